What follows belongs to an exercise in optimizing a design on an open flow for small area and a short achievable clock period; a production flow would make more cautious choices. RTL that was checked went through simulation tests only; none was proved equivalent to the original. Order is by start time. A run may have started before the one above it ended, and the first run may already hold edits. The series may have gaps, and a smaller design here may also do less where the tests do not look. No functional check of the RTL was part of runs 2 to 4, 11, 12, 14, 16, 19, 23, 24, 26, 27, 29 to 31, 44 to 46, 50 to 54, 61, 63, 65, 75 to 77, 81 to 84 and 90 to 92. The flow treats the clock pin as an ideal source, which a real chip does not have. Power figures rest on the tool's default switching activity, not on a simulated workload.

==> flow/design.v <==
`timescale 1ns / 1ps
module gelu_lut_module (
    input                       clk,
    input                       rst_n,
    input                       in_valid,     
    input      signed [15:0]    in_data,      
    output reg                  out_valid, 
    output reg signed [10:0]    out_data    
);
    logic signed [10:0] gelu_rom [0:2047];
    initial begin
        $readmemh("gelu_rom.hex", gelu_rom);
    end
    logic [10:0] address_n, address;
    logic [15:0] out_data_n,out_valid_n;
    logic get_address, get_address_n;
    assign address_n = $unsigned(in_data) + 640;
    always_ff @(posedge clk,negedge rst_n) begin
        if(!rst_n)begin
            out_data<=0;
            out_valid<=0;
            address<=0;
            get_address<=0;
        end else begin
            out_data<=out_data_n;
            out_valid<=out_valid_n;
            address<=address_n;
            get_address<=get_address_n;
        end
    end
    always_comb begin 
        out_data_n = gelu_rom[address];
        get_address_n = 0;
        out_valid_n = 0;
        if(in_valid)begin
            get_address_n = 1;
        end
        if (get_address) begin
            out_valid_n = 1;
        end 
    end
endmodule
==> flow/gelu_rom.hex <==
7FC
7FC
7FC
7FC
7FC
7FC
7FC
7FC
7FC
7FC
7FC
7FC
7FC
7FC
7FB
7FB
7FB
7FB
7FB
7FB
7FB
7FB
7FB
7FB
7FB
7FB
7FB
7FB
7FB
7FB
7FB
7FB
7FB
7FB
7FB
7FB
7FA
7FA
7FA
7FA
7FA
7FA
7FA
7FA
7FA
7FA
7FA
7FA
7FA
7FA
7FA
7FA
7FA
7FA
7FA
7F9
7F9
7F9
7F9
7F9
7F9
7F9
7F9
7F9
7F9
7F9
7F9
7F9
7F9
7F9
7F9
7F9
7F8
7F8
7F8
7F8
7F8
7F8
7F8
7F8
7F8
7F8
7F8
7F8
7F8
7F8
7F8
7F7
7F7
7F7
7F7
7F7
7F7
7F7
7F7
7F7
7F7
7F7
7F7
7F7
7F7
7F7
7F6
7F6
7F6
7F6
7F6
7F6
7F6
7F6
7F6
7F6
7F6
7F6
7F6
7F5
7F5
7F5
7F5
7F5
7F5
7F5
7F5
7F5
7F5
7F5
7F5
7F4
7F4
7F4
7F4
7F4
7F4
7F4
7F4
7F4
7F4
7F4
7F3
7F3
7F3
7F3
7F3
7F3
7F3
7F3
7F3
7F3
7F3
7F2
7F2
7F2
7F2
7F2
7F2
7F2
7F2
7F2
7F2
7F2
7F1
7F1
7F1
7F1
7F1
7F1
7F1
7F1
7F1
7F1
7F0
7F0
7F0
7F0
7F0
7F0
7F0
7F0
7F0
7EF
7EF
7EF
7EF
7EF
7EF
7EF
7EF
7EF
7EE
7EE
7EE
7EE
7EE
7EE
7EE
7EE
7EE
7ED
7ED
7ED
7ED
7ED
7ED
7ED
7ED
7ED
7EC
7EC
7EC
7EC
7EC
7EC
7EC
7EC
7EC
7EB
7EB
7EB
7EB
7EB
7EB
7EB
7EB
7EA
7EA
7EA
7EA
7EA
7EA
7EA
7EA
7E9
7E9
7E9
7E9
7E9
7E9
7E9
7E9
7E8
7E8
7E8
7E8
7E8
7E8
7E8
7E8
7E7
7E7
7E7
7E7
7E7
7E7
7E7
7E7
7E6
7E6
7E6
7E6
7E6
7E6
7E6
7E6
7E5
7E5
7E5
7E5
7E5
7E5
7E5
7E5
7E4
7E4
7E4
7E4
7E4
7E4
7E4
7E4
7E3
7E3
7E3
7E3
7E3
7E3
7E3
7E2
7E2
7E2
7E2
7E2
7E2
7E2
7E2
7E1
7E1
7E1
7E1
7E1
7E1
7E1
7E1
7E0
7E0
7E0
7E0
7E0
7E0
7E0
7E0
7DF
7DF
7DF
7DF
7DF
7DF
7DF
7DF
7DE
7DE
7DE
7DE
7DE
7DE
7DE
7DE
7DD
7DD
7DD
7DD
7DD
7DD
7DD
7DD
7DD
7DC
7DC
7DC
7DC
7DC
7DC
7DC
7DC
7DB
7DB
7DB
7DB
7DB
7DB
7DB
7DB
7DB
7DA
7DA
7DA
7DA
7DA
7DA
7DA
7DA
7DA
7DA
7D9
7D9
7D9
7D9
7D9
7D9
7D9
7D9
7D9
7D9
7D8
7D8
7D8
7D8
7D8
7D8
7D8
7D8
7D8
7D8
7D8
7D7
7D7
7D7
7D7
7D7
7D7
7D7
7D7
7D7
7D7
7D7
7D7
7D7
7D6
7D6
7D6
7D6
7D6
7D6
7D6
7D6
7D6
7D6
7D6
7D6
7D6
7D6
7D6
7D6
7D5
7D5
7D5
7D5
7D5
7D5
7D5
7D5
7D5
7D5
7D5
7D5
7D5
7D5
7D5
7D5
7D5
7D5
7D5
7D5
7D5
7D5
7D5
7D5
7D5
7D5
7D5
7D5
7D5
7D5
7D5
7D5
7D4
7D4
7D4
7D4
7D4
7D4
7D4
7D4
7D5
7D5
7D5
7D5
7D5
7D5
7D5
7D5
7D5
7D5
7D5
7D5
7D5
7D5
7D5
7D5
7D5
7D5
7D5
7D5
7D5
7D5
7D5
7D5
7D5
7D5
7D5
7D5
7D5
7D6
7D6
7D6
7D6
7D6
7D6
7D6
7D6
7D6
7D6
7D6
7D6
7D6
7D7
7D7
7D7
7D7
7D7
7D7
7D7
7D7
7D7
7D7
7D8
7D8
7D8
7D8
7D8
7D8
7D8
7D8
7D9
7D9
7D9
7D9
7D9
7D9
7D9
7D9
7DA
7DA
7DA
7DA
7DA
7DA
7DB
7DB
7DB
7DB
7DB
7DB
7DC
7DC
7DC
7DC
7DC
7DD
7DD
7DD
7DD
7DD
7DE
7DE
7DE
7DE
7DE
7DF
7DF
7DF
7DF
7E0
7E0
7E0
7E0
7E1
7E1
7E1
7E1
7E2
7E2
7E2
7E2
7E3
7E3
7E3
7E3
7E4
7E4
7E4
7E5
7E5
7E5
7E5
7E6
7E6
7E6
7E7
7E7
7E7
7E8
7E8
7E8
7E9
7E9
7E9
7EA
7EA
7EA
7EB
7EB
7EB
7EC
7EC
7EC
7ED
7ED
7ED
7EE
7EE
7EE
7EF
7EF
7F0
7F0
7F0
7F1
7F1
7F2
7F2
7F2
7F3
7F3
7F4
7F4
7F4
7F5
7F5
7F6
7F6
7F7
7F7
7F8
7F8
7F8
7F9
7F9
7FA
7FA
7FB
7FB
7FC
7FC
7FD
7FD
7FE
7FE
7FF
7FF
000
000
001
001
002
002
003
003
004
004
005
005
006
006
007
007
008
008
009
00A
00A
00B
00B
00C
00C
00D
00D
00E
00F
00F
010
010
011
012
012
013
013
014
015
015
016
016
017
018
018
019
01A
01A
01B
01C
01C
01D
01E
01E
01F
020
020
021
022
022
023
024
024
025
026
026
027
028
028
029
02A
02B
02B
02C
02D
02D
02E
02F
030
030
031
032
033
033
034
035
036
036
037
038
039
039
03A
03B
03C
03C
03D
03E
03F
040
040
041
042
043
044
044
045
046
047
048
048
049
04A
04B
04C
04D
04D
04E
04F
050
051
052
052
053
054
055
056
057
058
059
059
05A
05B
05C
05D
05E
05F
060
060
061
062
063
064
065
066
067
068
069
069
06A
06B
06C
06D
06E
06F
070
071
072
073
074
075
075
076
077
078
079
07A
07B
07C
07D
07E
07F
080
081
082
083
084
085
086
087
088
089
08A
08B
08C
08D
08E
08F
090
091
091
092
093
094
095
096
097
098
09A
09B
09C
09D
09E
09F
0A0
0A1
0A2
0A3
0A4
0A5
0A6
0A7
0A8
0A9
0AA
0AB
0AC
0AD
0AE
0AF
0B0
0B1
0B2
0B3
0B4
0B5
0B6
0B7
0B8
0B9
0BB
0BC
0BD
0BE
0BF
0C0
0C1
0C2
0C3
0C4
0C5
0C6
0C7
0C8
0C9
0CA
0CC
0CD
0CE
0CF
0D0
0D1
0D2
0D3
0D4
0D5
0D6
0D7
0D8
0DA
0DB
0DC
0DD
0DE
0DF
0E0
0E1
0E2
0E3
0E4
0E6
0E7
0E8
0E9
0EA
0EB
0EC
0ED
0EE
0EF
0F1
0F2
0F3
0F4
0F5
0F6
0F7
0F8
0F9
0FA
0FC
0FD
0FE
0FF
100
101
102
103
104
106
107
108
109
10A
10B
10C
10D
10F
110
111
112
113
114
115
116
117
119
11A
11B
11C
11D
11E
11F
120
122
123
124
125
126
127
128
129
12B
12C
12D
12E
12F
130
131
132
134
135
136
137
138
139
13A
13B
13D
13E
13F
140
141
142
143
144
146
147
148
149
14A
14B
14C
14E
14F
150
151
152
153
154
155
157
158
159
15A
15B
15C
15D
15E
160
161
162
163
164
165
166
167
169
16A
16B
16C
16D
16E
16F
170
172
173
174
175
176
177
178
179
17B
17C
17D
17E
17F
180
181
182
184
185
186
187
188
189
18A
18B
18D
18E
18F
190
191
192
193
194
196
197
198
199
19A
19B
19C
19D
19E
1A0
1A1
1A2
1A3
1A4
1A5
1A6
1A7
1A8
1AA
1AB
1AC
1AD
1AE
1AF
1B0
1B1
1B2
1B4
1B5
1B6
1B7
1B8
1B9
1BA
1BB
1BC
1BE
1BF
1C0
1C1
1C2
1C3
1C4
1C5
1C6
1C8
1C9
1CA
1CB
1CC
1CD
1CE
1CF
1D0
1D1
1D3
1D4
1D5
1D6
1D7
1D8
1D9
1DA
1DB
1DC
1DD
1DF
1E0
1E1
1E2
1E3
1E4
1E5
1E6
1E7
1E8
1E9
1EB
1EC
1ED
1EE
1EF
1F0
1F1
1F2
1F3
1F4
1F5
1F7
1F8
1F9
1FA
1FB
1FC
1FD
1FE
1FF
200
201
202
204
205
206
207
208
209
20A
20B
20C
20D
20E
20F
210
212
213
214
215
216
217
218
219
21A
21B
21C
21D
21E
21F
220
222
223
224
225
226
227
228
229
22A
22B
22C
22D
22E
22F
230
232
233
234
235
236
237
238
239
23A
23B
23C
23D
23E
23F
240
241
242
244
245
246
247
248
249
24A
24B
24C
24D
24E
24F
250
251
252
253
254
255
256
258
259
25A
25B
25C
25D
25E
25F
260
261
262
263
264
265
266
267
268
269
26A
26B
26C
26D
26F
270
271
272
273
274
275
276
277
278
279
27A
27B
000
000
000
000
000
000
000
000
000
000
000
000
000
000
000
000
000
000
000
000
000
000
000
000
000
000
000
000
000
000
000
000
000
000
000
000
000
000
000
000
000
000
000
000
000
000
000
000
000
000
000
000
000
000
000
000
000
000
000
000
000
000
000
000
000
000
000
000
000
000
000
000
000
000
000
000
000
000
000
000
000
000
000
000
000
000
000
000
000
000
000
000
000
000
000
000
000
000
000
000
000
000
000
000
000
000
000
000
000
000
000
000
000
000
000
000
000
000
000
000
000
000
000
000
000
000
000
000
000
000
000
000
000
000
000
000
000
000
000
000
000
000
000
000
000
000
000
000
000
000
000
000
000
000
000
000
000
000
000
000
000
000
000
000
000
000
000
000
000
000
000
000
000
000
000
000
000
000
000
000
000
000
000
000
000
000
000
000
000
000
000
000
000
000
000
000
000
000
000
000
000
000
000
000
000
000
000
000
000
000
000
000
000
000
000
000
000
000
000
000
000
000
000
000
000
000
000
000
000
000
000
000
000
000
000
000
000
000
000
000
000
000
000
000
000
000
000
000
000
000
000
000
000
000
000
000
000
000
000
000
000
000
000
000
000
000
000
000
000
000
000
000
000
000
000
000
000
000
000
000
000
000
000
000
000
000
000
000
000
000
000
000
000
000
000
000
000
000
000
000
000
000
000
000
000
000
000
000
000
000
000
000
000
000
000
000
000
000
000
000
000
000
000
000
000
000
000
000
000
000
000
000
000
000
000
000
000
000
000
000
000
000
000
000
000
000
000
000
000
000
000
000
000
000
000
000
000
000
000
000
000
000
000
000
000
000
000
000
000
000
000
000
000
000
000
000
000
000
000
000
000
000
000
000
000
000
000
000
000
000
000
000
000
000
000
000
000
000
000
000
000
000
000
000
000
000
000
000
000
000
000
000
000
000
000
000
000
000
000
000
000
000
000
000
000
000
000
000
000
000
000
000
000
000
000
000
000
000
000
000
000
000
000
000
000
000
000
000
000
000
000
000
000
000
000
000
000
000
000
000
000
000
000
000
000
000
000
000
000
000
000
000
000
000
000
000
000
000
000
000
000
000
000
000
000
000
000
000
000
000
000
000
000
000
000
000
000
000
000
000
000
000
000
000
000
000
000
000
000
000
000
000
000
000
000
000
000
000
000
000
000
000
000
000
000
000
000
000
000
000
000
000
000
000
000
000
000
000
000
000
000
000
000
000
000
000
000
000
000
000
000
000
000
000
000
000
000
000
000
000
000
000
000
000
000
000
000
000
000
000
000
000
000
000
000
000
000
000
000
000
000
000
000
000
000
000
000
000
000
000
000
000
000
000
000
000
000
000
000
000
000
000
000
000
000
000
000
000
000
000
000
000
000
000
000
000
000
000
000
000
000
000
000
000
000
000
000
000
000
000
000
000
000
000
000
000
000
000
000
000
000
000
000
000
000
000
000
000
000
000
000
000
000
000
000
000
000
000
000
000
000
000
000
000
000
000
000
000
000
000
000
000
000
000
000
000
000
000
000
000
000
000
000
000
000
000
000
000
000
000
000
000
000
000
000
000
000
000
000
000
000
000
000
000
000
000
000
000
000
000
000
000
000
000
000
000
000
000
000
000
000
000
000
000
000
000
000
000
000
000
000
000
000
000
000
000
000
000
000
000
000
000
000
000
000
000
000
000
000
000
000
000
000
000
000
000
000
000
000
000
000
000
000
000
000
000
000
000
==> flow/run.sh <==
#!/bin/bash
# synth_recipe.tcl (not shown) runs the flow's synth.tcl, then flattens the netlist and writes it again
# the make line also repeats each setting of config.mk as NAME=value (left out here)
make -C /OpenROAD-flow-scripts/flow DESIGN_CONFIG=/design/flow/config.mk WORK_HOME=/design/flow/orfs CLKGATE_MAP_FILE= SYNTH_SCRIPT=/design/flow/synth_recipe.tcl finish
==> flow/config.mk <==
export PLATFORM = sky130hd
export DESIGN_NAME = gelu_lut_module
export DESIGN_NICKNAME = gelu_lut_module
export VERILOG_FILES = /design/flow/design.v
export SDC_FILE = /design/flow/constraint.sdc
export NUM_CORES = 4
export LEC_CHECK = 0
export CAP_MARGIN = 20
export CORE_MARGIN = 2
export CORE_UTILIZATION = 40
export SLEW_MARGIN = 20
export SYNTH_MEMORY_MAX_BITS = 32768
==> flow/constraint.sdc <==
create_clock -name core_clock -period 5.0 [get_ports {clk}]
set_input_delay 1.0000 -clock core_clock [delete_from_list [all_inputs] [get_ports {clk}]]
set_output_delay 1.0000 -clock core_clock [all_outputs]
set_load 0.01 [all_outputs]
==> results of run 1 <==
[layer usage]
layer	share of wire [%]	vias up	track usage, %
li1	-	3106	-
met1	40	3266	45.1
met2	41	583	48.2
met3	12	142	6.20
met4	6.6	0	19.3
met5	0	-	0
[synthesized netlist by cell type, types with 9 or more instances]
cell,count,area (um2)
a311oi_1,10,87.6
dfrtp_1,24,601
nor3_1,18,90.1
a21oi_1,93,465
nand4_1,9,56.3
a211oi_1,32,240
nand3_1,29,145
ha_1,18,225
clkbuf_1,37,139
nand2_1,95,357
nand2b_1,31,194
a31oi_1,18,113
buf_2,42,210
o22ai_1,11,68.8
a2111oi_0,10,87.6
mux2i_1,9,90.1
nor2_1,67,251
o21ai_0,71,355
nor2b_1,15,93.8
o211ai_1,24,180
buf_4,9,67.6
[layout make-up]
class / count / area [um2]
inverter: 11 / 41.3
tap: 176 / 220
clock buffer: 3 / 75.1
multi-input combinational: 710 / 4380
timing repair buffer: 50 / 450
antenna: 1 / 2.50
clock inverter: 1 / 30.0
sequential: 24 / 612
fill: 1471 / 7540
[flip-flops by register name (all words and copies together), names as in the netlist]
| signal | count |
|---|---|
| out_valid | 1 |
| address | 11 |
| get_address | 1 |
| out_data | 11 |
[power by group through the flow]
| stage | sequential [W] | combinational, W | clock, W |
|---|---|---|---|
| after floorplan | 0.000241 | 0.000386 | 0 |
| after global placement | 0.000262 | 0.000548 | 0 |
| after detailed placement | 0.000263 | 0.000546 | 0 |
| after CTS | 0.000258 | 0.000548 | 0.000248 |
| after global routing | 0.000263 | 0.000607 | 0.000257 |
| final | 0.000260 | 0.000569 | 0.000245 |
[critical path: stages, from the launching register on]
cell       delay (ns)
dfrtp_1          0.36
buf_4            0.22
inv_1            0.35
ha_1             0.55
and2b_1          0.37
a2111oi_4        0.31
or2_2            0.20
a21oi_2          0.08
a221oi_2         0.29
nand4_1          0.18
a221o_1          0.44
[stage by stage]
| step | instance area [um2] | std cells | power, W | setup WS, ns |
|---|---|---|---|---|
| after floorplan | 5520 | 846 | 0.000626 | 2.08 |
| after global placement | 5700 | 971 | 0.000810 | 1.60 |
| after detailed placement | 5700 | 971 | 0.000809 | 1.61 |
| after CTS | 5810 | 975 | 0.00105 | 1.58 |
| after global routing | 5810 | 975 | 0.00113 | 1.22 |
| final | 5810 | 976 | 0.00107 | 1.50 |
[path summary, 6_finish.rpt]
path / endpoint / cells past startpoint / slack [ns]
min in group asynchronous: address[0] / 2 / 1.08
setup reg to reg: out_data[2] / 10 / 1.50
hold reg to reg: out_valid / 0 / 0.35
max in group asynchronous: address[6] / 2 / 3.63
setup / recovery: out_data[2] / 10 / 1.50
hold / removal: out_valid / 0 / 0.35
[logic make-up (layout without fill, tap and decap cells)]
logic type	count (synthesis)	in the layout
muxes	12	12
and+or+nand+nor	304	304
xor gates and xnor gates	9	9
adders and majority gates	20	20
AOI/OAI and AO/OA	365	365
buffers and inverters	112	65
other	0	1
DFF	24	24
==> impl_metrics.yaml, run 1 <==
power:
  leakagePower_nw: 2.05
  p_sw_w: 0.000488
  p_clk_share_pct: 22.8
  p_per_area_nw_per_um2: 185
  vdd_ir_drop_max_mv: 0.0945
  swShare_pct: 45.4
  sequentialPowerShare_pct: 24.2
  power_frac_comb_pct: 53.0
  p_int_w: 0.000586
timing:
  rsz0062_at_grt: "no"
  finalCritPeriodShare_pct: 70.0
  hold_viol: 0
  slew-limit-headroom_pct: 31.4
  whs_ns: 0.353
  clock_skew_ns: 0.0111
  fin_tns_setup_ns: 0
  fmax_mhz: 286
  period_minus_slack_ns: 3.50
  setup_viol: 0
  drv_slew: 0
  max_slew.worst_pin.slew_ns: 1.03
critical_path:
  critPathCaptureType: "flop"
  path_max_fanout: 18
  cp_data_required_time_ns: 5.14
  critPathLaunchType: "flop"
  critPathKind: "reg2reg"
  crit_start: "address[1]"
  reg2reg_from: "address[1]"
  cp.arrival_ns: 3.64
detailed_routing:
  wirelength_um: 24500
  routedWlPerCell_um: 25.1
  vias: 7097
  viasPerCell: 7.27
  drtIter0Drc: 1331
  drt_drc_violations_left: 0
  ant_nets: 0
  drt_pre_antenna_iters: 7
global_routing:
  antenna_found_initial: 0
  grt_remaining_overflow: 0
  grt_usage_pct: 33.0
  grt_pass1_vias: 6408
  grt_max_degree: 68
  grt_pass1_wl_um: 37900
yosys:
  mappedNetlistArea_um2: 5520
  synth_warnings: 1
  synthMuxAreaShare_pct: 2.24
  synth-edff-count: 0
  seq_area_frac_synth_pct: 10.9
  synthSimpleGateAreaFrac_pct: 26.4
  ys_seq_elements: 24
  synth-compound-area-share_pct: 44.8
  synth_top_family_by_area: "compound AO/OA/AOI/OAI gates"
  synth_cells: 846
  synth_nets: 883
  ys_types: 74
  async_reset_ff_share_pct: 100
  ys.flop_type: "dfrtp_1"
  syn_area_per_cell_um2: 6.53
  synth_xor_area_share_pct: 1.43
  synth_fa_ha_area_share_pct: 4.44
finish:
  post-route-util_pct: 43.5
  drive_above_1_share_pct: 7.63
  final_common_cell: "nand2_1"
  nets: 837
  synthToLayoutAreaGrowth_pct: 5.19
  layout_common_cells: "nand2_1 (95), a21oi_1 (93), o21ai_0 (71)"
hold_path:
  hold_path_startpoint: "get_address"
  min_path_type: "reg2reg"
clock_network:
  cts-buffers-inserted: 3
  ctsResizeCount: 0
  cts-root-buf: "clkbuf_16"
  cts_tree: "built"
  cts_setup_buffers: 0
  cts_sinks: 24
  clk-insertion-delay-late_ns: 0.28
  clk_pin_slew_ns: 0.08
  htree_levels: 1
  hold_buffers: 0
  clockBufferDepth: 2
place:
  place_hpwl_um: 16500
  gp_congestion: 1.06
  port_buffers: 25
die:
  die_area_um2: 14800
  die_y_um: 121
  initial_utilization_pct: 41.4
  pin_count: 31
  rows: 42
  dieWidth_um: 121
  core_area_um2: 13300
flow_run:
  maxCapViolCount: 0
outcome:
  run_status: "timing/DRC/antenna clean"
==> run 2, diff against run 1 <==
==> flow/design.v (replaced) <==
`timescale 1ns / 1ps
module gelu_lut_module (
    input                       clk,
    input                       rst_n,
    input                       in_valid,
    input      signed [15:0]    in_data,
    output reg                  out_valid,
    output reg signed [10:0]    out_data
);
    reg         v1, s1;
    reg  [9:0]  m1;
    wire [5:0]  c;
    wire [9:0]  xa = in_data[9:0];
    always @(posedge clk or negedge rst_n)
        if (!rst_n) begin v1 <= 1'b0; out_valid <= 1'b0; end
        else begin v1 <= in_valid; out_valid <= v1; end
    always @(posedge clk) begin
        s1 <= in_data[10];
        m1 <= in_data[10] ? (~xa + 10'd1) : xa;
        out_data <= (s1 ? 11'd0 : {1'b0, m1}) - {5'd0, c};
    end
    gelu_c u_c (.a(m1), .y(c));
endmodule
module gelu_c (input [9:0] a, output [5:0] y);
  wire n17, n18, n19, n20, n21, n22, n23,
    n24, n25, n26, n27, n28, n29, n30, n31,
    n32, n33, n34, n35, n37, n38, n39, n40,
    n41, n42, n43, n44, n45, n46, n47, n48,
    n49, n51, n52, n53, n54, n55, n56, n57,
    n58, n59, n60, n61, n62, n63, n64, n65,
    n66, n67, n68, n69, n70, n71, n72, n73,
    n74, n75, n76, n77, n78, n79, n80, n81,
    n82, n83, n84, n85, n86, n87, n88, n89,
    n90, n91, n92, n93, n95, n96, n97, n98,
    n99, n100, n101, n102, n103, n104, n105,
    n106, n107, n108, n109, n110, n111, n112,
    n113, n114, n115, n116, n117, n118, n119,
    n120, n121, n122, n123, n124, n125, n126,
    n127, n128, n129, n130, n131, n132, n133,
    n134, n135, n137, n138, n139, n140, n141,
    n142, n143, n144, n145, n146, n147, n148,
    n149, n150, n151, n152, n153, n154, n155,
    n156, n157, n158, n159, n160, n161, n162,
    n163, n164, n165, n166, n167, n168, n169,
    n170, n171, n172, n173, n174, n175, n176,
    n177, n178, n179, n180, n181, n182, n183,
    n184, n185, n186, n187, n188, n189, n190,
    n191, n192, n193, n194, n195, n196, n197,
    n198, n199, n200, n201, n202, n203, n205,
    n206, n207, n208, n209, n210, n211, n212,
    n213, n214, n215, n216, n217, n218, n219,
    n220, n221, n222, n223, n224, n225, n226,
    n227, n228, n229, n230, n231, n232, n233,
    n234, n235, n236, n237, n238, n239, n240,
    n241, n242, n243, n244, n245, n246, n247,
    n248, n249, n250, n251, n252, n253, n254,
    n255, n256, n257, n258, n259, n260, n261,
    n262, n263, n264, n265, n266, n267, n268,
    n269, n270, n271, n272, n273, n274, n275,
    n276, n277, n278, n279, n280, n281, n282,
    n283, n284, n285, n286, n287, n288, n289,
    n290, n291, n292, n293, n294, n295, n296,
    n297, n298, n299, n300, n301;
  assign n17 = a[8] & a[7];
  assign n18 = ~a[8] & ~a[6];
  assign n19 = a[2] & a[1];
  assign n20 = ~a[3] & ~n19;
  assign n21 = a[4] & ~n20;
  assign n22 = ~a[8] & ~n21;
  assign n23 = a[1] & a[0];
  assign n24 = ~a[3] & ~n23;
  assign n25 = ~a[2] & n24;
  assign n26 = a[4] & ~n25;
  assign n27 = a[8] & n26;
  assign n28 = ~n22 & ~n27;
  assign n29 = ~a[5] & ~n28;
  assign n30 = a[8] & a[5];
  assign n31 = ~n29 & ~n30;
  assign n32 = a[6] & ~n31;
  assign n33 = ~n18 & ~n32;
  assign n34 = ~a[7] & ~n33;
  assign n35 = ~a[9] & ~n17;
  assign y[5] = ~n34 & n35;
  assign n37 = ~a[4] & n25;
  assign n38 = a[5] & ~n37;
  assign n39 = ~a[6] & ~n38;
  assign n40 = n34 & ~n39;
  assign n41 = ~a[3] & ~a[2];
  assign n42 = ~n24 & ~n41;
  assign n43 = a[4] & n42;
  assign n44 = a[8] & ~a[5];
  assign n45 = ~n43 & n44;
  assign n46 = a[6] & ~n45;
  assign n47 = a[7] & ~n18;
  assign n48 = ~n46 & n47;
  assign n49 = ~n40 & ~n48;
  assign y[4] = ~a[9] & ~n49;
  assign n51 = ~a[2] & ~a[1];
  assign n52 = ~a[0] & n51;
  assign n53 = a[3] & ~n52;
  assign n54 = a[4] & n53;
  assign n55 = a[5] & n54;
  assign n56 = ~a[7] & n18;
  assign n57 = ~n55 & n56;
  assign n58 = a[9] & ~n57;
  assign n59 = ~a[6] & ~n30;
  assign n60 = ~a[1] & ~a[0];
  assign n61 = a[2] & ~n60;
  assign n62 = ~a[3] & ~n61;
  assign n63 = ~a[4] & n62;
  assign n64 = ~a[8] & ~n63;
  assign n65 = ~a[5] & ~n64;
  assign n66 = ~a[3] & n51;
  assign n67 = a[8] & ~n66;
  assign n68 = a[4] & n67;
  assign n69 = ~a[4] & ~a[3];
  assign n70 = n52 & n69;
  assign n71 = ~n26 & ~n70;
  assign n72 = ~a[8] & ~n71;
  assign n73 = ~a[5] & ~n68;
  assign n74 = ~n72 & n73;
  assign n75 = n65 & ~n74;
  assign n76 = n59 & ~n75;
  assign n77 = ~n46 & ~n76;
  assign n78 = a[7] & ~n77;
  assign n79 = ~a[8] & ~a[4];
  assign n80 = a[3] & n61;
  assign n81 = ~a[4] & ~n80;
  assign n82 = a[8] & ~n81;
  assign n83 = ~n79 & ~n82;
  assign n84 = ~a[5] & ~n83;
  assign n85 = a[3] & ~n51;
  assign n86 = a[4] & n85;
  assign n87 = n38 & ~n86;
  assign n88 = n59 & ~n87;
  assign n89 = ~n84 & n88;
  assign n90 = ~n32 & ~n89;
  assign n91 = ~a[7] & ~n90;
  assign n92 = ~a[9] & ~n78;
  assign n93 = ~n91 & n92;
  assign y[3] = ~n58 & ~n93;
  assign n95 = n51 & n69;
  assign n96 = ~a[5] & n95;
  assign n97 = n57 & ~n96;
  assign n98 = a[9] & ~n97;
  assign n99 = ~a[4] & ~n42;
  assign n100 = n22 & ~n99;
  assign n101 = ~a[5] & ~n27;
  assign n102 = ~n100 & n101;
  assign n103 = ~a[8] & n69;
  assign n104 = ~n68 & ~n103;
  assign n105 = a[5] & ~n104;
  assign n106 = a[6] & ~n105;
  assign n107 = ~n102 & n106;
  assign n108 = ~a[5] & ~n82;
  assign n109 = n26 & ~n53;
  assign n110 = ~a[8] & a[3];
  assign n111 = ~n109 & n110;
  assign n112 = n108 & ~n111;
  assign n113 = a[3] & n19;
  assign n114 = ~a[4] & ~n113;
  assign n115 = ~n25 & n114;
  assign n116 = ~n86 & ~n115;
  assign n117 = ~a[8] & ~n116;
  assign n118 = ~n68 & ~n117;
  assign n119 = a[5] & ~n118;
  assign n120 = ~a[6] & ~n112;
  assign n121 = ~n119 & n120;
  assign n122 = ~a[7] & ~n107;
  assign n123 = ~n121 & n122;
  assign n124 = a[4] & n80;
  assign n125 = ~a[8] & ~n124;
  assign n126 = a[5] & ~n125;
  assign n127 = ~n27 & n126;
  assign n128 = ~n75 & ~n127;
  assign n129 = ~a[6] & ~n128;
  assign n130 = ~n30 & ~n65;
  assign n131 = n46 & ~n130;
  assign n132 = a[7] & ~n131;
  assign n133 = ~n129 & n132;
  assign n134 = ~a[9] & ~n123;
  assign n135 = ~n133 & n134;
  assign y[2] = n98 | n135;
  assign n137 = a[9] & ~a[7];
  assign n138 = a[6] & ~a[5];
  assign n139 = n125 & n138;
  assign n140 = a[5] & ~n54;
  assign n141 = ~a[2] & ~n23;
  assign n142 = a[3] & ~n141;
  assign n143 = a[4] & n142;
  assign n144 = ~a[8] & ~n95;
  assign n145 = ~n143 & n144;
  assign n146 = ~a[5] & ~n145;
  assign n147 = n59 & ~n140;
  assign n148 = ~n146 & n147;
  assign n149 = ~n139 & ~n148;
  assign n150 = n137 & ~n149;
  assign n151 = a[8] & n37;
  assign n152 = ~n20 & ~n113;
  assign n153 = ~n99 & n152;
  assign n154 = ~a[8] & ~n153;
  assign n155 = n101 & ~n154;
  assign n156 = a[5] & n104;
  assign n157 = ~n72 & n156;
  assign n158 = ~n155 & ~n157;
  assign n159 = ~n151 & ~n158;
  assign n160 = a[6] & ~n159;
  assign n161 = ~a[4] & a[2];
  assign n162 = a[4] & ~n62;
  assign n163 = ~n19 & n53;
  assign n164 = n162 & ~n163;
  assign n165 = ~n161 & ~n164;
  assign n166 = ~a[8] & ~n165;
  assign n167 = n108 & ~n166;
  assign n168 = a[4] & n66;
  assign n169 = ~a[0] & n66;
  assign n170 = ~a[4] & ~n169;
  assign n171 = a[8] & ~n168;
  assign n172 = ~n170 & n171;
  assign n173 = ~n41 & ~n85;
  assign n174 = a[4] & ~n173;
  assign n175 = ~a[3] & ~n141;
  assign n176 = ~n19 & ~n175;
  assign n177 = ~a[4] & ~n176;
  assign n178 = ~a[8] & ~n174;
  assign n179 = ~n177 & n178;
  assign n180 = a[5] & ~n172;
  assign n181 = ~n179 & n180;
  assign n182 = ~a[6] & ~n181;
  assign n183 = ~n167 & n182;
  assign n184 = ~a[7] & ~n183;
  assign n185 = ~n160 & n184;
  assign n186 = ~n74 & ~n127;
  assign n187 = a[8] & n95;
  assign n188 = ~n186 & ~n187;
  assign n189 = ~a[6] & ~n188;
  assign n190 = n64 & ~n162;
  assign n191 = a[3] & a[2];
  assign n192 = ~a[4] & ~n191;
  assign n193 = a[5] & ~n192;
  assign n194 = ~n190 & n193;
  assign n195 = ~n43 & ~n63;
  assign n196 = a[8] & ~n195;
  assign n197 = n65 & ~n196;
  assign n198 = a[6] & ~n194;
  assign n199 = ~n197 & n198;
  assign n200 = a[7] & ~n199;
  assign n201 = ~n189 & n200;
  assign n202 = ~a[9] & ~n185;
  assign n203 = ~n201 & n202;
  assign y[1] = n150 | n203;
  assign n205 = a[5] & n26;
  assign n206 = ~a[4] & ~n85;
  assign n207 = ~a[5] & ~n206;
  assign n208 = ~n124 & n207;
  assign n209 = ~n205 & ~n208;
  assign n210 = a[6] & ~n209;
  assign n211 = n140 & ~n206;
  assign n212 = ~n66 & n114;
  assign n213 = ~a[5] & ~n143;
  assign n214 = ~n212 & n213;
  assign n215 = ~n211 & ~n214;
  assign n216 = ~a[6] & ~n215;
  assign n217 = ~a[8] & n137;
  assign n218 = ~n210 & n217;
  assign n219 = ~n216 & n218;
  assign n220 = n81 & ~n175;
  assign n221 = a[5] & ~n109;
  assign n222 = ~n220 & n221;
  assign n223 = ~a[0] & n69;
  assign n224 = ~n19 & ~n51;
  assign n225 = ~n223 & ~n224;
  assign n226 = ~a[2] & n223;
  assign n227 = ~a[5] & ~n225;
  assign n228 = ~n226 & n227;
  assign n229 = ~a[8] & ~n228;
  assign n230 = ~n222 & n229;
  assign n231 = ~a[5] & ~n25;
  assign n232 = ~n142 & n231;
  assign n233 = ~n85 & ~n169;
  assign n234 = ~a[4] & ~n233;
  assign n235 = ~n143 & ~n168;
  assign n236 = ~n234 & n235;
  assign n237 = n87 & n236;
  assign n238 = a[8] & ~n232;
  assign n239 = ~n237 & n238;
  assign n240 = a[6] & ~n230;
  assign n241 = ~n239 & n240;
  assign n242 = ~n61 & n85;
  assign n243 = ~n60 & n174;
  assign n244 = ~n43 & ~n243;
  assign n245 = ~n242 & ~n244;
  assign n246 = ~n19 & ~n141;
  assign n247 = ~n60 & ~n246;
  assign n248 = ~a[3] & ~n247;
  assign n249 = a[3] & ~n246;
  assign n250 = ~a[4] & ~n249;
  assign n251 = ~n248 & n250;
  assign n252 = ~a[8] & ~n251;
  assign n253 = ~n245 & n252;
  assign n254 = a[8] & ~n236;
  assign n255 = ~n253 & ~n254;
  assign n256 = a[5] & ~n255;
  assign n257 = ~a[4] & ~a[1];
  assign n258 = ~a[2] & n53;
  assign n259 = a[2] & n60;
  assign n260 = n24 & ~n259;
  assign n261 = ~n113 & ~n260;
  assign n262 = ~n258 & n261;
  assign n263 = a[4] & ~n262;
  assign n264 = ~a[8] & ~n257;
  assign n265 = ~n263 & n264;
  assign n266 = n82 & n195;
  assign n267 = ~a[5] & ~n187;
  assign n268 = ~n266 & n267;
  assign n269 = ~n265 & n268;
  assign n270 = ~a[6] & ~n269;
  assign n271 = ~n256 & n270;
  assign n272 = ~a[7] & ~n241;
  assign n273 = ~n271 & n272;
  assign n274 = ~n62 & n114;
  assign n275 = ~n43 & ~n274;
  assign n276 = a[8] & ~n275;
  assign n277 = n65 & ~n276;
  assign n278 = ~n169 & n192;
  assign n279 = ~n43 & ~n278;
  assign n280 = a[8] & ~n279;
  assign n281 = ~n190 & ~n280;
  assign n282 = a[5] & ~n281;
  assign n283 = a[6] & ~n277;
  assign n284 = ~n282 & n283;
  assign n285 = n67 & ~n85;
  assign n286 = ~n53 & n170;
  assign n287 = ~a[8] & ~n26;
  assign n288 = ~n286 & n287;
  assign n289 = ~a[5] & ~n285;
  assign n290 = ~n288 & n289;
  assign n291 = n26 & ~n191;
  assign n292 = ~n66 & n206;
  assign n293 = ~n291 & ~n292;
  assign n294 = a[8] & ~n293;
  assign n295 = n126 & ~n294;
  assign n296 = ~a[6] & ~n290;
  assign n297 = ~n295 & n296;
  assign n298 = a[7] & ~n284;
  assign n299 = ~n297 & n298;
  assign n300 = ~a[9] & ~n299;
  assign n301 = ~n273 & n300;
  assign y[0] = n219 | n301;
endmodule
--- a/flow/config.mk
+++ b/flow/config.mk
@@ -5,8 +5,8 @@
 export SDC_FILE = /design/flow/constraint.sdc
 export NUM_CORES = 4
 export LEC_CHECK = 0
+export ABC_AREA = 1
 export CAP_MARGIN = 20
 export CORE_MARGIN = 2
 export CORE_UTILIZATION = 40
 export SLEW_MARGIN = 20
-export SYNTH_MEMORY_MAX_BITS = 32768
removed: flow/gelu_rom.hex
==> impl_metrics.yaml, run 2 <==
yosys:
  synth-compound-area-share_pct: 13.2
  mappedNetlistArea_um2: 2300
  synth_top_family_by_area: "simple AND/OR/NAND/NOR gates"
  synth_top_area_share_pct: 19.2
  ys.flop_type: "dfxtp_1"
  synth_area_leaders: "dfxtp_1 (19%), nand2_1 (16%), nor2_1 (7.3%)"
  synth_most_common_cell: "nand2_1"
  synth-edff-count: 0
  synthSimpleGateAreaFrac_pct: 41.8
  async_reset_ff_share_pct: 8.33
global_routing:
  grt_pass1_wl_um: 10500
  grt_usage_pct: 20.9
  grt_max_degree: 23
  grt_remaining_overflow: 0
outcome:
  run_status: "timing/DRC/antenna clean"
detailed_routing:
  vias: 2436
  top_layer_used: "met4"
  dr_wl_met3_um: 457
power:
  sequentialPowerShare_pct: 31.3
  vdd_ir_drop_max_mv: 0.211
  power_frac_comb_pct: 49.8
  clk-power_w: 0.000163
  pg_comb_w: 0.000432
  swShare_pct: 39.2
  p_per_area_nw_per_um2: 328
hold_path:
  hold_path_startpoint: "v1"
critical_path:
  critPathLaunchType: "flop"
  reg2reg_depth: 22
  cp_num_buf_inv: 3
  cpMaxStageDelayCell: "dfxtp_1"
  crit_path_end: "out_data[8]"
  path_max_fanout: 9
  max_stage_delay_ns: 0.63
die:
  dieWidth_um: 79.8
  pin_count: 31
  die_area_um2: 6370
place:
  dp_cells: 458
  place_hpwl_um: 4790
timing:
  max_slew.worst_pin.slew_ns: 0.648
  timing.final.ws_setup_ns: 1.35
  finalCritPeriodShare_pct: 73.0
  setup_viol: 0
  rsz0062_at_grt: "no"
finish:
  largest_reg_flops: 11
  synthToLayoutAreaGrowth_pct: 14.9
  layout_common_cells: "nand2_1 (101), nor2_1 (45), inv_1 (34)"
clock_network:
  clk_pin_slew_ns: 0.08
  clockBufferDepth: 2
  cts_tree: "built"
## run 2: cell types whose count changed in the layout (fill, tap and decap cells not counted), moves of 11 or more
cell | previous run | this run
xor2_1 | 2 | 14
dfrtp_1 | 19 | 2
a31oi_1 | 18 | 2
nand2b_1 | 31 | 0
dfxtp_1 | 0 | 22
o211ai_1 | 24 | 1
buf_4 | 24 | 2
o22ai_1 | 11 | 0
nor2b_1 | 15 | 0
a21oi_1 | 93 | 27
inv_1 | 6 | 34
o21ai_0 | 71 | 19
nor2_1 | 67 | 45
a211oi_1 | 32 | 0
## run 2: metrics by stage
step                hold slack (ns)  cell area (um2)  util (%)
floorplan                     0.331             2300         -
global placement              0.335             2570      46.4
detailed placement            0.345             2570      46.4
CTS                           0.366             2640      47.7
global route                  0.387             2640      47.7
finish                        0.366             2640      47.7
## run 2: area by class of cell
type                       count  area, um2  area share [%]
multi-input combinational    296       1570            59.6
sequential                    24        490            18.6
clock inverter                 1       30.0            1.14
clock buffer                   3       41.3            1.56
tap                           72       90.1            3.41
timing repair buffer          27        265            10.0
inverter                      39        149            5.64
==> run 3, diff against run 2 <==
--- a/flow/config.mk
+++ b/flow/config.mk
@@ -9,4 +9,5 @@
 export CAP_MARGIN = 20
 export CORE_MARGIN = 2
 export CORE_UTILIZATION = 40
+export SETUP_SLACK_MARGIN = 2.0
 export SLEW_MARGIN = 20
==> impl_metrics.yaml, run 3 <==
outcome:
  run_status: "timing/DRC/antenna clean"
timing:
  fmax_mhz: 337
  setup_viol: 0
  period_minus_slack_ns: 2.97
  finalCritPeriodShare_pct: 59.4
  fin_tns_setup_ns: 0
  timing.final.ws_setup_ns: 2.03
  clock_skew_ns: 0.00839
  hold_viol: 0
yosys:
  ys_types: 35
  synth-edff-count: 0
  ys.flop_type: "dfxtp_1"
  mappedNetlistArea_um2: 2300
  seq_area_frac_synth_pct: 21.3
  synth_nets: 403
detailed_routing:
  routedWlPerCell_um: 13.9
  top_layer_used: "met4"
  drtIter0Drc: 284
  dr_wl_met3_um: 474
  wl_met1_um: 3060
  drt_pre_antenna_iters: 5
  route.met2.wl_um: 3150
hold_path:
  min_path_type: "reg2reg"
critical_path:
  crit_chain: "clkinvlp_4 > ha_4 > inv_2 > nor2_2 > nand3_1 > nand2_1 > inv_2 > nand2_2 > nand2_1 > nand2_1 > nand2_1 > nand3_1 > nand2_1 > nor2_2 > nor2_2 > buf_4 > fa_2 > nand3_2 > nand2_2 > a21oi_2 > nor2_2 > nor2_2 > buf_4 > xor2_1"
  critPathCaptureType: "flop"
  cp.arrival_ns: 3.16
  critPathKind: "reg2reg"
finish:
  layout_common_cells: "nand2_1 (93), nor2_1 (34), nand3_1 (29)"
  multi_input_area_share_pct: 58.0
  clock_buffers: 3
  signal_buffers: 49
  nets: 445
  post-route-cell-area_um2: 3020
  final_cells: 484
  nFlopsAndLatches: 24
die:
  core_area_um2: 5540
  die_y_um: 79.8
global_routing:
  grt_remaining_overflow: 0
  grt_use_met2_pct: 34.7
clock_network:
  ctsResizeCount: 15
  cts_tree: "built"
  clockBufferDepth: 2
  clk_pin_slew_ns: 0.08
power:
  p_clk_share_pct: 16.9
  vdd_ir_drop_max_mv: 0.216
  leakagePower_nw: 1.40
  p_sw_w: 0.000381
place:
  dpl_worst_slack_ns: 1.39
flow_run:
  maxCapViolCount: 0
==> run 3: power by group through the flow <==
stage / sequential [W] / combinational (W) / clock (W)
2_1_floorplan: 0.000280 / 0.000277 / 0
3_3_place_gp: 0.000275 / 0.000428 / 0
3_5_place_dp: 0.000276 / 0.000428 / 0
4_1_cts: 0.000267 / 0.000461 / 0.000169
5_1_grt: 0.000274 / 0.000583 / 0.000176
6_report: 0.000269 / 0.000529 / 0.000162
==> run 3: logic make-up after synthesis <==
family / after synthesis / share of synthesized area [%]
AND/OR/NAND/NOR: 210 / 41.8
AO/OA/AOI/OAI: 57 / 13.2
adder cells (fa/ha/maj): 13 / 7.40
flip-flops: 24 / 21.3
buffers and inverters: 51 / 10.2
XOR/XNOR: 16 / 6.10
==> run 3: path summary, 6_finish.rpt <==
kind                        from          end  slack (ns)  cells after the start
max in group asynchronous  rst_n    out_valid        4.00                      1
max reg2reg                m1[1]  out_data[6]        2.03                     24
max                        m1[1]  out_data[6]        2.03                     24
min                           v1    out_valid        0.37                      0
min in group asynchronous  rst_n           v1        0.89                      1
min reg2reg                   v1    out_valid        0.37                      0
==> run 4, diff against run 3 <==
--- a/flow/config.mk
+++ b/flow/config.mk
@@ -9,5 +9,5 @@
 export CAP_MARGIN = 20
 export CORE_MARGIN = 2
 export CORE_UTILIZATION = 40
-export SETUP_SLACK_MARGIN = 2.0
+export SETUP_SLACK_MARGIN = 3.0
 export SLEW_MARGIN = 20
==> impl_metrics.yaml, run 4 <==
outcome:
  run_status: "timing/DRC/antenna clean"
power:
  pg_comb_w: 0.000595
  p_sw_w: 0.000422
  power_frac_comb_pct: 57.6
  swShare_pct: 40.9
  top_power_group: "combinational logic"
  p_int_w: 0.000611
finish:
  largestRegisters: "out_data (11), m1 (10)"
  fillers: 511
  inv_count: 40
  largest_reg_flops: 11
  largest_class: "multi-input gates"
  signal_buffers: 64
  seq_share_pct: 15.0
  nets: 461
  final_common_cell: "nand2_1"
  multi_input_area_share_pct: 56.9
  nFlopsAndLatches: 24
die:
  dieWidth_um: 79.8
  pin_count: 31
  taps: 72
yosys:
  ys.flop_type: "dfxtp_1"
  ys_types: 35
  mappedNetlistArea_um2: 2300
  synth-compound-area-share_pct: 13.2
detailed_routing:
  route.met2.wl_um: 3360
  wl_met1_um: 3220
  wirelength_um: 7320
  drt_pre_antenna_iters: 5
  ant_nets: 0
timing:
  fin_tns_setup_ns: 0
  hold_viol: 0
  max_slew.worst_pin.slew_ns: 0.421
  slew-limit-headroom_pct: 71.9
  drv_slew: 0
  period_minus_slack_ns: 2.90
place:
  port_buffers: 25
critical_path:
  r2r_setup_slack_ns: 2.10
  critPathKind: "reg2reg"
  cp_common_cell: "nand2_1"
  cp_num_buf_inv: 3
  max_stage_delay_ns: 0.41
  cpMaxStageDelayCell: "dfxtp_4"
clock_network:
  cts_tree: "built"
  cts-buffers-inserted: 3
  htree_levels: 1
global_routing:
  grt_usage_pct: 21.5
  grt_remaining_overflow: 0
flow_run:
  maxCapViolCount: 0
==> run 4: repair_timing <==
action                                  CTS  global route
endpoints found under the setup margin   27            14
endpoints found under the hold margin     0             0
pin swaps                                15            44
resized for setup                        76            57
setup buffers                            20            15
gates cloned                              2             1
==> run 4: path summary, 6_finish.rpt <==
| kind | endpoint | start | cells after the start |
|---|---|---|---|
| setup / recovery | out_data[8] | m1[1] | 23 |
| hold / removal | out_valid | v1 | 0 |
| setup reg to reg | out_data[8] | m1[1] | 23 |
| hold reg to reg | out_valid | v1 | 0 |
| max in group asynchronous | out_valid | rst_n | 1 |
| min in group asynchronous | v1 | rst_n | 1 |
==> run 4: per-stage QoR <==
stage               worst slack, ns  std cells  hold slack (ns)
floorplan                      2.38        371            0.331
global placement               1.59        458            0.335
detailed placement             1.55        458            0.339
CTS                            2.15        484            0.360
global route                   1.86        500            0.387
finish                         2.10        500            0.359
==> run 5, diff against run 4 <==
--- a/flow/design.v
+++ b/flow/design.v
@@ -11,13 +11,18 @@
     reg  [9:0]  m1;
     wire [5:0]  c;
     wire [9:0]  xa = in_data[9:0];
+    wire [5:0]  pos_lo = s1 ? 6'd0 : m1[5:0];
+    wire [4:0]  pos_hi = s1 ? 5'd0 : {1'b0, m1[9:6]};
+    wire [6:0]  dlo = {1'b0, pos_lo} - {1'b0, c};
+    wire [4:0]  hi_m1 = pos_hi - 5'd1;
+    wire [10:0] y = {dlo[6] ? hi_m1 : pos_hi, dlo[5:0]};
     always @(posedge clk or negedge rst_n)
         if (!rst_n) begin v1 <= 1'b0; out_valid <= 1'b0; end
         else begin v1 <= in_valid; out_valid <= v1; end
     always @(posedge clk) begin
         s1 <= in_data[10];
         m1 <= in_data[10] ? (~xa + 10'd1) : xa;
-        out_data <= (s1 ? 11'd0 : {1'b0, m1}) - {5'd0, c};
+        out_data <= y;
     end
     gelu_c u_c (.a(m1), .y(c));
 endmodule
--- a/flow/config.mk
+++ b/flow/config.mk
@@ -5,9 +5,8 @@
 export SDC_FILE = /design/flow/constraint.sdc
 export NUM_CORES = 4
 export LEC_CHECK = 0
-export ABC_AREA = 1
+export ABC_AREA = 0
 export CAP_MARGIN = 20
 export CORE_MARGIN = 2
 export CORE_UTILIZATION = 40
-export SETUP_SLACK_MARGIN = 3.0
 export SLEW_MARGIN = 20
==> impl_metrics.yaml, run 5 <==
clock_network:
  clk_pin_slew_ns: 0.09
  cts_setup_buffers: 0
critical_path:
  cp_data_required_time_ns: 5.17
  critPathKind: "reg2reg"
  critPathCaptureType: "flop"
  cp.arrival_ns: 4.37
  critPathLaunchType: "flop"
  crit_chain: "inv_1 > ha_1 > nand2b_1 > a221oi_2 > a2111oi_1 > nor3_1 > a221oi_1 > o31ai_1 > ha_1 > inv_1 > fa_1 > a21o_1 > a21oi_1 > o21bai_1 > a21oi_1 > nand2_1 > xnor2_1"
detailed_routing:
  drtIter0Drc: 366
  wl_met1_um: 3040
  viasPerCell: 6.19
  vias: 2605
  drt_drc_violations_left: 0
  drt_pre_antenna_iters: 5
  routedWlPerCell_um: 16.3
global_routing:
  grt_util_met3_pct: 4.18
  grt_remaining_overflow: 0
  gr-max-usage-layer: "met2"
hold_path:
  min_path_type: "reg2reg"
timing:
  clock_skew_ns: 0.0102
  finalCritPeriodShare_pct: 84.1
  rsz0062_at_grt: "no"
yosys:
  synth_area_leaders: "dfxtp_1 (18%), ha_1 (6.7%), o21ai_0 (6.6%)"
  synth-compound-area-share_pct: 34.1
  synth_nets: 367
  synth_commonest_cells: "nor2_1 (32), o21ai_0 (32), nand2_1 (28)"
  synthSimpleGateAreaFrac_pct: 20.4
  seq_area_frac_synth_pct: 20.4
  ys_seq_elements: 24
  syn_area_per_cell_um2: 7.22
  async_reset_ff_share_pct: 8.33
  synth_top_area_share_pct: 18.3
  synth-edff-count: 0
power:
  power.total_w: 0.000884
  leakagePower_nw: 1.10
  power_frac_comb_pct: 49.4
  top_power_group: "combinational logic"
finish:
  final_cells: 421
  fillers: 620
  nets: 380
  post-route-cell-area_um2: 2780
  post-route-util_pct: 47.2
die:
  core_area_um2: 5890
  initial_utilization_pct: 40.9
  dieWidth_um: 81.6
  pin_count: 31
place:
  place_hpwl_um: 4990
  placed_area_um2: 2710
outcome:
  run_status: "timing/DRC/antenna clean"
run 5: changes by cell type after synthesis, moves of 7 or more:
cell / delta
buf_2: +7
nand3_1: -23
o21ai_0: +13
xnor2_1: +11
xor2_1: -12
a211oi_1: +7
inv_1: -20
nor2b_1: +7
nand2b_1: +8
nor2_1: -13
nand2_1: -73
clkbuf_1: +11
run 5: path summary, 6_finish.rpt:
check	startpoint	to	slack, ns	cells past startpoint
max	m1[1]	out_data[8]	0.79	17
min	v1	out_valid	0.36	0
max reg2reg	m1[1]	out_data[8]	0.79	17
min reg2reg	v1	out_valid	0.36	0
max in group asynchronous	rst_n	out_valid	4.00	1
min in group asynchronous	rst_n	v1	0.88	1
run 5: kinds of logic after synthesis:
group / count (synthesis)
compound gates: 123
mux: 6
xor+xnor: 15
simple gates: 104
fa+ha+maj: 16
flops: 24
buf+inv: 46
run 5: layout make-up:
type                       instances  area, um2  area share (%)
multi-input combinational        264       1710            61.6
sequential                        24        490            17.7
timing repair buffer              39        355            12.8
tap                               75       93.8            3.38
inverter                          15       56.3            2.03
clock buffer                       3       41.3            1.49
clock inverter                     1       30.0            1.08
==> run 6, diff against run 5 <==
--- a/flow/config.mk
+++ b/flow/config.mk
@@ -5,7 +5,7 @@
 export SDC_FILE = /design/flow/constraint.sdc
 export NUM_CORES = 4
 export LEC_CHECK = 0
-export ABC_AREA = 0
+export ABC_AREA = 1
 export CAP_MARGIN = 20
 export CORE_MARGIN = 2
 export CORE_UTILIZATION = 40
==> impl_metrics.yaml, run 6 <==
place:
  place_hpwl_um: 4690
  port_buffers: 25
  dp_cells: 462
timing:
  max_slew.worst_pin.slew_ns: 0.707
  period_minus_slack_ns: 3.46
  rsz0062_at_grt: "no"
  clock_skew_ns: 0.00944
  drv_slew: 0
  fin_tns_setup_ns: 0
critical_path:
  cp_common_cell: "nand2_1"
  critPathLaunchType: "flop"
  cp.arrival_ns: 3.67
  path_max_fanout: 7
die:
  dieWidth_um: 79.3
  core_area_um2: 5470
global_routing:
  grt_max_degree: 25
  grt_pass1_wl_um: 10300
  use_met1_pct: 27.9
  grt_use_met2_pct: 32.5
clock_network:
  hold_buffers: 0
  cts-buffers-inserted: 3
yosys:
  synth-compound-area-share_pct: 10.7
  synth_area_leaders: "dfxtp_1 (19%), nand2_1 (19%), nand3_1 (8.6%)"
  synth_top_area_share_pct: 19.4
  synth_commonest_cells: "nand2_1 (113), nor2_1 (44), nand3_1 (39)"
  synth_most_common_cell: "nand2_1"
  syn_area_per_cell_um2: 6.01
  synth_xor_area_share_pct: 5.80
  ys_types: 34
  synth_warnings: 1
  synth-edff-count: 0
detailed_routing:
  drt_pre_antenna_iters: 5
  routedWlPerCell_um: 12.9
  ant_nets: 0
  drtIter0Drc: 234
  dr_wl_met3_um: 341
  route.met2.wl_um: 2690
finish:
  nets: 428
  largest_reg_flops: 11
  final_cells: 466
  synthToLayoutAreaGrowth_pct: 15.3
flow_run:
  maxCapViolCount: 0
hold_path:
  min_path_type: "reg2reg"
power:
  p_per_area_nw_per_um2: 329
  top_power_group: "combinational logic"
  power.total_w: 0.000859
  vdd_ir_drop_max_mv: 0.171
  sequentialPowerShare_pct: 31.3
outcome:
  run_status: "timing/DRC/antenna clean"
-- run 6: path summary, 6_finish.rpt --
| path | start | to | slack [ns] | cells after the start |
|---|---|---|---|---|
| max reg2reg | m1[2] | out_data[9] | 1.54 | 23 |
| min | v1 | out_valid | 0.36 | 0 |
| min in group asynchronous | rst_n | out_valid | 0.88 | 1 |
| max in group asynchronous | rst_n | v1 | 4.00 | 1 |
| min reg2reg | v1 | out_valid | 0.36 | 0 |
| max | m1[2] | out_data[9] | 1.54 | 23 |
-- run 6: area by class of cell --
type | count | area (um2)
Fill cell | 610 | 2860
Multi-Input combinational cell | 300 | 1550
Sequential cell | 24 | 490
Timing Repair Buffer | 27 | 265
Inverter | 39 | 146
Tap cell | 72 | 90.1
Clock buffer | 3 | 41.3
Clock inverter | 1 | 30.0
-- run 6: metrics by stage --
step	instance area (um2)	hold WS [ns]	util [%]
6_report	2610	0.356	47.7
5_1_grt	2610	0.388	47.7
4_1_cts	2610	0.360	47.7
3_5_place_dp	2540	0.338	46.4
3_3_place_gp	2540	0.334	46.4
2_1_floorplan	2270	0.331	-
==> run 7, diff against run 6 <==
==> flow/flow/run.sh (new file) <==
#!/bin/bash
set -euo pipefail
bash standard.sh ADDER_MAP_FILE= finish > run_make.log 2>&1
==> flow/standard.sh (new file) <==
#!/bin/bash
# synth_recipe.tcl (not shown) runs the flow's synth.tcl, then flattens the netlist and writes it again
# the make line also repeats each setting of config.mk as NAME=value (left out here)
make -C /OpenROAD-flow-scripts/flow DESIGN_CONFIG=/design/flow/config.mk WORK_HOME=/design/flow/orfs CLKGATE_MAP_FILE= SYNTH_SCRIPT=/design/flow/synth_recipe.tcl "${@:-finish}"
removed: flow/run.sh
==> impl_metrics.yaml, run 7 <==
die:
  dieWidth_um: 80.2
  rows: 27
  pin_count: 31
power:
  p_per_area_nw_per_um2: 335
  pg_comb_w: 0.000459
  p_sw_w: 0.000368
  p_seq_w: 0.000266
  power_frac_comb_pct: 51.1
  power.total_w: 0.000897
timing:
  fmax_mhz: 369
  rsz0062_at_grt: "no"
  fin_tns_setup_ns: 0
  whs_ns: 0.361
  setup_viol: 0
  timing.final.ws_setup_ns: 2.29
  drv_slew: 0
place:
  port_buffers: 25
  place_hpwl_um: 5040
  dp_cells: 506
finish:
  post-route-util_pct: 48.3
  final_cells: 510
  largest-register: "out_data"
  synthToLayoutAreaGrowth_pct: 15.4
  layout_common_cells: "nand2_1 (157), nand3_1 (52), nor2_1 (47)"
detailed_routing:
  wl_met1_um: 3050
  vias: 2674
  viasPerCell: 5.24
critical_path:
  critPathLaunchType: "flop"
  cpMaxStageDelayCell: "dfxtp_1"
  cp.arrival_ns: 2.94
  cp_top_family: "simple AND/OR/NAND/NOR gates"
outcome:
  run_status: "timing/DRC/antenna clean"
yosys:
  synth_cells: 421
  syn_area_per_cell_um2: 5.51
  ys.flop_type: "dfxtp_1"
  synth_most_common_cell: "nand2_1"
  ys_seq_elements: 24
global_routing:
  grt_pass1_wl_um: 10800
  use_met1_pct: 29.5
  grt_use_met2_pct: 34.9
  grt_pass1_vias: 2393
  gr-max-usage-layer: "met2"
  grt_max_degree: 26
  grt_remaining_overflow: 0
  grt_util_met3_pct: 3.15
clock_network:
  cts_sinks: 24
  cts_tree: "built"
  htree_levels: 1
  clk-insertion-delay-late_ns: 0.28
[run 7: logic make-up (layout without fill, tap and decap cells)]
logic type / Yosys count / in the layout / synth area share, %
flops: 24 / 24 / 21.1
buf+inv: 60 / 77 / 10.5
xor+xnor: 11 / 11 / 4.15
compound gates: 34 / 34 / 8.47
simple gates: 292 / 292 / 55.7
[run 7: worst paths after layout]
path	startpoint	end	slack, ns	cells past startpoint
setup / recovery	m1[5]	out_data[7]	2.29	17
hold / removal	v1	out_valid	0.36	0
setup reg to reg	m1[5]	out_data[7]	2.29	17
hold reg to reg	v1	out_valid	0.36	0
max in group asynchronous	rst_n	out_valid	4.01	1
min in group asynchronous	rst_n	v1	0.87	1
[run 7: area by class of cell]
| type | instances | area, um2 | share of cell area, % |
|---|---|---|---|
| clock inverters | 1 | 30.0 | 1.12 |
| clock buffers | 3 | 41.3 | 1.54 |
| well taps | 72 | 90.1 | 3.36 |
| multi-input cells | 337 | 1590 | 59.2 |
| repair buffers | 27 | 265 | 9.91 |
| flip-flops and latches | 24 | 490 | 18.3 |
| inverters | 46 | 175 | 6.54 |
==> run 8, diff against run 7 <==
--- a/flow/config.mk
+++ b/flow/config.mk
@@ -9,4 +9,5 @@
 export CAP_MARGIN = 20
 export CORE_MARGIN = 2
 export CORE_UTILIZATION = 40
+export SETUP_SLACK_MARGIN = 3.1
 export SLEW_MARGIN = 20
==> impl_metrics.yaml, run 8 <==
hold_path:
  hold_path_startpoint: "v1"
detailed_routing:
  wl_met1_um: 3290
  route.met2.wl_um: 3860
  drtIter0Drc: 401
  ant_nets: 0
  vias: 3065
  routedWlPerCell_um: 14.3
power:
  power_frac_comb_pct: 59.2
  pg_comb_w: 0.000631
  leakagePower_nw: 1.85
  swShare_pct: 42.1
  vdd_ir_drop_max_mv: 0.180
  clk-power_w: 0.000170
  top_power_group: "combinational logic"
finish:
  largest-register: "out_data"
  largestRegisters: "out_data (11), m1 (10)"
  antenna_cells: 0
  post-route-cell-area_um2: 3620
  largest_reg_flops: 11
  post-route-util_pct: 65.3
  nets: 516
yosys:
  synth_warnings: 1
  synth_commonest_cells: "nand2_1 (157), nand3_1 (52), nor2_1 (47)"
  ys_types: 36
  synth_cells: 421
  synth_nets: 440
  mappedNetlistArea_um2: 2320
  synth_area_leaders: "nand2_1 (25%), dfxtp_1 (19%), nand3_1 (11%)"
clock_network:
  cts-buffers-inserted: 3
  cts_tree: "built"
  clockBufferDepth: 2
  htree_levels: 1
critical_path:
  critPathLaunchType: "flop"
  max_stage_delay_ns: 0.37
  crit_chain: "buf_12 > clkinvlp_4 > buf_6 > nand2_4 > a21oi_4 > nand2_1 > nand3_2 > nand3_2 > nand3_2 > nand2_1 > nand2_1 > nand2_2 > nor2_4 > and2_4 > nand2_4 > nand2_4 > nor2_1"
  cp.arrival_ns: 2.45
  cp_num_buf_inv: 3
  critPathCaptureType: "flop"
  r2r_setup_slack_ns: 2.72
die:
  die_area_um2: 6420
place:
  place_hpwl_um: 4940
  dpl_worst_slack_ns: 2.31
  placed_area_um2: 2640
  gp_congestion: 0.934
outcome:
  run_status: "timing/DRC/antenna clean"
flow_run:
  maxCapViolCount: 0
global_routing:
  grt_pass1_wl_um: 12700
timing:
  period_minus_slack_ns: 2.28
  fin_tns_setup_ns: 0
==> run 8: cell counts after synthesis <==
Identical to the previous run, type by type.
==> run 8: area by class of cell <==
type | count | share of cell area (%)
Clock buffer | 3 | 1.14
Clock inverter | 1 | 0.830
Inverter | 46 | 5.36
Multi-Input combinational cell | 337 | 53.2
Sequential cell | 24 | 14.2
Tap cell | 72 | 2.49
Timing Repair Buffer | 84 | 22.6
Timing Repair inverter | 1 | 0.208
==> run 8: worst max-delay path by stage <==
stage,slack [ns],depth (start not counted),start,end
3_3_place_gp,2.33,16,m1[5],out_data[8]
2_1_floorplan,2.99,10,in_data[0],m1[9]
3_5_place_dp,2.31,11,in_data[0],m1[9]
6_report,2.72,17,m1[4],out_data[10]
4_1_cts,2.88,18,m1[4],out_data[7]
5_1_grt,2.57,19,m1[4],out_data[7]
==> run 8: kinds of logic after synthesis <==
group | count (synthesis) | synth area share, %
AO/OA/AOI/OAI | 34 | 8.47
XOR/XNOR | 11 | 4.15
buffers and inverters | 60 | 10.5
flip-flops | 24 | 21.1
AND/OR/NAND/NOR | 292 | 55.7
==> run 9, diff against run 8 <==
--- a/flow/config.mk
+++ b/flow/config.mk
@@ -9,5 +9,5 @@
 export CAP_MARGIN = 20
 export CORE_MARGIN = 2
 export CORE_UTILIZATION = 40
-export SETUP_SLACK_MARGIN = 3.1
+export SETUP_SLACK_MARGIN = 2.6
 export SLEW_MARGIN = 20
==> impl_metrics.yaml, run 9 <==
outcome:
  run_status: "timing/DRC/antenna clean"
finish:
  layout_common_cells: "nand2_1 (150), nand3_1 (50), nor2_1 (42)"
  drive_above_1_share_pct: 20.9
  post-route-util_pct: 54.6
  signal_buffers: 52
  multi_input_area_um2: 1680
  register_area_um2: 509
  largest-register: "out_data"
critical_path:
  crit_start: "m1[8]"
  path_max_fanout: 26
  critPathKind: "reg2reg"
  crit_path_end: "out_data[7]"
  critPathCaptureType: "flop"
  reg2reg_depth: 14
  r2r_setup_slack_ns: 2.75
  critPathLaunchType: "flop"
detailed_routing:
  vias: 2867
  drt_pre_antenna_iters: 6
  wirelength_um: 6980
  drtIter0Drc: 264
  ant_nets: 0
hold_path:
  whs_endpoint: "out_valid"
  holdPathStages: 0
place:
  gp_congestion: 0.940
  placed_area_um2: 2610
  dp_cells: 506
  dpl_worst_slack_ns: 2.10
die:
  die_y_um: 80.2
  taps: 72
  pin_count: 31
  dieWidth_um: 80.2
flow_run:
  maxCapViolCount: 0
clock_network:
  cts-buffers-inserted: 3
  cts_tree: "built"
  cts-root-buf: "clkbuf_8"
yosys:
  synth_nets: 440
  synth_most_common_cell: "nand2_1"
  synth_area_leaders: "nand2_1 (25%), dfxtp_1 (19%), nand3_1 (11%)"
  ys_seq_elements: 24
  synth_top_area_share_pct: 25.4
  synth_commonest_cells: "nand2_1 (157), nand3_1 (52), nor2_1 (47)"
  ys.flop_type: "dfxtp_1"
  async_reset_ff_share_pct: 8.33
timing:
  fin_tns_setup_ns: 0
  clock_skew_ns: 0.00196
  period_minus_slack_ns: 2.25
power:
  vdd_ir_drop_max_mv: 0.162
global_routing:
  grt_pass1_vias: 2521
  grt_max_degree: 26
-- run 9: worst max-delay path: stages (launching register included) --
cell	delay, ns
dfxtp_1	0.36
buf_12	0.19
clkinvlp_4	0.20
buf_4	0.18
buf_4	0.13
nand4_1	0.08
nand2_1	0.05
a21oi_1	0.27
nand3_2	0.17
nand3_1	0.13
nand2_2	0.10
nand2_4	0.12
nand2_4	0.07
nand2_1	0.06
nand2_1	0.05
-- run 9: power by group --
group / internal, W / total (W) / leakage (nW) / switching (W)
registers: 0.000237 / 0.000268 / 0.210 / 0.0000319
logic: 0.000226 / 0.000522 / 1.29 / 0.000296
clock network: 0.000107 / 0.000172 / 0.0357 / 0.0000651
total: 0.000570 / 0.000962 / 1.53 / 0.000393
-- run 9: routing by layer --
layer,vias to the layer above,track usage [%],wire length (um)
met3,21,3.03,499
met4,0,6.61,152
met5,-,0,0
li1,1423,-,-
met2,141,36.8,3240
met1,1282,29.7,3090
-- run 9: cell families after synthesis --
logic type      after synthesis  synth area share, %
compound gates               34                 8.47
xor+xnor                     11                 4.15
buf+inv                      60                 10.5
flops                        24                 21.1
simple gates                292                 55.7
==> run 10, diff against run 9 <==
==> flow/flow/run.sh (replaced) <==
#!/bin/bash
set -euo pipefail
bash standard.sh ADDER_MAP_FILE= \
  "BUFFER_PORTS_ARGS=-buffer_cell sky130_fd_sc_hd__buf_1" \
  "CTS_ARGS=-sink_clustering_enable -repair_clock_nets -dont_use_dummy_load" \
  finish > run_make.log 2>&1
--- a/flow/config.mk
+++ b/flow/config.mk
@@ -9,5 +9,5 @@
 export CAP_MARGIN = 20
 export CORE_MARGIN = 2
 export CORE_UTILIZATION = 40
-export SETUP_SLACK_MARGIN = 2.6
+export SETUP_SLACK_MARGIN = 0
 export SLEW_MARGIN = 20
==> impl_metrics.yaml, run 10 <==
power:
  vdd_ir_drop_max_mv: 0.124
  swShare_pct: 45.5
  power_frac_comb_pct: 51.9
  p_clk_share_pct: 14.3
yosys:
  synth_commonest_cells: "nand2_1 (157), nand3_1 (52), nor2_1 (47)"
  synth_top_area_share_pct: 25.4
  synth_fa_ha_area_share_pct: 0
  synth_xor_area_share_pct: 4.15
  synthSimpleGateAreaFrac_pct: 55.7
  yosysTopAreaCell: "nand2_1"
  ys_types: 36
  synthMuxAreaShare_pct: 0
  synth_most_common_cell: "nand2_1"
  synth_area_leaders: "nand2_1 (25%), dfxtp_1 (19%), nand3_1 (11%)"
critical_path:
  cp.arrival_ns: 2.93
  reg2reg_from: "m1[5]"
  critPathLaunchType: "flop"
  cp_top_family: "simple AND/OR/NAND/NOR gates"
  cp_num_buf_inv: 2
  critPathCaptureType: "flop"
  crit_path_end: "out_data[9]"
  worstSetupPathDepth: 17
clock_network:
  clk-insertion-delay-late_ns: 0.27
  cts_tree: "built"
  ctsResizeCount: 0
  htree_levels: 1
  cts_sinks: 24
  hold_buffers: 0
  clk_pin_slew_ns: 0.09
hold_path:
  holdPathStages: 0
  hold_path_startpoint: "v1"
  min_path_type: "reg2reg"
outcome:
  run_status: "timing/DRC/antenna clean"
finish:
  antenna_cells: 0
  final_cells: 509
  fillers: 637
timing:
  hold_viol: 0
  period_minus_slack_ns: 2.70
  setup_viol: 0
  fmax_mhz: 370
detailed_routing:
  routedWlPerCell_um: 12.0
  drtIter0Drc: 230
  ant_nets: 0
flow_run:
  maxCapViolCount: 0
place:
  gp_congestion: 0.922
  dpl_worst_slack_ns: 2.34
die:
  rows: 27
  initial_utilization_pct: 41.9
global_routing:
  grt_pass1_wl_um: 10600
[run 10: per-layer routing]
metal / track usage (%) / up-vias / share of wire, %
met3: 2.58 / 21 / 7.3
met5: 0 / - / 0
met4: 8.31 / 0 / 3.2
met2: 31.8 / 115 / 43
li1: - / 1363 / -
met1: 29.2 / 1112 / 46
[run 10: cells by family after synthesis]
family,Yosys count
AOI/OAI and AO/OA,34
xor gates and xnor gates,11
and+or+nand+nor,292
DFF,24
buffers and inverters,60
[run 10: power by group through the flow]
stage          clock, W  combinational [W]  sequential [W]
4_1_cts        0.000120           0.000405        0.000265
3_5_place_dp          0           0.000404        0.000269
2_1_floorplan         0           0.000307        0.000273
6_report       0.000112           0.000407        0.000265
3_3_place_gp          0           0.000403        0.000269
5_1_grt        0.000125           0.000467        0.000271
[run 10: final cells by class]
cell class / instances / area [um2] / area share, %
clock buffer: 3 / 41.3 / 1.66
inverter: 46 / 175 / 7.03
multi-input combinational: 337 / 1590 / 63.6
sequential: 24 / 490 / 19.7
tap: 72 / 90.1 / 3.62
timing repair buffer: 27 / 109 / 4.37
==> run 11, diff against run 10 <==
--- a/flow/design.v
+++ b/flow/design.v
@@ -5,25 +5,24 @@
     input                       in_valid,
     input      signed [15:0]    in_data,
     output reg                  out_valid,
-    output reg signed [10:0]    out_data
+    output     signed [10:0]    out_data
 );
     reg         v1, s1;
     reg  [9:0]  m1;
+    reg  [9:0]  p2;
+    reg  [5:0]  c2;
     wire [5:0]  c;
     wire [9:0]  xa = in_data[9:0];
-    wire [5:0]  pos_lo = s1 ? 6'd0 : m1[5:0];
-    wire [4:0]  pos_hi = s1 ? 5'd0 : {1'b0, m1[9:6]};
-    wire [6:0]  dlo = {1'b0, pos_lo} - {1'b0, c};
-    wire [4:0]  hi_m1 = pos_hi - 5'd1;
-    wire [10:0] y = {dlo[6] ? hi_m1 : pos_hi, dlo[5:0]};
     always @(posedge clk or negedge rst_n)
         if (!rst_n) begin v1 <= 1'b0; out_valid <= 1'b0; end
         else begin v1 <= in_valid; out_valid <= v1; end
     always @(posedge clk) begin
         s1 <= in_data[10];
         m1 <= in_data[10] ? (~xa + 10'd1) : xa;
-        out_data <= y;
+        p2 <= s1 ? 10'd0 : m1;
+        c2 <= c;
     end
+    assign out_data = {1'b0, p2} - {5'd0, c2};
     gelu_c u_c (.a(m1), .y(c));
 endmodule
 module gelu_c (input [9:0] a, output [5:0] y);
==> impl_metrics.yaml, run 11 <==
detailed_routing:
  viasPerCell: 5.17
  drt_pre_antenna_iters: 6
  drt_drc_violations_left: 0
  ant_nets: 0
  vias: 2525
  dr_wl_met3_um: 480
  top_layer_used: "met4"
clock_network:
  clockBufferDepth: 2
  clk_pin_slew_ns: 0.05
  clk-insertion-delay-late_ns: 0.28
  cts_setup_buffers: 0
critical_path:
  critPathKind: "reg2out"
  cp_num_buf_inv: 2
  crit_path_end: "out_data[5]"
  reg2reg_from: "m1[8]"
  cp_data_required_time_ns: 4.00
  crit_start: "p2[0]"
timing:
  clock_skew_ns: 0.00945
  hold_viol: 0
  slew-limit-headroom_pct: 35.2
  whs_ns: 0.359
  drv_slew: 0
finish:
  post-route-util_pct: 44.9
  final_common_cell: "nand2_1"
  drive_above_1_share_pct: 8.17
  nets: 437
die:
  dieWidth_um: 80.5
  pin_count: 31
  initial_utilization_pct: 42.0
  die_y_um: 80.5
outcome:
  run_status: "timing/DRC/antenna clean"
yosys:
  seq_area_frac_synth_pct: 25.2
  synth_most_common_cell: "nand2_1"
  synth_top_area_share_pct: 23.1
  mappedNetlistArea_um2: 2340
  synth_area_leaders: "dfxtp_1 (23%), nand2_1 (22%), nor2_1 (8.8%)"
  synth_cells: 401
hold_path:
  min_path_type: "reg2reg"
power:
  sequentialPowerShare_pct: 36.5
  power_frac_comb_pct: 43.8
  leakagePower_nw: 1.27
  p_seq_w: 0.000302
global_routing:
  grt_max_degree: 24
  grt_use_met2_pct: 33.8
  grt_usage_pct: 19.9
  use_met1_pct: 25.3
  antenna_found_initial: 0
place:
  gp_congestion: 0.938
  port_buffers: 25
==> run 11: cell count changes after synthesis, sizes merged, moves of 3 or more <==
cell	before	now
nand2	171	145
nor2	51	57
dfxtp	22	27
xor2	6	11
inv	43	39
a21oi	16	21
o21ai	12	19
nand3	56	35
buf	11	14
or2	1	4
==> run 11: kinds of logic after synthesis <==
family          synth area share, %
simple gates                   46.5
buf+inv                        10.7
compound gates                 11.7
flops                          25.2
xor+xnor                       5.98
==> run 11: cell type report <==
class                      count  area share, %
clock buffer                   5           2.75
inverter                      41           6.25
multi-input combinational    316           60.0
sequential                    29           23.6
tap                           72           3.60
timing repair buffer          25           3.75
==> run 11: through the flow <==
stage / total power [W] / cells
5_1_grt: 0.000902 / 488
3_5_place_dp: 0.000665 / 483
2_1_floorplan: 0.000582 / 401
6_report: 0.000828 / 488
4_1_cts: 0.000830 / 488
3_3_place_gp: 0.000664 / 483
==> run 12, diff against run 11 <==
--- a/flow/config.mk
+++ b/flow/config.mk
@@ -9,5 +9,5 @@
 export CAP_MARGIN = 20
 export CORE_MARGIN = 2
 export CORE_UTILIZATION = 40
-export SETUP_SLACK_MARGIN = 0
+export SETUP_SLACK_MARGIN = 2.8
 export SLEW_MARGIN = 20
==> impl_metrics.yaml, run 12 <==
timing:
  clock_skew_ns: 0.00636
  setup_viol: 0
  period_minus_slack_ns: 2.81
  finalCritPeriodShare_pct: 56.1
  rsz0062_at_grt: "yes"
  slew-limit-headroom_pct: 65.6
  fin_tns_setup_ns: 0
global_routing:
  grt_remaining_overflow: 0
clock_network:
  cts_tree: "built"
  cts-root-buf: "clkbuf_8"
  clockBufferDepth: 2
finish:
  drive_above_1_share_pct: 20.8
  post-route-cell-area_um2: 2760
  post-route-util_pct: 49.6
  nets: 448
  final_cells: 499
  synthToLayoutAreaGrowth_pct: 17.9
yosys:
  synth_most_common_cell: "nand2_1"
  synth_fa_ha_area_share_pct: 0
  synthMuxAreaShare_pct: 0
  synth_warnings: 1
  synth-edff-count: 0
  seq_area_frac_synth_pct: 25.2
  synth_top_family_by_area: "simple AND/OR/NAND/NOR gates"
power:
  power_frac_comb_pct: 49.1
  leakagePower_nw: 1.37
  p_per_area_nw_per_um2: 335
  p_int_w: 0.000537
  p_sw_w: 0.000388
  clk-power_w: 0.000161
  sequentialPowerShare_pct: 33.5
detailed_routing:
  drt_pre_antenna_iters: 5
  dr_wl_met3_um: 505
  wirelength_um: 6510
  top_layer_used: "met4"
  ant_nets: 0
place:
  dpl_worst_slack_ns: 2.40
  placed_area_um2: 2480
  gp_congestion: 0.940
  dp_cells: 483
  port_buffers: 25
critical_path:
  r2r_setup_slack_ns: 3.03
  cp.arrival_ns: 1.81
  worst_r2r_endpoint: "c2[0]"
  cp_common_cell: "or2_4"
die:
  pin_count: 31
  core_area_um2: 5570
outcome:
  run_status: "timing/DRC/antenna clean"
flow_run:
  maxCapViolCount: 0
run 12: repair_timing:
action / in CTS / in global routing
endpoints found under the setup margin: 15 / 15
pin swaps: 4 / 6
buffers inserted: 7 / 4
resized for setup: 26 / 26
run 12: layer usage:
metal | vias up | GRT usage, %
li1 | 1319 | -
met1 | 1107 | 27.1
met2 | 116 | 35.2
met3 | 29 | 4.27
met4 | 0 | 10.8
met5 | - | 0
run 12: worst max-delay path: cells and delay by family (launching register included):
family | cells | cell delay [ns]
buf+inv | 2 | 0.14
compound gates | 2 | 0.33
simple gates | 5 | 0.75
flops | 1 | 0.32
run 12: worst min-delay path by stage:
stage / start / to / slack (ns) / cells after the start
floorplan: v1 / out_valid / 0.33 / 0
global placement: v1 / out_valid / 0.34 / 0
detailed placement: v1 / out_valid / 0.35 / 0
CTS: v1 / out_valid / 0.36 / 0
global route: v1 / out_valid / 0.38 / 0
finish: v1 / out_valid / 0.36 / 0
run 12: final cells by class:
cell class,count,area [um2]
fillers,586,2810
multi-input cells,316,1620
flip-flops and latches,29,609
repair buffers,36,214
inverters,41,158
well taps,72,90.1
clock buffers,5,68.8
==> run 13, diff against run 12 <==
--- a/flow/design.v
+++ b/flow/design.v
@@ -5,24 +5,25 @@
     input                       in_valid,
     input      signed [15:0]    in_data,
     output reg                  out_valid,
-    output     signed [10:0]    out_data
+    output reg signed [10:0]    out_data
 );
     reg         v1, s1;
     reg  [9:0]  m1;
-    reg  [9:0]  p2;
-    reg  [5:0]  c2;
     wire [5:0]  c;
     wire [9:0]  xa = in_data[9:0];
+    wire [5:0]  pos_lo = s1 ? 6'd0 : m1[5:0];
+    wire [4:0]  pos_hi = s1 ? 5'd0 : {1'b0, m1[9:6]};
+    wire [6:0]  dlo = {1'b0, pos_lo} - {1'b0, c};
+    wire [4:0]  hi_m1 = pos_hi - 5'd1;
+    wire [10:0] y = {dlo[6] ? hi_m1 : pos_hi, dlo[5:0]};
     always @(posedge clk or negedge rst_n)
         if (!rst_n) begin v1 <= 1'b0; out_valid <= 1'b0; end
         else begin v1 <= in_valid; out_valid <= v1; end
     always @(posedge clk) begin
         s1 <= in_data[10];
         m1 <= in_data[10] ? (~xa + 10'd1) : xa;
-        p2 <= s1 ? 10'd0 : m1;
-        c2 <= c;
+        out_data <= y;
     end
-    assign out_data = {1'b0, p2} - {5'd0, c2};
     gelu_c u_c (.a(m1), .y(c));
 endmodule
 module gelu_c (input [9:0] a, output [5:0] y);
--- a/flow/config.mk
+++ b/flow/config.mk
@@ -9,5 +9,5 @@
 export CAP_MARGIN = 20
 export CORE_MARGIN = 2
 export CORE_UTILIZATION = 40
-export SETUP_SLACK_MARGIN = 2.8
+export SETUP_SLACK_MARGIN = 2.6
 export SLEW_MARGIN = 20
==> impl_metrics.yaml, run 13 <==
clock_network:
  cts_sinks: 24
  clk-insertion-delay-late_ns: 0.27
  cts-root-buf: "clkbuf_8"
  clk_pin_slew_ns: 0.09
die:
  initial_utilization_pct: 41.9
  die_area_um2: 6420
  rows: 27
  dieWidth_um: 80.2
  pin_count: 31
  core_area_um2: 5540
finish:
  largestRegisters: "out_data (11), m1 (10)"
  final_common_cell: "nand2_1"
  drive_above_1_share_pct: 19.9
  post-route-util_pct: 51.1
  synthToLayoutAreaGrowth_pct: 22.0
  layout_common_cells: "nand2_1 (148), nand3_1 (47), nor2_1 (42)"
  multi_input_area_um2: 1670
yosys:
  synth_top_family_by_area: "simple AND/OR/NAND/NOR gates"
  synth_fa_ha_area_share_pct: 0
  mappedNetlistArea_um2: 2320
  synth_cells: 421
  synthMuxAreaShare_pct: 0
  seq_area_frac_synth_pct: 21.1
hold_path:
  whs_endpoint: "out_valid"
  min_path_type: "reg2reg"
power:
  pg_comb_w: 0.000479
  sequentialPowerShare_pct: 31.0
  p_per_area_nw_per_um2: 303
  power.total_w: 0.000856
  vdd_ir_drop_max_mv: 0.137
  p_seq_w: 0.000265
  leakagePower_nw: 1.43
  clk-power_w: 0.000113
  p_int_w: 0.000470
critical_path:
  cp_data_required_time_ns: 5.18
  cp_common_cell: "nand2_1"
  path_max_fanout: 7
place:
  dp_cells: 506
  port_buffers: 25
  gp_congestion: 0.922
global_routing:
  grt_pass1_vias: 2396
detailed_routing:
  drtIter0Drc: 377
  vias: 2799
  drt_pre_antenna_iters: 5
timing:
  timing.final.ws_setup_ns: 2.73
  max_slew.worst_pin.slew_ns: 0.392
  rsz0062_at_grt: "yes"
  whs_ns: 0.361
outcome:
  run_status: "timing/DRC/antenna clean"
-- run 13: metal layers --
metal | global-route usage, % | wire [um] | vias to the layer above
li1 | - | - | 1410
met1 | 29.4 | 2980 | 1193
met2 | 31.9 | 2910 | 167
met3 | 2.70 | 595 | 29
met4 | 9.32 | 260 | 0
met5 | 0 | 0 | -
-- run 13: how the worst max path moves through the flow --
stage,end,slack [ns],cells after the start
after detailed placement,out_data[9],2.34,17
after global placement,out_data[8],2.34,16
final,out_data[9],2.73,20
after CTS,out_data[9],2.61,21
after global routing,out_data[8],2.56,20
after floorplan,m1[9],2.80,10
-- run 13: cell type report --
class | instances | area share, %
tap | 72 | 3.18
timing repair inverter | 2 | 0.531
multi-input combinational | 337 | 58.9
inverter | 46 | 6.72
sequential | 24 | 18.0
timing repair buffer | 50 | 11.3
clock buffer | 3 | 1.46
-- run 13: what timing repair did --
action | CTS | global route
cloned | 0 | 2
gates resized for setup | 4 | 41
pin swaps | 0 | 4
setup buffers | 5 | 18
endpoints found under the setup margin | 9 | 10
endpoints found under the hold margin | 0 | 0
==> run 14, diff against run 13 <==
--- a/flow/design.v
+++ b/flow/design.v
@@ -5,25 +5,32 @@
     input                       in_valid,
     input      signed [15:0]    in_data,
     output reg                  out_valid,
-    output reg signed [10:0]    out_data
+    output     signed [10:0]    out_data
 );
     reg         v1, s1;
     reg  [9:0]  m1;
     wire [5:0]  c;
     wire [9:0]  xa = in_data[9:0];
     wire [5:0]  pos_lo = s1 ? 6'd0 : m1[5:0];
-    wire [4:0]  pos_hi = s1 ? 5'd0 : {1'b0, m1[9:6]};
-    wire [6:0]  dlo = {1'b0, pos_lo} - {1'b0, c};
-    wire [4:0]  hi_m1 = pos_hi - 5'd1;
-    wire [10:0] y = {dlo[6] ? hi_m1 : pos_hi, dlo[5:0]};
+    wire [4:0]  hi     = s1 ? 5'd0 : {1'b0, m1[9:6]};
+    wire [6:0]  dlo    = {1'b0, pos_lo} - {1'b0, c};
     always @(posedge clk or negedge rst_n)
         if (!rst_n) begin v1 <= 1'b0; out_valid <= 1'b0; end
         else begin v1 <= in_valid; out_valid <= v1; end
     always @(posedge clk) begin
         s1 <= in_data[10];
         m1 <= in_data[10] ? (~xa + 10'd1) : xa;
-        out_data <= y;
     end
+    reg  [5:0]  lo2;
+    reg         b2;
+    reg  [4:0]  hi2, hm2;
+    always @(posedge clk) begin
+        lo2 <= dlo[5:0];
+        b2  <= dlo[6];
+        hi2 <= hi;
+        hm2 <= hi - 5'd1;
+    end
+    assign out_data = {b2 ? hm2 : hi2, lo2};
     gelu_c u_c (.a(m1), .y(c));
 endmodule
 module gelu_c (input [9:0] a, output [5:0] y);
--- a/flow/config.mk
+++ b/flow/config.mk
@@ -9,5 +9,5 @@
 export CAP_MARGIN = 20
 export CORE_MARGIN = 2
 export CORE_UTILIZATION = 40
-export SETUP_SLACK_MARGIN = 2.6
+export SETUP_SLACK_MARGIN = 2.9
 export SLEW_MARGIN = 20
==> impl_metrics.yaml, run 14 <==
power:
  power_frac_comb_pct: 55.1
  p_per_area_nw_per_um2: 311
  p_seq_w: 0.000323
  p_sw_w: 0.000475
  leakagePower_nw: 1.68
  top_power_group: "combinational logic"
critical_path:
  worstSetupPathDepth: 17
  crit_chain: "buf_6 > nor2_4 > buf_12 > a21oi_4 > nand2_2 > a21oi_2 > nor2_2 > nor2_2 > nor2_2 > nand2_2 > nand2_2 > nand2_4 > nand3_2 > nand2_2 > nand2_2 > nand3b_1 > nand2_1"
  reg2reg_from: "m1[3]"
  critPathLaunchType: "flop"
  worst_r2r_endpoint: "lo2[4]"
finish:
  layout_common_cells: "nand2_1 (108), nand3_1 (42), nor2_1 (35)"
  multi_input_area_um2: 2050
  drive_above_1_share_pct: 35.6
  largestRegisters: "m1 (10), lo2 (6), hm2 (5)"
  nets: 487
  post-route-util_pct: 59.8
  post-route-cell-area_um2: 3500
place:
  placed_area_um2: 2520
  dpl_worst_slack_ns: 2.29
die:
  pin_count: 31
  dieWidth_um: 81.4
  die_y_um: 81.4
timing:
  max_slew.worst_pin.slew_ns: 0.395
  finalCritPeriodShare_pct: 43.2
  rsz0062_at_grt: "yes"
  period_minus_slack_ns: 2.16
  fmax_mhz: 463
  slew-limit-headroom_pct: 73.6
  setup_viol: 0
detailed_routing:
  vias: 2982
  drt_drc_violations_left: 0
  viasPerCell: 5.51
  ant_nets: 0
  drtIter0Drc: 273
global_routing:
  grt_usage_pct: 24.0
  antenna_found_initial: 0
  grt_remaining_overflow: 0
  grt_max_degree: 21
clock_network:
  clockBufferDepth: 2
  cts_setup_buffers: 9
  hold_buffers: 0
  cts-buffers-inserted: 5
  htree_levels: 2
outcome:
  run_status: "timing/DRC/antenna clean"
yosys:
  ys_seq_elements: 29
  synth_most_common_cell: "nand2_1"
  synth_cells: 420
  synth_warnings: 1
## run 14: cells by family (layout without fill, tap and decap cells)
kind of cell,Yosys count,count (layout),synth area share (%)
compound gates,36,36,8.14
xor+xnor,11,11,4.02
buf+inv,61,107,10.8
flops,29,29,24.6
mux,4,4,1.88
simple gates,279,279,50.6
## run 14: how the worst min path moves through the flow
stage / depth (start not counted) / startpoint / to
detailed placement: 0 / v1 / out_valid
finish: 0 / v1 / out_valid
global route: 0 / v1 / out_valid
global placement: 0 / v1 / out_valid
CTS: 0 / v1 / out_valid
floorplan: 0 / v1 / out_valid
## run 14: metal layers
layer	up-vias	routed length (um)	track usage (%)
met3	38	604	4.29
met1	1346	3240	30.4
met4	0	384	9.83
met2	157	3820	40.0
met5	-	0	0
li1	1441	-	-
## run 14: layout make-up
class | instances | share of cell area, %
sequential | 29 | 17.7
clock buffer | 5 | 1.97
multi-input combinational | 330 | 58.6
timing repair buffer | 54 | 13.2
inverter | 48 | 5.80
tap | 75 | 2.68
==> run 15, diff against run 14 <==
--- a/flow/design.v
+++ b/flow/design.v
@@ -11,6 +11,11 @@
     reg  [9:0]  m1;
     wire [5:0]  c;
     wire [9:0]  xa = in_data[9:0];
+    wire [9:0]  lowor;
+    genvar gi;
+    generate for (gi = 0; gi < 10; gi = gi + 1) begin : g_or
+        assign lowor[gi] = |xa[gi:0];
+    end endgenerate
     wire [5:0]  pos_lo = s1 ? 6'd0 : m1[5:0];
     wire [4:0]  hi     = s1 ? 5'd0 : {1'b0, m1[9:6]};
     wire [6:0]  dlo    = {1'b0, pos_lo} - {1'b0, c};
@@ -19,7 +24,7 @@
         else begin v1 <= in_valid; out_valid <= v1; end
     always @(posedge clk) begin
         s1 <= in_data[10];
-        m1 <= in_data[10] ? (~xa + 10'd1) : xa;
+        m1 <= xa ^ ({10{in_data[10]}} & {lowor[8:0], 1'b0});
     end
     reg  [5:0]  lo2;
     reg         b2;
--- a/flow/config.mk
+++ b/flow/config.mk
@@ -9,5 +9,4 @@
 export CAP_MARGIN = 20
 export CORE_MARGIN = 2
 export CORE_UTILIZATION = 40
-export SETUP_SLACK_MARGIN = 2.9
 export SLEW_MARGIN = 20
==> impl_metrics.yaml, run 15 <==
outcome:
  run_status: "timing/DRC/antenna clean"
clock_network:
  cts-buffers-inserted: 5
  cts_setup_buffers: 0
  cts-root-buf: "clkbuf_8"
  clockBufferDepth: 2
yosys:
  synth_cells: 413
  syn_area_per_cell_um2: 5.70
  synth_nets: 432
  ys.flop_type: "dfxtp_1"
  ys_seq_elements: 29
  synth_top_area_share_pct: 24.6
  synth_area_leaders: "nand2_1 (25%), dfxtp_1 (23%), nand3_1 (12%)"
  seq_area_frac_synth_pct: 25.1
  synth-edff-count: 0
critical_path:
  worst_r2r_endpoint: "b2"
  crit_chain: "inv_1 > nand2_1 > o21ai_1 > nand3b_1 > nand3_1 > inv_1 > nor2_1 > nand2_1 > nand3b_1 > nand2_1 > nor2_1 > nand2_1 > a21oi_1 > nor3_1"
  cpMaxStageDelayCell: "dfxtp_1"
  cp_num_buf_inv: 2
  cp_top_family: "simple AND/OR/NAND/NOR gates"
  cp_common_cell: "nand2_1"
  path_max_fanout: 23
  critPathKind: "reg2reg"
finish:
  antenna_cells: 0
  layout_common_cells: "nand2_1 (154), nand3_1 (55), nor2_1 (46)"
  buf_share_pct: 3.70
  signal_buffers: 25
  nFlopsAndLatches: 29
place:
  dp_cells: 496
  placed_area_um2: 2470
  place_hpwl_um: 4920
  dpl_worst_slack_ns: 2.03
timing:
  hold_viol: 0
  fin_tns_setup_ns: 0
  timing.final.ws_setup_ns: 1.97
global_routing:
  gr-max-usage-layer: "met2"
  grt_util_met3_pct: 3.82
  grt_usage_pct: 21.9
  use_met1_pct: 30.0
detailed_routing:
  drtIter0Drc: 272
  drt_pre_antenna_iters: 5
  viasPerCell: 5.22
  wirelength_um: 6360
power:
  p_per_area_nw_per_um2: 337
  leakagePower_nw: 1.29
  power.total_w: 0.000854
die:
  die_y_um: 80.7
  rows: 27
hold_path:
  min_path_type: "reg2reg"
  hold_path_startpoint: "v1"
run 15: cell families (layout without fill, tap and decap cells):
| logic type | after synthesis | count (layout) | share of synthesized area [%] |
|---|---|---|---|
| AND/OR/NAND/NOR | 278 | 278 | 50.6 |
| buffers and inverters | 53 | 69 | 9.25 |
| AO/OA/AOI/OAI | 37 | 37 | 8.72 |
| flip-flops | 29 | 29 | 25.1 |
| XOR/XNOR | 12 | 12 | 4.47 |
| multiplexers | 4 | 4 | 1.91 |
run 15: where the power goes:
part           switching, W  leakage [nW]  internal [W]
combinational      0.000244          1.01      0.000131
sequential        0.0000428         0.251      0.000272
clock             0.0000757        0.0359     0.0000890
run 15: worst max-delay path by stage:
stage	start	depth (start not counted)	slack, ns	to
floorplan	in_data[1]	7	2.90	m1[9]
global placement	m1[8]	16	2.00	lo2[5]
detailed placement	m1[8]	14	2.03	b2
CTS	m1[8]	14	2.03	b2
global route	m1[8]	16	1.58	lo2[5]
finish	m1[8]	14	1.97	b2
==> run 16, diff against run 15 <==
--- a/flow/design.v
+++ b/flow/design.v
@@ -5,7 +5,7 @@
     input                       in_valid,
     input      signed [15:0]    in_data,
     output reg                  out_valid,
-    output     signed [10:0]    out_data
+    output reg signed [10:0]    out_data
 );
     reg         v1, s1;
     reg  [9:0]  m1;
@@ -17,25 +17,18 @@
         assign lowor[gi] = |xa[gi:0];
     end endgenerate
     wire [5:0]  pos_lo = s1 ? 6'd0 : m1[5:0];
-    wire [4:0]  hi     = s1 ? 5'd0 : {1'b0, m1[9:6]};
-    wire [6:0]  dlo    = {1'b0, pos_lo} - {1'b0, c};
+    wire [4:0]  pos_hi = s1 ? 5'd0 : {1'b0, m1[9:6]};
+    wire [6:0]  dlo = {1'b0, pos_lo} - {1'b0, c};
+    wire [4:0]  hi_m1 = pos_hi - 5'd1;
+    wire [10:0] y = {dlo[6] ? hi_m1 : pos_hi, dlo[5:0]};
     always @(posedge clk or negedge rst_n)
         if (!rst_n) begin v1 <= 1'b0; out_valid <= 1'b0; end
         else begin v1 <= in_valid; out_valid <= v1; end
     always @(posedge clk) begin
         s1 <= in_data[10];
         m1 <= xa ^ ({10{in_data[10]}} & {lowor[8:0], 1'b0});
+        out_data <= y;
     end
-    reg  [5:0]  lo2;
-    reg         b2;
-    reg  [4:0]  hi2, hm2;
-    always @(posedge clk) begin
-        lo2 <= dlo[5:0];
-        b2  <= dlo[6];
-        hi2 <= hi;
-        hm2 <= hi - 5'd1;
-    end
-    assign out_data = {b2 ? hm2 : hi2, lo2};
     gelu_c u_c (.a(m1), .y(c));
 endmodule
 module gelu_c (input [9:0] a, output [5:0] y);
==> impl_metrics.yaml, run 16 <==
die:
  die_y_um: 82.4
  die_area_um2: 6790
  initial_utilization_pct: 41.5
finish:
  drive_above_1_share_pct: 15.3
  post-route-cell-area_um2: 2610
  nFlopsAndLatches: 24
  clk_share_pct: 1.58
  register_area_um2: 490
  fillers: 642
  buf_share_pct: 3.89
global_routing:
  grt_remaining_overflow: 0
  antenna_found_initial: 0
  grt_pass1_vias: 2480
  grt_use_met2_pct: 34.1
  use_met1_pct: 28.4
timing:
  timing.final.ws_setup_ns: 2.10
  whs_ns: 0.357
  finalCritPeriodShare_pct: 57.9
  rsz0062_at_grt: "no"
  period_minus_slack_ns: 2.90
  slew-limit-headroom_pct: 45.7
  setup_viol: 0
  max_slew.worst_pin.slew_ns: 0.813
clock_network:
  clk_pin_slew_ns: 0.08
  htree_levels: 1
power:
  p_clk_share_pct: 13.9
  p_per_area_nw_per_um2: 313
  leakagePower_nw: 1.33
  swShare_pct: 47.0
outcome:
  run_status: "timing/DRC/antenna clean"
yosys:
  syn_area_per_cell_um2: 5.90
  yosysTopAreaCell: "nand2_1"
  synth_nets: 436
  synth-edff-count: 0
  ys_seq_elements: 24
  seq_area_frac_synth_pct: 19.9
  synth_area_leaders: "nand2_1 (22%), dfxtp_1 (18%), nand3_1 (10%)"
  synthMuxAreaShare_pct: 0
  mappedNetlistArea_um2: 2460
critical_path:
  cpMaxStageDelayCell: "dfxtp_1"
  worstSetupPathDepth: 15
  crit_chain: "inv_1 > o21ai_2 > nand3_1 > nand2_1 > nand2_1 > nand2_1 > nand3_1 > nand3_2 > nand3_2 > nand3_2 > nand2_4 > nand2_4 > nand2_4 > nand2_1 > nand2_1"
  r2r_setup_slack_ns: 2.10
  crit_path_end: "out_data[9]"
  cp.arrival_ns: 3.06
  cp_num_buf_inv: 1
place:
  dpl_worst_slack_ns: 2.20
  gp_congestion: 0.934
detailed_routing:
  vias: 2612
[run 16: changes by cell type in the layout (fill, tap and decap cells not counted), sizes merged, moves of 2 or more]
| cell | before | now |
|---|---|---|
| dfxtp | 27 | 22 |
| o22ai | 0 | 2 |
| nand3b | 5 | 2 |
| nand4 | 6 | 4 |
| a21oi | 13 | 10 |
| nor2 | 47 | 49 |
| mux2 | 4 | 0 |
| inv | 37 | 39 |
| xnor2 | 7 | 5 |
| clkbuf | 5 | 3 |
| nand3 | 58 | 65 |
| nand2 | 159 | 167 |
[run 16: power groups by stage]
| stage | combinational (W) | clock, W | sequential, W |
|---|---|---|---|
| after global placement | 0.000425 | 0 | 0.000276 |
| after global routing | 0.000492 | 0.000126 | 0.000279 |
| after detailed placement | 0.000426 | 0 | 0.000276 |
| final | 0.000429 | 0.000114 | 0.000273 |
| after CTS | 0.000428 | 0.000121 | 0.000272 |
| after floorplan | 0.000340 | 0 | 0.000272 |
[run 16: routing by layer]
metal | part of all wire, % | vias up
met1 | 46 | 1132
met5 | 0 | -
li1 | - | 1361
met3 | 5.9 | 20
met2 | 45 | 99
met4 | 2.7 | 0
==> run 17, diff against run 16 <==
--- a/flow/design.v
+++ b/flow/design.v
@@ -5,7 +5,7 @@
     input                       in_valid,
     input      signed [15:0]    in_data,
     output reg                  out_valid,
-    output reg signed [10:0]    out_data
+    output     signed [10:0]    out_data
 );
     reg         v1, s1;
     reg  [9:0]  m1;
@@ -17,18 +17,25 @@
         assign lowor[gi] = |xa[gi:0];
     end endgenerate
     wire [5:0]  pos_lo = s1 ? 6'd0 : m1[5:0];
-    wire [4:0]  pos_hi = s1 ? 5'd0 : {1'b0, m1[9:6]};
-    wire [6:0]  dlo = {1'b0, pos_lo} - {1'b0, c};
-    wire [4:0]  hi_m1 = pos_hi - 5'd1;
-    wire [10:0] y = {dlo[6] ? hi_m1 : pos_hi, dlo[5:0]};
+    wire [4:0]  hi     = s1 ? 5'd0 : {1'b0, m1[9:6]};
+    wire [6:0]  dlo    = {1'b0, pos_lo} - {1'b0, c};
     always @(posedge clk or negedge rst_n)
         if (!rst_n) begin v1 <= 1'b0; out_valid <= 1'b0; end
         else begin v1 <= in_valid; out_valid <= v1; end
     always @(posedge clk) begin
         s1 <= in_data[10];
         m1 <= xa ^ ({10{in_data[10]}} & {lowor[8:0], 1'b0});
-        out_data <= y;
     end
+    reg  [5:0]  lo2;
+    reg         b2;
+    reg  [4:0]  hi2, hm2;
+    always @(posedge clk) begin
+        lo2 <= dlo[5:0];
+        b2  <= dlo[6];
+        hi2 <= hi;
+        hm2 <= hi - 5'd1;
+    end
+    assign out_data = {b2 ? hm2 : hi2, lo2};
     gelu_c u_c (.a(m1), .y(c));
 endmodule
 module gelu_c (input [9:0] a, output [5:0] y);
--- a/flow/config.mk
+++ b/flow/config.mk
@@ -6,7 +6,7 @@
 export NUM_CORES = 4
 export LEC_CHECK = 0
 export ABC_AREA = 1
-export CAP_MARGIN = 20
+export CAP_MARGIN = 70
 export CORE_MARGIN = 2
 export CORE_UTILIZATION = 40
-export SLEW_MARGIN = 20
+export SLEW_MARGIN = 70
==> impl_metrics.yaml, run 17 <==
detailed_routing:
  viasPerCell: 5.21
  route.met2.wl_um: 2780
  drtIter0Drc: 223
  wirelength_um: 6310
  vias: 2612
  dr_wl_met3_um: 443
  drt_pre_antenna_iters: 5
critical_path:
  cp.arrival_ns: 2.57
  crit_start: "m1[5]"
  worst_r2r_endpoint: "b2"
  path_max_fanout: 19
  cp_data_required_time_ns: 5.16
  crit_path_end: "b2"
timing:
  clock_skew_ns: 0.0169
  whs_ns: 0.364
  finalCritPeriodShare_pct: 48.1
  hold_viol: 0
  fin_tns_setup_ns: 0
  max_slew.worst_pin.slew_ns: 0.369
  fmax_mhz: 416
power:
  p_clk_share_pct: 19.3
  clk-power_w: 0.000165
  p_per_area_nw_per_um2: 336
  sequentialPowerShare_pct: 37.1
  swShare_pct: 42.3
  top_power_group: "combinational logic"
  p_sw_w: 0.000362
  vdd_ir_drop_max_mv: 0.170
  leakagePower_nw: 1.29
  p_seq_w: 0.000317
place:
  dp_cells: 496
finish:
  clock_buffers: 5
  nets: 450
  largest-register: "m1"
  inv_count: 39
  fillers: 624
  final_cells: 501
  register_area_um2: 603
  multi_input_area_um2: 1550
  signal_buffers: 25
  buf_share_pct: 3.68
  seq_share_pct: 23.7
  largest_reg_flops: 10
yosys:
  mappedNetlistArea_um2: 2350
  synth-compound-area-share_pct: 8.72
  ys_types: 30
  synth_warnings: 1
  synth_most_common_cell: "nand2_1"
  synth_top_area_share_pct: 24.6
  yosysTopAreaCell: "nand2_1"
  ys.flop_type: "dfxtp_1"
global_routing:
  antenna_found_initial: 0
  grt_usage_pct: 21.6
  grt_remaining_overflow: 0
  gr-max-usage-layer: "met2"
  grt_util_met3_pct: 3.60
  use_met1_pct: 30.1
  grt_pass1_vias: 2421
  grt_pass1_wl_um: 11100
  grt_max_degree: 24
outcome:
  run_status: "timing/DRC/antenna clean"
die:
  core_area_um2: 5610
  initial_utilization_pct: 42.0
  dieWidth_um: 80.7
  die_area_um2: 6510
clock_network:
  clk-insertion-delay-late_ns: 0.28
  clockBufferDepth: 2
  clk_pin_slew_ns: 0.06
  ctsResizeCount: 0
  cts-root-buf: "clkbuf_8"
  cts_sinks: 29
run 17: worst max-delay path, cell delays in order, from the launching register on:
cell and delay, ns:
dfxtp_2 0.53, clkinv_2 0.34, nor2_1 0.33, nand2_1 0.10
nand3_1 0.09, nand3_1 0.08, nand3_1 0.16, nand2_1 0.08
nand2_2 0.09, nand2_1 0.10, nor2_1 0.15, nand2_1 0.07
a21oi_1 0.12, nor3_1 0.06
run 17: per-stage QoR:
stage | instance area [um2] | util, % | setup WS (ns)
floorplan | 2350 | - | 2.90
global placement | 2470 | 44.0 | 2.00
detailed placement | 2470 | 44.1 | 2.60
CTS | 2540 | 45.4 | 2.61
global route | 2550 | 45.4 | 2.33
finish | 2550 | 45.4 | 2.60
run 17: how the worst min path moves through the flow:
stage	from	to	slack, ns	cells after the start
5_1_grt	v1	out_valid	0.37	0
4_1_cts	v1	out_valid	0.36	0
3_5_place_dp	v1	out_valid	0.34	0
2_1_floorplan	v1	out_valid	0.33	0
6_report	v1	out_valid	0.36	0
3_3_place_gp	v1	out_valid	0.34	0
==> run 18, diff against run 17 <==
--- a/flow/config.mk
+++ b/flow/config.mk
@@ -6,7 +6,7 @@
 export NUM_CORES = 4
 export LEC_CHECK = 0
 export ABC_AREA = 1
-export CAP_MARGIN = 70
+export CAP_MARGIN = 85
 export CORE_MARGIN = 2
 export CORE_UTILIZATION = 40
-export SLEW_MARGIN = 70
+export SLEW_MARGIN = 85
==> impl_metrics.yaml, run 18 <==
outcome:
  run_status: "timing/DRC/antenna clean"
critical_path:
  critPathCaptureType: "flop"
  reg2reg_depth: 18
  critPathKind: "reg2reg"
  path_max_fanout: 15
  worst_r2r_endpoint: "lo2[4]"
  cp_top_family: "simple AND/OR/NAND/NOR gates"
  cp_data_required_time_ns: 5.17
  cpMaxStageDelayCell: "dfxtp_4"
  cp.arrival_ns: 2.48
  reg2reg_from: "m1[4]"
clock_network:
  clockBufferDepth: 2
  clk-insertion-delay-late_ns: 0.28
  cts-root-buf: "clkbuf_8"
  clk_pin_slew_ns: 0.06
  cts-buffers-inserted: 5
  ctsResizeCount: 0
  cts_sinks: 29
  hold_buffers: 0
  htree_levels: 2
detailed_routing:
  drt_pre_antenna_iters: 5
  ant_nets: 0
  vias: 2705
  routedWlPerCell_um: 12.9
  drtIter0Drc: 210
  dr_wl_met3_um: 426
  route.met2.wl_um: 2930
  wirelength_um: 6520
yosys:
  synth_fa_ha_area_share_pct: 0
  seq_area_frac_synth_pct: 25.1
  synthSimpleGateAreaFrac_pct: 50.6
  yosysTopAreaCell: "nand2_1"
  synth_xor_area_share_pct: 4.47
  ys_seq_elements: 29
  synth_top_family_by_area: "simple AND/OR/NAND/NOR gates"
  synth_cells: 413
  synthMuxAreaShare_pct: 1.91
  synth_commonest_cells: "nand2_1 (154), nand3_1 (55), nor2_1 (46)"
  synth-compound-area-share_pct: 8.72
global_routing:
  grt_pass1_wl_um: 11200
  antenna_found_initial: 0
  grt_remaining_overflow: 0
  grt_util_met3_pct: 3.71
  grt_use_met2_pct: 33.9
hold_path:
  holdPathStages: 0
  whs_endpoint: "out_valid"
  min_path_type: "reg2reg"
power:
  swShare_pct: 42.6
  pg_comb_w: 0.000408
  p_sw_w: 0.000377
  power_frac_comb_pct: 46.0
  power.total_w: 0.000886
  p_int_w: 0.000509
  p_seq_w: 0.000312
finish:
  final_cells: 506
  final_common_cell: "nand2_1"
  largest-register: "m1"
  largest_reg_flops: 10
  antenna_cells: 0
  nets: 455
timing:
  rsz0062_at_grt: "no"
  whs_ns: 0.359
  hold_viol: 0
  timing.final.ws_setup_ns: 2.70
die:
  initial_utilization_pct: 42.0
  core_area_um2: 5610
  die_area_um2: 6510
  pin_count: 31
place:
  placed_area_um2: 2610
  port_buffers: 25
flow_run:
  maxCapViolCount: 0
==> run 18: cell types whose count changed in the layout (fill, tap and decap cells not counted), moves of 3 or more <==
cell	previous run	this run
buf_6	0	3
dfxtp_1	21	17
o21ai_0	13	10
nor2_1	46	37
o21ai_1	3	6
dfxtp_4	2	8
nor2_2	0	7
==> run 18: worst max-delay path by stage <==
stage | from | to | slack, ns | depth (start not counted)
floorplan | in_data[1] | m1[9] | 2.90 | 7
global placement | m1[8] | lo2[5] | 2.00 | 16
detailed placement | m1[1] | b2 | 2.75 | 19
CTS | m1[1] | b2 | 2.75 | 19
global route | m1[4] | lo2[5] | 2.38 | 18
finish | m1[4] | lo2[4] | 2.70 | 18
==> run 18: layout make-up <==
type,instances,area share [%]
Timing Repair Buffer,30,5.34
Multi-Input combinational cell,331,60.0
Tap cell,72,3.32
Sequential cell,29,22.9
Clock buffer,5,2.53
Inverter,39,5.90
==> run 19, diff against run 18 <==
--- a/flow/design.v
+++ b/flow/design.v
@@ -5,7 +5,7 @@
     input                       in_valid,
     input      signed [15:0]    in_data,
     output reg                  out_valid,
-    output     signed [10:0]    out_data
+    output reg signed [10:0]    out_data
 );
     reg         v1, s1;
     reg  [9:0]  m1;
@@ -17,25 +17,18 @@
         assign lowor[gi] = |xa[gi:0];
     end endgenerate
     wire [5:0]  pos_lo = s1 ? 6'd0 : m1[5:0];
-    wire [4:0]  hi     = s1 ? 5'd0 : {1'b0, m1[9:6]};
-    wire [6:0]  dlo    = {1'b0, pos_lo} - {1'b0, c};
+    wire [4:0]  pos_hi = s1 ? 5'd0 : {1'b0, m1[9:6]};
+    wire [6:0]  dlo = {1'b0, pos_lo} - {1'b0, c};
+    wire [4:0]  hi_m1 = pos_hi - 5'd1;
+    wire [10:0] y = {dlo[6] ? hi_m1 : pos_hi, dlo[5:0]};
     always @(posedge clk or negedge rst_n)
         if (!rst_n) begin v1 <= 1'b0; out_valid <= 1'b0; end
         else begin v1 <= in_valid; out_valid <= v1; end
     always @(posedge clk) begin
         s1 <= in_data[10];
         m1 <= xa ^ ({10{in_data[10]}} & {lowor[8:0], 1'b0});
+        out_data <= y;
     end
-    reg  [5:0]  lo2;
-    reg         b2;
-    reg  [4:0]  hi2, hm2;
-    always @(posedge clk) begin
-        lo2 <= dlo[5:0];
-        b2  <= dlo[6];
-        hi2 <= hi;
-        hm2 <= hi - 5'd1;
-    end
-    assign out_data = {b2 ? hm2 : hi2, lo2};
     gelu_c u_c (.a(m1), .y(c));
 endmodule
 module gelu_c (input [9:0] a, output [5:0] y);
--- a/flow/config.mk
+++ b/flow/config.mk
@@ -6,7 +6,7 @@
 export NUM_CORES = 4
 export LEC_CHECK = 0
 export ABC_AREA = 1
-export CAP_MARGIN = 85
+export CAP_MARGIN = 80
 export CORE_MARGIN = 2
 export CORE_UTILIZATION = 40
-export SLEW_MARGIN = 85
+export SLEW_MARGIN = 80
==> impl_metrics.yaml, run 19 <==
finish:
  nets: 454
  antenna_cells: 0
  layout_common_cells: "nand2_1 (142), nand3_1 (49), nor2_1 (44)"
  largestRegisters: "out_data (11), m1 (10)"
  largest-register: "out_data"
timing:
  setup_viol: 0
  clock_skew_ns: 0.00288
  max_slew.worst_pin.slew_ns: 0.281
  fmax_mhz: 425
place:
  port_buffers: 25
  place_hpwl_um: 5010
detailed_routing:
  ant_nets: 0
  top_layer_used: "met4"
  drtIter0Drc: 236
  vias: 2614
critical_path:
  critPathKind: "reg2reg"
  critPathLaunchType: "flop"
  cp_num_buf_inv: 2
  crit_start: "m1[2]"
  cp_data_required_time_ns: 5.17
  reg2reg_depth: 18
  path_max_fanout: 9
clock_network:
  cts_setup_buffers: 0
  htree_levels: 1
  cts_sinks: 24
  clockBufferDepth: 2
  cts-root-buf: "clkbuf_8"
global_routing:
  grt_usage_pct: 21.4
  grt_pass1_wl_um: 11400
  grt_util_met3_pct: 3.59
  grt_use_met2_pct: 34.7
  grt_remaining_overflow: 0
yosys:
  mappedNetlistArea_um2: 2460
  ys.flop_type: "dfxtp_1"
  synth_most_common_cell: "nand2_1"
  yosysTopAreaCell: "nand2_1"
  synth_cells: 417
power:
  power.total_w: 0.000822
  p_sw_w: 0.000386
  p_int_w: 0.000436
  top_power_group: "combinational logic"
  power_frac_comb_pct: 52.8
  p_seq_w: 0.000275
  leakagePower_nw: 1.34
  vdd_ir_drop_max_mv: 0.143
die:
  die_area_um2: 6790
  core_area_um2: 5920
  die_y_um: 82.4
outcome:
  run_status: "timing/DRC/antenna clean"
==> run 19: cell types whose count changed after synthesis, sizes merged, moves of 2 or more <==
cell,change
nand3b,-3
nor2,+2
nand4,-2
xnor2,-2
mux2,-4
nand2,+8
o22ai,+2
nand3,+7
dfxtp,-5
inv,+2
a21oi,-3
==> run 19: area by class of cell <==
| type | count | area [um2] |
|---|---|---|
| clock buffer | 3 | 41.3 |
| multi-input combinational | 337 | 1720 |
| inverter | 42 | 173 |
| timing repair buffer | 27 | 108 |
| sequential | 24 | 508 |
| tap | 75 | 93.8 |
| fill | 645 | 3270 |
==> run 19: cells by family after synthesis <==
group	Yosys count	synth area share, %
AO/OA/AOI/OAI	35	8.09
XOR/XNOR	10	3.56
buffers and inverters	56	10.2
flip-flops	24	19.9
AND/OR/NAND/NOR	292	58.2
==> run 19: stage by stage <==
step	setup slack, ns	hold WS [ns]	instances
after global placement	2.18	0.338	504
after floorplan	2.90	0.331	417
final	2.65	0.357	508
after global routing	2.37	0.374	508
after detailed placement	2.65	0.340	504
after CTS	2.69	0.361	507
==> run 20, diff against run 19 <==
--- a/flow/design.v
+++ b/flow/design.v
@@ -5,7 +5,7 @@
     input                       in_valid,
     input      signed [15:0]    in_data,
     output reg                  out_valid,
-    output reg signed [10:0]    out_data
+    output     signed [10:0]    out_data
 );
     reg         v1, s1;
     reg  [9:0]  m1;
@@ -17,18 +17,25 @@
         assign lowor[gi] = |xa[gi:0];
     end endgenerate
     wire [5:0]  pos_lo = s1 ? 6'd0 : m1[5:0];
-    wire [4:0]  pos_hi = s1 ? 5'd0 : {1'b0, m1[9:6]};
-    wire [6:0]  dlo = {1'b0, pos_lo} - {1'b0, c};
-    wire [4:0]  hi_m1 = pos_hi - 5'd1;
-    wire [10:0] y = {dlo[6] ? hi_m1 : pos_hi, dlo[5:0]};
+    wire [4:0]  hi     = s1 ? 5'd0 : {1'b0, m1[9:6]};
+    wire [6:0]  dlo    = {1'b0, pos_lo} - {1'b0, c};
     always @(posedge clk or negedge rst_n)
         if (!rst_n) begin v1 <= 1'b0; out_valid <= 1'b0; end
         else begin v1 <= in_valid; out_valid <= v1; end
     always @(posedge clk) begin
         s1 <= in_data[10];
         m1 <= xa ^ ({10{in_data[10]}} & {lowor[8:0], 1'b0});
-        out_data <= y;
     end
+    reg  [5:0]  lo2;
+    reg         b2;
+    reg  [4:0]  hi2, hm2;
+    always @(posedge clk) begin
+        lo2 <= dlo[5:0];
+        b2  <= dlo[6];
+        hi2 <= hi;
+        hm2 <= hi - 5'd1;
+    end
+    assign out_data = {b2 ? hm2 : hi2, lo2};
     gelu_c u_c (.a(m1), .y(c));
 endmodule
 module gelu_c (input [9:0] a, output [5:0] y);
--- a/flow/config.mk
+++ b/flow/config.mk
@@ -6,7 +6,7 @@
 export NUM_CORES = 4
 export LEC_CHECK = 0
 export ABC_AREA = 1
-export CAP_MARGIN = 80
+export CAP_MARGIN = 95
 export CORE_MARGIN = 2
 export CORE_UTILIZATION = 40
-export SLEW_MARGIN = 80
+export SLEW_MARGIN = 95
==> impl_metrics.yaml, run 20 <==
outcome:
  run_status: "aborted with a tool error"
  failed_stage: "detailed placement"
  error: "[ERROR DPL-0038] Utilization greater than 100%, impossible to legalize"
place:
  gp_congestion: 0.918
  port_buffers: 25
yosys:
  seq_area_frac_synth_pct: 25.1
  synthMuxAreaShare_pct: 1.91
  mappedNetlistArea_um2: 2350
  synth_cells: 413
  synth_xor_area_share_pct: 4.47
  ys_seq_elements: 29
  synth_top_area_share_pct: 24.6
  synth_commonest_cells: "nand2_1 (154), nand3_1 (55), nor2_1 (46)"
  synth_most_common_cell: "nand2_1"
  yosysTopAreaCell: "nand2_1"
  synth_warnings: 1
  syn_area_per_cell_um2: 5.70
  synth-edff-count: 0
  synth-compound-area-share_pct: 8.72
  ys_types: 30
  synth_top_family_by_area: "simple AND/OR/NAND/NOR gates"
  synth_nets: 432
  ys.flop_type: "dfxtp_1"
  synthSimpleGateAreaFrac_pct: 50.6
  async_reset_ff_share_pct: 6.90
  synth_area_leaders: "nand2_1 (25%), dfxtp_1 (23%), nand3_1 (12%)"
  synth_fa_ha_area_share_pct: 0
die:
  pin_count: 31
  rows: 27
  die_y_um: 80.7
  initial_utilization_pct: 42.0
  dieWidth_um: 80.7
[run 20: cell types whose count changed after synthesis, sizes merged, moves of 2 or more]
cell,change
inv,-2
nor2,-2
mux2,+4
nand3b,+3
dfxtp,+5
a21oi,+3
nand3,-7
xnor2,+2
nand4,+2
nand2,-8
o22ai,-2
[run 20: worst max-delay path by stage]
stage,start,cells past startpoint,endpoint
floorplan,in_data[1],7,m1[9]
global placement,m1[8],16,lo2[5]
[run 20: logic make-up after synthesis]
| kind of cell | after synthesis |
|---|---|
| buffers and inverters | 53 |
| xor gates and xnor gates | 12 |
| DFF | 29 |
| muxes | 4 |
| AOI/OAI and AO/OA | 37 |
| and+or+nand+nor | 278 |
[run 20: power by group through the flow]
stage	Combinational, W	Sequential (W)	Clock (W)
floorplan	0.000297	0.000304	0
global placement	0.000368	0.000320	0
[run 20: stage by stage]
stage          power [W]  cell area, um2  instances  hold WS, ns
2_1_floorplan   0.000600            2350        413        0.331
3_3_place_gp    0.000688            2470        496        0.341
==> run 21, diff against run 20 <==
--- a/flow/config.mk
+++ b/flow/config.mk
@@ -6,7 +6,8 @@
 export NUM_CORES = 4
 export LEC_CHECK = 0
 export ABC_AREA = 1
-export CAP_MARGIN = 95
+export CAP_MARGIN = 70
 export CORE_MARGIN = 2
-export CORE_UTILIZATION = 40
-export SLEW_MARGIN = 95
+export CORE_UTILIZATION = 70
+export PLACE_DENSITY = 0.8
+export SLEW_MARGIN = 70
==> impl_metrics.yaml, run 21 <==
outcome:
  run_status: "timing/DRC/antenna clean"
power:
  vdd_ir_drop_max_mv: 0.249
  leakagePower_nw: 1.28
clock_network:
  cts-root-buf: "clkbuf_4"
  cts-buffers-inserted: 5
  hold_buffers: 0
  cts_tree: "built"
  htree_levels: 2
  cts_sinks: 29
yosys:
  synth_warnings: 1
  synth_commonest_cells: "nand2_1 (154), nand3_1 (55), nor2_1 (46)"
  synth_xor_area_share_pct: 4.47
  synth_top_area_share_pct: 24.6
  async_reset_ff_share_pct: 6.90
  synth_nets: 432
  synth_most_common_cell: "nand2_1"
place:
  port_buffers: 25
  dp_cells: 470
  place_hpwl_um: 4730
global_routing:
  grt_usage_pct: 35.7
  grt_use_met2_pct: 58.0
  grt_pass1_vias: 2368
  grt_remaining_overflow: 0
timing:
  drv_slew: 0
  max_slew.worst_pin.slew_ns: 0.424
  fmax_mhz: 407
  setup_viol: 0
  rsz0062_at_grt: "no"
  fin_tns_setup_ns: 0
detailed_routing:
  drt_pre_antenna_iters: 5
  routedWlPerCell_um: 13.3
  drtIter0Drc: 335
  wirelength_um: 6300
  dr_wl_met3_um: 681
  drt_drc_violations_left: 0
critical_path:
  crit_start: "m1[5]"
  path_max_fanout: 19
  cpMaxStageDelayCell: "dfxtp_2"
  cp_common_cell: "nor2_1"
  cp_data_required_time_ns: 5.23
  crit_chain: "clkinv_2 > nor2_1 > nor2_1 > nand3_1 > inv_1 > nor2_1 > nand2_1 > nand3b_1 > nand2_1 > nor2_1 > nand2_1 > a21oi_1 > nor3_1"
finish:
  antenna_cells: 0
  largest-register: "m1"
  drive_above_1_share_pct: 7.69
  final_cells: 475
die:
  core_area_um2: 3280
  dieWidth_um: 62.0
hold_path:
  min_path_type: "reg2reg"
flow_run:
  maxCapViolCount: 0
-- run 21: path summary, 6_finish.rpt --
check / to / slack [ns] / cells after the start
max in group asynchronous: v1 / 4.45 / 1
min: out_valid / 0.37 / 0
min reg2reg: out_valid / 0.37 / 0
min in group asynchronous: out_valid / 0.43 / 1
max: b2 / 2.54 / 13
max reg2reg: b2 / 2.54 / 13
-- run 21: layout make-up --
| cell class | instances | area share (%) |
|---|---|---|
| Tap cell | 46 | 2.32 |
| Timing Repair Buffer | 25 | 3.78 |
| Sequential cell | 29 | 24.2 |
| Inverter | 39 | 5.95 |
| Multi-Input combinational cell | 331 | 62.2 |
| Clock buffer | 5 | 1.51 |
-- run 21: metrics by stage --
stage | area [um2] | power [W] | worst slack [ns] | hold WS [ns]
floorplan | 2350 | 0.000600 | 2.90 | 0.331
global placement | 2430 | 0.000677 | 2.08 | 0.341
detailed placement | 2440 | 0.000690 | 2.56 | 0.336
CTS | 2480 | 0.000805 | 2.57 | 0.370
global route | 2480 | 0.000880 | 2.32 | 0.384
finish | 2480 | 0.000811 | 2.54 | 0.369
==> run 22, diff against run 21 <==
==> flow/flow/run.sh (replaced) <==
#!/bin/bash
set -euo pipefail
bash standard.sh ADDER_MAP_FILE= \
  "BUFFER_PORTS_ARGS=-buffer_cell sky130_fd_sc_hd__buf_1" \
  "CTS_ARGS=-sink_clustering_enable -sink_clustering_size 40 -sink_clustering_max_diameter 200 -buf_list sky130_fd_sc_hd__clkbuf_8 -root_buf sky130_fd_sc_hd__clkbuf_8 -dont_use_dummy_load -repair_clock_nets" \
  finish > run_make.log 2>&1
--- a/flow/config.mk
+++ b/flow/config.mk
@@ -8,6 +8,5 @@
 export ABC_AREA = 1
 export CAP_MARGIN = 70
 export CORE_MARGIN = 2
-export CORE_UTILIZATION = 70
-export PLACE_DENSITY = 0.8
+export CORE_UTILIZATION = 40
 export SLEW_MARGIN = 70
==> impl_metrics.yaml, run 22 <==
outcome:
  run_status: "timing/DRC/antenna clean"
yosys:
  synth-edff-count: 0
  synth_top_area_share_pct: 24.6
  synth_xor_area_share_pct: 4.47
  ys_types: 30
  synth_area_leaders: "nand2_1 (25%), dfxtp_1 (23%), nand3_1 (12%)"
  synth_warnings: 1
  syn_area_per_cell_um2: 5.70
clock_network:
  ctsResizeCount: 0
  clk-insertion-delay-late_ns: 0.28
  clk_pin_slew_ns: 0.06
  clockBufferDepth: 2
  hold_buffers: 0
finish:
  synthToLayoutAreaGrowth_pct: 8.29
  largest-register: "m1"
  nets: 450
  largest_reg_flops: 10
  final_common_cell: "nand2_1"
  layout_common_cells: "nand2_1 (154), nand3_1 (55), nor2_1 (46)"
  drive_above_1_share_pct: 7.69
die:
  pin_count: 31
  dieWidth_um: 80.7
timing:
  timing.final.ws_setup_ns: 2.60
  whs_ns: 0.364
  setup_viol: 0
  slew-limit-headroom_pct: 75.3
  drv_slew: 0
critical_path:
  critPathKind: "reg2reg"
  cp_common_cell: "nand2_1"
  critPathLaunchType: "flop"
  cp.arrival_ns: 2.57
  cp_num_buf_inv: 1
  max_stage_delay_ns: 0.53
detailed_routing:
  wirelength_um: 6310
  dr_wl_met3_um: 443
  routedWlPerCell_um: 12.6
  wl_met1_um: 2940
  drt_pre_antenna_iters: 5
power:
  power.total_w: 0.000856
  vdd_ir_drop_max_mv: 0.170
place:
  dpl_worst_slack_ns: 2.60
  dp_cells: 496
  placed_area_um2: 2470
global_routing:
  grt_use_met2_pct: 33.5
  grt_util_met3_pct: 3.60
  antenna_found_initial: 0
  use_met1_pct: 30.1
  grt_remaining_overflow: 0
flow_run:
  maxCapViolCount: 0
==> run 22: cell types whose count changed in the layout (fill, tap and decap cells not counted) <==
cell	previous run	this run
clkbuf_4	5	0
clkbuf_8	0	5
dfxtp_4	1	2
dfxtp_2	5	4
==> run 22: cell type report <==
class / instances / area, um2 / share of cell area [%]
Sequential cell: 29 / 603 / 23.7
Tap cell: 72 / 90.1 / 3.53
Multi-Input combinational cell: 331 / 1550 / 60.6
Timing Repair Buffer: 25 / 93.8 / 3.68
Inverter: 39 / 148 / 5.79
Clock buffer: 5 / 68.8 / 2.70
==> run 22: final timing paths <==
kind,start,to,slack (ns),depth (start not counted)
hold reg to reg,v1,out_valid,0.36,0
max in group asynchronous,rst_n,v1,4.38,1
min in group asynchronous,rst_n,out_valid,0.50,1
setup reg to reg,m1[5],b2,2.60,13
setup / recovery,m1[5],b2,2.60,13
hold / removal,v1,out_valid,0.36,0
==> run 22: where the power goes <==
group	switching [W]	total (W)	internal, W
Clock	0.0000761	0.000165	0.0000890
Sequential	0.0000435	0.000317	0.000274
Combinational	0.000243	0.000374	0.000131
==> run 23, diff against run 22 <==
--- a/flow/design.v
+++ b/flow/design.v
@@ -8,7 +8,7 @@
     output     signed [10:0]    out_data
 );
     reg         v1, s1;
-    reg  [9:0]  m1;
+    reg  [9:0]  m1, m1n;
     wire [5:0]  c;
     wire [9:0]  xa = in_data[9:0];
     wire [9:0]  lowor;
@@ -16,6 +16,7 @@
     generate for (gi = 0; gi < 10; gi = gi + 1) begin : g_or
         assign lowor[gi] = |xa[gi:0];
     end endgenerate
+    wire [9:0]  mabs = xa ^ ({10{in_data[10]}} & {lowor[8:0], 1'b0});
     wire [5:0]  pos_lo = s1 ? 6'd0 : m1[5:0];
     wire [4:0]  hi     = s1 ? 5'd0 : {1'b0, m1[9:6]};
     wire [6:0]  dlo    = {1'b0, pos_lo} - {1'b0, c};
@@ -23,8 +24,9 @@
         if (!rst_n) begin v1 <= 1'b0; out_valid <= 1'b0; end
         else begin v1 <= in_valid; out_valid <= v1; end
     always @(posedge clk) begin
-        s1 <= in_data[10];
-        m1 <= xa ^ ({10{in_data[10]}} & {lowor[8:0], 1'b0});
+        s1  <= in_data[10];
+        m1  <= mabs;
+        m1n <= ~mabs & 10'b0101110000;
     end
     reg  [5:0]  lo2;
     reg         b2;
@@ -36,9 +38,9 @@
         hm2 <= hi - 5'd1;
     end
     assign out_data = {b2 ? hm2 : hi2, lo2};
-    gelu_c u_c (.a(m1), .y(c));
+    gelu_c u_c (.a(m1), .an(m1n), .y(c));
 endmodule
-module gelu_c (input [9:0] a, output [5:0] y);
+module gelu_c (input [9:0] a, input [9:0] an, output [5:0] y);
   wire n17, n18, n19, n20, n21, n22, n23,
     n24, n25, n26, n27, n28, n29, n30, n31,
     n32, n33, n34, n35, n37, n38, n39, n40,
@@ -79,18 +81,18 @@
     n290, n291, n292, n293, n294, n295, n296,
     n297, n298, n299, n300, n301;
   assign n17 = a[8] & a[7];
-  assign n18 = ~a[8] & ~a[6];
+  assign n18 = an[8] & an[6];
   assign n19 = a[2] & a[1];
   assign n20 = ~a[3] & ~n19;
   assign n21 = a[4] & ~n20;
-  assign n22 = ~a[8] & ~n21;
+  assign n22 = an[8] & ~n21;
   assign n23 = a[1] & a[0];
   assign n24 = ~a[3] & ~n23;
   assign n25 = ~a[2] & n24;
   assign n26 = a[4] & ~n25;
   assign n27 = a[8] & n26;
   assign n28 = ~n22 & ~n27;
-  assign n29 = ~a[5] & ~n28;
+  assign n29 = an[5] & ~n28;
   assign n30 = a[8] & a[5];
   assign n31 = ~n29 & ~n30;
   assign n32 = a[6] & ~n31;
@@ -98,14 +100,14 @@
   assign n34 = ~a[7] & ~n33;
   assign n35 = ~a[9] & ~n17;
   assign y[5] = ~n34 & n35;
-  assign n37 = ~a[4] & n25;
+  assign n37 = an[4] & n25;
   assign n38 = a[5] & ~n37;
-  assign n39 = ~a[6] & ~n38;
+  assign n39 = an[6] & ~n38;
   assign n40 = n34 & ~n39;
   assign n41 = ~a[3] & ~a[2];
   assign n42 = ~n24 & ~n41;
   assign n43 = a[4] & n42;
-  assign n44 = a[8] & ~a[5];
+  assign n44 = a[8] & an[5];
   assign n45 = ~n43 & n44;
   assign n46 = a[6] & ~n45;
   assign n47 = a[7] & ~n18;
@@ -120,32 +122,32 @@
   assign n56 = ~a[7] & n18;
   assign n57 = ~n55 & n56;
   assign n58 = a[9] & ~n57;
-  assign n59 = ~a[6] & ~n30;
+  assign n59 = an[6] & ~n30;
   assign n60 = ~a[1] & ~a[0];
   assign n61 = a[2] & ~n60;
   assign n62 = ~a[3] & ~n61;
-  assign n63 = ~a[4] & n62;
-  assign n64 = ~a[8] & ~n63;
-  assign n65 = ~a[5] & ~n64;
+  assign n63 = an[4] & n62;
+  assign n64 = an[8] & ~n63;
+  assign n65 = an[5] & ~n64;
   assign n66 = ~a[3] & n51;
   assign n67 = a[8] & ~n66;
   assign n68 = a[4] & n67;
-  assign n69 = ~a[4] & ~a[3];
+  assign n69 = an[4] & ~a[3];
   assign n70 = n52 & n69;
   assign n71 = ~n26 & ~n70;
-  assign n72 = ~a[8] & ~n71;
-  assign n73 = ~a[5] & ~n68;
+  assign n72 = an[8] & ~n71;
+  assign n73 = an[5] & ~n68;
   assign n74 = ~n72 & n73;
   assign n75 = n65 & ~n74;
   assign n76 = n59 & ~n75;
   assign n77 = ~n46 & ~n76;
   assign n78 = a[7] & ~n77;
-  assign n79 = ~a[8] & ~a[4];
+  assign n79 = an[8] & an[4];
   assign n80 = a[3] & n61;
-  assign n81 = ~a[4] & ~n80;
+  assign n81 = an[4] & ~n80;
   assign n82 = a[8] & ~n81;
   assign n83 = ~n79 & ~n82;
-  assign n84 = ~a[5] & ~n83;
+  assign n84 = an[5] & ~n83;
   assign n85 = a[3] & ~n51;
   assign n86 = a[4] & n85;
   assign n87 = n38 & ~n86;
@@ -157,40 +159,40 @@
   assign n93 = ~n91 & n92;
   assign y[3] = ~n58 & ~n93;
   assign n95 = n51 & n69;
-  assign n96 = ~a[5] & n95;
+  assign n96 = an[5] & n95;
   assign n97 = n57 & ~n96;
   assign n98 = a[9] & ~n97;
-  assign n99 = ~a[4] & ~n42;
+  assign n99 = an[4] & ~n42;
   assign n100 = n22 & ~n99;
-  assign n101 = ~a[5] & ~n27;
+  assign n101 = an[5] & ~n27;
   assign n102 = ~n100 & n101;
-  assign n103 = ~a[8] & n69;
+  assign n103 = an[8] & n69;
   assign n104 = ~n68 & ~n103;
   assign n105 = a[5] & ~n104;
   assign n106 = a[6] & ~n105;
   assign n107 = ~n102 & n106;
-  assign n108 = ~a[5] & ~n82;
+  assign n108 = an[5] & ~n82;
   assign n109 = n26 & ~n53;
-  assign n110 = ~a[8] & a[3];
+  assign n110 = an[8] & a[3];
   assign n111 = ~n109 & n110;
   assign n112 = n108 & ~n111;
   assign n113 = a[3] & n19;
-  assign n114 = ~a[4] & ~n113;
+  assign n114 = an[4] & ~n113;
   assign n115 = ~n25 & n114;
   assign n116 = ~n86 & ~n115;
-  assign n117 = ~a[8] & ~n116;
+  assign n117 = an[8] & ~n116;
   assign n118 = ~n68 & ~n117;
   assign n119 = a[5] & ~n118;
-  assign n120 = ~a[6] & ~n112;
+  assign n120 = an[6] & ~n112;
   assign n121 = ~n119 & n120;
   assign n122 = ~a[7] & ~n107;
   assign n123 = ~n121 & n122;
   assign n124 = a[4] & n80;
-  assign n125 = ~a[8] & ~n124;
+  assign n125 = an[8] & ~n124;
   assign n126 = a[5] & ~n125;
   assign n127 = ~n27 & n126;
   assign n128 = ~n75 & ~n127;
-  assign n129 = ~a[6] & ~n128;
+  assign n129 = an[6] & ~n128;
   assign n130 = ~n30 & ~n65;
   assign n131 = n46 & ~n130;
   assign n132 = a[7] & ~n131;
@@ -199,15 +201,15 @@
   assign n135 = ~n133 & n134;
   assign y[2] = n98 | n135;
   assign n137 = a[9] & ~a[7];
-  assign n138 = a[6] & ~a[5];
+  assign n138 = a[6] & an[5];
   assign n139 = n125 & n138;
   assign n140 = a[5] & ~n54;
   assign n141 = ~a[2] & ~n23;
   assign n142 = a[3] & ~n141;
   assign n143 = a[4] & n142;
-  assign n144 = ~a[8] & ~n95;
+  assign n144 = an[8] & ~n95;
   assign n145 = ~n143 & n144;
-  assign n146 = ~a[5] & ~n145;
+  assign n146 = an[5] & ~n145;
   assign n147 = n59 & ~n140;
   assign n148 = ~n146 & n147;
   assign n149 = ~n139 & ~n148;
@@ -215,45 +217,45 @@
   assign n151 = a[8] & n37;
   assign n152 = ~n20 & ~n113;
   assign n153 = ~n99 & n152;
-  assign n154 = ~a[8] & ~n153;
+  assign n154 = an[8] & ~n153;
   assign n155 = n101 & ~n154;
   assign n156 = a[5] & n104;
   assign n157 = ~n72 & n156;
   assign n158 = ~n155 & ~n157;
   assign n159 = ~n151 & ~n158;
   assign n160 = a[6] & ~n159;
-  assign n161 = ~a[4] & a[2];
+  assign n161 = an[4] & a[2];
   assign n162 = a[4] & ~n62;
   assign n163 = ~n19 & n53;
   assign n164 = n162 & ~n163;
   assign n165 = ~n161 & ~n164;
-  assign n166 = ~a[8] & ~n165;
+  assign n166 = an[8] & ~n165;
   assign n167 = n108 & ~n166;
   assign n168 = a[4] & n66;
   assign n169 = ~a[0] & n66;
-  assign n170 = ~a[4] & ~n169;
+  assign n170 = an[4] & ~n169;
   assign n171 = a[8] & ~n168;
   assign n172 = ~n170 & n171;
   assign n173 = ~n41 & ~n85;
   assign n174 = a[4] & ~n173;
   assign n175 = ~a[3] & ~n141;
   assign n176 = ~n19 & ~n175;
-  assign n177 = ~a[4] & ~n176;
-  assign n178 = ~a[8] & ~n174;
+  assign n177 = an[4] & ~n176;
+  assign n178 = an[8] & ~n174;
   assign n179 = ~n177 & n178;
   assign n180 = a[5] & ~n172;
   assign n181 = ~n179 & n180;
-  assign n182 = ~a[6] & ~n181;
+  assign n182 = an[6] & ~n181;
   assign n183 = ~n167 & n182;
   assign n184 = ~a[7] & ~n183;
   assign n185 = ~n160 & n184;
   assign n186 = ~n74 & ~n127;
   assign n187 = a[8] & n95;
   assign n188 = ~n186 & ~n187;
-  assign n189 = ~a[6] & ~n188;
+  assign n189 = an[6] & ~n188;
   assign n190 = n64 & ~n162;
   assign n191 = a[3] & a[2];
-  assign n192 = ~a[4] & ~n191;
+  assign n192 = an[4] & ~n191;
   assign n193 = a[5] & ~n192;
   assign n194 = ~n190 & n193;
   assign n195 = ~n43 & ~n63;
@@ -267,18 +269,18 @@
   assign n203 = ~n201 & n202;
   assign y[1] = n150 | n203;
   assign n205 = a[5] & n26;
-  assign n206 = ~a[4] & ~n85;
-  assign n207 = ~a[5] & ~n206;
+  assign n206 = an[4] & ~n85;
+  assign n207 = an[5] & ~n206;
   assign n208 = ~n124 & n207;
   assign n209 = ~n205 & ~n208;
   assign n210 = a[6] & ~n209;
   assign n211 = n140 & ~n206;
   assign n212 = ~n66 & n114;
-  assign n213 = ~a[5] & ~n143;
+  assign n213 = an[5] & ~n143;
   assign n214 = ~n212 & n213;
   assign n215 = ~n211 & ~n214;
-  assign n216 = ~a[6] & ~n215;
-  assign n217 = ~a[8] & n137;
+  assign n216 = an[6] & ~n215;
+  assign n217 = an[8] & n137;
   assign n218 = ~n210 & n217;
   assign n219 = ~n216 & n218;
   assign n220 = n81 & ~n175;
@@ -288,14 +290,14 @@
   assign n224 = ~n19 & ~n51;
   assign n225 = ~n223 & ~n224;
   assign n226 = ~a[2] & n223;
-  assign n227 = ~a[5] & ~n225;
+  assign n227 = an[5] & ~n225;
   assign n228 = ~n226 & n227;
-  assign n229 = ~a[8] & ~n228;
+  assign n229 = an[8] & ~n228;
   assign n230 = ~n222 & n229;
-  assign n231 = ~a[5] & ~n25;
+  assign n231 = an[5] & ~n25;
   assign n232 = ~n142 & n231;
   assign n233 = ~n85 & ~n169;
-  assign n234 = ~a[4] & ~n233;
+  assign n234 = an[4] & ~n233;
   assign n235 = ~n143 & ~n168;
   assign n236 = ~n234 & n235;
   assign n237 = n87 & n236;
@@ -311,27 +313,27 @@
   assign n247 = ~n60 & ~n246;
   assign n248 = ~a[3] & ~n247;
   assign n249 = a[3] & ~n246;
-  assign n250 = ~a[4] & ~n249;
+  assign n250 = an[4] & ~n249;
   assign n251 = ~n248 & n250;
-  assign n252 = ~a[8] & ~n251;
+  assign n252 = an[8] & ~n251;
   assign n253 = ~n245 & n252;
   assign n254 = a[8] & ~n236;
   assign n255 = ~n253 & ~n254;
   assign n256 = a[5] & ~n255;
-  assign n257 = ~a[4] & ~a[1];
+  assign n257 = an[4] & ~a[1];
   assign n258 = ~a[2] & n53;
   assign n259 = a[2] & n60;
   assign n260 = n24 & ~n259;
   assign n261 = ~n113 & ~n260;
   assign n262 = ~n258 & n261;
   assign n263 = a[4] & ~n262;
-  assign n264 = ~a[8] & ~n257;
+  assign n264 = an[8] & ~n257;
   assign n265 = ~n263 & n264;
   assign n266 = n82 & n195;
-  assign n267 = ~a[5] & ~n187;
+  assign n267 = an[5] & ~n187;
   assign n268 = ~n266 & n267;
   assign n269 = ~n265 & n268;
-  assign n270 = ~a[6] & ~n269;
+  assign n270 = an[6] & ~n269;
   assign n271 = ~n256 & n270;
   assign n272 = ~a[7] & ~n241;
   assign n273 = ~n271 & n272;
@@ -348,16 +350,16 @@
   assign n284 = ~n282 & n283;
   assign n285 = n67 & ~n85;
   assign n286 = ~n53 & n170;
-  assign n287 = ~a[8] & ~n26;
+  assign n287 = an[8] & ~n26;
   assign n288 = ~n286 & n287;
-  assign n289 = ~a[5] & ~n285;
+  assign n289 = an[5] & ~n285;
   assign n290 = ~n288 & n289;
   assign n291 = n26 & ~n191;
   assign n292 = ~n66 & n206;
   assign n293 = ~n291 & ~n292;
   assign n294 = a[8] & ~n293;
   assign n295 = n126 & ~n294;
-  assign n296 = ~a[6] & ~n290;
+  assign n296 = an[6] & ~n290;
   assign n297 = ~n295 & n296;
   assign n298 = a[7] & ~n284;
   assign n299 = ~n297 & n298;
==> flow/flow/run.sh (replaced) <==
#!/bin/bash
set -euo pipefail
bash standard.sh ADDER_MAP_FILE= \
  "BUFFER_PORTS_ARGS=-buffer_cell sky130_fd_sc_hd__buf_1" \
  "CTS_ARGS=-sink_clustering_enable -repair_clock_nets -dont_use_dummy_load" \
  finish > run_make.log 2>&1
==> impl_metrics.yaml, run 23 <==
finish:
  drive_above_1_share_pct: 8.11
  synthToLayoutAreaGrowth_pct: 8.11
clock_network:
  cts-root-buf: "clkbuf_8"
  htree_levels: 2
  clockBufferDepth: 2
  cts-buffers-inserted: 5
detailed_routing:
  top_layer_used: "met4"
  wl_met1_um: 2990
  ant_nets: 0
timing:
  slew-limit-headroom_pct: 73.8
  clock_skew_ns: 0.0101
  setup_viol: 0
  finalCritPeriodShare_pct: 48.8
  fmax_mhz: 410
  rsz0062_at_grt: "no"
  period_minus_slack_ns: 2.44
yosys:
  synth_commonest_cells: "nand2_1 (173), nand3_1 (58), inv_1 (42), nor2_1 (42), dfxtp_1 (31)"
  syn_area_per_cell_um2: 5.67
  synth_top_area_share_pct: 26.0
  async_reset_ff_share_pct: 6.06
  synth_nets: 460
  synthMuxAreaShare_pct: 1.80
  synth_xor_area_share_pct: 3.85
  synth_top_family_by_area: "simple AND/OR/NAND/NOR gates"
  yosysTopAreaCell: "nand2_1"
  ys_seq_elements: 33
  mappedNetlistArea_um2: 2500
  synth_area_leaders: "nand2_1 (26%), dfxtp_1 (25%), nand3_1 (12%)"
  seq_area_frac_synth_pct: 26.8
power:
  p_seq_w: 0.000377
  p_per_area_nw_per_um2: 358
  power.total_w: 0.000966
  top_power_group: "combinational logic"
  pg_comb_w: 0.000420
global_routing:
  grt_use_met2_pct: 31.6
  grt_pass1_vias: 2565
  grt_max_degree: 21
  antenna_found_initial: 0
  grt_usage_pct: 20.2
die:
  core_area_um2: 5990
  initial_utilization_pct: 41.7
  dieWidth_um: 83.1
critical_path:
  crit_start: "in_data[10]"
  worst_r2r_endpoint: "lo2[5]"
  reg2reg_depth: 19
place:
  gp_congestion: 0.977
  place_hpwl_um: 5210
hold_path:
  holdPathStages: 0
outcome:
  run_status: "timing/DRC/antenna clean"
[run 23: layout make-up]
type,count,share of cell area (%)
Multi-Input combinational cell,343,58.4
Sequential cell,33,25.2
Inverter,50,6.94
Timing Repair Buffer,25,3.47
Tap cell,75,3.47
Clock buffer,5,2.55
[run 23: per-stage QoR]
stage | worst slack (ns) | instance area [um2] | util [%] | instances
floorplan | 2.52 | 2500 | - | 441
global placement | 2.27 | 2620 | 43.8 | 526
detailed placement | 2.24 | 2630 | 43.9 | 526
CTS | 2.53 | 2700 | 45.1 | 531
global route | 2.28 | 2700 | 45.1 | 531
finish | 2.56 | 2700 | 45.1 | 531
[run 23: how the worst max path moves through the flow]
stage	endpoint	slack [ns]	cells past startpoint
2_1_floorplan	m1[9]	2.52	10
3_3_place_gp	m1[9]	2.27	10
3_5_place_dp	m1[9]	2.24	10
4_1_cts	m1[9]	2.53	10
5_1_grt	lo2[5]	2.28	19
6_report	m1[9]	2.56	10
==> run 24, diff against run 23 <==
==> flow/design.v: back to that of run 16 <==
--- a/flow/config.mk
+++ b/flow/config.mk
@@ -9,4 +9,5 @@
 export CAP_MARGIN = 70
 export CORE_MARGIN = 2
 export CORE_UTILIZATION = 40
+export SETUP_SLACK_MARGIN = 2.75
 export SLEW_MARGIN = 70
==> impl_metrics.yaml, run 24 <==
detailed_routing:
  drt_pre_antenna_iters: 5
  top_layer_used: "met4"
  ant_nets: 0
  wl_met1_um: 2940
  vias: 2831
  drtIter0Drc: 256
clock_network:
  cts_setup_buffers: 2
  htree_levels: 1
  cts_tree: "built"
  cts_sinks: 24
  ctsResizeCount: 10
  cts-root-buf: "clkbuf_8"
  hold_buffers: 0
global_routing:
  gr-max-usage-layer: "met2"
  grt_usage_pct: 21.4
  grt_remaining_overflow: 0
timing:
  timing.final.ws_setup_ns: 2.84
  fmax_mhz: 462
  drv_slew: 0
  max_slew.worst_pin.slew_ns: 0.387
finish:
  nFlopsAndLatches: 24
  layout_common_cells: "nand2_1 (124), nand3_1 (45), nor2_1 (38)"
  post-route-cell-area_um2: 3100
  drive_above_1_share_pct: 28.8
  largest-register: "out_data"
  final_cells: 530
  final_common_cell: "nand2_1"
  buf_share_pct: 9.41
  multi_input_gates: 337
  fillers: 600
yosys:
  ys_types: 38
  synth_warnings: 1
  synth_commonest_cells: "nand2_1 (142), nand3_1 (49), nor2_1 (44)"
  ys.flop_type: "dfxtp_1"
  synth_cells: 417
  synth_area_leaders: "nand2_1 (22%), dfxtp_1 (18%), nand3_1 (10%)"
place:
  dp_cells: 504
outcome:
  run_status: "timing/DRC/antenna clean"
critical_path:
  critPathCaptureType: "flop"
  crit_chain: "nor2_4 > buf_8 > nand2_8 > nand3_4 > nand2_1 > nor2_1 > nand2_1 > nand2_1 > nand2_1 > nand2_1 > nand3_2 > nand3_4 > nand2_4 > nand2_4 > nand2_2 > nor2_2 > nand3_2 > nand3_2 > nand2_1"
  cpMaxStageDelayCell: "dfxtp_4"
  cp_common_cell: "nand2_1"
  critPathKind: "reg2reg"
  critPathLaunchType: "flop"
  max_stage_delay_ns: 0.39
die:
  dieWidth_um: 82.4
  initial_utilization_pct: 41.5
  die_area_um2: 6790
power:
  vdd_ir_drop_max_mv: 0.140
run 24: worst max-delay path, delay by kind of cell (launching register included):
| kind | cells | cell delay, ns |
|---|---|---|
| DFF | 1 | 0.39 |
| and+or+nand+nor | 18 | 1.52 |
| buffers and inverters | 1 | 0.15 |
run 24: power by group:
group	leakage (nW)	switching, W	total (W)	internal (W)
Sequential	0.211	0.0000363	0.000272	0.000236
Clock	0.0216	0.0000584	0.000112	0.0000539
Combinational	1.27	0.000341	0.000542	0.000200
Total	1.50	0.000436	0.000926	0.000490
run 24: worst paths after layout:
path	from	end	slack (ns)	cells past startpoint
setup / recovery	m1[3]	out_data[5]	2.84	19
hold / removal	v1	out_valid	0.36	0
setup reg to reg	m1[3]	out_data[5]	2.84	19
hold reg to reg	v1	out_valid	0.36	0
max in group asynchronous	rst_n	out_valid	4.38	1
min in group asynchronous	rst_n	v1	0.50	1
run 24: kinds of logic after synthesis:
logic type,count (synthesis),synth area share (%)
AO/OA/AOI/OAI,35,8.09
AND/OR/NAND/NOR,292,58.2
buffers and inverters,56,10.2
XOR/XNOR,10,3.56
flip-flops,24,19.9
==> run 25, diff against run 24 <==
--- a/flow/design.v
+++ b/flow/design.v
@@ -5,7 +5,7 @@
     input                       in_valid,
     input      signed [15:0]    in_data,
     output reg                  out_valid,
-    output reg signed [10:0]    out_data
+    output     signed [10:0]    out_data
 );
     reg         v1, s1;
     reg  [9:0]  m1;
@@ -17,18 +17,25 @@
         assign lowor[gi] = |xa[gi:0];
     end endgenerate
     wire [5:0]  pos_lo = s1 ? 6'd0 : m1[5:0];
-    wire [4:0]  pos_hi = s1 ? 5'd0 : {1'b0, m1[9:6]};
-    wire [6:0]  dlo = {1'b0, pos_lo} - {1'b0, c};
-    wire [4:0]  hi_m1 = pos_hi - 5'd1;
-    wire [10:0] y = {dlo[6] ? hi_m1 : pos_hi, dlo[5:0]};
+    wire [4:0]  hi     = s1 ? 5'd0 : {1'b0, m1[9:6]};
+    wire [6:0]  dlo    = {1'b0, pos_lo} - {1'b0, c};
     always @(posedge clk or negedge rst_n)
         if (!rst_n) begin v1 <= 1'b0; out_valid <= 1'b0; end
         else begin v1 <= in_valid; out_valid <= v1; end
     always @(posedge clk) begin
         s1 <= in_data[10];
         m1 <= xa ^ ({10{in_data[10]}} & {lowor[8:0], 1'b0});
-        out_data <= y;
     end
+    reg  [5:0]  lo2;
+    reg         b2;
+    reg  [4:0]  hi2, hm2;
+    always @(posedge clk) begin
+        lo2 <= dlo[5:0];
+        b2  <= dlo[6];
+        hi2 <= hi;
+        hm2 <= hi - 5'd1;
+    end
+    assign out_data = {b2 ? hm2 : hi2, lo2};
     gelu_c u_c (.a(m1), .y(c));
 endmodule
 module gelu_c (input [9:0] a, output [5:0] y);
--- a/flow/config.mk
+++ b/flow/config.mk
@@ -9,5 +9,5 @@
 export CAP_MARGIN = 70
 export CORE_MARGIN = 2
 export CORE_UTILIZATION = 40
-export SETUP_SLACK_MARGIN = 2.75
+export SETUP_SLACK_MARGIN = 2.9
 export SLEW_MARGIN = 70
==> impl_metrics.yaml, run 25 <==
yosys:
  synth_area_leaders: "nand2_1 (25%), dfxtp_1 (23%), nand3_1 (12%)"
  synthSimpleGateAreaFrac_pct: 50.6
  synth_cells: 413
  synth-edff-count: 0
  synth_nets: 432
  synth_xor_area_share_pct: 4.47
  synth_most_common_cell: "nand2_1"
detailed_routing:
  vias: 2833
  route.met2.wl_um: 3340
  drt_drc_violations_left: 0
  ant_nets: 0
  drtIter0Drc: 319
  viasPerCell: 5.42
finish:
  synthToLayoutAreaGrowth_pct: 34.8
  drive_above_1_share_pct: 29.0
  signal_buffers: 47
  nFlopsAndLatches: 29
  multi_input_area_um2: 1910
  nets: 472
  antenna_cells: 0
  register_area_um2: 622
clock_network:
  cts-root-buf: "clkbuf_8"
  clk-insertion-delay-late_ns: 0.28
  cts-buffers-inserted: 5
  clk_pin_slew_ns: 0.06
  cts_sinks: 29
  clockBufferDepth: 2
die:
  die_y_um: 80.7
  die_area_um2: 6510
timing:
  fmax_mhz: 478
  fin_tns_setup_ns: 0
  finalCritPeriodShare_pct: 41.9
  rsz0062_at_grt: "yes"
  clock_skew_ns: 0.0181
  drv_slew: 0
  setup_viol: 0
global_routing:
  grt_pass1_vias: 2540
  grt_pass1_wl_um: 11600
  grt_max_degree: 20
critical_path:
  cp_data_required_time_ns: 4.00
  r2r_setup_slack_ns: 2.91
  path_max_fanout: 5
  crit_chain: "mux2_4 > buf_6"
power:
  power.total_w: 0.00101
  leakagePower_nw: 1.53
  p_per_area_nw_per_um2: 319
outcome:
  run_status: "timing/DRC/antenna clean"
place:
  port_buffers: 25
  dp_cells: 496
## run 25: cell types whose count changed after synthesis, sizes merged, moves of 2 or more
| cell | delta |
|---|---|
| nand2 | -8 |
| nand3 | -7 |
| dfxtp | +5 |
| mux2 | +4 |
| a21oi | +3 |
| nand3b | +3 |
| inv | -2 |
| nand4 | +2 |
| nor2 | -2 |
| o22ai | -2 |
| xnor2 | +2 |
## run 25: final timing paths
check / from / to / cells after the start
worst max register to register: m1[3] / b2 / 16
min in group asynchronous: rst_n / out_valid / 1
worst max-delay path: b2 / out_data[9] / 2
max in group asynchronous: rst_n / v1 / 1
worst min-delay path: v1 / out_valid / 0
worst min register to register: v1 / out_valid / 0
## run 25: power by group
| group | internal [W] | switching (W) | leakage [nW] | total (W) |
|---|---|---|---|---|
| combinational | 0.000212 | 0.000315 | 1.24 | 0.000527 |
| sequential | 0.000276 | 0.0000450 | 0.253 | 0.000320 |
| clock | 0.0000890 | 0.0000763 | 0.0359 | 0.000165 |
==> run 26, diff against run 25 <==
==> flow/design.v (replaced) <==
`timescale 1ns / 1ps
module gelu_lut_module (
    input                       clk,
    input                       rst_n,
    input                       in_valid,
    input      signed [15:0]    in_data,
    output reg                  out_valid,
    output reg signed [10:0]    out_data
);
    reg         v1, s1;
    reg  [9:0]  m1;
    wire [5:0]  c;
    wire        bp;
    wire [9:0]  xa = in_data[9:0];
    wire [9:0]  lowor;
    genvar gi;
    generate for (gi = 0; gi < 10; gi = gi + 1) begin : g_or
        assign lowor[gi] = |xa[gi:0];
    end endgenerate
    wire [5:0]  pos_lo = s1 ? 6'd0 : m1[5:0];
    wire [4:0]  hi     = s1 ? 5'd0 : {1'b0, m1[9:6]};
    wire [5:0]  lo     = pos_lo - c;
    wire        b      = s1 ? (|m1[9:1]) : bp;
    always @(posedge clk or negedge rst_n)
        if (!rst_n) begin v1 <= 1'b0; out_valid <= 1'b0; end
        else begin v1 <= in_valid; out_valid <= v1; end
    always @(posedge clk) begin
        s1 <= in_data[10];
        m1 <= xa ^ ({10{in_data[10]}} & {lowor[8:0], 1'b0});
        out_data <= {b ? hi - 5'd1 : hi, lo};
    end
    gelu_c u_c (.a(m1), .y({bp, c}));
endmodule
module gelu_c (input [9:0] a, output [6:0] y);
  wire n18, n19, n20, n21, n22, n23, n24,
    n25, n26, n27, n28, n29, n30, n31, n32,
    n33, n34, n35, n36, n37, n38, n39, n40,
    n41, n42, n43, n44, n45, n46, n47, n48,
    n49, n50, n51, n52, n53, n54, n55, n56,
    n57, n58, n59, n60, n61, n62, n63, n64,
    n65, n66, n68, n69, n70, n71, n72, n73,
    n74, n75, n76, n77, n78, n79, n80, n81,
    n82, n84, n85, n86, n87, n88, n89, n90,
    n91, n92, n93, n95, n96, n97, n98, n99,
    n100, n101, n102, n103, n104, n105, n106,
    n107, n108, n109, n110, n111, n112, n113,
    n114, n115, n116, n117, n118, n119, n120,
    n121, n122, n123, n124, n125, n126, n127,
    n128, n129, n130, n131, n132, n133, n134,
    n136, n137, n138, n139, n140, n141, n142,
    n143, n144, n145, n146, n147, n148, n149,
    n150, n151, n152, n153, n154, n155, n156,
    n157, n158, n159, n160, n161, n162, n163,
    n164, n165, n166, n167, n168, n169, n170,
    n171, n172, n173, n174, n175, n176, n177,
    n178, n180, n181, n182, n183, n184, n185,
    n186, n187, n188, n189, n190, n191, n192,
    n193, n194, n195, n196, n197, n198, n199,
    n200, n201, n202, n203, n204, n205, n206,
    n207, n208, n209, n210, n211, n212, n213,
    n214, n215, n216, n217, n218, n219, n220,
    n221, n222, n223, n224, n225, n226, n227,
    n228, n229, n230, n231, n232, n233, n234,
    n235, n236, n237, n238, n239, n240, n241,
    n242, n243, n244, n245, n247, n248, n249,
    n250, n251, n252, n253, n254, n255, n256,
    n257, n258, n259, n260, n261, n262, n263,
    n264, n265, n266, n267, n268, n269, n270,
    n271, n272, n273, n274, n275, n276, n277,
    n278, n279, n280, n281, n282, n283, n284,
    n285, n286, n287, n288, n289, n290, n291,
    n292, n293, n294, n295, n296, n297, n298,
    n299, n300, n301, n302, n303, n304, n305,
    n306, n307, n308, n309, n310, n311, n312,
    n313, n314, n315, n316, n317, n318, n319,
    n320, n321, n322, n323, n324, n325, n326,
    n327, n328;
  assign n18 = ~a[5] & ~a[4];
  assign n19 = a[9] & n18;
  assign n20 = ~a[3] & ~a[2];
  assign n21 = a[1] & a[0];
  assign n22 = ~a[3] & ~n21;
  assign n23 = a[6] & ~n22;
  assign n24 = ~a[2] & ~n21;
  assign n25 = a[3] & ~n24;
  assign n26 = ~a[8] & ~a[7];
  assign n27 = ~n23 & n26;
  assign n28 = ~n25 & n27;
  assign n29 = ~n20 & ~n28;
  assign n30 = n19 & ~n29;
  assign n31 = a[8] & a[4];
  assign n32 = a[2] & a[1];
  assign n33 = a[3] & n32;
  assign n34 = n31 & n33;
  assign n35 = ~a[2] & ~a[1];
  assign n36 = ~a[4] & ~a[3];
  assign n37 = n35 & n36;
  assign n38 = ~a[8] & n37;
  assign n39 = a[5] & ~n38;
  assign n40 = a[6] & ~n34;
  assign n41 = ~n39 & n40;
  assign n42 = ~a[1] & ~a[0];
  assign n43 = a[2] & ~n42;
  assign n44 = ~a[3] & ~n43;
  assign n45 = ~a[4] & n44;
  assign n46 = a[5] & ~n45;
  assign n47 = a[8] & ~a[6];
  assign n48 = ~n46 & n47;
  assign n49 = ~a[7] & ~n41;
  assign n50 = ~n48 & n49;
  assign n51 = ~a[6] & n25;
  assign n52 = ~a[4] & ~n51;
  assign n53 = a[5] & ~n52;
  assign n54 = a[3] & ~n35;
  assign n55 = a[5] & n54;
  assign n56 = ~n31 & ~n55;
  assign n57 = a[6] & ~n56;
  assign n58 = ~n20 & ~n22;
  assign n59 = a[4] & n58;
  assign n60 = ~a[5] & ~n59;
  assign n61 = a[8] & ~n60;
  assign n62 = ~n53 & ~n57;
  assign n63 = ~n61 & n62;
  assign n64 = a[7] & ~n63;
  assign n65 = ~a[9] & ~n50;
  assign n66 = ~n64 & n65;
  assign y[6] = n30 | n66;
  assign n68 = a[8] & a[7];
  assign n69 = ~a[8] & ~a[6];
  assign n70 = ~a[3] & ~n32;
  assign n71 = a[4] & ~n70;
  assign n72 = ~a[5] & ~n71;
  assign n73 = ~a[8] & ~n72;
  assign n74 = ~a[2] & n22;
  assign n75 = a[4] & ~n74;
  assign n76 = ~a[5] & ~n75;
  assign n77 = a[8] & n76;
  assign n78 = a[6] & ~n73;
  assign n79 = ~n77 & n78;
  assign n80 = ~n69 & ~n79;
  assign n81 = ~a[7] & ~n80;
  assign n82 = ~a[9] & ~n68;
  assign y[5] = ~n81 & n82;
  assign n84 = ~a[4] & n74;
  assign n85 = a[5] & n69;
  assign n86 = ~n84 & n85;
  assign n87 = ~a[7] & ~n86;
  assign n88 = ~n79 & n87;
  assign n89 = a[8] & n60;
  assign n90 = a[6] & ~n89;
  assign n91 = ~n69 & ~n90;
  assign n92 = a[7] & ~n91;
  assign n93 = ~a[9] & ~n88;
  assign y[4] = ~n92 & n93;
  assign n95 = a[5] & a[4];
  assign n96 = a[3] & a[2];
  assign n97 = ~a[2] & ~n42;
  assign n98 = ~a[1] & ~n97;
  assign n99 = a[3] & ~n98;
  assign n100 = ~n96 & ~n99;
  assign n101 = n95 & ~n100;
  assign n102 = ~a[7] & n69;
  assign n103 = ~n101 & n102;
  assign n104 = a[9] & ~n103;
  assign n105 = ~a[3] & n35;
  assign n106 = a[4] & n105;
  assign n107 = a[5] & ~n106;
  assign n108 = ~n84 & n107;
  assign n109 = ~n54 & n108;
  assign n110 = a[5] & ~n36;
  assign n111 = ~n75 & n110;
  assign n112 = ~n18 & ~n111;
  assign n113 = ~n109 & n112;
  assign n114 = ~a[8] & ~n113;
  assign n115 = a[3] & n43;
  assign n116 = n18 & ~n115;
  assign n117 = a[8] & ~n116;
  assign n118 = ~a[6] & ~n117;
  assign n119 = ~n114 & n118;
  assign n120 = ~n79 & ~n119;
  assign n121 = ~a[7] & ~n120;
  assign n122 = a[4] & ~n105;
  assign n123 = ~a[5] & ~n122;
  assign n124 = a[8] & ~n123;
  assign n125 = ~a[8] & ~a[5];
  assign n126 = n20 & n42;
  assign n127 = ~a[4] & n126;
  assign n128 = n125 & n127;
  assign n129 = ~a[6] & ~n128;
  assign n130 = ~n124 & n129;
  assign n131 = ~n90 & ~n130;
  assign n132 = a[7] & ~n131;
  assign n133 = ~a[9] & ~n132;
  assign n134 = ~n121 & n133;
  assign y[3] = ~n104 & ~n134;
  assign n136 = ~n37 & ~n122;
  assign n137 = n19 & ~n136;
  assign n138 = a[5] & n122;
  assign n139 = n117 & ~n138;
  assign n140 = a[4] & n54;
  assign n141 = ~a[4] & ~n33;
  assign n142 = ~n105 & n141;
  assign n143 = ~n140 & ~n142;
  assign n144 = n108 & ~n143;
  assign n145 = n75 & n100;
  assign n146 = a[3] & ~n145;
  assign n147 = ~a[5] & ~n146;
  assign n148 = ~a[8] & ~n144;
  assign n149 = ~n147 & n148;
  assign n150 = ~n139 & ~n149;
  assign n151 = ~a[6] & ~n150;
  assign n152 = ~n76 & ~n138;
  assign n153 = a[8] & ~n152;
  assign n154 = ~a[4] & ~n58;
  assign n155 = n72 & ~n154;
  assign n156 = ~a[8] & ~n110;
  assign n157 = ~n155 & n156;
  assign n158 = a[6] & ~n157;
  assign n159 = ~n153 & n158;
  assign n160 = ~a[7] & ~n159;
  assign n161 = ~n151 & n160;
  assign n162 = n45 & n125;
  assign n163 = ~n61 & ~n162;
  assign n164 = a[6] & ~n163;
  assign n165 = a[5] & n75;
  assign n166 = ~n123 & ~n165;
  assign n167 = a[8] & ~n166;
  assign n168 = a[4] & n115;
  assign n169 = a[5] & n168;
  assign n170 = ~a[8] & ~n169;
  assign n171 = ~n128 & n170;
  assign n172 = ~a[6] & ~n167;
  assign n173 = ~n171 & n172;
  assign n174 = a[7] & ~n164;
  assign n175 = ~n173 & n174;
  assign n176 = ~a[9] & ~n175;
  assign n177 = ~n161 & n176;
  assign n178 = ~n104 & ~n137;
  assign y[2] = n177 | ~n178;
  assign n180 = ~a[4] & ~n96;
  assign n181 = a[5] & ~n180;
  assign n182 = ~n45 & n60;
  assign n183 = ~n181 & ~n182;
  assign n184 = a[8] & ~n183;
  assign n185 = ~a[5] & ~n45;
  assign n186 = ~a[8] & ~n185;
  assign n187 = a[4] & ~n44;
  assign n188 = a[5] & ~n187;
  assign n189 = n186 & ~n188;
  assign n190 = ~n184 & ~n189;
  assign n191 = a[6] & ~n190;
  assign n192 = a[8] & ~n136;
  assign n193 = ~n111 & n192;
  assign n194 = ~n76 & n170;
  assign n195 = n129 & ~n193;
  assign n196 = ~n194 & n195;
  assign n197 = a[7] & ~n196;
  assign n198 = ~n191 & n197;
  assign n199 = a[5] & ~n122;
  assign n200 = ~n127 & n199;
  assign n201 = n117 & ~n200;
  assign n202 = ~a[3] & ~n24;
  assign n203 = ~n32 & ~n202;
  assign n204 = ~a[4] & ~n203;
  assign n205 = a[4] & n20;
  assign n206 = ~n140 & ~n205;
  assign n207 = ~n204 & n206;
  assign n208 = a[5] & ~n207;
  assign n209 = ~a[4] & a[2];
  assign n210 = ~n32 & ~n100;
  assign n211 = n187 & ~n210;
  assign n212 = ~a[5] & ~n209;
  assign n213 = ~n211 & n212;
  assign n214 = ~a[8] & ~n208;
  assign n215 = ~n213 & n214;
  assign n216 = ~a[6] & ~n201;
  assign n217 = ~n215 & n216;
  assign n218 = ~n76 & ~n199;
  assign n219 = ~n84 & ~n218;
  assign n220 = a[8] & ~n219;
  assign n221 = ~a[0] & n36;
  assign n222 = a[2] & n221;
  assign n223 = ~a[5] & ~n222;
  assign n224 = ~n33 & ~n70;
  assign n225 = n223 & n224;
  assign n226 = ~a[8] & ~n111;
  assign n227 = ~n225 & n226;
  assign n228 = a[6] & ~n227;
  assign n229 = ~n220 & n228;
  assign n230 = ~a[7] & ~n229;
  assign n231 = ~n217 & n230;
  assign n232 = ~n198 & ~n231;
  assign n233 = ~a[9] & ~n232;
  assign n234 = ~a[5] & ~n25;
  assign n235 = ~n74 & n234;
  assign n236 = ~n76 & ~n235;
  assign n237 = ~n37 & ~n236;
  assign n238 = ~a[6] & ~n101;
  assign n239 = ~n237 & n238;
  assign n240 = ~a[5] & ~n168;
  assign n241 = a[6] & ~n240;
  assign n242 = a[9] & ~a[8];
  assign n243 = ~a[7] & n242;
  assign n244 = ~n241 & n243;
  assign n245 = ~n239 & n244;
  assign y[1] = n233 | n245;
  assign n247 = ~a[4] & a[1];
  assign n248 = ~n43 & n145;
  assign n249 = ~n59 & ~n248;
  assign n250 = ~n99 & ~n249;
  assign n251 = ~a[5] & ~n247;
  assign n252 = ~n250 & n251;
  assign n253 = n22 & ~n97;
  assign n254 = ~n43 & n54;
  assign n255 = ~n253 & ~n254;
  assign n256 = a[4] & n255;
  assign n257 = a[3] & n24;
  assign n258 = ~n202 & ~n253;
  assign n259 = ~n32 & ~n258;
  assign n260 = n141 & ~n257;
  assign n261 = ~n259 & n260;
  assign n262 = a[5] & ~n256;
  assign n263 = ~n261 & n262;
  assign n264 = ~a[6] & ~n263;
  assign n265 = ~n252 & n264;
  assign n266 = ~n32 & ~n35;
  assign n267 = ~n221 & n266;
  assign n268 = n223 & ~n267;
  assign n269 = ~a[4] & ~n115;
  assign n270 = ~n202 & n269;
  assign n271 = ~n145 & ~n270;
  assign n272 = a[5] & ~n271;
  assign n273 = a[6] & ~n268;
  assign n274 = ~n272 & n273;
  assign n275 = ~n265 & ~n274;
  assign n276 = ~a[8] & ~n275;
  assign n277 = a[6] & ~n235;
  assign n278 = ~n109 & n277;
  assign n279 = ~n105 & n269;
  assign n280 = n60 & ~n279;
  assign n281 = ~n255 & n270;
  assign n282 = ~n25 & n107;
  assign n283 = ~n281 & n282;
  assign n284 = ~a[6] & ~n280;
  assign n285 = ~n283 & n284;
  assign n286 = a[8] & ~n278;
  assign n287 = ~n285 & n286;
  assign n288 = ~n276 & ~n287;
  assign n289 = ~a[7] & ~n288;
  assign n290 = ~n44 & n141;
  assign n291 = n60 & ~n290;
  assign n292 = ~n126 & n180;
  assign n293 = ~n59 & ~n292;
  assign n294 = a[5] & ~n293;
  assign n295 = ~n291 & ~n294;
  assign n296 = a[8] & ~n295;
  assign n297 = ~n45 & ~n187;
  assign n298 = a[5] & ~n297;
  assign n299 = n186 & ~n298;
  assign n300 = ~n296 & ~n299;
  assign n301 = a[6] & ~n300;
  assign n302 = ~n96 & n165;
  assign n303 = ~n54 & ~n95;
  assign n304 = ~n105 & n303;
  assign n305 = ~n302 & ~n304;
  assign n306 = a[8] & ~n305;
  assign n307 = ~n99 & n292;
  assign n308 = ~n75 & ~n307;
  assign n309 = ~a[5] & ~n308;
  assign n310 = n170 & ~n309;
  assign n311 = ~a[6] & ~n306;
  assign n312 = ~n310 & n311;
  assign n313 = a[7] & ~n301;
  assign n314 = ~n312 & n313;
  assign n315 = ~n289 & ~n314;
  assign n316 = ~a[9] & ~n315;
  assign n317 = ~n142 & ~n236;
  assign n318 = ~a[4] & ~n54;
  assign n319 = a[5] & ~n318;
  assign n320 = ~n101 & n319;
  assign n321 = ~n317 & ~n320;
  assign n322 = ~a[6] & ~n321;
  assign n323 = n240 & ~n318;
  assign n324 = ~n165 & ~n323;
  assign n325 = a[6] & ~n324;
  assign n326 = a[9] & n26;
  assign n327 = ~n325 & n326;
  assign n328 = ~n322 & n327;
  assign y[0] = n316 | n328;
endmodule
--- a/flow/config.mk
+++ b/flow/config.mk
@@ -9,5 +9,4 @@
 export CAP_MARGIN = 70
 export CORE_MARGIN = 2
 export CORE_UTILIZATION = 40
-export SETUP_SLACK_MARGIN = 2.9
 export SLEW_MARGIN = 70
==> impl_metrics.yaml, run 26 <==
timing:
  setup_viol: 0
  timing.final.ws_setup_ns: 2.62
  max_slew.worst_pin.slew_ns: 0.413
  drv_slew: 0
  period_minus_slack_ns: 2.38
power:
  p_seq_w: 0.000273
  sequentialPowerShare_pct: 35.3
  p_clk_share_pct: 14.1
  clk-power_w: 0.000109
  vdd_ir_drop_max_mv: 0.154
  leakagePower_nw: 1.30
  p_per_area_nw_per_um2: 303
  top_power_group: "combinational logic"
yosys:
  synth_fa_ha_area_share_pct: 0
  ys.flop_type: "dfxtp_1"
  seq_area_frac_synth_pct: 20.5
  synth_area_leaders: "nand2_1 (23%), dfxtp_1 (18%), nand3_1 (7.7%)"
  ys_seq_elements: 24
  synthMuxAreaShare_pct: 0
  async_reset_ff_share_pct: 8.33
  synth_xor_area_share_pct: 5.49
  synth_warnings: 1
  synth-edff-count: 0
clock_network:
  cts-root-buf: "clkbuf_8"
  hold_buffers: 0
  ctsResizeCount: 0
detailed_routing:
  drt_drc_violations_left: 0
  viasPerCell: 5.23
  vias: 2663
finish:
  largestRegisters: "out_data (11), m1 (10)"
  largest_reg_flops: 11
  layout_common_cells: "nand2_1 (149), nor2_1 (46), inv_1 (38)"
  post-route-util_pct: 43.7
  largest-register: "out_data"
  post-route-cell-area_um2: 2550
flow_run:
  maxCapViolCount: 0
global_routing:
  use_met1_pct: 29.1
  antenna_found_initial: 0
critical_path:
  crit_chain: "inv_2 > nand2_1 > nand3_2 > nand2_2 > nand2_1 > o21ai_0 > nand2_1 > nand3_1 > nand2_1 > inv_1 > nand2_2 > nand3_2 > nand2_1 > nor2_1 > nand3_1 > nand3_1 > nand2_1 > nand2_1"
  cp_data_required_time_ns: 5.22
  critPathCaptureType: "flop"
  cp.arrival_ns: 2.61
  cp_num_buf_inv: 2
  critPathKind: "reg2reg"
outcome:
  run_status: "timing/DRC/antenna clean"
die:
  initial_utilization_pct: 40.9
  rows: 28
  die_area_um2: 6620
hold_path:
  min_path_type: "reg2reg"
-- run 26: area by class of cell --
| cell class | instances | area (um2) | share of cell area (%) |
|---|---|---|---|
| Multi-Input combinational cell | 336 | 1650 | 64.4 |
| Sequential cell | 24 | 503 | 19.7 |
| Inverter | 45 | 170 | 6.66 |
| Timing Repair Buffer | 26 | 101 | 3.97 |
| Tap cell | 75 | 93.8 | 3.67 |
| Clock buffer | 3 | 41.3 | 1.62 |
-- run 26: worst paths after layout --
check                      startpoint     endpoint  slack, ns  cells after the start
max reg2reg                     m1[3]  out_data[5]       2.62                     18
max                             m1[3]  out_data[5]       2.62                     18
min                                v1    out_valid       0.37                      0
max in group asynchronous       rst_n    out_valid       4.39                      1
min reg2reg                        v1    out_valid       0.37                      0
min in group asynchronous       rst_n           v1       0.49                      1
-- run 26: through the flow --
stage               std cells  power, W
finish                    509  0.000775
global route              509  0.000851
CTS                       509  0.000777
detailed placement        506  0.000665
global placement          506  0.000663
floorplan                 419  0.000576
-- run 26: cells by family after synthesis --
kind of cell    after synthesis
compound gates               55
simple gates                266
flops                        24
buf+inv                      59
xor+xnor                     15
==> run 27, diff against run 26 <==
--- a/flow/config.mk
+++ b/flow/config.mk
@@ -9,4 +9,5 @@
 export CAP_MARGIN = 70
 export CORE_MARGIN = 2
 export CORE_UTILIZATION = 40
+export SETUP_SLACK_MARGIN = 2.75
 export SLEW_MARGIN = 70
==> impl_metrics.yaml, run 27 <==
power:
  clk-power_w: 0.000111
  p_seq_w: 0.000275
  leakagePower_nw: 1.44
  power.total_w: 0.000869
  swShare_pct: 46.2
outcome:
  run_status: "timing/DRC/antenna clean"
timing:
  fin_tns_setup_ns: 0
  max_slew.worst_pin.slew_ns: 0.386
  clock_skew_ns: 0.0168
  finalCritPeriodShare_pct: 43.8
  setup_viol: 0
  period_minus_slack_ns: 2.19
detailed_routing:
  vias: 2818
  wl_met1_um: 3090
  drtIter0Drc: 239
die:
  die_y_um: 81.3
  core_area_um2: 5850
  dieWidth_um: 81.3
hold_path:
  whs_endpoint: "out_valid"
  min_path_type: "reg2reg"
  hold_path_startpoint: "v1"
critical_path:
  critPathKind: "reg2reg"
  cpMaxStageDelayCell: "dfxtp_4"
  crit_chain: "nor2_8 > nand2_8 > nor2_4 > inv_1 > nand2_1 > nand2_1 > a21oi_2 > nand2_1 > nand2_2 > nand2_4 > nand2_2 > nand2_2 > nand2_4 > inv_2 > nand2_2 > nand2_2 > nand2_2 > nand2_1 > nand2_1 > nand2_1"
  max_stage_delay_ns: 0.42
  reg2reg_depth: 20
yosys:
  ys_seq_elements: 24
  synthMuxAreaShare_pct: 0
  synth_xor_area_share_pct: 5.49
  synth_warnings: 1
  yosysTopAreaCell: "nand2_1"
  synth_top_area_share_pct: 23.4
  synth_fa_ha_area_share_pct: 0
place:
  gp_congestion: 0.939
  dp_cells: 506
  port_buffers: 25
  dpl_worst_slack_ns: 2.55
finish:
  final_cells: 528
  antenna_cells: 0
  drive_above_1_share_pct: 22.7
  final_common_cell: "nand2_1"
  largestRegisters: "out_data (11), m1 (10)"
  largest_reg_flops: 11
  largest-register: "out_data"
global_routing:
  use_met1_pct: 29.3
clock_network:
  clockBufferDepth: 2
  clk-insertion-delay-late_ns: 0.27
  cts-buffers-inserted: 3
  cts_tree: "built"
==> run 27: kinds of logic (layout without fill, tap and decap cells) <==
| family | after synthesis | in the layout |
|---|---|---|
| buffers and inverters | 59 | 93 |
| XOR/XNOR | 15 | 15 |
| AND/OR/NAND/NOR | 266 | 266 |
| flip-flops | 24 | 24 |
| AO/OA/AOI/OAI | 55 | 55 |
==> run 27: worst max-delay path, delay by kind of cell (launching register included) <==
| family | cells | cell delay [ns] |
|---|---|---|
| DFF | 1 | 0.42 |
| AOI/OAI and AO/OA | 1 | 0.12 |
| buffers and inverters | 2 | 0.11 |
| and+or+nand+nor | 17 | 1.45 |
==> run 27: cell type report <==
type                    count  area, um2  share of cell area (%)
clock buffers               3       41.3                    1.41
inverters                  45        190                    6.48
multi-input cells         336       1820                    62.0
flip-flops and latches     24        517                    17.6
well taps                  75       93.8                    3.20
repair buffers             45        274                    9.34
==> run 27: repair_timing <==
action,4_1_cts,5_1_grt
pin swaps,0,19
setup endpoints to repair,4,5
setup buffers,4,14
resized for setup,9,57
hold buffers,0,0
gates cloned,0,1
==> run 28, diff against run 27 <==
==> flow/design.v: back to that of run 15 <==
==> impl_metrics.yaml, run 28 <==
place:
  dp_cells: 496
  place_hpwl_um: 4800
global_routing:
  grt_max_degree: 24
  use_met1_pct: 30.0
  grt_remaining_overflow: 0
yosys:
  synthSimpleGateAreaFrac_pct: 50.6
  seq_area_frac_synth_pct: 25.1
  synth_commonest_cells: "nand2_1 (154), nand3_1 (55), nor2_1 (46)"
  ys.flop_type: "dfxtp_1"
  synth-edff-count: 0
  synth_warnings: 1
  synth_most_common_cell: "nand2_1"
  synth_top_area_share_pct: 24.6
  synth_area_leaders: "nand2_1 (25%), dfxtp_1 (23%), nand3_1 (12%)"
  synth_xor_area_share_pct: 4.47
  mappedNetlistArea_um2: 2350
power:
  sequentialPowerShare_pct: 34.9
  pg_comb_w: 0.000427
  p_seq_w: 0.000317
  swShare_pct: 43.1
critical_path:
  critPathCaptureType: "flop"
  r2r_setup_slack_ns: 2.86
  worst_r2r_endpoint: "lo2[4]"
  crit_chain: "inv_4 > a21oi_1 > nand2_1 > nand3_1 > nand3_1 > nand3_1 > nand3_1 > nand2_1 > nand2_1 > nand2_2 > nand3_2 > nand2_2 > nand2_2 > nand3b_1 > nand2_1"
  crit_start: "m1[4]"
  critPathLaunchType: "flop"
  crit_path_end: "lo2[4]"
  critPathKind: "reg2reg"
  reg2reg_depth: 15
clock_network:
  htree_levels: 2
  clk_pin_slew_ns: 0.06
  cts_sinks: 29
  cts_tree: "built"
detailed_routing:
  drt_drc_violations_left: 0
finish:
  largest_class: "multi-input gates"
  register_area_um2: 617
  seq_share_pct: 22.3
  largest-register: "m1"
  largestRegisters: "m1 (10), lo2 (6), hm2 (5)"
  synthToLayoutAreaGrowth_pct: 17.6
  largest_reg_flops: 10
  multi_input_area_share_pct: 60.5
outcome:
  run_status: "timing/DRC/antenna clean"
die:
  rows: 27
  initial_utilization_pct: 42.0
  die_y_um: 80.7
  pin_count: 31
timing:
  fin_tns_setup_ns: 0
  fmax_mhz: 467
## run 28: what timing repair did
item / in CTS / in global routing
hold buffers: 0 / 0
gates resized for setup: 7 / 51
setup endpoints to repair: 5 / 11
cloned: 0 / 0
hold endpoints to repair: 0 / 0
pin swaps: 0 / 8
buffers inserted: 0 / 8
## run 28: routing by layer
metal	part of all wire [%]	up-vias
li1	-	1376
met2	46	108
met3	7.1	11
met4	1.8	0
met5	0	-
met1	45	1182
## run 28: metrics by stage
step / hold WS [ns] / setup WS, ns / power [W] / utilization [%]
after global routing: 0.365 / 2.69 / 0.000990 / 49.4
after global placement: 0.341 / 2.00 / 0.000688 / 44.0
after CTS: 0.364 / 2.77 / 0.000863 / 45.6
after detailed placement: 0.340 / 2.60 / 0.000690 / 44.1
final: 0.364 / 2.86 / 0.000909 / 49.4
after floorplan: 0.331 / 2.90 / 0.000600 / -
## run 28: worst max-delay path, delay by kind of cell (launching register included)
family          cells  cell delay, ns
simple gates       13            1.21
flops               1            0.46
compound gates      1            0.24
buf+inv             1            0.12
==> run 29, diff against run 28 <==
==> flow/design.v: back to that of run 26 <==
==> flow/flow/run.sh (replaced) <==
#!/bin/bash
set -euo pipefail
cts_args=$(cat flow/cts_args.txt)
bash standard.sh ADDER_MAP_FILE= \
  "BUFFER_PORTS_ARGS=-buffer_cell sky130_fd_sc_hd__buf_1" \
  "CTS_ARGS=$cts_args" \
  finish > run_make.log 2>&1
==> flow/flow/cts_args.txt (new file) <==
-buf_list sky130_fd_sc_hd__clkbuf_8 -root_buf sky130_fd_sc_hd__clkbuf_8 -dont_use_dummy_load
--- a/flow/config.mk
+++ b/flow/config.mk
@@ -9,5 +9,4 @@
 export CAP_MARGIN = 70
 export CORE_MARGIN = 2
 export CORE_UTILIZATION = 40
-export SETUP_SLACK_MARGIN = 2.75
 export SLEW_MARGIN = 70
==> impl_metrics.yaml, run 29 <==
outcome:
  run_status: "timing/DRC/antenna clean"
global_routing:
  antenna_found_initial: 0
  grt_pass1_vias: 2407
  grt_remaining_overflow: 0
  grt_max_degree: 24
  grt_use_met2_pct: 35.2
critical_path:
  reg2reg_from: "m1[3]"
  critPathCaptureType: "flop"
  cp.arrival_ns: 2.61
  max_stage_delay_ns: 0.53
  crit_start: "m1[3]"
  critPathKind: "reg2reg"
  critPathLaunchType: "flop"
  r2r_setup_slack_ns: 2.62
  cp_common_cell: "nand2_1"
  worstSetupPathDepth: 18
  reg2reg_depth: 18
  cp_num_buf_inv: 2
  crit_path_end: "out_data[5]"
  cp_data_required_time_ns: 5.22
yosys:
  synth_most_common_cell: "nand2_1"
  syn_area_per_cell_um2: 5.71
  ys_types: 35
  async_reset_ff_share_pct: 8.33
  synth-edff-count: 0
  synth_nets: 438
  synth_commonest_cells: "nand2_1 (149), nor2_1 (46), inv_1 (38)"
  synth_top_area_share_pct: 23.4
  synth_warnings: 1
  seq_area_frac_synth_pct: 20.5
  synth_cells: 419
detailed_routing:
  wirelength_um: 6540
  drt_pre_antenna_iters: 5
  dr_wl_met3_um: 421
  drt_drc_violations_left: 0
  ant_nets: 0
clock_network:
  hold_buffers: 0
  htree_levels: 1
  cts-root-buf: "clkbuf_8"
  cts_setup_buffers: 0
  cts_tree: "built"
  cts-buffers-inserted: 3
  clk-insertion-delay-late_ns: 0.27
power:
  p_seq_w: 0.000273
  p_int_w: 0.000420
  power_frac_comb_pct: 50.7
  p_per_area_nw_per_um2: 303
  p_sw_w: 0.000355
  swShare_pct: 45.8
  top_power_group: "combinational logic"
place:
  placed_area_um2: 2510
  dpl_worst_slack_ns: 2.55
  dp_cells: 506
  place_hpwl_um: 5120
finish:
  register_area_um2: 503
  post-route-cell-area_um2: 2550
  multi_input_area_um2: 1650
  nets: 455
  synthToLayoutAreaGrowth_pct: 6.80
  final_cells: 509
  layout_common_cells: "nand2_1 (149), nor2_1 (46), inv_1 (38)"
timing:
  drv_slew: 0
  clock_skew_ns: 0.0159
  setup_viol: 0
  whs_ns: 0.370
die:
  die_y_um: 81.3
  rows: 28
  pin_count: 31
  core_area_um2: 5850
flow_run:
  maxCapViolCount: 0
hold_path:
  hold_path_startpoint: "v1"
## run 29: cell types whose count changed in the layout (fill, tap and decap cells not counted), moves of 4 or more
cell,previous run,this run
buf_4,7,1
dfxtp_4,6,2
nand3_1,49,37
mux2_2,4,0
inv_1,26,38
a21oi_1,12,23
nor2_2,7,2
inv_2,7,3
nand2_1,138,149
nand3_2,7,3
nand2_2,18,14
nor2_1,39,46
## run 29: area by class of cell
cell class / instances / share of cell area, %
clock buffer: 3 / 1.62
inverter: 45 / 6.66
tap: 75 / 3.67
timing repair buffer: 26 / 3.97
sequential: 24 / 19.7
multi-input combinational: 336 / 64.4
## run 29: cell families (layout without fill, tap and decap cells)
kind of cell / after synthesis / count (layout) / share of synthesized area, %
flops: 24 / 24 / 20.5
simple gates: 266 / 266 / 49.8
compound gates: 55 / 55 / 13.5
buf+inv: 59 / 74 / 10.7
xor+xnor: 15 / 15 / 5.49
==> run 30, diff against run 29 <==
--- a/flow/design.v
+++ b/flow/design.v
@@ -5,7 +5,7 @@
     input                       in_valid,
     input      signed [15:0]    in_data,
     output reg                  out_valid,
-    output reg signed [10:0]    out_data
+    output     signed [10:0]    out_data
 );
     reg         v1, s1;
     reg  [9:0]  m1;
@@ -21,13 +21,16 @@
     wire [4:0]  hi     = s1 ? 5'd0 : {1'b0, m1[9:6]};
     wire [5:0]  lo     = pos_lo - c;
     wire        b      = s1 ? (|m1[9:1]) : bp;
+    wire [4:0]  y_hi   = b ? hi - 5'd1 : hi;
+    reg  [9:0]  q;
+    assign out_data = {q[9] & q[8], q};
     always @(posedge clk or negedge rst_n)
         if (!rst_n) begin v1 <= 1'b0; out_valid <= 1'b0; end
         else begin v1 <= in_valid; out_valid <= v1; end
     always @(posedge clk) begin
         s1 <= in_data[10];
         m1 <= xa ^ ({10{in_data[10]}} & {lowor[8:0], 1'b0});
-        out_data <= {b ? hi - 5'd1 : hi, lo};
+        q <= {y_hi[3:0], lo};
     end
     gelu_c u_c (.a(m1), .y({bp, c}));
 endmodule
==> flow/flow/run.sh (replaced) <==
#!/bin/bash
set -euo pipefail
bash standard.sh ADDER_MAP_FILE= \
  "BUFFER_PORTS_ARGS=-buffer_cell sky130_fd_sc_hd__buf_1" \
  "CTS_ARGS=-sink_clustering_enable -repair_clock_nets -dont_use_dummy_load" \
  finish > run_make.log 2>&1
removed: flow/flow/cts_args.txt
==> impl_metrics.yaml, run 30 <==
outcome:
  run_status: "timing/DRC/antenna clean"
global_routing:
  grt_util_met3_pct: 3.62
  grt_usage_pct: 22.0
  grt_pass1_wl_um: 11100
  grt_pass1_vias: 2485
  antenna_found_initial: 0
  gr-max-usage-layer: "met2"
  grt_remaining_overflow: 0
  grt_max_degree: 25
timing:
  rsz0062_at_grt: "no"
  fmax_mhz: 390
  setup_viol: 0
  timing.final.ws_setup_ns: 2.43
  max_slew.worst_pin.slew_ns: 0.403
  period_minus_slack_ns: 2.57
critical_path:
  path_max_fanout: 10
  critPathCaptureType: "flop"
  crit_chain: "inv_1 > nor2_1 > nand2_1 > nand2_1 > nand2_1 > nand2_1 > nand2_1 > nand2_1 > nor2_1 > a21oi_1 > nand2_1 > nand2_1 > nand2_1 > nand2_2 > nand2_1 > nand2_1 > nand2_1 > nand3_1 > nand2_1"
  cpMaxStageDelayCell: "dfxtp_2"
  cp_top_family: "simple AND/OR/NAND/NOR gates"
  reg2reg_depth: 19
  crit_path_end: "q[4]"
  critPathLaunchType: "flop"
detailed_routing:
  vias: 2686
  wl_met1_um: 2870
  viasPerCell: 5.33
  ant_nets: 0
  routedWlPerCell_um: 13.1
power:
  p_per_area_nw_per_um2: 309
hold_path:
  holdPathStages: 0
  whs_endpoint: "out_valid"
yosys:
  mappedNetlistArea_um2: 2280
  synth_nets: 437
  synth_most_common_cell: "nand2_1"
  yosysTopAreaCell: "nand2_1"
  synth_cells: 418
place:
  port_buffers: 25
  place_hpwl_um: 5010
clock_network:
  cts_sinks: 23
  cts_tree: "built"
  cts-buffers-inserted: 3
  htree_levels: 1
  clockBufferDepth: 2
  clk_pin_slew_ns: 0.08
  clk-insertion-delay-late_ns: 0.27
die:
  initial_utilization_pct: 41.4
  rows: 27
  core_area_um2: 5510
finish:
  synthToLayoutAreaGrowth_pct: 6.92
==> run 30: changes by cell type in the layout (fill, tap and decap cells not counted), sizes merged, moves of 2 or more <==
cell   delta
nor2      -6
o21ai     +6
nand2     -4
inv       +2
nand4     +2
==> run 30: layout make-up <==
cell class,count,area [um2]
fillers,587,3070
multi-input cells,334,1550
flip-flops and latches,23,480
inverters,46,175
repair buffers,26,101
well taps,72,90.1
clock buffers,3,41.3
==> run 30: report_power, final <==
part           switching, W  internal, W  total [W]
clock network     0.0000586    0.0000539   0.000113
registers         0.0000415     0.000223   0.000264
logic              0.000249     0.000127   0.000377
total              0.000349     0.000404   0.000753
==> run 30: stage by stage <==
stage                     cells  instance area, um2
final                       504                2440
after global routing        504                2440
after CTS                   504                2440
after detailed placement    501                2390
after global placement      501                2380
after floorplan             418                2280
==> run 30: kinds of logic after synthesis <==
family                 count (synthesis)  share of synthesized area (%)
AO/OA/AOI/OAI                         60                           14.4
buffers and inverters                 61                           11.4
AND/OR/NAND/NOR                      260                           48.2
flip-flops                            23                           20.6
XOR/XNOR                              14                           5.38
==> run 31, diff against run 30 <==
--- a/flow/config.mk
+++ b/flow/config.mk
@@ -9,4 +9,6 @@
 export CAP_MARGIN = 70
 export CORE_MARGIN = 2
 export CORE_UTILIZATION = 40
+export SETUP_SLACK_MARGIN = 2.75
 export SLEW_MARGIN = 70
+export TNS_END_PERCENT = 5
==> impl_metrics.yaml, run 31 <==
place:
  place_hpwl_um: 5010
  dp_cells: 501
  dpl_worst_slack_ns: 2.49
yosys:
  synth_xor_area_share_pct: 5.38
  synthSimpleGateAreaFrac_pct: 48.2
  ys_seq_elements: 23
  synthMuxAreaShare_pct: 0
  synth_most_common_cell: "nand2_1"
  ys.flop_type: "dfxtp_1"
  synth_fa_ha_area_share_pct: 0
detailed_routing:
  viasPerCell: 5.39
  routedWlPerCell_um: 13.9
  drt_pre_antenna_iters: 5
  drt_drc_violations_left: 0
global_routing:
  grt_pass1_vias: 2533
  grt_usage_pct: 22.4
  grt_pass1_wl_um: 11300
  grt_remaining_overflow: 0
  gr-max-usage-layer: "met2"
  grt_max_degree: 25
  grt_use_met2_pct: 36.8
  antenna_found_initial: 0
  use_met1_pct: 29.0
finish:
  layout_common_cells: "nand2_1 (124), inv_1 (36), nor2_1 (33), nand3_1 (33), nand2_2 (26)"
  nets: 475
  final_common_cell: "nand2_1"
die:
  rows: 27
  initial_utilization_pct: 41.4
  die_area_um2: 6320
critical_path:
  critPathKind: "reg2reg"
  max_stage_delay_ns: 0.42
  cp_data_required_time_ns: 5.16
  cp.arrival_ns: 2.39
  path_max_fanout: 6
  cp_top_family: "simple AND/OR/NAND/NOR gates"
  cpMaxStageDelayCell: "dfxtp_4"
  reg2reg_from: "m1[2]"
power:
  p_sw_w: 0.000410
  leakagePower_nw: 1.45
  p_int_w: 0.000467
  sequentialPowerShare_pct: 30.1
  power_frac_comb_pct: 57.1
clock_network:
  cts_sinks: 23
timing:
  drv_slew: 0
  whs_ns: 0.361
  fin_tns_setup_ns: 0
  max_slew.worst_pin.slew_ns: 0.346
  clock_skew_ns: 0.00610
outcome:
  run_status: "timing/DRC/antenna clean"
[run 31: cell counts after synthesis]
No cell type changed its count.
[run 31: final timing paths]
check | cells after the start | to | slack (ns)
max | 19 | q[2] | 2.77
min | 0 | out_valid | 0.36
max reg2reg | 19 | q[2] | 2.77
min reg2reg | 0 | out_valid | 0.36
max in group asynchronous | 1 | out_valid | 4.38
min in group asynchronous | 1 | v1 | 0.50
[run 31: cell type report]
type                            count  area (um2)  area share, %
Multi-Input combinational cell    334        1830           62.2
Timing Repair Buffer               48         294           10.0
Sequential cell                    23         495           16.9
Inverter                           46         188           6.39
Clock buffer                        3        41.3           1.41
Tap cell                           72        90.1           3.07
[run 31: power groups by stage]
stage | logic (W) | clock network, W | registers, W
after global placement | 0.000371 | 0 | 0.000266
after CTS | 0.000388 | 0.000116 | 0.000261
after floorplan | 0.000293 | 0 | 0.000254
after global routing | 0.000555 | 0.000122 | 0.000268
after detailed placement | 0.000370 | 0 | 0.000268
final | 0.000501 | 0.000112 | 0.000264
==> run 32, diff against run 31 <==
==> flow/design.v: back to that of run 15 <==
==> impl_metrics.yaml, run 32 <==
outcome:
  run_status: "timing/DRC/antenna clean"
clock_network:
  hold_buffers: 0
  clockBufferDepth: 2
critical_path:
  crit_start: "b2"
  cpMaxStageDelayCell: "dfxtp_1"
  critPathCaptureType: "output pin"
  worstSetupPathDepth: 2
  cp.arrival_ns: 1.19
  path_max_fanout: 5
  crit_path_end: "out_data[8]"
yosys:
  synth_warnings: 1
  ys.flop_type: "dfxtp_1"
  mappedNetlistArea_um2: 2350
  synth_commonest_cells: "nand2_1 (154), nand3_1 (55), nor2_1 (46)"
  seq_area_frac_synth_pct: 25.1
  yosysTopAreaCell: "nand2_1"
  synth_most_common_cell: "nand2_1"
timing:
  finalCritPeriodShare_pct: 43.9
  clock_skew_ns: 0.0166
  drv_slew: 0
  fmax_mhz: 456
  max_slew.worst_pin.slew_ns: 0.372
  whs_ns: 0.364
die:
  initial_utilization_pct: 42.0
  die_area_um2: 6510
  taps: 72
  core_area_um2: 5610
finish:
  post-route-cell-area_um2: 2760
  buf_share_pct: 5.49
  final_cells: 509
  synthToLayoutAreaGrowth_pct: 17.2
  nets: 458
  largest_class: "multi-input gates"
  seq_share_pct: 22.3
  fillers: 615
global_routing:
  grt_max_degree: 24
  use_met1_pct: 30.0
  grt_pass1_vias: 2424
power:
  power.total_w: 0.000905
  p_per_area_nw_per_um2: 328
  vdd_ir_drop_max_mv: 0.171
detailed_routing:
  viasPerCell: 5.38
  top_layer_used: "met4"
  drt_pre_antenna_iters: 5
  dr_wl_met3_um: 496
  drt_drc_violations_left: 0
place:
  dp_cells: 496
  port_buffers: 25
hold_path:
  min_path_type: "reg2reg"
-- run 32: how the worst min path moves through the flow --
| stage | from | to | slack [ns] |
|---|---|---|---|
| finish | v1 | out_valid | 0.36 |
| global route | v1 | out_valid | 0.37 |
| CTS | v1 | out_valid | 0.36 |
| detailed placement | v1 | out_valid | 0.34 |
| global placement | v1 | out_valid | 0.34 |
| floorplan | v1 | out_valid | 0.33 |
-- run 32: logic make-up (layout without fill, tap and decap cells) --
logic type / count (synthesis) / in the layout / synth area share, %
simple gates: 278 / 278 / 50.6
mux: 4 / 4 / 1.91
flops: 29 / 29 / 25.1
compound gates: 37 / 37 / 8.72
buf+inv: 53 / 77 / 9.25
xor+xnor: 12 / 12 / 4.47
-- run 32: power breakdown --
part / leakage [nW] / switching [W] / internal, W / total (W)
sequential: 0.253 / 0.0000418 / 0.000274 / 0.000316
clock: 0.0359 / 0.0000760 / 0.0000890 / 0.000165
combinational: 1.07 / 0.000271 / 0.000153 / 0.000424
total: 1.36 / 0.000388 / 0.000516 / 0.000905
==> run 33, diff against run 32 <==
--- a/flow/config.mk
+++ b/flow/config.mk
@@ -6,9 +6,9 @@
 export NUM_CORES = 4
 export LEC_CHECK = 0
 export ABC_AREA = 1
-export CAP_MARGIN = 70
+export CAP_MARGIN = 60
 export CORE_MARGIN = 2
 export CORE_UTILIZATION = 40
 export SETUP_SLACK_MARGIN = 2.75
-export SLEW_MARGIN = 70
+export SLEW_MARGIN = 60
 export TNS_END_PERCENT = 5
==> impl_metrics.yaml, run 33 <==
outcome:
  run_status: "timing/DRC/antenna clean"
critical_path:
  cp.arrival_ns: 1.20
  max_stage_delay_ns: 0.43
  cp_num_buf_inv: 1
  crit_chain: "mux2_2 > buf_1"
  cpMaxStageDelayCell: "dfxtp_1"
finish:
  multi_input_area_share_pct: 58.8
  antenna_cells: 0
  nFlopsAndLatches: 29
  largest_class: "multi-input gates"
  largest_reg_flops: 10
  multi_input_area_um2: 1640
  inv_count: 40
  nets: 466
  signal_buffers: 40
detailed_routing:
  routedWlPerCell_um: 13.3
  drt_pre_antenna_iters: 7
  viasPerCell: 5.29
  wirelength_um: 6880
global_routing:
  grt_pass1_wl_um: 11500
  grt_pass1_vias: 2437
power:
  clk-power_w: 0.000166
  p_seq_w: 0.000313
  top_power_group: "combinational logic"
  p_int_w: 0.000519
  sequentialPowerShare_pct: 34.6
die:
  die_y_um: 80.7
  taps: 72
  pin_count: 31
yosys:
  synthSimpleGateAreaFrac_pct: 50.6
  synth-edff-count: 0
  synth_top_area_share_pct: 24.6
  synth_fa_ha_area_share_pct: 0
  yosysTopAreaCell: "nand2_1"
  synth-compound-area-share_pct: 8.72
  synth_nets: 432
  async_reset_ff_share_pct: 6.90
  synthMuxAreaShare_pct: 1.91
  ys_seq_elements: 29
  synth_most_common_cell: "nand2_1"
  synth_area_leaders: "nand2_1 (25%), dfxtp_1 (23%), nand3_1 (12%)"
flow_run:
  maxCapViolCount: 0
clock_network:
  clk_pin_slew_ns: 0.06
  cts-buffers-inserted: 5
  clk-insertion-delay-late_ns: 0.28
  htree_levels: 2
timing:
  drv_slew: 0
  period_minus_slack_ns: 2.20
place:
  port_buffers: 25
==> run 33: cell counts after synthesis <==
Identical to the previous run, type by type.
==> run 33: routing by layer <==
layer,up-vias,GRT usage [%],wire length (um)
met1,1187,30.7,3150
met4,0,7.97,138
met5,-,0,0
li1,1398,-,-
met3,15,3.48,512
met2,137,35.8,3080
==> run 33: path summary, 6_finish.rpt <==
kind                       startpoint     endpoint  slack (ns)  cells after the start
setup / recovery                   b2  out_data[8]        2.80                      2
hold / removal                     v1    out_valid        0.37                      0
setup reg to reg                m1[3]       lo2[5]        2.87                     18
hold reg to reg                    v1    out_valid        0.37                      0
max in group asynchronous       rst_n           v1        4.39                      1
min in group asynchronous       rst_n    out_valid        0.49                      1
==> run 33: per-stage QoR <==
stage	cell area [um2]	power [W]	worst slack (ns)	hold slack [ns]
2_1_floorplan	2350	0.000600	2.90	0.331
3_3_place_gp	2470	0.000688	2.00	0.341
3_5_place_dp	2470	0.000689	2.10	0.340
4_1_cts	2630	0.000873	2.76	0.364
5_1_grt	2790	0.000984	2.65	0.366
6_report	2790	0.000906	2.80	0.366
==> run 34, diff against run 33 <==
--- a/flow/config.mk
+++ b/flow/config.mk
@@ -6,9 +6,9 @@
 export NUM_CORES = 4
 export LEC_CHECK = 0
 export ABC_AREA = 1
-export CAP_MARGIN = 60
+export CAP_MARGIN = 80
 export CORE_MARGIN = 2
 export CORE_UTILIZATION = 40
 export SETUP_SLACK_MARGIN = 2.75
-export SLEW_MARGIN = 60
+export SLEW_MARGIN = 80
 export TNS_END_PERCENT = 5
==> impl_metrics.yaml, run 34 <==
outcome:
  run_status: "timing/DRC/antenna clean"
clock_network:
  clk-insertion-delay-late_ns: 0.28
  cts-root-buf: "clkbuf_8"
  htree_levels: 2
place:
  placed_area_um2: 2500
  gp_congestion: 0.918
  port_buffers: 25
global_routing:
  grt_util_met3_pct: 3.82
  antenna_found_initial: 0
  gr-max-usage-layer: "met2"
  use_met1_pct: 29.5
  grt_remaining_overflow: 0
  grt_pass1_vias: 2408
  grt_use_met2_pct: 33.6
critical_path:
  cp.arrival_ns: 2.30
  crit_chain: "inv_4 > nand2_4 > nand2_1 > nand2_1 > a21oi_1 > nand2_1 > nand3_1 > nand3_1 > nand3_2 > nand2_1 > nand2_2 > nand2_2 > nor2_1 > nand2_1 > a21oi_1 > nor3_1"
  critPathCaptureType: "flop"
  cp_num_buf_inv: 1
  reg2reg_from: "m1[1]"
  max_stage_delay_ns: 0.38
detailed_routing:
  dr_wl_met3_um: 575
  viasPerCell: 5.40
  wl_met1_um: 3030
  ant_nets: 0
  drt_pre_antenna_iters: 6
  routedWlPerCell_um: 13.4
die:
  die_y_um: 80.7
  dieWidth_um: 80.7
  core_area_um2: 5610
yosys:
  synthSimpleGateAreaFrac_pct: 50.6
  seq_area_frac_synth_pct: 25.1
  synth_top_family_by_area: "simple AND/OR/NAND/NOR gates"
  synth_fa_ha_area_share_pct: 0
  synth_warnings: 1
  synth_most_common_cell: "nand2_1"
  synth_cells: 413
  async_reset_ff_share_pct: 6.90
  yosysTopAreaCell: "nand2_1"
  syn_area_per_cell_um2: 5.70
flow_run:
  maxCapViolCount: 0
hold_path:
  min_path_type: "reg2reg"
  whs_endpoint: "out_valid"
finish:
  largest-register: "m1"
  largest_reg_flops: 10
  synthToLayoutAreaGrowth_pct: 24.8
  nets: 469
timing:
  rsz0062_at_grt: "yes"
  whs_ns: 0.366
  fmax_mhz: 467
-- run 34: cell types whose count changed in the layout (fill, tap and decap cells not counted), sizes merged --
cell,delta
inv,+1
clkinvlp,-2
buf,+4
-- run 34: how the worst max path moves through the flow --
stage,cells after the start,startpoint,slack (ns),to
after floorplan,7,in_data[1],2.90,m1[9]
after global placement,16,m1[8],2.00,lo2[5]
after detailed placement,8,in_data[1],2.64,m1[9]
after CTS,16,m1[4],2.78,lo2[5]
after global routing,16,m1[1],2.68,lo2[3]
final,16,m1[1],2.86,b2
-- run 34: area by class of cell --
cell class	instances	area [um2]
fillers	611	2670
multi-input cells	331	1730
inverters	39	171
flip-flops and latches	29	619
clock buffers	5	68.8
repair buffers	44	255
well taps	72	90.1
-- run 34: power breakdown --
group	total (W)	switching [W]	internal, W
logic	0.000461	0.000285	0.000175
registers	0.000315	0.0000399	0.000275
clock network	0.000166	0.0000769	0.0000890
-- run 34: repair_timing --
action / in CTS / in global routing
gates cloned: 0 / 0
pin swaps: 0 / 11
setup buffers: 0 / 18
endpoints found under the setup margin: 3 / 9
gates resized for setup: 1 / 63
hold buffers: 0 / 0
==> run 35, diff against run 34 <==
--- a/flow/config.mk
+++ b/flow/config.mk
@@ -6,9 +6,9 @@
 export NUM_CORES = 4
 export LEC_CHECK = 0
 export ABC_AREA = 1
-export CAP_MARGIN = 80
+export CAP_MARGIN = 70
 export CORE_MARGIN = 2
 export CORE_UTILIZATION = 40
-export SETUP_SLACK_MARGIN = 2.75
-export SLEW_MARGIN = 80
+export SETUP_SLACK_MARGIN = 2.85
+export SLEW_MARGIN = 70
 export TNS_END_PERCENT = 5
==> impl_metrics.yaml, run 35 <==
power:
  p_per_area_nw_per_um2: 316
  vdd_ir_drop_max_mv: 0.171
  p_seq_w: 0.000317
  pg_comb_w: 0.000501
  p_sw_w: 0.000429
global_routing:
  gr-max-usage-layer: "met2"
  grt_use_met2_pct: 33.7
  grt_usage_pct: 21.8
  grt_remaining_overflow: 0
detailed_routing:
  ant_nets: 0
  wirelength_um: 7290
  dr_wl_met3_um: 585
  routedWlPerCell_um: 13.9
  top_layer_used: "met4"
  vias: 2883
  drt_pre_antenna_iters: 5
  drt_drc_violations_left: 0
  drtIter0Drc: 354
clock_network:
  hold_buffers: 0
  clk_pin_slew_ns: 0.06
  cts_tree: "built"
  cts_setup_buffers: 0
timing:
  clock_skew_ns: 0.0159
  rsz0062_at_grt: "yes"
  finalCritPeriodShare_pct: 42.5
  fin_tns_setup_ns: 0
  drv_slew: 0
place:
  gp_congestion: 0.918
yosys:
  synth_cells: 413
  synth_most_common_cell: "nand2_1"
  synth_commonest_cells: "nand2_1 (154), nand3_1 (55), nor2_1 (46)"
  ys.flop_type: "dfxtp_1"
  synth_nets: 432
  syn_area_per_cell_um2: 5.70
critical_path:
  r2r_setup_slack_ns: 2.88
  critPathCaptureType: "output pin"
  cp.arrival_ns: 1.13
die:
  rows: 27
  initial_utilization_pct: 42.0
flow_run:
  maxCapViolCount: 0
finish:
  nFlopsAndLatches: 29
  multi_input_area_um2: 1860
  register_area_um2: 619
  multi_input_area_share_pct: 59.8
  final_common_cell: "nand2_1"
  clk_share_pct: 2.21
  signal_buffers: 48
outcome:
  run_status: "timing/DRC/antenna clean"
hold_path:
  whs_endpoint: "out_valid"
==> run 35: cell count changes in the layout (fill, tap and decap cells not counted), moves of 3 or more <==
cell / previous run / this run
nand2_4: 5 / 11
nand2_1: 135 / 119
nand3_1: 44 / 41
buf_4: 16 / 20
dfxtp_2: 5 / 2
nor2_4: 3 / 6
nand2_2: 19 / 28
==> run 35: stage by stage <==
stage               setup WS (ns)  instance area, um2  std cells  utilization, %
floorplan                    2.90                2350        413               -
global placement             2.00                2470        496            44.0
detailed placement           2.60                2470        496            44.1
CTS                          2.80                2570        501            45.8
global route                 2.70                3110        524            55.5
finish                       2.87                3110        524            55.5
==> run 35: logic make-up after synthesis <==
| kind of cell | after synthesis | share of synthesized area (%) |
|---|---|---|
| compound gates | 37 | 8.72 |
| xor+xnor | 12 | 4.47 |
| buf+inv | 53 | 9.25 |
| flops | 29 | 25.1 |
| mux | 4 | 1.91 |
| simple gates | 278 | 50.6 |
==> run 35: worst max-delay path, cell delays in order (launching register included) <==
cell and delay (ns):
dfxtp_2 0.38, mux2_2 0.34, buf_1 0.13
==> run 36, diff against run 35 <==
--- a/flow/config.mk
+++ b/flow/config.mk
@@ -8,7 +8,7 @@
 export ABC_AREA = 1
 export CAP_MARGIN = 70
 export CORE_MARGIN = 2
-export CORE_UTILIZATION = 40
-export SETUP_SLACK_MARGIN = 2.85
+export CORE_UTILIZATION = 50
+export SETUP_SLACK_MARGIN = 2.75
 export SLEW_MARGIN = 70
 export TNS_END_PERCENT = 5
==> impl_metrics.yaml, run 36 <==
critical_path:
  r2r_setup_slack_ns: 2.85
  cp.arrival_ns: 1.20
  crit_chain: "mux2_2 > buf_1"
  reg2reg_depth: 18
clock_network:
  clk_pin_slew_ns: 0.07
  cts-buffers-inserted: 5
  cts_sinks: 29
  ctsResizeCount: 8
  clk-insertion-delay-late_ns: 0.28
finish:
  seq_share_pct: 22.7
  largest_class: "multi-input gates"
  synthToLayoutAreaGrowth_pct: 14.6
  multi_input_area_share_pct: 60.9
  final_common_cell: "nand2_1"
  buf_share_pct: 5.24
  drive_above_1_share_pct: 14.5
  clock_buffers: 5
  register_area_um2: 612
  largestRegisters: "m1 (10), lo2 (6), hm2 (5)"
  nFlopsAndLatches: 29
  largest_reg_flops: 10
  multi_input_gates: 331
global_routing:
  grt_use_met2_pct: 38.5
detailed_routing:
  vias: 2714
  route.met2.wl_um: 2880
  drt_pre_antenna_iters: 5
timing:
  rsz0062_at_grt: "yes"
  fmax_mhz: 454
  setup_viol: 0
  finalCritPeriodShare_pct: 44.0
  max_slew.worst_pin.slew_ns: 0.362
hold_path:
  hold_path_startpoint: "v1"
  min_path_type: "reg2reg"
yosys:
  synth_commonest_cells: "nand2_1 (154), nand3_1 (55), nor2_1 (46)"
  syn_area_per_cell_um2: 5.70
  mappedNetlistArea_um2: 2350
  synth_most_common_cell: "nand2_1"
  synth_nets: 432
  synth_top_area_share_pct: 24.6
  synth_warnings: 1
  synth-edff-count: 0
outcome:
  run_status: "timing/DRC/antenna clean"
die:
  pin_count: 31
  rows: 24
  dieWidth_um: 72.6
  die_area_um2: 5270
  taps: 52
power:
  p_clk_share_pct: 18.4
place:
  port_buffers: 25
==> run 36: cell counts after synthesis <==
Identical to the previous run, type by type.
==> run 36: worst max path at each step <==
stage	cells after the start	slack, ns	to
final	2	2.80	out_data[9]
after global routing	17	2.67	lo2[5]
after CTS	18	2.77	lo2[5]
after detailed placement	19	2.60	lo2[4]
after global placement	14	1.98	b2
after floorplan	7	2.90	m1[9]
==> run 36: per-stage QoR <==
step	total power [W]	setup slack (ns)	hold slack [ns]	cell area, um2
6_report	0.000892	2.80	0.348	2700
3_5_place_dp	0.000691	2.60	0.340	2460
3_3_place_gp	0.000687	1.98	0.336	2450
2_1_floorplan	0.000600	2.90	0.331	2350
4_1_cts	0.000861	2.77	0.352	2540
5_1_grt	0.000964	2.67	0.354	2700
==> run 36: power by group through the flow <==
stage	Sequential [W]	Combinational [W]	Clock, W
after global routing	0.000319	0.000466	0.000179
after detailed placement	0.000315	0.000376	0
after CTS	0.000312	0.000379	0.000170
after global placement	0.000314	0.000373	0
final	0.000313	0.000414	0.000165
after floorplan	0.000304	0.000297	0
==> run 37, diff against run 36 <==
--- a/flow/config.mk
+++ b/flow/config.mk
@@ -8,7 +8,8 @@
 export ABC_AREA = 1
 export CAP_MARGIN = 70
 export CORE_MARGIN = 2
-export CORE_UTILIZATION = 50
+export CORE_UTILIZATION = 40
+export GPL_TIMING_DRIVEN = 1
 export SETUP_SLACK_MARGIN = 2.75
 export SLEW_MARGIN = 70
 export TNS_END_PERCENT = 5
==> impl_metrics.yaml, run 37 <==
outcome:
  run_status: "timing/DRC/antenna clean"
yosys:
  synth_top_area_share_pct: 24.6
  synth_area_leaders: "nand2_1 (25%), dfxtp_1 (23%), nand3_1 (12%)"
  synth_cells: 413
  synth_nets: 432
  synth_commonest_cells: "nand2_1 (154), nand3_1 (55), nor2_1 (46)"
  synthSimpleGateAreaFrac_pct: 50.6
  ys.flop_type: "dfxtp_1"
  async_reset_ff_share_pct: 6.90
  synth_most_common_cell: "nand2_1"
  ys_seq_elements: 29
  syn_area_per_cell_um2: 5.70
  synth_fa_ha_area_share_pct: 0
critical_path:
  cpMaxStageDelayCell: "dfxtp_1"
  crit_start: "b2"
  max_stage_delay_ns: 0.43
  cp.arrival_ns: 1.19
  crit_chain: "mux2_2 > buf_1"
  cp_data_required_time_ns: 4.00
  reg2reg_from: "m1[4]"
  cp_top_family: "flip-flops"
timing:
  max_slew.worst_pin.slew_ns: 0.372
  period_minus_slack_ns: 2.19
  fin_tns_setup_ns: 0
  rsz0062_at_grt: "yes"
  timing.final.ws_setup_ns: 2.81
  clock_skew_ns: 0.0166
  finalCritPeriodShare_pct: 43.9
  hold_viol: 0
power:
  vdd_ir_drop_max_mv: 0.171
  power.total_w: 0.000905
die:
  die_y_um: 80.7
  dieWidth_um: 80.7
  core_area_um2: 5610
detailed_routing:
  drtIter0Drc: 224
  viasPerCell: 5.38
  vias: 2739
  drt_pre_antenna_iters: 5
  ant_nets: 0
  wirelength_um: 6710
finish:
  largestRegisters: "m1 (10), lo2 (6), hm2 (5)"
  synthToLayoutAreaGrowth_pct: 17.2
  final_common_cell: "nand2_1"
place:
  dp_cells: 496
global_routing:
  grt_remaining_overflow: 0
  grt_pass1_vias: 2424
  grt_pass1_wl_um: 11200
clock_network:
  hold_buffers: 0
  clk-insertion-delay-late_ns: 0.28
[run 37: stage by stage]
stage | hold slack [ns] | cell area (um2)
final | 0.364 | 2760
after detailed placement | 0.340 | 2470
after CTS | 0.364 | 2560
after floorplan | 0.331 | 2350
after global routing | 0.365 | 2760
after global placement | 0.341 | 2470
[run 37: where the power goes]
group | switching (W) | total [W] | internal (W)
clock network | 0.0000760 | 0.000165 | 0.0000890
logic | 0.000271 | 0.000424 | 0.000153
registers | 0.0000418 | 0.000316 | 0.000274
total | 0.000388 | 0.000905 | 0.000516
[run 37: per-layer routing]
metal / vias to the layer above / global-route usage, % / share of wire (%)
met2: 136 / 33.7 / 45
met1: 1203 / 30.0 / 45
li1: 1378 / - / -
met3: 22 / 4.27 / 7.4
met4: 0 / 7.97 / 2.7
met5: - / 0 / 0
[run 37: layout make-up]
cell class / instances / area, um2
well taps: 72 / 90.1
fillers: 615 / 2850
multi-input cells: 331 / 1670
inverters: 39 / 165
repair buffers: 33 / 151
flip-flops and latches: 29 / 616
clock buffers: 5 / 68.8
==> run 38, diff against run 37 <==
==> flow/flow/run.sh (replaced) <==
#!/bin/bash
set -euo pipefail
args=()
while IFS= read -r line || [[ -n "$line" ]]; do
  [[ -z "$line" || "$line" == \#* ]] && continue
  args+=("$line")
done < flow/make_args.txt
bash standard.sh "${args[@]}" finish > run_make.log 2>&1
==> flow/flow/make_args.txt (new file) <==
ADDER_MAP_FILE=
BUFFER_PORTS_ARGS=-buffer_cell sky130_fd_sc_hd__buf_1
CTS_ARGS=-sink_clustering_enable -repair_clock_nets -dont_use_dummy_load
--- a/flow/config.mk
+++ b/flow/config.mk
@@ -9,7 +9,6 @@
 export CAP_MARGIN = 70
 export CORE_MARGIN = 2
 export CORE_UTILIZATION = 40
-export GPL_TIMING_DRIVEN = 1
-export SETUP_SLACK_MARGIN = 2.75
+export SETUP_SLACK_MARGIN = 2.7
 export SLEW_MARGIN = 70
 export TNS_END_PERCENT = 5
==> impl_metrics.yaml, run 38 <==
detailed_routing:
  viasPerCell: 5.30
  route.met2.wl_um: 3060
  drt_drc_violations_left: 0
  wl_met1_um: 2940
  wirelength_um: 6680
  dr_wl_met3_um: 535
global_routing:
  gr-max-usage-layer: "met2"
  grt_max_degree: 24
timing:
  hold_viol: 0
  max_slew.worst_pin.slew_ns: 0.367
  whs_ns: 0.364
  finalCritPeriodShare_pct: 43.9
  drv_slew: 0
  fin_tns_setup_ns: 0
  setup_viol: 0
power:
  p_clk_share_pct: 18.3
  p_per_area_nw_per_um2: 328
  pg_comb_w: 0.000422
  clk-power_w: 0.000165
  top_power_group: "combinational logic"
  p_sw_w: 0.000387
  power.total_w: 0.000903
critical_path:
  critPathCaptureType: "output pin"
  cp.arrival_ns: 1.19
  cp_top_family: "flip-flops"
  cp_data_required_time_ns: 4.00
  cp_num_buf_inv: 1
yosys:
  synth_warnings: 1
  seq_area_frac_synth_pct: 25.1
  yosysTopAreaCell: "nand2_1"
  synth-edff-count: 0
  synth_most_common_cell: "nand2_1"
clock_network:
  cts_sinks: 29
  htree_levels: 2
  hold_buffers: 0
outcome:
  run_status: "timing/DRC/antenna clean"
place:
  dpl_worst_slack_ns: 2.60
  gp_congestion: 0.918
  dp_cells: 496
  placed_area_um2: 2470
finish:
  drive_above_1_share_pct: 17.4
  largest_reg_flops: 10
  largest-register: "m1"
  nets: 458
  final_common_cell: "nand2_1"
  final_cells: 509
die:
  rows: 27
  die_y_um: 80.7
  die_area_um2: 6510
[run 38: cell counts after synthesis]
Identical to the previous run, type by type.
[run 38: final cells by class]
cell class                      instances  area, um2  share of cell area (%)
Inverter                               39        165                    6.00
Clock buffer                            5       68.8                    2.50
Multi-Input combinational cell        331       1660                    60.4
Sequential cell                        29        616                    22.4
Tap cell                               72       90.1                    3.27
Timing Repair Buffer                   33        151                    5.50
[run 38: worst max-delay path by stage]
stage / start / end / slack [ns] / cells past startpoint
global placement: m1[8] / lo2[5] / 2.00 / 16
finish: b2 / out_data[8] / 2.81 / 2
CTS: m1[3] / b2 / 2.71 / 15
detailed placement: m1[6] / b2 / 2.60 / 13
global route: m1[3] / lo2[4] / 2.67 / 20
floorplan: in_data[1] / m1[9] / 2.90 / 7
[run 38: cells by family (layout without fill, tap and decap cells)]
kind of cell           count (synthesis)  count (layout)
AO/OA/AOI/OAI                         37              37
XOR/XNOR                              12              12
buffers and inverters                 53              77
flip-flops                            29              29
multiplexers                           4               4
AND/OR/NAND/NOR                      278             278
==> run 39, diff against run 38 <==
==> flow/flow/make_args.txt (replaced) <==
ADDER_MAP_FILE=
BUFFER_PORTS_ARGS=-buffer_cell sky130_fd_sc_hd__buf_1
CTS_ARGS=-sink_clustering_enable -repair_clock_nets -dont_use_dummy_load
SKIP_GATE_CLONING=1
==> impl_metrics.yaml, run 39 <==
power:
  power.total_w: 0.000903
  power_frac_comb_pct: 46.8
  swShare_pct: 42.9
  clk-power_w: 0.000165
  p_per_area_nw_per_um2: 328
  sequentialPowerShare_pct: 35.0
die:
  die_area_um2: 6510
  pin_count: 31
  core_area_um2: 5610
place:
  place_hpwl_um: 4800
  dpl_worst_slack_ns: 2.60
yosys:
  ys_seq_elements: 29
  synth_nets: 432
  synth-edff-count: 0
  ys_types: 30
  synth_top_area_share_pct: 24.6
  synth_most_common_cell: "nand2_1"
  yosysTopAreaCell: "nand2_1"
  synth_warnings: 1
  syn_area_per_cell_um2: 5.70
finish:
  synthToLayoutAreaGrowth_pct: 17.0
  multi_input_gates: 331
  drive_above_1_share_pct: 17.4
  largest-register: "m1"
  inv_count: 39
  antenna_cells: 0
  largest_reg_flops: 10
  buf_share_pct: 5.50
  largest_class: "multi-input gates"
critical_path:
  cp_num_buf_inv: 1
  path_max_fanout: 5
  crit_chain: "mux2_2 > buf_1"
  cpMaxStageDelayCell: "dfxtp_1"
  critPathCaptureType: "output pin"
  max_stage_delay_ns: 0.43
timing:
  period_minus_slack_ns: 2.19
  setup_viol: 0
  finalCritPeriodShare_pct: 43.9
  timing.final.ws_setup_ns: 2.81
  fin_tns_setup_ns: 0
  max_slew.worst_pin.slew_ns: 0.367
clock_network:
  cts-buffers-inserted: 5
  htree_levels: 2
  clk_pin_slew_ns: 0.06
outcome:
  run_status: "timing/DRC/antenna clean"
detailed_routing:
  drtIter0Drc: 228
  ant_nets: 0
global_routing:
  grt_pass1_vias: 2423
  grt_max_degree: 24
run 39: final timing paths:
| kind | start | to | cells after the start |
|---|---|---|---|
| max | b2 | out_data[8] | 2 |
| min | v1 | out_valid | 0 |
| max reg2reg | m1[4] | lo2[4] | 15 |
| min reg2reg | v1 | out_valid | 0 |
| max in group asynchronous | rst_n | v1 | 1 |
| min in group asynchronous | rst_n | out_valid | 1 |
run 39: metal layers:
| layer | vias to the layer above | wire length [um] | part of all wire, % |
|---|---|---|---|
| li1 | 1381 | - | - |
| met1 | 1176 | 2940 | 44 |
| met2 | 126 | 3060 | 46 |
| met3 | 15 | 535 | 8.0 |
| met4 | 0 | 155 | 2.3 |
| met5 | - | 0 | 0 |
run 39: logic make-up (layout without fill, tap and decap cells):
logic type      count (synthesis)  in the layout  synth area share [%]
simple gates                  278            278                  50.6
xor+xnor                       12             12                  4.47
flops                          29             29                  25.1
mux                             4              4                  1.91
buf+inv                        53             77                  9.25
compound gates                 37             37                  8.72
==> run 40, diff against run 39 <==
==> flow/flow/make_args.txt (replaced) <==
ADDER_MAP_FILE=
BUFFER_PORTS_ARGS=-buffer_cell sky130_fd_sc_hd__buf_1
CTS_ARGS=-sink_clustering_enable -repair_clock_nets -dont_use_dummy_load
SETUP_MOVE_SEQUENCE=unbuffer,sizeup,swap
==> impl_metrics.yaml, run 40 <==
hold_path:
  whs_endpoint: "out_valid"
  min_path_type: "reg2reg"
finish:
  final_cells: 501
  post-route-cell-area_um2: 2700
  nets: 450
  final_common_cell: "nand2_1"
  largestRegisters: "m1 (10), lo2 (6), hm2 (5)"
  largest_reg_flops: 10
detailed_routing:
  vias: 2636
  drtIter0Drc: 260
  viasPerCell: 5.26
  drt_drc_violations_left: 0
  wirelength_um: 6410
  routedWlPerCell_um: 12.8
die:
  core_area_um2: 5610
  rows: 27
  pin_count: 31
  die_area_um2: 6510
  dieWidth_um: 80.7
yosys:
  synth_commonest_cells: "nand2_1 (154), nand3_1 (55), nor2_1 (46)"
  synth_area_leaders: "nand2_1 (25%), dfxtp_1 (23%), nand3_1 (12%)"
  synth_nets: 432
  yosysTopAreaCell: "nand2_1"
  async_reset_ff_share_pct: 6.90
  synth_top_area_share_pct: 24.6
critical_path:
  r2r_setup_slack_ns: 2.85
  critPathLaunchType: "flop"
  crit_start: "b2"
  cpMaxStageDelayCell: "dfxtp_1"
  crit_path_end: "out_data[8]"
  crit_chain: "mux2_2 > buf_1"
  cp_num_buf_inv: 1
  critPathKind: "reg2out"
  cp.arrival_ns: 1.19
  reg2reg_depth: 18
clock_network:
  cts_setup_buffers: 0
  htree_levels: 2
  clk_pin_slew_ns: 0.06
  cts_sinks: 29
  clockBufferDepth: 2
timing:
  hold_viol: 0
  slew-limit-headroom_pct: 74.9
global_routing:
  grt_usage_pct: 21.8
  grt_pass1_wl_um: 11200
  grt_remaining_overflow: 0
  grt_pass1_vias: 2423
place:
  gp_congestion: 0.918
  place_hpwl_um: 4800
outcome:
  run_status: "timing/DRC/antenna clean"
## run 40: power by group
group | leakage, nW | internal (W) | total [W] | switching [W]
combinational | 1.04 | 0.000142 | 0.000400 | 0.000258
sequential | 0.253 | 0.000274 | 0.000322 | 0.0000476
clock | 0.0359 | 0.0000890 | 0.000164 | 0.0000753
## run 40: final cells by class
class	instances	area (um2)	area share (%)
inverter	39	168	6.22
multi-input combinational	331	1660	61.6
timing repair buffer	25	93.8	3.48
sequential	29	616	22.8
tap	72	90.1	3.34
clock buffer	5	68.8	2.55
## run 40: per-layer routing
layer	vias up	global-route usage, %	share of wire, %
met2	95	33.7	45
met1	1167	30.0	47
met3	14	4.27	5.8
met4	0	7.97	2.3
met5	-	0	0
li1	1360	-	-
## run 40: cells by family (layout without fill, tap and decap cells)
family / after synthesis / after routing / synth area share [%]
mux: 4 / 4 / 1.91
xor+xnor: 12 / 12 / 4.47
compound gates: 37 / 37 / 8.72
buf+inv: 53 / 69 / 9.25
flops: 29 / 29 / 25.1
simple gates: 278 / 278 / 50.6
==> run 41, diff against run 40 <==
==> flow/flow/make_args.txt (replaced) <==
ADDER_MAP_FILE=
BUFFER_PORTS_ARGS=-buffer_cell sky130_fd_sc_hd__buf_1
CTS_ARGS=-sink_clustering_enable -repair_clock_nets -dont_use_dummy_load
SKIP_GATE_CLONING=1
SKIP_BUFFER_REMOVAL=1
==> impl_metrics.yaml, run 41 <==
finish:
  synthToLayoutAreaGrowth_pct: 17.0
  largest_reg_flops: 10
  post-route-cell-area_um2: 2750
  final_common_cell: "nand2_1"
  nets: 458
yosys:
  seq_area_frac_synth_pct: 25.1
  synth_most_common_cell: "nand2_1"
  syn_area_per_cell_um2: 5.70
  ys_types: 30
hold_path:
  hold_path_startpoint: "v1"
  min_path_type: "reg2reg"
  whs_endpoint: "out_valid"
critical_path:
  r2r_setup_slack_ns: 2.88
  max_stage_delay_ns: 0.43
  worst_r2r_endpoint: "lo2[4]"
  cp_data_required_time_ns: 4.00
  path_max_fanout: 5
  critPathLaunchType: "flop"
  cpMaxStageDelayCell: "dfxtp_1"
power:
  p_int_w: 0.000516
  p_per_area_nw_per_um2: 328
  leakagePower_nw: 1.36
  top_power_group: "combinational logic"
  swShare_pct: 42.9
  clk-power_w: 0.000165
  power.total_w: 0.000903
timing:
  fin_tns_setup_ns: 0
  drv_slew: 0
  timing.final.ws_setup_ns: 2.81
  clock_skew_ns: 0.0166
  fmax_mhz: 456
  whs_ns: 0.364
die:
  pin_count: 31
  initial_utilization_pct: 42.0
  rows: 27
outcome:
  run_status: "timing/DRC/antenna clean"
clock_network:
  ctsResizeCount: 4
  cts-buffers-inserted: 5
  cts_tree: "built"
  clk_pin_slew_ns: 0.06
  cts_sinks: 29
global_routing:
  grt_pass1_wl_um: 11200
  grt_usage_pct: 21.8
place:
  dp_cells: 496
  gp_congestion: 0.918
detailed_routing:
  wirelength_um: 6680
  viasPerCell: 5.30
  vias: 2698
flow_run:
  maxCapViolCount: 0
-- run 41: kinds of logic (layout without fill, tap and decap cells) --
kind of cell | Yosys count | after routing | share of synthesized area (%)
xor gates and xnor gates | 12 | 12 | 4.47
DFF | 29 | 29 | 25.1
muxes | 4 | 4 | 1.91
buffers and inverters | 53 | 77 | 9.25
AOI/OAI and AO/OA | 37 | 37 | 8.72
and+or+nand+nor | 278 | 278 | 50.6
-- run 41: final cells by class --
type / count / share of cell area (%)
Sequential cell: 29 / 22.4
Inverter: 39 / 6.00
Timing Repair Buffer: 33 / 5.50
Tap cell: 72 / 3.27
Clock buffer: 5 / 2.50
Multi-Input combinational cell: 331 / 60.4
-- run 41: per-layer routing --
| layer | GRT usage, % | vias up | routed length [um] |
|---|---|---|---|
| li1 | - | 1381 | - |
| met1 | 30.0 | 1176 | 2940 |
| met2 | 33.7 | 126 | 3060 |
| met3 | 4.27 | 15 | 535 |
| met4 | 7.97 | 0 | 155 |
| met5 | 0 | - | 0 |
==> run 42, diff against run 41 <==
==> flow/flow/make_args.txt (replaced) <==
ADDER_MAP_FILE=
BUFFER_PORTS_ARGS=-buffer_cell sky130_fd_sc_hd__buf_1
CTS_ARGS=-sink_clustering_enable -repair_clock_nets -dont_use_dummy_load
SETUP_MOVE_SEQUENCE=sizeup,swap,buffer
==> impl_metrics.yaml, run 42 <==
clock_network:
  cts_tree: "built"
  cts-buffers-inserted: 5
  hold_buffers: 0
  clockBufferDepth: 2
  cts-root-buf: "clkbuf_8"
die:
  dieWidth_um: 80.7
  die_y_um: 80.7
  initial_utilization_pct: 42.0
  die_area_um2: 6510
hold_path:
  whs_endpoint: "out_valid"
  min_path_type: "reg2reg"
power:
  swShare_pct: 43.2
  power_frac_comb_pct: 47.6
  p_int_w: 0.000531
  pg_comb_w: 0.000444
critical_path:
  worst_r2r_endpoint: "lo2[4]"
  cp_num_buf_inv: 1
  crit_start: "b2"
  max_stage_delay_ns: 0.43
  reg2reg_depth: 18
timing:
  slew-limit-headroom_pct: 74.8
  period_minus_slack_ns: 2.19
  max_slew.worst_pin.slew_ns: 0.377
  clock_skew_ns: 0.0168
  fin_tns_setup_ns: 0
  rsz0062_at_grt: "yes"
  timing.final.ws_setup_ns: 2.81
place:
  dpl_worst_slack_ns: 2.60
  place_hpwl_um: 4800
yosys:
  ys_seq_elements: 29
  synth_top_area_share_pct: 24.6
  syn_area_per_cell_um2: 5.70
  mappedNetlistArea_um2: 2350
  synth_commonest_cells: "nand2_1 (154), nand3_1 (55), nor2_1 (46)"
  synth_xor_area_share_pct: 4.47
  seq_area_frac_synth_pct: 25.1
  yosysTopAreaCell: "nand2_1"
detailed_routing:
  route.met2.wl_um: 3140
  dr_wl_met3_um: 505
  drtIter0Drc: 342
  viasPerCell: 5.32
finish:
  largest-register: "m1"
  antenna_cells: 0
outcome:
  run_status: "timing/DRC/antenna clean"
global_routing:
  gr-max-usage-layer: "met2"
  grt_use_met2_pct: 33.7
  antenna_found_initial: 0
  use_met1_pct: 30.0
flow_run:
  maxCapViolCount: 0
==> run 42: cell count changes in the layout (fill, tap and decap cells not counted), sizes merged <==
cell / before / now
inv: 37 / 36
buf: 32 / 37
clkinv: 2 / 3
clkbuf: 6 / 5
==> run 42: through the flow <==
step | hold WS [ns] | instance area (um2) | std cells | total power, W | util, %
floorplan | 0.331 | 2350 | 413 | 0.000600 | -
global placement | 0.341 | 2470 | 496 | 0.000688 | 44.0
detailed placement | 0.340 | 2470 | 496 | 0.000690 | 44.1
CTS | 0.364 | 2550 | 501 | 0.000862 | 45.5
global route | 0.365 | 2890 | 513 | 0.00102 | 51.5
finish | 0.364 | 2890 | 513 | 0.000934 | 51.5
==> run 42: what timing repair did <==
item,CTS,global route
gates resized for setup,4,77
pin swaps,0,16
setup buffers,0,12
hold endpoints to repair,0,0
setup endpoints to repair,4,6
==> run 42: final cells by class <==
class                   count  area (um2)
flip-flops and latches     29         616
inverters                  39         175
multi-input cells         331        1750
clock buffers               5        68.8
fillers                   599        2720
well taps                  72        90.1
repair buffers             37         188
==> run 43, diff against run 42 <==
==> flow/flow/make_args.txt (replaced) <==
ADDER_MAP_FILE=
BUFFER_PORTS_ARGS=-buffer_cell sky130_fd_sc_hd__buf_1
CTS_ARGS=-sink_clustering_enable -repair_clock_nets -dont_use_dummy_load
SKIP_LAST_GASP=1
==> impl_metrics.yaml, run 43 <==
critical_path:
  crit_path_end: "out_data[8]"
  cp.arrival_ns: 1.19
  worst_r2r_endpoint: "lo2[4]"
place:
  dp_cells: 496
  port_buffers: 25
outcome:
  run_status: "timing/DRC/antenna clean"
detailed_routing:
  dr_wl_met3_um: 535
  wl_met1_um: 2940
  ant_nets: 0
  vias: 2698
  drt_pre_antenna_iters: 5
timing:
  rsz0062_at_grt: "yes"
  finalCritPeriodShare_pct: 43.9
  setup_viol: 0
  clock_skew_ns: 0.0166
  timing.final.ws_setup_ns: 2.81
finish:
  final_cells: 509
  layout_common_cells: "nand2_1 (139), nand3_1 (50), nor2_1 (39)"
  drive_above_1_share_pct: 17.4
  final_common_cell: "nand2_1"
power:
  power.total_w: 0.000903
  vdd_ir_drop_max_mv: 0.170
  leakagePower_nw: 1.36
global_routing:
  grt_remaining_overflow: 0
  gr-max-usage-layer: "met2"
  grt_usage_pct: 21.8
  use_met1_pct: 30.0
  grt_util_met3_pct: 4.27
  antenna_found_initial: 0
flow_run:
  maxCapViolCount: 0
clock_network:
  htree_levels: 2
  cts-buffers-inserted: 5
  clk-insertion-delay-late_ns: 0.28
  clockBufferDepth: 2
yosys:
  synth-compound-area-share_pct: 8.72
  synth_commonest_cells: "nand2_1 (154), nand3_1 (55), nor2_1 (46)"
  synth_cells: 413
  syn_area_per_cell_um2: 5.70
  yosysTopAreaCell: "nand2_1"
  synthSimpleGateAreaFrac_pct: 50.6
  seq_area_frac_synth_pct: 25.1
  synth_xor_area_share_pct: 4.47
  synth_most_common_cell: "nand2_1"
  synth_warnings: 1
die:
  pin_count: 31
  initial_utilization_pct: 42.0
  dieWidth_um: 80.7
hold_path:
  min_path_type: "reg2reg"
  holdPathStages: 0
==> run 43: cell count changes in the layout (fill, tap and decap cells not counted), sizes merged <==
cell    delta
buf        -5
clkbuf     +1
clkinv     -1
inv        +1
==> run 43: what timing repair did <==
item,4_1_cts,5_1_grt
pin swaps,0,8
gates resized for setup,4,50
setup endpoints to repair,4,6
endpoints found under the hold margin,0,0
setup buffers,0,8
==> run 43: power by group <==
part / internal, W / switching [W] / total, W
Clock: 0.0000890 / 0.0000761 / 0.000165
Combinational: 0.000153 / 0.000269 / 0.000422
Sequential: 0.000274 / 0.0000419 / 0.000316
==> run 43: worst max-delay path: stages, from the launching register on <==
cell and delay [ns]:
dfxtp_1 0.43, mux2_2 0.36, buf_1 0.13
==> run 43: cell type report <==
class | instances | area (um2) | area share, %
clock buffers | 5 | 68.8 | 2.50
inverters | 39 | 165 | 6.00
multi-input cells | 331 | 1660 | 60.4
flip-flops and latches | 29 | 616 | 22.4
well taps | 72 | 90.1 | 3.27
repair buffers | 33 | 151 | 5.50
==> run 44, diff against run 43 <==
==> flow/design.v: back to that of run 26 <==
==> flow/flow/make_args.txt (replaced) <==
ADDER_MAP_FILE=
BUFFER_PORTS_ARGS=-buffer_cell sky130_fd_sc_hd__buf_1
CTS_ARGS=-sink_clustering_enable -repair_clock_nets -dont_use_dummy_load
--- a/flow/config.mk
+++ b/flow/config.mk
@@ -9,6 +9,6 @@
 export CAP_MARGIN = 70
 export CORE_MARGIN = 2
 export CORE_UTILIZATION = 40
-export SETUP_SLACK_MARGIN = 2.7
+export SETUP_SLACK_MARGIN = 2.6
 export SLEW_MARGIN = 70
 export TNS_END_PERCENT = 5
==> impl_metrics.yaml, run 44 <==
outcome:
  run_status: "timing/DRC/antenna clean"
critical_path:
  cp_top_family: "simple AND/OR/NAND/NOR gates"
  cp_data_required_time_ns: 5.17
  critPathCaptureType: "flop"
  cp_num_buf_inv: 3
  worstSetupPathDepth: 20
finish:
  layout_common_cells: "nand2_1 (145), nor2_1 (43), nand3_1 (37)"
  largestRegisters: "out_data (11), m1 (10)"
  largest_reg_flops: 11
  nFlopsAndLatches: 24
  multi_input_area_share_pct: 62.1
  largest-register: "out_data"
  post-route-cell-area_um2: 2690
  final_common_cell: "nand2_1"
  inv_count: 45
clock_network:
  clk-insertion-delay-late_ns: 0.27
  cts_setup_buffers: 0
  hold_buffers: 0
  cts_tree: "built"
  clockBufferDepth: 2
  clk_pin_slew_ns: 0.08
  htree_levels: 1
yosys:
  synthSimpleGateAreaFrac_pct: 49.8
  synth_fa_ha_area_share_pct: 0
  ys_types: 35
  synthMuxAreaShare_pct: 0
  ys_seq_elements: 24
  async_reset_ff_share_pct: 8.33
  synth_nets: 438
  synth_top_family_by_area: "simple AND/OR/NAND/NOR gates"
  seq_area_frac_synth_pct: 20.5
  synth-compound-area-share_pct: 13.5
global_routing:
  grt_pass1_vias: 2407
  grt_pass1_wl_um: 11100
  grt_usage_pct: 21.5
timing:
  max_slew.worst_pin.slew_ns: 0.383
  setup_viol: 0
  hold_viol: 0
  fmax_mhz: 452
  fin_tns_setup_ns: 0
  whs_ns: 0.369
power:
  pg_comb_w: 0.000422
  power_frac_comb_pct: 52.5
  leakagePower_nw: 1.35
place:
  placed_area_um2: 2510
  gp_congestion: 0.939
die:
  rows: 28
  initial_utilization_pct: 40.9
hold_path:
  holdPathStages: 0
-- run 44: changes by cell type after synthesis, moves of 5 or more --
cell     delta
nand3_1    -18
a21oi_1    +10
nand2_2     +9
inv_1       +7
nand2_4     +6
dfxtp_1     -5
nand2_1     -5
-- run 44: worst paths after layout --
path | start | to | slack [ns]
min reg2reg | v1 | out_valid | 0.37
max in group asynchronous | rst_n | out_valid | 4.39
max | m1[2] | out_data[4] | 2.79
min | v1 | out_valid | 0.37
max reg2reg | m1[2] | out_data[4] | 2.79
min in group asynchronous | rst_n | v1 | 0.49
-- run 44: metal layers --
layer  vias to the layer above  part of all wire [%]  GRT usage (%)
met3                        19                   7.6           3.11
met2                       121                    46           35.2
met5                         -                     0              0
li1                       1389                     -              -
met1                      1228                    44           29.1
met4                         0                   2.9           6.10
-- run 44: metrics by stage --
step	worst slack (ns)	power, W	utilization, %
floorplan	2.90	0.000576	-
global placement	2.16	0.000663	42.7
detailed placement	2.55	0.000665	42.9
CTS	2.64	0.000777	43.6
global route	2.59	0.000879	46.0
finish	2.79	0.000805	46.0
==> run 45, diff against run 44 <==
--- a/flow/config.mk
+++ b/flow/config.mk
@@ -9,6 +9,6 @@
 export CAP_MARGIN = 70
 export CORE_MARGIN = 2
 export CORE_UTILIZATION = 40
-export SETUP_SLACK_MARGIN = 2.6
+export SETUP_SLACK_MARGIN = 2.7
 export SLEW_MARGIN = 70
 export TNS_END_PERCENT = 5
==> impl_metrics.yaml, run 45 <==
critical_path:
  path_max_fanout: 8
  critPathKind: "reg2reg"
  worst_r2r_endpoint: "out_data[4]"
  reg2reg_depth: 18
  cpMaxStageDelayCell: "dfxtp_4"
  crit_path_end: "out_data[4]"
  crit_start: "m1[3]"
yosys:
  ys_seq_elements: 24
  ys_types: 35
  synth-edff-count: 0
  async_reset_ff_share_pct: 8.33
  ys.flop_type: "dfxtp_1"
  mappedNetlistArea_um2: 2390
  synth_top_area_share_pct: 23.4
  synth_area_leaders: "nand2_1 (23%), dfxtp_1 (18%), nand3_1 (7.7%)"
  seq_area_frac_synth_pct: 20.5
  synth_most_common_cell: "nand2_1"
finish:
  fillers: 629
  final_cells: 528
  multi_input_area_share_pct: 61.5
  buf_share_pct: 8.99
  largest-register: "out_data"
  clk_share_pct: 1.45
  largest_class: "multi-input gates"
  nFlopsAndLatches: 24
place:
  port_buffers: 25
  place_hpwl_um: 5120
timing:
  fmax_mhz: 453
  clock_skew_ns: 0.0158
  whs_ns: 0.370
  slew-limit-headroom_pct: 74.3
  setup_viol: 0
  hold_viol: 0
  finalCritPeriodShare_pct: 44.2
detailed_routing:
  drt_pre_antenna_iters: 5
  viasPerCell: 5.39
  wirelength_um: 7240
outcome:
  run_status: "timing/DRC/antenna clean"
global_routing:
  grt_pass1_vias: 2413
  grt_max_degree: 24
  grt_usage_pct: 21.5
hold_path:
  min_path_type: "reg2reg"
  holdPathStages: 0
clock_network:
  cts_tree: "built"
  cts-buffers-inserted: 3
power:
  pg_comb_w: 0.000466
  swShare_pct: 46.0
  leakagePower_nw: 1.41
  p_int_w: 0.000457
==> run 45: changes by cell type in the layout (fill, tap and decap cells not counted), moves of 2 or more <==
cell and change:
nor2_1 -3, nand2_4 +2, nand3_1 -2, nand2_2 +5
nand3_4 +2, nor2_2 +3, buf_4 +8, nand2_1 -8
==> run 45: cells by family (layout without fill, tap and decap cells) <==
| logic type | after synthesis | count (layout) | share of synthesized area, % |
|---|---|---|---|
| buf+inv | 59 | 93 | 10.7 |
| flops | 24 | 24 | 20.5 |
| simple gates | 266 | 266 | 49.8 |
| xor+xnor | 15 | 15 | 5.49 |
| compound gates | 55 | 55 | 13.5 |
==> run 45: per-stage QoR <==
stage                     total power [W]  instance area (um2)  worst slack, ns
after floorplan                  0.000576                 2390             2.90
after global routing             0.000919                 2850             2.65
after global placement           0.000663                 2500             2.16
final                            0.000847                 2850             2.79
after detailed placement         0.000665                 2510             2.55
after CTS                        0.000778                 2560             2.71
==> run 45: layer usage <==
metal,share of wire (%),GRT usage (%)
met1,42,29.1
met2,45,34.8
met3,8.5,3.22
met4,3.6,6.95
met5,0,0
==> run 46, diff against run 45 <==
==> flow/flow/make_args.txt (replaced) <==
ADDER_MAP_FILE=
BUFFER_PORTS_ARGS=-buffer_cell sky130_fd_sc_hd__buf_1
CTS_ARGS=-sink_clustering_enable -repair_clock_nets -dont_use_dummy_load
SETUP_MOVE_SEQUENCE=unbuffer,sizeup,swap
==> impl_metrics.yaml, run 46 <==
timing:
  hold_viol: 0
  fin_tns_setup_ns: 0
  fmax_mhz: 434
  timing.final.ws_setup_ns: 2.70
  slew-limit-headroom_pct: 72.1
place:
  place_hpwl_um: 5120
  gp_congestion: 0.939
  dp_cells: 506
  dpl_worst_slack_ns: 2.55
clock_network:
  cts_tree: "built"
  htree_levels: 1
  ctsResizeCount: 5
  hold_buffers: 0
  clk_pin_slew_ns: 0.09
critical_path:
  worst_r2r_endpoint: "out_data[4]"
  max_stage_delay_ns: 0.51
  path_max_fanout: 16
  cp_num_buf_inv: 2
global_routing:
  antenna_found_initial: 0
  grt_max_degree: 24
  grt_remaining_overflow: 0
  grt_pass1_wl_um: 11200
yosys:
  synth_top_area_share_pct: 23.4
  synth_xor_area_share_pct: 5.49
  ys_types: 35
  synth_cells: 419
  ys_seq_elements: 24
  yosysTopAreaCell: "nand2_1"
  synth_area_leaders: "nand2_1 (23%), dfxtp_1 (18%), nand3_1 (7.7%)"
  synthMuxAreaShare_pct: 0
flow_run:
  maxCapViolCount: 0
finish:
  post-route-cell-area_um2: 2650
  register_area_um2: 508
  largestRegisters: "out_data (11), m1 (10)"
  largest-register: "out_data"
  antenna_cells: 0
  largest_reg_flops: 11
  fillers: 646
detailed_routing:
  top_layer_used: "met4"
  dr_wl_met3_um: 459
  vias: 2696
  route.met2.wl_um: 3020
  drt_pre_antenna_iters: 5
power:
  p_int_w: 0.000430
  power_frac_comb_pct: 52.1
  leakagePower_nw: 1.31
outcome:
  run_status: "timing/DRC/antenna clean"
die:
  rows: 28
hold_path:
  whs_endpoint: "out_valid"
-- run 46: cell counts after synthesis --
No cell type changed its count.
-- run 46: how the worst max path moves through the flow --
stage	startpoint	slack, ns	end
after floorplan	in_data[1]	2.90	m1[9]
after global placement	m1[4]	2.16	out_data[4]
after detailed placement	m1[4]	2.55	out_data[4]
after CTS	m1[4]	2.71	out_data[4]
after global routing	m1[4]	2.53	out_data[4]
final	m1[4]	2.70	out_data[4]
-- run 46: power by group through the flow --
stage | logic [W] | registers, W | clock network [W]
after floorplan | 0.000311 | 0.000264 | 0
after global placement | 0.000387 | 0.000275 | 0
after detailed placement | 0.000388 | 0.000277 | 0
after CTS | 0.000390 | 0.000273 | 0.000115
after global routing | 0.000476 | 0.000281 | 0.000121
final | 0.000418 | 0.000275 | 0.000110
-- run 46: layout make-up --
type | instances | share of cell area (%)
tap | 75 | 3.54
multi-input combinational | 336 | 65.1
inverter | 45 | 6.88
timing repair buffer | 26 | 3.82
clock buffer | 3 | 1.56
sequential | 24 | 19.1
==> run 47, diff against run 46 <==
==> flow/design.v: back to that of run 15 <==
==> flow/flow/run.sh (replaced) <==
#!/bin/bash
set -euo pipefail
bash standard.sh ADDER_MAP_FILE= \
  "BUFFER_PORTS_ARGS=-buffer_cell sky130_fd_sc_hd__buf_1" \
  "CTS_ARGS=-sink_clustering_enable -repair_clock_nets -dont_use_dummy_load" \
  finish > run_make.log 2>&1
--- a/flow/config.mk
+++ b/flow/config.mk
@@ -9,6 +9,6 @@
 export CAP_MARGIN = 70
 export CORE_MARGIN = 2
 export CORE_UTILIZATION = 40
-export SETUP_SLACK_MARGIN = 2.7
+export SETUP_SLACK_MARGIN = 2.65
 export SLEW_MARGIN = 70
 export TNS_END_PERCENT = 5
removed: flow/flow/make_args.txt
==> impl_metrics.yaml, run 47 <==
detailed_routing:
  wirelength_um: 6640
  ant_nets: 0
  top_layer_used: "met4"
  drt_drc_violations_left: 0
  viasPerCell: 5.26
  drt_pre_antenna_iters: 5
  dr_wl_met3_um: 525
  drtIter0Drc: 289
  route.met2.wl_um: 2970
outcome:
  run_status: "timing/DRC/antenna clean"
power:
  pg_comb_w: 0.000403
  p_seq_w: 0.000317
  p_clk_share_pct: 18.6
  swShare_pct: 42.9
  p_per_area_nw_per_um2: 330
critical_path:
  reg2reg_from: "m1[2]"
  critPathKind: "reg2out"
  worst_r2r_endpoint: "lo2[4]"
  critPathCaptureType: "output pin"
  cp_data_required_time_ns: 4.00
  path_max_fanout: 5
  critPathLaunchType: "flop"
die:
  die_y_um: 80.7
  initial_utilization_pct: 42.0
  pin_count: 31
  core_area_um2: 5610
  rows: 27
yosys:
  ys_types: 30
  synth_cells: 413
  synth_warnings: 1
timing:
  slew-limit-headroom_pct: 75.6
  hold_viol: 0
  max_slew.worst_pin.slew_ns: 0.366
  clock_skew_ns: 0.0167
  setup_viol: 0
  drv_slew: 0
  finalCritPeriodShare_pct: 43.8
  rsz0062_at_grt: "yes"
place:
  dpl_worst_slack_ns: 2.60
  gp_congestion: 0.918
  port_buffers: 25
clock_network:
  clk-insertion-delay-late_ns: 0.27
  cts-root-buf: "clkbuf_8"
finish:
  fillers: 624
  final_common_cell: "nand2_1"
  nets: 453
  largest-register: "m1"
global_routing:
  use_met1_pct: 30.0
flow_run:
  maxCapViolCount: 0
[run 47: cell count changes in the layout (fill, tap and decap cells not counted), moves of 3 or more]
cell / change
nand3_1: +17
nand2_2: -9
a21oi_1: -8
inv_1: -8
nand2_4: -6
nand2_1: +5
a21oi_2: -4
mux2_2: +4
dfxtp_1: +3
inv_4: +3
nand3b_1: +3
xnor2_1: -3
[run 47: worst max-delay path: stages, from the launching register on]
cell,delay [ns]
dfxtp_1,0.43
mux2_2,0.36
buf_1,0.13
[run 47: logic make-up after synthesis]
| logic type | synth area share (%) |
|---|---|
| AO/OA/AOI/OAI | 8.72 |
| buffers and inverters | 9.25 |
| multiplexers | 1.91 |
| XOR/XNOR | 4.47 |
| AND/OR/NAND/NOR | 50.6 |
| flip-flops | 25.1 |
[run 47: final cells by class]
cell class,instances,area (um2),area share [%]
inverter,39,165,6.17
sequential,29,616,23.0
multi-input combinational,331,1620,60.6
clock buffer,5,68.8,2.57
timing repair buffer,28,116,4.34
tap,72,90.1,3.36
==> run 48, diff against run 47 <==
==> flow/flow/run.sh (replaced) <==
#!/bin/bash
set -euo pipefail
rm -rf orfs_scripts
cp -r "$FLOW_HOME/scripts" orfs_scripts
cp flow/abc_area.script orfs_scripts/abc_area.script
args=()
while IFS= read -r line || [[ -n "$line" ]]; do
  [[ -z "$line" || "$line" == \#* ]] && continue
  args+=("$line")
done < flow/make_args.txt
bash standard.sh "SCRIPTS_DIR=$PWD/orfs_scripts" "${args[@]}" finish > run_make.log 2>&1
==> flow/flow/abc_area.script (new file) <==
strash; dch; map -a; topo; stime -c; buffer -c; upsize -c; dnsize -c
==> flow/flow/make_args.txt (new file) <==
ADDER_MAP_FILE=
BUFFER_PORTS_ARGS=-buffer_cell sky130_fd_sc_hd__buf_1
CTS_ARGS=-sink_clustering_enable -repair_clock_nets -dont_use_dummy_load
--- a/flow/config.mk
+++ b/flow/config.mk
@@ -9,6 +9,6 @@
 export CAP_MARGIN = 70
 export CORE_MARGIN = 2
 export CORE_UTILIZATION = 40
-export SETUP_SLACK_MARGIN = 2.65
+export SETUP_SLACK_MARGIN = 2.7
 export SLEW_MARGIN = 70
 export TNS_END_PERCENT = 5
==> impl_metrics.yaml, run 48 <==
hold_path:
  min_path_type: "reg2reg"
die:
  taps: 75
power:
  p_per_area_nw_per_um2: 333
  swShare_pct: 42.2
  power.total_w: 0.000894
  top_power_group: "combinational logic"
  p_sw_w: 0.000377
critical_path:
  cpMaxStageDelayCell: "dfxtp_4"
  path_max_fanout: 7
  max_stage_delay_ns: 0.38
  crit_start: "m1[2]"
  r2r_setup_slack_ns: 2.42
yosys:
  syn_area_per_cell_um2: 7.00
  synthMuxAreaShare_pct: 0
  synth_area_leaders: "dfxtp_1 (23%), nor2_1 (7.6%), nand2_1 (6.9%)"
  ys_types: 42
  synthSimpleGateAreaFrac_pct: 34.6
  async_reset_ff_share_pct: 6.90
  ys_seq_elements: 29
  synth-edff-count: 0
finish:
  largestRegisters: "m1 (10), lo2 (6), hm2 (5)"
  seq_share_pct: 22.9
  synthToLayoutAreaGrowth_pct: 12.6
  register_area_um2: 613
  clk_share_pct: 2.57
  multi_input_gates: 255
  post-route-cell-area_um2: 2680
detailed_routing:
  routedWlPerCell_um: 14.2
  wl_met1_um: 2660
  drt_drc_violations_left: 0
  dr_wl_met3_um: 357
  wirelength_um: 6190
  drtIter0Drc: 198
flow_run:
  maxCapViolCount: 0
global_routing:
  grt_usage_pct: 21.2
  grt_remaining_overflow: 0
  grt_util_met3_pct: 5.78
  grt_pass1_wl_um: 10700
  grt_max_degree: 21
timing:
  fmax_mhz: 387
  drv_slew: 0
  rsz0062_at_grt: "yes"
  max_slew.worst_pin.slew_ns: 0.401
  timing.final.ws_setup_ns: 2.42
clock_network:
  cts_tree: "built"
  hold_buffers: 0
  cts_sinks: 29
  clockBufferDepth: 2
outcome:
  run_status: "timing/DRC/antenna clean"
## run 48: what timing repair did
action	in CTS	in global routing
pin swaps	4	0
gates resized for setup	15	0
gates cloned	1	0
endpoints found under the setup margin	6	6
setup buffers	4	0
## run 48: worst min-delay path by stage
stage               startpoint        end  slack [ns]  depth (start not counted)
floorplan                   v1  out_valid        0.33                          0
global placement            v1  out_valid        0.34                          0
detailed placement          v1  out_valid        0.34                          0
CTS                         v1  out_valid        0.36                          0
global route                v1  out_valid        0.37                          0
finish                      v1  out_valid        0.35                          0
## run 48: kinds of logic after synthesis
family,Yosys count
DFF,29
and+or+nand+nor,150
AOI/OAI and AO/OA,91
buffers and inverters,56
xor gates and xnor gates,14
## run 48: metrics by stage
stage          util [%]  hold WS, ns  std cells
6_report           45.8        0.353        436
5_1_grt            45.8        0.366        436
4_1_cts            45.8        0.357        436
3_5_place_dp       42.6        0.342        426
3_3_place_gp       42.3        0.336        426
2_1_floorplan         -        0.331        340
==> run 49, diff against run 48 <==
--- a/flow/config.mk
+++ b/flow/config.mk
@@ -9,6 +9,4 @@
 export CAP_MARGIN = 70
 export CORE_MARGIN = 2
 export CORE_UTILIZATION = 40
-export SETUP_SLACK_MARGIN = 2.7
 export SLEW_MARGIN = 70
-export TNS_END_PERCENT = 5
==> impl_metrics.yaml, run 49 <==
clock_network:
  htree_levels: 2
  cts_tree: "built"
  cts-root-buf: "clkbuf_8"
  clk_pin_slew_ns: 0.06
  ctsResizeCount: 0
detailed_routing:
  ant_nets: 0
  drt_pre_antenna_iters: 5
  dr_wl_met3_um: 407
  wirelength_um: 5950
  drt_drc_violations_left: 0
die:
  dieWidth_um: 81.2
  die_y_um: 81.2
  rows: 28
finish:
  post-route-util_pct: 43.8
  drive_above_1_share_pct: 21.3
  largestRegisters: "m1 (10), lo2 (6), hm2 (5)"
  final_cells: 431
  layout_common_cells: "nor2_1 (48), nand2_1 (44), inv_1 (25), buf_1 (25), a21oi_1 (23)"
  largest-register: "m1"
  nets: 377
  final_common_cell: "nor2_1"
flow_run:
  maxCapViolCount: 0
critical_path:
  reg2reg_depth: 20
  critPathCaptureType: "flop"
  worst_r2r_endpoint: "lo2[4]"
  critPathLaunchType: "flop"
  crit_start: "m1[3]"
  crit_chain: "inv_2 > nor2_4 > inv_2 > nor3_2 > nor2_1 > nor2_2 > o21ai_1 > inv_1 > nor2_1 > o21ai_1 > nand3_1 > nand3_1 > nand2_2 > nor3_4 > nor2_2 > nand2_2 > inv_2 > nor2_2 > o21ai_2 > xor2_1"
  max_stage_delay_ns: 0.53
timing:
  fin_tns_setup_ns: 0
  setup_viol: 0
  max_slew.worst_pin.slew_ns: 0.406
  hold_viol: 0
  timing.final.ws_setup_ns: 2.17
yosys:
  seq_area_frac_synth_pct: 24.8
  synth-edff-count: 0
  synth_warnings: 1
  synth_most_common_cell: "nor2_1"
  async_reset_ff_share_pct: 6.90
  synth_commonest_cells: "nor2_1 (48), nand2_1 (44), inv_1 (28)"
place:
  placed_area_um2: 2490
  gp_congestion: 0.976
global_routing:
  grt_usage_pct: 20.5
  antenna_found_initial: 0
  gr-max-usage-layer: "met2"
  grt_pass1_wl_um: 10400
outcome:
  run_status: "timing/DRC/antenna clean"
hold_path:
  holdPathStages: 0
power:
  vdd_ir_drop_max_mv: 0.183
[run 49: cell counts after synthesis]
No cell type changed its count.
[run 49: cells by family (layout without fill, tap and decap cells)]
group / count (synthesis) / in the layout / synth area share [%]
AND/OR/NAND/NOR: 150 / 150 / 34.6
AO/OA/AOI/OAI: 91 / 91 / 24.4
buffers and inverters: 56 / 72 / 11.0
flip-flops: 29 / 29 / 24.8
XOR/XNOR: 14 / 14 / 5.15
[run 49: cell type report]
cell class / instances / area (um2) / area share (%)
repair buffers: 26 / 101 / 3.96
flip-flops and latches: 29 / 603 / 23.6
well taps: 75 / 93.8 / 3.67
clock buffers: 5 / 68.8 / 2.69
inverters: 41 / 159 / 6.21
multi-input cells: 255 / 1530 / 59.9
[run 49: report_power, final]
group / switching (W) / internal [W] / total [W]
combinational: 0.000250 / 0.000134 / 0.000383
sequential: 0.0000463 / 0.000276 / 0.000323
clock: 0.0000732 / 0.0000889 / 0.000162
[run 49: critical path: cells and delay by family, from the launching register on]
family          cells  cell delay (ns)
flops               1             0.53
buf+inv             4             0.40
compound gates      3             0.27
xor+xnor            1             0.14
simple gates       12             1.34
==> run 50, diff against run 49 <==
==> flow/design.v (replaced) <==
`timescale 1ns / 1ps
module gelu_lut_module (
    input                       clk,
    input                       rst_n,
    input                       in_valid,
    input      signed [15:0]    in_data,
    output reg                  out_valid,
    output reg signed [10:0]    out_data
);
    reg         v1, s1;
    reg  [9:0]  n1;
    wire [5:0]  c;
    wire        b;
    wire [5:0]  pos_lo = s1 ? 6'd0 : n1[5:0];
    wire [4:0]  hi     = s1 ? 5'd0 : {1'b0, n1[9:6]};
    wire [5:0]  lo     = pos_lo - c;
    always @(posedge clk or negedge rst_n)
        if (!rst_n) begin v1 <= 1'b0; out_valid <= 1'b0; end
        else begin v1 <= in_valid; out_valid <= v1; end
    always @(posedge clk) begin
        s1 <= in_data[10];
        n1 <= in_data[9:0] ^ {10{in_data[10]}};
        out_data <= {b ? hi - 5'd1 : hi, lo};
    end
    gelu_c u_c (.a({s1, n1}), .y({b, c}));
endmodule
module gelu_c (input [10:0] a, output [6:0] y);
  wire n19, n20, n21, n22, n23, n24, n25,
    n26, n27, n28, n29, n30, n31, n32, n33,
    n34, n35, n36, n37, n38, n39, n40, n41,
    n42, n43, n44, n45, n46, n47, n48, n49,
    n50, n51, n52, n53, n54, n55, n56, n57,
    n58, n59, n60, n61, n62, n63, n64, n65,
    n66, n67, n68, n69, n71, n72, n73, n74,
    n75, n76, n77, n78, n79, n80, n81, n82,
    n83, n84, n85, n86, n87, n88, n89, n90,
    n91, n93, n94, n95, n96, n97, n98, n99,
    n100, n101, n102, n103, n104, n105, n107,
    n108, n109, n110, n111, n112, n113, n114,
    n115, n116, n117, n118, n119, n120, n121,
    n122, n123, n124, n125, n126, n127, n128,
    n129, n130, n131, n132, n133, n134, n135,
    n136, n137, n138, n139, n140, n141, n142,
    n143, n144, n145, n146, n147, n148, n150,
    n151, n152, n153, n154, n155, n156, n157,
    n158, n159, n160, n161, n162, n163, n164,
    n165, n166, n167, n168, n169, n170, n171,
    n172, n173, n174, n175, n176, n177, n178,
    n179, n180, n181, n182, n183, n184, n185,
    n186, n187, n188, n189, n190, n191, n192,
    n193, n194, n196, n197, n198, n199, n200,
    n201, n202, n203, n204, n205, n206, n207,
    n208, n209, n210, n211, n212, n213, n214,
    n215, n216, n217, n218, n219, n220, n221,
    n222, n223, n224, n225, n226, n227, n228,
    n229, n230, n231, n232, n233, n234, n235,
    n236, n237, n238, n239, n240, n241, n242,
    n243, n244, n245, n246, n247, n248, n249,
    n250, n251, n252, n253, n254, n255, n256,
    n257, n258, n259, n260, n261, n262, n263,
    n264, n265, n266, n268, n269, n270, n271,
    n272, n273, n274, n275, n276, n277, n278,
    n279, n280, n281, n282, n283, n284, n285,
    n286, n287, n288, n289, n290, n291, n292,
    n293, n294, n295, n296, n297, n298, n299,
    n300, n301, n302, n303, n304, n305, n306,
    n307, n308, n309, n310, n311, n312, n313,
    n314, n315, n316, n317, n318, n319, n320,
    n321, n322, n323, n324, n325, n326, n327,
    n328, n329, n330, n331, n332, n333, n334,
    n335, n336, n337, n338, n339, n340, n341,
    n342, n343, n344, n345, n346, n347, n348,
    n349, n350, n351, n352, n353, n354, n355,
    n356, n357, n358, n359;
  assign n19 = ~a[5] & ~a[4];
  assign n20 = a[1] & a[0];
  assign n21 = ~a[2] & ~n20;
  assign n22 = a[3] & ~n21;
  assign n23 = a[2] & a[1];
  assign n24 = a[0] & n23;
  assign n25 = ~a[3] & ~n24;
  assign n26 = a[6] & ~n25;
  assign n27 = ~a[3] & ~a[2];
  assign n28 = ~a[8] & ~a[7];
  assign n29 = ~n27 & ~n28;
  assign n30 = a[9] & n19;
  assign n31 = ~n29 & n30;
  assign n32 = ~n22 & n31;
  assign n33 = ~n26 & n32;
  assign n34 = ~a[6] & n25;
  assign n35 = a[8] & a[4];
  assign n36 = ~n34 & n35;
  assign n37 = ~a[5] & ~n36;
  assign n38 = a[6] & a[1];
  assign n39 = n21 & ~n38;
  assign n40 = a[3] & ~n39;
  assign n41 = ~a[8] & ~a[4];
  assign n42 = ~n40 & n41;
  assign n43 = ~n37 & ~n42;
  assign n44 = a[7] & ~n43;
  assign n45 = ~a[8] & ~a[6];
  assign n46 = ~a[8] & ~a[2];
  assign n47 = ~a[1] & n46;
  assign n48 = a[5] & ~n47;
  assign n49 = a[3] & n23;
  assign n50 = n35 & n49;
  assign n51 = ~n48 & ~n50;
  assign n52 = a[6] & ~n51;
  assign n53 = ~a[1] & ~a[0];
  assign n54 = a[2] & ~n53;
  assign n55 = ~a[4] & ~a[3];
  assign n56 = ~n54 & n55;
  assign n57 = a[5] & ~n56;
  assign n58 = ~a[7] & ~n45;
  assign n59 = ~n57 & n58;
  assign n60 = ~n52 & n59;
  assign n61 = ~n44 & ~n60;
  assign n62 = ~a[9] & ~n61;
  assign n63 = ~a[10] & ~n33;
  assign n64 = ~n62 & n63;
  assign n65 = n19 & n27;
  assign n66 = ~a[9] & ~a[6];
  assign n67 = n28 & n66;
  assign n68 = n53 & n67;
  assign n69 = n65 & n68;
  assign y[6] = ~n64 & ~n69;
  assign n71 = a[10] & a[0];
  assign n72 = ~a[1] & ~n71;
  assign n73 = a[2] & ~n72;
  assign n74 = ~a[3] & ~n73;
  assign n75 = a[4] & ~n74;
  assign n76 = ~a[5] & ~n75;
  assign n77 = a[6] & ~n76;
  assign n78 = ~a[8] & ~n77;
  assign n79 = ~a[7] & n78;
  assign n80 = ~a[10] & ~a[0];
  assign n81 = a[1] & ~n80;
  assign n82 = ~a[2] & ~n81;
  assign n83 = ~a[3] & n82;
  assign n84 = a[4] & ~n83;
  assign n85 = ~a[5] & ~n84;
  assign n86 = a[6] & n85;
  assign n87 = a[8] & ~n86;
  assign n88 = a[6] & n87;
  assign n89 = ~a[7] & ~n88;
  assign n90 = a[8] & ~n89;
  assign n91 = ~a[9] & ~n79;
  assign y[5] = ~n90 & n91;
  assign n93 = a[2] & n81;
  assign n94 = ~a[3] & ~n93;
  assign n95 = a[4] & ~n94;
  assign n96 = ~a[5] & ~n95;
  assign n97 = a[6] & ~n96;
  assign n98 = a[8] & ~n97;
  assign n99 = a[7] & ~n98;
  assign n100 = n55 & n82;
  assign n101 = a[5] & ~n100;
  assign n102 = ~a[6] & ~n101;
  assign n103 = n78 & ~n102;
  assign n104 = n89 & ~n103;
  assign n105 = ~a[9] & ~n99;
  assign y[4] = ~n104 & n105;
  assign n107 = ~a[2] & n72;
  assign n108 = a[3] & ~n107;
  assign n109 = a[4] & n108;
  assign n110 = n101 & ~n109;
  assign n111 = n23 & n71;
  assign n112 = a[3] & n111;
  assign n113 = ~a[4] & ~n112;
  assign n114 = ~a[5] & n113;
  assign n115 = ~n110 & ~n114;
  assign n116 = ~a[6] & ~n115;
  assign n117 = n78 & ~n116;
  assign n118 = ~a[1] & n80;
  assign n119 = a[2] & ~n118;
  assign n120 = a[3] & n119;
  assign n121 = ~a[4] & ~n120;
  assign n122 = ~a[5] & n121;
  assign n123 = ~a[6] & ~n122;
  assign n124 = n87 & ~n123;
  assign n125 = ~n117 & ~n124;
  assign n126 = ~a[7] & ~n125;
  assign n127 = n65 & n118;
  assign n128 = n45 & n127;
  assign n129 = ~a[3] & n107;
  assign n130 = a[4] & ~n129;
  assign n131 = ~a[5] & ~n130;
  assign n132 = ~a[6] & n131;
  assign n133 = n98 & ~n132;
  assign n134 = a[7] & ~n128;
  assign n135 = ~n133 & n134;
  assign n136 = ~n126 & ~n135;
  assign n137 = ~a[9] & ~n136;
  assign n138 = a[1] & n71;
  assign n139 = ~a[2] & ~n138;
  assign n140 = ~n118 & n139;
  assign n141 = ~n73 & ~n140;
  assign n142 = a[3] & ~n141;
  assign n143 = ~n22 & ~n142;
  assign n144 = a[4] & ~n143;
  assign n145 = a[5] & n144;
  assign n146 = ~a[6] & ~n145;
  assign n147 = a[9] & n28;
  assign n148 = n146 & n147;
  assign y[3] = n137 | n148;
  assign n150 = n65 & n72;
  assign n151 = n148 & ~n150;
  assign n152 = ~a[4] & ~n111;
  assign n153 = ~a[3] & n152;
  assign n154 = a[5] & ~n153;
  assign n155 = ~a[4] & n94;
  assign n156 = n76 & ~n155;
  assign n157 = a[6] & ~n154;
  assign n158 = ~n156 & n157;
  assign n159 = a[3] & n73;
  assign n160 = ~a[4] & ~n159;
  assign n161 = ~n83 & n160;
  assign n162 = a[5] & ~n109;
  assign n163 = ~n161 & n162;
  assign n164 = ~a[3] & ~n111;
  assign n165 = n113 & ~n164;
  assign n166 = ~n144 & ~n165;
  assign n167 = ~a[5] & ~n166;
  assign n168 = ~a[6] & ~n163;
  assign n169 = ~n167 & n168;
  assign n170 = ~a[8] & ~n158;
  assign n171 = ~n169 & n170;
  assign n172 = a[5] & n130;
  assign n173 = ~n122 & ~n172;
  assign n174 = n87 & n173;
  assign n175 = ~n171 & ~n174;
  assign n176 = ~a[7] & ~n175;
  assign n177 = a[5] & a[4];
  assign n178 = ~n83 & n177;
  assign n179 = ~a[6] & ~n178;
  assign n180 = ~n131 & n179;
  assign n181 = n98 & ~n180;
  assign n182 = n120 & n177;
  assign n183 = ~a[6] & ~n182;
  assign n184 = ~n127 & n183;
  assign n185 = ~a[3] & ~n119;
  assign n186 = ~a[4] & n185;
  assign n187 = ~a[5] & n186;
  assign n188 = a[6] & ~n187;
  assign n189 = ~n184 & ~n188;
  assign n190 = ~a[8] & ~n189;
  assign n191 = a[7] & ~n181;
  assign n192 = ~n190 & n191;
  assign n193 = ~a[9] & ~n192;
  assign n194 = ~n176 & n193;
  assign y[2] = ~n151 & ~n194;
  assign n196 = ~n139 & n152;
  assign n197 = a[4] & ~n185;
  assign n198 = ~n73 & ~n143;
  assign n199 = n197 & ~n198;
  assign n200 = ~a[5] & ~n196;
  assign n201 = ~n199 & n200;
  assign n202 = ~n82 & n164;
  assign n203 = n160 & ~n202;
  assign n204 = n108 & ~n111;
  assign n205 = a[4] & ~n204;
  assign n206 = ~a[3] & n139;
  assign n207 = n205 & ~n206;
  assign n208 = a[5] & ~n203;
  assign n209 = ~n207 & n208;
  assign n210 = ~a[6] & ~n209;
  assign n211 = ~n201 & n210;
  assign n212 = ~n84 & n154;
  assign n213 = a[4] & n74;
  assign n214 = ~a[5] & ~n159;
  assign n215 = ~n155 & n214;
  assign n216 = ~n213 & n215;
  assign n217 = a[6] & ~n212;
  assign n218 = ~n216 & n217;
  assign n219 = ~a[8] & ~n218;
  assign n220 = ~n211 & n219;
  assign n221 = n27 & n118;
  assign n222 = ~a[4] & n221;
  assign n223 = a[5] & ~n222;
  assign n224 = ~n130 & n223;
  assign n225 = n123 & ~n224;
  assign n226 = ~a[5] & n84;
  assign n227 = ~n100 & ~n172;
  assign n228 = ~n226 & n227;
  assign n229 = a[6] & ~n228;
  assign n230 = a[8] & ~n225;
  assign n231 = ~n229 & n230;
  assign n232 = ~a[7] & ~n231;
  assign n233 = ~n220 & n232;
  assign n234 = n96 & ~n186;
  assign n235 = a[3] & ~n139;
  assign n236 = ~a[4] & ~n235;
  assign n237 = a[5] & ~n236;
  assign n238 = ~n234 & ~n237;
  assign n239 = a[6] & ~n238;
  assign n240 = a[5] & ~n84;
  assign n241 = ~n131 & ~n240;
  assign n242 = n55 & n107;
  assign n243 = ~a[6] & ~n242;
  assign n244 = ~n241 & n243;
  assign n245 = ~n239 & ~n244;
  assign n246 = a[8] & ~n245;
  assign n247 = n85 & ~n222;
  assign n248 = n183 & ~n247;
  assign n249 = n177 & ~n185;
  assign n250 = n188 & ~n249;
  assign n251 = ~a[8] & ~n248;
  assign n252 = ~n250 & n251;
  assign n253 = a[7] & ~n252;
  assign n254 = ~n246 & n253;
  assign n255 = ~n233 & ~n254;
  assign n256 = ~a[9] & ~n255;
  assign n257 = a[3] & ~n82;
  assign n258 = a[4] & n257;
  assign n259 = ~a[5] & ~n242;
  assign n260 = ~n258 & n259;
  assign n261 = n146 & ~n260;
  assign n262 = a[4] & n120;
  assign n263 = ~a[5] & ~n262;
  assign n264 = a[6] & ~n263;
  assign n265 = n147 & ~n264;
  assign n266 = ~n261 & n265;
  assign y[1] = n256 | n266;
  assign n268 = ~a[4] & ~n72;
  assign n269 = ~n138 & n268;
  assign n270 = n84 & n143;
  assign n271 = ~n119 & n270;
  assign n272 = ~n95 & ~n271;
  assign n273 = ~n142 & ~n272;
  assign n274 = ~a[5] & ~n269;
  assign n275 = ~n273 & n274;
  assign n276 = n83 & ~n118;
  assign n277 = n73 & ~n138;
  assign n278 = ~n257 & ~n277;
  assign n279 = ~n276 & n278;
  assign n280 = n160 & ~n279;
  assign n281 = n94 & ~n140;
  assign n282 = ~n205 & ~n262;
  assign n283 = ~n112 & ~n281;
  assign n284 = ~n282 & n283;
  assign n285 = a[5] & ~n280;
  assign n286 = ~n284 & n285;
  assign n287 = ~a[6] & ~n286;
  assign n288 = ~n275 & n287;
  assign n289 = n121 & ~n202;
  assign n290 = ~n270 & ~n289;
  assign n291 = a[5] & ~n290;
  assign n292 = ~n55 & ~n73;
  assign n293 = ~n107 & n292;
  assign n294 = ~n82 & n155;
  assign n295 = ~a[5] & ~n293;
  assign n296 = ~n294 & n295;
  assign n297 = a[6] & ~n296;
  assign n298 = ~n291 & n297;
  assign n299 = ~n288 & ~n298;
  assign n300 = ~a[8] & ~n299;
  assign n301 = ~n83 & ~n257;
  assign n302 = a[6] & ~n101;
  assign n303 = ~n301 & n302;
  assign n304 = a[4] & n129;
  assign n305 = a[6] & n108;
  assign n306 = ~n304 & ~n305;
  assign n307 = a[5] & ~n306;
  assign n308 = ~n108 & n224;
  assign n309 = ~n177 & ~n308;
  assign n310 = ~n258 & ~n309;
  assign n311 = n121 & ~n129;
  assign n312 = n96 & ~n311;
  assign n313 = ~a[6] & ~n312;
  assign n314 = ~n310 & n313;
  assign n315 = a[8] & ~n303;
  assign n316 = ~n307 & n315;
  assign n317 = ~n314 & n316;
  assign n318 = ~n300 & ~n317;
  assign n319 = ~a[7] & ~n318;
  assign n320 = n160 & ~n185;
  assign n321 = n96 & ~n320;
  assign n322 = ~n221 & n236;
  assign n323 = ~n95 & ~n322;
  assign n324 = a[5] & ~n323;
  assign n325 = ~n321 & ~n324;
  assign n326 = a[6] & ~n325;
  assign n327 = ~n108 & ~n177;
  assign n328 = ~n129 & n327;
  assign n329 = n178 & ~n235;
  assign n330 = ~a[6] & ~n328;
  assign n331 = ~n329 & n330;
  assign n332 = ~n326 & ~n331;
  assign n333 = a[8] & ~n332;
  assign n334 = a[5] & ~n186;
  assign n335 = ~n197 & n334;
  assign n336 = n188 & ~n335;
  assign n337 = ~n83 & ~n112;
  assign n338 = a[4] & ~n337;
  assign n339 = n143 & n247;
  assign n340 = ~n226 & ~n339;
  assign n341 = ~n338 & ~n340;
  assign n342 = n183 & ~n341;
  assign n343 = ~a[8] & ~n336;
  assign n344 = ~n342 & n343;
  assign n345 = a[7] & ~n333;
  assign n346 = ~n344 & n345;
  assign n347 = ~n319 & ~n346;
  assign n348 = ~a[9] & ~n347;
  assign n349 = ~a[4] & ~n108;
  assign n350 = a[5] & n349;
  assign n351 = ~n160 & ~n258;
  assign n352 = n259 & ~n351;
  assign n353 = ~n350 & ~n352;
  assign n354 = n146 & n353;
  assign n355 = n263 & ~n349;
  assign n356 = ~n178 & ~n355;
  assign n357 = a[6] & ~n356;
  assign n358 = n147 & ~n357;
  assign n359 = ~n354 & n358;
  assign y[0] = n348 | n359;
endmodule
==> flow/flow/run.sh (replaced) <==
#!/bin/bash
set -euo pipefail
args=()
while IFS= read -r line || [[ -n "$line" ]]; do
  [[ -z "$line" || "$line" == \#* ]] && continue
  args+=("$line")
done < flow/make_args.txt
bash standard.sh "${args[@]}" finish > run_make.log 2>&1
--- a/flow/config.mk
+++ b/flow/config.mk
@@ -9,4 +9,6 @@
 export CAP_MARGIN = 70
 export CORE_MARGIN = 2
 export CORE_UTILIZATION = 40
+export SETUP_SLACK_MARGIN = 2.6
 export SLEW_MARGIN = 70
+export TNS_END_PERCENT = 5
removed: flow/flow/abc_area.script
==> impl_metrics.yaml, run 50 <==
finish:
  register_area_um2: 522
  signal_buffers: 48
  inv_count: 35
  nFlopsAndLatches: 24
  buf_share_pct: 9.39
  multi_input_gates: 317
  multi_input_area_um2: 1770
  largest_reg_flops: 11
  drive_above_1_share_pct: 23.7
  multi_input_area_share_pct: 62.0
yosys:
  synth_nets: 413
  synth_area_leaders: "dfxtp_1 (18%), nand2_1 (18%), nand3_1 (8.5%)"
  ys_seq_elements: 24
  syn_area_per_cell_um2: 6.28
  ys.flop_type: "dfxtp_1"
  synth_top_area_share_pct: 17.8
  synthSimpleGateAreaFrac_pct: 50.1
  synth-compound-area-share_pct: 14.2
power:
  pg_comb_w: 0.000432
  p_clk_share_pct: 13.5
  power.total_w: 0.000819
  swShare_pct: 46.1
  clk-power_w: 0.000111
  p_per_area_nw_per_um2: 287
  power_frac_comb_pct: 52.7
  leakagePower_nw: 1.36
  top_power_group: "combinational logic"
  sequentialPowerShare_pct: 33.8
die:
  taps: 75
  core_area_um2: 5960
detailed_routing:
  wirelength_um: 7680
  vias: 2822
global_routing:
  grt_max_degree: 23
  grt_pass1_vias: 2363
  grt_usage_pct: 22.8
clock_network:
  cts_setup_buffers: 0
  ctsResizeCount: 1
  hold_buffers: 0
  clk-insertion-delay-late_ns: 0.27
  cts_tree: "built"
critical_path:
  crit_chain: "nor2_4 > nand2_4 > nand4_1 > nand3_2 > nand3_2 > nand2_2 > nor3_2 > o21ai_1 > nand3b_1 > nand2_2 > nor2_4 > nand3b_1 > nand3b_1 > nand2_1"
  cp_num_buf_inv: 0
timing:
  finalCritPeriodShare_pct: 44.6
  max_slew.worst_pin.slew_ns: 0.417
  hold_viol: 0
  fmax_mhz: 448
  drv_slew: 0
outcome:
  run_status: "timing/DRC/antenna clean"
place:
  place_hpwl_um: 5530
run 50: per-stage QoR:
stage | hold WS, ns | cell area [um2] | utilization [%] | setup slack, ns
2_1_floorplan | 0.331 | 2470 | - | 3.07
3_3_place_gp | 0.338 | 2550 | 42.8 | 1.87
3_5_place_dp | 0.346 | 2560 | 43.1 | 2.55
4_1_cts | 0.367 | 2610 | 43.8 | 2.65
5_1_grt | 0.376 | 2850 | 47.9 | 2.56
6_report | 0.362 | 2850 | 47.9 | 2.77
run 50: layer usage:
metal	up-vias	track usage (%)	part of all wire [%]
met5	-	0	0
met4	0	7.70	1.3
met3	11	3.26	8.6
met2	165	36.3	47
met1	1281	31.6	43
li1	1365	-	-
run 50: worst paths after layout:
| kind | to | slack (ns) | cells past startpoint |
|---|---|---|---|
| max | out_data[5] | 2.77 | 14 |
| min | out_valid | 0.36 | 0 |
| max reg2reg | out_data[5] | 2.77 | 14 |
| min reg2reg | out_valid | 0.36 | 0 |
| max in group asynchronous | out_valid | 4.38 | 1 |
| min in group asynchronous | v1 | 0.49 | 1 |
==> run 51, diff against run 50 <==
--- a/flow/config.mk
+++ b/flow/config.mk
@@ -9,6 +9,6 @@
 export CAP_MARGIN = 70
 export CORE_MARGIN = 2
 export CORE_UTILIZATION = 40
-export SETUP_SLACK_MARGIN = 2.6
+export SETUP_SLACK_MARGIN = 2.7
 export SLEW_MARGIN = 70
 export TNS_END_PERCENT = 5
==> impl_metrics.yaml, run 51 <==
place:
  dpl_worst_slack_ns: 2.55
  gp_congestion: 0.920
  place_hpwl_um: 5530
finish:
  final_cells: 518
  fillers: 619
  largest-register: "out_data"
  multi_input_area_um2: 1870
detailed_routing:
  drt_pre_antenna_iters: 5
  wl_met1_um: 3390
  routedWlPerCell_um: 15.5
  top_layer_used: "met4"
yosys:
  synth_warnings: 1
  synth-edff-count: 0
  mappedNetlistArea_um2: 2470
  yosysTopAreaCell: "dfxtp_1"
  synth_top_area_share_pct: 17.8
  ys_types: 44
  async_reset_ff_share_pct: 8.33
die:
  rows: 28
  pin_count: 31
  core_area_um2: 5960
  initial_utilization_pct: 41.6
  die_y_um: 82.7
clock_network:
  cts_setup_buffers: 1
  cts_tree: "built"
  hold_buffers: 0
  clk-insertion-delay-late_ns: 0.27
  cts_sinks: 24
  cts-buffers-inserted: 3
timing:
  drv_slew: 0
  timing.final.ws_setup_ns: 2.76
  rsz0062_at_grt: "yes"
  period_minus_slack_ns: 2.24
  slew-limit-headroom_pct: 76.4
  max_slew.worst_pin.slew_ns: 0.354
  fmax_mhz: 446
  hold_viol: 0
outcome:
  run_status: "timing/DRC/antenna clean"
critical_path:
  cpMaxStageDelayCell: "dfxtp_4"
  cp_top_family: "simple AND/OR/NAND/NOR gates"
  path_max_fanout: 7
  critPathCaptureType: "flop"
global_routing:
  grt_util_met3_pct: 3.26
  antenna_found_initial: 0
  grt_use_met2_pct: 36.6
  grt_max_degree: 23
  grt_usage_pct: 23.0
power:
  leakagePower_nw: 1.48
flow_run:
  maxCapViolCount: 0
run 51: cell counts after synthesis:
Identical to the previous run, type by type.
run 51: kinds of logic (layout without fill, tap and decap cells):
group | after synthesis | after routing | share of synthesized area [%]
simple gates | 243 | 243 | 50.1
xor+xnor | 16 | 16 | 5.66
buf+inv | 53 | 102 | 10.3
compound gates | 58 | 58 | 14.2
flops | 24 | 24 | 19.8
run 51: area by class of cell:
cell class	instances	area share (%)
well taps	75	3.04
inverters	35	5.19
repair buffers	64	12.9
clock buffers	3	1.34
multi-input cells	317	60.6
flip-flops and latches	24	17.0
run 51: final timing paths:
check,to,slack [ns],cells after the start
setup / recovery,out_data[5],2.76,17
hold / removal,out_valid,0.36,0
setup reg to reg,out_data[5],2.76,17
hold reg to reg,out_valid,0.36,0
max in group asynchronous,out_valid,4.37,1
min in group asynchronous,v1,0.50,1
run 51: power by group:
part	total, W	switching, W	leakage, nW	internal (W)
combinational	0.000485	0.000300	1.24	0.000184
clock	0.000111	0.0000567	0.0216	0.0000538
sequential	0.000272	0.0000408	0.212	0.000231
==> run 52, diff against run 51 <==
--- a/flow/config.mk
+++ b/flow/config.mk
@@ -9,6 +9,6 @@
 export CAP_MARGIN = 70
 export CORE_MARGIN = 2
 export CORE_UTILIZATION = 40
-export SETUP_SLACK_MARGIN = 2.7
+export SETUP_SLACK_MARGIN = 2.8
 export SLEW_MARGIN = 70
 export TNS_END_PERCENT = 5
==> impl_metrics.yaml, run 52 <==
finish:
  post-route-cell-area_um2: 3040
  nets: 459
  antenna_cells: 0
  fillers: 622
  post-route-util_pct: 51.1
  drive_above_1_share_pct: 28.5
  final_cells: 513
global_routing:
  gr-max-usage-layer: "met2"
  grt_max_degree: 23
  grt_usage_pct: 23.3
  grt_use_met2_pct: 37.6
die:
  die_area_um2: 6830
  die_y_um: 82.7
  rows: 28
clock_network:
  clk_pin_slew_ns: 0.09
  htree_levels: 1
  clk-insertion-delay-late_ns: 0.27
  cts-buffers-inserted: 3
  cts-root-buf: "clkbuf_8"
  ctsResizeCount: 12
detailed_routing:
  drt_drc_violations_left: 0
  viasPerCell: 5.69
  drt_pre_antenna_iters: 5
  drtIter0Drc: 351
  vias: 2919
  dr_wl_met3_um: 720
critical_path:
  cp_common_cell: "nand2_1"
  critPathKind: "reg2reg"
  cpMaxStageDelayCell: "dfxtp_4"
yosys:
  synth_area_leaders: "dfxtp_1 (18%), nand2_1 (18%), nand3_1 (8.5%)"
  synthMuxAreaShare_pct: 0
  synth_commonest_cells: "nand2_1 (116), nand3_1 (42), nor2_1 (28)"
  async_reset_ff_share_pct: 8.33
  synth-edff-count: 0
  synth_top_family_by_area: "simple AND/OR/NAND/NOR gates"
  synth_xor_area_share_pct: 5.66
  ys.flop_type: "dfxtp_1"
  synthSimpleGateAreaFrac_pct: 50.1
  mappedNetlistArea_um2: 2470
timing:
  slew-limit-headroom_pct: 76.9
  rsz0062_at_grt: "yes"
  finalCritPeriodShare_pct: 45.0
outcome:
  run_status: "timing/DRC/antenna clean"
place:
  placed_area_um2: 2560
  port_buffers: 25
  place_hpwl_um: 5530
power:
  sequentialPowerShare_pct: 31.8
  p_clk_share_pct: 12.9
flow_run:
  maxCapViolCount: 0
[run 52: cell types whose count changed in the layout (fill, tap and decap cells not counted), moves of 2 or more]
| cell | previous run | this run |
|---|---|---|
| inv_2 | 10 | 8 |
| buf_4 | 37 | 32 |
| nand2_2 | 20 | 18 |
| nand2_1 | 107 | 109 |
[run 52: area by class of cell]
class                      count  area, um2  share of cell area [%]
multi-input combinational    317       1860                    61.0
sequential                    24        522                    17.2
timing repair buffer          59        360                    11.9
inverter                      35        168                    5.51
tap                           75       93.8                    3.09
clock buffer                   3       41.3                    1.36
[run 52: path summary, 6_finish.rpt]
check	from	to	slack [ns]	cells past startpoint
max	n1[1]	out_data[4]	2.75	19
min	v1	out_valid	0.36	0
max reg2reg	n1[1]	out_data[4]	2.75	19
min reg2reg	v1	out_valid	0.36	0
max in group asynchronous	rst_n	out_valid	4.38	1
min in group asynchronous	rst_n	v1	0.49	1
[run 52: cells by family after synthesis]
logic type / Yosys count
AND/OR/NAND/NOR: 243
AO/OA/AOI/OAI: 58
buffers and inverters: 53
flip-flops: 24
XOR/XNOR: 16
==> run 53, diff against run 52 <==
==> flow/design.v (replaced) <==
`timescale 1ns / 1ps
module gelu_lut_module (
    input                       clk,
    input                       rst_n,
    input                       in_valid,
    input      signed [15:0]    in_data,
    output reg                  out_valid,
    output     signed [10:0]    out_data
);
    reg         v1, s1;
    reg  [9:0]  m1;
    wire [5:0]  c;
    wire [9:0]  xa = in_data[9:0];
    wire [9:0]  lowor;
    genvar gi;
    generate for (gi = 0; gi < 10; gi = gi + 1) begin : g_or
        assign lowor[gi] = |xa[gi:0];
    end endgenerate
    wire [5:0]  pos_lo = s1 ? 6'd0 : m1[5:0];
    wire [4:0]  hi     = s1 ? 5'd0 : {1'b0, m1[9:6]};
    wire [6:0]  dlo    = {1'b0, pos_lo} - {1'b0, c};
    always @(posedge clk or negedge rst_n)
        if (!rst_n) begin v1 <= 1'b0; out_valid <= 1'b0; end
        else begin v1 <= in_valid; out_valid <= v1; end
    always @(posedge clk) begin
        s1 <= in_data[10];
        m1 <= xa ^ ({10{in_data[10]}} & {lowor[8:0], 1'b0});
    end
    reg  [5:0]  lo2;
    reg         b2;
    reg  [4:0]  hi2, hm2;
    always @(posedge clk) begin
        lo2 <= dlo[5:0];
        b2  <= dlo[6];
        hi2 <= hi;
        hm2 <= hi - 5'd1;
    end
    assign out_data = {b2 ? hm2 : hi2, lo2};
    wire [5:0]  cg;
    gelu_c u_c (.a(m1), .y(cg));
    assign c = {cg[5:1], cg[1] ^ cg[0]};
endmodule
module gelu_c (input [9:0] a, output [5:0] y);
  wire n17, n18, n19, n20, n21, n22, n23,
    n24, n25, n26, n27, n28, n29, n30, n31,
    n32, n33, n34, n35, n36, n38, n39, n40,
    n41, n42, n43, n44, n45, n46, n47, n48,
    n49, n50, n52, n53, n54, n55, n56, n57,
    n58, n59, n60, n61, n62, n63, n64, n65,
    n66, n67, n68, n69, n70, n71, n72, n73,
    n74, n75, n76, n77, n78, n79, n80, n81,
    n82, n83, n84, n85, n86, n87, n88, n89,
    n90, n91, n92, n93, n94, n95, n97, n98,
    n99, n100, n101, n102, n103, n104, n105,
    n106, n107, n108, n109, n110, n111, n112,
    n113, n114, n115, n116, n117, n118, n119,
    n120, n121, n122, n123, n124, n125, n126,
    n127, n128, n129, n130, n131, n132, n133,
    n134, n135, n136, n137, n138, n139, n140,
    n141, n142, n143, n144, n145, n146, n147,
    n148, n150, n151, n152, n153, n154, n155,
    n156, n157, n158, n159, n160, n161, n162,
    n163, n164, n165, n166, n167, n168, n169,
    n170, n171, n172, n173, n174, n175, n176,
    n177, n178, n179, n180, n181, n182, n183,
    n184, n185, n186, n187, n188, n189, n190,
    n191, n192, n193, n194, n195, n196, n197,
    n198, n199, n200, n201, n202, n203, n204,
    n205, n206, n207, n208, n210, n211, n212,
    n213, n214, n215, n216, n217, n218, n219,
    n220, n221, n222, n223, n224, n225, n226,
    n227, n228, n229, n230, n231, n232, n233,
    n234, n235, n236, n237, n238, n239, n240,
    n241, n242, n243, n244, n245, n246, n247,
    n248, n249, n250, n251, n252, n253, n254,
    n255, n256, n257, n258, n259, n260, n261,
    n262, n263, n264, n265, n266, n267, n268,
    n269, n270, n271, n272, n273;
  assign n17 = a[8] & a[7];
  assign n18 = ~a[8] & ~a[6];
  assign n19 = a[8] & a[5];
  assign n20 = ~a[8] & ~a[4];
  assign n21 = a[1] & a[0];
  assign n22 = ~a[3] & ~a[2];
  assign n23 = ~n21 & n22;
  assign n24 = a[4] & ~n23;
  assign n25 = a[8] & n24;
  assign n26 = a[2] & a[1];
  assign n27 = ~a[3] & ~n26;
  assign n28 = ~a[8] & n27;
  assign n29 = ~n20 & ~n28;
  assign n30 = ~n25 & n29;
  assign n31 = ~a[5] & ~n30;
  assign n32 = ~n19 & ~n31;
  assign n33 = a[6] & ~n32;
  assign n34 = ~n18 & ~n33;
  assign n35 = ~a[7] & ~n34;
  assign n36 = ~a[9] & ~n17;
  assign y[5] = ~n35 & n36;
  assign n38 = ~a[4] & n23;
  assign n39 = a[5] & ~n38;
  assign n40 = ~n33 & ~n39;
  assign n41 = n35 & ~n40;
  assign n42 = a[0] & n26;
  assign n43 = ~a[3] & ~n42;
  assign n44 = a[4] & ~n43;
  assign n45 = a[8] & ~a[5];
  assign n46 = ~n44 & n45;
  assign n47 = a[6] & ~n46;
  assign n48 = a[7] & ~n47;
  assign n49 = ~n18 & n48;
  assign n50 = ~n41 & ~n49;
  assign y[4] = ~a[9] & ~n50;
  assign n52 = ~a[2] & ~a[1];
  assign n53 = ~a[3] & n52;
  assign n54 = a[4] & ~n53;
  assign n55 = ~a[4] & ~a[3];
  assign n56 = ~a[0] & n52;
  assign n57 = n55 & n56;
  assign n58 = ~n54 & ~n57;
  assign n59 = ~a[8] & n55;
  assign n60 = a[8] & n54;
  assign n61 = ~n59 & ~n60;
  assign n62 = ~a[5] & ~n58;
  assign n63 = ~n61 & n62;
  assign n64 = ~a[6] & ~n19;
  assign n65 = ~n63 & n64;
  assign n66 = n48 & ~n65;
  assign n67 = ~a[1] & ~a[0];
  assign n68 = a[2] & ~n67;
  assign n69 = a[3] & n68;
  assign n70 = ~a[4] & ~n69;
  assign n71 = a[8] & ~n70;
  assign n72 = ~a[5] & ~n71;
  assign n73 = ~n20 & n72;
  assign n74 = ~n24 & ~n57;
  assign n75 = ~a[8] & ~n74;
  assign n76 = ~n59 & ~n75;
  assign n77 = a[3] & ~n52;
  assign n78 = ~a[8] & ~n77;
  assign n79 = ~n38 & n78;
  assign n80 = a[5] & ~n79;
  assign n81 = ~n76 & n80;
  assign n82 = ~n73 & ~n81;
  assign n83 = ~a[6] & ~n82;
  assign n84 = ~a[7] & ~n33;
  assign n85 = ~n83 & n84;
  assign n86 = ~n66 & ~n85;
  assign n87 = ~a[9] & ~n86;
  assign n88 = a[3] & ~n56;
  assign n89 = a[4] & n88;
  assign n90 = ~a[8] & ~n89;
  assign n91 = a[5] & ~n90;
  assign n92 = ~a[7] & ~a[6];
  assign n93 = ~n45 & n92;
  assign n94 = ~n91 & n93;
  assign n95 = a[9] & ~n94;
  assign y[3] = ~n87 & ~n95;
  assign n97 = ~a[4] & n53;
  assign n98 = ~a[5] & n97;
  assign n99 = n94 & ~n98;
  assign n100 = a[9] & ~n99;
  assign n101 = a[5] & n61;
  assign n102 = ~a[4] & n43;
  assign n103 = n31 & ~n102;
  assign n104 = ~n101 & ~n103;
  assign n105 = a[6] & ~n104;
  assign n106 = n20 & n76;
  assign n107 = n72 & ~n89;
  assign n108 = ~n106 & n107;
  assign n109 = a[4] & n77;
  assign n110 = a[3] & n26;
  assign n111 = ~a[4] & ~n110;
  assign n112 = ~n23 & n111;
  assign n113 = ~n109 & ~n112;
  assign n114 = ~a[8] & ~n113;
  assign n115 = ~n60 & ~n114;
  assign n116 = a[5] & ~n115;
  assign n117 = ~a[6] & ~n108;
  assign n118 = ~n116 & n117;
  assign n119 = ~a[7] & ~n105;
  assign n120 = ~n118 & n119;
  assign n121 = ~a[2] & ~n21;
  assign n122 = a[3] & ~n121;
  assign n123 = ~a[4] & ~n122;
  assign n124 = n27 & ~n56;
  assign n125 = n123 & ~n124;
  assign n126 = n43 & ~n56;
  assign n127 = ~n69 & ~n126;
  assign n128 = a[4] & ~n127;
  assign n129 = ~a[8] & ~n125;
  assign n130 = ~n128 & n129;
  assign n131 = ~n90 & ~n130;
  assign n132 = a[5] & ~n25;
  assign n133 = n131 & n132;
  assign n134 = ~n63 & ~n133;
  assign n135 = ~a[6] & ~n134;
  assign n136 = ~a[3] & ~n68;
  assign n137 = ~a[4] & n136;
  assign n138 = ~a[8] & ~n137;
  assign n139 = a[8] & n137;
  assign n140 = ~a[5] & ~n44;
  assign n141 = ~n138 & n140;
  assign n142 = ~n139 & n141;
  assign n143 = ~a[8] & ~n142;
  assign n144 = n47 & ~n143;
  assign n145 = a[7] & ~n144;
  assign n146 = ~n135 & n145;
  assign n147 = ~a[9] & ~n120;
  assign n148 = ~n146 & n147;
  assign y[2] = n100 | n148;
  assign n150 = a[4] & n122;
  assign n151 = ~a[8] & ~n97;
  assign n152 = ~n150 & n151;
  assign n153 = ~a[6] & ~a[5];
  assign n154 = ~n152 & n153;
  assign n155 = a[6] & n131;
  assign n156 = n18 & n89;
  assign n157 = a[5] & ~n156;
  assign n158 = ~a[7] & ~n154;
  assign n159 = ~n157 & n158;
  assign n160 = ~n155 & n159;
  assign n161 = a[9] & ~n160;
  assign n162 = ~a[8] & n136;
  assign n163 = a[4] & ~n162;
  assign n164 = a[3] & a[2];
  assign n165 = a[8] & n164;
  assign n166 = ~n163 & ~n165;
  assign n167 = a[5] & ~n166;
  assign n168 = ~n142 & ~n167;
  assign n169 = a[6] & ~n168;
  assign n170 = ~a[5] & ~n60;
  assign n171 = ~n75 & n170;
  assign n172 = ~n133 & ~n171;
  assign n173 = a[8] & n97;
  assign n174 = ~a[6] & ~n173;
  assign n175 = ~n172 & n174;
  assign n176 = ~n169 & ~n175;
  assign n177 = a[7] & ~n176;
  assign n178 = ~n26 & n88;
  assign n179 = ~n136 & ~n178;
  assign n180 = a[4] & ~n179;
  assign n181 = ~a[4] & ~a[2];
  assign n182 = ~a[8] & ~n181;
  assign n183 = ~n180 & n182;
  assign n184 = n72 & ~n183;
  assign n185 = a[8] & ~n58;
  assign n186 = ~n22 & ~n77;
  assign n187 = a[4] & ~n186;
  assign n188 = ~a[4] & ~n121;
  assign n189 = ~n178 & n188;
  assign n190 = ~a[8] & ~n187;
  assign n191 = ~n189 & n190;
  assign n192 = a[5] & ~n185;
  assign n193 = ~n191 & n192;
  assign n194 = ~a[6] & ~n193;
  assign n195 = ~n184 & n194;
  assign n196 = ~n45 & ~n101;
  assign n197 = ~n24 & ~n38;
  assign n198 = ~n196 & n197;
  assign n199 = ~a[8] & ~a[5];
  assign n200 = ~n27 & n199;
  assign n201 = ~n110 & n200;
  assign n202 = ~n102 & n201;
  assign n203 = a[6] & ~n202;
  assign n204 = ~n198 & n203;
  assign n205 = ~a[7] & ~n195;
  assign n206 = ~n204 & n205;
  assign n207 = ~n177 & ~n206;
  assign n208 = ~a[9] & ~n207;
  assign y[1] = ~n161 & ~n208;
  assign n210 = ~n44 & ~n97;
  assign n211 = a[8] & ~n210;
  assign n212 = ~a[3] & a[0];
  assign n213 = a[4] & ~n212;
  assign n214 = ~a[2] & n213;
  assign n215 = ~n26 & ~n52;
  assign n216 = ~n213 & ~n215;
  assign n217 = ~a[8] & ~n214;
  assign n218 = ~n216 & n217;
  assign n219 = ~n211 & ~n218;
  assign n220 = ~a[6] & ~n219;
  assign n221 = ~n53 & n79;
  assign n222 = a[8] & ~n150;
  assign n223 = ~n123 & n222;
  assign n224 = a[6] & ~n221;
  assign n225 = ~n223 & n224;
  assign n226 = ~a[5] & ~n225;
  assign n227 = ~n220 & n226;
  assign n228 = ~a[4] & ~n77;
  assign n229 = n222 & ~n228;
  assign n230 = ~a[6] & ~n229;
  assign n231 = ~n130 & n230;
  assign n232 = ~n109 & ~n228;
  assign n233 = a[8] & ~n232;
  assign n234 = ~n23 & n70;
  assign n235 = n90 & ~n234;
  assign n236 = ~n233 & ~n235;
  assign n237 = a[6] & ~n236;
  assign n238 = a[5] & ~n231;
  assign n239 = ~n237 & n238;
  assign n240 = ~n227 & ~n239;
  assign n241 = ~a[7] & ~n240;
  assign n242 = a[5] & n138;
  assign n243 = ~a[5] & n111;
  assign n244 = a[5] & ~n57;
  assign n245 = ~n44 & n244;
  assign n246 = ~n243 & ~n245;
  assign n247 = a[8] & ~n246;
  assign n248 = a[6] & ~n242;
  assign n249 = ~n247 & n248;
  assign n250 = a[4] & n164;
  assign n251 = ~n228 & ~n250;
  assign n252 = n19 & ~n251;
  assign n253 = ~a[4] & ~n88;
  assign n254 = ~a[8] & ~n253;
  assign n255 = ~n233 & ~n254;
  assign n256 = ~a[5] & ~n255;
  assign n257 = ~a[6] & ~n252;
  assign n258 = ~n256 & n257;
  assign n259 = ~n249 & ~n258;
  assign n260 = a[7] & ~n259;
  assign n261 = ~a[9] & ~n260;
  assign n262 = ~n241 & n261;
  assign n263 = ~a[5] & n228;
  assign n264 = a[5] & n24;
  assign n265 = a[6] & ~n263;
  assign n266 = ~n264 & n265;
  assign n267 = a[5] & ~n228;
  assign n268 = ~a[6] & ~n243;
  assign n269 = ~n267 & n268;
  assign n270 = ~n266 & ~n269;
  assign n271 = a[9] & ~a[8];
  assign n272 = ~a[7] & n271;
  assign n273 = ~n270 & n272;
  assign y[0] = n262 | n273;
endmodule
--- a/flow/config.mk
+++ b/flow/config.mk
@@ -9,6 +9,6 @@
 export CAP_MARGIN = 70
 export CORE_MARGIN = 2
 export CORE_UTILIZATION = 40
-export SETUP_SLACK_MARGIN = 2.8
+export SETUP_SLACK_MARGIN = 2.65
 export SLEW_MARGIN = 70
 export TNS_END_PERCENT = 5
==> impl_metrics.yaml, run 53 <==
timing:
  drv_slew: 0
  clock_skew_ns: 0.0106
  timing.final.ws_setup_ns: 2.72
  finalCritPeriodShare_pct: 45.5
  setup_viol: 0
  max_slew.worst_pin.slew_ns: 0.376
  fin_tns_setup_ns: 0
critical_path:
  critPathCaptureType: "flop"
  critPathKind: "reg2reg"
  cp_data_required_time_ns: 5.21
  critPathLaunchType: "flop"
power:
  swShare_pct: 42.8
  power_frac_comb_pct: 49.8
  p_per_area_nw_per_um2: 335
  pg_comb_w: 0.000485
  power.total_w: 0.000973
  p_clk_share_pct: 16.7
  clk-power_w: 0.000163
  top_power_group: "combinational logic"
  vdd_ir_drop_max_mv: 0.213
  leakagePower_nw: 1.42
yosys:
  synth_warnings: 1
  syn_area_per_cell_um2: 5.89
  synth_top_family_by_area: "simple AND/OR/NAND/NOR gates"
  synth_nets: 406
  synth_xor_area_share_pct: 5.00
  async_reset_ff_share_pct: 6.90
  synthSimpleGateAreaFrac_pct: 45.6
  ys_seq_elements: 29
  synth_commonest_cells: "nand2_1 (135), nand3_1 (49), inv_1 (33)"
global_routing:
  use_met1_pct: 26.8
  gr-max-usage-layer: "met2"
  grt_max_degree: 21
  antenna_found_initial: 0
place:
  place_hpwl_um: 4640
  placed_area_um2: 2400
  port_buffers: 25
  dp_cells: 470
outcome:
  run_status: "timing/DRC/antenna clean"
die:
  taps: 72
  dieWidth_um: 79.5
  pin_count: 31
  die_area_um2: 6320
  initial_utilization_pct: 41.4
finish:
  signal_buffers: 51
  fillers: 540
  layout_common_cells: "nand2_1 (116), nand3_1 (40), nor2_1 (28)"
  multi_input_area_share_pct: 57.3
  post-route-util_pct: 52.7
  nets: 450
  nFlopsAndLatches: 29
  largest_reg_flops: 10
  seq_share_pct: 21.3
  largest-register: "m1"
  largest_class: "multi-input gates"
  inv_count: 41
  antenna_cells: 0
  multi_input_area_um2: 1660
detailed_routing:
  routedWlPerCell_um: 13.8
  wirelength_um: 6900
  wl_met1_um: 2820
  drt_drc_violations_left: 0
  route.met2.wl_um: 3190
  top_layer_used: "met4"
  ant_nets: 0
clock_network:
  clockBufferDepth: 2
  cts_tree: "built"
  hold_buffers: 0
  clk_pin_slew_ns: 0.06
  cts_sinks: 29
hold_path:
  min_path_type: "reg2reg"
-- run 53: worst max-delay path, cell delays in order, from the launching register on --
cell and delay [ns]:
dfxtp_4 0.50, clkinvlp_4 0.26, buf_4 0.20, nand2_1 0.09, a31o_1 0.12, nand2_1 0.07, nor2_1 0.14, o21ai_2 0.11
nand4_4 0.14, nand2_2 0.06, buf_4 0.14, nor2_4 0.11, nand2_1 0.05, nand2_1 0.06, xor2_1 0.13
-- run 53: what timing repair did --
item / CTS / global route
gates cloned: 0 / 0
endpoints found under the setup margin: 4 / 6
resized for setup: 6 / 68
pin swaps: 0 / 22
buffers inserted: 3 / 23
-- run 53: final timing paths --
check / from / end / slack, ns / cells after the start
min in group asynchronous: rst_n / out_valid / 0.49 / 1
min: v1 / out_valid / 0.35 / 0
max in group asynchronous: rst_n / v1 / 4.38 / 1
max: m1[5] / lo2[3] / 2.72 / 14
max reg2reg: m1[5] / lo2[3] / 2.72 / 14
min reg2reg: v1 / out_valid / 0.35 / 0
==> run 54, diff against run 53 <==
--- a/flow/config.mk
+++ b/flow/config.mk
@@ -9,6 +9,6 @@
 export CAP_MARGIN = 70
 export CORE_MARGIN = 2
 export CORE_UTILIZATION = 40
-export SETUP_SLACK_MARGIN = 2.65
+export SETUP_SLACK_MARGIN = 2.75
 export SLEW_MARGIN = 70
 export TNS_END_PERCENT = 5
==> impl_metrics.yaml, run 54 <==
finish:
  antenna_cells: 0
  seq_share_pct: 20.8
  post-route-cell-area_um2: 2980
  largestRegisters: "m1 (10), lo2 (6), hm2 (5)"
  signal_buffers: 54
  multi_input_area_share_pct: 57.6
  clk_share_pct: 2.31
  synthToLayoutAreaGrowth_pct: 30.7
  fillers: 535
  clock_buffers: 5
  largest_reg_flops: 10
  buf_share_pct: 10.7
  largest_class: "multi-input gates"
  final_cells: 504
yosys:
  synth_commonest_cells: "nand2_1 (135), nand3_1 (49), inv_1 (33)"
  yosysTopAreaCell: "dfxtp_1"
  synth_cells: 387
  synth_nets: 406
  synth_most_common_cell: "nand2_1"
  async_reset_ff_share_pct: 6.90
  synth_xor_area_share_pct: 5.00
  mappedNetlistArea_um2: 2280
  synthSimpleGateAreaFrac_pct: 45.6
  ys_types: 37
  synth-edff-count: 0
  syn_area_per_cell_um2: 5.89
critical_path:
  max_stage_delay_ns: 0.39
  cpMaxStageDelayCell: "dfxtp_4"
  critPathKind: "reg2reg"
  cp_num_buf_inv: 2
  critPathLaunchType: "flop"
  cp.arrival_ns: 2.39
global_routing:
  grt_max_degree: 21
  grt_pass1_vias: 2369
  grt_usage_pct: 21.7
  gr-max-usage-layer: "met2"
  grt_use_met2_pct: 37.1
  antenna_found_initial: 0
power:
  p_clk_share_pct: 16.4
  power_frac_comb_pct: 51.3
  p_sw_w: 0.000428
  p_per_area_nw_per_um2: 335
  leakagePower_nw: 1.45
  pg_comb_w: 0.000511
  swShare_pct: 42.9
  sequentialPowerShare_pct: 32.3
  top_power_group: "combinational logic"
  clk-power_w: 0.000163
detailed_routing:
  drtIter0Drc: 440
  vias: 2756
  wirelength_um: 7100
  drt_pre_antenna_iters: 5
  ant_nets: 0
die:
  pin_count: 31
  taps: 72
timing:
  finalCritPeriodShare_pct: 44.2
  timing.final.ws_setup_ns: 2.79
  slew-limit-headroom_pct: 73.8
  setup_viol: 0
  fmax_mhz: 452
clock_network:
  clockBufferDepth: 2
  htree_levels: 2
  ctsResizeCount: 15
  clk-insertion-delay-late_ns: 0.28
  cts_setup_buffers: 6
place:
  port_buffers: 25
  place_hpwl_um: 4640
  dp_cells: 470
hold_path:
  min_path_type: "reg2reg"
outcome:
  run_status: "timing/DRC/antenna clean"
flow_run:
  maxCapViolCount: 0
-- run 54: cell counts after synthesis --
Identical to the previous run, type by type.
-- run 54: routing by layer --
layer / routed length, um / up-vias
met2: 3440 / 164
met4: 215 / 0
met5: 0 / -
li1: - / 1340
met1: 2880 / 1221
met3: 564 / 31
-- run 54: worst paths after layout --
check | from | to | slack (ns) | cells past startpoint
hold reg to reg | v1 | out_valid | 0.35 | 0
max in group asynchronous | rst_n | v1 | 4.39 | 1
hold / removal | v1 | out_valid | 0.35 | 0
setup / recovery | m1[3] | lo2[5] | 2.79 | 21
setup reg to reg | m1[3] | lo2[5] | 2.79 | 21
min in group asynchronous | rst_n | out_valid | 0.49 | 1
-- run 54: metrics by stage --
| stage | util, % | hold WS, ns |
|---|---|---|
| after global routing | 54.1 | 0.380 |
| after CTS | 46.3 | 0.353 |
| final | 54.1 | 0.350 |
| after detailed placement | 43.5 | 0.339 |
| after global placement | 43.4 | 0.338 |
| after floorplan | - | 0.331 |
==> run 55, diff against run 54 <==
==> flow/design.v: back to that of run 15 <==
==> flow/flow/make_args.txt (replaced) <==
ADDER_MAP_FILE=
BUFFER_PORTS_ARGS=-buffer_cell sky130_fd_sc_hd__buf_1
CTS_ARGS=-sink_clustering_enable -repair_clock_nets -dont_use_dummy_load
CTS_ARGS=-buf_list sky130_fd_sc_hd__clkbuf_8 -root_buf sky130_fd_sc_hd__clkbuf_8 -dont_use_dummy_load
--- a/flow/config.mk
+++ b/flow/config.mk
@@ -9,6 +9,6 @@
 export CAP_MARGIN = 70
 export CORE_MARGIN = 2
 export CORE_UTILIZATION = 40
-export SETUP_SLACK_MARGIN = 2.75
+export SETUP_SLACK_MARGIN = 2.65
 export SLEW_MARGIN = 70
 export TNS_END_PERCENT = 5
==> impl_metrics.yaml, run 55 <==
timing:
  drv_slew: 0
  max_slew.worst_pin.slew_ns: 0.366
  rsz0062_at_grt: "yes"
  whs_ns: 0.364
  timing.final.ws_setup_ns: 2.81
critical_path:
  cp_data_required_time_ns: 4.00
  cp_num_buf_inv: 1
  cpMaxStageDelayCell: "dfxtp_1"
  crit_chain: "mux2_2 > buf_1"
  critPathCaptureType: "output pin"
  critPathLaunchType: "flop"
power:
  p_seq_w: 0.000317
  swShare_pct: 42.9
  top_power_group: "combinational logic"
  pg_comb_w: 0.000403
global_routing:
  grt_util_met3_pct: 4.27
  grt_usage_pct: 21.8
  grt_remaining_overflow: 0
  grt_pass1_vias: 2423
  grt_use_met2_pct: 33.7
  grt_pass1_wl_um: 11200
yosys:
  synth_nets: 432
  synth_area_leaders: "nand2_1 (25%), dfxtp_1 (23%), nand3_1 (12%)"
  ys_types: 30
  synth_top_area_share_pct: 24.6
  seq_area_frac_synth_pct: 25.1
  synth-edff-count: 0
finish:
  multi_input_area_um2: 1620
  layout_common_cells: "nand2_1 (144), nand3_1 (52), nor2_1 (41)"
  synthToLayoutAreaGrowth_pct: 13.8
  antenna_cells: 0
  drive_above_1_share_pct: 13.4
  largestRegisters: "m1 (10), lo2 (6), hm2 (5)"
  final_cells: 504
  nets: 453
  largest-register: "m1"
clock_network:
  cts-buffers-inserted: 5
  clk-insertion-delay-late_ns: 0.27
  cts-root-buf: "clkbuf_8"
  clk_pin_slew_ns: 0.06
  hold_buffers: 0
  cts_sinks: 29
place:
  dp_cells: 496
  placed_area_um2: 2470
outcome:
  run_status: "timing/DRC/antenna clean"
detailed_routing:
  wirelength_um: 6640
  route.met2.wl_um: 2970
  drt_drc_violations_left: 0
die:
  die_area_um2: 6510
-- run 55: cell count changes after synthesis, moves of 3 or more --
cell      delta
nand2_1     +19
nor2_1      +14
nand2_2      -6
nand3_1      +6
o21ai_1      -5
buf_2        +4
nand3b_1     +4
clkbuf_1     -3
-- run 55: cells by family after synthesis --
group / count (synthesis) / synth area share [%]
DFF: 29 / 25.1
AOI/OAI and AO/OA: 37 / 8.72
xor gates and xnor gates: 12 / 4.47
and+or+nand+nor: 278 / 50.6
buffers and inverters: 53 / 9.25
muxes: 4 / 1.91
-- run 55: final cells by class --
cell class,count,share of cell area [%]
timing repair buffer,28,4.34
tap,72,3.36
clock buffer,5,2.57
multi-input combinational,331,60.6
inverter,39,6.17
sequential,29,23.0
-- run 55: final timing paths --
check / startpoint / to / slack, ns / cells after the start
setup / recovery: b2 / out_data[8] / 2.81 / 2
min in group asynchronous: rst_n / out_valid / 0.50 / 1
max in group asynchronous: rst_n / v1 / 4.38 / 1
hold reg to reg: v1 / out_valid / 0.36 / 0
hold / removal: v1 / out_valid / 0.36 / 0
setup reg to reg: m1[2] / lo2[4] / 2.87 / 17
==> run 56, diff against run 55 <==
==> flow/flow/make_args.txt (replaced) <==
ADDER_MAP_FILE=
BUFFER_PORTS_ARGS=-buffer_cell sky130_fd_sc_hd__buf_1
CTS_ARGS=-sink_clustering_enable -repair_clock_nets -dont_use_dummy_load
--- a/flow/config.mk
+++ b/flow/config.mk
@@ -8,7 +8,7 @@
 export ABC_AREA = 1
 export CAP_MARGIN = 70
 export CORE_MARGIN = 2
-export CORE_UTILIZATION = 40
+export CORE_UTILIZATION = 45
 export SETUP_SLACK_MARGIN = 2.65
 export SLEW_MARGIN = 70
 export TNS_END_PERCENT = 5
==> impl_metrics.yaml, run 56 <==
outcome:
  run_status: "timing/DRC/antenna clean"
timing:
  fin_tns_setup_ns: 0
  max_slew.worst_pin.slew_ns: 0.363
  setup_viol: 0
detailed_routing:
  wirelength_um: 6660
  ant_nets: 0
  routedWlPerCell_um: 13.1
finish:
  drive_above_1_share_pct: 13.9
  post-route-util_pct: 53.6
  multi_input_area_share_pct: 59.3
  clk_share_pct: 2.53
  multi_input_gates: 331
  signal_buffers: 35
  buf_share_pct: 6.63
  largest-register: "m1"
  antenna_cells: 0
flow_run:
  maxCapViolCount: 0
clock_network:
  htree_levels: 2
  clk-insertion-delay-late_ns: 0.28
  hold_buffers: 0
  cts_sinks: 29
power:
  pg_comb_w: 0.000420
  sequentialPowerShare_pct: 34.8
  p_int_w: 0.000512
  swShare_pct: 42.3
  power_frac_comb_pct: 47.2
  vdd_ir_drop_max_mv: 0.183
  p_seq_w: 0.000309
  p_clk_share_pct: 18.0
yosys:
  synthMuxAreaShare_pct: 1.91
  synth_cells: 413
  syn_area_per_cell_um2: 5.70
  synth_fa_ha_area_share_pct: 0
  synth_top_family_by_area: "simple AND/OR/NAND/NOR gates"
  synth_commonest_cells: "nand2_1 (154), nand3_1 (55), nor2_1 (46)"
  synth_area_leaders: "nand2_1 (25%), dfxtp_1 (23%), nand3_1 (12%)"
  async_reset_ff_share_pct: 6.90
  synth_warnings: 1
critical_path:
  cp_num_buf_inv: 1
  worst_r2r_endpoint: "b2"
  path_max_fanout: 5
  crit_chain: "mux2_2 > buf_1"
global_routing:
  grt_pass1_wl_um: 11300
  antenna_found_initial: 0
die:
  taps: 70
  core_area_um2: 5070
  pin_count: 31
  die_y_um: 76.3
hold_path:
  hold_path_startpoint: "v1"
[run 56: cell counts after synthesis]
No cell type changed its count.
[run 56: worst max path at each step]
stage / startpoint / end / slack [ns]
2_1_floorplan: in_data[1] / m1[9] / 2.90
3_3_place_gp: m1[5] / lo2[5] / 2.08
3_5_place_dp: m1[2] / lo2[4] / 2.60
4_1_cts: m1[5] / lo2[5] / 2.65
5_1_grt: m1[2] / lo2[4] / 2.64
6_report: b2 / out_data[8] / 2.81
[run 56: through the flow]
stage / area, um2 / power [W] / hold WS [ns] / std cells
after floorplan: 2350 / 0.000600 / 0.331 / 413
after global placement: 2480 / 0.000692 / 0.340 / 496
after detailed placement: 2480 / 0.000694 / 0.336 / 496
after CTS: 2560 / 0.000859 / 0.358 / 501
after global routing: 2720 / 0.000965 / 0.375 / 509
final: 2720 / 0.000889 / 0.351 / 509
[run 56: layer usage]
| layer | global-route usage [%] | wire length [um] |
|---|---|---|
| met1 | 34.3 | 3090 |
| met2 | 35.1 | 2970 |
| met3 | 4.62 | 468 |
| met4 | 7.09 | 131 |
| met5 | 0 | 0 |
==> run 57, diff against run 56 <==
--- a/flow/config.mk
+++ b/flow/config.mk
@@ -6,9 +6,9 @@
 export NUM_CORES = 4
 export LEC_CHECK = 0
 export ABC_AREA = 1
-export CAP_MARGIN = 70
+export CAP_MARGIN = 65
 export CORE_MARGIN = 2
-export CORE_UTILIZATION = 45
+export CORE_UTILIZATION = 40
 export SETUP_SLACK_MARGIN = 2.65
-export SLEW_MARGIN = 70
+export SLEW_MARGIN = 65
 export TNS_END_PERCENT = 5
==> impl_metrics.yaml, run 57 <==
clock_network:
  cts-root-buf: "clkbuf_8"
  cts_sinks: 29
  clk-insertion-delay-late_ns: 0.28
yosys:
  ys_seq_elements: 29
  mappedNetlistArea_um2: 2350
  ys.flop_type: "dfxtp_1"
  synth_most_common_cell: "nand2_1"
  synth_warnings: 1
  ys_types: 30
  synth_area_leaders: "nand2_1 (25%), dfxtp_1 (23%), nand3_1 (12%)"
  async_reset_ff_share_pct: 6.90
  seq_area_frac_synth_pct: 25.1
hold_path:
  hold_path_startpoint: "v1"
finish:
  register_area_um2: 613
  nFlopsAndLatches: 29
  post-route-cell-area_um2: 2830
  clock_buffers: 5
  post-route-util_pct: 50.5
  largest-register: "m1"
  multi_input_gates: 331
  clk_share_pct: 2.43
timing:
  slew-limit-headroom_pct: 74.8
  drv_slew: 0
  setup_viol: 0
  fin_tns_setup_ns: 0
  hold_viol: 0
critical_path:
  path_max_fanout: 5
  crit_chain: "mux2_2 > buf_1"
  cp_data_required_time_ns: 4.00
  cp.arrival_ns: 1.19
  critPathLaunchType: "flop"
die:
  core_area_um2: 5610
  die_area_um2: 6510
  pin_count: 31
  initial_utilization_pct: 42.0
  taps: 72
  rows: 27
power:
  p_clk_share_pct: 18.0
  leakagePower_nw: 1.40
  p_int_w: 0.000527
  swShare_pct: 42.6
  top_power_group: "combinational logic"
  vdd_ir_drop_max_mv: 0.167
global_routing:
  grt_remaining_overflow: 0
  grt_pass1_vias: 2451
detailed_routing:
  drtIter0Drc: 298
  wirelength_um: 7000
flow_run:
  maxCapViolCount: 0
outcome:
  run_status: "timing/DRC/antenna clean"
[run 57: final timing paths]
kind	to	depth (start not counted)
setup / recovery	out_data[8]	2
hold / removal	out_valid	0
setup reg to reg	lo2[5]	14
hold reg to reg	out_valid	0
max in group asynchronous	v1	1
min in group asynchronous	out_valid	1
[run 57: worst max-delay path, delay by kind of cell, from the launching register on]
family | cells | cell delay, ns
multiplexers | 1 | 0.36
buffers and inverters | 1 | 0.13
flip-flops | 1 | 0.43
[run 57: cells by family (layout without fill, tap and decap cells)]
kind of cell    Yosys count  count (layout)  share of synthesized area [%]
compound gates           37              37                           8.72
xor+xnor                 12              12                           4.47
buf+inv                  53              88                           9.25
flops                    29              29                           25.1
mux                       4               4                           1.91
simple gates            278             278                           50.6
[run 57: layer usage]
metal	vias to the layer above	wire [um]	track usage [%]
met2	133	3120	36.0
met5	-	0	0
met4	0	182	5.59
met3	20	558	3.60
li1	1399	-	-
met1	1223	3140	30.6
[run 57: timing repair]
item                                    CTS  global route
buffers inserted                          8            11
pin swaps                                 0             4
resized for setup                         7            44
endpoints found under the setup margin    5             5
==> run 58, diff against run 57 <==
--- a/flow/config.mk
+++ b/flow/config.mk
@@ -6,9 +6,9 @@
 export NUM_CORES = 4
 export LEC_CHECK = 0
 export ABC_AREA = 1
-export CAP_MARGIN = 65
+export CAP_MARGIN = 75
 export CORE_MARGIN = 2
 export CORE_UTILIZATION = 40
-export SETUP_SLACK_MARGIN = 2.65
-export SLEW_MARGIN = 65
+export SETUP_SLACK_MARGIN = 2.6
+export SLEW_MARGIN = 75
 export TNS_END_PERCENT = 5
==> impl_metrics.yaml, run 58 <==
outcome:
  run_status: "timing/DRC/antenna clean"
detailed_routing:
  drtIter0Drc: 175
  wirelength_um: 6350
  top_layer_used: "met4"
  routedWlPerCell_um: 12.6
  drt_drc_violations_left: 0
global_routing:
  grt_remaining_overflow: 0
  grt_max_degree: 24
  use_met1_pct: 29.1
timing:
  drv_slew: 0
  whs_ns: 0.365
  finalCritPeriodShare_pct: 44.5
  hold_viol: 0
  timing.final.ws_setup_ns: 2.78
  fin_tns_setup_ns: 0
yosys:
  synth_most_common_cell: "nand2_1"
  synth_top_family_by_area: "simple AND/OR/NAND/NOR gates"
  synthSimpleGateAreaFrac_pct: 50.6
  synth-compound-area-share_pct: 8.72
  async_reset_ff_share_pct: 6.90
  ys.flop_type: "dfxtp_1"
  seq_area_frac_synth_pct: 25.1
  synth_top_area_share_pct: 24.6
  synth_commonest_cells: "nand2_1 (154), nand3_1 (55), nor2_1 (46)"
  ys_seq_elements: 29
finish:
  antenna_cells: 0
  largest_reg_flops: 10
  final_cells: 503
  drive_above_1_share_pct: 11.4
  layout_common_cells: "nand2_1 (148), nand3_1 (55), nor2_1 (42)"
  multi_input_area_um2: 1590
  post-route-cell-area_um2: 2620
die:
  die_area_um2: 6510
  initial_utilization_pct: 42.0
  pin_count: 31
  rows: 27
  die_y_um: 80.7
power:
  leakagePower_nw: 1.31
  p_per_area_nw_per_um2: 332
critical_path:
  cp.arrival_ns: 2.45
  crit_start: "m1[4]"
  reg2reg_depth: 16
  reg2reg_from: "m1[4]"
place:
  dpl_worst_slack_ns: 2.64
  place_hpwl_um: 4830
clock_network:
  cts-root-buf: "clkbuf_8"
  clk_pin_slew_ns: 0.06
  clockBufferDepth: 2
  hold_buffers: 0
==> run 58: cell counts after synthesis <==
No cell type changed its count.
==> run 58: how the worst min path moves through the flow <==
stage	from	end	slack [ns]	cells past startpoint
floorplan	v1	out_valid	0.33	0
global placement	v1	out_valid	0.34	0
detailed placement	v1	out_valid	0.34	0
CTS	v1	out_valid	0.36	0
global route	v1	out_valid	0.37	0
finish	v1	out_valid	0.37	0
==> run 58: report_power, final <==
group,internal [W],leakage (nW),switching [W]
sequential,0.000274,0.252,0.0000451
clock,0.0000889,0.0359,0.0000745
combinational,0.000138,1.02,0.000249
total,0.000501,1.31,0.000369
==> run 58: layout make-up <==
type / count / area share, %
clock buffer: 5 / 2.63
inverter: 39 / 5.97
multi-input combinational: 331 / 60.5
sequential: 29 / 23.4
tap: 72 / 3.44
timing repair buffer: 27 / 4.11
==> run 58: timing repair <==
action / in CTS / in global routing
setup endpoints to repair: 0 / 5
setup buffers: 0 / 1
gates resized for setup: 0 / 20
==> run 59, diff against run 58 <==
--- a/flow/config.mk
+++ b/flow/config.mk
@@ -6,9 +6,9 @@
 export NUM_CORES = 4
 export LEC_CHECK = 0
 export ABC_AREA = 1
-export CAP_MARGIN = 75
+export CAP_MARGIN = 70
 export CORE_MARGIN = 2
-export CORE_UTILIZATION = 40
-export SETUP_SLACK_MARGIN = 2.6
-export SLEW_MARGIN = 75
+export CORE_UTILIZATION = 35
+export SETUP_SLACK_MARGIN = 2.65
+export SLEW_MARGIN = 70
 export TNS_END_PERCENT = 5
==> impl_metrics.yaml, run 59 <==
finish:
  fillers: 672
  largest_class: "multi-input gates"
  post-route-cell-area_um2: 2740
  final_common_cell: "nand2_1"
  signal_buffers: 32
  post-route-util_pct: 42.6
  multi_input_area_um2: 1630
  register_area_um2: 611
  seq_share_pct: 22.3
  clock_buffers: 5
  buf_share_pct: 6.27
  antenna_cells: 0
timing:
  slew-limit-headroom_pct: 74.4
  rsz0062_at_grt: "yes"
critical_path:
  cpMaxStageDelayCell: "dfxtp_4"
  worst_r2r_endpoint: "lo2[4]"
  reg2reg_from: "m1[3]"
yosys:
  synthMuxAreaShare_pct: 1.91
  synth_area_leaders: "nand2_1 (25%), dfxtp_1 (23%), nand3_1 (12%)"
  synth_commonest_cells: "nand2_1 (154), nand3_1 (55), nor2_1 (46)"
  synth-compound-area-share_pct: 8.72
  synth-edff-count: 0
  ys_seq_elements: 29
  ys_types: 30
power:
  swShare_pct: 42.7
  vdd_ir_drop_max_mv: 0.170
  p_sw_w: 0.000384
  power_frac_comb_pct: 47.0
  pg_comb_w: 0.000423
  leakagePower_nw: 1.35
  p_int_w: 0.000515
global_routing:
  grt_pass1_wl_um: 11200
  grt_max_degree: 24
  use_met1_pct: 25.3
  grt_usage_pct: 18.7
  grt_use_met2_pct: 30.0
clock_network:
  hold_buffers: 0
  cts-root-buf: "clkbuf_8"
  clk_pin_slew_ns: 0.06
  cts_sinks: 29
die:
  dieWidth_um: 86
  rows: 29
hold_path:
  min_path_type: "reg2reg"
  hold_path_startpoint: "v1"
place:
  port_buffers: 25
  dpl_worst_slack_ns: 2.57
  gp_congestion: 0.941
flow_run:
  maxCapViolCount: 0
outcome:
  run_status: "timing/DRC/antenna clean"
[run 59: cell types whose count changed in the layout (fill, tap and decap cells not counted), moves of 2 or more]
cell and change:
nand3_2 +2, buf_12 +2, nand3_1 -2, a21oi_2 +2, nand2_1 -4, buf_4 +4, a21oi_1 -2, dfxtp_2 -4
inv_4 -2, nand2_2 +3, dfxtp_1 +3
[run 59: how the worst max path moves through the flow]
stage          slack, ns  cells past startpoint  startpoint      to
2_1_floorplan       2.90                      7  in_data[1]   m1[9]
3_3_place_gp        2.02                     16       m1[8]  lo2[5]
3_5_place_dp        2.57                     16       m1[8]  lo2[5]
4_1_cts             2.66                     15       m1[3]      b2
5_1_grt             2.63                     19       m1[1]      b2
6_report            2.78                     17       m1[3]  lo2[4]
[run 59: repair_timing]
item,CTS,global route
setup endpoints to repair,4,5
setup buffers,0,6
pin swaps,0,2
resized for setup,5,37
hold endpoints to repair,0,0
[run 59: cells by family after synthesis]
group / count (synthesis)
flip-flops: 29
XOR/XNOR: 12
AO/OA/AOI/OAI: 37
multiplexers: 4
AND/OR/NAND/NOR: 278
buffers and inverters: 53
==> run 60, diff against run 59 <==
--- a/flow/config.mk
+++ b/flow/config.mk
@@ -8,7 +8,7 @@
 export ABC_AREA = 1
 export CAP_MARGIN = 70
 export CORE_MARGIN = 2
-export CORE_UTILIZATION = 35
-export SETUP_SLACK_MARGIN = 2.65
+export CORE_UTILIZATION = 40
+export SETUP_SLACK_MARGIN = 2.55
 export SLEW_MARGIN = 70
 export TNS_END_PERCENT = 5
==> impl_metrics.yaml, run 60 <==
place:
  port_buffers: 25
  place_hpwl_um: 4800
  placed_area_um2: 2470
yosys:
  synth-edff-count: 0
  ys_seq_elements: 29
  synth_nets: 432
  synth_warnings: 1
  synth_area_leaders: "nand2_1 (25%), dfxtp_1 (23%), nand3_1 (12%)"
  synth_top_area_share_pct: 24.6
  async_reset_ff_share_pct: 6.90
  syn_area_per_cell_um2: 5.70
power:
  p_per_area_nw_per_um2: 333
  top_power_group: "combinational logic"
  clk-power_w: 0.000164
  sequentialPowerShare_pct: 36.9
  leakagePower_nw: 1.30
  power_frac_comb_pct: 44.1
detailed_routing:
  vias: 2659
  viasPerCell: 5.31
timing:
  hold_viol: 0
  fmax_mhz: 439
  drv_slew: 0
  slew-limit-headroom_pct: 75.3
clock_network:
  cts-buffers-inserted: 5
  ctsResizeCount: 0
  cts_tree: "built"
  clockBufferDepth: 2
  clk_pin_slew_ns: 0.06
  cts_setup_buffers: 0
finish:
  drive_above_1_share_pct: 10.0
  register_area_um2: 609
  largest-register: "m1"
hold_path:
  holdPathStages: 0
critical_path:
  crit_path_end: "lo2[5]"
  r2r_setup_slack_ns: 2.72
  critPathKind: "reg2reg"
  critPathCaptureType: "flop"
  worst_r2r_endpoint: "lo2[5]"
  cp_data_required_time_ns: 5.22
  crit_chain: "inv_4 > a21oi_1 > nand2_1 > nand2_1 > nand2_1 > nand3_1 > nand3_1 > nand3_1 > nand2_1 > nand2_2 > nand2_1 > inv_2 > nand4_1 > nand2_1 > nand3_1 > nand2_1"
die:
  dieWidth_um: 80.7
  pin_count: 31
global_routing:
  grt_usage_pct: 21.6
  grt_max_degree: 24
  grt_remaining_overflow: 0
  grt_pass1_wl_um: 11100
  grt_pass1_vias: 2421
  antenna_found_initial: 0
outcome:
  run_status: "timing/DRC/antenna clean"
==> run 60: cell type report <==
type	count	area share, %
Inverter	39	6.15
Tap cell	72	3.46
Clock buffer	5	2.64
Timing Repair Buffer	25	3.61
Multi-Input combinational cell	331	60.7
Sequential cell	29	23.4
==> run 60: stage by stage <==
stage	cells	worst slack [ns]	hold WS, ns	total power [W]
after floorplan	413	2.90	0.331	0.000600
after global placement	496	2.00	0.341	0.000688
after detailed placement	496	2.60	0.340	0.000690
after CTS	501	2.61	0.364	0.000861
after global routing	501	2.55	0.365	0.000949
final	501	2.72	0.364	0.000867
==> run 60: kinds of logic (layout without fill, tap and decap cells) <==
group,count (synthesis),in the layout,synth area share (%)
XOR/XNOR,12,12,4.47
AND/OR/NAND/NOR,278,278,50.6
AO/OA/AOI/OAI,37,37,8.72
buffers and inverters,53,69,9.25
multiplexers,4,4,1.91
flip-flops,29,29,25.1
==> run 60: per-layer routing <==
layer	track usage (%)	up-vias
met1	30.1	1176
met4	8.14	0
met3	3.60	11
li1	-	1358
met5	0	-
met2	33.5	114
==> run 61, diff against run 60 <==
==> flow/design.v: back to that of run 26 <==
==> impl_metrics.yaml, run 61 <==
finish:
  final_cells: 518
  multi_input_gates: 336
  layout_common_cells: "nand2_1 (148), nor2_1 (45), nand3_1 (37)"
  antenna_cells: 0
  largest-register: "out_data"
  largestRegisters: "out_data (11), m1 (10)"
  multi_input_area_share_pct: 62.2
  drive_above_1_share_pct: 13.5
  post-route-cell-area_um2: 2660
  multi_input_area_um2: 1660
  nets: 464
  seq_share_pct: 19.2
  clk_share_pct: 1.55
  buf_share_pct: 6.49
  signal_buffers: 35
yosys:
  synth_top_area_share_pct: 23.4
  synth_fa_ha_area_share_pct: 0
  synth_nets: 438
  ys_types: 35
  ys_seq_elements: 24
  async_reset_ff_share_pct: 8.33
  syn_area_per_cell_um2: 5.71
  synth_most_common_cell: "nand2_1"
  synth_top_family_by_area: "simple AND/OR/NAND/NOR gates"
critical_path:
  critPathLaunchType: "flop"
  cp_num_buf_inv: 2
  worst_r2r_endpoint: "out_data[4]"
  r2r_setup_slack_ns: 2.76
  critPathKind: "reg2reg"
  cp_top_family: "simple AND/OR/NAND/NOR gates"
  max_stage_delay_ns: 0.41
  reg2reg_depth: 20
  cp.arrival_ns: 2.41
die:
  pin_count: 31
  dieWidth_um: 81.3
  core_area_um2: 5850
  taps: 75
  initial_utilization_pct: 40.9
  die_y_um: 81.3
global_routing:
  grt_use_met2_pct: 35.2
  grt_remaining_overflow: 0
  grt_usage_pct: 21.5
  grt_max_degree: 24
  grt_pass1_wl_um: 11100
  grt_pass1_vias: 2407
power:
  power.total_w: 0.000797
  leakagePower_nw: 1.34
  pg_comb_w: 0.000414
  clk-power_w: 0.000109
  p_int_w: 0.000433
  p_seq_w: 0.000274
detailed_routing:
  wl_met1_um: 2990
  ant_nets: 0
  wirelength_um: 6720
  routedWlPerCell_um: 13.0
timing:
  clock_skew_ns: 0.0154
  period_minus_slack_ns: 2.24
  drv_slew: 0
  setup_viol: 0
  fmax_mhz: 446
  slew-limit-headroom_pct: 74.9
  timing.final.ws_setup_ns: 2.76
clock_network:
  cts_sinks: 24
  ctsResizeCount: 0
  cts-buffers-inserted: 3
place:
  placed_area_um2: 2510
  dpl_worst_slack_ns: 2.55
  dp_cells: 506
  gp_congestion: 0.939
hold_path:
  holdPathStages: 0
outcome:
  run_status: "timing/DRC/antenna clean"
==> run 61: worst register-to-register path, stage by stage (launching register included) <==
cell     delay, ns
dfxtp_4       0.41
inv_4         0.13
nand2_1       0.15
nand3_2       0.14
nand2_2       0.08
inv_2         0.11
nand2_1       0.07
nand2_1       0.06
nand2_1       0.04
nand2_1       0.07
nand2_1       0.08
a21oi_1       0.19
nand2_1       0.07
nand2_1       0.09
nand2_2       0.08
nand2_4       0.08
nand2_1       0.07
nand2_2       0.08
nand2_2       0.06
nand3_1       0.06
nand2_1       0.05
==> run 61: worst max path at each step <==
| stage | start | end | slack (ns) | depth (start not counted) |
|---|---|---|---|---|
| floorplan | in_data[1] | m1[9] | 2.90 | 7 |
| global placement | m1[4] | out_data[4] | 2.16 | 19 |
| detailed placement | m1[4] | out_data[4] | 2.55 | 19 |
| CTS | m1[4] | out_data[4] | 2.57 | 19 |
| global route | m1[2] | out_data[4] | 2.52 | 23 |
| finish | m1[3] | out_data[4] | 2.76 | 20 |
==> run 62, diff against run 61 <==
==> flow/design.v: back to that of run 15 <==
==> flow/flow/make_args.txt (replaced) <==
ADDER_MAP_FILE=
BUFFER_PORTS_ARGS=-buffer_cell sky130_fd_sc_hd__buf_1
CTS_ARGS=-sink_clustering_enable -repair_clock_nets -dont_use_dummy_load
SETUP_MOVE_SEQUENCE=unbuffer,sizeup,swap
--- a/flow/config.mk
+++ b/flow/config.mk
@@ -9,6 +9,6 @@
 export CAP_MARGIN = 70
 export CORE_MARGIN = 2
 export CORE_UTILIZATION = 40
-export SETUP_SLACK_MARGIN = 2.55
+export SETUP_SLACK_MARGIN = 2.65
 export SLEW_MARGIN = 70
 export TNS_END_PERCENT = 5
==> impl_metrics.yaml, run 62 <==
clock_network:
  cts-root-buf: "clkbuf_8"
  clk-insertion-delay-late_ns: 0.28
  cts_sinks: 29
  cts-buffers-inserted: 5
timing:
  fin_tns_setup_ns: 0
  slew-limit-headroom_pct: 75.4
  period_minus_slack_ns: 2.19
  fmax_mhz: 456
  drv_slew: 0
  finalCritPeriodShare_pct: 43.9
  timing.final.ws_setup_ns: 2.81
power:
  power.total_w: 0.000883
  sequentialPowerShare_pct: 36.4
finish:
  inv_count: 39
  register_area_um2: 616
  largest_class: "multi-input gates"
  post-route-cell-area_um2: 2690
  multi_input_area_share_pct: 61.5
  largestRegisters: "m1 (10), lo2 (6), hm2 (5)"
  multi_input_area_um2: 1660
  multi_input_gates: 331
  layout_common_cells: "nand2_1 (142), nand3_1 (49), nor2_1 (41)"
  drive_above_1_share_pct: 14.9
hold_path:
  whs_endpoint: "out_valid"
  hold_path_startpoint: "v1"
global_routing:
  grt_usage_pct: 21.8
  antenna_found_initial: 0
  grt_max_degree: 24
  grt_remaining_overflow: 0
die:
  pin_count: 31
  dieWidth_um: 80.7
flow_run:
  maxCapViolCount: 0
yosys:
  syn_area_per_cell_um2: 5.70
  synth_top_area_share_pct: 24.6
  seq_area_frac_synth_pct: 25.1
  mappedNetlistArea_um2: 2350
  ys_types: 30
  synth_warnings: 1
  synth_area_leaders: "nand2_1 (25%), dfxtp_1 (23%), nand3_1 (12%)"
outcome:
  run_status: "timing/DRC/antenna clean"
critical_path:
  max_stage_delay_ns: 0.43
  critPathLaunchType: "flop"
  r2r_setup_slack_ns: 2.85
  cp_num_buf_inv: 1
place:
  place_hpwl_um: 4800
  dpl_worst_slack_ns: 2.60
detailed_routing:
  wl_met1_um: 2940
  vias: 2637
  dr_wl_met3_um: 417
[run 62: power by group through the flow]
stage	clock network (W)	logic [W]	registers (W)
3_5_place_dp	0	0.000369	0.000321
4_1_cts	0.000173	0.000372	0.000317
3_3_place_gp	0	0.000368	0.000320
6_report	0.000164	0.000397	0.000322
2_1_floorplan	0	0.000297	0.000304
5_1_grt	0.000185	0.000453	0.000329
[run 62: worst max path at each step]
| stage | startpoint | to |
|---|---|---|
| CTS | m1[3] | b2 |
| global placement | m1[8] | lo2[5] |
| floorplan | in_data[1] | m1[9] |
| global route | m1[3] | lo2[4] |
| finish | b2 | out_data[8] |
| detailed placement | m1[6] | b2 |
[run 62: repair_timing]
action | CTS | global route
hold buffers | 0 | 0
pin swaps | 0 | 5
gates resized for setup | 4 | 47
endpoints found under the setup margin | 3 | 5
[run 62: kinds of logic after synthesis]
kind of cell | synth area share, %
AND/OR/NAND/NOR | 50.6
buffers and inverters | 9.25
AO/OA/AOI/OAI | 8.72
flip-flops | 25.1
XOR/XNOR | 4.47
multiplexers | 1.91
==> run 63, diff against run 62 <==
==> flow/design.v: back to that of run 26 <==
==> impl_metrics.yaml, run 63 <==
timing:
  setup_viol: 0
  hold_viol: 0
  fin_tns_setup_ns: 0
  timing.final.ws_setup_ns: 2.70
  fmax_mhz: 434
finish:
  final_cells: 509
  layout_common_cells: "nand2_1 (139), nor2_1 (43), inv_1 (36)"
  seq_share_pct: 19.2
  register_area_um2: 508
  multi_input_area_share_pct: 65.1
  largest-register: "out_data"
  largest_reg_flops: 11
  multi_input_gates: 336
  signal_buffers: 26
clock_network:
  cts_sinks: 24
  ctsResizeCount: 3
  clockBufferDepth: 2
  hold_buffers: 0
  cts-buffers-inserted: 3
  clk_pin_slew_ns: 0.09
critical_path:
  cp_common_cell: "nand2_1"
  cpMaxStageDelayCell: "dfxtp_4"
  critPathCaptureType: "flop"
yosys:
  seq_area_frac_synth_pct: 20.5
  async_reset_ff_share_pct: 8.33
  ys.flop_type: "dfxtp_1"
  synth_fa_ha_area_share_pct: 0
  synth_top_area_share_pct: 23.4
  synth-compound-area-share_pct: 13.5
  synth_cells: 419
  synth_warnings: 1
  synth_area_leaders: "nand2_1 (23%), dfxtp_1 (18%), nand3_1 (7.7%)"
power:
  p_int_w: 0.000430
  pg_comb_w: 0.000418
  top_power_group: "combinational logic"
  p_per_area_nw_per_um2: 303
global_routing:
  antenna_found_initial: 0
  grt_pass1_wl_um: 11200
die:
  core_area_um2: 5850
  pin_count: 31
  die_area_um2: 6620
  rows: 28
  initial_utilization_pct: 40.9
  die_y_um: 81.3
detailed_routing:
  wirelength_um: 6620
  ant_nets: 0
place:
  dp_cells: 506
  place_hpwl_um: 5120
outcome:
  run_status: "timing/DRC/antenna clean"
## run 63: cell count changes after synthesis, moves of 3 or more
| cell | change |
|---|---|
| nand3_1 | -18 |
| dfxtp_1 | -5 |
| inv_1 | +7 |
| inv_2 | -3 |
| nand3b_1 | -3 |
| nand2_2 | +9 |
| a21oi_1 | +10 |
| nand2_1 | -5 |
| buf_4 | +3 |
| xnor2_1 | +3 |
| nand2_4 | +6 |
| mux2_2 | -4 |
## run 63: final timing paths
check / slack (ns) / from / cells past startpoint / end
min in group asynchronous: 0.49 / rst_n / 1 / v1
worst max register to register: 2.70 / m1[4] / 19 / out_data[4]
worst max-delay path: 2.70 / m1[4] / 19 / out_data[4]
worst min-delay path: 0.37 / v1 / 0 / out_valid
max in group asynchronous: 4.39 / rst_n / 1 / out_valid
worst min register to register: 0.37 / v1 / 0 / out_valid
## run 63: routing by layer
metal	share of wire (%)	GRT usage [%]
met2	45	34.8
met5	0	0
met3	7.6	3.22
met4	2.3	6.95
met1	45	29.1
==> run 64, diff against run 63 <==
==> flow/design.v: back to that of run 15 <==
--- a/flow/config.mk
+++ b/flow/config.mk
@@ -9,6 +9,6 @@
 export CAP_MARGIN = 70
 export CORE_MARGIN = 2
 export CORE_UTILIZATION = 40
-export SETUP_SLACK_MARGIN = 2.65
+export SETUP_SLACK_MARGIN = 2.6
 export SLEW_MARGIN = 70
 export TNS_END_PERCENT = 5
==> impl_metrics.yaml, run 64 <==
yosys:
  synth_commonest_cells: "nand2_1 (154), nand3_1 (55), nor2_1 (46)"
  synth_top_area_share_pct: 24.6
  syn_area_per_cell_um2: 5.70
  synth-compound-area-share_pct: 8.72
  synth_nets: 432
  ys_seq_elements: 29
finish:
  nFlopsAndLatches: 29
  layout_common_cells: "nand2_1 (147), nand3_1 (53), nor2_1 (41)"
  register_area_um2: 613
  post-route-cell-area_um2: 2640
  multi_input_gates: 331
  largest_reg_flops: 10
  final_common_cell: "nand2_1"
  nets: 450
  final_cells: 501
  signal_buffers: 25
  clk_share_pct: 2.61
die:
  dieWidth_um: 80.7
  initial_utilization_pct: 42.0
  pin_count: 31
  die_area_um2: 6510
clock_network:
  clk-insertion-delay-late_ns: 0.28
  clockBufferDepth: 2
  cts_tree: "built"
power:
  leakagePower_nw: 1.30
  power_frac_comb_pct: 44.4
  sequentialPowerShare_pct: 36.8
  p_per_area_nw_per_um2: 331
  power.total_w: 0.000874
  vdd_ir_drop_max_mv: 0.170
  swShare_pct: 42.7
detailed_routing:
  wirelength_um: 6380
  ant_nets: 0
  routedWlPerCell_um: 12.7
  vias: 2648
critical_path:
  critPathLaunchType: "flop"
  cpMaxStageDelayCell: "dfxtp_1"
  crit_chain: "mux2_2 > buf_1"
  cp.arrival_ns: 1.19
  critPathKind: "reg2out"
timing:
  fin_tns_setup_ns: 0
  fmax_mhz: 456
  clock_skew_ns: 0.0165
  setup_viol: 0
hold_path:
  min_path_type: "reg2reg"
outcome:
  run_status: "timing/DRC/antenna clean"
place:
  dpl_worst_slack_ns: 2.60
flow_run:
  maxCapViolCount: 0
global_routing:
  antenna_found_initial: 0
run 64: routing by layer:
layer | part of all wire, % | global-route usage (%) | up-vias | wire, um
li1 | - | - | 1363 | -
met1 | 47 | 30.1 | 1177 | 2980
met2 | 45 | 33.5 | 94 | 2880
met3 | 5.8 | 3.60 | 14 | 369
met4 | 2.3 | 8.14 | 0 | 149
met5 | 0 | 0 | - | 0
run 64: path summary, 6_finish.rpt:
| kind | startpoint | endpoint | slack (ns) | cells after the start |
|---|---|---|---|---|
| max in group asynchronous | rst_n | v1 | 4.38 | 1 |
| min in group asynchronous | rst_n | out_valid | 0.50 | 1 |
| worst max-delay path | b2 | out_data[8] | 2.81 | 2 |
| worst max register to register | m1[5] | lo2[5] | 2.83 | 15 |
| worst min register to register | v1 | out_valid | 0.36 | 0 |
| worst min-delay path | v1 | out_valid | 0.36 | 0 |
run 64: worst max-delay path, delay by kind of cell, from the launching register on:
kind	cells	cell delay, ns
buffers and inverters	1	0.13
multiplexers	1	0.36
flip-flops	1	0.43
==> run 65, diff against run 64 <==
==> flow/design.v: back to that of run 26 <==
--- a/flow/config.mk
+++ b/flow/config.mk
@@ -9,6 +9,6 @@
 export CAP_MARGIN = 70
 export CORE_MARGIN = 2
 export CORE_UTILIZATION = 40
-export SETUP_SLACK_MARGIN = 2.6
+export SETUP_SLACK_MARGIN = 2.5
 export SLEW_MARGIN = 70
 export TNS_END_PERCENT = 5
==> impl_metrics.yaml, run 65 <==
place:
  dpl_worst_slack_ns: 2.55
  dp_cells: 506
  place_hpwl_um: 5120
  gp_congestion: 0.939
  port_buffers: 25
power:
  top_power_group: "combinational logic"
  p_clk_share_pct: 13.9
  vdd_ir_drop_max_mv: 0.157
  p_per_area_nw_per_um2: 302
  p_seq_w: 0.000274
  p_int_w: 0.000427
clock_network:
  cts_tree: "built"
  cts-buffers-inserted: 3
detailed_routing:
  drtIter0Drc: 208
  viasPerCell: 5.31
  top_layer_used: "met4"
  dr_wl_met3_um: 468
  route.met2.wl_um: 3030
finish:
  nets: 455
  fillers: 649
  final_common_cell: "nand2_1"
  multi_input_area_share_pct: 64.8
  signal_buffers: 26
  largestRegisters: "out_data (11), m1 (10)"
  largest_class: "multi-input gates"
  drive_above_1_share_pct: 13.8
global_routing:
  gr-max-usage-layer: "met2"
  grt_use_met2_pct: 35.2
  antenna_found_initial: 0
  grt_max_degree: 24
  grt_util_met3_pct: 3.11
  grt_pass1_wl_um: 11100
yosys:
  yosysTopAreaCell: "nand2_1"
  synth_warnings: 1
  ys.flop_type: "dfxtp_1"
  seq_area_frac_synth_pct: 20.5
  ys_seq_elements: 24
  synth_fa_ha_area_share_pct: 0
  async_reset_ff_share_pct: 8.33
  synth-compound-area-share_pct: 13.5
timing:
  slew-limit-headroom_pct: 72.1
  timing.final.ws_setup_ns: 2.68
  finalCritPeriodShare_pct: 46.4
  fin_tns_setup_ns: 0
die:
  die_y_um: 81.3
  initial_utilization_pct: 40.9
  dieWidth_um: 81.3
hold_path:
  min_path_type: "reg2reg"
outcome:
  run_status: "timing/DRC/antenna clean"
-- run 65: cell count changes after synthesis, moves of 4 or more --
cell     delta
a21oi_1    +10
dfxtp_1     -5
inv_1       +7
mux2_2      -4
nand2_1     -5
nand2_2     +9
nand2_4     +6
nand3_1    -18
-- run 65: critical path, cell delays in order, from the launching register on --
cell and delay (ns):
dfxtp_4 0.51, clkinvlp_4 0.33, nand2_2 0.14, inv_1 0.08, nand2_1 0.08, nand2_1 0.06
nand2_1 0.05, nand2_1 0.04, nand2_1 0.07, nand2_1 0.09, a21oi_2 0.15, nand2_1 0.06
nand2_1 0.09, nand2_2 0.08, nand2_4 0.09, nand2_1 0.07, nand2_2 0.08, nand2_2 0.06
nand3_1 0.06, nand2_1 0.05
-- run 65: path summary, 6_finish.rpt --
check / start / endpoint / slack [ns]
min in group asynchronous: rst_n / v1 / 0.49
max: m1[4] / out_data[4] / 2.68
max in group asynchronous: rst_n / out_valid / 4.39
max reg2reg: m1[4] / out_data[4] / 2.68
min reg2reg: v1 / out_valid / 0.37
min: v1 / out_valid / 0.37
==> run 66, diff against run 65 <==
==> flow/design.v: back to that of run 15 <==
--- a/flow/config.mk
+++ b/flow/config.mk
@@ -9,6 +9,6 @@
 export CAP_MARGIN = 70
 export CORE_MARGIN = 2
 export CORE_UTILIZATION = 40
-export SETUP_SLACK_MARGIN = 2.5
+export SETUP_SLACK_MARGIN = 2.75
 export SLEW_MARGIN = 70
 export TNS_END_PERCENT = 5
==> impl_metrics.yaml, run 66 <==
outcome:
  run_status: "timing/DRC/antenna clean"
critical_path:
  cp_top_family: "flip-flops"
  reg2reg_from: "m1[3]"
  max_stage_delay_ns: 0.43
  cpMaxStageDelayCell: "dfxtp_1"
  r2r_setup_slack_ns: 2.86
  cp.arrival_ns: 1.19
  cp_data_required_time_ns: 4.00
global_routing:
  gr-max-usage-layer: "met2"
  grt_util_met3_pct: 4.27
  antenna_found_initial: 0
  use_met1_pct: 30.0
  grt_pass1_vias: 2424
  grt_usage_pct: 21.8
  grt_max_degree: 24
place:
  port_buffers: 25
  place_hpwl_um: 4800
  dp_cells: 496
  gp_congestion: 0.918
finish:
  largest-register: "m1"
  layout_common_cells: "nand2_1 (140), nand3_1 (49), nor2_1 (41)"
  nets: 450
  fillers: 615
  synthToLayoutAreaGrowth_pct: 14.6
die:
  core_area_um2: 5610
  die_y_um: 80.7
  dieWidth_um: 80.7
  die_area_um2: 6510
  rows: 27
  pin_count: 31
power:
  vdd_ir_drop_max_mv: 0.170
  pg_comb_w: 0.000400
  p_sw_w: 0.000381
  power_frac_comb_pct: 45.1
  p_seq_w: 0.000322
  p_clk_share_pct: 18.6
  p_int_w: 0.000505
  leakagePower_nw: 1.33
timing:
  hold_viol: 0
  finalCritPeriodShare_pct: 43.9
  drv_slew: 0
  rsz0062_at_grt: "yes"
  period_minus_slack_ns: 2.19
  clock_skew_ns: 0.0169
  slew-limit-headroom_pct: 75.5
yosys:
  ys_types: 30
  async_reset_ff_share_pct: 6.90
  synth_cells: 413
  synth_warnings: 1
  synth-edff-count: 0
  synth_nets: 432
  ys.flop_type: "dfxtp_1"
  synth_most_common_cell: "nand2_1"
  syn_area_per_cell_um2: 5.70
  synth_top_area_share_pct: 24.6
clock_network:
  clk_pin_slew_ns: 0.06
  cts_sinks: 29
  ctsResizeCount: 6
  cts-buffers-inserted: 5
  htree_levels: 2
detailed_routing:
  wirelength_um: 6400
  drt_drc_violations_left: 0
  drt_pre_antenna_iters: 5
  wl_met1_um: 2940
  drtIter0Drc: 238
  top_layer_used: "met4"
  ant_nets: 0
  vias: 2617
hold_path:
  whs_endpoint: "out_valid"
  holdPathStages: 0
  min_path_type: "reg2reg"
run 66: through the flow:
stage / hold WS [ns] / setup slack, ns / utilization, % / total power [W]
6_report: 0.364 / 2.81 / 48.1 / 0.000886
5_1_grt: 0.365 / 2.63 / 48.1 / 0.000969
4_1_cts: 0.364 / 2.75 / 45.6 / 0.000862
3_5_place_dp: 0.340 / 2.60 / 44.1 / 0.000690
3_3_place_gp: 0.341 / 2.00 / 44.0 / 0.000688
2_1_floorplan: 0.331 / 2.90 / - / 0.000600
run 66: layout make-up:
cell class | count | area, um2 | share of cell area, %
sequential | 29 | 616 | 22.8
multi-input combinational | 331 | 1660 | 61.6
tap | 72 | 90.1 | 3.34
timing repair buffer | 25 | 93.8 | 3.48
inverter | 39 | 168 | 6.22
clock buffer | 5 | 68.8 | 2.55
run 66: cell families after synthesis:
group                  share of synthesized area (%)
AND/OR/NAND/NOR                                 50.6
buffers and inverters                           9.25
AO/OA/AOI/OAI                                   8.72
flip-flops                                      25.1
XOR/XNOR                                        4.47
multiplexers                                    1.91
==> run 67, diff against run 66 <==
==> flow/flow/make_args.txt (replaced) <==
ADDER_MAP_FILE=
BUFFER_PORTS_ARGS=-buffer_cell sky130_fd_sc_hd__buf_1
CTS_ARGS=-sink_clustering_enable -repair_clock_nets -dont_use_dummy_load
CTS_ARGS=-sink_clustering_enable -sink_clustering_size 30 -sink_clustering_max_diameter 150 -buf_list sky130_fd_sc_hd__clkbuf_8 -dont_use_dummy_load -repair_clock_nets
--- a/flow/config.mk
+++ b/flow/config.mk
@@ -9,6 +9,6 @@
 export CAP_MARGIN = 70
 export CORE_MARGIN = 2
 export CORE_UTILIZATION = 40
-export SETUP_SLACK_MARGIN = 2.75
+export SETUP_SLACK_MARGIN = 2.65
 export SLEW_MARGIN = 70
 export TNS_END_PERCENT = 5
==> impl_metrics.yaml, run 67 <==
yosys:
  syn_area_per_cell_um2: 5.70
  synth_commonest_cells: "nand2_1 (154), nand3_1 (55), nor2_1 (46)"
  seq_area_frac_synth_pct: 25.1
  synth_most_common_cell: "nand2_1"
  ys_types: 30
  ys.flop_type: "dfxtp_1"
  synth_top_area_share_pct: 24.6
  synth_cells: 413
finish:
  largestRegisters: "m1 (10), lo2 (6), hm2 (5)"
  antenna_cells: 0
  multi_input_area_um2: 1620
  seq_share_pct: 23.0
  post-route-cell-area_um2: 2680
  nets: 453
  multi_input_gates: 331
  largest_reg_flops: 10
outcome:
  run_status: "timing/DRC/antenna clean"
die:
  die_area_um2: 6510
  core_area_um2: 5610
timing:
  fin_tns_setup_ns: 0
  rsz0062_at_grt: "yes"
global_routing:
  grt_use_met2_pct: 33.7
  antenna_found_initial: 0
  grt_pass1_wl_um: 11200
  gr-max-usage-layer: "met2"
  grt_max_degree: 24
place:
  port_buffers: 25
  placed_area_um2: 2470
  place_hpwl_um: 4800
  dpl_worst_slack_ns: 2.60
  gp_congestion: 0.918
critical_path:
  critPathCaptureType: "output pin"
  critPathLaunchType: "flop"
  reg2reg_depth: 17
  crit_path_end: "out_data[8]"
power:
  p_sw_w: 0.000379
  pg_comb_w: 0.000403
  power_frac_comb_pct: 45.5
  sequentialPowerShare_pct: 35.9
  clk-power_w: 0.000164
  p_clk_share_pct: 18.6
clock_network:
  clockBufferDepth: 2
  clk-insertion-delay-late_ns: 0.27
  cts-root-buf: "clkbuf_8"
  cts-buffers-inserted: 5
detailed_routing:
  vias: 2650
  drt_drc_violations_left: 0
  drt_pre_antenna_iters: 5
  wirelength_um: 6640
[run 67: cell types whose count changed in the layout (fill, tap and decap cells not counted)]
| cell | change |
|---|---|
| a21oi_1 | +2 |
| a21oi_2 | -2 |
| buf_4 | +3 |
| inv_1 | +2 |
| inv_2 | -2 |
| inv_4 | +1 |
| inv_6 | -1 |
| nand2_1 | +4 |
| nand2_2 | -3 |
| nand2_4 | -1 |
| nand3_1 | +3 |
| nand3_2 | -3 |
[run 67: what timing repair did]
| item | in CTS | in global routing |
|---|---|---|
| pin swaps | 0 | 1 |
| hold endpoints to repair | 0 | 0 |
| endpoints found under the setup margin | 3 | 5 |
| setup buffers | 0 | 3 |
| gates resized for setup | 4 | 36 |
[run 67: cell families (layout without fill, tap and decap cells)]
family,after synthesis,count (layout),share of synthesized area [%]
buffers and inverters,53,72,9.25
DFF,29,29,25.1
AOI/OAI and AO/OA,37,37,8.72
muxes,4,4,1.91
and+or+nand+nor,278,278,50.6
xor gates and xnor gates,12,12,4.47
[run 67: worst max-delay path, cell delays in order, from the launching register on]
cell and delay, ns:
dfxtp_1 0.43, mux2_2 0.36, buf_1 0.13
==> run 68, diff against run 67 <==
==> flow/flow/make_args.txt (replaced) <==
ADDER_MAP_FILE=
BUFFER_PORTS_ARGS=-buffer_cell sky130_fd_sc_hd__buf_1
CTS_ARGS=-sink_clustering_enable -repair_clock_nets -dont_use_dummy_load
CTS_ARGS=-sink_clustering_enable -sink_clustering_size 30 -sink_clustering_max_diameter 150 -sink_clustering_levels 1 -buf_list sky130_fd_sc_hd__clkbuf_16 -root_buf sky130_fd_sc_hd__clkbuf_16 -dont_use_dummy_load
==> impl_metrics.yaml, run 68 <==
yosys:
  async_reset_ff_share_pct: 6.90
  synth_cells: 413
  ys_types: 30
  ys_seq_elements: 29
  mappedNetlistArea_um2: 2350
  seq_area_frac_synth_pct: 25.1
  ys.flop_type: "dfxtp_1"
  synth-edff-count: 0
power:
  p_per_area_nw_per_um2: 358
  leakagePower_nw: 1.35
critical_path:
  max_stage_delay_ns: 0.43
  cp_data_required_time_ns: 4.00
  cpMaxStageDelayCell: "dfxtp_1"
  r2r_setup_slack_ns: 2.86
  crit_start: "b2"
  reg2reg_from: "m1[3]"
  cp_top_family: "flip-flops"
finish:
  post-route-cell-area_um2: 2740
  layout_common_cells: "nand2_1 (144), nand3_1 (52), nor2_1 (41)"
  largest-register: "m1"
  post-route-util_pct: 48.9
  final_cells: 503
  synthToLayoutAreaGrowth_pct: 16.5
detailed_routing:
  wl_met1_um: 2940
  drt_drc_violations_left: 0
  drt_pre_antenna_iters: 5
  top_layer_used: "met4"
  drtIter0Drc: 246
  dr_wl_met3_um: 527
  viasPerCell: 5.31
  ant_nets: 0
timing:
  drv_slew: 0
  fmax_mhz: 458
  setup_viol: 0
  timing.final.ws_setup_ns: 2.82
  slew-limit-headroom_pct: 75.3
  whs_ns: 0.362
  max_slew.worst_pin.slew_ns: 0.370
  hold_viol: 0
  fin_tns_setup_ns: 0
global_routing:
  grt_pass1_vias: 2440
die:
  pin_count: 31
  rows: 27
hold_path:
  hold_path_startpoint: "v1"
place:
  placed_area_um2: 2470
  port_buffers: 25
clock_network:
  clk-insertion-delay-late_ns: 0.27
flow_run:
  maxCapViolCount: 0
outcome:
  run_status: "timing/DRC/antenna clean"
run 68: cell counts after synthesis:
No cell type changed its count.
run 68: area by class of cell:
cell class	instances	area (um2)	share of cell area, %
Sequential cell	29	616	22.5
Tap cell	72	90.1	3.29
Multi-Input combinational cell	331	1630	59.5
Timing Repair Buffer	27	109	3.97
Inverter	39	170	6.21
Clock buffer	5	125	4.56
run 68: logic make-up after synthesis:
family / Yosys count / synth area share, %
AND/OR/NAND/NOR: 278 / 50.6
buffers and inverters: 53 / 9.25
AO/OA/AOI/OAI: 37 / 8.72
flip-flops: 29 / 25.1
XOR/XNOR: 12 / 4.47
multiplexers: 4 / 1.91
run 68: what timing repair did:
| item | in CTS | in global routing |
|---|---|---|
| pin swaps | 0 | 1 |
| setup endpoints to repair | 3 | 5 |
| gates resized for setup | 1 | 43 |
| hold buffers | 0 | 0 |
| buffers inserted | 0 | 2 |
run 68: power by group:
group	internal (W)	switching, W	total, W
Clock	0.000174	0.0000873	0.000262
Combinational	0.000142	0.000258	0.000400
Sequential	0.000275	0.0000463	0.000321
Total	0.000591	0.000391	0.000982
==> run 69, diff against run 68 <==
==> flow/flow/make_args.txt (replaced) <==
ADDER_MAP_FILE=
BUFFER_PORTS_ARGS=-buffer_cell sky130_fd_sc_hd__buf_1
CTS_ARGS=-sink_clustering_enable -repair_clock_nets -dont_use_dummy_load
--- a/flow/config.mk
+++ b/flow/config.mk
@@ -9,6 +9,7 @@
 export CAP_MARGIN = 70
 export CORE_MARGIN = 2
 export CORE_UTILIZATION = 40
+export PLACE_DENSITY = 0.6
 export SETUP_SLACK_MARGIN = 2.65
 export SLEW_MARGIN = 70
 export TNS_END_PERCENT = 5
==> impl_metrics.yaml, run 69 <==
power:
  top_power_group: "combinational logic"
  power.total_w: 0.000884
  sequentialPowerShare_pct: 35.9
  pg_comb_w: 0.000403
  p_sw_w: 0.000379
critical_path:
  path_max_fanout: 5
  cp.arrival_ns: 1.19
  critPathLaunchType: "flop"
place:
  port_buffers: 25
outcome:
  run_status: "timing/DRC/antenna clean"
finish:
  nets: 453
  final_common_cell: "nand2_1"
  post-route-cell-area_um2: 2680
  largest-register: "m1"
  final_cells: 504
  post-route-util_pct: 47.8
  layout_common_cells: "nand2_1 (144), nand3_1 (52), nor2_1 (41)"
  drive_above_1_share_pct: 13.4
yosys:
  synth_top_area_share_pct: 24.6
  mappedNetlistArea_um2: 2350
  ys_seq_elements: 29
  seq_area_frac_synth_pct: 25.1
  ys_types: 30
  synth_warnings: 1
  syn_area_per_cell_um2: 5.70
  synth_most_common_cell: "nand2_1"
  synth_commonest_cells: "nand2_1 (154), nand3_1 (55), nor2_1 (46)"
  synthSimpleGateAreaFrac_pct: 50.6
  synth_nets: 432
global_routing:
  grt_remaining_overflow: 0
  antenna_found_initial: 0
  grt_max_degree: 24
  grt_pass1_wl_um: 11200
detailed_routing:
  wirelength_um: 6640
  drt_drc_violations_left: 0
  drtIter0Drc: 289
  vias: 2650
clock_network:
  cts_sinks: 29
  clockBufferDepth: 2
  clk-insertion-delay-late_ns: 0.27
timing:
  hold_viol: 0
  fmax_mhz: 456
  setup_viol: 0
die:
  initial_utilization_pct: 42.0
  rows: 27
  die_y_um: 80.7
  dieWidth_um: 80.7
flow_run:
  maxCapViolCount: 0
hold_path:
  min_path_type: "reg2reg"
## run 69: area by class of cell
cell class                      count  area [um2]
Clock buffer                        5        68.8
Inverter                           39         165
Multi-Input combinational cell    331        1620
Sequential cell                    29         616
Fill cell                         624        2930
Timing Repair Buffer               28         116
Tap cell                           72        90.1
## run 69: what timing repair did
item                                    CTS  global route
endpoints found under the setup margin    3             5
pin swaps                                 0             1
gates resized for setup                   4            36
setup buffers                             0             3
## run 69: final timing paths
path | cells after the start | to | start
max in group asynchronous | 1 | v1 | rst_n
min in group asynchronous | 1 | out_valid | rst_n
worst max register to register | 17 | lo2[4] | m1[2]
worst max-delay path | 2 | out_data[8] | b2
worst min register to register | 0 | out_valid | v1
worst min-delay path | 0 | out_valid | v1
## run 69: metal layers
| metal | track usage [%] | share of wire (%) |
|---|---|---|
| met1 | 30.0 | 45 |
| met2 | 33.7 | 45 |
| met3 | 4.27 | 7.9 |
| met4 | 7.97 | 2.1 |
| met5 | 0 | 0 |
## run 69: critical path, cell delays in order, from the launching register on
cell and delay, ns:
dfxtp_1 0.43, mux2_2 0.36, buf_1 0.13
==> run 70, diff against run 69 <==
--- a/flow/config.mk
+++ b/flow/config.mk
@@ -7,9 +7,9 @@
 export LEC_CHECK = 0
 export ABC_AREA = 1
 export CAP_MARGIN = 70
+export CORE_ASPECT_RATIO = 0.5
 export CORE_MARGIN = 2
 export CORE_UTILIZATION = 40
-export PLACE_DENSITY = 0.6
 export SETUP_SLACK_MARGIN = 2.65
 export SLEW_MARGIN = 70
 export TNS_END_PERCENT = 5
==> impl_metrics.yaml, run 70 <==
outcome:
  run_status: "timing/DRC/antenna clean"
yosys:
  synth_commonest_cells: "nand2_1 (154), nand3_1 (55), nor2_1 (46)"
  synth_top_family_by_area: "simple AND/OR/NAND/NOR gates"
  synthSimpleGateAreaFrac_pct: 50.6
  async_reset_ff_share_pct: 6.90
  synth-edff-count: 0
  syn_area_per_cell_um2: 5.70
  synth_xor_area_share_pct: 4.47
  ys_types: 30
global_routing:
  grt_remaining_overflow: 0
  grt_usage_pct: 22.1
  antenna_found_initial: 0
  grt_max_degree: 24
clock_network:
  cts-root-buf: "clkbuf_16"
  clk-insertion-delay-late_ns: 0.28
  cts_setup_buffers: 0
  hold_buffers: 0
  clk_pin_slew_ns: 0.05
  clockBufferDepth: 2
  ctsResizeCount: 4
  cts-buffers-inserted: 5
critical_path:
  cpMaxStageDelayCell: "dfxtp_4"
  cp.arrival_ns: 2.35
  critPathLaunchType: "flop"
  critPathCaptureType: "flop"
  critPathKind: "reg2reg"
  cp_num_buf_inv: 1
  path_max_fanout: 10
power:
  vdd_ir_drop_max_mv: 0.268
  top_power_group: "combinational logic"
  clk-power_w: 0.000272
  power.total_w: 0.00101
  pg_comb_w: 0.000420
  leakagePower_nw: 1.38
  swShare_pct: 40.7
timing:
  finalCritPeriodShare_pct: 43.8
  fmax_mhz: 457
  period_minus_slack_ns: 2.19
  whs_ns: 0.336
  fin_tns_setup_ns: 0
  drv_slew: 0
die:
  rows: 19
  taps: 73
  die_y_um: 58.2
  pin_count: 31
  die_area_um2: 6550
finish:
  antenna_cells: 0
  synthToLayoutAreaGrowth_pct: 18.3
  seq_share_pct: 22.0
  register_area_um2: 613
  inv_count: 39
  largest_class: "multi-input gates"
  post-route-cell-area_um2: 2780
  clock_buffers: 5
  clk_share_pct: 4.49
  nets: 455
  largest_reg_flops: 10
  signal_buffers: 30
  multi_input_area_um2: 1650
  layout_common_cells: "nand2_1 (144), nand3_1 (50), nor2_1 (42)"
detailed_routing:
  drtIter0Drc: 343
  wirelength_um: 7200
  routedWlPerCell_um: 14.2
  viasPerCell: 5.50
  ant_nets: 0
  drt_drc_violations_left: 0
  vias: 2787
place:
  gp_congestion: 0.949
  place_hpwl_um: 5210
  dpl_worst_slack_ns: 2.52
hold_path:
  min_path_type: "reg2reg"
[run 70: cell count changes in the layout (fill, tap and decap cells not counted), sizes merged]
| cell | change |
|---|---|
| buf | +1 |
| clkbuf | +1 |
[run 70: per-layer routing]
layer / wire [um] / up-vias / track usage [%]
li1: - / 1377 / -
met2: 2970 / 183 / 34.4
met5: 0 / - / 0
met1: 3160 / 1206 / 29.4
met3: 894 / 21 / 8.05
met4: 178 / 0 / 5.40
[run 70: metrics by stage]
stage	utilization, %	instances
final	49.8	507
after global routing	49.8	507
after CTS	46.8	503
after detailed placement	44.4	498
after global placement	44.3	498
after floorplan	-	413
[run 70: worst paths after layout]
| path | startpoint | to | cells after the start |
|---|---|---|---|
| worst min register to register | v1 | out_valid | 0 |
| worst max register to register | m1[2] | lo2[4] | 18 |
| worst min-delay path | v1 | out_valid | 0 |
| max in group asynchronous | rst_n | v1 | 1 |
| worst max-delay path | m1[2] | lo2[4] | 18 |
| min in group asynchronous | rst_n | out_valid | 1 |
==> run 71, diff against run 70 <==
--- a/flow/config.mk
+++ b/flow/config.mk
@@ -7,9 +7,9 @@
 export LEC_CHECK = 0
 export ABC_AREA = 1
 export CAP_MARGIN = 70
-export CORE_ASPECT_RATIO = 0.5
 export CORE_MARGIN = 2
 export CORE_UTILIZATION = 40
+export GPL_ROUTABILITY_DRIVEN = 0
 export SETUP_SLACK_MARGIN = 2.65
 export SLEW_MARGIN = 70
 export TNS_END_PERCENT = 5
==> impl_metrics.yaml, run 71 <==
timing:
  timing.final.ws_setup_ns: 2.81
  hold_viol: 0
  fin_tns_setup_ns: 0
  setup_viol: 0
  slew-limit-headroom_pct: 75.6
yosys:
  mappedNetlistArea_um2: 2350
  yosysTopAreaCell: "nand2_1"
  synth_nets: 432
  ys.flop_type: "dfxtp_1"
  synth_most_common_cell: "nand2_1"
  synth_cells: 413
  synth_top_family_by_area: "simple AND/OR/NAND/NOR gates"
  synth-compound-area-share_pct: 8.72
  synthSimpleGateAreaFrac_pct: 50.6
power:
  power.total_w: 0.000884
  p_per_area_nw_per_um2: 330
  leakagePower_nw: 1.33
die:
  rows: 27
  dieWidth_um: 80.7
  initial_utilization_pct: 42.0
  pin_count: 31
  die_area_um2: 6510
detailed_routing:
  routedWlPerCell_um: 13.2
  top_layer_used: "met4"
  viasPerCell: 5.26
  drt_pre_antenna_iters: 5
place:
  dp_cells: 496
global_routing:
  antenna_found_initial: 0
  grt_use_met2_pct: 33.7
  grt_remaining_overflow: 0
  grt_pass1_vias: 2423
  gr-max-usage-layer: "met2"
  grt_util_met3_pct: 4.27
critical_path:
  cp_num_buf_inv: 1
  worstSetupPathDepth: 2
  crit_chain: "mux2_2 > buf_1"
  path_max_fanout: 5
  cpMaxStageDelayCell: "dfxtp_1"
hold_path:
  holdPathStages: 0
  min_path_type: "reg2reg"
clock_network:
  clk-insertion-delay-late_ns: 0.27
  cts_sinks: 29
  hold_buffers: 0
finish:
  post-route-cell-area_um2: 2680
  synthToLayoutAreaGrowth_pct: 13.8
  antenna_cells: 0
  layout_common_cells: "nand2_1 (144), nand3_1 (52), nor2_1 (41)"
  final_cells: 504
outcome:
  run_status: "timing/DRC/antenna clean"
[run 71: power breakdown]
group          internal (W)  switching, W  leakage [nW]  total [W]
Combinational      0.000142      0.000261          1.04   0.000403
Sequential         0.000274     0.0000431         0.253   0.000317
Clock             0.0000890     0.0000752        0.0359   0.000164
Total              0.000505      0.000379          1.33   0.000884
[run 71: timing repair]
item / in CTS / in global routing
resized for setup: 4 / 36
pin swaps: 0 / 1
endpoints found under the setup margin: 3 / 5
buffers inserted: 0 / 3
[run 71: final cells by class]
type	count	area [um2]	area share [%]
Tap cell	72	90.1	3.36
Inverter	39	165	6.17
Timing Repair Buffer	28	116	4.34
Multi-Input combinational cell	331	1620	60.6
Clock buffer	5	68.8	2.57
Sequential cell	29	616	23.0
[run 71: final timing paths]
check,from,endpoint,slack (ns)
max in group asynchronous,rst_n,v1,4.38
min in group asynchronous,rst_n,out_valid,0.50
setup / recovery,b2,out_data[8],2.81
setup reg to reg,m1[2],lo2[4],2.87
hold / removal,v1,out_valid,0.36
hold reg to reg,v1,out_valid,0.36
==> run 72, diff against run 71 <==
==> flow/flow/make_args.txt (replaced) <==
ADDER_MAP_FILE=
BUFFER_PORTS_ARGS=-buffer_cell sky130_fd_sc_hd__buf_1
CTS_ARGS=-sink_clustering_enable -repair_clock_nets -dont_use_dummy_load
SKIP_LAST_GASP=1
--- a/flow/config.mk
+++ b/flow/config.mk
@@ -9,7 +9,6 @@
 export CAP_MARGIN = 70
 export CORE_MARGIN = 2
 export CORE_UTILIZATION = 40
-export GPL_ROUTABILITY_DRIVEN = 0
 export SETUP_SLACK_MARGIN = 2.65
 export SLEW_MARGIN = 70
 export TNS_END_PERCENT = 5
==> impl_metrics.yaml, run 72 <==
clock_network:
  clockBufferDepth: 2
  clk-insertion-delay-late_ns: 0.27
  cts-root-buf: "clkbuf_8"
die:
  core_area_um2: 5610
  initial_utilization_pct: 42.0
  rows: 27
  die_area_um2: 6510
power:
  swShare_pct: 42.9
  clk-power_w: 0.000164
  power.total_w: 0.000884
  vdd_ir_drop_max_mv: 0.171
  p_sw_w: 0.000379
  p_int_w: 0.000505
  pg_comb_w: 0.000403
  p_clk_share_pct: 18.6
finish:
  clk_share_pct: 2.57
  largest_reg_flops: 10
  final_common_cell: "nand2_1"
  largest-register: "m1"
  drive_above_1_share_pct: 13.4
  largestRegisters: "m1 (10), lo2 (6), hm2 (5)"
  multi_input_area_um2: 1620
  fillers: 624
  multi_input_area_share_pct: 60.6
yosys:
  synth_cells: 413
  synth_nets: 432
  mappedNetlistArea_um2: 2350
  ys_seq_elements: 29
  synth_top_family_by_area: "simple AND/OR/NAND/NOR gates"
  synth_warnings: 1
  synth-edff-count: 0
  ys.flop_type: "dfxtp_1"
  yosysTopAreaCell: "nand2_1"
  synthMuxAreaShare_pct: 1.91
  synth-compound-area-share_pct: 8.72
critical_path:
  cp_data_required_time_ns: 4.00
  cp.arrival_ns: 1.19
  cp_top_family: "flip-flops"
timing:
  fmax_mhz: 456
  period_minus_slack_ns: 2.19
detailed_routing:
  vias: 2650
  drt_drc_violations_left: 0
  wirelength_um: 6640
  wl_met1_um: 3000
  drt_pre_antenna_iters: 5
global_routing:
  grt_usage_pct: 21.8
  grt_use_met2_pct: 33.7
outcome:
  run_status: "timing/DRC/antenna clean"
place:
  gp_congestion: 0.918
-- run 72: cell counts after synthesis --
Identical to the previous run, type by type.
-- run 72: timing repair --
item / in CTS / in global routing
pin swaps: 0 / 1
setup buffers: 0 / 3
gates resized for setup: 4 / 36
gates cloned: 0 / 0
endpoints found under the setup margin: 3 / 5
-- run 72: metrics by stage --
stage / util (%) / instance area, um2 / std cells / hold slack [ns]
after floorplan: - / 2350 / 413 / 0.331
after global placement: 44.0 / 2470 / 496 / 0.341
after detailed placement: 44.1 / 2470 / 496 / 0.340
after CTS: 45.5 / 2550 / 501 / 0.364
after global routing: 47.8 / 2680 / 504 / 0.365
final: 47.8 / 2680 / 504 / 0.364
-- run 72: path summary, 6_finish.rpt --
kind / start / slack, ns / end / cells past startpoint
max in group asynchronous: rst_n / 4.38 / v1 / 1
setup / recovery: b2 / 2.81 / out_data[8] / 2
min in group asynchronous: rst_n / 0.50 / out_valid / 1
setup reg to reg: m1[2] / 2.87 / lo2[4] / 17
hold / removal: v1 / 0.36 / out_valid / 0
hold reg to reg: v1 / 0.36 / out_valid / 0
==> run 73, diff against run 72 <==
==> flow/flow/make_args.txt (replaced) <==
ADDER_MAP_FILE=
BUFFER_PORTS_ARGS=-buffer_cell sky130_fd_sc_hd__buf_1
CTS_ARGS=-sink_clustering_enable -repair_clock_nets -dont_use_dummy_load
--- a/flow/config.mk
+++ b/flow/config.mk
@@ -9,6 +9,7 @@
 export CAP_MARGIN = 70
 export CORE_MARGIN = 2
 export CORE_UTILIZATION = 40
+export PLACE_DENSITY = 0.75
 export SETUP_SLACK_MARGIN = 2.65
 export SLEW_MARGIN = 70
 export TNS_END_PERCENT = 5
==> impl_metrics.yaml, run 73 <==
finish:
  post-route-util_pct: 48.4
  largest-register: "m1"
  inv_count: 39
  seq_share_pct: 22.7
  fillers: 591
  largest_class: "multi-input gates"
  buf_share_pct: 4.75
  post-route-cell-area_um2: 2710
  synthToLayoutAreaGrowth_pct: 15.3
  multi_input_gates: 331
timing:
  whs_ns: 0.359
  fin_tns_setup_ns: 0
  rsz0062_at_grt: "yes"
  timing.final.ws_setup_ns: 2.80
  clock_skew_ns: 0.00802
  fmax_mhz: 455
yosys:
  synth_top_area_share_pct: 24.6
  synth_cells: 413
  synth_nets: 432
  ys_types: 30
  mappedNetlistArea_um2: 2350
  synth_commonest_cells: "nand2_1 (154), nand3_1 (55), nor2_1 (46)"
  async_reset_ff_share_pct: 6.90
critical_path:
  cp_data_required_time_ns: 4.00
die:
  die_y_um: 80.7
  taps: 72
  rows: 27
  dieWidth_um: 80.7
  core_area_um2: 5610
power:
  power.total_w: 0.000892
  p_seq_w: 0.000316
  clk-power_w: 0.000165
  p_clk_share_pct: 18.5
  p_per_area_nw_per_um2: 329
clock_network:
  htree_levels: 2
  clk_pin_slew_ns: 0.06
  cts_tree: "built"
  cts_sinks: 29
global_routing:
  grt_pass1_vias: 2326
detailed_routing:
  vias: 2747
  routedWlPerCell_um: 12.7
  route.met2.wl_um: 2850
  wl_met1_um: 2670
  ant_nets: 0
  viasPerCell: 5.43
place:
  port_buffers: 25
  place_hpwl_um: 4640
  dp_cells: 496
outcome:
  run_status: "timing/DRC/antenna clean"
-- run 73: what timing repair did --
action                                  CTS  global route
resized for setup                         3            45
pin swaps                                 0             2
endpoints found under the setup margin    3             5
setup buffers                             0             5
-- run 73: kinds of logic (layout without fill, tap and decap cells) --
group / count (synthesis) / in the layout / share of synthesized area, %
and+or+nand+nor: 278 / 278 / 50.6
buffers and inverters: 53 / 74 / 9.25
AOI/OAI and AO/OA: 37 / 37 / 8.72
DFF: 29 / 29 / 25.1
xor gates and xnor gates: 12 / 12 / 4.47
muxes: 4 / 4 / 1.91
-- run 73: final timing paths --
kind                       startpoint     endpoint  slack (ns)  cells past startpoint
setup reg to reg                m1[8]       lo2[5]        2.84                     17
hold / removal                     v1    out_valid        0.36                      0
min in group asynchronous       rst_n    out_valid        0.49                      1
hold reg to reg                    v1    out_valid        0.36                      0
setup / recovery                   b2  out_data[8]        2.80                      2
max in group asynchronous       rst_n           v1        4.38                      1
-- run 73: critical path, stage by stage, from the launching register on --
cell	delay [ns]
dfxtp_1	0.43
mux2_2	0.36
buf_1	0.12
==> run 74, diff against run 73 <==
--- a/flow/config.mk
+++ b/flow/config.mk
@@ -7,9 +7,9 @@
 export LEC_CHECK = 0
 export ABC_AREA = 1
 export CAP_MARGIN = 70
+export CORE_ASPECT_RATIO = 2.0
 export CORE_MARGIN = 2
 export CORE_UTILIZATION = 40
-export PLACE_DENSITY = 0.75
 export SETUP_SLACK_MARGIN = 2.65
 export SLEW_MARGIN = 70
 export TNS_END_PERCENT = 5
==> impl_metrics.yaml, run 74 <==
critical_path:
  max_stage_delay_ns: 0.37
  cp_data_required_time_ns: 5.17
  critPathKind: "reg2reg"
outcome:
  run_status: "timing/DRC/antenna clean"
yosys:
  synth_warnings: 1
  synth_nets: 432
  synth_top_area_share_pct: 24.6
  ys.flop_type: "dfxtp_1"
  syn_area_per_cell_um2: 5.70
  synth_cells: 413
die:
  initial_utilization_pct: 41.2
  core_area_um2: 5710
  die_y_um: 112
detailed_routing:
  wl_met1_um: 2580
  route.met2.wl_um: 4640
  wirelength_um: 8290
  ant_nets: 0
  top_layer_used: "met4"
  vias: 2835
  drt_pre_antenna_iters: 5
timing:
  slew-limit-headroom_pct: 74.1
  hold_viol: 0
  setup_viol: 0
  fin_tns_setup_ns: 0
  fmax_mhz: 447
  timing.final.ws_setup_ns: 2.76
  max_slew.worst_pin.slew_ns: 0.387
clock_network:
  clk-insertion-delay-late_ns: 0.28
  hold_buffers: 0
  ctsResizeCount: 8
  htree_levels: 2
  cts_setup_buffers: 0
  cts-buffers-inserted: 5
finish:
  largest-register: "m1"
  synthToLayoutAreaGrowth_pct: 23.0
  multi_input_gates: 331
  multi_input_area_um2: 1710
  nets: 464
  clk_share_pct: 4.32
  final_cells: 504
  drive_above_1_share_pct: 19.6
  antenna_cells: 0
  signal_buffers: 39
global_routing:
  grt_remaining_overflow: 0
  grt_pass1_wl_um: 12800
  use_met1_pct: 22.2
  grt_util_met3_pct: 4.26
power:
  leakagePower_nw: 1.42
place:
  dp_cells: 486
-- run 74: report_power, final --
| group | leakage (nW) | switching [W] | internal [W] |
|---|---|---|---|
| logic | 1.11 | 0.000299 | 0.000163 |
| clock network | 0.0616 | 0.0000933 | 0.000174 |
| registers | 0.252 | 0.0000383 | 0.000274 |
-- run 74: stage by stage --
stage	hold slack, ns	total power, W	instance area (um2)
finish	0.355	0.00104	2900
global route	0.366	0.00112	2900
CTS	0.359	0.000984	2620
detailed placement	0.348	0.000707	2470
global placement	0.341	0.000701	2460
floorplan	0.331	0.000600	2350
-- run 74: worst max-delay path by stage --
stage	startpoint	end	cells past startpoint
CTS	m1[5]	lo2[5]	15
global route	m1[2]	lo2[5]	20
finish	m1[3]	lo2[5]	18
global placement	m1[8]	b2	14
floorplan	in_data[1]	m1[9]	7
detailed placement	m1[2]	lo2[4]	17
-- run 74: kinds of logic after synthesis --
family          after synthesis  share of synthesized area [%]
compound gates               37                           8.72
xor+xnor                     12                           4.47
mux                           4                           1.91
flops                        29                           25.1
buf+inv                      53                           9.25
simple gates                278                           50.6
==> run 75, diff against run 74 <==
--- a/flow/design.v
+++ b/flow/design.v
@@ -9,36 +9,48 @@
 );
     reg         v1, s1;
     reg  [9:0]  m1;
-    wire [5:0]  c;
-    wire [9:0]  xa = in_data[9:0];
-    wire [9:0]  lowor;
-    genvar gi;
-    generate for (gi = 0; gi < 10; gi = gi + 1) begin : g_or
-        assign lowor[gi] = |xa[gi:0];
-    end endgenerate
-    wire [5:0]  pos_lo = s1 ? 6'd0 : m1[5:0];
-    wire [4:0]  hi     = s1 ? 5'd0 : {1'b0, m1[9:6]};
-    wire [6:0]  dlo    = {1'b0, pos_lo} - {1'b0, c};
-    always @(posedge clk or negedge rst_n)
-        if (!rst_n) begin v1 <= 1'b0; out_valid <= 1'b0; end
-        else begin v1 <= in_valid; out_valid <= v1; end
-    always @(posedge clk) begin
-        s1 <= in_data[10];
-        m1 <= xa ^ ({10{in_data[10]}} & {lowor[8:0], 1'b0});
-    end
     reg  [5:0]  lo2;
     reg         b2;
     reg  [4:0]  hi2, hm2;
+    wire [9:0]  m0;
+    wire [5:0]  lo;
+    wire        b;
+    wire [4:0]  hi, hm;
+    gelu_abs u_abs (.x(in_data[10:0]), .m(m0));
+    gelu_s2  u_s2  (.s(s1), .m(m1), .lo(lo), .b(b), .hi(hi), .hm(hm));
+    gelu_out u_out (.lo(lo2), .b(b2), .hi(hi2), .hm(hm2), .y(out_data));
+    always @(posedge clk or negedge rst_n)
+        if (!rst_n) begin v1 <= 1'b0; out_valid <= 1'b0; end
+        else begin v1 <= in_valid; out_valid <= v1; end
     always @(posedge clk) begin
-        lo2 <= dlo[5:0];
-        b2  <= dlo[6];
+        s1  <= in_data[10];
+        m1  <= m0;
+        lo2 <= lo;
+        b2  <= b;
         hi2 <= hi;
-        hm2 <= hi - 5'd1;
+        hm2 <= hm;
     end
-    assign out_data = {b2 ? hm2 : hi2, lo2};
-    gelu_c u_c (.a(m1), .y(c));
 endmodule
-module gelu_c (input [9:0] a, output [5:0] y);
+module gelu_abs (input [10:0] x, output [9:0] m);
+    wire [9:0]  lowor;
+    genvar gi;
+    generate for (gi = 0; gi < 10; gi = gi + 1) begin : g_or
+        assign lowor[gi] = |x[gi:0];
+    end endgenerate
+    assign m = x[9:0] ^ ({10{x[10]}} & {lowor[8:0], 1'b0});
+endmodule
+module gelu_s2 (input s, input [9:0] m, output [5:0] lo, output b,
+                output [4:0] hi, output [4:0] hm);
+    wire [5:0]  c;
+    wire [5:0]  pos_lo = s ? 6'd0 : m[5:0];
+    wire [6:0]  dlo    = {1'b0, pos_lo} - {1'b0, c};
+    assign lo = dlo[5:0];
+    assign b  = dlo[6];
+    assign hi = s ? 5'd0 : {1'b0, m[9:6]};
+    assign hm = hi - 5'd1;
+    wire [9:0]  a = m;
+    wire [5:0]  y;
+    assign c = y;
   wire n17, n18, n19, n20, n21, n22, n23,
     n24, n25, n26, n27, n28, n29, n30, n31,
     n32, n33, n34, n35, n37, n38, n39, n40,
@@ -365,3 +377,7 @@
   assign n301 = ~n273 & n300;
   assign y[0] = n219 | n301;
 endmodule
+module gelu_out (input [5:0] lo, input b, input [4:0] hi, input [4:0] hm,
+                 output [10:0] y);
+    assign y = {b ? hm : hi, lo};
+endmodule
--- a/flow/config.mk
+++ b/flow/config.mk
@@ -7,9 +7,9 @@
 export LEC_CHECK = 0
 export ABC_AREA = 1
 export CAP_MARGIN = 70
-export CORE_ASPECT_RATIO = 2.0
 export CORE_MARGIN = 2
 export CORE_UTILIZATION = 40
 export SETUP_SLACK_MARGIN = 2.65
 export SLEW_MARGIN = 70
+export SYNTH_HIERARCHICAL = 1
 export TNS_END_PERCENT = 5
==> impl_metrics.yaml, run 75 <==
clock_network:
  cts_setup_buffers: 0
  clk_pin_slew_ns: 0.05
  cts-buffers-inserted: 5
  cts_tree: "built"
  clockBufferDepth: 2
  cts_sinks: 30
timing:
  hold_viol: 0
  clock_skew_ns: 0.0174
  rsz0062_at_grt: "yes"
  drv_slew: 0
  setup_viol: 0
  period_minus_slack_ns: 2.24
  fin_tns_setup_ns: 0
  timing.final.ws_setup_ns: 2.76
critical_path:
  critPathCaptureType: "flop"
  critPathLaunchType: "flop"
  cpMaxStageDelayCell: "dfxtp_4"
  cp_data_required_time_ns: 5.15
yosys:
  ys_seq_elements: 30
  synth_cells: 442
  synth_commonest_cells: "nand2_1 (154), nand3_1 (53), nor2_1 (53)"
  synth_area_leaders: "nand2_1 (23%), dfxtp_1 (22%), nand3_1 (10%)"
  synth_warnings: 7
  seq_area_frac_synth_pct: 23.8
  synth_nets: 461
  ys_types: 36
  synth-compound-area-share_pct: 9.17
  synth_xor_area_share_pct: 3.76
die:
  die_y_um: 84.1
  dieWidth_um: 84.1
  rows: 29
detailed_routing:
  drt_drc_violations_left: 0
  drt_pre_antenna_iters: 5
power:
  swShare_pct: 43.3
  sequentialPowerShare_pct: 34.1
  p_clk_share_pct: 17.0
  power_frac_comb_pct: 48.8
  leakagePower_nw: 1.49
  top_power_group: "combinational logic"
  p_int_w: 0.000538
place:
  port_buffers: 25
  gp_congestion: 0.961
  dp_cells: 521
finish:
  synthToLayoutAreaGrowth_pct: 16.5
  nets: 488
  final_cells: 544
  fillers: 696
flow_run:
  maxCapViolCount: 0
outcome:
  run_status: "timing/DRC/antenna clean"
-- run 75: stage by stage --
step                area (um2)  power [W]
global placement          2610   0.000715
floorplan                 2560   0.000653
CTS                       2690   0.000886
detailed placement        2620   0.000721
finish                    2990   0.000949
global route              2990    0.00102
-- run 75: routing by layer --
layer,up-vias,global-route usage [%],routed length (um)
met5,-,0,0
met4,0,5.13,59
met3,8,3.36,496
met2,124,32.8,3390
met1,1310,26.6,3300
li1,1458,-,-
-- run 75: layout make-up --
| cell class | count | share of cell area [%] |
|---|---|---|
| inverters | 40 | 5.44 |
| clock buffers | 5 | 2.30 |
| multi-input cells | 349 | 60.2 |
| well taps | 77 | 3.22 |
| flip-flops and latches | 30 | 21.3 |
| repair buffers | 43 | 7.53 |
-- run 75: final timing paths --
path                            start  depth (start not counted)         to
worst max-delay path            m1[3]                         14     lo2[5]
worst min-delay path               v1                          0  out_valid
worst max register to register  m1[3]                         14     lo2[5]
worst min register to register     v1                          0  out_valid
max in group asynchronous       rst_n                          1  out_valid
min in group asynchronous       rst_n                          1         v1
==> run 76, diff against run 75 <==
--- a/flow/config.mk
+++ b/flow/config.mk
@@ -9,7 +9,7 @@
 export CAP_MARGIN = 70
 export CORE_MARGIN = 2
 export CORE_UTILIZATION = 40
-export SETUP_SLACK_MARGIN = 2.65
+export SETUP_SLACK_MARGIN = 2.8
 export SLEW_MARGIN = 70
 export SYNTH_HIERARCHICAL = 1
 export TNS_END_PERCENT = 5
==> impl_metrics.yaml, run 76 <==
finish:
  largestRegisters: "m1 (10), lo2 (6)"
  seq_share_pct: 20.1
  clock_buffers: 5
  clk_share_pct: 2.17
  multi_input_gates: 349
  nets: 490
  largest_class: "multi-input gates"
  synthToLayoutAreaGrowth_pct: 23.5
  nFlopsAndLatches: 30
  largest_reg_flops: 10
yosys:
  synth_area_leaders: "nand2_1 (23%), dfxtp_1 (22%), nand3_1 (10%)"
  synth_nets: 461
  synth_top_area_share_pct: 22.5
  ys.flop_type: "dfxtp_1"
  synth_fa_ha_area_share_pct: 0
  ys_types: 36
  ys_seq_elements: 30
detailed_routing:
  drt_drc_violations_left: 0
  drtIter0Drc: 236
  dr_wl_met3_um: 416
  viasPerCell: 5.34
  wl_met1_um: 3330
  top_layer_used: "met4"
global_routing:
  grt_pass1_vias: 2534
  grt_pass1_wl_um: 11700
  antenna_found_initial: 0
  grt_max_degree: 24
  grt_usage_pct: 20.0
  gr-max-usage-layer: "met2"
clock_network:
  cts_tree: "built"
  cts_sinks: 30
  clk_pin_slew_ns: 0.05
  clk-insertion-delay-late_ns: 0.28
  cts-buffers-inserted: 5
critical_path:
  cp_top_family: "simple AND/OR/NAND/NOR gates"
  cp_num_buf_inv: 0
  cp_common_cell: "nand2_2"
  crit_start: "m1[3]"
place:
  dpl_worst_slack_ns: 2.51
timing:
  clock_skew_ns: 0.0191
  period_minus_slack_ns: 2.28
  drv_slew: 0
power:
  leakagePower_nw: 1.52
  clk-power_w: 0.000163
die:
  rows: 29
  taps: 77
  core_area_um2: 6280
hold_path:
  hold_path_startpoint: "v1"
outcome:
  run_status: "timing/DRC/antenna clean"
-- run 76: path summary, 6_finish.rpt --
path	end	slack [ns]	cells past startpoint
max	lo2[5]	2.72	15
min	out_valid	0.35	0
max reg2reg	lo2[5]	2.72	15
min reg2reg	out_valid	0.35	0
max in group asynchronous	out_valid	4.37	1
min in group asynchronous	v1	0.51	1
-- run 76: modules after synthesis (local to each module, per instance) --
| module | cells inside | flops+latches | area [um2] | copies in the design |
|---|---|---|---|---|
| gelu_lut_module | 30 | 30 | 611 | 1 |
| gelu_out | 22 | 0 | 105 | 1 |
| gelu_s2 | 348 | 0 | 1630 | 1 |
| gelu_abs | 42 | 0 | 223 | 1 |
-- run 76: per-stage QoR --
stage	hold slack (ns)	total power [W]	util (%)	cell area, um2
after global routing	0.375	0.00107	50.5	3170
after floorplan	0.331	0.000653	-	2560
after CTS	0.359	0.000895	43.7	2740
after global placement	0.344	0.000715	41.6	2610
after detailed placement	0.348	0.000721	41.7	2620
final	0.352	0.000994	50.5	3170
==> run 77, diff against run 76 <==
--- a/flow/config.mk
+++ b/flow/config.mk
@@ -9,7 +9,7 @@
 export CAP_MARGIN = 70
 export CORE_MARGIN = 2
 export CORE_UTILIZATION = 40
-export SETUP_SLACK_MARGIN = 2.8
+export SETUP_SLACK_MARGIN = 2.9
 export SLEW_MARGIN = 70
 export SYNTH_HIERARCHICAL = 1
 export TNS_END_PERCENT = 5
==> impl_metrics.yaml, run 77 <==
outcome:
  run_status: "timing/DRC/antenna clean"
power:
  p_clk_share_pct: 16.4
  p_per_area_nw_per_um2: 315
  clk-power_w: 0.000163
  power_frac_comb_pct: 50.5
  top_power_group: "combinational logic"
  p_sw_w: 0.000435
place:
  gp_congestion: 0.961
detailed_routing:
  drt_pre_antenna_iters: 5
  vias: 2960
  drtIter0Drc: 270
  routedWlPerCell_um: 13.8
critical_path:
  critPathCaptureType: "flop"
  path_max_fanout: 8
  critPathKind: "reg2reg"
  max_stage_delay_ns: 0.39
  cp.arrival_ns: 2.36
  cp_common_cell: "nand2_2"
  crit_chain: "nor2_8 > nand2_8 > nand3_4 > nand2_2 > or2_4 > nand2_2 > o21ai_2 > nand2_1 > nand3_2 > nand2_2 > nand2_4 > nand2_4 > nor2_4 > or2_0 > nand3_1 > nand2_1"
  reg2reg_from: "m1[2]"
  r2r_setup_slack_ns: 2.79
clock_network:
  clk-insertion-delay-late_ns: 0.28
  ctsResizeCount: 33
  cts-root-buf: "clkbuf_8"
  hold_buffers: 0
  cts_tree: "built"
yosys:
  ys_seq_elements: 30
  synthSimpleGateAreaFrac_pct: 51.7
  synth_warnings: 7
  synth_nets: 461
  synth_fa_ha_area_share_pct: 0
  mappedNetlistArea_um2: 2560
  synth_top_area_share_pct: 22.5
  synth-compound-area-share_pct: 9.17
  synth_cells: 442
finish:
  largestRegisters: "m1 (10), lo2 (6)"
  drive_above_1_share_pct: 26.5
  register_area_um2: 636
  largest_reg_flops: 10
  layout_common_cells: "nand2_1 (132), nand3_1 (45), nor2_1 (42)"
global_routing:
  antenna_found_initial: 0
  grt_pass1_vias: 2626
die:
  core_area_um2: 6280
  initial_utilization_pct: 40.9
  dieWidth_um: 84.1
  die_area_um2: 7070
timing:
  clock_skew_ns: 0.0175
  fmax_mhz: 452
  fin_tns_setup_ns: 0
-- run 77: area by class of cell --
type,instances,share of cell area (%)
Clock buffer,5,2.19
Sequential cell,30,20.2
Inverter,40,5.42
Timing Repair Buffer,47,8.33
Tap cell,77,3.07
Multi-Input combinational cell,349,60.8
-- run 77: logic make-up after synthesis --
kind of cell | after synthesis
other | 1
AND/OR/NAND/NOR | 296
AO/OA/AOI/OAI | 41
XOR/XNOR | 11
buffers and inverters | 63
flip-flops | 30
-- run 77: metrics by stage --
stage,hold WS [ns],utilization [%],setup slack [ns]
after global placement,0.344,41.6,2.28
after floorplan,0.331,-,3.07
final,0.352,50.0,2.79
after detailed placement,0.348,41.7,2.51
after global routing,0.375,50.0,2.67
after CTS,0.359,46.3,2.88
-- run 77: metal layers --
metal | routed length [um] | vias to the layer above | GRT usage, %
met4 | 141 | 0 | 5.28
met2 | 3610 | 129 | 35.2
met5 | 0 | - | 0
met3 | 549 | 17 | 4.45
met1 | 3280 | 1348 | 27.5
li1 | - | 1466 | -
==> run 78, diff against run 77 <==
==> flow/design.v: back to that of run 15 <==
--- a/flow/config.mk
+++ b/flow/config.mk
@@ -6,10 +6,9 @@
 export NUM_CORES = 4
 export LEC_CHECK = 0
 export ABC_AREA = 1
-export CAP_MARGIN = 70
+export CAP_MARGIN = 50
 export CORE_MARGIN = 2
 export CORE_UTILIZATION = 40
-export SETUP_SLACK_MARGIN = 2.9
+export SETUP_SLACK_MARGIN = 2.65
 export SLEW_MARGIN = 70
-export SYNTH_HIERARCHICAL = 1
 export TNS_END_PERCENT = 5
==> impl_metrics.yaml, run 78 <==
power:
  leakagePower_nw: 1.33
  p_per_area_nw_per_um2: 330
  p_int_w: 0.000505
  swShare_pct: 42.9
timing:
  period_minus_slack_ns: 2.19
  timing.final.ws_setup_ns: 2.81
  finalCritPeriodShare_pct: 43.8
  max_slew.worst_pin.slew_ns: 0.366
finish:
  largestRegisters: "m1 (10), lo2 (6), hm2 (5)"
  post-route-util_pct: 47.8
  final_common_cell: "nand2_1"
  nets: 453
  synthToLayoutAreaGrowth_pct: 13.8
  drive_above_1_share_pct: 13.4
  largest-register: "m1"
  final_cells: 504
clock_network:
  clockBufferDepth: 2
  cts_sinks: 29
  ctsResizeCount: 4
  clk-insertion-delay-late_ns: 0.27
critical_path:
  critPathKind: "reg2out"
  worst_r2r_endpoint: "lo2[4]"
  max_stage_delay_ns: 0.43
  r2r_setup_slack_ns: 2.87
  crit_chain: "mux2_2 > buf_1"
  critPathLaunchType: "flop"
hold_path:
  hold_path_startpoint: "v1"
global_routing:
  grt_pass1_vias: 2423
  grt_pass1_wl_um: 11200
  grt_usage_pct: 21.8
  grt_max_degree: 24
  gr-max-usage-layer: "met2"
outcome:
  run_status: "timing/DRC/antenna clean"
die:
  die_area_um2: 6510
  initial_utilization_pct: 42.0
  die_y_um: 80.7
  rows: 27
  dieWidth_um: 80.7
yosys:
  ys_types: 30
  synth_warnings: 1
  synth-edff-count: 0
  synth_area_leaders: "nand2_1 (25%), dfxtp_1 (23%), nand3_1 (12%)"
  ys.flop_type: "dfxtp_1"
  ys_seq_elements: 29
detailed_routing:
  top_layer_used: "met4"
  viasPerCell: 5.26
place:
  place_hpwl_um: 4800
  dpl_worst_slack_ns: 2.60
  port_buffers: 25
==> run 78: layout make-up <==
type | count | area [um2]
repair buffers | 28 | 116
inverters | 39 | 165
well taps | 72 | 90.1
clock buffers | 5 | 68.8
flip-flops and latches | 29 | 616
multi-input cells | 331 | 1620
fillers | 624 | 2930
==> run 78: cells by family (layout without fill, tap and decap cells) <==
group | count (synthesis) | in the layout | synth area share (%)
multiplexers | 4 | 4 | 1.91
flip-flops | 29 | 29 | 25.1
XOR/XNOR | 12 | 12 | 4.47
buffers and inverters | 53 | 72 | 9.25
AND/OR/NAND/NOR | 278 | 278 | 50.6
AO/OA/AOI/OAI | 37 | 37 | 8.72
==> run 78: power groups by stage <==
stage | Clock, W | Combinational [W] | Sequential, W
floorplan | 0 | 0.000297 | 0.000304
global placement | 0 | 0.000368 | 0.000320
detailed placement | 0 | 0.000369 | 0.000321
CTS | 0.000173 | 0.000372 | 0.000317
global route | 0.000185 | 0.000458 | 0.000324
finish | 0.000164 | 0.000403 | 0.000317
==> run 79, diff against run 78 <==
--- a/flow/config.mk
+++ b/flow/config.mk
@@ -6,7 +6,7 @@
 export NUM_CORES = 4
 export LEC_CHECK = 0
 export ABC_AREA = 1
-export CAP_MARGIN = 50
+export CAP_MARGIN = 85
 export CORE_MARGIN = 2
 export CORE_UTILIZATION = 40
 export SETUP_SLACK_MARGIN = 2.65
==> impl_metrics.yaml, run 79 <==
outcome:
  run_status: "timing/DRC/antenna clean"
clock_network:
  cts_tree: "built"
  cts_setup_buffers: 0
  cts_sinks: 29
  cts-buffers-inserted: 5
  cts-root-buf: "clkbuf_8"
detailed_routing:
  drtIter0Drc: 197
  wirelength_um: 6440
  viasPerCell: 5.21
  routedWlPerCell_um: 12.4
yosys:
  syn_area_per_cell_um2: 5.70
  ys_types: 30
  synth-edff-count: 0
  synth_top_area_share_pct: 24.6
  ys_seq_elements: 29
  synth_cells: 413
  synth_commonest_cells: "nand2_1 (154), nand3_1 (55), nor2_1 (46)"
  async_reset_ff_share_pct: 6.90
timing:
  drv_slew: 0
  fmax_mhz: 420
  fin_tns_setup_ns: 0
  clock_skew_ns: 0.0133
global_routing:
  grt_usage_pct: 21.8
  grt_remaining_overflow: 0
  grt_max_degree: 20
  antenna_found_initial: 0
critical_path:
  cp_common_cell: "nand2_1"
  cp.arrival_ns: 2.60
  max_stage_delay_ns: 0.39
  cp_num_buf_inv: 5
  cp_data_required_time_ns: 5.22
  critPathKind: "reg2reg"
  path_max_fanout: 10
hold_path:
  min_path_type: "reg2reg"
power:
  p_per_area_nw_per_um2: 325
  sequentialPowerShare_pct: 34.2
  power.total_w: 0.000880
  top_power_group: "combinational logic"
  clk-power_w: 0.000164
  p_clk_share_pct: 18.6
die:
  rows: 27
  die_area_um2: 6510
finish:
  largest-register: "m1"
  multi_input_area_um2: 1570
  post-route-cell-area_um2: 2710
  register_area_um2: 606
  antenna_cells: 0
  drive_above_1_share_pct: 12.3
  final_common_cell: "nand2_1"
## run 79: kinds of logic after synthesis
group	count (synthesis)	synth area share, %
AO/OA/AOI/OAI	37	8.72
XOR/XNOR	12	4.47
buffers and inverters	53	9.25
flip-flops	29	25.1
multiplexers	4	1.91
AND/OR/NAND/NOR	278	50.6
## run 79: worst paths after layout
path	startpoint	endpoint	slack (ns)	cells after the start
setup / recovery	m1[5]	lo2[5]	2.62	17
hold / removal	v1	out_valid	0.36	0
setup reg to reg	m1[5]	lo2[5]	2.62	17
hold reg to reg	v1	out_valid	0.36	0
max in group asynchronous	rst_n	v1	4.38	1
min in group asynchronous	rst_n	out_valid	0.50	1
## run 79: final cells by class
class,count,area share [%]
clock buffer,5,2.54
inverter,39,5.46
multi-input combinational,331,57.9
sequential,29,22.4
tap,72,3.33
timing repair buffer,44,8.41
## run 79: per-layer routing
metal | share of wire (%) | GRT usage, % | vias up
li1 | - | - | 1399
met1 | 48 | 29.4 | 1198
met2 | 44 | 35.1 | 97
met3 | 5.6 | 3.71 | 14
met4 | 2.4 | 7.97 | 0
met5 | 0 | 0 | -
==> run 80, diff against run 79 <==
==> flow/flow/make_args.txt (replaced) <==
ADDER_MAP_FILE=
BUFFER_PORTS_ARGS=-buffer_cell sky130_fd_sc_hd__buf_1
CTS_ARGS=-sink_clustering_enable -repair_clock_nets -dont_use_dummy_load
SYNTH_ARGS=-noabc
--- a/flow/config.mk
+++ b/flow/config.mk
@@ -6,7 +6,7 @@
 export NUM_CORES = 4
 export LEC_CHECK = 0
 export ABC_AREA = 1
-export CAP_MARGIN = 85
+export CAP_MARGIN = 70
 export CORE_MARGIN = 2
 export CORE_UTILIZATION = 40
 export SETUP_SLACK_MARGIN = 2.65
==> impl_metrics.yaml, run 80 <==
yosys:
  synth_commonest_cells: "nand2_1 (130), nand3_1 (45), nor2_1 (42)"
  syn_area_per_cell_um2: 6.02
  mappedNetlistArea_um2: 2420
  synth_top_area_share_pct: 22.3
  synth_nets: 421
  synth_area_leaders: "dfxtp_1 (22%), nand2_1 (20%), nand3_1 (9.3%)"
  async_reset_ff_share_pct: 6.90
critical_path:
  crit_chain: "nor2_4 > nand2_4 > nand2_4 > nand2_2 > nand2_2 > nand2_2 > nand2_2 > nand2_1 > nand2_1 > nand3_1 > nand3_2 > nand3_1 > nand2_4 > inv_2 > nor2_2 > nand2_1 > a21oi_1 > nor2_1"
  cp.arrival_ns: 2.42
  path_max_fanout: 8
  cpMaxStageDelayCell: "dfxtp_4"
  reg2reg_from: "m1[2]"
  cp_top_family: "simple AND/OR/NAND/NOR gates"
  max_stage_delay_ns: 0.38
  critPathLaunchType: "flop"
timing:
  finalCritPeriodShare_pct: 45.1
  slew-limit-headroom_pct: 74.9
  drv_slew: 0
  hold_viol: 0
clock_network:
  clockBufferDepth: 2
  cts_tree: "built"
  hold_buffers: 0
  cts_sinks: 29
power:
  vdd_ir_drop_max_mv: 0.160
  power.total_w: 0.000896
finish:
  final_common_cell: "nand2_1"
  signal_buffers: 30
  largest-register: "m1"
  largest_class: "multi-input gates"
  seq_share_pct: 22.3
  buf_share_pct: 4.87
  post-route-cell-area_um2: 2730
  clock_buffers: 5
  final_cells: 498
  drive_above_1_share_pct: 19.1
  synthToLayoutAreaGrowth_pct: 12.6
hold_path:
  holdPathStages: 0
  whs_endpoint: "out_valid"
  hold_path_startpoint: "v1"
  min_path_type: "reg2reg"
outcome:
  run_status: "timing/DRC/antenna clean"
die:
  initial_utilization_pct: 41.1
  pin_count: 31
  taps: 75
global_routing:
  grt_pass1_wl_um: 10800
  antenna_found_initial: 0
  grt_usage_pct: 20.8
detailed_routing:
  drt_drc_violations_left: 0
place:
  port_buffers: 25
-- run 80: power breakdown --
group	leakage [nW]	internal, W	switching [W]
clock	0.0359	0.0000890	0.0000718
combinational	1.07	0.000150	0.000271
sequential	0.252	0.000276	0.0000375
-- run 80: worst max path at each step --
| stage | cells after the start | to | slack (ns) | from |
|---|---|---|---|---|
| finish | 18 | b2 | 2.74 | m1[2] |
| global route | 19 | b2 | 2.62 | m1[4] |
| CTS | 17 | b2 | 2.65 | m1[5] |
| detailed placement | 13 | b2 | 2.54 | m1[6] |
| global placement | 17 | b2 | 2.25 | m1[8] |
| floorplan | 7 | m1[9] | 2.90 | in_data[0] |
-- run 80: per-layer routing --
layer / global-route usage [%] / vias up / part of all wire, %
met5: 0 / - / 0
met4: 8.17 / 0 / 3.1
met3: 3.41 / 21 / 6.3
met2: 32.7 / 103 / 45
met1: 28.3 / 1157 / 45
li1: - / 1328 / -
-- run 80: repair_timing --
item                       4_1_cts  5_1_grt
cloned                           0        0
setup buffers                    0        4
setup endpoints to repair        4        5
gates resized for setup          3       34
pin swaps                        0        8
hold endpoints to repair         0        0
==> run 81, diff against run 80 <==
==> flow/design.v: back to that of run 26 <==
==> flow/flow/make_args.txt (replaced) <==
ADDER_MAP_FILE=
BUFFER_PORTS_ARGS=-buffer_cell sky130_fd_sc_hd__buf_1
CTS_ARGS=-sink_clustering_enable -repair_clock_nets -dont_use_dummy_load
SETUP_MOVE_SEQUENCE=unbuffer,sizeup,swap
--- a/flow/config.mk
+++ b/flow/config.mk
@@ -9,6 +9,6 @@
 export CAP_MARGIN = 70
 export CORE_MARGIN = 2
 export CORE_UTILIZATION = 40
-export SETUP_SLACK_MARGIN = 2.65
+export SETUP_SLACK_MARGIN = 2.6
 export SLEW_MARGIN = 70
 export TNS_END_PERCENT = 5
==> impl_metrics.yaml, run 81 <==
outcome:
  run_status: "timing/DRC/antenna clean"
finish:
  multi_input_area_share_pct: 65.6
  fillers: 645
  seq_share_pct: 18.9
  nFlopsAndLatches: 24
  clk_share_pct: 1.54
  largest_class: "multi-input gates"
  inv_count: 45
  layout_common_cells: "nand2_1 (133), nor2_1 (42), inv_1 (36)"
  final_cells: 509
clock_network:
  clockBufferDepth: 2
  cts-buffers-inserted: 3
  cts_tree: "built"
  clk-insertion-delay-late_ns: 0.27
critical_path:
  r2r_setup_slack_ns: 2.68
  crit_chain: "clkinvlp_4 > nand2_2 > inv_2 > nand2_2 > nand2_1 > nand2_1 > nand2_1 > nand2_1 > nand2_2 > a21oi_2 > nand2_1 > nand2_2 > nand2_2 > nand2_4 > nand2_2 > nand2_2 > nand2_2 > nand2_1 > nand2_1 > nand2_1"
  worstSetupPathDepth: 20
  critPathKind: "reg2reg"
  cp_top_family: "simple AND/OR/NAND/NOR gates"
  cp_data_required_time_ns: 5.22
  critPathLaunchType: "flop"
global_routing:
  grt_remaining_overflow: 0
  antenna_found_initial: 0
  grt_pass1_wl_um: 11100
  grt_usage_pct: 21.5
place:
  gp_congestion: 0.939
yosys:
  async_reset_ff_share_pct: 8.33
  synth_commonest_cells: "nand2_1 (149), nor2_1 (46), inv_1 (38)"
  yosysTopAreaCell: "nand2_1"
  mappedNetlistArea_um2: 2390
  synth_warnings: 1
  ys.flop_type: "dfxtp_1"
  synth_top_area_share_pct: 23.4
  synth_area_leaders: "nand2_1 (23%), dfxtp_1 (18%), nand3_1 (7.7%)"
  seq_area_frac_synth_pct: 20.5
  ys_seq_elements: 24
hold_path:
  min_path_type: "reg2reg"
  whs_endpoint: "out_valid"
timing:
  hold_viol: 0
  timing.final.ws_setup_ns: 2.68
  fin_tns_setup_ns: 0
  drv_slew: 0
power:
  power.total_w: 0.000812
  p_per_area_nw_per_um2: 302
  vdd_ir_drop_max_mv: 0.159
die:
  initial_utilization_pct: 40.9
  pin_count: 31
detailed_routing:
  ant_nets: 0
  drtIter0Drc: 203
-- run 81: changes by cell type after synthesis, moves of 4 or more --
cell,delta
inv_2,-4
inv_1,+7
a21oi_1,+7
dfxtp_1,-5
nor2_1,+4
mux2_2,-4
nand2_1,+19
nand3_1,-8
-- run 81: layer usage --
metal | global-route usage (%) | up-vias | wire length (um)
met1 | 29.1 | 1193 | 2980
li1 | - | 1364 | -
met2 | 35.2 | 128 | 3060
met4 | 6.10 | 0 | 111
met3 | 3.11 | 13 | 492
met5 | 0 | - | 0
-- run 81: report_power, final --
part | total [W] | switching (W) | internal (W) | leakage, nW
Sequential | 0.000275 | 0.0000432 | 0.000232 | 0.210
Clock | 0.000110 | 0.0000557 | 0.0000538 | 0.0216
Combinational | 0.000427 | 0.000279 | 0.000148 | 1.08
Total | 0.000812 | 0.000378 | 0.000434 | 1.32
-- run 81: kinds of logic after synthesis --
group                  share of synthesized area, %
AO/OA/AOI/OAI                                  13.5
AND/OR/NAND/NOR                                49.8
XOR/XNOR                                       5.49
flip-flops                                     20.5
buffers and inverters                          10.7
==> run 82, diff against run 81 <==
==> flow/design.v (replaced) <==
`timescale 1ns / 1ps
module gelu_lut_module (
    input                       clk,
    input                       rst_n,
    input                       in_valid,
    input      signed [15:0]    in_data,
    output reg                  out_valid,
    output reg signed [10:0]    out_data
);
    reg         v1, s1;
    reg  [9:0]  m1;
    wire [5:0]  c;
    wire        bp;
    wire [9:0]  xa = in_data[9:0];
    wire [9:0]  lowor;
    genvar gi;
    generate for (gi = 0; gi < 10; gi = gi + 1) begin : g_or
        assign lowor[gi] = |xa[gi:0];
    end endgenerate
    wire [5:0]  pos_lo = s1 ? 6'd0 : m1[5:0];
    wire [4:0]  hi     = s1 ? 5'd0 : {1'b0, m1[9:6]};
    wire [5:0]  lo     = pos_lo - c;
    wire        b      = s1 ? (|m1[9:1]) : bp;
    always @(posedge clk or negedge rst_n)
        if (!rst_n) begin v1 <= 1'b0; out_valid <= 1'b0; end
        else begin v1 <= in_valid; out_valid <= v1; end
    always @(posedge clk) begin
        s1 <= in_data[10];
        m1 <= xa ^ ({10{in_data[10]}} & {lowor[8:0], 1'b0});
        out_data <= {b ? hi - 5'd1 : hi, lo};
    end
    gelu_c u_c (.a(m1), .y(c));
    gelu_b u_b (.a(m1), .y(bp));
endmodule
module gelu_c (input [9:0] a, output [5:0] y);
  wire n17, n18, n19, n20, n21, n22, n23,
    n24, n25, n26, n27, n28, n29, n30, n31,
    n32, n33, n34, n35, n37, n38, n39, n40,
    n41, n42, n43, n44, n45, n46, n47, n48,
    n49, n51, n52, n53, n54, n55, n56, n57,
    n58, n59, n60, n61, n62, n63, n64, n65,
    n66, n67, n68, n69, n70, n71, n72, n73,
    n74, n75, n76, n77, n78, n79, n80, n81,
    n82, n83, n84, n85, n86, n87, n88, n89,
    n90, n91, n92, n93, n95, n96, n97, n98,
    n99, n100, n101, n102, n103, n104, n105,
    n106, n107, n108, n109, n110, n111, n112,
    n113, n114, n115, n116, n117, n118, n119,
    n120, n121, n122, n123, n124, n125, n126,
    n127, n128, n129, n130, n131, n132, n133,
    n134, n135, n137, n138, n139, n140, n141,
    n142, n143, n144, n145, n146, n147, n148,
    n149, n150, n151, n152, n153, n154, n155,
    n156, n157, n158, n159, n160, n161, n162,
    n163, n164, n165, n166, n167, n168, n169,
    n170, n171, n172, n173, n174, n175, n176,
    n177, n178, n179, n180, n181, n182, n183,
    n184, n185, n186, n187, n188, n189, n190,
    n191, n192, n193, n194, n195, n196, n197,
    n198, n199, n200, n201, n202, n203, n205,
    n206, n207, n208, n209, n210, n211, n212,
    n213, n214, n215, n216, n217, n218, n219,
    n220, n221, n222, n223, n224, n225, n226,
    n227, n228, n229, n230, n231, n232, n233,
    n234, n235, n236, n237, n238, n239, n240,
    n241, n242, n243, n244, n245, n246, n247,
    n248, n249, n250, n251, n252, n253, n254,
    n255, n256, n257, n258, n259, n260, n261,
    n262, n263, n264, n265, n266, n267, n268,
    n269, n270, n271, n272, n273, n274, n275,
    n276, n277, n278, n279, n280, n281, n282,
    n283, n284, n285, n286, n287, n288, n289,
    n290, n291, n292, n293, n294, n295, n296,
    n297, n298, n299, n300, n301;
  assign n17 = a[8] & a[7];
  assign n18 = ~a[8] & ~a[6];
  assign n19 = a[2] & a[1];
  assign n20 = ~a[3] & ~n19;
  assign n21 = a[4] & ~n20;
  assign n22 = ~a[8] & ~n21;
  assign n23 = a[1] & a[0];
  assign n24 = ~a[3] & ~n23;
  assign n25 = ~a[2] & n24;
  assign n26 = a[4] & ~n25;
  assign n27 = a[8] & n26;
  assign n28 = ~n22 & ~n27;
  assign n29 = ~a[5] & ~n28;
  assign n30 = a[8] & a[5];
  assign n31 = ~n29 & ~n30;
  assign n32 = a[6] & ~n31;
  assign n33 = ~n18 & ~n32;
  assign n34 = ~a[7] & ~n33;
  assign n35 = ~a[9] & ~n17;
  assign y[5] = ~n34 & n35;
  assign n37 = ~a[4] & n25;
  assign n38 = a[5] & ~n37;
  assign n39 = ~a[6] & ~n38;
  assign n40 = n34 & ~n39;
  assign n41 = ~a[3] & ~a[2];
  assign n42 = ~n24 & ~n41;
  assign n43 = a[4] & n42;
  assign n44 = a[8] & ~a[5];
  assign n45 = ~n43 & n44;
  assign n46 = a[6] & ~n45;
  assign n47 = a[7] & ~n18;
  assign n48 = ~n46 & n47;
  assign n49 = ~n40 & ~n48;
  assign y[4] = ~a[9] & ~n49;
  assign n51 = ~a[2] & ~a[1];
  assign n52 = ~a[0] & n51;
  assign n53 = a[3] & ~n52;
  assign n54 = a[4] & n53;
  assign n55 = a[5] & n54;
  assign n56 = ~a[7] & n18;
  assign n57 = ~n55 & n56;
  assign n58 = a[9] & ~n57;
  assign n59 = ~a[6] & ~n30;
  assign n60 = ~a[1] & ~a[0];
  assign n61 = a[2] & ~n60;
  assign n62 = ~a[3] & ~n61;
  assign n63 = ~a[4] & n62;
  assign n64 = ~a[8] & ~n63;
  assign n65 = ~a[5] & ~n64;
  assign n66 = ~a[3] & n51;
  assign n67 = a[8] & ~n66;
  assign n68 = a[4] & n67;
  assign n69 = ~a[4] & ~a[3];
  assign n70 = n52 & n69;
  assign n71 = ~n26 & ~n70;
  assign n72 = ~a[8] & ~n71;
  assign n73 = ~a[5] & ~n68;
  assign n74 = ~n72 & n73;
  assign n75 = n65 & ~n74;
  assign n76 = n59 & ~n75;
  assign n77 = ~n46 & ~n76;
  assign n78 = a[7] & ~n77;
  assign n79 = ~a[8] & ~a[4];
  assign n80 = a[3] & n61;
  assign n81 = ~a[4] & ~n80;
  assign n82 = a[8] & ~n81;
  assign n83 = ~n79 & ~n82;
  assign n84 = ~a[5] & ~n83;
  assign n85 = a[3] & ~n51;
  assign n86 = a[4] & n85;
  assign n87 = n38 & ~n86;
  assign n88 = n59 & ~n87;
  assign n89 = ~n84 & n88;
  assign n90 = ~n32 & ~n89;
  assign n91 = ~a[7] & ~n90;
  assign n92 = ~a[9] & ~n78;
  assign n93 = ~n91 & n92;
  assign y[3] = ~n58 & ~n93;
  assign n95 = n51 & n69;
  assign n96 = ~a[5] & n95;
  assign n97 = n57 & ~n96;
  assign n98 = a[9] & ~n97;
  assign n99 = ~a[4] & ~n42;
  assign n100 = n22 & ~n99;
  assign n101 = ~a[5] & ~n27;
  assign n102 = ~n100 & n101;
  assign n103 = ~a[8] & n69;
  assign n104 = ~n68 & ~n103;
  assign n105 = a[5] & ~n104;
  assign n106 = a[6] & ~n105;
  assign n107 = ~n102 & n106;
  assign n108 = ~a[5] & ~n82;
  assign n109 = n26 & ~n53;
  assign n110 = ~a[8] & a[3];
  assign n111 = ~n109 & n110;
  assign n112 = n108 & ~n111;
  assign n113 = a[3] & n19;
  assign n114 = ~a[4] & ~n113;
  assign n115 = ~n25 & n114;
  assign n116 = ~n86 & ~n115;
  assign n117 = ~a[8] & ~n116;
  assign n118 = ~n68 & ~n117;
  assign n119 = a[5] & ~n118;
  assign n120 = ~a[6] & ~n112;
  assign n121 = ~n119 & n120;
  assign n122 = ~a[7] & ~n107;
  assign n123 = ~n121 & n122;
  assign n124 = a[4] & n80;
  assign n125 = ~a[8] & ~n124;
  assign n126 = a[5] & ~n125;
  assign n127 = ~n27 & n126;
  assign n128 = ~n75 & ~n127;
  assign n129 = ~a[6] & ~n128;
  assign n130 = ~n30 & ~n65;
  assign n131 = n46 & ~n130;
  assign n132 = a[7] & ~n131;
  assign n133 = ~n129 & n132;
  assign n134 = ~a[9] & ~n123;
  assign n135 = ~n133 & n134;
  assign y[2] = n98 | n135;
  assign n137 = a[9] & ~a[7];
  assign n138 = a[6] & ~a[5];
  assign n139 = n125 & n138;
  assign n140 = a[5] & ~n54;
  assign n141 = ~a[2] & ~n23;
  assign n142 = a[3] & ~n141;
  assign n143 = a[4] & n142;
  assign n144 = ~a[8] & ~n95;
  assign n145 = ~n143 & n144;
  assign n146 = ~a[5] & ~n145;
  assign n147 = n59 & ~n140;
  assign n148 = ~n146 & n147;
  assign n149 = ~n139 & ~n148;
  assign n150 = n137 & ~n149;
  assign n151 = a[8] & n37;
  assign n152 = ~n20 & ~n113;
  assign n153 = ~n99 & n152;
  assign n154 = ~a[8] & ~n153;
  assign n155 = n101 & ~n154;
  assign n156 = a[5] & n104;
  assign n157 = ~n72 & n156;
  assign n158 = ~n155 & ~n157;
  assign n159 = ~n151 & ~n158;
  assign n160 = a[6] & ~n159;
  assign n161 = ~a[4] & a[2];
  assign n162 = a[4] & ~n62;
  assign n163 = ~n19 & n53;
  assign n164 = n162 & ~n163;
  assign n165 = ~n161 & ~n164;
  assign n166 = ~a[8] & ~n165;
  assign n167 = n108 & ~n166;
  assign n168 = a[4] & n66;
  assign n169 = ~a[0] & n66;
  assign n170 = ~a[4] & ~n169;
  assign n171 = a[8] & ~n168;
  assign n172 = ~n170 & n171;
  assign n173 = ~n41 & ~n85;
  assign n174 = a[4] & ~n173;
  assign n175 = ~a[3] & ~n141;
  assign n176 = ~n19 & ~n175;
  assign n177 = ~a[4] & ~n176;
  assign n178 = ~a[8] & ~n174;
  assign n179 = ~n177 & n178;
  assign n180 = a[5] & ~n172;
  assign n181 = ~n179 & n180;
  assign n182 = ~a[6] & ~n181;
  assign n183 = ~n167 & n182;
  assign n184 = ~a[7] & ~n183;
  assign n185 = ~n160 & n184;
  assign n186 = ~n74 & ~n127;
  assign n187 = a[8] & n95;
  assign n188 = ~n186 & ~n187;
  assign n189 = ~a[6] & ~n188;
  assign n190 = n64 & ~n162;
  assign n191 = a[3] & a[2];
  assign n192 = ~a[4] & ~n191;
  assign n193 = a[5] & ~n192;
  assign n194 = ~n190 & n193;
  assign n195 = ~n43 & ~n63;
  assign n196 = a[8] & ~n195;
  assign n197 = n65 & ~n196;
  assign n198 = a[6] & ~n194;
  assign n199 = ~n197 & n198;
  assign n200 = a[7] & ~n199;
  assign n201 = ~n189 & n200;
  assign n202 = ~a[9] & ~n185;
  assign n203 = ~n201 & n202;
  assign y[1] = n150 | n203;
  assign n205 = a[5] & n26;
  assign n206 = ~a[4] & ~n85;
  assign n207 = ~a[5] & ~n206;
  assign n208 = ~n124 & n207;
  assign n209 = ~n205 & ~n208;
  assign n210 = a[6] & ~n209;
  assign n211 = n140 & ~n206;
  assign n212 = ~n66 & n114;
  assign n213 = ~a[5] & ~n143;
  assign n214 = ~n212 & n213;
  assign n215 = ~n211 & ~n214;
  assign n216 = ~a[6] & ~n215;
  assign n217 = ~a[8] & n137;
  assign n218 = ~n210 & n217;
  assign n219 = ~n216 & n218;
  assign n220 = n81 & ~n175;
  assign n221 = a[5] & ~n109;
  assign n222 = ~n220 & n221;
  assign n223 = ~a[0] & n69;
  assign n224 = ~n19 & ~n51;
  assign n225 = ~n223 & ~n224;
  assign n226 = ~a[2] & n223;
  assign n227 = ~a[5] & ~n225;
  assign n228 = ~n226 & n227;
  assign n229 = ~a[8] & ~n228;
  assign n230 = ~n222 & n229;
  assign n231 = ~a[5] & ~n25;
  assign n232 = ~n142 & n231;
  assign n233 = ~n85 & ~n169;
  assign n234 = ~a[4] & ~n233;
  assign n235 = ~n143 & ~n168;
  assign n236 = ~n234 & n235;
  assign n237 = n87 & n236;
  assign n238 = a[8] & ~n232;
  assign n239 = ~n237 & n238;
  assign n240 = a[6] & ~n230;
  assign n241 = ~n239 & n240;
  assign n242 = ~n61 & n85;
  assign n243 = ~n60 & n174;
  assign n244 = ~n43 & ~n243;
  assign n245 = ~n242 & ~n244;
  assign n246 = ~n19 & ~n141;
  assign n247 = ~n60 & ~n246;
  assign n248 = ~a[3] & ~n247;
  assign n249 = a[3] & ~n246;
  assign n250 = ~a[4] & ~n249;
  assign n251 = ~n248 & n250;
  assign n252 = ~a[8] & ~n251;
  assign n253 = ~n245 & n252;
  assign n254 = a[8] & ~n236;
  assign n255 = ~n253 & ~n254;
  assign n256 = a[5] & ~n255;
  assign n257 = ~a[4] & ~a[1];
  assign n258 = ~a[2] & n53;
  assign n259 = a[2] & n60;
  assign n260 = n24 & ~n259;
  assign n261 = ~n113 & ~n260;
  assign n262 = ~n258 & n261;
  assign n263 = a[4] & ~n262;
  assign n264 = ~a[8] & ~n257;
  assign n265 = ~n263 & n264;
  assign n266 = n82 & n195;
  assign n267 = ~a[5] & ~n187;
  assign n268 = ~n266 & n267;
  assign n269 = ~n265 & n268;
  assign n270 = ~a[6] & ~n269;
  assign n271 = ~n256 & n270;
  assign n272 = ~a[7] & ~n241;
  assign n273 = ~n271 & n272;
  assign n274 = ~n62 & n114;
  assign n275 = ~n43 & ~n274;
  assign n276 = a[8] & ~n275;
  assign n277 = n65 & ~n276;
  assign n278 = ~n169 & n192;
  assign n279 = ~n43 & ~n278;
  assign n280 = a[8] & ~n279;
  assign n281 = ~n190 & ~n280;
  assign n282 = a[5] & ~n281;
  assign n283 = a[6] & ~n277;
  assign n284 = ~n282 & n283;
  assign n285 = n67 & ~n85;
  assign n286 = ~n53 & n170;
  assign n287 = ~a[8] & ~n26;
  assign n288 = ~n286 & n287;
  assign n289 = ~a[5] & ~n285;
  assign n290 = ~n288 & n289;
  assign n291 = n26 & ~n191;
  assign n292 = ~n66 & n206;
  assign n293 = ~n291 & ~n292;
  assign n294 = a[8] & ~n293;
  assign n295 = n126 & ~n294;
  assign n296 = ~a[6] & ~n290;
  assign n297 = ~n295 & n296;
  assign n298 = a[7] & ~n284;
  assign n299 = ~n297 & n298;
  assign n300 = ~a[9] & ~n299;
  assign n301 = ~n273 & n300;
  assign y[0] = n219 | n301;
endmodule
module gelu_b (input [9:0] a, output [0:0] y);
  wire n12, n13, n14, n15, n16, n17, n18,
    n19, n20, n21, n22, n23, n24, n25, n26,
    n27, n28, n29, n30, n31, n32, n33, n34,
    n35, n36, n37, n38, n39, n40, n41, n42,
    n43, n44, n45, n46, n47, n48, n49, n50,
    n51, n52, n53, n54, n55, n56;
  assign n12 = ~a[2] & ~a[1];
  assign n13 = a[6] & n12;
  assign n14 = ~a[7] & ~n13;
  assign n15 = ~a[6] & ~a[2];
  assign n16 = ~a[0] & n15;
  assign n17 = ~n12 & ~n16;
  assign n18 = a[7] & ~n17;
  assign n19 = a[3] & ~n18;
  assign n20 = ~a[8] & a[5];
  assign n21 = ~n14 & n20;
  assign n22 = ~n19 & n21;
  assign n23 = ~a[6] & ~a[3];
  assign n24 = ~a[1] & ~a[0];
  assign n25 = a[2] & ~n24;
  assign n26 = a[8] & ~a[7];
  assign n27 = n23 & n26;
  assign n28 = ~n25 & n27;
  assign n29 = ~n22 & ~n28;
  assign n30 = ~a[9] & ~n29;
  assign n31 = ~a[9] & ~a[8];
  assign n32 = ~a[3] & ~a[2];
  assign n33 = ~a[8] & ~a[7];
  assign n34 = a[3] & ~n15;
  assign n35 = a[1] & a[0];
  assign n36 = ~n23 & n35;
  assign n37 = n33 & ~n34;
  assign n38 = ~n36 & n37;
  assign n39 = a[9] & ~n32;
  assign n40 = ~n38 & n39;
  assign n41 = ~a[5] & ~n31;
  assign n42 = ~n40 & n41;
  assign n43 = ~n30 & ~n42;
  assign n44 = ~a[4] & ~n43;
  assign n45 = ~a[6] & n33;
  assign n46 = a[7] & ~n23;
  assign n47 = a[6] & a[3];
  assign n48 = a[7] & a[0];
  assign n49 = ~n47 & ~n48;
  assign n50 = a[2] & a[1];
  assign n51 = ~n49 & n50;
  assign n52 = ~n46 & ~n51;
  assign n53 = a[8] & ~n52;
  assign n54 = ~a[9] & ~a[5];
  assign n55 = ~n45 & n54;
  assign n56 = ~n53 & n55;
  assign y[0] = n44 | n56;
endmodule
==> flow/flow/make_args.txt (replaced) <==
ADDER_MAP_FILE=
BUFFER_PORTS_ARGS=-buffer_cell sky130_fd_sc_hd__buf_1
CTS_ARGS=-sink_clustering_enable -repair_clock_nets -dont_use_dummy_load
--- a/flow/config.mk
+++ b/flow/config.mk
@@ -9,6 +9,6 @@
 export CAP_MARGIN = 70
 export CORE_MARGIN = 2
 export CORE_UTILIZATION = 40
-export SETUP_SLACK_MARGIN = 2.6
+export SETUP_SLACK_MARGIN = 2.65
 export SLEW_MARGIN = 70
 export TNS_END_PERCENT = 5
==> impl_metrics.yaml, run 82 <==
power:
  p_seq_w: 0.000268
  pg_comb_w: 0.000462
  sequentialPowerShare_pct: 31.8
  p_sw_w: 0.000385
  clk-power_w: 0.000112
timing:
  timing.final.ws_setup_ns: 2.79
  finalCritPeriodShare_pct: 44.2
  period_minus_slack_ns: 2.21
  hold_viol: 0
  rsz0062_at_grt: "yes"
  setup_viol: 0
  drv_slew: 0
  slew-limit-headroom_pct: 77.4
detailed_routing:
  drt_drc_violations_left: 0
  top_layer_used: "met4"
  route.met2.wl_um: 3310
  wl_met1_um: 3100
  viasPerCell: 5.42
  vias: 2874
  drtIter0Drc: 235
global_routing:
  grt_pass1_vias: 2469
  grt_usage_pct: 22.7
critical_path:
  reg2reg_from: "m1[3]"
  reg2reg_depth: 18
  cp_data_required_time_ns: 5.16
hold_path:
  min_path_type: "reg2reg"
finish:
  fillers: 600
  post-route-util_pct: 51.2
  final_cells: 530
  largestRegisters: "out_data (11), m1 (10)"
  nets: 479
  drive_above_1_share_pct: 20.1
  largest_reg_flops: 11
place:
  placed_area_um2: 2460
  dpl_worst_slack_ns: 2.61
yosys:
  ys_types: 35
  async_reset_ff_share_pct: 8.33
  synth_nets: 442
  synth_cells: 423
  synth_most_common_cell: "nand2_1"
  synth_commonest_cells: "nand2_1 (153), nand3_1 (54), nor2_1 (43)"
die:
  core_area_um2: 5570
  die_area_um2: 6450
clock_network:
  htree_levels: 1
  ctsResizeCount: 1
  clk_pin_slew_ns: 0.08
  hold_buffers: 0
  cts_tree: "built"
outcome:
  run_status: "timing/DRC/antenna clean"
==> run 82: cells by family (layout without fill, tap and decap cells) <==
group | count (synthesis) | count (layout) | share of synthesized area, %
AO/OA/AOI/OAI | 51 | 51 | 12.2
XOR/XNOR | 14 | 14 | 5.26
buffers and inverters | 58 | 93 | 10.0
flip-flops | 24 | 24 | 21.0
AND/OR/NAND/NOR | 276 | 276 | 51.5
==> run 82: worst max path at each step <==
stage / start / slack, ns / end / cells past startpoint
floorplan: in_data[1] / 2.90 / m1[9] / 7
global route: m1[1] / 2.63 / out_data[5] / 19
detailed placement: m1[1] / 2.61 / out_data[5] / 13
global placement: m1[5] / 2.29 / out_data[5] / 12
CTS: m1[2] / 2.65 / out_data[5] / 18
finish: m1[3] / 2.79 / out_data[5] / 18
==> run 82: worst max-delay path: cells and delay by family, from the launching register on <==
kind,cells,cell delay (ns)
AND/OR/NAND/NOR,18,1.68
flip-flops,1,0.41
==> run 82: layout make-up <==
class	instances	area share [%]
clock buffer	3	1.45
inverter	42	6.09
multi-input combinational	341	61.8
sequential	24	17.9
tap	72	3.15
timing repair buffer	48	9.64
==> run 83, diff against run 82 <==
==> flow/design.v: back to that of run 26 <==
--- a/flow/config.mk
+++ b/flow/config.mk
@@ -9,6 +9,6 @@
 export CAP_MARGIN = 70
 export CORE_MARGIN = 2
 export CORE_UTILIZATION = 40
-export SETUP_SLACK_MARGIN = 2.65
+export SETUP_SLACK_MARGIN = 2.75
 export SLEW_MARGIN = 70
 export TNS_END_PERCENT = 5
==> impl_metrics.yaml, run 83 <==
outcome:
  run_status: "timing/DRC/antenna clean"
finish:
  multi_input_area_um2: 1810
  synthToLayoutAreaGrowth_pct: 22.4
  drive_above_1_share_pct: 22.5
  largest_class: "multi-input gates"
  clk_share_pct: 1.41
  seq_share_pct: 17.6
  antenna_cells: 0
  largest-register: "out_data"
  largest_reg_flops: 11
  buf_share_pct: 9.35
  post-route-cell-area_um2: 2930
  multi_input_area_share_pct: 61.9
  layout_common_cells: "nand2_1 (133), nor2_1 (40), inv_1 (34), nand3_1 (34), buf_1 (25)"
  clock_buffers: 3
  fillers: 614
  nFlopsAndLatches: 24
  inv_count: 45
  nets: 474
yosys:
  synth_most_common_cell: "nand2_1"
  syn_area_per_cell_um2: 5.71
  synth_nets: 438
  ys_seq_elements: 24
  synth_top_area_share_pct: 23.4
  synth_commonest_cells: "nand2_1 (149), nor2_1 (46), inv_1 (38)"
  synth-edff-count: 0
power:
  p_clk_share_pct: 12.7
  p_int_w: 0.000467
  vdd_ir_drop_max_mv: 0.158
  sequentialPowerShare_pct: 31.7
  pg_comb_w: 0.000483
  swShare_pct: 46.2
hold_path:
  hold_path_startpoint: "v1"
  whs_endpoint: "out_valid"
  holdPathStages: 0
  min_path_type: "reg2reg"
critical_path:
  reg2reg_from: "m1[3]"
  r2r_setup_slack_ns: 2.82
  critPathLaunchType: "flop"
  worst_r2r_endpoint: "out_data[4]"
  max_stage_delay_ns: 0.42
  crit_path_end: "out_data[4]"
place:
  placed_area_um2: 2510
  gp_congestion: 0.939
  port_buffers: 25
  place_hpwl_um: 5120
clock_network:
  ctsResizeCount: 9
  htree_levels: 1
  clockBufferDepth: 2
  hold_buffers: 0
  cts_tree: "built"
die:
  rows: 28
  initial_utilization_pct: 40.9
  taps: 75
  dieWidth_um: 81.3
  core_area_um2: 5850
  pin_count: 31
global_routing:
  grt_pass1_vias: 2439
  grt_max_degree: 24
detailed_routing:
  wirelength_um: 7230
  ant_nets: 0
  drt_drc_violations_left: 0
  vias: 2840
  wl_met1_um: 3120
  viasPerCell: 5.38
timing:
  hold_viol: 0
  clock_skew_ns: 0.0177
  finalCritPeriodShare_pct: 43.7
  period_minus_slack_ns: 2.18
  max_slew.worst_pin.slew_ns: 0.388
flow_run:
  maxCapViolCount: 0
==> run 83: metal layers <==
metal  vias to the layer above  GRT usage (%)
met2                       169           35.2
met3                        16           3.00
met1                      1245           29.3
met4                         0           6.61
met5                         -              0
li1                       1410              -
==> run 83: kinds of logic after synthesis <==
| kind of cell | Yosys count | synth area share [%] |
|---|---|---|
| AOI/OAI and AO/OA | 55 | 13.5 |
| buffers and inverters | 59 | 10.7 |
| and+or+nand+nor | 266 | 49.8 |
| xor gates and xnor gates | 15 | 5.49 |
| DFF | 24 | 20.5 |
==> run 83: through the flow <==
step | setup slack [ns] | hold WS (ns)
after floorplan | 2.90 | 0.331
after global routing | 2.70 | 0.390
after global placement | 2.16 | 0.333
final | 2.82 | 0.371
after CTS | 2.75 | 0.379
after detailed placement | 2.55 | 0.346
==> run 83: critical path: cells and delay by family (launching register included) <==
family	cells	cell delay [ns]
AOI/OAI and AO/OA	1	0.12
buffers and inverters	2	0.11
DFF	1	0.42
and+or+nand+nor	17	1.45
==> run 84, diff against run 83 <==
==> flow/design.v: back to that of run 82 <==
==> impl_metrics.yaml, run 84 <==
critical_path:
  reg2reg_depth: 18
  reg2reg_from: "m1[2]"
  crit_path_end: "out_data[5]"
  cp_data_required_time_ns: 5.16
  path_max_fanout: 8
  cp_common_cell: "nand2_4"
  crit_chain: "nor2_8 > nand2_8 > nand2_4 > nand2_4 > nand2_4 > nand2_4 > nand2_4 > nand2_2 > nand2_1 > nand2_1 > nand2_1 > nand2_2 > or2_4 > nand2_4 > nor2_2 > or2_0 > nand3_1 > nand2_1"
  critPathKind: "reg2reg"
  cp_num_buf_inv: 0
  critPathCaptureType: "flop"
  worst_r2r_endpoint: "out_data[5]"
die:
  die_area_um2: 6450
  die_y_um: 80.3
clock_network:
  clockBufferDepth: 2
  cts-buffers-inserted: 3
  htree_levels: 1
  clk-insertion-delay-late_ns: 0.27
  cts_tree: "built"
timing:
  finalCritPeriodShare_pct: 43.8
  drv_slew: 0
  max_slew.worst_pin.slew_ns: 0.383
  timing.final.ws_setup_ns: 2.81
power:
  top_power_group: "combinational logic"
  swShare_pct: 46.3
  power_frac_comb_pct: 56.3
  p_int_w: 0.000470
  p_clk_share_pct: 12.9
yosys:
  ys_seq_elements: 24
  ys_types: 35
  synth_cells: 423
  async_reset_ff_share_pct: 8.33
  synth_commonest_cells: "nand2_1 (153), nand3_1 (54), nor2_1 (43)"
  seq_area_frac_synth_pct: 21.0
  synth_nets: 442
  mappedNetlistArea_um2: 2330
finish:
  fillers: 576
  post-route-cell-area_um2: 2990
  register_area_um2: 509
  final_common_cell: "nand2_1"
  largestRegisters: "out_data (11), m1 (10)"
  layout_common_cells: "nand2_1 (126), nor2_1 (39), nand3_1 (38)"
global_routing:
  grt_remaining_overflow: 0
  grt_usage_pct: 23.0
detailed_routing:
  vias: 2883
  drt_pre_antenna_iters: 5
  routedWlPerCell_um: 13.9
outcome:
  run_status: "timing/DRC/antenna clean"
place:
  port_buffers: 25
hold_path:
  hold_path_startpoint: "v1"
## run 84: layer usage
metal	GRT usage, %	routed length (um)	up-vias
li1	-	-	1427
met1	30.4	3120	1277
met2	37.3	3470	155
met3	2.81	584	24
met4	10.3	193	0
met5	0	0	-
## run 84: final cells by class
class / count / area share [%]
clock buffer: 3 / 1.38
timing repair buffer: 47 / 9.87
inverter: 42 / 6.48
sequential: 24 / 17.0
multi-input combinational: 341 / 62.2
tap: 72 / 3.01
## run 84: per-stage QoR
stage          total power [W]  utilization [%]  std cells
2_1_floorplan         0.000560                -        423
3_3_place_gp          0.000653             44.0        506
3_5_place_dp          0.000655             44.2        506
4_1_cts               0.000783             46.4        514
5_1_grt               0.000946             53.7        529
6_report              0.000875             53.7        529
## run 84: timing repair
action	CTS	global route
endpoints found under the hold margin	0	0
buffers inserted	5	15
endpoints found under the setup margin	4	5
pin swaps	1	22
gates resized for setup	12	88
## run 84: kinds of logic after synthesis
kind of cell | synth area share (%)
simple gates | 51.5
compound gates | 12.2
buf+inv | 10.0
flops | 21.0
xor+xnor | 5.26
==> run 85, diff against run 84 <==
==> flow/design.v: back to that of run 15 <==
==> flow/flow/make_args.txt (replaced) <==
ADDER_MAP_FILE=
BUFFER_PORTS_ARGS=-buffer_cell sky130_fd_sc_hd__buf_1
CTS_ARGS=-sink_clustering_enable -repair_clock_nets -dont_use_dummy_load
DONT_USE_CELLS=sky130_fd_sc_hd__probe_p_8 sky130_fd_sc_hd__probec_p_8 sky130_fd_sc_hd__lpflow_bleeder_1 sky130_fd_sc_hd__lpflow_clkbufkapwr_1 sky130_fd_sc_hd__lpflow_clkbufkapwr_16 sky130_fd_sc_hd__lpflow_clkbufkapwr_2 sky130_fd_sc_hd__lpflow_clkbufkapwr_4 sky130_fd_sc_hd__lpflow_clkbufkapwr_8 sky130_fd_sc_hd__lpflow_clkinvkapwr_1 sky130_fd_sc_hd__lpflow_clkinvkapwr_16 sky130_fd_sc_hd__lpflow_clkinvkapwr_2 sky130_fd_sc_hd__lpflow_clkinvkapwr_4 sky130_fd_sc_hd__lpflow_clkinvkapwr_8 sky130_fd_sc_hd__lpflow_decapkapwr_12 sky130_fd_sc_hd__lpflow_decapkapwr_3 sky130_fd_sc_hd__lpflow_decapkapwr_4 sky130_fd_sc_hd__lpflow_decapkapwr_6 sky130_fd_sc_hd__lpflow_decapkapwr_8 sky130_fd_sc_hd__lpflow_inputiso0n_1 sky130_fd_sc_hd__lpflow_inputiso0p_1 sky130_fd_sc_hd__lpflow_inputiso1n_1 sky130_fd_sc_hd__lpflow_inputiso1p_1 sky130_fd_sc_hd__lpflow_inputisolatch_1 sky130_fd_sc_hd__lpflow_isobufsrc_1 sky130_fd_sc_hd__lpflow_isobufsrc_16 sky130_fd_sc_hd__lpflow_isobufsrc_2 sky130_fd_sc_hd__lpflow_isobufsrc_4 sky130_fd_sc_hd__lpflow_isobufsrc_8 sky130_fd_sc_hd__lpflow_isobufsrckapwr_16 sky130_fd_sc_hd__lpflow_lsbuf_lh_hl_isowell_tap_1 sky130_fd_sc_hd__lpflow_lsbuf_lh_hl_isowell_tap_2 sky130_fd_sc_hd__lpflow_lsbuf_lh_hl_isowell_tap_4 sky130_fd_sc_hd__lpflow_lsbuf_lh_isowell_4 sky130_fd_sc_hd__lpflow_lsbuf_lh_isowell_tap_1 sky130_fd_sc_hd__lpflow_lsbuf_lh_isowell_tap_2 sky130_fd_sc_hd__lpflow_lsbuf_lh_isowell_tap_4  sky130_fd_sc_hd__mux2_1 sky130_fd_sc_hd__mux2_2 sky130_fd_sc_hd__mux2i_1 sky130_fd_sc_hd__o21ai_0
--- a/flow/config.mk
+++ b/flow/config.mk
@@ -9,6 +9,6 @@
 export CAP_MARGIN = 70
 export CORE_MARGIN = 2
 export CORE_UTILIZATION = 40
-export SETUP_SLACK_MARGIN = 2.75
+export SETUP_SLACK_MARGIN = 2.65
 export SLEW_MARGIN = 70
 export TNS_END_PERCENT = 5
==> impl_metrics.yaml, run 85 <==
detailed_routing:
  drt_pre_antenna_iters: 5
  drtIter0Drc: 324
  top_layer_used: "met4"
  wirelength_um: 6850
  routedWlPerCell_um: 12.9
  drt_drc_violations_left: 0
critical_path:
  cp_data_required_time_ns: 5.18
  crit_path_end: "lo2[4]"
  max_stage_delay_ns: 0.39
  cp_common_cell: "nand2_1"
  worstSetupPathDepth: 18
  critPathLaunchType: "flop"
  path_max_fanout: 8
  cp_top_family: "simple AND/OR/NAND/NOR gates"
  critPathCaptureType: "flop"
timing:
  slew-limit-headroom_pct: 76.2
  timing.final.ws_setup_ns: 2.77
  max_slew.worst_pin.slew_ns: 0.356
place:
  dpl_worst_slack_ns: 2.58
  placed_area_um2: 2540
  port_buffers: 25
yosys:
  syn_area_per_cell_um2: 5.72
  ys_types: 33
  synth-compound-area-share_pct: 9.94
  synth-edff-count: 0
  ys_seq_elements: 29
  synth_xor_area_share_pct: 4.33
power:
  power.total_w: 0.000926
  top_power_group: "combinational logic"
  leakagePower_nw: 1.43
  clk-power_w: 0.000164
  p_clk_share_pct: 17.7
finish:
  synthToLayoutAreaGrowth_pct: 18.4
  largest-register: "m1"
  post-route-util_pct: 48.9
  multi_input_area_um2: 1680
  antenna_cells: 0
hold_path:
  holdPathStages: 0
global_routing:
  antenna_found_initial: 0
  grt_usage_pct: 21.3
  use_met1_pct: 28.6
die:
  dieWidth_um: 81.9
  pin_count: 31
  initial_utilization_pct: 41.3
  rows: 28
clock_network:
  cts_setup_buffers: 5
  clk-insertion-delay-late_ns: 0.28
  ctsResizeCount: 4
outcome:
  run_status: "timing/DRC/antenna clean"
==> run 85: cell types whose count changed after synthesis, sizes merged, moves of 2 or more <==
cell / before / now
o21ai: 18 / 23
clkbuf: 6 / 4
inv: 38 / 45
a21oi: 20 / 12
nand3: 56 / 53
nand3b: 3 / 5
o22ai: 3 / 0
clkinv: 4 / 1
nor2: 47 / 55
dfxtp: 22 / 27
nand2: 162 / 159
==> run 85: worst min path at each step <==
stage / startpoint / endpoint / slack, ns
2_1_floorplan: v1 / out_valid / 0.33
6_report: v1 / out_valid / 0.36
5_1_grt: v1 / out_valid / 0.37
3_5_place_dp: v1 / out_valid / 0.34
3_3_place_gp: v1 / out_valid / 0.34
4_1_cts: v1 / out_valid / 0.37
==> run 85: area by class of cell <==
type	count	share of cell area, %
clock buffer	5	2.39
inverter	46	6.74
multi-input combinational	335	58.4
sequential	29	21.3
tap	75	3.26
timing repair buffer	40	7.96
==> run 85: cell families (layout without fill, tap and decap cells) <==
logic type,Yosys count,count (layout)
simple gates,280,280
buf+inv,61,91
compound gates,43,43
flops,29,29
xor+xnor,12,12
==> run 86, diff against run 85 <==
==> flow/flow/make_args.txt (replaced) <==
ADDER_MAP_FILE=
BUFFER_PORTS_ARGS=-buffer_cell sky130_fd_sc_hd__buf_1
CTS_ARGS=-sink_clustering_enable -repair_clock_nets -dont_use_dummy_load
DONT_USE_CELLS=sky130_fd_sc_hd__probe_p_8 sky130_fd_sc_hd__probec_p_8 sky130_fd_sc_hd__lpflow_bleeder_1 sky130_fd_sc_hd__lpflow_clkbufkapwr_1 sky130_fd_sc_hd__lpflow_clkbufkapwr_16 sky130_fd_sc_hd__lpflow_clkbufkapwr_2 sky130_fd_sc_hd__lpflow_clkbufkapwr_4 sky130_fd_sc_hd__lpflow_clkbufkapwr_8 sky130_fd_sc_hd__lpflow_clkinvkapwr_1 sky130_fd_sc_hd__lpflow_clkinvkapwr_16 sky130_fd_sc_hd__lpflow_clkinvkapwr_2 sky130_fd_sc_hd__lpflow_clkinvkapwr_4 sky130_fd_sc_hd__lpflow_clkinvkapwr_8 sky130_fd_sc_hd__lpflow_decapkapwr_12 sky130_fd_sc_hd__lpflow_decapkapwr_3 sky130_fd_sc_hd__lpflow_decapkapwr_4 sky130_fd_sc_hd__lpflow_decapkapwr_6 sky130_fd_sc_hd__lpflow_decapkapwr_8 sky130_fd_sc_hd__lpflow_inputiso0n_1 sky130_fd_sc_hd__lpflow_inputiso0p_1 sky130_fd_sc_hd__lpflow_inputiso1n_1 sky130_fd_sc_hd__lpflow_inputiso1p_1 sky130_fd_sc_hd__lpflow_inputisolatch_1 sky130_fd_sc_hd__lpflow_isobufsrc_1 sky130_fd_sc_hd__lpflow_isobufsrc_16 sky130_fd_sc_hd__lpflow_isobufsrc_2 sky130_fd_sc_hd__lpflow_isobufsrc_4 sky130_fd_sc_hd__lpflow_isobufsrc_8 sky130_fd_sc_hd__lpflow_isobufsrckapwr_16 sky130_fd_sc_hd__lpflow_lsbuf_lh_hl_isowell_tap_1 sky130_fd_sc_hd__lpflow_lsbuf_lh_hl_isowell_tap_2 sky130_fd_sc_hd__lpflow_lsbuf_lh_hl_isowell_tap_4 sky130_fd_sc_hd__lpflow_lsbuf_lh_isowell_4 sky130_fd_sc_hd__lpflow_lsbuf_lh_isowell_tap_1 sky130_fd_sc_hd__lpflow_lsbuf_lh_isowell_tap_2 sky130_fd_sc_hd__lpflow_lsbuf_lh_isowell_tap_4  sky130_fd_sc_hd__mux2_1 sky130_fd_sc_hd__mux2_2 sky130_fd_sc_hd__mux2i_1 sky130_fd_sc_hd__o21ai_0 sky130_fd_sc_hd__nand4_1 sky130_fd_sc_hd__nor4_1 sky130_fd_sc_hd__nor3_1 sky130_fd_sc_hd__o2111ai_1 sky130_fd_sc_hd__o311ai_0 sky130_fd_sc_hd__a2111oi_0
==> impl_metrics.yaml, run 86 <==
outcome:
  run_status: "timing/DRC/antenna clean"
power:
  swShare_pct: 43.2
  sequentialPowerShare_pct: 35.5
  p_int_w: 0.000515
  vdd_ir_drop_max_mv: 0.150
  p_clk_share_pct: 18.0
  leakagePower_nw: 1.37
critical_path:
  critPathCaptureType: "flop"
  cp.arrival_ns: 2.36
  worstSetupPathDepth: 15
  cp_top_family: "simple AND/OR/NAND/NOR gates"
  crit_start: "m1[3]"
  path_max_fanout: 9
  r2r_setup_slack_ns: 2.79
  cp_num_buf_inv: 1
  crit_chain: "nor2_4 > nand2_4 > nand3_2 > nand2_1 > inv_2 > nand2_1 > nand3_1 > nand2_1 > a211oi_2 > nand2b_1 > nand2_1 > nor2_2 > nand2_1 > a21oi_1 > nor2_1"
finish:
  largest-register: "m1"
  nets: 466
  register_area_um2: 617
  synthToLayoutAreaGrowth_pct: 16.1
yosys:
  synth_cells: 420
  synth_fa_ha_area_share_pct: 0
  synth_area_leaders: "nand2_1 (23%), dfxtp_1 (23%), nand3_1 (12%)"
  ys_types: 30
  yosysTopAreaCell: "nand2_1"
  ys.flop_type: "dfxtp_1"
  synth_warnings: 1
  synth_most_common_cell: "nand2_1"
  async_reset_ff_share_pct: 6.90
  synth_xor_area_share_pct: 4.40
  synth_top_area_share_pct: 23.3
hold_path:
  hold_path_startpoint: "v1"
  holdPathStages: 0
  min_path_type: "reg2reg"
clock_network:
  htree_levels: 2
  clk_pin_slew_ns: 0.06
  hold_buffers: 0
  clockBufferDepth: 2
timing:
  rsz0062_at_grt: "yes"
  drv_slew: 0
  hold_viol: 0
  slew-limit-headroom_pct: 73.6
detailed_routing:
  viasPerCell: 5.20
  drtIter0Drc: 329
  routedWlPerCell_um: 12.6
  wirelength_um: 6550
  vias: 2703
place:
  place_hpwl_um: 4940
  port_buffers: 25
run 86: cell types whose count changed in the layout (fill, tap and decap cells not counted), sizes merged, moves of 2 or more:
cell,previous run,this run
nor2,55,50
clkbuf,7,5
inv,44,40
nand4,5,0
buf,38,35
nand3,53,63
nor3,2,0
run 86: layout make-up:
cell class | instances | area share (%)
Multi-Input combinational cell | 332 | 59.3
Sequential cell | 29 | 22.3
Inverter | 44 | 6.50
Timing Repair Buffer | 35 | 6.10
Tap cell | 75 | 3.39
Clock buffer | 5 | 2.48
run 86: through the flow:
step | utilization (%) | cells | instance area (um2) | power (W)
6_report | 47.3 | 520 | 2770 | 0.000907
3_5_place_dp | 42.8 | 505 | 2500 | 0.000706
2_1_floorplan | - | 420 | 2390 | 0.000612
5_1_grt | 47.3 | 520 | 2770 | 0.000985
4_1_cts | 44.0 | 510 | 2580 | 0.000873
3_3_place_gp | 42.7 | 505 | 2500 | 0.000700
run 86: routing by layer:
layer,vias to the layer above,track usage [%],wire (um)
met5,-,0,0
met4,0,6.95,164
met3,21,4.11,455
met2,115,32.4,3030
met1,1179,28.7,2900
li1,1388,-,-
==> run 87, diff against run 86 <==
==> flow/flow/make_args.txt (replaced) <==
ADDER_MAP_FILE=
BUFFER_PORTS_ARGS=-buffer_cell sky130_fd_sc_hd__buf_1
CTS_ARGS=-sink_clustering_enable -repair_clock_nets -dont_use_dummy_load
DONT_USE_CELLS=sky130_fd_sc_hd__probe_p_8 sky130_fd_sc_hd__probec_p_8 sky130_fd_sc_hd__lpflow_bleeder_1 sky130_fd_sc_hd__lpflow_clkbufkapwr_1 sky130_fd_sc_hd__lpflow_clkbufkapwr_16 sky130_fd_sc_hd__lpflow_clkbufkapwr_2 sky130_fd_sc_hd__lpflow_clkbufkapwr_4 sky130_fd_sc_hd__lpflow_clkbufkapwr_8 sky130_fd_sc_hd__lpflow_clkinvkapwr_1 sky130_fd_sc_hd__lpflow_clkinvkapwr_16 sky130_fd_sc_hd__lpflow_clkinvkapwr_2 sky130_fd_sc_hd__lpflow_clkinvkapwr_4 sky130_fd_sc_hd__lpflow_clkinvkapwr_8 sky130_fd_sc_hd__lpflow_decapkapwr_12 sky130_fd_sc_hd__lpflow_decapkapwr_3 sky130_fd_sc_hd__lpflow_decapkapwr_4 sky130_fd_sc_hd__lpflow_decapkapwr_6 sky130_fd_sc_hd__lpflow_decapkapwr_8 sky130_fd_sc_hd__lpflow_inputiso0n_1 sky130_fd_sc_hd__lpflow_inputiso0p_1 sky130_fd_sc_hd__lpflow_inputiso1n_1 sky130_fd_sc_hd__lpflow_inputiso1p_1 sky130_fd_sc_hd__lpflow_inputisolatch_1 sky130_fd_sc_hd__lpflow_isobufsrc_1 sky130_fd_sc_hd__lpflow_isobufsrc_16 sky130_fd_sc_hd__lpflow_isobufsrc_2 sky130_fd_sc_hd__lpflow_isobufsrc_4 sky130_fd_sc_hd__lpflow_isobufsrc_8 sky130_fd_sc_hd__lpflow_isobufsrckapwr_16 sky130_fd_sc_hd__lpflow_lsbuf_lh_hl_isowell_tap_1 sky130_fd_sc_hd__lpflow_lsbuf_lh_hl_isowell_tap_2 sky130_fd_sc_hd__lpflow_lsbuf_lh_hl_isowell_tap_4 sky130_fd_sc_hd__lpflow_lsbuf_lh_isowell_4 sky130_fd_sc_hd__lpflow_lsbuf_lh_isowell_tap_1 sky130_fd_sc_hd__lpflow_lsbuf_lh_isowell_tap_2 sky130_fd_sc_hd__lpflow_lsbuf_lh_isowell_tap_4  sky130_fd_sc_hd__mux2_1 sky130_fd_sc_hd__mux2_2 sky130_fd_sc_hd__mux2i_1 sky130_fd_sc_hd__o21ai_0
--- a/flow/config.mk
+++ b/flow/config.mk
@@ -9,6 +9,6 @@
 export CAP_MARGIN = 70
 export CORE_MARGIN = 2
 export CORE_UTILIZATION = 40
-export SETUP_SLACK_MARGIN = 2.65
+export SETUP_SLACK_MARGIN = 2.75
 export SLEW_MARGIN = 70
 export TNS_END_PERCENT = 5
==> impl_metrics.yaml, run 87 <==
place:
  gp_congestion: 0.968
clock_network:
  clk-insertion-delay-late_ns: 0.28
  cts_sinks: 29
  cts-root-buf: "clkbuf_8"
yosys:
  ys_types: 33
  synth_top_area_share_pct: 22.9
  syn_area_per_cell_um2: 5.72
  ys.flop_type: "dfxtp_1"
  synth_area_leaders: "nand2_1 (23%), dfxtp_1 (22%), nand3_1 (10%)"
  ys_seq_elements: 29
  synth_cells: 425
detailed_routing:
  wl_met1_um: 3080
  dr_wl_met3_um: 565
  route.met2.wl_um: 3220
  ant_nets: 0
  drt_pre_antenna_iters: 5
critical_path:
  r2r_setup_slack_ns: 2.89
  worstSetupPathDepth: 18
  crit_path_end: "lo2[4]"
  crit_chain: "buf_4 > nand3_1 > nand2_2 > inv_1 > nand2_1 > nand2_1 > nand2_1 > nand2_1 > nand3_1 > nand3_1 > nand3_1 > nand2_1 > nand2_2 > nand3_2 > nand2_2 > nand2_2 > nand3b_1 > nand2_1"
  cpMaxStageDelayCell: "dfxtp_4"
  cp.arrival_ns: 2.29
  cp_num_buf_inv: 2
  reg2reg_from: "m1[3]"
finish:
  final_common_cell: "nand2_1"
  seq_share_pct: 20.7
  nFlopsAndLatches: 29
  fillers: 636
  buf_share_pct: 8.90
  layout_common_cells: "nand2_1 (136), nor2_1 (47), nand3_1 (40)"
  signal_buffers: 42
  multi_input_gates: 335
  largest_reg_flops: 10
power:
  p_sw_w: 0.000413
  leakagePower_nw: 1.47
  p_clk_share_pct: 17.7
die:
  pin_count: 31
  die_area_um2: 6710
timing:
  setup_viol: 0
  max_slew.worst_pin.slew_ns: 0.372
  clock_skew_ns: 0.0134
  fin_tns_setup_ns: 0
global_routing:
  grt_usage_pct: 21.4
  grt_remaining_overflow: 0
  grt_use_met2_pct: 32.8
  grt_pass1_wl_um: 11100
hold_path:
  whs_endpoint: "out_valid"
flow_run:
  maxCapViolCount: 0
outcome:
  run_status: "timing/DRC/antenna clean"
-- run 87: metrics by stage --
stage / setup WS (ns) / util, % / hold WS [ns] / cells / total power (W)
after floorplan: 2.93 / - / 0.331 / 425 / 0.000617
after CTS: 2.75 / 46.0 / 0.368 / 523 / 0.000894
after detailed placement: 2.58 / 43.2 / 0.342 / 511 / 0.000710
after global placement: 2.24 / 43.1 / 0.344 / 511 / 0.000707
final: 2.89 / 50.4 / 0.362 / 532 / 0.000944
after global routing: 2.67 / 50.4 / 0.370 / 532 / 0.00103
-- run 87: timing repair --
action,CTS,global route
buffers inserted,7,8
gates cloned,0,1
endpoints found under the setup margin,4,8
pin swaps,0,10
resized for setup,12,51
hold buffers,0,0
-- run 87: power groups by stage --
stage	registers, W	logic [W]	clock network [W]
4_1_cts	0.000314	0.000408	0.000172
3_5_place_dp	0.000318	0.000391	0
2_1_floorplan	0.000301	0.000315	0
5_1_grt	0.000325	0.000520	0.000183
6_report	0.000317	0.000460	0.000167
3_3_place_gp	0.000316	0.000390	0
==> run 88, diff against run 87 <==
==> flow/flow/make_args.txt (replaced) <==
ADDER_MAP_FILE=
BUFFER_PORTS_ARGS=-buffer_cell sky130_fd_sc_hd__buf_1
CTS_ARGS=-sink_clustering_enable -repair_clock_nets -dont_use_dummy_load
--- a/flow/config.mk
+++ b/flow/config.mk
@@ -5,10 +5,10 @@
 export SDC_FILE = /design/flow/constraint.sdc
 export NUM_CORES = 4
 export LEC_CHECK = 0
-export ABC_AREA = 1
+export ABC_AREA = 0
 export CAP_MARGIN = 70
 export CORE_MARGIN = 2
 export CORE_UTILIZATION = 40
-export SETUP_SLACK_MARGIN = 2.75
+export SETUP_SLACK_MARGIN = 2.65
 export SLEW_MARGIN = 70
 export TNS_END_PERCENT = 5
==> impl_metrics.yaml, run 88 <==
die:
  pin_count: 31
  dieWidth_um: 91.2
  initial_utilization_pct: 41.7
  taps: 99
  die_y_um: 91.2
yosys:
  synth-edff-count: 0
  yosysTopAreaCell: "dfxtp_1"
  ys.flop_type: "dfxtp_1"
  synth_cells: 416
  synthSimpleGateAreaFrac_pct: 26.0
  ys_types: 80
  synth_fa_ha_area_share_pct: 0.658
finish:
  clk_share_pct: 1.78
  clock_buffers: 5
  largest-register: "m1"
  post-route-util_pct: 53.2
  nFlopsAndLatches: 29
  multi_input_area_share_pct: 64.1
  signal_buffers: 70
  nets: 469
  antenna_cells: 0
  largest_class: "multi-input gates"
timing:
  period_minus_slack_ns: 3.16
  timing.final.ws_setup_ns: 1.84
critical_path:
  reg2reg_from: "m1[0]"
  reg2reg_depth: 11
  cp.arrival_ns: 3.34
  critPathCaptureType: "flop"
clock_network:
  clockBufferDepth: 2
  cts_setup_buffers: 23
  ctsResizeCount: 45
  clk-insertion-delay-late_ns: 0.28
place:
  gp_congestion: 0.946
detailed_routing:
  dr_wl_met3_um: 1120
  ant_nets: 0
  top_layer_used: "met4"
  drt_pre_antenna_iters: 7
  vias: 3656
  drt_drc_violations_left: 0
  viasPerCell: 6.68
  wl_met1_um: 4250
hold_path:
  holdPathStages: 0
  whs_endpoint: "out_valid"
  hold_path_startpoint: "v1"
power:
  p_clk_share_pct: 14.7
  vdd_ir_drop_max_mv: 0.187
  swShare_pct: 43.5
outcome:
  run_status: "timing/DRC/antenna clean"
global_routing:
  gr-max-usage-layer: "met2"
==> run 88: worst max-delay path by stage <==
stage | start | end | slack [ns] | depth (start not counted)
final | m1[0] | lo2[3] | 1.84 | 11
after global routing | m1[4] | lo2[3] | 1.75 | 12
after CTS | m1[3] | lo2[3] | 1.93 | 12
after detailed placement | m1[4] | lo2[3] | 1.31 | 12
after global placement | m1[4] | lo2[3] | 1.05 | 11
after floorplan | m1[3] | b2 | 2.15 | 11
==> run 88: power groups by stage <==
stage	clock network, W	logic, W	registers, W
3_5_place_dp	0	0.000505	0.000344
6_report	0.000171	0.000666	0.000327
2_1_floorplan	0	0.000411	0.000309
5_1_grt	0.000184	0.000709	0.000334
3_3_place_gp	0	0.000481	0.000342
4_1_cts	0.000177	0.000619	0.000326
==> run 88: critical path, stage by stage (launching register included) <==
cell and delay [ns]:
dfxtp_4 0.38, buf_4 0.19, clkinvlp_4 0.16, maj3_1 0.37, o2111ai_1 0.22, a311o_1 0.22
o221a_2 0.26, o21a_4 0.19, a21boi_2 0.11, or3_4 0.41, a311o_1 0.37, nor4_2 0.18
==> run 89, diff against run 88 <==
--- a/flow/config.mk
+++ b/flow/config.mk
@@ -9,6 +9,4 @@
 export CAP_MARGIN = 70
 export CORE_MARGIN = 2
 export CORE_UTILIZATION = 40
-export SETUP_SLACK_MARGIN = 2.65
 export SLEW_MARGIN = 70
-export TNS_END_PERCENT = 5
==> impl_metrics.yaml, run 89 <==
die:
  core_area_um2: 7290
  dieWidth_um: 91.2
  die_area_um2: 8310
  initial_utilization_pct: 41.7
detailed_routing:
  dr_wl_met3_um: 830
  route.met2.wl_um: 4360
  drt_pre_antenna_iters: 7
  drt_drc_violations_left: 0
clock_network:
  cts_tree: "built"
  clockBufferDepth: 2
  cts_setup_buffers: 0
  htree_levels: 2
hold_path:
  hold_path_startpoint: "v1"
  min_path_type: "reg2reg"
place:
  gp_congestion: 0.970
  place_hpwl_um: 6590
power:
  power_frac_comb_pct: 50.8
  vdd_ir_drop_max_mv: 0.151
  leakagePower_nw: 1.12
  pg_comb_w: 0.000529
  p_per_area_nw_per_um2: 309
  clk-power_w: 0.000177
  p_sw_w: 0.000457
  swShare_pct: 44.0
timing:
  finalCritPeriodShare_pct: 72.2
  fin_tns_setup_ns: 0
  rsz0062_at_grt: "no"
  setup_viol: 0
finish:
  largest_reg_flops: 10
  buf_share_pct: 7.02
  antenna_cells: 0
  multi_input_area_um2: 2280
  final_common_cell: "o21ai_0"
  clock_buffers: 5
critical_path:
  cp_num_buf_inv: 3
  cpMaxStageDelayCell: "dfxtp_2"
  worstSetupPathDepth: 12
  critPathKind: "reg2reg"
  reg2reg_depth: 12
  crit_path_end: "lo2[3]"
  critPathLaunchType: "flop"
yosys:
  synth_nets: 435
  async_reset_ff_share_pct: 6.90
  synth_most_common_cell: "o21ai_0"
  synth_warnings: 1
  synth-edff-count: 0
outcome:
  run_status: "timing/DRC/antenna clean"
global_routing:
  grt_pass1_wl_um: 15800
  grt_max_degree: 33
-- run 89: cell counts after synthesis --
Identical to the previous run, type by type.
-- run 89: routing by layer --
| metal | up-vias | track usage (%) |
|---|---|---|
| met4 | 0 | 8.71 |
| met3 | 39 | 5.39 |
| met1 | 1595 | 31.2 |
| li1 | 1599 | - |
| met2 | 197 | 36.3 |
| met5 | - | 0 |
-- run 89: logic make-up after synthesis --
family / Yosys count / share of synthesized area, %
flops: 29 / 19.4
simple gates: 145 / 26.0
buf+inv: 56 / 8.60
mux: 4 / 1.48
compound gates: 160 / 38.1
fa+ha+maj: 2 / 0.658
xor+xnor: 20 / 5.76
-- run 89: per-stage QoR --
step	utilization [%]	area, um2	std cells	setup WS (ns)	power (W)
after CTS	45.6	3330	522	1.25	0.00103
after floorplan	-	3040	416	2.07	0.000702
after global placement	43.5	3170	514	1.01	0.000823
final	46.2	3370	522	1.39	0.00104
after global routing	46.2	3370	522	1.23	0.00111
after detailed placement	44.7	3260	517	1.28	0.000849
==> run 90, diff against run 89 <==
--- a/flow/design.v
+++ b/flow/design.v
@@ -27,15 +27,16 @@
         m1 <= xa ^ ({10{in_data[10]}} & {lowor[8:0], 1'b0});
     end
     reg  [5:0]  lo2;
-    reg         b2;
+    reg         b2, b2n;
     reg  [4:0]  hi2, hm2;
     always @(posedge clk) begin
         lo2 <= dlo[5:0];
         b2  <= dlo[6];
+        b2n <= ~dlo[6];
         hi2 <= hi;
         hm2 <= hi - 5'd1;
     end
-    assign out_data = {b2 ? hm2 : hi2, lo2};
+    assign out_data = {({5{b2}} & hm2) | ({5{b2n}} & hi2), lo2};
     gelu_c u_c (.a(m1), .y(c));
 endmodule
 module gelu_c (input [9:0] a, output [5:0] y);
--- a/flow/config.mk
+++ b/flow/config.mk
@@ -5,8 +5,10 @@
 export SDC_FILE = /design/flow/constraint.sdc
 export NUM_CORES = 4
 export LEC_CHECK = 0
-export ABC_AREA = 0
+export ABC_AREA = 1
 export CAP_MARGIN = 70
 export CORE_MARGIN = 2
 export CORE_UTILIZATION = 40
+export SETUP_SLACK_MARGIN = 2.65
 export SLEW_MARGIN = 70
+export TNS_END_PERCENT = 5
==> impl_metrics.yaml, run 90 <==
clock_network:
  clk_pin_slew_ns: 0.06
  ctsResizeCount: 10
  cts_setup_buffers: 8
  cts-root-buf: "clkbuf_8"
power:
  p_clk_share_pct: 17.2
  p_seq_w: 0.000329
  leakagePower_nw: 1.46
  p_int_w: 0.000550
  sequentialPowerShare_pct: 34.1
  p_per_area_nw_per_um2: 327
finish:
  final_common_cell: "nand2_1"
  multi_input_area_share_pct: 58.1
  inv_count: 41
  seq_share_pct: 21.6
  clk_share_pct: 2.33
  largest_reg_flops: 10
  multi_input_gates: 336
  synthToLayoutAreaGrowth_pct: 24.7
  register_area_um2: 637
detailed_routing:
  wl_met1_um: 2920
  dr_wl_met3_um: 592
  vias: 2903
yosys:
  synth_most_common_cell: "nand2_1"
  synth_warnings: 1
  synth-compound-area-share_pct: 10.4
  async_reset_ff_share_pct: 6.67
  synthMuxAreaShare_pct: 0
  synthSimpleGateAreaFrac_pct: 49.8
  synth_commonest_cells: "nand2_1 (163), nand3_1 (55), nor2_1 (49)"
  synth_fa_ha_area_share_pct: 0
  synth_area_leaders: "nand2_1 (26%), dfxtp_1 (24%), nand3_1 (12%)"
  synth_xor_area_share_pct: 4.44
critical_path:
  cp.arrival_ns: 2.42
  crit_chain: "clkinvlp_2 > buf_4 > nand2_1 > nand2_1 > nand2_1 > nand3_1 > nand2_1 > nand3_1 > nand3_1 > nand3_2 > nand2_1 > nand2_1 > nand3_2 > nand2_2 > buf_4 > xor2_1"
  critPathCaptureType: "flop"
  cp_num_buf_inv: 3
  cp_common_cell: "nand2_1"
timing:
  setup_viol: 0
  drv_slew: 0
  clock_skew_ns: 0.0131
  hold_viol: 0
  max_slew.worst_pin.slew_ns: 0.407
global_routing:
  grt_remaining_overflow: 0
  grt_pass1_vias: 2599
flow_run:
  maxCapViolCount: 0
die:
  rows: 28
  dieWidth_um: 81.0
  initial_utilization_pct: 40.7
outcome:
  run_status: "timing/DRC/antenna clean"
## run 90: cell types whose count changed in the layout (fill, tap and decap cells not counted), moves of 9 or more
cell	change
nor2b_1	-10
a21oi_1	-15
nor2_1	+15
xnor2_1	-11
nand3_1	+31
o21ai_0	-18
nand3_2	+9
nand2_2	+21
nand2_1	+121
nor3_1	-16
nand2b_1	-11
a211oi_1	-9
inv_1	+24
## run 90: stage by stage
step                      instances  hold WS (ns)
final                           531         0.364
after global routing            531         0.372
after CTS                       520         0.366
after detailed placement        506         0.351
after global placement          506         0.344
after floorplan                 422         0.331
## run 90: path summary, 6_finish.rpt
path	slack (ns)	end	from	cells past startpoint
max	2.75	lo2[2]	m1[3]	16
min	0.36	out_valid	v1	0
max reg2reg	2.75	lo2[2]	m1[3]	16
min reg2reg	0.36	out_valid	v1	0
max in group asynchronous	4.39	v1	rst_n	1
min in group asynchronous	0.49	out_valid	rst_n	1
==> run 91, diff against run 90 <==
--- a/flow/config.mk
+++ b/flow/config.mk
@@ -9,6 +9,6 @@
 export CAP_MARGIN = 70
 export CORE_MARGIN = 2
 export CORE_UTILIZATION = 40
-export SETUP_SLACK_MARGIN = 2.65
+export SETUP_SLACK_MARGIN = 2.75
 export SLEW_MARGIN = 70
 export TNS_END_PERCENT = 5
==> impl_metrics.yaml, run 91 <==
power:
  clk-power_w: 0.000166
  power.total_w: 0.00101
  p_per_area_nw_per_um2: 326
  swShare_pct: 43.1
  leakagePower_nw: 1.53
  p_int_w: 0.000577
  p_sw_w: 0.000437
timing:
  finalCritPeriodShare_pct: 45.2
  max_slew.worst_pin.slew_ns: 0.395
  drv_slew: 0
  hold_viol: 0
  clock_skew_ns: 0.0137
  slew-limit-headroom_pct: 73.7
die:
  initial_utilization_pct: 40.7
  taps: 75
  dieWidth_um: 81.0
  die_area_um2: 6550
  die_y_um: 81.0
clock_network:
  hold_buffers: 0
  cts-buffers-inserted: 5
  clockBufferDepth: 2
yosys:
  seq_area_frac_synth_pct: 25.8
  syn_area_per_cell_um2: 5.61
  synth_commonest_cells: "nand2_1 (163), nand3_1 (55), nor2_1 (49)"
  synth_cells: 422
  synth_area_leaders: "nand2_1 (26%), dfxtp_1 (24%), nand3_1 (12%)"
  mappedNetlistArea_um2: 2370
  ys_seq_elements: 30
  synth-edff-count: 0
global_routing:
  grt_remaining_overflow: 0
  grt_pass1_wl_um: 11500
  grt_usage_pct: 22.1
critical_path:
  critPathLaunchType: "flop"
  reg2reg_from: "m1[3]"
  cp_common_cell: "nand2_1"
  cp.arrival_ns: 2.44
  max_stage_delay_ns: 0.42
  cpMaxStageDelayCell: "dfxtp_4"
finish:
  multi_input_area_um2: 1780
  seq_share_pct: 20.4
  final_cells: 542
  post-route-util_pct: 53.6
  synthToLayoutAreaGrowth_pct: 31.6
  final_common_cell: "nand2_1"
  register_area_um2: 637
  layout_common_cells: "nand2_1 (132), nand3_1 (44), nor2_1 (37)"
hold_path:
  min_path_type: "reg2reg"
outcome:
  run_status: "timing/DRC/antenna clean"
flow_run:
  maxCapViolCount: 0
[run 91: cell count changes in the layout (fill, tap and decap cells not counted), sizes merged]
cell / before / now
buf: 43 / 55
clkinvlp: 4 / 3
[run 91: cells by family (layout without fill, tap and decap cells)]
kind of cell,Yosys count,count (layout),synth area share [%]
buffers and inverters,56,101,9.67
and+or+nand+nor,282,282,49.8
AOI/OAI and AO/OA,42,42,10.4
xor gates and xnor gates,12,12,4.44
DFF,30,30,25.8
[run 91: what timing repair did]
action	in CTS	in global routing
pin swaps	1	36
cloned	1	1
endpoints found under the setup margin	7	8
gates resized for setup	18	83
buffers inserted	13	16
[run 91: path summary, 6_finish.rpt]
kind                       cells after the start  slack (ns)        end
setup / recovery                              20        2.74        b2n
hold / removal                                 0        0.36  out_valid
setup reg to reg                              20        2.74        b2n
hold reg to reg                                0        0.36  out_valid
max in group asynchronous                      1        4.39         v1
min in group asynchronous                      1        0.49  out_valid
[run 91: routing by layer]
metal	wire, um	up-vias	GRT usage, %
li1	-	1451	-
met2	3410	194	36.5
met1	2940	1281	28.4
met3	682	48	3.78
met4	320	0	9.49
met5	0	-	0
==> run 92, diff against run 91 <==
--- a/flow/config.mk
+++ b/flow/config.mk
@@ -9,6 +9,6 @@
 export CAP_MARGIN = 70
 export CORE_MARGIN = 2
 export CORE_UTILIZATION = 40
-export SETUP_SLACK_MARGIN = 2.75
+export SETUP_SLACK_MARGIN = 2.85
 export SLEW_MARGIN = 70
 export TNS_END_PERCENT = 5
==> impl_metrics.yaml, run 92 <==
place:
  dpl_worst_slack_ns: 2.42
  dp_cells: 506
  gp_congestion: 0.948
  place_hpwl_um: 4820
  port_buffers: 25
finish:
  nets: 490
  register_area_um2: 634
  fillers: 557
  final_cells: 544
  synthToLayoutAreaGrowth_pct: 33.6
  post-route-util_pct: 54.4
  largest_reg_flops: 10
  post-route-cell-area_um2: 3160
global_routing:
  grt_pass1_wl_um: 12400
  grt_util_met3_pct: 4.67
  grt_usage_pct: 23.8
  grt_use_met2_pct: 39.0
critical_path:
  critPathLaunchType: "flop"
  cp_top_family: "simple AND/OR/NAND/NOR gates"
  cp_num_buf_inv: 5
detailed_routing:
  dr_wl_met3_um: 792
  drtIter0Drc: 466
  viasPerCell: 5.65
  wl_met1_um: 3120
  drt_drc_violations_left: 0
  drt_pre_antenna_iters: 6
clock_network:
  clk-insertion-delay-late_ns: 0.28
  cts_setup_buffers: 19
  clockBufferDepth: 2
  cts-root-buf: "clkbuf_8"
die:
  initial_utilization_pct: 40.7
yosys:
  synth_most_common_cell: "nand2_1"
  seq_area_frac_synth_pct: 25.8
  async_reset_ff_share_pct: 6.67
  synth_cells: 422
  synth-edff-count: 0
timing:
  timing.final.ws_setup_ns: 2.68
  fmax_mhz: 431
  period_minus_slack_ns: 2.32
  drv_slew: 0
  whs_ns: 0.365
  finalCritPeriodShare_pct: 46.4
power:
  p_per_area_nw_per_um2: 324
  sequentialPowerShare_pct: 32.1
  p_sw_w: 0.000444
  p_clk_share_pct: 16.2
  vdd_ir_drop_max_mv: 0.187
flow_run:
  maxCapViolCount: 0
outcome:
  run_status: "timing/DRC/antenna clean"
-- run 92: cell count changes in the layout (fill, tap and decap cells not counted), sizes merged --
cell / delta
bufbuf: +1
clkbuf: -1
buf: +2
-- run 92: path summary, 6_finish.rpt --
path                              to  slack (ns)  depth (start not counted)
hold / removal             out_valid        0.36                          0
min in group asynchronous  out_valid        0.49                          1
setup / recovery              lo2[5]        2.68                         17
hold reg to reg            out_valid        0.36                          0
max in group asynchronous         v1        4.39                          1
setup reg to reg              lo2[5]        2.68                         17
-- run 92: power by group through the flow --
stage / clock (W) / sequential [W] / combinational, W
after detailed placement: 0 / 0.000329 / 0.000376
after global routing: 0.000181 / 0.000335 / 0.000581
after CTS: 0.000170 / 0.000324 / 0.000451
final: 0.000166 / 0.000329 / 0.000529
after global placement: 0 / 0.000328 / 0.000375
after floorplan: 0 / 0.000316 / 0.000297
-- run 92: final cells by class --
class                      instances  share of cell area [%]
clock buffer                       5                    2.17
inverter                          39                    5.18
multi-input combinational        336                    56.7
sequential                        30                    20.0
tap                               75                    2.97
timing repair buffer              58                    12.7
timing repair inverter             1                   0.237

re-timing with driven ports:
The flow's constraints put no driver on any port. The routed layouts listed below were extracted and timed again, unchanged, in two steps.
Step 1 (the two cells are an assumption about what drives the block):
set clk [get_ports {clk}]
set_driving_cell -lib_cell sky130_fd_sc_hd__clkbuf_16 $clk
set_driving_cell -lib_cell sky130_fd_sc_hd__buf_2 [delete_from_list [all_inputs] $clk]
Step 2 moves the port delays by t, midway between the first and last clock arrival at a register: inputs arrive t later, outputs are due t later. That takes back most of the time a late clock gives input paths.
Three values: ideal ports, drivers, drivers and shift; two values: the first two.
run | t (ns) | setup WS [ns] | clock arrival spread, ns | worst register clock-pin slew, ns | pins driven straight from the clock port
run 1 | 0.314 | 1.502 / 1.502 / 1.502 | 0.011 / 0.011 | 0.08 / 0.08 | 1
run 2 | 0.285 | 1.350 / 1.350 / 1.350 | 0.007 / 0.007 | 0.08 / 0.08 | 1
run 3 | 0.283 | 2.031 / 2.031 / 2.031 | 0.008 / 0.008 | 0.08 / 0.08 | 1
run 4 | 0.293 | 2.096 / 2.096 / 2.096 | 0.009 / 0.008 | 0.09 / 0.09 | 1
run 5 | 0.292 | 0.794 / 0.794 / 0.794 | 0.010 / 0.010 | 0.09 / 0.09 | 1
run 6 | 0.291 | 1.538 / 1.538 / 1.538 | 0.009 / 0.010 | 0.09 / 0.09 | 1
run 7 | 0.303 | 2.292 / 2.292 / 2.119 | 0.002 / 0.002 | 0.09 / 0.09 | 1
run 8 | 0.295 | 2.718 / 2.718 / 2.718 | 0.009 / 0.008 | 0.09 / 0.09 | 1
run 9 | 0.302 | 2.749 / 2.749 / 2.472 | 0.002 / 0.002 | 0.09 / 0.09 | 1
run 10 | 0.292 | 2.295 / 2.295 / 2.295 | 0.019 / 0.019 | 0.09 / 0.09 | 1
run 11 | 0.301 | 2.092 / 2.064 / 2.365 | 0.010 / 0.010 | 0.06 / 0.06 | 1
run 12 | 0.297 | 2.194 / 2.168 / 2.465 | 0.007 / 0.008 | 0.06 / 0.06 | 1
run 13 | 0.292 | 2.727 / 2.727 / 2.564 | 0.019 / 0.019 | 0.09 / 0.09 | 1
run 14 | 0.306 | 2.842 / 2.842 / 2.638 | 0.016 / 0.015 | 0.06 / 0.06 | 1
run 15 | 0.296 | 1.971 / 1.971 / 1.971 | 0.016 / 0.016 | 0.06 / 0.06 | 1
run 16 | 0.292 | 2.104 / 2.104 / 2.104 | 0.004 / 0.004 | 0.08 / 0.08 | 1
run 17 | 0.294 | 2.597 / 2.597 / 2.597 | 0.017 / 0.017 | 0.06 / 0.06 | 1
run 18 | 0.298 | 2.697 / 2.697 / 2.697 | 0.013 / 0.014 | 0.06 / 0.06 | 1
run 19 | 0.291 | 2.646 / 2.646 / 2.646 | 0.003 / 0.003 | 0.08 / 0.08 | 1
run 21 | 0.348 | 2.545 / 2.545 / 2.545 | 0.021 / 0.022 | 0.09 / 0.09 | 1
run 22 | 0.294 | 2.597 / 2.597 / 2.597 | 0.017 / 0.017 | 0.06 / 0.06 | 1
run 23 | 0.301 | 2.560 / 2.561 / 2.266 | 0.010 / 0.011 | 0.06 / 0.06 | 1
run 24 | 0.293 | 2.836 / 2.836 / 2.738 | 0.003 / 0.003 | 0.08 / 0.08 | 1
run 25 | 0.295 | 2.906 / 2.879 / 2.763 | 0.018 / 0.018 | 0.06 / 0.06 | 1
run 26 | 0.289 | 2.615 / 2.615 / 2.615 | 0.016 / 0.016 | 0.08 / 0.08 | 1
run 27 | 0.292 | 2.809 / 2.809 / 2.749 | 0.016 / 0.017 | 0.09 / 0.09 | 1
run 28 | 0.294 | 2.859 / 2.847 / 2.695 | 0.017 / 0.017 | 0.06 / 0.06 | 1
run 29 | 0.289 | 2.615 / 2.615 / 2.615 | 0.016 / 0.016 | 0.08 / 0.08 | 1
run 30 | 0.292 | 2.435 / 2.435 / 2.435 | 0.009 / 0.010 | 0.08 / 0.08 | 1
run 31 | 0.290 | 2.765 / 2.765 / 2.684 | 0.006 / 0.007 | 0.08 / 0.08 | 1
run 32 | 0.295 | 2.806 / 2.779 / 2.695 | 0.016 / 0.016 | 0.06 / 0.06 | 1
run 33 | 0.301 | 2.796 / 2.767 / 2.681 | 0.014 / 0.013 | 0.06 / 0.06 | 1
run 34 | 0.294 | 2.858 / 2.842 / 2.716 | 0.018 / 0.018 | 0.06 / 0.06 | 1
run 35 | 0.296 | 2.873 / 2.845 / 2.695 | 0.016 / 0.015 | 0.06 / 0.06 | 1
run 36 | 0.302 | 2.798 / 2.769 / 2.700 | 0.017 / 0.017 | 0.07 / 0.07 | 1
run 37 | 0.295 | 2.806 / 2.779 / 2.695 | 0.016 / 0.016 | 0.06 / 0.06 | 1
run 38 | 0.295 | 2.806 / 2.779 / 2.627 | 0.016 / 0.016 | 0.06 / 0.06 | 1
run 39 | 0.295 | 2.806 / 2.779 / 2.627 | 0.016 / 0.016 | 0.06 / 0.06 | 1
run 40 | 0.294 | 2.807 / 2.780 / 2.626 | 0.017 / 0.016 | 0.06 / 0.06 | 1
run 41 | 0.295 | 2.806 / 2.779 / 2.627 | 0.016 / 0.016 | 0.06 / 0.06 | 1
run 42 | 0.295 | 2.806 / 2.778 / 2.626 | 0.017 / 0.017 | 0.06 / 0.06 | 1
run 43 | 0.295 | 2.806 / 2.779 / 2.627 | 0.016 / 0.016 | 0.06 / 0.06 | 1
run 44 | 0.290 | 2.785 / 2.785 / 2.675 | 0.016 / 0.017 | 0.08 / 0.08 | 1
run 45 | 0.290 | 2.790 / 2.790 / 2.674 | 0.016 / 0.016 | 0.08 / 0.08 | 1
run 46 | 0.289 | 2.696 / 2.696 / 2.676 | 0.017 / 0.017 | 0.09 / 0.09 | 1
run 47 | 0.293 | 2.809 / 2.781 / 2.627 | 0.017 / 0.017 | 0.06 / 0.06 | 1
run 48 | 0.297 | 2.419 / 2.419 / 2.419 | 0.013 / 0.012 | 0.06 / 0.06 | 1
run 49 | 0.294 | 2.167 / 2.167 / 2.167 | 0.012 / 0.011 | 0.06 / 0.06 | 1
run 50 | 0.291 | 2.770 / 2.770 / 2.770 | 0.022 / 0.022 | 0.09 / 0.09 | 1
run 51 | 0.289 | 2.759 / 2.759 / 2.759 | 0.022 / 0.022 | 0.09 / 0.09 | 1
run 52 | 0.291 | 2.748 / 2.748 / 2.748 | 0.022 / 0.022 | 0.09 / 0.09 | 1
run 53 | 0.302 | 2.723 / 2.723 / 2.650 | 0.011 / 0.011 | 0.06 / 0.06 | 1
run 54 | 0.302 | 2.788 / 2.788 / 2.650 | 0.011 / 0.011 | 0.06 / 0.06 | 1
run 55 | 0.293 | 2.809 / 2.781 / 2.627 | 0.017 / 0.017 | 0.06 / 0.06 | 1
run 56 | 0.295 | 2.809 / 2.783 / 2.653 | 0.020 / 0.020 | 0.06 / 0.06 | 1
run 57 | 0.296 | 2.808 / 2.780 / 2.635 | 0.017 / 0.017 | 0.06 / 0.06 | 1
run 58 | 0.300 | 2.775 / 2.766 / 2.653 | 0.013 / 0.013 | 0.06 / 0.06 | 1
run 59 | 0.295 | 2.778 / 2.778 / 2.679 | 0.013 / 0.013 | 0.06 / 0.06 | 1
run 60 | 0.294 | 2.721 / 2.721 / 2.625 | 0.017 / 0.017 | 0.06 / 0.06 | 1
run 61 | 0.289 | 2.760 / 2.760 / 2.675 | 0.016 / 0.016 | 0.08 / 0.08 | 1
run 62 | 0.294 | 2.807 / 2.780 / 2.626 | 0.016 / 0.016 | 0.06 / 0.06 | 1
run 63 | 0.290 | 2.696 / 2.696 / 2.675 | 0.017 / 0.016 | 0.09 / 0.09 | 1
run 64 | 0.294 | 2.808 / 2.781 / 2.626 | 0.017 / 0.017 | 0.06 / 0.06 | 1
run 65 | 0.290 | 2.680 / 2.680 / 2.675 | 0.016 / 0.015 | 0.09 / 0.09 | 1
run 66 | 0.295 | 2.806 / 2.779 / 2.625 | 0.017 / 0.017 | 0.06 / 0.06 | 1
run 67 | 0.293 | 2.809 / 2.781 / 2.627 | 0.017 / 0.017 | 0.06 / 0.06 | 1
run 68 | 0.296 | 2.817 / 2.785 / 2.622 | 0.011 / 0.011 | 0.05 / 0.05 | 1
run 69 | 0.293 | 2.809 / 2.781 / 2.627 | 0.017 / 0.017 | 0.06 / 0.06 | 1
run 70 | 0.304 | 2.810 / 2.788 / 2.639 | 0.013 / 0.014 | 0.05 / 0.05 | 1
run 71 | 0.293 | 2.809 / 2.781 / 2.627 | 0.017 / 0.017 | 0.06 / 0.06 | 1
run 72 | 0.293 | 2.809 / 2.781 / 2.627 | 0.017 / 0.017 | 0.06 / 0.06 | 1
run 73 | 0.304 | 2.801 / 2.771 / 2.614 | 0.011 / 0.012 | 0.06 / 0.06 | 1
run 74 | 0.309 | 2.764 / 2.764 / 2.568 | 0.011 / 0.011 | 0.05 / 0.05 | 1
run 75 | 0.292 | 2.762 / 2.762 / 2.762 | 0.017 / 0.017 | 0.07 / 0.07 | 1
run 76 | 0.294 | 2.719 / 2.719 / 2.719 | 0.020 / 0.019 | 0.07 / 0.07 | 1
run 77 | 0.295 | 2.788 / 2.788 / 2.788 | 0.017 / 0.017 | 0.07 / 0.07 | 1
run 78 | 0.293 | 2.809 / 2.781 / 2.627 | 0.017 / 0.017 | 0.06 / 0.06 | 1
run 79 | 0.299 | 2.618 / 2.618 / 2.618 | 0.013 / 0.013 | 0.06 / 0.06 | 1
run 80 | 0.294 | 2.744 / 2.744 / 2.659 | 0.006 / 0.005 | 0.06 / 0.06 | 1
run 81 | 0.290 | 2.684 / 2.684 / 2.675 | 0.016 / 0.016 | 0.08 / 0.08 | 1
run 82 | 0.297 | 2.790 / 2.790 / 2.665 | 0.007 / 0.007 | 0.08 / 0.08 | 1
run 83 | 0.292 | 2.816 / 2.816 / 2.676 | 0.018 / 0.018 | 0.09 / 0.09 | 1
run 84 | 0.295 | 2.809 / 2.809 / 2.665 | 0.006 / 0.006 | 0.08 / 0.08 | 1
run 85 | 0.302 | 2.775 / 2.775 / 2.608 | 0.015 / 0.014 | 0.06 / 0.06 | 1
run 86 | 0.291 | 2.792 / 2.792 / 2.695 | 0.007 / 0.007 | 0.06 / 0.06 | 1
run 87 | 0.301 | 2.888 / 2.888 / 2.676 | 0.014 / 0.014 | 0.06 / 0.06 | 1
run 88 | 0.310 | 1.843 / 1.843 / 1.843 | 0.006 / 0.006 | 0.06 / 0.06 | 1
run 89 | 0.316 | 1.392 / 1.392 / 1.392 | 0.014 / 0.013 | 0.07 / 0.07 | 1
run 90 | 0.299 | 2.752 / 2.752 / 2.619 | 0.013 / 0.013 | 0.06 / 0.06 | 1
run 91 | 0.298 | 2.739 / 2.739 / 2.619 | 0.014 / 0.014 | 0.06 / 0.06 | 1
run 92 | 0.297 | 2.682 / 2.682 / 2.682 | 0.014 / 0.015 | 0.06 / 0.06 | 1
After both steps setup and hold are still met in every run listed. The setup slack of run 23, which loses most, moves by +0.001 ns with the drivers and by -0.294 ns with both steps.
